Source: an optimization exercise on an open RTL-to-GDS flow (aim: small area, a short achievable clock period and few clock cycles). Production flows keep margins and buffers that such runs may drop.
Where RTL was checked, it was by simulation tests only, not by an equivalence proof against the original.
Runs are listed by start time; runs that overlapped did not see each other's results, and the first one shown may already differ from the original design.
Some runs may be left out. An edit can pass the tests and still lose a function that they never use.
The RTL of runs 1, 2, 9 to 12, 15 and 16 was laid out without a check of its function.
Power figures rest on the tool's default switching activity, not on a simulated workload.

==> design.v <==
`timescale 1ns / 1ps
module mat_mul #
    (
        parameter integer INPUT_SIZE = 49,  
        parameter integer RESULT_SIZE = 1,
        parameter integer WEIGHT_SIZE = INPUT_SIZE*RESULT_SIZE,
        parameter integer INPUT_ADDR_SIZE = 10,  
        parameter integer RESULT_ADDR_SIZE = 2,  
        parameter integer WEIGHT_ADDR_SIZE = 6,  
        parameter integer FIXED_POINT_AMOUNT = 12, 
        parameter integer DATA_WIDTH = 32
    )
    (
        input wire  s00_axi_aclk,
        input wire  s00_axi_aresetn,
        output wire  s00_axis_tready,
        input  wire  [DATA_WIDTH-1 : 0] s00_axis_tdata,
        input  wire  s00_axis_tlast,
        input  wire  s00_axis_tvalid,
        output wire  m00_axis_tvalid,
        (* mark_debug = "true", keep = "true" *) output wire  [DATA_WIDTH-1 : 0] m00_axis_tdata,
        output wire  [(DATA_WIDTH/8)-1 : 0] m00_axis_tstrb,
        output wire  m00_axis_tlast,
        input  wire  m00_axis_tready,
        input wire sel,
        input wire start,
        output wire [DATA_WIDTH-1 : 0] MAC_result,
        output wire valid_MAC_result
    ); 
    assign m00_axis_tstrb = 4'hf;    
    wire [DATA_WIDTH-1:0] data_out_mat_INPUT;
    wire [DATA_WIDTH-1:0] data_out_mat_WEIGHTS;
    (* mark_debug = "true", keep = "true" *) wire [DATA_WIDTH-1:0] data_in_mat_RESULT;
    wire en_INPUT, rw_INPUT;
    wire en_WEIGHTS, rw_WEIGHTS;
    wire en_RESULT, rw_RESULT;
    wire clear;
    (* mark_debug = "true", keep = "true" *) wire [INPUT_ADDR_SIZE-1 : 0] addr_INPUT;
    (* mark_debug = "true", keep = "true" *) wire [WEIGHT_ADDR_SIZE-1 : 0] addr_WEIGHTS;
    (* mark_debug = "true", keep = "true" *) wire [RESULT_ADDR_SIZE-1 : 0] addr_RESULT;
    reg en_R_pipe_1;
    reg rw_R_pipe_1;
    reg en_R_pipe_2;
    reg rw_R_pipe_2;
    reg [RESULT_ADDR_SIZE-1 : 0] addr_R_pipe_1;
    reg [RESULT_ADDR_SIZE-1 : 0] addr_R_pipe_2;
    (* mark_debug = "true", keep = "true" *) wire m00_axis_tready_from_agu;
    reg m00_axis_tready_pipe_1;
    reg m00_axis_tready_pipe_2;
    reg m00_axis_tready_pipe_3;
    (* mark_debug = "true", keep = "true" *) wire m00_axis_tlast_from_agu;
    reg m00_axis_tlast_pipe_1;
    reg m00_axis_tlast_pipe_2;
    reg m00_axis_tlast_pipe_3;
    assign m00_axis_tvalid = m00_axis_tready_pipe_3;
    assign m00_axis_tlast = m00_axis_tlast_pipe_3;
    assign MAC_result = data_in_mat_RESULT;
    assign valid_MAC_result = rw_R_pipe_2;
    assign clear = en_R_pipe_2 & rw_R_pipe_2;
    wire en_A, en_B, en_R, rw_A, rw_B, rw_R;    
    AGU # (INPUT_SIZE, RESULT_SIZE, WEIGHT_SIZE, INPUT_ADDR_SIZE, RESULT_ADDR_SIZE,  WEIGHT_ADDR_SIZE, DATA_WIDTH) agu(s00_axi_aclk,
                                                         s00_axi_aresetn,
                                                         s00_axis_tready,            
                                                         s00_axis_tlast,             
                                                         s00_axis_tvalid,            
                                                         m00_axis_tready_from_agu,   
                                                         m00_axis_tlast_from_agu,    
                                                         m00_axis_tready,            
                                                         sel,
                                                         start,
                                                         en_A,
                                                         en_B,
                                                         en_R,
                                                         rw_A,
                                                         rw_B,
                                                         rw_R,
                                                         addr_INPUT,
                                                         addr_WEIGHTS,
                                                         addr_RESULT
                                                         );
    weight_storage # (INPUT_SIZE, RESULT_SIZE, WEIGHT_SIZE, WEIGHT_ADDR_SIZE, DATA_WIDTH) weights (s00_axi_aclk, s00_axi_aresetn, en_A, rw_A, addr_WEIGHTS, s00_axis_tdata, data_out_mat_WEIGHTS);
    vector_storage # (INPUT_SIZE, INPUT_ADDR_SIZE , DATA_WIDTH) inputs (s00_axi_aclk, s00_axi_aresetn, en_B, rw_B, addr_INPUT, s00_axis_tdata, data_out_mat_INPUT);
    MAC # (INPUT_SIZE, RESULT_SIZE, WEIGHT_SIZE, INPUT_ADDR_SIZE, RESULT_ADDR_SIZE,  WEIGHT_ADDR_SIZE, DATA_WIDTH, FIXED_POINT_AMOUNT) alu (s00_axi_aclk, s00_axi_aresetn, clear, data_out_mat_WEIGHTS, data_out_mat_INPUT, data_in_mat_RESULT);
    vector_storage # (RESULT_SIZE, RESULT_ADDR_SIZE , DATA_WIDTH) results (s00_axi_aclk, s00_axi_aresetn, en_R_pipe_2, rw_R_pipe_2, addr_R_pipe_2, data_in_mat_RESULT, m00_axis_tdata);
    always @ (posedge s00_axi_aclk)
        if(!s00_axi_aresetn) begin
            en_R_pipe_1 <= 1'b0;
            en_R_pipe_2 <= 1'b0;
            rw_R_pipe_1 <= 1'b0;
            rw_R_pipe_2 <= 1'b0;
            addr_R_pipe_1 <= 'b0;
            addr_R_pipe_2 <= 'b0;
            m00_axis_tready_pipe_1 <= 1'b0;
            m00_axis_tready_pipe_2 <= 1'b0;
            m00_axis_tready_pipe_3 <= 1'b0;
            m00_axis_tlast_pipe_1 <= 1'b0;
            m00_axis_tlast_pipe_2 <= 1'b0;
            m00_axis_tlast_pipe_3 <= 1'b0;
        end else begin
            en_R_pipe_1 <= en_R;
            en_R_pipe_2 <= en_R_pipe_1;
            rw_R_pipe_1 <= rw_R;
            rw_R_pipe_2 <= rw_R_pipe_1;
            addr_R_pipe_1 <= addr_RESULT;
            addr_R_pipe_2 <= addr_R_pipe_1;
            m00_axis_tready_pipe_1 <= m00_axis_tready_from_agu;
            m00_axis_tready_pipe_2 <= m00_axis_tready_pipe_1;
            m00_axis_tready_pipe_3 <= m00_axis_tready_pipe_2;
            m00_axis_tlast_pipe_1 <= m00_axis_tlast_from_agu;
            m00_axis_tlast_pipe_2 <= m00_axis_tlast_pipe_1;
            m00_axis_tlast_pipe_3 <= m00_axis_tlast_pipe_2;
        end
endmodule
module weight_storage #
    (
        parameter integer INPUT_SIZE = 784,
        parameter integer RESULT_SIZE = 1,
        parameter integer WEIGHT_SIZE = INPUT_SIZE*RESULT_SIZE,
        parameter integer WEIGHT_ADDR_SIZE = 10,  
        parameter integer DATA_WIDTH = 32
    )
    (
        input wire s00_axi_aclk,
        input wire s00_axi_aresetn,  
        input wire en,
        input wire rw,
        input wire [WEIGHT_ADDR_SIZE-1 : 0] addr,
        input wire [DATA_WIDTH-1 : 0] data_in,
        output reg [DATA_WIDTH-1 : 0] data_out
    );
    reg [DATA_WIDTH-1 : 0] mem [0 : WEIGHT_SIZE-1];  
    always @ (posedge s00_axi_aclk)
        if(!s00_axi_aresetn) begin: bram_init
            integer row;
            integer column;
            data_out <= 'b0;
            for (row = 0; row < WEIGHT_SIZE; row = row + 1)
                mem[row] <= 'b0;
        end else if (en)
                if (rw)
                    mem[addr] <= data_in;
                else
                    data_out <= mem[addr];
        else
            data_out <= 'b0;
endmodule
module vector_storage #
    (
        parameter integer RESULT_SIZE = 1,
        parameter integer RESULT_ADDR_SIZE = 2,  
        parameter integer DATA_WIDTH = 32
    )
    (
        input wire s00_axi_aclk,
        input wire s00_axi_aresetn,  
        input wire en,
        input wire rw,
        input wire [RESULT_ADDR_SIZE-1 : 0] addr,
        input wire [DATA_WIDTH-1 : 0] data_in,
        output reg [DATA_WIDTH-1 : 0] data_out
    );
    (* mark_debug = "true", keep = "true" *) reg [DATA_WIDTH-1 : 0] mem [0 : RESULT_SIZE-1];  
    always @ (posedge s00_axi_aclk)
        if(!s00_axi_aresetn) begin: bram_init
            integer i;
            data_out <= 'b0;
            for (i = 0; i < RESULT_SIZE; i = i + 1)
                mem[i] <= 'b0;
        end else if (en)
            if (rw)
                mem[addr] <= data_in;
            else if (addr < RESULT_SIZE)
                data_out <= mem[addr];
            else
                data_out <= 'b0;
        else
            data_out <= 'b0;
endmodule
module MAC #
    (
        parameter integer INPUT_SIZE = 784,
        parameter integer RESULT_SIZE = 1,
        parameter integer WEIGHT_SIZE = INPUT_SIZE*RESULT_SIZE,
        parameter integer INPUT_ADDR_SIZE = 10,  
        parameter integer RESULT_ADDR_SIZE = 2,  
        parameter integer WEIGHT_ADDR_SIZE = 10,  
        parameter integer DATA_WIDTH = 32,
        parameter integer FIXED_POINT_AMOUNT = 12
    )
    (
        input wire s00_axi_aclk,
        input wire s00_axi_aresetn,
        input wire clear, 
        input wire [DATA_WIDTH-1 : 0] data_WEIGHTS,
        input wire [DATA_WIDTH-1 : 0] data_INPUT,
        output wire [DATA_WIDTH-1 : 0] data_RESULT
    );
    (* mark_debug = "true", keep = "true" *) reg [DATA_WIDTH*2-1 : 0] reg_INPUT, reg_WEIGHTS;
    (* mark_debug = "true", keep = "true" *) reg [DATA_WIDTH*2-1 : 0] cur_result;
    (* mark_debug = "true", keep = "true" *) reg [DATA_WIDTH-1 : 0] pre_result;
    assign data_RESULT = cur_result[DATA_WIDTH-1 : 0];
    always @ (posedge s00_axi_aclk) begin
        if (!s00_axi_aresetn) begin
            reg_INPUT <= 'b0;
            reg_WEIGHTS <= 'b0;
        end else begin
            reg_INPUT <= { {DATA_WIDTH{data_INPUT[DATA_WIDTH-1]}}, data_INPUT[DATA_WIDTH-1:0] };
            reg_WEIGHTS <= { {DATA_WIDTH{data_WEIGHTS[DATA_WIDTH-1]}}, data_WEIGHTS[DATA_WIDTH-1:0] };
        end
    end
    always @ (reg_INPUT, reg_WEIGHTS, pre_result) begin
        cur_result = ( (reg_INPUT * reg_WEIGHTS) >> FIXED_POINT_AMOUNT )+ pre_result;
    end
    always @ (posedge s00_axi_aclk) begin
        if (!s00_axi_aresetn || clear) begin
            pre_result <= 'b0;
        end else begin
            pre_result <= cur_result;
        end
    end
endmodule
module AGU #
    (
        parameter integer INPUT_SIZE = 784,
        parameter integer RESULT_SIZE = 1,
        parameter integer WEIGHT_SIZE = INPUT_SIZE*RESULT_SIZE,
        parameter integer INPUT_ADDR_SIZE = 10,  
        parameter integer RESULT_ADDR_SIZE = 2,  
        parameter integer WEIGHT_ADDR_SIZE = 10,  
        parameter integer DATA_WIDTH = 32
    )
    (
        input wire  s00_axi_aclk,
        input wire  s00_axi_aresetn,
        output reg  s00_axis_tready,
        input wire  s00_axis_tlast,
        input wire  s00_axis_tvalid,
        output reg  m00_axis_tvalid,
        output reg  m00_axis_tlast,
        input wire  m00_axis_tready,
        input wire sel,
        input wire start,
        output reg en_A,  
        output reg en_B,  
        output reg en_R,
        output reg rw_A,
        output reg rw_B,
        output reg rw_R,
        output reg [INPUT_ADDR_SIZE-1 : 0] addr_INPUT,
        output reg [WEIGHT_ADDR_SIZE-1 : 0] addr_WEIGHTS,
        output reg [RESULT_ADDR_SIZE-1 : 0] addr_RESULT
    );
    localparam
        S_IDLE =        5'b00001,  
        S_LOAD_A =      5'b00010,  
        S_LOAD_B =      5'b00100,  
        S_CALCULATE =   5'b01000,  
        S_OUTPUT =      5'b10000;  
    (* mark_debug = "true", keep = "true" *) reg [4:0] cur_state;
    reg [4:0] next_state;
    reg [INPUT_ADDR_SIZE-1 : 0] addr_INPUT_in;
    reg [WEIGHT_ADDR_SIZE-1 : 0] addr_WEIGHTS_in;  
    reg [RESULT_ADDR_SIZE-1 : 0] output_neuron_cnt;     
    reg [INPUT_ADDR_SIZE-1 : 0] input_cnt;     
    integer counter;
    always@(cur_state, 
            s00_axis_tvalid,
            s00_axis_tlast,
            sel,
            start,
            output_neuron_cnt,
            m00_axis_tready,
            counter
            ) begin
        next_state = cur_state;
        case(cur_state) 
            S_IDLE: begin
                if (s00_axis_tvalid)
                    if (!sel)
                        next_state = S_LOAD_A;
                    else
                        next_state = S_LOAD_B;
                if (start)
                    next_state = S_CALCULATE;
                if (m00_axis_tready)  
                    next_state = S_OUTPUT;
            end
            S_LOAD_A: begin
                if (s00_axis_tlast)
                    next_state = S_IDLE;
            end
            S_LOAD_B: begin
                if (s00_axis_tlast)
                    next_state = S_IDLE;
            end
            S_CALCULATE: begin
                if (counter == INPUT_SIZE - 1 )
                    next_state = S_IDLE;
            end
            S_OUTPUT: begin
                if (output_neuron_cnt == RESULT_SIZE - 1 + 3)
                    next_state = S_IDLE;
            end
        endcase
    end
    always@(posedge s00_axi_aclk) begin
        if (!s00_axi_aresetn) begin
            cur_state <= S_IDLE;
        end else begin
            cur_state <= next_state;
        end
    end
    always@(posedge s00_axi_aclk) begin  
        if (!s00_axi_aresetn) begin
            addr_INPUT_in <= 'b0;
            addr_WEIGHTS_in <= 'b0;  
            output_neuron_cnt <= 'b0;
            input_cnt <= 'b0;
            counter <= 0;
        end else begin
            case(cur_state)
                S_IDLE: begin
                    addr_INPUT_in <= 'b0;
                    addr_WEIGHTS_in <= 'b0;  
                    output_neuron_cnt <= 'b0;
                    input_cnt <= 'b0;
                    counter <= 0;
                end
                S_LOAD_A: begin 
                    addr_WEIGHTS_in <= addr_WEIGHTS_in + 1;
                end
                S_LOAD_B: begin
                    addr_INPUT_in <= addr_INPUT_in + 1;
                end
                S_CALCULATE: begin
                    counter <= counter + 1;
                    input_cnt <= input_cnt+1;
                    if (input_cnt == INPUT_SIZE-1) begin
                        output_neuron_cnt <= output_neuron_cnt + 1;
                        input_cnt <= 0;
                    end
                end
                S_OUTPUT: begin
                    output_neuron_cnt <= output_neuron_cnt + 1;
                end
            endcase
        end
    end
    always@(posedge s00_axi_aclk) begin  
        if (!s00_axi_aresetn) begin
            {en_A, en_B, en_R} <= {1'b0, 1'b0, 1'b0};
            {rw_A, rw_B, rw_R} <= {1'b0, 1'b0, 1'b0};
            addr_INPUT <= 'b0;
            addr_WEIGHTS <= 'b0;
            addr_RESULT <= 'b0;
            {s00_axis_tready, m00_axis_tvalid, m00_axis_tlast} <= {1'b0, 1'b0, 1'b0};
        end else begin
            case(cur_state)
                S_IDLE: begin
                    {en_A, en_B, en_R} <= {1'b0, 1'b0, 1'b0};  
                    {rw_A, rw_B, rw_R} <= {1'b0, 1'b0, 1'b0};  
                    addr_INPUT <= 'b0;
                    addr_WEIGHTS <= 'b0;
                    addr_RESULT <= 'b0;
                    {s00_axis_tready, m00_axis_tvalid, m00_axis_tlast} <= {1'b0, 1'b0, 1'b0};
                end
                S_LOAD_A: begin 
                    {en_A, en_B, en_R} <= {1'b1, 1'b0, 1'b0};
                    {rw_A, rw_B, rw_R} <= {1'b1, 1'b0, 1'b0};
                    addr_WEIGHTS <= addr_WEIGHTS_in;
                    addr_INPUT <= 'b0;
                    addr_RESULT <= 'b0;
                    {s00_axis_tready, m00_axis_tvalid, m00_axis_tlast} <= {1'b1, 1'b0, 1'b0};
                end
                S_LOAD_B: begin
                    {en_A, en_B, en_R} <= {1'b0, 1'b1, 1'b0};
                    {rw_A, rw_B, rw_R} <= {1'b0, 1'b1, 1'b0};
                    addr_WEIGHTS <= 'b0;
                    addr_INPUT <= addr_INPUT_in;
                    addr_RESULT <= 'b0;
                    {s00_axis_tready, m00_axis_tvalid, m00_axis_tlast} <= {1'b1, 1'b0, 1'b0};
                end
                S_CALCULATE: begin
                    {en_A, en_B} <= {1'b1, 1'b1};
                    {rw_A, rw_B} <= {1'b0, 1'b0};
                    addr_WEIGHTS <= input_cnt;
                    addr_INPUT <= input_cnt;
                    if(input_cnt == INPUT_SIZE-1) begin
                        {en_R, rw_R} <= {1'b1, 1'b1};
                        addr_RESULT <= output_neuron_cnt;
                    end else begin
                        {en_R, rw_R} <= {1'b0, 1'b0};
                        addr_RESULT <= 'b0;
                    end
                    {s00_axis_tready, m00_axis_tvalid, m00_axis_tlast} <= {1'b0, 1'b0, 1'b0};
                end
                S_OUTPUT: begin
                    {en_A, en_B, en_R} <= {1'b0, 1'b0, 1'b1};
                    {rw_A, rw_B, rw_R} <= {1'b0, 1'b0, 1'b0};
                    addr_WEIGHTS <= 'b0;
                    addr_INPUT <= 'b0;
                    addr_RESULT <= output_neuron_cnt;
                    {s00_axis_tready, m00_axis_tvalid} <= {1'b0, 1'b1};
                    if(output_neuron_cnt == RESULT_SIZE-1) begin
                        m00_axis_tlast <= 1'b1;
                    end else begin
                        m00_axis_tlast <= 1'b0;
                    end                
                end
            endcase
        end
    end
endmodule
==> run.sh <==
#!/bin/bash
# synth_recipe.tcl (not shown) runs the flow's synth.tcl, then flattens the netlist and writes it again
# the make line also repeats each setting of config.mk as NAME=value (left out here)
make -C /OpenROAD-flow-scripts/flow DESIGN_CONFIG=/design/flow/config.mk WORK_HOME=/design/flow/orfs CLKGATE_MAP_FILE= SYNTH_SCRIPT=/design/flow/synth_recipe.tcl finish
==> config.mk <==
export PLATFORM = sky130hd
export DESIGN_NAME = mat_mul
export DESIGN_NICKNAME = mat_mul
export VERILOG_FILES = /design/flow/design.v
export SDC_FILE = /design/flow/constraint.sdc
export NUM_CORES = 4
export LEC_CHECK = 0
export CAP_MARGIN = 20
export CORE_MARGIN = 2
export CORE_UTILIZATION = 45
export PLACE_DENSITY = 0.6
export SLEW_MARGIN = 20
==> constraint.sdc <==
create_clock -name core_clock -period 15.0 [get_ports {s00_axi_aclk}]
set_input_delay 3.0000 -clock core_clock [delete_from_list [all_inputs] [get_ports {s00_axi_aclk}]]
set_output_delay 3.0000 -clock core_clock [all_outputs]
set_load 0.01 [all_outputs]
==> results.cfg, run 1 <==
[layout]
fin_area_sq_mm = 0.237
nets = 15779
final_cells = 21414
drive_gt1_frac = 0.135
area_growth_syn_to_layout_pct = 10.8

[critical_path]
worst_setup_path_end_kind = output pin
critical_path.max_stage_delay_ns = 0.91
crit_slowest_cell = dfxtp_1
cpMostUsedCell = fa_1
critPathKind = flip-flop to output pin
crit_arrival_ns = 11.28
crit_fanout = 20
cp-start-kind = flip-flop
critPathRequiredTime_ns = 12.00

[grt]
grt_antenna_before_repair = 50
grt_pass1_vias = 126935
grt.total_usage = 0.270
grt_max_degree = 108
grt_pass1_wl_mm = 939
grt_overflow = 0

[power_and_ir_drop]
p_per_area_mw_per_mm2 = 127
finalPower_mw = 30.1
peakVddDrop_v = 0.000118
leakage_nw = 86.6

[place]
place_congestion = 0.858
detailed_place.area_sq_mm = 0.223
port_buffers = 106
dp_cells = 20554
hpwl_mm = 386

[floorplanning]
num_rows = 253
dieArea_sq_mm = 0.482
die_h_um = 694
die_w_um = 694
core_sq_mm = 0.475
ios = 111
start_util = 0.452

[sta]
fin_crit_ns = 14.28
slew_headroom = 0.110
finalCritPeriodShare = 0.952
hold_viol = 0
maxSlewViolCount = 0
tightest_slew_ns = 1.32
setup_tns_ns = 0
skew_ns = 0.0982
max_freq_ghz = 0.0701
rsz0062_at_grt = no
setup_violations = 0

[route]
viasPerCell = 5.95
first_pass_iters = 9
vias = 127494
ant_nets = 0
drc = 0
drt_wl_total_mm = 659
dr.first_iter.drc_count = 16652
routedWlPerCell_um = 30.8

[clock_network]
clk_pin_slew_ns = 0.07
cts-root-buf = clkbuf_16
hold_buffers = 0
post_cts_resized = 0
clock_latency_ns = 1.08
cts.path.max_buffers = 4
numCtsBuffers = 452
cts_setup_buffers = 0
cts_sinks = 4432
cts_tree = done
ctsHtreeMaxLevel = 5

[logic_synthesis]
synth_area_sq_mm = 0.214
syn_avg_cell_area_sq_um = 14.1
yosys_warnings = 6
synth_cells = 15183

[worst_hold_path]
min_path_type = flip-flop to flip-flop

[run_status]
status = finished clean

[job]
cap_violations = 0
power breakdown:
part	total, mW	switching [mW]	internal (mW)
logic	5.10	3.54	1.56
clock network	11.0	4.94	6.07
registers	14.0	0.187	13.8
total	30.1	8.66	21.4
worst max-delay path, delay by kind of cell (launching register included):
family	cells	cell delay [ns]
adders and majority gates	11	4.29
DFF	1	0.91
and+or+nand+nor	4	1.06
xor gates and xnor gates	2	0.40
AOI/OAI and AO/OA	10	2.39
buffers and inverters	8	1.21
layout by cell type, fill, tap and decap left out, types with 24 or more instances in the layout:
cell type and n:
a22o_1 183, o21ai_4 99, clkbuf_1 103, nand4_1 188
a21oi_1 202, xnor2_1 34, ha_1 205, mux4_2 660
inv_1 782, o211ai_1 35, o21ai_0 107, and2_1 3750
a22oi_1 728, nand2b_1 31, nor2_1 262, buf_4 425
clkbuf_16 461, clkinv_1 111, clkdlybuf4s50_1 73, nand2_1 470
a31oi_1 92, edfxtp_1 4128, nor2_2 52, a221oi_1 175
nand3_1 56, fa_1 770, nor3_1 35, dfxtp_1 289
or3_1 24, xor2_1 30, clkinv_2 77, nor2_4 79
worst paths after layout:
kind         cells past startpoint                 from                  to  slack, ns
max reg2reg                     34   alu.reg_WEIGHTS[2]  results.mem[0][30]       5.03
min                              2  weights.data_out[7]  alu.reg_WEIGHTS[7]       0.42
max                             35   alu.reg_WEIGHTS[2]      MAC_result[30]       0.72
min reg2reg                      2  weights.data_out[7]  alu.reg_WEIGHTS[7]       0.42
metrics by stage:
| step | utilization | hold WS, ns | worst slack, ns |
|---|---|---|---|
| 6_report | 0.500 | 0.421 | 0.725 |
| 4_1_cts | 0.500 | 0.420 | 0.718 |
| 3_3_place_gp | 0.470 | 0.417 | 1.80 |
| 2_1_floorplan | - | 0.412 | 3.63 |
| 3_5_place_dp | 0.470 | 0.417 | 1.80 |
| 5_1_grt | 0.500 | 0.433 | 0.279 |
per-layer routing:
| layer | global-route usage | vias to the layer above | wire length, um |
|---|---|---|---|
| li1 | - | 53567 | - |
| met1 | 0.380 | 66711 | 267000 |
| met2 | 0.423 | 6292 | 304000 |
| met3 | 0.0546 | 916 | 64900 |
| met4 | 0.0895 | 8 | 23500 |
| met5 | 0 | - | 59 |
sequential cells by signal, summed over array words and instances (netlist names), 5 cells and up, named ones only:
name                 count
alu.reg_INPUT           32
results.mem             32
alu.pre_result          32
results.data_out        32
agu.addr_INPUT          10
agu.addr_WEIGHTS         6
agu.input_cnt           10
agu.addr_INPUT_in       10
weights.data_out        32
alu.reg_WEIGHTS         32
agu.cur_state            5
agu.addr_WEIGHTS_in      6
weights.mem           2048
agu.counter             32
inputs.mem            2048
inputs.data_out         32
area by class of cell:
type | instances | area (sq um)
sequential | 4432 | 130000
clock buffer | 579 | 12100
fill | 39544 | 237000
antenna | 22 | 55.1
inverter | 783 | 2940
multi-input combinational | 8571 | 77900
tap | 6247 | 7820
clock inverter | 255 | 2140
timing repair buffer | 525 | 4440
==> inputs of run 2 (changes only) <==
==> design.v (replaced) <==
`timescale 1ns / 1ps
module mat_mul #
    (
        parameter integer INPUT_SIZE = 49,
        parameter integer RESULT_SIZE = 1,
        parameter integer WEIGHT_SIZE = INPUT_SIZE*RESULT_SIZE,
        parameter integer INPUT_ADDR_SIZE = 10,
        parameter integer RESULT_ADDR_SIZE = 2,
        parameter integer WEIGHT_ADDR_SIZE = 6,
        parameter integer FIXED_POINT_AMOUNT = 12,
        parameter integer DATA_WIDTH = 32
    )
    (
        input wire  s00_axi_aclk,
        input wire  s00_axi_aresetn,
        output wire  s00_axis_tready,
        input  wire  [DATA_WIDTH-1 : 0] s00_axis_tdata,
        input  wire  s00_axis_tlast,
        input  wire  s00_axis_tvalid,
        output wire  m00_axis_tvalid,
        output wire  [DATA_WIDTH-1 : 0] m00_axis_tdata,
        output wire  [(DATA_WIDTH/8)-1 : 0] m00_axis_tstrb,
        output wire  m00_axis_tlast,
        input  wire  m00_axis_tready,
        input wire sel,
        input wire start,
        output wire [DATA_WIDTH-1 : 0] MAC_result,
        output wire valid_MAC_result
    );
    localparam integer N = 49;
    localparam integer NT = 6;
    wire clk = s00_axi_aclk;
    wire rst = !s00_axi_aresetn;
    function automatic in_taps(input [5:0] c);
        in_taps = (c == 6'd1) || (c == 6'd9) || (c == 6'd17) ||
                  (c == 6'd25) || (c == 6'd33) || (c == 6'd41);
    endfunction
    function automatic [NT-1:0] tap_onehot(input [5:0] c);
        tap_onehot = {c == 6'd41, c == 6'd33, c == 6'd25, c == 6'd17, c == 6'd9, c == 6'd1};
    endfunction
    function automatic [5:0] inc49(input [5:0] c);
        inc49 = (c == 6'd48) ? 6'd0 : c + 6'd1;
    endfunction
    reg        rdy;            
    reg        busy;           
    reg        w_ok, x_ok;     
    reg        dirty;          
    reg  [5:0] cw, cx;         
    reg  [5:0] d;              
    reg  [NT-1:0] tsel;        
    wire xfer  = s00_axis_tvalid & rdy;
    wire first = xfer & ~busy;
    wire ins_w = xfer & ~sel;
    wire ins_x = xfer & sel;
    localparam [2:0] SP_IDLE = 3'd0, SP_ALIGN = 3'd1, SP_SHIFT = 3'd2,
                     SP_WAIT = 3'd3, SP_RUN = 3'd4, SP_D1 = 3'd5, SP_D2 = 3'd6;
    reg  [2:0] sp;
    reg  [5:0] spc;
    wire rl = (sp == SP_SHIFT);
    reg        m1v, m1f, m1e;
    reg        m2v, m2f, m2e;
    reg        vq;             
    reg  [31:0] acc;
    reg  [31:0] res;
    reg        s0, s1, s2, tv;
    reg [31:0] w [0:N-1];
    reg [31:0] x [0:N-1];
    integer k;
    always @(posedge clk) begin
        for (k = 1; k < N; k = k + 1) begin
            w[k] <= w[k-1];
            x[k] <= x[k-1];
        end
        w[0] <= ins_w ? s00_axis_tdata : w[N-1];
        x[0] <= ins_x ? s00_axis_tdata : (rl ? acc : x[N-1]);
    end
    wire [31:0] wtap = ({32{tsel[0]}} & w[1])  | ({32{tsel[1]}} & w[9])  |
                       ({32{tsel[2]}} & w[17]) | ({32{tsel[3]}} & w[25]) |
                       ({32{tsel[4]}} & w[33]) | ({32{tsel[5]}} & w[41]);
    reg  [43:0] p2;
    wire [43:0] prod = $signed(x[0]) * $signed(wtap);
    always @(posedge clk) begin
        p2 <= prod;
    end
    always @(posedge clk) begin
        if (rst) begin
            acc <= 32'd0;
        end else if (rl) begin
            acc <= x[N-1];
        end else if (m2v) begin
            acc <= (m2f ? 32'd0 : acc) + (m2e ? p2[43:12] : 32'd0);
        end
    end
    wire [5:0] cw_n = (first & ~sel) ? 6'd1 : inc49(cw);
    always @(posedge clk) begin
        if (rst) begin
            rdy <= 1'b0; busy <= 1'b0; w_ok <= 1'b0; x_ok <= 1'b0; dirty <= 1'b0;
            cw <= 6'd0; cx <= 6'd0; d <= 6'd0; tsel <= {NT{1'b0}};
            sp <= SP_IDLE; spc <= 6'd0;
            m1v <= 1'b0; m1f <= 1'b0; m1e <= 1'b0;
            m2v <= 1'b0; m2f <= 1'b0; m2e <= 1'b0;
            vq <= 1'b0; res <= 32'd0;
            s0 <= 1'b0; s1 <= 1'b0; s2 <= 1'b0; tv <= 1'b0;
        end else begin
            if (xfer & s00_axis_tlast)
                busy <= 1'b0;
            else if (first)
                busy <= 1'b1;
            if (xfer & s00_axis_tlast)
                rdy <= 1'b0;
            else if (busy | first)
                rdy <= 1'b1;
            else if (s00_axis_tvalid & ~sel)
                rdy <= 1'b1;
            else
                rdy <= in_taps(cw_n);
            cw <= cw_n;
            if (first & sel)
                cx <= 6'd1;
            else if (!(rl && spc == 6'd0))
                cx <= inc49(cx);
            if (first & sel) begin
                d <= cw; tsel <= tap_onehot(cw);
                x_ok <= 1'b1; dirty <= 1'b0;
            end else if (first & ~sel) begin
                d <= (cx == 6'd0) ? 6'd0 : 6'd49 - cx;
                tsel <= tap_onehot((cx == 6'd0) ? 6'd0 : 6'd49 - cx);
                w_ok <= 1'b1; dirty <= 1'b1;
            end else if (rl && spc == 6'd0) begin
                d <= inc49(d); tsel <= tap_onehot(inc49(d));
            end
            m1v <= ins_x;
            m1f <= first & sel;
            m1e <= w_ok;
            case (sp)
                SP_IDLE: if (start & dirty) sp <= SP_ALIGN;
                SP_ALIGN: begin
                    if (|tsel) sp <= SP_WAIT;
                    else begin sp <= SP_SHIFT; spc <= 6'd49; end
                end
                SP_SHIFT: begin
                    spc <= spc - 6'd1;
                    if (spc == 6'd0) sp <= SP_ALIGN;
                end
                SP_WAIT: if (cx == 6'd0) begin
                    sp <= SP_RUN;
                    m1v <= 1'b1; m1f <= 1'b1; m1e <= x_ok;
                end
                SP_RUN: begin
                    m1v <= 1'b1; m1f <= 1'b0; m1e <= x_ok;
                    if (cx == 6'd48) sp <= SP_D1;
                end
                SP_D1: sp <= SP_D2;
                SP_D2: begin sp <= SP_IDLE; dirty <= 1'b0; end
                default: sp <= SP_IDLE;
            endcase
            m2v <= m1v; m2f <= m1f; m2e <= m1e;
            vq <= (start & ~dirty) | (sp == SP_D2);
            if (vq) res <= acc;
            s0 <= m00_axis_tready;
            s1 <= s0;
            s2 <= s1;
            tv <= m00_axis_tready | s0 | s1 | s2;
        end
    end
    assign s00_axis_tready  = rdy;
    assign valid_MAC_result = vq;
    assign MAC_result       = acc;
    assign m00_axis_tvalid  = tv;
    assign m00_axis_tlast   = s0;
    assign m00_axis_tdata   = res & {32{s0}};
    assign m00_axis_tstrb   = 4'hf;
endmodule
==> results.cfg, run 2 <==
[logic_synthesis]
synth_fa_ha_area_frac = 0.177
synthArstFlopShare = 0
synthSimpleGateAreaFrac = 0.0692
ys_seq_area_frac = 0.668
synth_area_leader_cell = dfxtp_1
synth_area_sq_mm = 0.0984
syn_avg_cell_area_sq_um = 13.7
synth_cells = 7194
synth_area_leaders = dfxtp_1 (67%), fa_1 (15%), and2_1 (3.3%)
synth-compound-area-share = 0.0276
synth-main-ff-cell = dfxtp_1
yosysMostFrequentCell = dfxtp_1
post_synth_num_cell_types = 72
synthMuxAreaShare = 0.00957
yosys-top-cells-count = dfxtp_1 (3281), inv_1 (757), fa_1 (746)
synth_top_area_frac = 0.668
synth_xor_area_frac = 0.0102
synth_edf_count = 0
synth_seq_cells = 3281
yosys_warnings = 3
synth_top_family_by_area = adder cells

[floorplanning]
start_util = 0.453
die_h_um = 472
dieArea_sq_mm = 0.222
core_sq_mm = 0.217
num_rows = 171
ios = 111
die_w_um = 472

[sta]
fin_crit_ns = 8.95
setup_tns_ns = 0
setup_violations = 0
max_freq_ghz = 0.112
slew_headroom = 0.212
finalCritPeriodShare = 0.597
hold_viol = 0
skew_ns = 0.0720
maxSlewViolCount = 0
rsz0062_at_grt = no
tightest_slew_ns = 1.18

[route]
vias = 48492
drt_wl_total_mm = 197
drc = 0
viasPerCell = 4.61
first_pass_iters = 5
dr.first_iter.drc_count = 3025
routedWlPerCell_um = 18.8
ant_nets = 0

[grt]
grt_pass1_wl_mm = 305
grt_max_degree = 84
grt_antenna_before_repair = 13
grt.total_usage = 0.181
grt_pass1_vias = 51144
grt_overflow = 0

[critical_path]
crit_fanout = 31
r2r-start = tsel[3]
crit_family = adder cells
cpMostUsedCell = fa_1
critical_path.max_stage_delay_ns = 0.85
critPathRequiredTime_ns = 15.80
cp-start-kind = flip-flop
crit_slowest_cell = nand3_2
critPathKind = flip-flop to flip-flop
cp-startpoint = tsel[3]
worst_setup_path_end_kind = flip-flop
worst-path-buf-inv = 3
crit_arrival_ns = 9.75

[place]
place_congestion = 0.850
hpwl_mm = 130
detailed_place.area_sq_mm = 0.103
port_buffers = 106

[layout]
fin_area_sq_mm = 0.113
nets = 8419
area_growth_syn_to_layout_pct = 14.5
drive_gt1_frac = 0.0848
final_common_cell = dfxtp_1
top_regs = w: 1568 flops, x: 1568 flops
mostFrequentLayoutCells = dfxtp_1 (3253), inv_1 (756), fa_1 (746)

[clock_network]
cts_sinks = 3281
cts_setup_buffers = 0
clock_latency_ns = 0.93
cts-root-buf = clkbuf_16
cts_tree = done
ctsHtreeMaxLevel = 5
numCtsBuffers = 307
clk_pin_slew_ns = 0.06
post_cts_resized = 0
hold_buffers = 0
cts.path.max_buffers = 4

[worst_hold_path]
min_path_type = flip-flop to flip-flop
min_from = x[41][15]

[run_status]
status = finished clean

[power_and_ir_drop]
leakage_nw = 48.7
p_per_area_mw_per_mm2 = 166
peakVddDrop_v = 0.000103

[job]
cap_violations = 0
==> run 2: stage by stage <==
stage               hold WS, ns  power (mW)  worst slack [ns]   util  std cells
global placement          0.310        11.4              6.36  0.473       9979
CTS                       0.272        18.9              6.12  0.518      10508
global route              0.286        19.5              5.75  0.518      10509
floorplan                 0.310        10.6              7.38      -       7197
finish                    0.279        18.7              6.05  0.518      10515
detailed placement        0.312        11.5              6.20  0.473       9980
==> run 2: logic make-up (layout without fill, tap and decap cells) <==
family,after synthesis,in the layout
other cells,1,11
compound gates,394,394
mux,90,90
buf+inv,999,1456
flops,3281,3281
fa+ha+maj,945,945
simple gates,1369,1369
xor+xnor,115,115
==> run 2: worst reg2reg max path, stage by stage (launching register included) <==
cell	delay, ns
dfxtp_2	0.43
buf_4	0.32
a22oi_1	0.32
nand3_2	0.85
and2_1	0.58
fa_1	0.49
inv_1	0.06
fa_1	0.47
fa_1	0.52
fa_1	0.51
inv_1	0.05
fa_1	0.55
fa_1	0.44
fa_1	0.51
fa_1	0.41
ha_1	0.38
a21oi_1	0.18
o21ai_0	0.13
a21oi_1	0.19
o21ai_0	0.13
and3_1	0.22
o31a_1	0.31
o41ai_4	0.33
nand2_2	0.15
a21oi_2	0.17
xnor2_1	0.11
==> run 2: routing by layer <==
| layer | routed length (um) | track usage | part of all wire |
|---|---|---|---|
| met1 | 92100 | 0.252 | 0.47 |
| met2 | 87100 | 0.278 | 0.44 |
| met3 | 12900 | 0.0406 | 0.065 |
| met4 | 5380 | 0.0620 | 0.027 |
| met5 | 0 | 0 | 0 |
==> run 2: area by class of cell <==
cell class / instances / area [sq um]
Antenna cell: 7 / 17.5
Clock buffer: 431 / 8900
Clock inverter: 97 / 978
Fill cell: 18026 / 105000
Inverter: 757 / 2840
Multi-Input combinational cell: 2917 / 29000
Sequential cell: 3281 / 65700
Tap cell: 2854 / 3570
Timing Repair Buffer: 171 / 1560
==> run 2: path summary, 6_finish.rpt <==
kind          endpoint  slack [ns]  depth (start not counted)
min reg2reg  x[42][15]        0.28                          0
max             p2[42]        6.05                         25
max reg2reg     p2[42]        6.05                         25
min          x[42][15]        0.28                          0
==> run 2: power by group <==
group | total (mW) | leakage, nW | switching (mW) | internal (mW)
sequential | 9.82 | 26.7 | 0.432 | 9.39
combinational | 1.49 | 17.1 | 1.02 | 0.476
clock | 7.42 | 4.88 | 3.03 | 4.39
==> run 3: too many edits to list; what changed since run 2 <==
design.v: 173 -> 1552 lines; modules unchanged: 0
  mat_mul: edited, 172 -> 193 lines
  booth_enc: new, 11 lines
  booth_mul44e: new, 1347 lines, shown in part
==> module mat_mul as of run 3 <==
module mat_mul #
    (
        parameter integer INPUT_SIZE = 49,
        parameter integer RESULT_SIZE = 1,
        parameter integer WEIGHT_SIZE = INPUT_SIZE*RESULT_SIZE,
        parameter integer INPUT_ADDR_SIZE = 10,
        parameter integer RESULT_ADDR_SIZE = 2,
        parameter integer WEIGHT_ADDR_SIZE = 6,
        parameter integer FIXED_POINT_AMOUNT = 12,
        parameter integer DATA_WIDTH = 32
    )
    (
        input wire  s00_axi_aclk,
        input wire  s00_axi_aresetn,
        output wire  s00_axis_tready,
        input  wire  [DATA_WIDTH-1 : 0] s00_axis_tdata,
        input  wire  s00_axis_tlast,
        input  wire  s00_axis_tvalid,
        output wire  m00_axis_tvalid,
        output wire  [DATA_WIDTH-1 : 0] m00_axis_tdata,
        output wire  [(DATA_WIDTH/8)-1 : 0] m00_axis_tstrb,
        output wire  m00_axis_tlast,
        input  wire  m00_axis_tready,
        input wire sel,
        input wire start,
        output wire [DATA_WIDTH-1 : 0] MAC_result,
        output wire valid_MAC_result
    );
    localparam integer N = 49;
    localparam integer NT = 6;    
    wire clk = s00_axi_aclk;
    wire rst = !s00_axi_aresetn;
    function automatic in_taps(input [5:0] c);
        in_taps = (c == 6'd1) || (c == 6'd9) || (c == 6'd17) ||
                  (c == 6'd25) || (c == 6'd33) || (c == 6'd41);
    endfunction
    function automatic [NT-1:0] tap_onehot(input [5:0] c);
        tap_onehot = {c == 6'd41, c == 6'd33, c == 6'd25, c == 6'd17, c == 6'd9, c == 6'd1};
    endfunction
    function automatic [5:0] inc49(input [5:0] c);
        inc49 = (c == 6'd48) ? 6'd0 : c + 6'd1;
    endfunction
    reg        rdy;            
    reg        busy;           
    reg        ldx;            
    reg        w_ok, x_ok;     
    reg        dirty;          
    reg  [5:0] cw, cx;         
    reg  [5:0] d;              
    reg  [NT-1:0] tsel;        
    wire xfer  = s00_axis_tvalid & rdy;
    wire first = xfer & ~busy;
    wire ins_w = xfer & ~sel;
    wire ins_x = xfer & sel;
    localparam [2:0] SP_IDLE = 3'd0, SP_ALIGN = 3'd1, SP_SHIFT = 3'd2,
                     SP_WAIT = 3'd3, SP_RUN = 3'd4, SP_D1 = 3'd5, SP_D2 = 3'd6;
    reg  [2:0] sp;
    reg  [5:0] spc;
    wire rl = (sp == SP_SHIFT);
    reg        m1v, m1f;       
    reg        m2v, m2f;       
    reg        vq;             
    reg        vr;             
    reg  [31:0] acc;           
    reg  [31:0] res;           
    reg  [31:0] od;            
    reg        s0, s1, s2, tv;
    reg [31:0] w [0:N-1];
    reg [31:0] x [0:N-1];
    integer k;
    always @(posedge clk) begin
        for (k = 1; k < N; k = k + 1) begin
            w[k] <= w[k-1];
            x[k] <= x[k-1];
        end
        w[0] <= ins_w ? s00_axis_tdata : w[N-1];
        x[0] <= ins_x ? s00_axis_tdata : (rl ? acc : x[N-1]);
    end
    wire        wen = (sp != SP_IDLE) ? x_ok : w_ok;
    wire [31:0] wtap = ({32{tsel[0]}} & w[0])  | ({32{tsel[1]}} & w[8])  |
                       ({32{tsel[2]}} & w[16]) | ({32{tsel[3]}} & w[24]) |
                       ({32{tsel[4]}} & w[32]) | ({32{tsel[5]}} & w[40]);
    wire [47:0] wenc;
    booth_enc benc (.y(wtap), .e(wenc));
    reg  [47:0] wb;
    always @(posedge clk) wb <= wenc & {48{wen}};
    wire [43:0] ms, mc;
    booth_mul44e mul (.e(wb), .m(x[0]), .s(ms), .c(mc));
    wire [12:0] lo = {1'b0, ms[11:0]} + {1'b0, mc[11:0]};
    reg  [31:0] ps, pc;
    reg         pcy;
    always @(posedge clk) begin
        ps  <= ms[43:12];
        pc  <= mc[43:12];
        pcy <= lo[12];
    end
    wire [31:0] acc_in = m2f ? 32'd0 : acc;
    wire [31:0] t3 = acc_in ^ ps ^ pc;
    wire [31:0] u3 = (acc_in & ps) | (acc_in & pc) | (ps & pc);
    wire [31:0] acc_sum = t3 + {u3[30:0], 1'b0} + {31'd0, pcy};
    always @(posedge clk) begin
        if (rst)
            acc <= 32'd0;
        else if (rl)
            acc <= x[N-1];
        else if (m2v)
            acc <= acc_sum;
    end
    wire [5:0] cw_n = (first & ~sel) ? 6'd1 : inc49(cw);
    wire [5:0] dx   = (cw >= cx) ? cw - cx : cw + 6'd49 - cx;
    always @(posedge clk) begin
        if (rst) begin
            rdy <= 1'b0; busy <= 1'b0; ldx <= 1'b0;
            w_ok <= 1'b0; x_ok <= 1'b0; dirty <= 1'b0;
            cw <= 6'd0; cx <= 6'd0; d <= 6'd0; tsel <= {NT{1'b0}};
            sp <= SP_IDLE; spc <= 6'd0;
            m1v <= 1'b0; m1f <= 1'b0; m2v <= 1'b0; m2f <= 1'b0;
            vq <= 1'b0; res <= 32'd0;
            s0 <= 1'b0; s1 <= 1'b0; s2 <= 1'b0; tv <= 1'b0;
        end else begin
            if (xfer & s00_axis_tlast)
                busy <= 1'b0;
            else if (first)
                busy <= 1'b1;
            if (first)
                ldx <= sel;
            if (xfer & s00_axis_tlast)
                rdy <= 1'b0;
            else if (busy | first)
                rdy <= 1'b1;
            else if (s00_axis_tvalid & ~sel)
                rdy <= 1'b1;
            else
                rdy <= in_taps(cw_n);
            cw <= cw_n;
            if (first & sel)
                cx <= 6'd1;
            else if (!(rl && spc == 6'd0))
                cx <= inc49(cx);
            if (first & sel) begin
                x_ok <= 1'b1; dirty <= 1'b0;
            end else if (first & ~sel) begin
                w_ok <= 1'b1; dirty <= 1'b1;
            end
            if (sp != SP_IDLE)
                tsel <= tap_onehot(rl && spc == 6'd0 ? inc49(d) : d);
            else if (!((first & sel) | (busy & ldx)))
                tsel <= tap_onehot(cw_n);
            m1v <= ins_x;
            m1f <= first & sel;
            case (sp)
                SP_IDLE: if (start & dirty) begin sp <= SP_ALIGN; d <= dx; end
                SP_ALIGN: begin
                    if (in_taps(d)) sp <= SP_WAIT;
                    else begin sp <= SP_SHIFT; spc <= 6'd49; end
                end
                SP_SHIFT: begin
                    spc <= spc - 6'd1;
                    if (spc == 6'd0) begin sp <= SP_ALIGN; d <= inc49(d); end
                end
                SP_WAIT: if (cx == 6'd0) begin
                    sp <= SP_RUN;
                    m1v <= 1'b1; m1f <= 1'b1;
                end
                SP_RUN: begin
                    m1v <= 1'b1; m1f <= 1'b0;
                    if (cx == 6'd48) sp <= SP_D1;
                end
                SP_D1: sp <= SP_D2;
                SP_D2: begin sp <= SP_IDLE; dirty <= 1'b0; end
                default: sp <= SP_IDLE;
            endcase
            m2v <= m1v; m2f <= m1f;
            vq <= (start & ~dirty) | (sp == SP_D2);
            if (vr) res <= acc;
            s0 <= m00_axis_tready;
            s1 <= s0;
            s2 <= s1;
            tv <= m00_axis_tready | s0 | s1 | s2;
        end
    end
    always @(posedge clk) begin
        vr <= (start & ~dirty) | (sp == SP_D2);
        od <= m00_axis_tready ? res : 32'd0;
    end
    assign s00_axis_tready  = rdy;
    assign valid_MAC_result = vq;
    assign MAC_result       = acc;
    assign m00_axis_tvalid  = tv;
    assign m00_axis_tlast   = s0;
    assign m00_axis_tdata   = od;
    assign m00_axis_tstrb   = 4'hf;
endmodule
==> module booth_enc as of run 3 <==
module booth_enc (input wire [31:0] y, output wire [47:0] e);
    genvar i;
    generate for (i = 0; i < 16; i = i + 1) begin : g
        wire b2 = y[2*i+1];
        wire b1 = y[2*i];
        wire b0 = (i == 0) ? 1'b0 : y[2*i-1];
        assign e[3*i]   = b1 ^ b0;
        assign e[3*i+1] = (b2 & ~b1 & ~b0) | (~b2 & b1 & b0);
        assign e[3*i+2] = b2;
    end endgenerate
endmodule
==> module booth_mul44e as of run 3, first 59 of 1347 lines <==
module booth_mul44e (input wire [47:0] e, input wire [31:0] m,
                    output wire [43:0] s, output wire [43:0] c);
    wire one0 = e[0];
    wire two0 = e[1];
    wire neg0 = e[2];
    wire one1 = e[3];
    wire two1 = e[4];
    wire neg1 = e[5];
    wire one2 = e[6];
    wire two2 = e[7];
    wire neg2 = e[8];
    wire one3 = e[9];
    wire two3 = e[10];
    wire neg3 = e[11];
    wire one4 = e[12];
    wire two4 = e[13];
    wire neg4 = e[14];
    wire one5 = e[15];
    wire two5 = e[16];
    wire neg5 = e[17];
    wire one6 = e[18];
    wire two6 = e[19];
    wire neg6 = e[20];
    wire one7 = e[21];
    wire two7 = e[22];
    wire neg7 = e[23];
    wire one8 = e[24];
    wire two8 = e[25];
    wire neg8 = e[26];
    wire one9 = e[27];
    wire two9 = e[28];
    wire neg9 = e[29];
    wire one10 = e[30];
    wire two10 = e[31];
    wire neg10 = e[32];
    wire one11 = e[33];
    wire two11 = e[34];
    wire neg11 = e[35];
    wire one12 = e[36];
    wire two12 = e[37];
    wire neg12 = e[38];
    wire one13 = e[39];
    wire two13 = e[40];
    wire neg13 = e[41];
    wire one14 = e[42];
    wire two14 = e[43];
    wire neg14 = e[44];
    wire one15 = e[45];
    wire two15 = e[46];
    wire neg15 = e[47];
    wire pp0_0 = ((one0 & m[0]) | (two0 & 1'b0)) ^ neg0;
    wire pp0_1 = ((one0 & m[1]) | (two0 & m[0])) ^ neg0;
    wire pp0_2 = ((one0 & m[2]) | (two0 & m[1])) ^ neg0;
    wire pp0_3 = ((one0 & m[3]) | (two0 & m[2])) ^ neg0;
    wire pp0_4 = ((one0 & m[4]) | (two0 & m[3])) ^ neg0;
    wire pp0_5 = ((one0 & m[5]) | (two0 & m[4])) ^ neg0;
    wire pp0_6 = ((one0 & m[6]) | (two0 & m[5])) ^ neg0;
    wire pp0_7 = ((one0 & m[7]) | (two0 & m[6])) ^ neg0;
    wire pp0_8 = ((one0 & m[8]) | (two0 & m[7])) ^ neg0;
--- a/config.mk
+++ b/config.mk
@@ -5,8 +5,12 @@
 export SDC_FILE = /design/flow/constraint.sdc
 export NUM_CORES = 4
 export LEC_CHECK = 0
+export ABC_AREA = 1
 export CAP_MARGIN = 20
 export CORE_MARGIN = 2
 export CORE_UTILIZATION = 45
+export CTS_BUF_LIST = sky130_fd_sc_hd__clkbuf_16
+export CTS_CLUSTER_DIAMETER = 100
+export CTS_CLUSTER_SIZE = 25
 export PLACE_DENSITY = 0.6
 export SLEW_MARGIN = 20
==> results.cfg, run 3 <==
[run_status]
status = finished clean

[logic_synthesis]
synth_edf_count = 0
yosys_warnings = 5
synth_area_sq_mm = 0.0939
synth_top_area_frac = 0.724
post_synth_num_cell_types = 50
synth_area_leaders = dfxtp_1 (72%), fa_1 (7.8%), xor2_1 (4.0%)
syn_avg_cell_area_sq_um = 12.9
synthArstFlopShare = 0
yosysMostFrequentCell = dfxtp_1
synth_area_leader_cell = dfxtp_1
ys_seq_area_frac = 0.724
yosys-top-cells-count = dfxtp_1 (3394), inv_1 (728), nand2_1 (723)
synth_seq_cells = 3394
synth_cells = 7262
synth-main-ff-cell = dfxtp_1

[grt]
grt_antenna_before_repair = 14
grt_overflow = 0
grt_pass1_wl_mm = 299
grt.total_usage = 0.188
grt_pass1_vias = 48199
grt_max_degree = 76

[floorplanning]
core_sq_mm = 0.207
num_rows = 167
die_h_um = 461
die_w_um = 461
dieArea_sq_mm = 0.212
start_util = 0.453
ios = 111

[place]
hpwl_mm = 133
place_congestion = 0.937
port_buffers = 106
dp_cells = 9957
detailed_place.area_sq_mm = 0.0978
place_ws_ns = 9.19

[layout]
final_common_cell = dfxtp_1
drive_gt1_frac = 0.0438
fill_cells = 18150
nets = 7837
final_cells = 10154
area_growth_syn_to_layout_pct = 9.00
final_util = 0.494
top_regs = w: 1568 flops, x: 1568 flops, wb: 48 flops
multi_input_area_sq_mm = 0.0219
regArea_sq_mm = 0.0680
mostFrequentLayoutCells = dfxtp_1 (3390), inv_1 (724), nand2_1 (723)
fin_area_sq_mm = 0.102

[clock_network]
cts.path.max_buffers = 3
cts-root-buf = clkbuf_16
post_cts_resized = 0
numCtsBuffers = 159
clk_pin_slew_ns = 0.09
cts_tree = done
clock_latency_ns = 0.84
cts_setup_buffers = 0
cts_sinks = 3394
ctsHtreeMaxLevel = 4
hold_buffers = 0

[critical_path]
reg2reg_setup_slack_ns = 9.78
r2r.worst_path.cells = 10
crit_arrival_ns = 5.95
critPathKind = flip-flop to flip-flop
worst_setup_path_end_kind = flip-flop
cp-startpoint = wb[5]
rr_endpoint = ps[22]
cp-start-kind = flip-flop
r2r-start = wb[5]
critPathRequiredTime_ns = 15.74
crit_fanout = 22

[route]
first_pass_iters = 6
routedWlPerCell_um = 19.6
viasPerCell = 4.72
drc = 0
ant_nets = 0
drt_wl_total_mm = 199
dr.first_iter.drc_count = 4063
vias = 47952

[power_and_ir_drop]
finalPower_mw = 16.2
peakVddDrop_v = 0.000117
leakage_nw = 43.0
p_per_area_mw_per_mm2 = 158

[sta]
setup_slack_ns = 9.78
fin_crit_ns = 5.22
max_freq_ghz = 0.192
skew_ns = 0.0364
setup_violations = 0
tightest_slew_ns = 1.24
finalCritPeriodShare = 0.348
slew_headroom = 0.173
finalHoldWorstSlack_ns = 0.300
rsz0062_at_grt = no
maxSlewViolCount = 0
hold_viol = 0
setup_tns_ns = 0

[worst_hold_path]
hold_path_depth = 0
min_from = w[36][2]
min_path_type = flip-flop to flip-flop
whs_endpoint = w[37][2]

[job]
cap_violations = 0
[run 3: cell types whose count changed after synthesis, sizes merged, moves of 113 or more]
cell / change
fa: -381
xor2: +399
o22ai: +394
nand2: +231
dfxtp: +113
and2: -507
[run 3: cell type report]
class | count | area share
Multi-Input combinational cell | 2836 | 0.214
Inverter | 765 | 0.0281
Sequential cell | 3394 | 0.664
Clock inverter | 30 | 0.00465
Antenna cell | 7 | 0.000171
Timing Repair Buffer | 174 | 0.0153
Clock buffer | 160 | 0.0391
Tap cell | 2788 | 0.0341
[run 3: kinds of logic (layout without fill, tap and decap cells)]
logic type,after synthesis,in the layout,synth area share
flops,3394,3394,0.724
mux,2,2,0.000240
simple gates,1103,1103,0.0479
compound gates,819,819,0.0528
other cells,1,11,0.0000399
xor+xnor,440,440,0.0411
buf+inv,1035,1129,0.0426
fa+ha+maj,468,468,0.0916
[run 3: critical path: stages, from the launching register on]
cell and delay [ns]:
dfxtp_1 0.32, buf_4 0.37, clkinv_1 0.74, xor2_1 0.57, fa_1 0.49, fa_1 0.53, fa_1 0.57, fa_1 0.46
fa_1 0.55, inv_1 0.05, fa_1 0.44
[run 3: worst max-delay path by stage]
| stage | to | slack (ns) | cells after the start |
|---|---|---|---|
| finish | ps[22] | 9.78 | 10 |
| global route | ps[22] | 9.60 | 10 |
| CTS | ps[22] | 9.79 | 10 |
| detailed placement | x[0][22] | 9.19 | 7 |
| global placement | x[0][17] | 9.21 | 7 |
| floorplan | ps[20] | 10.59 | 13 |
[run 3: report_power, final]
group,total [mW],switching [mW],internal [mW]
Clock,4.65,2.66,1.99
Combinational,1.84,1.27,0.567
Sequential,9.70,0.236,9.47
[run 3: per-layer routing]
metal  GRT usage  up-vias  share of wire
met4      0.0589        2          0.029
met3      0.0574      379          0.091
li1            -    22690              -
met2       0.273     1574           0.41
met5           0        -       0.000045
met1       0.267    23307           0.47
Testbench counts for the RTL of run 3, summed over its fixed seeds: cycles 27,609.
==> inputs of run 4 (changes only) <==
==> flow/run.sh (new file) <==
#!/bin/bash
set -euo pipefail
bash standard.sh SETUP_SLACK_MARGIN=10.8 \
    "BUFFER_PORTS_ARGS=-buffer_cell sky130_fd_sc_hd__buf_4" \
    finish > flow_make.log 2>&1
==> standard.sh (new file) <==
#!/bin/bash
# synth_recipe.tcl (not shown) runs the flow's synth.tcl, then flattens the netlist and writes it again
# the make line also repeats each setting of config.mk as NAME=value (left out here)
make -C /OpenROAD-flow-scripts/flow DESIGN_CONFIG=/design/flow/config.mk WORK_HOME=/design/flow/orfs CLKGATE_MAP_FILE= SYNTH_SCRIPT=/design/flow/synth_recipe.tcl "${@:-finish}"
removed: run.sh
==> results.cfg, run 4 <==
[run_status]
status = finished clean

[worst_hold_path]
min_from = x[40][19]
whs_endpoint = x[41][19]
min_path_type = flip-flop to flip-flop
hold_path_depth = 0

[sta]
setup_violations = 0
tightest_slew_ns = 1.11
fin_crit_ns = 4.36
skew_ns = 0.0405
slew_headroom = 0.254
setup_tns_ns = 0
rsz0062_at_grt = yes
hold_viol = 0
maxSlewViolCount = 0
finalCritPeriodShare = 0.291
setup_slack_ns = 10.64
max_freq_ghz = 0.229

[critical_path]
crit_slowest_cell = dfxtp_4
crit_family = flip-flops
path_cells = buf_6
critPathKind = flip-flop to output pin
worst_setup_path_end_kind = output pin
cp-start-kind = flip-flop
r2r.worst_path.cells = 12
reg2reg_setup_slack_ns = 10.65
rr_endpoint = ps[21]
crit_arrival_ns = 1.36
critPathRequiredTime_ns = 12.00
r2r-start = x[0][19]
critical_path.max_stage_delay_ns = 0.40
worst-path-buf-inv = 1
crit_fanout = 2

[logic_synthesis]
post_synth_num_cell_types = 50
synth_seq_cells = 3394
synth-compound-area-share = 0.0528
yosys_warnings = 5
yosys-top-cells-count = dfxtp_1 (3394), inv_1 (728), nand2_1 (723)
synth_edf_count = 0
synth_area_sq_mm = 0.0939
synthMuxAreaShare = 0.000240
synth_area_leaders = dfxtp_1 (72%), fa_1 (7.8%), xor2_1 (4.0%)
synth-main-ff-cell = dfxtp_1
synth_xor_area_frac = 0.0411
syn_avg_cell_area_sq_um = 12.9
synthSimpleGateAreaFrac = 0.0479
ys_seq_area_frac = 0.724
synth_cells = 7262
synth_top_area_frac = 0.724
synthArstFlopShare = 0
yosysMostFrequentCell = dfxtp_1
synth_fa_ha_area_frac = 0.0916
synth_top_family_by_area = adder cells
synth_area_leader_cell = dfxtp_1

[floorplanning]
die_h_um = 461
die_w_um = 461
ios = 111
start_util = 0.453
num_rows = 167
dieArea_sq_mm = 0.212
core_sq_mm = 0.207

[clock_network]
hold_buffers = 0
numCtsBuffers = 160
clock_latency_ns = 0.86
cts_sinks = 3394
cts-root-buf = clkbuf_16
clk_pin_slew_ns = 0.10
cts.path.max_buffers = 3
cts_tree = done
ctsHtreeMaxLevel = 4

[layout]
nets = 8033
area_growth_syn_to_layout_pct = 13.5
fill_cells = 17704
final_common_cell = dfxtp_1
mostFrequentLayoutCells = dfxtp_1 (3283), nand2_1 (721), inv_1 (665)
drive_gt1_frac = 0.124
top_regs = w: 1568 flops, x: 1568 flops, wb: 48 flops

[grt]
grt_pass1_vias = 49343
grt_pass1_wl_mm = 317
grt.total_usage = 0.202
grt_overflow = 0
grt_max_degree = 76
grt_antenna_before_repair = 15

[route]
top_layer = met5
first_pass_iters = 7
wl_met3_mm = 22.0
routedWlPerCell_um = 20.8
viasPerCell = 4.82
drc = 0
dr.first_iter.drc_count = 4550
ant_nets = 0
drt_wl_total_mm = 215
drt-met1-wl_mm = 97.3
wl_met2_mm = 86.0
vias = 49883

[place]
hpwl_mm = 135
place_ws_ns = 9.63
place_congestion = 0.952
port_buffers = 106

[power_and_ir_drop]
leakage_nw = 44.9
peakVddDrop_v = 0.000110
p_per_area_mw_per_mm2 = 156

[job]
cap_violations = 0
## run 4: cell count changes in the layout (fill, tap and decap cells not counted), moves of 45 or more
cell,previous run,this run
buf_12,0,49
clkdlybuf4s50_1,105,0
buf_4,68,193
o22ai_1,395,334
dfxtp_4,2,51
inv_1,724,665
o22ai_2,0,45
dfxtp_1,3390,3283
buf_6,0,87
dfxtp_2,2,60
## run 4: worst max path at each step
stage,from,end,slack [ns],cells past startpoint
floorplan,wb[1],ps[14],10.80,13
global placement,s00_axis_tvalid,x[0][17],9.69,7
detailed placement,s00_axis_tvalid,x[0][17],9.63,7
CTS,acc[6],MAC_result[6],10.55,1
global route,x[0][20],ps[20],10.57,12
finish,acc[31],MAC_result[31],10.64,1
## run 4: logic make-up (layout without fill, tap and decap cells)
family / after synthesis / after routing
multiplexers: 2 / 2
other: 1 / 9
buffers and inverters: 1035 / 1324
AND/OR/NAND/NOR: 1103 / 1104
flip-flops: 3394 / 3394
AO/OA/AOI/OAI: 819 / 819
XOR/XNOR: 440 / 440
adder cells (fa/ha/maj): 468 / 468
## run 4: routing by layer
metal / vias up / global-route usage
met2: 2127 / 0.287
met1: 24043 / 0.287
met5: - / 0
met4: 4 / 0.0816
li1: 23109 / -
met3: 600 / 0.0619
## run 4: timing repair
| item | 4_1_cts | 5_1_grt |
|---|---|---|
| resized for setup | 510 | 134 |
| setup endpoints to repair | 155 | 138 |
| gates cloned | 30 | 4 |
| buffers inserted | 139 | 21 |
| pin swaps | 88 | 109 |
## run 4: report_power, final
part | switching [mW] | internal, mW | total [mW] | leakage (nW)
combinational | 1.43 | 0.812 | 2.24 | 15.0
clock | 2.68 | 1.99 | 4.67 | 2.19
sequential | 0.248 | 9.48 | 9.73 | 27.7
total | 4.36 | 12.3 | 16.6 | 44.9
## run 4: through the flow
step / cells / instance area [sq um] / hold WS [ns] / util / power [mW]
6_report: 10348 / 107000 / 0.295 / 0.514 / 16.6
3_5_place_dp: 9958 / 97600 / 0.312 / 0.471 / 11.7
4_1_cts: 10318 / 106000 / 0.306 / 0.510 / 16.7
2_1_floorplan: 7265 / 93900 / 0.310 / - / 11.0
5_1_grt: 10344 / 107000 / 0.309 / 0.514 / 17.3
3_3_place_gp: 9958 / 97600 / 0.310 / 0.471 / 11.7
## run 4: layout make-up
type / count / area, sq um / share of cell area
sequential: 3394 / 68200 / 0.640
multi-input combinational: 2837 / 22800 / 0.214
timing repair buffer: 361 / 4310 / 0.0404
clock buffer: 161 / 4030 / 0.0378
tap: 2788 / 3490 / 0.0328
inverter: 765 / 3120 / 0.0293
clock inverter: 30 / 489 / 0.00459
timing repair inverter: 7 / 47.5 / 0.000446
antenna: 5 / 12.5 / 0.000117
==> inputs of run 5 (changes only) <==
==> flow/run.sh (replaced) <==
#!/bin/bash
set -euo pipefail
bash standard.sh SETUP_SLACK_MARGIN=11 \
    "BUFFER_PORTS_ARGS=-buffer_cell sky130_fd_sc_hd__buf_4" \
    "CTS_ARGS=-sink_clustering_enable -repair_clock_nets -sink_clustering_size 25 -sink_clustering_max_diameter 100 -buf_list sky130_fd_sc_hd__clkbuf_16 -dont_use_dummy_load" \
    finish > flow_make.log 2>&1
==> results.cfg, run 5 <==
[clock_network]
cts-root-buf = clkbuf_16
cts_sinks = 3394
hold_buffers = 0
cts_tree = done
clock_latency_ns = 0.85
cts.path.max_buffers = 3
numCtsBuffers = 158
clk_pin_slew_ns = 0.09
ctsHtreeMaxLevel = 4

[critical_path]
cp-start-kind = flip-flop
r2r.worst_path.cells = 14
critPathRequiredTime_ns = 15.75
crit_arrival_ns = 5.13
critPathKind = flip-flop to flip-flop
crit_fanout = 3
worst_setup_path_end_kind = flip-flop

[logic_synthesis]
synth_area_sq_mm = 0.0939
synthSimpleGateAreaFrac = 0.0479
synth_area_leader_cell = dfxtp_1
synth_top_area_frac = 0.724
synth_cells = 7262
yosys-top-cells-count = dfxtp_1 (3394), inv_1 (728), nand2_1 (723)
synth_top_family_by_area = adder cells
synth-main-ff-cell = dfxtp_1
synth_edf_count = 0
synth_fa_ha_area_frac = 0.0916
ys_seq_area_frac = 0.724
synth-compound-area-share = 0.0528
synth_seq_cells = 3394
synth_xor_area_frac = 0.0411
yosysMostFrequentCell = dfxtp_1
syn_avg_cell_area_sq_um = 12.9
synthArstFlopShare = 0
yosys_warnings = 5
synth_area_leaders = dfxtp_1 (72%), fa_1 (7.8%), xor2_1 (4.0%)
post_synth_num_cell_types = 50
synthMuxAreaShare = 0.000240

[layout]
final_common_cell = dfxtp_1
mostFrequentLayoutCells = dfxtp_1 (3282), nand2_1 (713), inv_1 (665)
final_util = 0.511
area_growth_syn_to_layout_pct = 12.8
drive_gt1_frac = 0.128
top_regs = w: 1568 flops, x: 1568 flops, wb: 48 flops
nets = 8011

[run_status]
status = finished clean

[sta]
setup_tns_ns = 0
hold_viol = 0
finalCritPeriodShare = 0.292
setup_slack_ns = 10.62
tightest_slew_ns = 1.08
setup_violations = 0
skew_ns = 0.0809
finalHoldWorstSlack_ns = 0.258
max_freq_ghz = 0.228
maxSlewViolCount = 0
slew_headroom = 0.276
rsz0062_at_grt = yes
fin_crit_ns = 4.38

[floorplanning]
die_w_um = 461
num_rows = 167
die_h_um = 461
dieArea_sq_mm = 0.212
ios = 111
start_util = 0.453
core_sq_mm = 0.207

[route]
routedWlPerCell_um = 20.5
dr.first_iter.drc_count = 4144
drt_wl_total_mm = 211
viasPerCell = 4.80
drc = 0
first_pass_iters = 6
vias = 49395
ant_nets = 0

[grt]
grt_antenna_before_repair = 11
grt_overflow = 0
grt_max_degree = 75
grt_pass1_wl_mm = 312
grt_pass1_vias = 49013
grt.total_usage = 0.198

[place]
port_buffers = 106
place_congestion = 0.937
place_ws_ns = 9.60
hpwl_mm = 133

[power_and_ir_drop]
leakage_nw = 44.4
finalPower_mw = 16.4
peakVddDrop_v = 0.000105
swShare = 0.257
p_per_area_mw_per_mm2 = 155
seqPwrFrac = 0.593
internal_power_mw = 12.2
pwr-share-clk = 0.268
power_frac_comb = 0.139
switching_power_mw = 4.21

[job]
cap_violations = 0

[worst_hold_path]
hold_path_depth = 0
min_path_type = flip-flop to flip-flop
run 5: cell counts after synthesis:
No cell type changed its count.
run 5: layout make-up:
type	instances	area [sq um]
Timing Repair Buffer	339	3790
Inverter	765	3150
Multi-Input combinational cell	2837	23200
Timing Repair inverter	9	68.8
Sequential cell	3394	68200
Clock buffer	158	3950
Antenna cell	7	17.5
Fill cell	17838	101000
Tap cell	2788	3490
run 5: worst max-delay path, cell delays in order, from the launching register on:
cell and delay (ns):
dfxtp_4 0.42, clkinvlp_4 0.15, buf_8 0.15, buf_12 0.13, o22ai_4 0.14, xor2_1 0.10, fa_1 0.54, inv_2 0.05
fa_1 0.57, inv_2 0.05, fa_1 0.49, fa_1 0.43, fa_1 0.51, inv_2 0.05, fa_2 0.52
run 5: path summary, 6_finish.rpt:
check	from	to	slack [ns]
worst max-delay path	x[0][22]	ps[14]	10.62
worst min-delay path	x[43][0]	x[44][0]	0.26
worst max register to register	x[0][22]	ps[14]	10.62
worst min register to register	x[43][0]	x[44][0]	0.26
run 5: repair_timing:
| action | in CTS | in global routing |
|---|---|---|
| gates cloned | 19 | 1 |
| gates resized for setup | 525 | 177 |
| pin swaps | 149 | 104 |
| endpoints found under the setup margin | 157 | 121 |
| buffers inserted | 140 | 21 |
run 5: logic make-up after synthesis:
kind of cell	after synthesis
AO/OA/AOI/OAI	819
XOR/XNOR	440
adder cells (fa/ha/maj)	468
buffers and inverters	1035
flip-flops	3394
multiplexers	2
other	1
AND/OR/NAND/NOR	1103
run 5: power by group through the flow:
stage                     clock (mW)  sequential (mW)  combinational (mW)
after floorplan                    0             9.78                1.20
after global placement             0             9.91                1.74
after detailed placement           0             9.91                1.77
after CTS                       4.57             9.73                2.12
after global routing            4.88             9.77                2.44
final                           4.40             9.73                2.27
run 5: stage by stage:
stage          cells  cell area, sq um
3_3_place_gp    9951             97700
5_1_grt        10291            106000
2_1_floorplan   7265             94300
6_report       10297            106000
4_1_cts        10268            105000
3_5_place_dp    9951             97700
run 5: layer usage:
layer  vias to the layer above  part of all wire  GRT usage
met5                         -          0.000062          0
met4                         2             0.044     0.0786
met3                       555             0.099     0.0623
met2                      1940              0.40      0.279
met1                     23877              0.46      0.281
li1                      23021                 -          -
==> inputs of run 6 (changes only) <==
==> flow/run.sh (replaced) <==
#!/bin/bash
set -euo pipefail
bash standard.sh SETUP_SLACK_MARGIN=10.8 \
    "BUFFER_PORTS_ARGS=-buffer_cell sky130_fd_sc_hd__buf_4" \
    finish > flow_make.log 2>&1
--- a/config.mk
+++ b/config.mk
@@ -8,9 +8,9 @@
 export ABC_AREA = 1
 export CAP_MARGIN = 20
 export CORE_MARGIN = 2
-export CORE_UTILIZATION = 45
+export CORE_UTILIZATION = 55
 export CTS_BUF_LIST = sky130_fd_sc_hd__clkbuf_16
 export CTS_CLUSTER_DIAMETER = 100
 export CTS_CLUSTER_SIZE = 25
-export PLACE_DENSITY = 0.6
+export PLACE_DENSITY = 0.65
 export SLEW_MARGIN = 20
==> results.cfg, run 6 <==
[route]
dr.first_iter.drc_count = 4045
drc = 0
first_pass_iters = 6
ant_nets = 0
vias = 49604
viasPerCell = 5.09
drt_wl_total_mm = 215
routedWlPerCell_um = 22.0

[sta]
hold_viol = 0
setup_tns_ns = 0
finalHoldWorstSlack_ns = 0.314
fin_crit_ns = 4.34
slew_headroom = 0.349
rsz0062_at_grt = yes
max_freq_ghz = 0.230
maxSlewViolCount = 0
finalCritPeriodShare = 0.290
setup_violations = 0
skew_ns = 0.0248
tightest_slew_ns = 0.975

[critical_path]
crit_slowest_cell = dfxtp_4
cp-startpoint = acc[17]
r2r.worst_path.cells = 13
critPathCapture = MAC_result[17]
critPathKind = flip-flop to output pin
rr_endpoint = ps[22]
worst_setup_path_end_kind = output pin
path_cells = buf_6
worst-path-buf-inv = 1
reg2reg_setup_slack_ns = 10.69
crit_arrival_ns = 1.34
crit_family = flip-flops
crit_fanout = 2
r2r-start = x[0][19]
critPathRequiredTime_ns = 12.00
cp-start-kind = flip-flop
path_depth = 1
critical_path.max_stage_delay_ns = 0.40

[run_status]
status = finished clean

[logic_synthesis]
ys_seq_area_frac = 0.724
synth_seq_cells = 3394
synth_area_sq_mm = 0.0939
synth_area_leaders = dfxtp_1 (72%), fa_1 (7.8%), xor2_1 (4.0%)
post_synth_num_cell_types = 50
yosysMostFrequentCell = dfxtp_1
synth_fa_ha_area_frac = 0.0916
synthArstFlopShare = 0
synthMuxAreaShare = 0.000240
synth-compound-area-share = 0.0528
synth_top_area_frac = 0.724
synth_top_family_by_area = adder cells
synth_area_leader_cell = dfxtp_1
synthSimpleGateAreaFrac = 0.0479
synth_xor_area_frac = 0.0411
yosys_warnings = 5
synth_edf_count = 0
syn_avg_cell_area_sq_um = 12.9
synth_cells = 7262
yosys-top-cells-count = dfxtp_1 (3394), inv_1 (728), nand2_1 (723)
synth-main-ff-cell = dfxtp_1

[grt]
grt_pass1_vias = 49286
grt_overflow = 0
grt_antenna_before_repair = 20
grt.total_usage = 0.247
grt_max_degree = 76
grt_pass1_wl_mm = 315

[floorplanning]
die_h_um = 417
core_sq_mm = 0.169
ios = 111
start_util = 0.554
dieArea_sq_mm = 0.174
die_w_um = 417
num_rows = 151

[clock_network]
clock_latency_ns = 0.84
cts_sinks = 3394
hold_buffers = 0
cts_tree = done
cts-root-buf = clkbuf_16
cts.path.max_buffers = 3
numCtsBuffers = 157
ctsHtreeMaxLevel = 4
clk_pin_slew_ns = 0.10

[place]
port_buffers = 106
place_congestion = 0.963
hpwl_mm = 137

[layout]
nets = 8016
area_growth_syn_to_layout_pct = 12.0
drive_gt1_frac = 0.118
final_util = 0.621
top_regs = w: 1568 flops, x: 1568 flops, wb: 48 flops
mostFrequentLayoutCells = dfxtp_1 (3280), nand2_1 (722), inv_1 (679)
final_common_cell = dfxtp_1

[power_and_ir_drop]
peakVddDrop_v = 0.000162
leakage_nw = 44.7
p_per_area_mw_per_mm2 = 156

[worst_hold_path]
min_path_type = flip-flop to flip-flop

[job]
cap_violations = 0
## run 6: cell counts after synthesis
No cell type changed its count.
## run 6: worst min path at each step
stage          startpoint   endpoint  slack, ns  depth (start not counted)
2_1_floorplan     w[9][0]   w[10][0]       0.31                          0
3_3_place_gp    x[21][14]  x[22][14]       0.31                          0
3_5_place_dp    w[10][18]  w[11][18]       0.31                          0
4_1_cts         x[15][15]  x[16][15]       0.32                          0
5_1_grt          x[12][3]   x[13][3]       0.32                          0
6_report         w[7][17]   w[8][17]       0.31                          0
## run 6: power breakdown
group	leakage (nW)	total, mW	switching, mW	internal [mW]
Clock	2.11	4.56	2.62	1.94
Combinational	14.9	2.15	1.40	0.755
Sequential	27.7	9.72	0.234	9.48
Total	44.7	16.4	4.26	12.2
## run 6: per-layer routing
| layer | wire length (um) | GRT usage |
|---|---|---|
| met5 | 307 | 0 |
| met4 | 9130 | 0.0973 |
| met3 | 21100 | 0.0782 |
| met2 | 90400 | 0.366 |
| met1 | 93700 | 0.336 |
## run 6: final cells by class
type	count	area [sq um]
fillers	13125	64300
repair buffers	349	4010
well taps	2218	2780
clock inverters	22	304
repair inverters	5	38.8
inverters	765	3090
diodes	5	12.5
multi-input cells	2837	22800
clock buffers	159	3980
flip-flops and latches	3394	68200
## run 6: logic make-up after synthesis
| kind of cell | after synthesis |
|---|---|
| flip-flops | 3394 |
| AO/OA/AOI/OAI | 819 |
| adder cells (fa/ha/maj) | 468 |
| multiplexers | 2 |
| AND/OR/NAND/NOR | 1103 |
| buffers and inverters | 1035 |
| XOR/XNOR | 440 |
| other | 1 |
## run 6: repair_timing
item	CTS	global route
endpoints found under the setup margin	155	149
gates cloned	22	1
resized for setup	464	161
pin swaps	72	104
buffers inserted	132	23
## run 6: stage by stage
step / total power, mW / setup slack, ns / area [sq um] / instances
floorplan: 11.0 / 10.80 / 93900 / 7265
global placement: 11.7 / 9.51 / 96900 / 9389
detailed placement: 11.7 / 9.41 / 96900 / 9390
CTS: 16.4 / 10.59 / 104000 / 9725
global route: 17.1 / 10.59 / 105000 / 9750
finish: 16.4 / 10.66 / 105000 / 9754
==> inputs of run 7 (changes only) <==
--- a/design.v
+++ b/design.v
@@ -32,11 +32,10 @@
     wire clk = s00_axi_aclk;
     wire rst = !s00_axi_aresetn;
     function automatic in_taps(input [5:0] c);
-        in_taps = (c == 6'd1) || (c == 6'd9) || (c == 6'd17) ||
-                  (c == 6'd25) || (c == 6'd33) || (c == 6'd41);
+        in_taps = (c[2:0] == 3'd1);
     endfunction
     function automatic [NT-1:0] tap_onehot(input [5:0] c);
-        tap_onehot = {c == 6'd41, c == 6'd33, c == 6'd25, c == 6'd17, c == 6'd9, c == 6'd1};
+        tap_onehot = (c[2:0] == 3'd1) ? (6'd1 << c[5:3]) : 6'd0;
     endfunction
     function automatic [5:0] inc49(input [5:0] c);
         inc49 = (c == 6'd48) ? 6'd0 : c + 6'd1;
@@ -47,16 +46,15 @@
     reg        w_ok, x_ok;     
     reg        dirty;          
     reg  [5:0] cw, cx;         
-    reg  [5:0] d;              
     reg  [NT-1:0] tsel;        
     wire xfer  = s00_axis_tvalid & rdy;
     wire first = xfer & ~busy;
     wire ins_w = xfer & ~sel;
     wire ins_x = xfer & sel;
-    localparam [2:0] SP_IDLE = 3'd0, SP_ALIGN = 3'd1, SP_SHIFT = 3'd2,
-                     SP_WAIT = 3'd3, SP_RUN = 3'd4, SP_D1 = 3'd5, SP_D2 = 3'd6;
+    localparam [2:0] SP_IDLE = 3'd0, SP_SYNC = 3'd1, SP_SHIFT = 3'd2,
+                     SP_RUN = 3'd3, SP_D1 = 3'd4, SP_D2 = 3'd5;
     reg  [2:0] sp;
-    reg  [5:0] spc;
+    reg        sh1;            
     wire rl = (sp == SP_SHIFT);
     reg        m1v, m1f;       
     reg        m2v, m2f;       
@@ -98,7 +96,7 @@
     wire [31:0] acc_in = m2f ? 32'd0 : acc;
     wire [31:0] t3 = acc_in ^ ps ^ pc;
     wire [31:0] u3 = (acc_in & ps) | (acc_in & pc) | (ps & pc);
-    wire [31:0] acc_sum = t3 + {u3[30:0], 1'b0} + {31'd0, pcy};
+    wire [31:0] acc_sum = t3 + {u3[30:0], pcy};
     always @(posedge clk) begin
         if (rst)
             acc <= 32'd0;
@@ -108,13 +106,12 @@
             acc <= acc_sum;
     end
     wire [5:0] cw_n = (first & ~sel) ? 6'd1 : inc49(cw);
-    wire [5:0] dx   = (cw >= cx) ? cw - cx : cw + 6'd49 - cx;
     always @(posedge clk) begin
         if (rst) begin
             rdy <= 1'b0; busy <= 1'b0; ldx <= 1'b0;
             w_ok <= 1'b0; x_ok <= 1'b0; dirty <= 1'b0;
-            cw <= 6'd0; cx <= 6'd0; d <= 6'd0; tsel <= {NT{1'b0}};
-            sp <= SP_IDLE; spc <= 6'd0;
+            cw <= 6'd0; cx <= 6'd0; tsel <= {NT{1'b0}};
+            sp <= SP_IDLE; sh1 <= 1'b0;
             m1v <= 1'b0; m1f <= 1'b0; m2v <= 1'b0; m2f <= 1'b0;
             vq <= 1'b0; res <= 32'd0;
             s0 <= 1'b0; s1 <= 1'b0; s2 <= 1'b0; tv <= 1'b0;
@@ -136,32 +133,28 @@
             cw <= cw_n;
             if (first & sel)
                 cx <= 6'd1;
-            else if (!(rl && spc == 6'd0))
+            else if (!(rl && sh1))
                 cx <= inc49(cx);
             if (first & sel) begin
                 x_ok <= 1'b1; dirty <= 1'b0;
             end else if (first & ~sel) begin
                 w_ok <= 1'b1; dirty <= 1'b1;
             end
-            if (sp != SP_IDLE)
-                tsel <= tap_onehot(rl && spc == 6'd0 ? inc49(d) : d);
-            else if (!((first & sel) | (busy & ldx)))
+            if (!((first & sel) | (busy & ldx) | (sp == SP_RUN) | (sp == SP_D1) | (sp == SP_D2) |
+                  (((sp == SP_SYNC) | (rl & ~sh1)) & (cx == 6'd0) & in_taps(cw))))
                 tsel <= tap_onehot(cw_n);
             m1v <= ins_x;
             m1f <= first & sel;
+            sh1 <= 1'b0;
             case (sp)
-                SP_IDLE: if (start & dirty) begin sp <= SP_ALIGN; d <= dx; end
-                SP_ALIGN: begin
-                    if (in_taps(d)) sp <= SP_WAIT;
-                    else begin sp <= SP_SHIFT; spc <= 6'd49; end
-                end
-                SP_SHIFT: begin
-                    spc <= spc - 6'd1;
-                    if (spc == 6'd0) begin sp <= SP_ALIGN; d <= inc49(d); end
-                end
-                SP_WAIT: if (cx == 6'd0) begin
-                    sp <= SP_RUN;
-                    m1v <= 1'b1; m1f <= 1'b1;
+                SP_IDLE: if (start & dirty) sp <= SP_SYNC;
+                SP_SYNC, SP_SHIFT: if (cx == 6'd0 && !(rl && sh1)) begin
+                    if (in_taps(cw)) begin
+                        sp <= SP_RUN;
+                        m1v <= 1'b1; m1f <= 1'b1;
+                    end else begin
+                        sp <= SP_SHIFT; sh1 <= 1'b1;
+                    end
                 end
                 SP_RUN: begin
                     m1v <= 1'b1; m1f <= 1'b0;
==> flow/run.sh (replaced) <==
#!/bin/bash
set -euo pipefail
bash standard.sh SETUP_SLACK_MARGIN=10.8 \
    "BUFFER_PORTS_ARGS=-buffer_cell sky130_fd_sc_hd__buf_4" \
    "CTS_ARGS=-sink_clustering_enable -repair_clock_nets -sink_clustering_size 25 -sink_clustering_max_diameter 100 -buf_list sky130_fd_sc_hd__clkbuf_16 -dont_use_dummy_load" \
    finish > flow_make.log 2>&1
==> results.cfg, run 7 <==
[run_status]
status = finished clean

[critical_path]
crit_arrival_ns = 5.08
r2r-start = x[0][29]
cp-startpoint = x[0][29]
crit_fanout = 5
critPathKind = flip-flop to flip-flop
r2r.worst_path.cells = 10
critPathRequiredTime_ns = 15.72
reg2reg_setup_slack_ns = 10.64
worst_setup_path_end_kind = flip-flop
rr_endpoint = ps[18]
cp-start-kind = flip-flop

[layout]
final_common_cell = dfxtp_1
area_growth_syn_to_layout_pct = 12.0
drive_gt1_frac = 0.122
nets = 7763
mostFrequentLayoutCells = dfxtp_1 (3269), nand2_1 (667), inv_1 (646)
final_cells = 9480
top_regs = w: 1568 flops, x: 1568 flops, wb: 48 flops

[clock_network]
numCtsBuffers = 155
cts_tree = done
ctsHtreeMaxLevel = 4
clock_latency_ns = 0.83
hold_buffers = 0
cts_sinks = 3383
clk_pin_slew_ns = 0.09
cts-root-buf = clkbuf_16
cts.path.max_buffers = 3

[route]
routedWlPerCell_um = 21.4
drc = 0
drt_wl_total_mm = 203
vias = 47710
viasPerCell = 5.03
ant_nets = 0
dr.first_iter.drc_count = 4004
first_pass_iters = 5

[logic_synthesis]
synth_seq_cells = 3383
synth_area_leaders = dfxtp_1 (73%), fa_1 (7.8%), xor2_1 (4.0%)
synth_area_leader_cell = dfxtp_1
yosys-top-cells-count = dfxtp_1 (3383), inv_1 (707), nand2_1 (670)
yosysMostFrequentCell = dfxtp_1
syn_avg_cell_area_sq_um = 13.2
synth_edf_count = 0
synth_cells = 7017
post_synth_num_cell_types = 51
ys_seq_area_frac = 0.732
synthArstFlopShare = 0
synth-main-ff-cell = dfxtp_1
synth_area_sq_mm = 0.0926
synth_top_area_frac = 0.732
yosys_warnings = 5

[grt]
grt_max_degree = 67
grt_overflow = 0
grt_antenna_before_repair = 13
grt_pass1_wl_mm = 298
grt_pass1_vias = 47172
grt.total_usage = 0.233

[floorplanning]
start_util = 0.554
num_rows = 150
ios = 111
die_w_um = 414
dieArea_sq_mm = 0.172
die_h_um = 414
core_sq_mm = 0.167

[sta]
fin_crit_ns = 4.36
slew_headroom = 0.332
finalCritPeriodShare = 0.291
rsz0062_at_grt = yes
setup_tns_ns = 0
setup_violations = 0
skew_ns = 0.0867
maxSlewViolCount = 0
tightest_slew_ns = 0.991
max_freq_ghz = 0.229
hold_viol = 0

[worst_hold_path]
whs_endpoint = x[10][13]
min_from = x[9][13]
min_path_type = flip-flop to flip-flop
hold_path_depth = 0

[place]
dp_cells = 9127
hpwl_mm = 126
port_buffers = 106
place_congestion = 0.941

[power_and_ir_drop]
leakage_nw = 43.4
peakVddDrop_v = 0.000112
p_per_area_mw_per_mm2 = 164
finalPower_mw = 17.0

[job]
cap_violations = 0
-- run 7: cell types whose count changed after synthesis, sizes merged, moves of 16 or more --
| cell | delta |
|---|---|
| a21oi | -83 |
| nand2 | -56 |
| o21ai | -40 |
| inv | -30 |
| nor2 | -29 |
| clkbuf | -27 |
| o211ai | +24 |
| buf | +21 |
| o22ai | +20 |
| ha | -16 |
-- run 7: per-layer routing --
metal | up-vias | GRT usage | share of wire | routed length, um
met4 | 10 | 0.0940 | 0.046 | 9400
li1 | 22273 | - | - | -
met2 | 1768 | 0.342 | 0.42 | 84300
met3 | 568 | 0.0705 | 0.092 | 18600
met1 | 23091 | 0.324 | 0.45 | 90500
met5 | - | 0 | 0.00045 | 92
-- run 7: logic make-up after synthesis --
logic type / synth area share
multiplexers: 0.000852
buffers and inverters: 0.0418
AO/OA/AOI/OAI: 0.0501
flip-flops: 0.732
XOR/XNOR: 0.0410
other: 0.0000405
adder cells (fa/ha/maj): 0.0898
AND/OR/NAND/NOR: 0.0448
-- run 7: what timing repair did --
item | CTS | global route
gates cloned | 21 | 8
setup buffers | 136 | 31
endpoints found under the setup margin | 127 | 120
resized for setup | 483 | 142
pin swaps | 60 | 95
-- run 7: cell type report --
type                            count  area [sq um]
Timing Repair inverter              5          35.0
Fill cell                       12776         63500
Tap cell                         2204          2760
Sequential cell                  3383         68000
Timing Repair Buffer              358          4170
Inverter                          736          3000
Multi-Input combinational cell   2637         21900
Clock buffer                      155          3880
Antenna cell                        2          5.00
-- run 7: worst max path at each step --
stage                endpoint  slack, ns  cells after the start
6_report               ps[18]      10.64                     10
2_1_floorplan          ps[20]      10.77                     13
3_5_place_dp           ps[21]       9.51                      9
5_1_grt                ps[19]      10.56                     14
4_1_cts        MAC_result[11]      10.63                      1
3_3_place_gp           ps[21]       9.59                      9
-- run 7: report_power, final --
group | internal (mW) | total [mW] | leakage [nW] | switching, mW
sequential | 10.5 | 10.9 | 27.7 | 0.418
clock | 1.85 | 4.33 | 1.91 | 2.48
combinational | 0.573 | 1.80 | 13.8 | 1.23
-- run 7: worst max-delay path, stage by stage, from the launching register on --
cell        delay [ns]
dfxtp_4           0.44
clkinvlp_4        0.26
o22ai_2           0.20
xor2_2            0.27
fa_1              0.47
fa_1              0.50
fa_1              0.59
fa_1              0.45
fa_1              0.54
inv_1             0.05
fa_2              0.52
-- run 7: through the flow --
| step | worst slack, ns | area (sq um) | hold slack [ns] | util |
|---|---|---|---|---|
| final | 10.64 | 104000 | 0.266 | 0.620 |
| after global routing | 10.56 | 104000 | 0.269 | 0.620 |
| after CTS | 10.63 | 103000 | 0.263 | 0.614 |
| after detailed placement | 9.51 | 95500 | 0.312 | 0.571 |
| after global placement | 9.59 | 95500 | 0.310 | 0.571 |
| after floorplan | 10.77 | 92600 | 0.310 | - |
Testbench counts for the RTL of run 7, summed over its fixed seeds: cycles 27,609.
==> inputs of run 8 (changes only) <==
==> flow/run.sh (replaced) <==
#!/bin/bash
set -euo pipefail
bash standard.sh SETUP_SLACK_MARGIN=11.2 \
    "BUFFER_PORTS_ARGS=-buffer_cell sky130_fd_sc_hd__buf_4" \
    "CTS_ARGS=-sink_clustering_enable -repair_clock_nets -sink_clustering_size 25 -sink_clustering_max_diameter 100 -buf_list sky130_fd_sc_hd__clkbuf_16 -dont_use_dummy_load" \
    finish > flow_make.log 2>&1
==> results.cfg, run 8 <==
[critical_path]
critical_path.max_stage_delay_ns = 0.38
crit_slowest_cell = dfxtp_4
crit_family = flip-flops
crit_arrival_ns = 1.31
worst-path-buf-inv = 1
critPathRequiredTime_ns = 12.00
path_cells = buf_6
worst_setup_path_end_kind = output pin
cp-start-kind = flip-flop
crit_fanout = 2
critPathKind = flip-flop to output pin

[floorplanning]
core_sq_mm = 0.167
start_util = 0.554
die_w_um = 414
num_rows = 150
ios = 111
die_h_um = 414
dieArea_sq_mm = 0.172

[logic_synthesis]
synth_top_family_by_area = adder cells
yosys_warnings = 5
synth-compound-area-share = 0.0501
synthMuxAreaShare = 0.000852
synth_seq_cells = 3383
synth_xor_area_frac = 0.0410
synth_edf_count = 0
synthSimpleGateAreaFrac = 0.0448
synth_area_sq_mm = 0.0926
synth_area_leader_cell = dfxtp_1
yosys-top-cells-count = dfxtp_1 (3383), inv_1 (707), nand2_1 (670)
synth-main-ff-cell = dfxtp_1
synth_cells = 7017
yosysMostFrequentCell = dfxtp_1
syn_avg_cell_area_sq_um = 13.2
synth_area_leaders = dfxtp_1 (73%), fa_1 (7.8%), xor2_1 (4.0%)
synth_fa_ha_area_frac = 0.0898
synth_top_area_frac = 0.732
post_synth_num_cell_types = 51
synthArstFlopShare = 0
ys_seq_area_frac = 0.732

[clock_network]
cts_sinks = 3383
cts-root-buf = clkbuf_16
cts.path.max_buffers = 3
ctsHtreeMaxLevel = 4
clk_pin_slew_ns = 0.10
cts_tree = done
numCtsBuffers = 156
hold_buffers = 0
clock_latency_ns = 0.83

[grt]
grt.total_usage = 0.237
grt_antenna_before_repair = 12
grt_max_degree = 65
grt_overflow = 0
grt_pass1_wl_mm = 302
grt_pass1_vias = 47933

[layout]
fill_cells = 12707
fin_area_sq_mm = 0.105
mostFrequentLayoutCells = dfxtp_1 (3261), nand2_1 (664), inv_1 (625)
regArea_sq_mm = 0.0680
top_regs = w: 1568 flops, x: 1568 flops, wb: 48 flops
final_common_cell = dfxtp_1
area_growth_syn_to_layout_pct = 13.1
final_cells = 9491
final_util = 0.626
nets = 7764
multi_input_area_sq_mm = 0.0226
drive_gt1_frac = 0.141

[power_and_ir_drop]
p_per_area_mw_per_mm2 = 164
peakVddDrop_v = 0.000117
leakage_nw = 43.6
finalPower_mw = 17.1

[route]
viasPerCell = 5.11
first_pass_iters = 6
dr.first_iter.drc_count = 4567
ant_nets = 0
vias = 48502
routedWlPerCell_um = 21.7
drt_wl_total_mm = 206
drc = 0

[sta]
setup_violations = 0
skew_ns = 0.110
slew_headroom = 0.220
fin_crit_ns = 4.31
setup_tns_ns = 0
rsz0062_at_grt = yes
max_freq_ghz = 0.232
maxSlewViolCount = 0
hold_viol = 0
tightest_slew_ns = 1.17
finalCritPeriodShare = 0.288

[place]
dp_cells = 9111
hpwl_mm = 124
detailed_place.area_sq_mm = 0.0958
port_buffers = 106
place_congestion = 0.960

[run_status]
status = finished clean

[job]
cap_violations = 0

[worst_hold_path]
min_path_type = flip-flop to flip-flop
## run 8: cell counts after synthesis
No cell type changed its count.
## run 8: path summary, 6_finish.rpt
path	slack (ns)	depth (start not counted)	endpoint	start
hold reg to reg	0.29	0	x[5][15]	x[4][15]
hold / removal	0.29	0	x[5][15]	x[4][15]
setup reg to reg	10.71	14	ps[14]	x[0][23]
setup / recovery	10.69	1	MAC_result[5]	acc[5]
## run 8: layout make-up
cell class                 count  area share
multi-input combinational   2638       0.215
timing repair buffer         347      0.0380
antenna                       12    0.000287
timing repair inverter        15     0.00131
sequential                  3383       0.650
clock buffer                 156      0.0373
inverter                     736      0.0315
tap                         2204      0.0263
## run 8: logic make-up after synthesis
group                    after synthesis
buffers and inverters               1000
AND/OR/NAND/NOR                     1002
adder cells (fa/ha/maj)              448
XOR/XNOR                             433
AO/OA/AOI/OAI                        743
multiplexers                           7
other                                  1
flip-flops                          3383
## run 8: power by group
| part | leakage [nW] | total [mW] | internal, mW | switching, mW |
|---|---|---|---|---|
| sequential | 27.8 | 10.9 | 10.5 | 0.439 |
| combinational | 13.9 | 1.89 | 0.585 | 1.30 |
| clock | 1.92 | 4.34 | 1.86 | 2.48 |
## run 8: layer usage
layer  global-route usage  vias to the layer above  wire, um
li1                     -                    22309         -
met1                0.319                    23362     88800
met2                0.346                     2129     84900
met3               0.0811                      696     21800
met4                0.106                        6     10500
met5                    0                        -        86
## run 8: per-stage QoR
step	hold WS, ns	setup slack [ns]
after global placement	0.309	9.81
after CTS	0.289	10.64
after global routing	0.292	10.62
after detailed placement	0.312	9.75
final	0.288	10.69
after floorplan	0.310	11.05
## run 8: what timing repair did
item,CTS,global route
gates cloned,26,7
pin swaps,130,88
setup buffers,155,24
setup endpoints to repair,166,138
gates resized for setup,617,144
==> inputs of run 9 (changes only) <==
--- a/design.v
+++ b/design.v
@@ -75,28 +75,29 @@
         w[0] <= ins_w ? s00_axis_tdata : w[N-1];
         x[0] <= ins_x ? s00_axis_tdata : (rl ? acc : x[N-1]);
     end
-    wire        wen = (sp != SP_IDLE) ? x_ok : w_ok;
     wire [31:0] wtap = ({32{tsel[0]}} & w[0])  | ({32{tsel[1]}} & w[8])  |
                        ({32{tsel[2]}} & w[16]) | ({32{tsel[3]}} & w[24]) |
                        ({32{tsel[4]}} & w[32]) | ({32{tsel[5]}} & w[40]);
     wire [47:0] wenc;
     booth_enc benc (.y(wtap), .e(wenc));
     reg  [47:0] wb;
-    always @(posedge clk) wb <= wenc & {48{wen}};
+    always @(posedge clk) wb <= wenc;
     wire [43:0] ms, mc;
     booth_mul44e mul (.e(wb), .m(x[0]), .s(ms), .c(mc));
-    wire [12:0] lo = {1'b0, ms[11:0]} + {1'b0, mc[11:0]};
+    wire        lo_cy;
+    cy12 lcy (.a(ms[11:0]), .b(mc[11:0]), .co(lo_cy));
     reg  [31:0] ps, pc;
     reg         pcy;
     always @(posedge clk) begin
         ps  <= ms[43:12];
         pc  <= mc[43:12];
-        pcy <= lo[12];
+        pcy <= lo_cy;
     end
     wire [31:0] acc_in = m2f ? 32'd0 : acc;
     wire [31:0] t3 = acc_in ^ ps ^ pc;
     wire [31:0] u3 = (acc_in & ps) | (acc_in & pc) | (ps & pc);
-    wire [31:0] acc_sum = t3 + {u3[30:0], pcy};
+    wire [31:0] acc_sum;
+    bk_add32 aadd (.a(t3), .b({u3[30:0], pcy}), .s(acc_sum));
     always @(posedge clk) begin
         if (rst)
             acc <= 32'd0;
@@ -142,7 +143,8 @@
             end
             if (!((first & sel) | (busy & ldx) | (sp == SP_RUN) | (sp == SP_D1) | (sp == SP_D2) |
                   (((sp == SP_SYNC) | (rl & ~sh1)) & (cx == 6'd0) & in_taps(cw))))
-                tsel <= tap_onehot(cw_n);
+                tsel <= tap_onehot(cw_n) &
+                        {NT{((sp != SP_IDLE) | (start & dirty)) ? x_ok : w_ok}};
             m1v <= ins_x;
             m1f <= first & sel;
             sh1 <= 1'b0;
@@ -1543,3 +1545,149 @@
     assign s[43] = s779;
     assign c[43] = c778;
 endmodule
+module bk_add32 (input wire [31:0] a, input wire [31:0] b, output wire [31:0] s);
+    wire [31:0] p = a ^ b;
+    wire [31:0] g = a & b;
+    wire G1 = g[1] | (p[1] & g[0]);
+    wire G2 = g[3] | (p[3] & g[2]);
+    wire P2 = p[3] & p[2];
+    wire G3 = g[5] | (p[5] & g[4]);
+    wire P3 = p[5] & p[4];
+    wire G4 = g[7] | (p[7] & g[6]);
+    wire P4 = p[7] & p[6];
+    wire G5 = g[9] | (p[9] & g[8]);
+    wire P5 = p[9] & p[8];
+    wire G6 = g[11] | (p[11] & g[10]);
+    wire P6 = p[11] & p[10];
+    wire G7 = g[13] | (p[13] & g[12]);
+    wire P7 = p[13] & p[12];
+    wire G8 = g[15] | (p[15] & g[14]);
+    wire P8 = p[15] & p[14];
+    wire G9 = g[17] | (p[17] & g[16]);
+    wire P9 = p[17] & p[16];
+    wire G10 = g[19] | (p[19] & g[18]);
+    wire P10 = p[19] & p[18];
+    wire G11 = g[21] | (p[21] & g[20]);
+    wire P11 = p[21] & p[20];
+    wire G12 = g[23] | (p[23] & g[22]);
+    wire P12 = p[23] & p[22];
+    wire G13 = g[25] | (p[25] & g[24]);
+    wire P13 = p[25] & p[24];
+    wire G14 = g[27] | (p[27] & g[26]);
+    wire P14 = p[27] & p[26];
+    wire G15 = g[29] | (p[29] & g[28]);
+    wire P15 = p[29] & p[28];
+    wire G16 = g[31] | (p[31] & g[30]);
+    wire P16 = p[31] & p[30];
+    wire G17 = G2 | (P2 & G1);
+    wire G18 = G4 | (P4 & G3);
+    wire P18 = P4 & P3;
+    wire G19 = G6 | (P6 & G5);
+    wire P19 = P6 & P5;
+    wire G20 = G8 | (P8 & G7);
+    wire P20 = P8 & P7;
+    wire G21 = G10 | (P10 & G9);
+    wire P21 = P10 & P9;
+    wire G22 = G12 | (P12 & G11);
+    wire P22 = P12 & P11;
+    wire G23 = G14 | (P14 & G13);
+    wire P23 = P14 & P13;
+    wire G24 = G16 | (P16 & G15);
+    wire P24 = P16 & P15;
+    wire G25 = G18 | (P18 & G17);
+    wire G26 = G20 | (P20 & G19);
+    wire P26 = P20 & P19;
+    wire G27 = G22 | (P22 & G21);
+    wire P27 = P22 & P21;
+    wire G28 = G24 | (P24 & G23);
+    wire P28 = P24 & P23;
+    wire G29 = G26 | (P26 & G25);
+    wire G30 = G28 | (P28 & G27);
+    wire P30 = P28 & P27;
+    wire G31 = G30 | (P30 & G29);
+    wire G32 = G27 | (P27 & G29);
+    wire G33 = G19 | (P19 & G25);
+    wire G34 = G21 | (P21 & G29);
+    wire G35 = G23 | (P23 & G32);
+    wire G36 = G3 | (P3 & G17);
+    wire G37 = G5 | (P5 & G25);
+    wire G38 = G7 | (P7 & G33);
+    wire G39 = G9 | (P9 & G29);
+    wire G40 = G11 | (P11 & G34);
+    wire G41 = G13 | (P13 & G32);
+    wire G42 = G15 | (P15 & G35);
+    wire G43 = g[2] | (p[2] & G1);
+    wire G44 = g[4] | (p[4] & G17);
+    wire G45 = g[6] | (p[6] & G36);
+    wire G46 = g[8] | (p[8] & G25);
+    wire G47 = g[10] | (p[10] & G37);
+    wire G48 = g[12] | (p[12] & G33);
+    wire G49 = g[14] | (p[14] & G38);
+    wire G50 = g[16] | (p[16] & G29);
+    wire G51 = g[18] | (p[18] & G39);
+    wire G52 = g[20] | (p[20] & G34);
+    wire G53 = g[22] | (p[22] & G40);
+    wire G54 = g[24] | (p[24] & G32);
+    wire G55 = g[26] | (p[26] & G41);
+    wire G56 = g[28] | (p[28] & G35);
+    wire G57 = g[30] | (p[30] & G42);
+    assign s[0] = p[0];
+    assign s[1] = p[1] ^ g[0];
+    assign s[2] = p[2] ^ G1;
+    assign s[3] = p[3] ^ G43;
+    assign s[4] = p[4] ^ G17;
+    assign s[5] = p[5] ^ G44;
+    assign s[6] = p[6] ^ G36;
+    assign s[7] = p[7] ^ G45;
+    assign s[8] = p[8] ^ G25;
+    assign s[9] = p[9] ^ G46;
+    assign s[10] = p[10] ^ G37;
+    assign s[11] = p[11] ^ G47;
+    assign s[12] = p[12] ^ G33;
+    assign s[13] = p[13] ^ G48;
+    assign s[14] = p[14] ^ G38;
+    assign s[15] = p[15] ^ G49;
+    assign s[16] = p[16] ^ G29;
+    assign s[17] = p[17] ^ G50;
+    assign s[18] = p[18] ^ G39;
+    assign s[19] = p[19] ^ G51;
+    assign s[20] = p[20] ^ G34;
+    assign s[21] = p[21] ^ G52;
+    assign s[22] = p[22] ^ G40;
+    assign s[23] = p[23] ^ G53;
+    assign s[24] = p[24] ^ G32;
+    assign s[25] = p[25] ^ G54;
+    assign s[26] = p[26] ^ G41;
+    assign s[27] = p[27] ^ G55;
+    assign s[28] = p[28] ^ G35;
+    assign s[29] = p[29] ^ G56;
+    assign s[30] = p[30] ^ G42;
+    assign s[31] = p[31] ^ G57;
+endmodule
+module cy12 (input wire [11:0] a, input wire [11:0] b, output wire co);
+    wire [11:0] p = a ^ b;
+    wire [11:0] g = a & b;
+    wire G1 = g[11] | (p[11] & g[10]);
+    wire P1 = p[11] & p[10];
+    wire G2 = G1 | (P1 & g[9]);
+    wire P2 = P1 & p[9];
+    wire G3 = g[8] | (p[8] & g[7]);
+    wire P3 = p[8] & p[7];
+    wire G4 = G3 | (P3 & g[6]);
+    wire P4 = P3 & p[6];
+    wire G5 = G2 | (P2 & G4);
+    wire P5 = P2 & P4;
+    wire G6 = g[5] | (p[5] & g[4]);
+    wire P6 = p[5] & p[4];
+    wire G7 = G6 | (P6 & g[3]);
+    wire P7 = P6 & p[3];
+    wire G8 = g[2] | (p[2] & g[1]);
+    wire P8 = p[2] & p[1];
+    wire G9 = G8 | (P8 & g[0]);
+    wire P9 = P8 & p[0];
+    wire G10 = G7 | (P7 & G9);
+    wire P10 = P7 & P9;
+    wire G11 = G5 | (P5 & G10);
+    wire P11 = P5 & P10;
+    assign co = G11;
+endmodule
==> flow/run.sh (replaced) <==
#!/bin/bash
set -euo pipefail
bash standard.sh SETUP_SLACK_MARGIN=10.8 \
    "BUFFER_PORTS_ARGS=-buffer_cell sky130_fd_sc_hd__buf_4" \
    "CTS_ARGS=-sink_clustering_enable -repair_clock_nets -sink_clustering_size 25 -sink_clustering_max_diameter 100 -buf_list sky130_fd_sc_hd__clkbuf_16 -dont_use_dummy_load" \
    finish > flow_make.log 2>&1
==> results.cfg, run 9 <==
[critical_path]
cp-start-kind = flip-flop
worst_setup_path_end_kind = flip-flop
path_depth = 13
crit_slowest_cell = fa_2
r2r-start = x[0][29]
crit_fanout = 4
critical_path.max_stage_delay_ns = 0.55
critPathRequiredTime_ns = 15.67
crit_arrival_ns = 5.11
rr_endpoint = ps[17]
reg2reg_setup_slack_ns = 10.57
path_cells = clkinvlp_4 > buf_6 > buf_6 > buf_6 > o22ai_4 > xor2_2 > fa_1 > fa_2 > fa_1 > fa_2 > fa_1 > inv_2 > fa_2
crit_family = adder cells
critPathKind = flip-flop to flip-flop
critPathCapture = ps[17]
worst-path-buf-inv = 5
r2r.worst_path.cells = 13
cp-startpoint = x[0][29]

[grt]
grt_max_degree = 57
grt_overflow = 0
grt_pass1_wl_mm = 280
grt_use_met3 = 0.0565
grt_pass1_vias = 45534
grt.busiest_layer = met2
met1_usage = 0.318
grt_antenna_before_repair = 8
grt.total_usage = 0.222
use_met2 = 0.321

[sta]
max_freq_ghz = 0.226
setup_violations = 0
fin_crit_ns = 4.43
slew_headroom = 0.269
tightest_slew_ns = 1.09
skew_ns = 0.0809
setup_tns_ns = 0
finalCritPeriodShare = 0.296
maxSlewViolCount = 0
hold_viol = 0
setup_slack_ns = 10.57
finalHoldWorstSlack_ns = 0.278
rsz0062_at_grt = yes

[floorplanning]
die_h_um = 411
core_sq_mm = 0.165
dieArea_sq_mm = 0.169
start_util = 0.553
die_w_um = 411
ios = 111
num_rows = 149

[clock_network]
cts.path.max_buffers = 3
hold_buffers = 0
clk_pin_slew_ns = 0.09
ctsHtreeMaxLevel = 4
cts_tree = done
cts-root-buf = clkbuf_16
numCtsBuffers = 156
clock_latency_ns = 0.84
cts_sinks = 3383

[place]
hpwl_mm = 116
place_ws_ns = 9.60
place_congestion = 0.908
dp_cells = 8718
port_buffers = 106

[layout]
drive_gt1_frac = 0.135
area_growth_syn_to_layout_pct = 12.3
regArea_sq_mm = 0.0680
mostFrequentLayoutCells = dfxtp_1 (3277), inv_1 (509), nand2_1 (488)
nets = 7390
final_cells = 9079
top_regs = w: 1568 flops, x: 1568 flops, wb: 48 flops
final_common_cell = dfxtp_1
multi_input_area_sq_mm = 0.0212
fill_cells = 12528

[route]
vias = 45367
viasPerCell = 5.00
drc = 0
ant_nets = 0
dr.first_iter.drc_count = 3713
first_pass_iters = 5
drt_wl_total_mm = 187
routedWlPerCell_um = 20.6

[logic_synthesis]
synth-main-ff-cell = dfxtp_1
synth_cells = 6612
synth_seq_cells = 3383
yosysMostFrequentCell = dfxtp_1
synth_edf_count = 0
synth_area_sq_mm = 0.0911
ys_seq_area_frac = 0.743
yosys_warnings = 5
post_synth_num_cell_types = 50
synth_top_area_frac = 0.743
synth_area_leader_cell = dfxtp_1
synth_area_leaders = dfxtp_1 (74%), fa_1 (8.3%), xor2_1 (4.3%)
synthArstFlopShare = 0
yosys-top-cells-count = dfxtp_1 (3383), inv_1 (573), nand2_1 (495)
syn_avg_cell_area_sq_um = 13.8

[run_status]
status = finished clean

[power_and_ir_drop]
peakVddDrop_v = 0.000140
p_per_area_mw_per_mm2 = 144
leakage_nw = 42.6

[worst_hold_path]
min_path_type = flip-flop to flip-flop
hold_path_depth = 0

[job]
cap_violations = 0
[run 9: changes by cell type in the layout (fill, tap and decap cells not counted), moves of 15 or more]
cell,before,now
a21oi_1,94,74
buf_4,181,201
clkinvlp_4,14,29
dfxtp_1,3261,3277
fa_1,287,330
fa_2,74,46
inv_1,625,509
nand2_1,664,488
nand3_1,124,66
xor2_1,378,415
xor2_2,46,31
[run 9: repair_timing]
item	CTS	global route
resized for setup	470	198
pin swaps	86	141
buffers inserted	135	44
setup endpoints to repair	139	127
cloned	21	3
[run 9: logic make-up after synthesis]
logic type / Yosys count / synth area share
buffers and inverters: 859 / 0.0362
adders and majority gates: 461 / 0.0943
muxes: 5 / 0.000618
DFF: 3383 / 0.743
other: 1 / 0.0000412
xor gates and xnor gates: 459 / 0.0441
AOI/OAI and AO/OA: 693 / 0.0472
and+or+nand+nor: 751 / 0.0341
[run 9: through the flow]
stage,util,cell area [sq um],total power [mW]
after floorplan,-,91200,10.1
final,0.621,102000,14.7
after global routing,0.621,102000,15.3
after detailed placement,0.571,94100,10.4
after global placement,0.571,94100,10.4
after CTS,0.613,101000,14.8
[run 9: where the power goes]
| group | total [mW] | internal (mW) | switching [mW] |
|---|---|---|---|
| logic | 0.746 | 0.265 | 0.481 |
| registers | 9.65 | 9.49 | 0.166 |
| clock network | 4.34 | 1.86 | 2.48 |
| total | 14.7 | 11.6 | 3.12 |
[run 9: worst reg2reg max path, cell delays in order, from the launching register on]
cell and delay, ns:
dfxtp_4 0.42, clkinvlp_4 0.16, buf_6 0.15, buf_6 0.12, buf_6 0.11, o22ai_4 0.19
xor2_2 0.24, fa_1 0.45, fa_2 0.55, fa_1 0.44, fa_2 0.55, fa_1 0.44
inv_2 0.08, fa_2 0.42
[run 9: final cells by class]
cell class	instances	area share
multi-input cells	2373	0.207
diodes	2	0.0000489
flip-flops and latches	3383	0.664
well taps	2189	0.0268
clock buffers	156	0.0381
inverters	603	0.0239
repair buffers	364	0.0389
repair inverters	9	0.000660
[run 9: worst min path at each step]
stage | from | to | slack (ns)
after floorplan | w[9][0] | w[10][0] | 0.31
after global placement | x[17][12] | x[18][12] | 0.31
after detailed placement | w[9][10] | w[10][10] | 0.31
after CTS | w[29][10] | w[30][10] | 0.27
after global routing | w[29][10] | w[30][10] | 0.27
final | w[19][22] | w[20][22] | 0.28
[run 9: layer usage]
metal | wire (um) | vias up | share of wire
li1 | - | 21107 | -
met1 | 86400 | 22106 | 0.46
met2 | 77100 | 1688 | 0.41
met3 | 15400 | 464 | 0.082
met4 | 8600 | 2 | 0.046
met5 | 11 | - | 0.000059
==> inputs of run 10 (changes only) <==
==> design.v (replaced) <==
`timescale 1ns / 1ps
module mat_mul #
    (
        parameter integer INPUT_SIZE = 49,
        parameter integer RESULT_SIZE = 1,
        parameter integer WEIGHT_SIZE = INPUT_SIZE*RESULT_SIZE,
        parameter integer INPUT_ADDR_SIZE = 10,
        parameter integer RESULT_ADDR_SIZE = 2,
        parameter integer WEIGHT_ADDR_SIZE = 6,
        parameter integer FIXED_POINT_AMOUNT = 12,
        parameter integer DATA_WIDTH = 32
    )
    (
        input wire  s00_axi_aclk,
        input wire  s00_axi_aresetn,
        output wire  s00_axis_tready,
        input  wire  [DATA_WIDTH-1 : 0] s00_axis_tdata,
        input  wire  s00_axis_tlast,
        input  wire  s00_axis_tvalid,
        output wire  m00_axis_tvalid,
        output wire  [DATA_WIDTH-1 : 0] m00_axis_tdata,
        output wire  [(DATA_WIDTH/8)-1 : 0] m00_axis_tstrb,
        output wire  m00_axis_tlast,
        input  wire  m00_axis_tready,
        input wire sel,
        input wire start,
        output wire [DATA_WIDTH-1 : 0] MAC_result,
        output wire valid_MAC_result
    );
    localparam integer N = 49;
    localparam integer NT = 6;    
    wire clk = s00_axi_aclk;
    wire rst = !s00_axi_aresetn;
    function automatic in_taps(input [5:0] c);
        in_taps = (c[2:0] == 3'd1);
    endfunction
    function automatic [NT-1:0] tap_onehot(input [5:0] c);
        tap_onehot = (c[2:0] == 3'd1) ? (6'd1 << c[5:3]) : 6'd0;
    endfunction
    function automatic [5:0] inc49(input [5:0] c);
        inc49 = (c == 6'd48) ? 6'd0 : c + 6'd1;
    endfunction
    reg        rdy;            
    reg        busy;           
    reg        ldx;            
    reg        w_ok, x_ok;     
    reg        dirty;          
    reg  [5:0] cw, cx;         
    reg  [NT-1:0] tsel;        
    wire xfer  = s00_axis_tvalid & rdy;
    wire first = xfer & ~busy;
    wire ins_w = xfer & ~sel;
    wire ins_x = xfer & sel;
    localparam [2:0] SP_IDLE = 3'd0, SP_SYNC = 3'd1, SP_SHIFT = 3'd2,
                     SP_RUN = 3'd3, SP_D1 = 3'd4, SP_D2 = 3'd5;
    reg  [2:0] sp;
    reg        sh1;            
    wire rl = (sp == SP_SHIFT);
    reg        m1v, m1f;       
    reg        m2v, m2f;       
    reg        vq;             
    reg        vr;             
    reg  [31:0] acc;           
    reg  [31:0] res;           
    reg  [31:0] od;            
    reg        s0, s1, s2, tv;
    reg [31:0] w [0:N-1];
    reg [31:0] x [0:N-1];
    reg [33:0] x3;             
    wire [31:0] x0_n = ins_x ? s00_axis_tdata : (rl ? acc : x[N-1]);
    integer k;
    always @(posedge clk) begin
        for (k = 1; k < N; k = k + 1) begin
            w[k] <= w[k-1];
            x[k] <= x[k-1];
        end
        w[0] <= ins_w ? s00_axis_tdata : w[N-1];
        x[0] <= x0_n;
        x3   <= {{2{x0_n[31]}}, x0_n} + {x0_n[31], x0_n, 1'b0};
    end
    wire [31:0] wtap = ({32{tsel[0]}} & w[0])  | ({32{tsel[1]}} & w[8])  |
                       ({32{tsel[2]}} & w[16]) | ({32{tsel[3]}} & w[24]) |
                       ({32{tsel[4]}} & w[32]) | ({32{tsel[5]}} & w[40]);
    wire [54:0] wenc;
    booth8_enc benc (.y(wtap), .e(wenc));
    reg  [54:0] wb;
    always @(posedge clk) wb <= wenc;
    wire [43:0] ms, mc;
    booth8_mul44 mul (.e(wb), .m(x[0]), .m3(x3), .s(ms), .c(mc));
    wire        lo_cy;
    cy12 lcy (.a(ms[11:0]), .b(mc[11:0]), .co(lo_cy));
    reg  [31:0] ps, pc;
    reg         pcy;
    always @(posedge clk) begin
        ps  <= ms[43:12];
        pc  <= mc[43:12];
        pcy <= lo_cy;
    end
    wire [31:0] acc_in = m2f ? 32'd0 : acc;
    wire [31:0] t3 = acc_in ^ ps ^ pc;
    wire [31:0] u3 = (acc_in & ps) | (acc_in & pc) | (ps & pc);
    wire [31:0] acc_sum;
    bk_add32 aadd (.a(t3), .b({u3[30:0], pcy}), .s(acc_sum));
    always @(posedge clk) begin
        if (rst)
            acc <= 32'd0;
        else if (rl)
            acc <= x[N-1];
        else if (m2v)
            acc <= acc_sum;
    end
    wire [5:0] cw_n = (first & ~sel) ? 6'd1 : inc49(cw);
    always @(posedge clk) begin
        if (rst) begin
            rdy <= 1'b0; busy <= 1'b0; ldx <= 1'b0;
            w_ok <= 1'b0; x_ok <= 1'b0; dirty <= 1'b0;
            cw <= 6'd0; cx <= 6'd0; tsel <= {NT{1'b0}};
            sp <= SP_IDLE; sh1 <= 1'b0;
            m1v <= 1'b0; m1f <= 1'b0; m2v <= 1'b0; m2f <= 1'b0;
            vq <= 1'b0; res <= 32'd0;
            s0 <= 1'b0; s1 <= 1'b0; s2 <= 1'b0; tv <= 1'b0;
        end else begin
            if (xfer & s00_axis_tlast)
                busy <= 1'b0;
            else if (first)
                busy <= 1'b1;
            if (first)
                ldx <= sel;
            if (xfer & s00_axis_tlast)
                rdy <= 1'b0;
            else if (busy | first)
                rdy <= 1'b1;
            else if (s00_axis_tvalid & ~sel)
                rdy <= 1'b1;
            else
                rdy <= in_taps(cw_n);
            cw <= cw_n;
            if (first & sel)
                cx <= 6'd1;
            else if (!(rl && sh1))
                cx <= inc49(cx);
            if (first & sel) begin
                x_ok <= 1'b1; dirty <= 1'b0;
            end else if (first & ~sel) begin
                w_ok <= 1'b1; dirty <= 1'b1;
            end
            if (!((first & sel) | (busy & ldx) | (sp == SP_RUN) | (sp == SP_D1) | (sp == SP_D2) |
                  (((sp == SP_SYNC) | (rl & ~sh1)) & (cx == 6'd0) & in_taps(cw))))
                tsel <= tap_onehot(cw_n) &
                        {NT{((sp != SP_IDLE) | (start & dirty)) ? x_ok : w_ok}};
            m1v <= ins_x;
            m1f <= first & sel;
            sh1 <= 1'b0;
            case (sp)
                SP_IDLE: if (start & dirty) sp <= SP_SYNC;
                SP_SYNC, SP_SHIFT: if (cx == 6'd0 && !(rl && sh1)) begin
                    if (in_taps(cw)) begin
                        sp <= SP_RUN;
                        m1v <= 1'b1; m1f <= 1'b1;
                    end else begin
                        sp <= SP_SHIFT; sh1 <= 1'b1;
                    end
                end
                SP_RUN: begin
                    m1v <= 1'b1; m1f <= 1'b0;
                    if (cx == 6'd48) sp <= SP_D1;
                end
                SP_D1: sp <= SP_D2;
                SP_D2: begin sp <= SP_IDLE; dirty <= 1'b0; end
                default: sp <= SP_IDLE;
            endcase
            m2v <= m1v; m2f <= m1f;
            vq <= (start & ~dirty) | (sp == SP_D2);
            if (vr) res <= acc;
            s0 <= m00_axis_tready;
            s1 <= s0;
            s2 <= s1;
            tv <= m00_axis_tready | s0 | s1 | s2;
        end
    end
    always @(posedge clk) begin
        vr <= (start & ~dirty) | (sp == SP_D2);
        od <= m00_axis_tready ? res : 32'd0;
    end
    assign s00_axis_tready  = rdy;
    assign valid_MAC_result = vq;
    assign MAC_result       = acc;
    assign m00_axis_tvalid  = tv;
    assign m00_axis_tlast   = s0;
    assign m00_axis_tdata   = od;
    assign m00_axis_tstrb   = 4'hf;
endmodule
module booth8_enc (input wire [31:0] y, output wire [54:0] e);
    wire [33:0] ye = {y[31], y[31], y};
    genvar i;
    generate for (i = 0; i < 11; i = i + 1) begin : g
        wire b3 = ye[3*i+2];
        wire c2 = ye[3*i+1] ^ b3;
        wire c1 = ye[3*i] ^ b3;
        wire c0 = ((i == 0) ? 1'b0 : ye[3*i-1]) ^ b3;
        assign e[5*i]   = ~c2 & (c1 ^ c0);
        assign e[5*i+1] = (~c2 & c1 & c0) | (c2 & ~c1 & ~c0);
        assign e[5*i+2] = c2 & (c1 ^ c0);
        assign e[5*i+3] = c2 & c1 & c0;
        assign e[5*i+4] = b3;
    end endgenerate
endmodule
module booth8_mul44 (input wire [54:0] e, input wire [31:0] m, input wire [33:0] m3,
                     output wire [43:0] s, output wire [43:0] c);
    wire one0 = e[0];
    wire two0 = e[1];
    wire thr0 = e[2];
    wire fou0 = e[3];
    wire neg0 = e[4];
    wire one1 = e[5];
    wire two1 = e[6];
    wire thr1 = e[7];
    wire fou1 = e[8];
    wire neg1 = e[9];
    wire one2 = e[10];
    wire two2 = e[11];
    wire thr2 = e[12];
    wire fou2 = e[13];
    wire neg2 = e[14];
    wire one3 = e[15];
    wire two3 = e[16];
    wire thr3 = e[17];
    wire fou3 = e[18];
    wire neg3 = e[19];
    wire one4 = e[20];
    wire two4 = e[21];
    wire thr4 = e[22];
    wire fou4 = e[23];
    wire neg4 = e[24];
    wire one5 = e[25];
    wire two5 = e[26];
    wire thr5 = e[27];
    wire fou5 = e[28];
    wire neg5 = e[29];
    wire one6 = e[30];
    wire two6 = e[31];
    wire thr6 = e[32];
    wire fou6 = e[33];
    wire neg6 = e[34];
    wire one7 = e[35];
    wire two7 = e[36];
    wire thr7 = e[37];
    wire fou7 = e[38];
    wire neg7 = e[39];
    wire one8 = e[40];
    wire two8 = e[41];
    wire thr8 = e[42];
    wire fou8 = e[43];
    wire neg8 = e[44];
    wire one9 = e[45];
    wire two9 = e[46];
    wire thr9 = e[47];
    wire fou9 = e[48];
    wire neg9 = e[49];
    wire one10 = e[50];
    wire two10 = e[51];
    wire thr10 = e[52];
    wire fou10 = e[53];
    wire neg10 = e[54];
    wire pp0_0 = ((one0 & m[0]) | (two0 & 1'b0) | (thr0 & m3[0]) | (fou0 & 1'b0)) ^ neg0;
    wire pp0_1 = ((one0 & m[1]) | (two0 & m[0]) | (thr0 & m3[1]) | (fou0 & 1'b0)) ^ neg0;
    wire pp0_2 = ((one0 & m[2]) | (two0 & m[1]) | (thr0 & m3[2]) | (fou0 & m[0])) ^ neg0;
    wire pp0_3 = ((one0 & m[3]) | (two0 & m[2]) | (thr0 & m3[3]) | (fou0 & m[1])) ^ neg0;
    wire pp0_4 = ((one0 & m[4]) | (two0 & m[3]) | (thr0 & m3[4]) | (fou0 & m[2])) ^ neg0;
    wire pp0_5 = ((one0 & m[5]) | (two0 & m[4]) | (thr0 & m3[5]) | (fou0 & m[3])) ^ neg0;
    wire pp0_6 = ((one0 & m[6]) | (two0 & m[5]) | (thr0 & m3[6]) | (fou0 & m[4])) ^ neg0;
    wire pp0_7 = ((one0 & m[7]) | (two0 & m[6]) | (thr0 & m3[7]) | (fou0 & m[5])) ^ neg0;
    wire pp0_8 = ((one0 & m[8]) | (two0 & m[7]) | (thr0 & m3[8]) | (fou0 & m[6])) ^ neg0;
    wire pp0_9 = ((one0 & m[9]) | (two0 & m[8]) | (thr0 & m3[9]) | (fou0 & m[7])) ^ neg0;
    wire pp0_10 = ((one0 & m[10]) | (two0 & m[9]) | (thr0 & m3[10]) | (fou0 & m[8])) ^ neg0;
    wire pp0_11 = ((one0 & m[11]) | (two0 & m[10]) | (thr0 & m3[11]) | (fou0 & m[9])) ^ neg0;
    wire pp0_12 = ((one0 & m[12]) | (two0 & m[11]) | (thr0 & m3[12]) | (fou0 & m[10])) ^ neg0;
    wire pp0_13 = ((one0 & m[13]) | (two0 & m[12]) | (thr0 & m3[13]) | (fou0 & m[11])) ^ neg0;
    wire pp0_14 = ((one0 & m[14]) | (two0 & m[13]) | (thr0 & m3[14]) | (fou0 & m[12])) ^ neg0;
    wire pp0_15 = ((one0 & m[15]) | (two0 & m[14]) | (thr0 & m3[15]) | (fou0 & m[13])) ^ neg0;
    wire pp0_16 = ((one0 & m[16]) | (two0 & m[15]) | (thr0 & m3[16]) | (fou0 & m[14])) ^ neg0;
    wire pp0_17 = ((one0 & m[17]) | (two0 & m[16]) | (thr0 & m3[17]) | (fou0 & m[15])) ^ neg0;
    wire pp0_18 = ((one0 & m[18]) | (two0 & m[17]) | (thr0 & m3[18]) | (fou0 & m[16])) ^ neg0;
    wire pp0_19 = ((one0 & m[19]) | (two0 & m[18]) | (thr0 & m3[19]) | (fou0 & m[17])) ^ neg0;
    wire pp0_20 = ((one0 & m[20]) | (two0 & m[19]) | (thr0 & m3[20]) | (fou0 & m[18])) ^ neg0;
    wire pp0_21 = ((one0 & m[21]) | (two0 & m[20]) | (thr0 & m3[21]) | (fou0 & m[19])) ^ neg0;
    wire pp0_22 = ((one0 & m[22]) | (two0 & m[21]) | (thr0 & m3[22]) | (fou0 & m[20])) ^ neg0;
    wire pp0_23 = ((one0 & m[23]) | (two0 & m[22]) | (thr0 & m3[23]) | (fou0 & m[21])) ^ neg0;
    wire pp0_24 = ((one0 & m[24]) | (two0 & m[23]) | (thr0 & m3[24]) | (fou0 & m[22])) ^ neg0;
    wire pp0_25 = ((one0 & m[25]) | (two0 & m[24]) | (thr0 & m3[25]) | (fou0 & m[23])) ^ neg0;
    wire pp0_26 = ((one0 & m[26]) | (two0 & m[25]) | (thr0 & m3[26]) | (fou0 & m[24])) ^ neg0;
    wire pp0_27 = ((one0 & m[27]) | (two0 & m[26]) | (thr0 & m3[27]) | (fou0 & m[25])) ^ neg0;
    wire pp0_28 = ((one0 & m[28]) | (two0 & m[27]) | (thr0 & m3[28]) | (fou0 & m[26])) ^ neg0;
    wire pp0_29 = ((one0 & m[29]) | (two0 & m[28]) | (thr0 & m3[29]) | (fou0 & m[27])) ^ neg0;
    wire pp0_30 = ((one0 & m[30]) | (two0 & m[29]) | (thr0 & m3[30]) | (fou0 & m[28])) ^ neg0;
    wire pp0_31 = ((one0 & m[31]) | (two0 & m[30]) | (thr0 & m3[31]) | (fou0 & m[29])) ^ neg0;
    wire pp0_32 = ((one0 & m[31]) | (two0 & m[31]) | (thr0 & m3[32]) | (fou0 & m[30])) ^ neg0;
    wire pp0_33 = ~(((one0 & m[31]) | (two0 & m[31]) | (thr0 & m3[33]) | (fou0 & m[31])) ^ neg0);
    wire pp1_0 = ((one1 & m[0]) | (two1 & 1'b0) | (thr1 & m3[0]) | (fou1 & 1'b0)) ^ neg1;
    wire pp1_1 = ((one1 & m[1]) | (two1 & m[0]) | (thr1 & m3[1]) | (fou1 & 1'b0)) ^ neg1;
    wire pp1_2 = ((one1 & m[2]) | (two1 & m[1]) | (thr1 & m3[2]) | (fou1 & m[0])) ^ neg1;
    wire pp1_3 = ((one1 & m[3]) | (two1 & m[2]) | (thr1 & m3[3]) | (fou1 & m[1])) ^ neg1;
    wire pp1_4 = ((one1 & m[4]) | (two1 & m[3]) | (thr1 & m3[4]) | (fou1 & m[2])) ^ neg1;
    wire pp1_5 = ((one1 & m[5]) | (two1 & m[4]) | (thr1 & m3[5]) | (fou1 & m[3])) ^ neg1;
    wire pp1_6 = ((one1 & m[6]) | (two1 & m[5]) | (thr1 & m3[6]) | (fou1 & m[4])) ^ neg1;
    wire pp1_7 = ((one1 & m[7]) | (two1 & m[6]) | (thr1 & m3[7]) | (fou1 & m[5])) ^ neg1;
    wire pp1_8 = ((one1 & m[8]) | (two1 & m[7]) | (thr1 & m3[8]) | (fou1 & m[6])) ^ neg1;
    wire pp1_9 = ((one1 & m[9]) | (two1 & m[8]) | (thr1 & m3[9]) | (fou1 & m[7])) ^ neg1;
    wire pp1_10 = ((one1 & m[10]) | (two1 & m[9]) | (thr1 & m3[10]) | (fou1 & m[8])) ^ neg1;
    wire pp1_11 = ((one1 & m[11]) | (two1 & m[10]) | (thr1 & m3[11]) | (fou1 & m[9])) ^ neg1;
    wire pp1_12 = ((one1 & m[12]) | (two1 & m[11]) | (thr1 & m3[12]) | (fou1 & m[10])) ^ neg1;
    wire pp1_13 = ((one1 & m[13]) | (two1 & m[12]) | (thr1 & m3[13]) | (fou1 & m[11])) ^ neg1;
    wire pp1_14 = ((one1 & m[14]) | (two1 & m[13]) | (thr1 & m3[14]) | (fou1 & m[12])) ^ neg1;
    wire pp1_15 = ((one1 & m[15]) | (two1 & m[14]) | (thr1 & m3[15]) | (fou1 & m[13])) ^ neg1;
    wire pp1_16 = ((one1 & m[16]) | (two1 & m[15]) | (thr1 & m3[16]) | (fou1 & m[14])) ^ neg1;
    wire pp1_17 = ((one1 & m[17]) | (two1 & m[16]) | (thr1 & m3[17]) | (fou1 & m[15])) ^ neg1;
    wire pp1_18 = ((one1 & m[18]) | (two1 & m[17]) | (thr1 & m3[18]) | (fou1 & m[16])) ^ neg1;
    wire pp1_19 = ((one1 & m[19]) | (two1 & m[18]) | (thr1 & m3[19]) | (fou1 & m[17])) ^ neg1;
    wire pp1_20 = ((one1 & m[20]) | (two1 & m[19]) | (thr1 & m3[20]) | (fou1 & m[18])) ^ neg1;
    wire pp1_21 = ((one1 & m[21]) | (two1 & m[20]) | (thr1 & m3[21]) | (fou1 & m[19])) ^ neg1;
    wire pp1_22 = ((one1 & m[22]) | (two1 & m[21]) | (thr1 & m3[22]) | (fou1 & m[20])) ^ neg1;
    wire pp1_23 = ((one1 & m[23]) | (two1 & m[22]) | (thr1 & m3[23]) | (fou1 & m[21])) ^ neg1;
    wire pp1_24 = ((one1 & m[24]) | (two1 & m[23]) | (thr1 & m3[24]) | (fou1 & m[22])) ^ neg1;
    wire pp1_25 = ((one1 & m[25]) | (two1 & m[24]) | (thr1 & m3[25]) | (fou1 & m[23])) ^ neg1;
    wire pp1_26 = ((one1 & m[26]) | (two1 & m[25]) | (thr1 & m3[26]) | (fou1 & m[24])) ^ neg1;
    wire pp1_27 = ((one1 & m[27]) | (two1 & m[26]) | (thr1 & m3[27]) | (fou1 & m[25])) ^ neg1;
    wire pp1_28 = ((one1 & m[28]) | (two1 & m[27]) | (thr1 & m3[28]) | (fou1 & m[26])) ^ neg1;
    wire pp1_29 = ((one1 & m[29]) | (two1 & m[28]) | (thr1 & m3[29]) | (fou1 & m[27])) ^ neg1;
    wire pp1_30 = ((one1 & m[30]) | (two1 & m[29]) | (thr1 & m3[30]) | (fou1 & m[28])) ^ neg1;
    wire pp1_31 = ((one1 & m[31]) | (two1 & m[30]) | (thr1 & m3[31]) | (fou1 & m[29])) ^ neg1;
    wire pp1_32 = ((one1 & m[31]) | (two1 & m[31]) | (thr1 & m3[32]) | (fou1 & m[30])) ^ neg1;
    wire pp1_33 = ~(((one1 & m[31]) | (two1 & m[31]) | (thr1 & m3[33]) | (fou1 & m[31])) ^ neg1);
    wire pp2_0 = ((one2 & m[0]) | (two2 & 1'b0) | (thr2 & m3[0]) | (fou2 & 1'b0)) ^ neg2;
    wire pp2_1 = ((one2 & m[1]) | (two2 & m[0]) | (thr2 & m3[1]) | (fou2 & 1'b0)) ^ neg2;
    wire pp2_2 = ((one2 & m[2]) | (two2 & m[1]) | (thr2 & m3[2]) | (fou2 & m[0])) ^ neg2;
    wire pp2_3 = ((one2 & m[3]) | (two2 & m[2]) | (thr2 & m3[3]) | (fou2 & m[1])) ^ neg2;
    wire pp2_4 = ((one2 & m[4]) | (two2 & m[3]) | (thr2 & m3[4]) | (fou2 & m[2])) ^ neg2;
    wire pp2_5 = ((one2 & m[5]) | (two2 & m[4]) | (thr2 & m3[5]) | (fou2 & m[3])) ^ neg2;
    wire pp2_6 = ((one2 & m[6]) | (two2 & m[5]) | (thr2 & m3[6]) | (fou2 & m[4])) ^ neg2;
    wire pp2_7 = ((one2 & m[7]) | (two2 & m[6]) | (thr2 & m3[7]) | (fou2 & m[5])) ^ neg2;
    wire pp2_8 = ((one2 & m[8]) | (two2 & m[7]) | (thr2 & m3[8]) | (fou2 & m[6])) ^ neg2;
    wire pp2_9 = ((one2 & m[9]) | (two2 & m[8]) | (thr2 & m3[9]) | (fou2 & m[7])) ^ neg2;
    wire pp2_10 = ((one2 & m[10]) | (two2 & m[9]) | (thr2 & m3[10]) | (fou2 & m[8])) ^ neg2;
    wire pp2_11 = ((one2 & m[11]) | (two2 & m[10]) | (thr2 & m3[11]) | (fou2 & m[9])) ^ neg2;
    wire pp2_12 = ((one2 & m[12]) | (two2 & m[11]) | (thr2 & m3[12]) | (fou2 & m[10])) ^ neg2;
    wire pp2_13 = ((one2 & m[13]) | (two2 & m[12]) | (thr2 & m3[13]) | (fou2 & m[11])) ^ neg2;
    wire pp2_14 = ((one2 & m[14]) | (two2 & m[13]) | (thr2 & m3[14]) | (fou2 & m[12])) ^ neg2;
    wire pp2_15 = ((one2 & m[15]) | (two2 & m[14]) | (thr2 & m3[15]) | (fou2 & m[13])) ^ neg2;
    wire pp2_16 = ((one2 & m[16]) | (two2 & m[15]) | (thr2 & m3[16]) | (fou2 & m[14])) ^ neg2;
    wire pp2_17 = ((one2 & m[17]) | (two2 & m[16]) | (thr2 & m3[17]) | (fou2 & m[15])) ^ neg2;
    wire pp2_18 = ((one2 & m[18]) | (two2 & m[17]) | (thr2 & m3[18]) | (fou2 & m[16])) ^ neg2;
    wire pp2_19 = ((one2 & m[19]) | (two2 & m[18]) | (thr2 & m3[19]) | (fou2 & m[17])) ^ neg2;
    wire pp2_20 = ((one2 & m[20]) | (two2 & m[19]) | (thr2 & m3[20]) | (fou2 & m[18])) ^ neg2;
    wire pp2_21 = ((one2 & m[21]) | (two2 & m[20]) | (thr2 & m3[21]) | (fou2 & m[19])) ^ neg2;
    wire pp2_22 = ((one2 & m[22]) | (two2 & m[21]) | (thr2 & m3[22]) | (fou2 & m[20])) ^ neg2;
    wire pp2_23 = ((one2 & m[23]) | (two2 & m[22]) | (thr2 & m3[23]) | (fou2 & m[21])) ^ neg2;
    wire pp2_24 = ((one2 & m[24]) | (two2 & m[23]) | (thr2 & m3[24]) | (fou2 & m[22])) ^ neg2;
    wire pp2_25 = ((one2 & m[25]) | (two2 & m[24]) | (thr2 & m3[25]) | (fou2 & m[23])) ^ neg2;
    wire pp2_26 = ((one2 & m[26]) | (two2 & m[25]) | (thr2 & m3[26]) | (fou2 & m[24])) ^ neg2;
    wire pp2_27 = ((one2 & m[27]) | (two2 & m[26]) | (thr2 & m3[27]) | (fou2 & m[25])) ^ neg2;
    wire pp2_28 = ((one2 & m[28]) | (two2 & m[27]) | (thr2 & m3[28]) | (fou2 & m[26])) ^ neg2;
    wire pp2_29 = ((one2 & m[29]) | (two2 & m[28]) | (thr2 & m3[29]) | (fou2 & m[27])) ^ neg2;
    wire pp2_30 = ((one2 & m[30]) | (two2 & m[29]) | (thr2 & m3[30]) | (fou2 & m[28])) ^ neg2;
    wire pp2_31 = ((one2 & m[31]) | (two2 & m[30]) | (thr2 & m3[31]) | (fou2 & m[29])) ^ neg2;
    wire pp2_32 = ((one2 & m[31]) | (two2 & m[31]) | (thr2 & m3[32]) | (fou2 & m[30])) ^ neg2;
    wire pp2_33 = ~(((one2 & m[31]) | (two2 & m[31]) | (thr2 & m3[33]) | (fou2 & m[31])) ^ neg2);
    wire pp3_0 = ((one3 & m[0]) | (two3 & 1'b0) | (thr3 & m3[0]) | (fou3 & 1'b0)) ^ neg3;
    wire pp3_1 = ((one3 & m[1]) | (two3 & m[0]) | (thr3 & m3[1]) | (fou3 & 1'b0)) ^ neg3;
    wire pp3_2 = ((one3 & m[2]) | (two3 & m[1]) | (thr3 & m3[2]) | (fou3 & m[0])) ^ neg3;
    wire pp3_3 = ((one3 & m[3]) | (two3 & m[2]) | (thr3 & m3[3]) | (fou3 & m[1])) ^ neg3;
    wire pp3_4 = ((one3 & m[4]) | (two3 & m[3]) | (thr3 & m3[4]) | (fou3 & m[2])) ^ neg3;
    wire pp3_5 = ((one3 & m[5]) | (two3 & m[4]) | (thr3 & m3[5]) | (fou3 & m[3])) ^ neg3;
    wire pp3_6 = ((one3 & m[6]) | (two3 & m[5]) | (thr3 & m3[6]) | (fou3 & m[4])) ^ neg3;
    wire pp3_7 = ((one3 & m[7]) | (two3 & m[6]) | (thr3 & m3[7]) | (fou3 & m[5])) ^ neg3;
    wire pp3_8 = ((one3 & m[8]) | (two3 & m[7]) | (thr3 & m3[8]) | (fou3 & m[6])) ^ neg3;
    wire pp3_9 = ((one3 & m[9]) | (two3 & m[8]) | (thr3 & m3[9]) | (fou3 & m[7])) ^ neg3;
    wire pp3_10 = ((one3 & m[10]) | (two3 & m[9]) | (thr3 & m3[10]) | (fou3 & m[8])) ^ neg3;
    wire pp3_11 = ((one3 & m[11]) | (two3 & m[10]) | (thr3 & m3[11]) | (fou3 & m[9])) ^ neg3;
    wire pp3_12 = ((one3 & m[12]) | (two3 & m[11]) | (thr3 & m3[12]) | (fou3 & m[10])) ^ neg3;
    wire pp3_13 = ((one3 & m[13]) | (two3 & m[12]) | (thr3 & m3[13]) | (fou3 & m[11])) ^ neg3;
    wire pp3_14 = ((one3 & m[14]) | (two3 & m[13]) | (thr3 & m3[14]) | (fou3 & m[12])) ^ neg3;
    wire pp3_15 = ((one3 & m[15]) | (two3 & m[14]) | (thr3 & m3[15]) | (fou3 & m[13])) ^ neg3;
    wire pp3_16 = ((one3 & m[16]) | (two3 & m[15]) | (thr3 & m3[16]) | (fou3 & m[14])) ^ neg3;
    wire pp3_17 = ((one3 & m[17]) | (two3 & m[16]) | (thr3 & m3[17]) | (fou3 & m[15])) ^ neg3;
    wire pp3_18 = ((one3 & m[18]) | (two3 & m[17]) | (thr3 & m3[18]) | (fou3 & m[16])) ^ neg3;
    wire pp3_19 = ((one3 & m[19]) | (two3 & m[18]) | (thr3 & m3[19]) | (fou3 & m[17])) ^ neg3;
    wire pp3_20 = ((one3 & m[20]) | (two3 & m[19]) | (thr3 & m3[20]) | (fou3 & m[18])) ^ neg3;
    wire pp3_21 = ((one3 & m[21]) | (two3 & m[20]) | (thr3 & m3[21]) | (fou3 & m[19])) ^ neg3;
    wire pp3_22 = ((one3 & m[22]) | (two3 & m[21]) | (thr3 & m3[22]) | (fou3 & m[20])) ^ neg3;
    wire pp3_23 = ((one3 & m[23]) | (two3 & m[22]) | (thr3 & m3[23]) | (fou3 & m[21])) ^ neg3;
    wire pp3_24 = ((one3 & m[24]) | (two3 & m[23]) | (thr3 & m3[24]) | (fou3 & m[22])) ^ neg3;
    wire pp3_25 = ((one3 & m[25]) | (two3 & m[24]) | (thr3 & m3[25]) | (fou3 & m[23])) ^ neg3;
    wire pp3_26 = ((one3 & m[26]) | (two3 & m[25]) | (thr3 & m3[26]) | (fou3 & m[24])) ^ neg3;
    wire pp3_27 = ((one3 & m[27]) | (two3 & m[26]) | (thr3 & m3[27]) | (fou3 & m[25])) ^ neg3;
    wire pp3_28 = ((one3 & m[28]) | (two3 & m[27]) | (thr3 & m3[28]) | (fou3 & m[26])) ^ neg3;
    wire pp3_29 = ((one3 & m[29]) | (two3 & m[28]) | (thr3 & m3[29]) | (fou3 & m[27])) ^ neg3;
    wire pp3_30 = ((one3 & m[30]) | (two3 & m[29]) | (thr3 & m3[30]) | (fou3 & m[28])) ^ neg3;
    wire pp3_31 = ((one3 & m[31]) | (two3 & m[30]) | (thr3 & m3[31]) | (fou3 & m[29])) ^ neg3;
    wire pp3_32 = ((one3 & m[31]) | (two3 & m[31]) | (thr3 & m3[32]) | (fou3 & m[30])) ^ neg3;
    wire pp3_33 = ~(((one3 & m[31]) | (two3 & m[31]) | (thr3 & m3[33]) | (fou3 & m[31])) ^ neg3);
    wire pp4_0 = ((one4 & m[0]) | (two4 & 1'b0) | (thr4 & m3[0]) | (fou4 & 1'b0)) ^ neg4;
    wire pp4_1 = ((one4 & m[1]) | (two4 & m[0]) | (thr4 & m3[1]) | (fou4 & 1'b0)) ^ neg4;
    wire pp4_2 = ((one4 & m[2]) | (two4 & m[1]) | (thr4 & m3[2]) | (fou4 & m[0])) ^ neg4;
    wire pp4_3 = ((one4 & m[3]) | (two4 & m[2]) | (thr4 & m3[3]) | (fou4 & m[1])) ^ neg4;
    wire pp4_4 = ((one4 & m[4]) | (two4 & m[3]) | (thr4 & m3[4]) | (fou4 & m[2])) ^ neg4;
    wire pp4_5 = ((one4 & m[5]) | (two4 & m[4]) | (thr4 & m3[5]) | (fou4 & m[3])) ^ neg4;
    wire pp4_6 = ((one4 & m[6]) | (two4 & m[5]) | (thr4 & m3[6]) | (fou4 & m[4])) ^ neg4;
    wire pp4_7 = ((one4 & m[7]) | (two4 & m[6]) | (thr4 & m3[7]) | (fou4 & m[5])) ^ neg4;
    wire pp4_8 = ((one4 & m[8]) | (two4 & m[7]) | (thr4 & m3[8]) | (fou4 & m[6])) ^ neg4;
    wire pp4_9 = ((one4 & m[9]) | (two4 & m[8]) | (thr4 & m3[9]) | (fou4 & m[7])) ^ neg4;
    wire pp4_10 = ((one4 & m[10]) | (two4 & m[9]) | (thr4 & m3[10]) | (fou4 & m[8])) ^ neg4;
    wire pp4_11 = ((one4 & m[11]) | (two4 & m[10]) | (thr4 & m3[11]) | (fou4 & m[9])) ^ neg4;
    wire pp4_12 = ((one4 & m[12]) | (two4 & m[11]) | (thr4 & m3[12]) | (fou4 & m[10])) ^ neg4;
    wire pp4_13 = ((one4 & m[13]) | (two4 & m[12]) | (thr4 & m3[13]) | (fou4 & m[11])) ^ neg4;
    wire pp4_14 = ((one4 & m[14]) | (two4 & m[13]) | (thr4 & m3[14]) | (fou4 & m[12])) ^ neg4;
    wire pp4_15 = ((one4 & m[15]) | (two4 & m[14]) | (thr4 & m3[15]) | (fou4 & m[13])) ^ neg4;
    wire pp4_16 = ((one4 & m[16]) | (two4 & m[15]) | (thr4 & m3[16]) | (fou4 & m[14])) ^ neg4;
    wire pp4_17 = ((one4 & m[17]) | (two4 & m[16]) | (thr4 & m3[17]) | (fou4 & m[15])) ^ neg4;
    wire pp4_18 = ((one4 & m[18]) | (two4 & m[17]) | (thr4 & m3[18]) | (fou4 & m[16])) ^ neg4;
    wire pp4_19 = ((one4 & m[19]) | (two4 & m[18]) | (thr4 & m3[19]) | (fou4 & m[17])) ^ neg4;
    wire pp4_20 = ((one4 & m[20]) | (two4 & m[19]) | (thr4 & m3[20]) | (fou4 & m[18])) ^ neg4;
    wire pp4_21 = ((one4 & m[21]) | (two4 & m[20]) | (thr4 & m3[21]) | (fou4 & m[19])) ^ neg4;
    wire pp4_22 = ((one4 & m[22]) | (two4 & m[21]) | (thr4 & m3[22]) | (fou4 & m[20])) ^ neg4;
    wire pp4_23 = ((one4 & m[23]) | (two4 & m[22]) | (thr4 & m3[23]) | (fou4 & m[21])) ^ neg4;
    wire pp4_24 = ((one4 & m[24]) | (two4 & m[23]) | (thr4 & m3[24]) | (fou4 & m[22])) ^ neg4;
    wire pp4_25 = ((one4 & m[25]) | (two4 & m[24]) | (thr4 & m3[25]) | (fou4 & m[23])) ^ neg4;
    wire pp4_26 = ((one4 & m[26]) | (two4 & m[25]) | (thr4 & m3[26]) | (fou4 & m[24])) ^ neg4;
    wire pp4_27 = ((one4 & m[27]) | (two4 & m[26]) | (thr4 & m3[27]) | (fou4 & m[25])) ^ neg4;
    wire pp4_28 = ((one4 & m[28]) | (two4 & m[27]) | (thr4 & m3[28]) | (fou4 & m[26])) ^ neg4;
    wire pp4_29 = ((one4 & m[29]) | (two4 & m[28]) | (thr4 & m3[29]) | (fou4 & m[27])) ^ neg4;
    wire pp4_30 = ((one4 & m[30]) | (two4 & m[29]) | (thr4 & m3[30]) | (fou4 & m[28])) ^ neg4;
    wire pp4_31 = ((one4 & m[31]) | (two4 & m[30]) | (thr4 & m3[31]) | (fou4 & m[29])) ^ neg4;
    wire pp5_0 = ((one5 & m[0]) | (two5 & 1'b0) | (thr5 & m3[0]) | (fou5 & 1'b0)) ^ neg5;
    wire pp5_1 = ((one5 & m[1]) | (two5 & m[0]) | (thr5 & m3[1]) | (fou5 & 1'b0)) ^ neg5;
    wire pp5_2 = ((one5 & m[2]) | (two5 & m[1]) | (thr5 & m3[2]) | (fou5 & m[0])) ^ neg5;
    wire pp5_3 = ((one5 & m[3]) | (two5 & m[2]) | (thr5 & m3[3]) | (fou5 & m[1])) ^ neg5;
    wire pp5_4 = ((one5 & m[4]) | (two5 & m[3]) | (thr5 & m3[4]) | (fou5 & m[2])) ^ neg5;
    wire pp5_5 = ((one5 & m[5]) | (two5 & m[4]) | (thr5 & m3[5]) | (fou5 & m[3])) ^ neg5;
    wire pp5_6 = ((one5 & m[6]) | (two5 & m[5]) | (thr5 & m3[6]) | (fou5 & m[4])) ^ neg5;
    wire pp5_7 = ((one5 & m[7]) | (two5 & m[6]) | (thr5 & m3[7]) | (fou5 & m[5])) ^ neg5;
    wire pp5_8 = ((one5 & m[8]) | (two5 & m[7]) | (thr5 & m3[8]) | (fou5 & m[6])) ^ neg5;
    wire pp5_9 = ((one5 & m[9]) | (two5 & m[8]) | (thr5 & m3[9]) | (fou5 & m[7])) ^ neg5;
    wire pp5_10 = ((one5 & m[10]) | (two5 & m[9]) | (thr5 & m3[10]) | (fou5 & m[8])) ^ neg5;
    wire pp5_11 = ((one5 & m[11]) | (two5 & m[10]) | (thr5 & m3[11]) | (fou5 & m[9])) ^ neg5;
    wire pp5_12 = ((one5 & m[12]) | (two5 & m[11]) | (thr5 & m3[12]) | (fou5 & m[10])) ^ neg5;
    wire pp5_13 = ((one5 & m[13]) | (two5 & m[12]) | (thr5 & m3[13]) | (fou5 & m[11])) ^ neg5;
    wire pp5_14 = ((one5 & m[14]) | (two5 & m[13]) | (thr5 & m3[14]) | (fou5 & m[12])) ^ neg5;
    wire pp5_15 = ((one5 & m[15]) | (two5 & m[14]) | (thr5 & m3[15]) | (fou5 & m[13])) ^ neg5;
    wire pp5_16 = ((one5 & m[16]) | (two5 & m[15]) | (thr5 & m3[16]) | (fou5 & m[14])) ^ neg5;
    wire pp5_17 = ((one5 & m[17]) | (two5 & m[16]) | (thr5 & m3[17]) | (fou5 & m[15])) ^ neg5;
    wire pp5_18 = ((one5 & m[18]) | (two5 & m[17]) | (thr5 & m3[18]) | (fou5 & m[16])) ^ neg5;
    wire pp5_19 = ((one5 & m[19]) | (two5 & m[18]) | (thr5 & m3[19]) | (fou5 & m[17])) ^ neg5;
    wire pp5_20 = ((one5 & m[20]) | (two5 & m[19]) | (thr5 & m3[20]) | (fou5 & m[18])) ^ neg5;
    wire pp5_21 = ((one5 & m[21]) | (two5 & m[20]) | (thr5 & m3[21]) | (fou5 & m[19])) ^ neg5;
    wire pp5_22 = ((one5 & m[22]) | (two5 & m[21]) | (thr5 & m3[22]) | (fou5 & m[20])) ^ neg5;
    wire pp5_23 = ((one5 & m[23]) | (two5 & m[22]) | (thr5 & m3[23]) | (fou5 & m[21])) ^ neg5;
    wire pp5_24 = ((one5 & m[24]) | (two5 & m[23]) | (thr5 & m3[24]) | (fou5 & m[22])) ^ neg5;
    wire pp5_25 = ((one5 & m[25]) | (two5 & m[24]) | (thr5 & m3[25]) | (fou5 & m[23])) ^ neg5;
    wire pp5_26 = ((one5 & m[26]) | (two5 & m[25]) | (thr5 & m3[26]) | (fou5 & m[24])) ^ neg5;
    wire pp5_27 = ((one5 & m[27]) | (two5 & m[26]) | (thr5 & m3[27]) | (fou5 & m[25])) ^ neg5;
    wire pp5_28 = ((one5 & m[28]) | (two5 & m[27]) | (thr5 & m3[28]) | (fou5 & m[26])) ^ neg5;
    wire pp6_0 = ((one6 & m[0]) | (two6 & 1'b0) | (thr6 & m3[0]) | (fou6 & 1'b0)) ^ neg6;
    wire pp6_1 = ((one6 & m[1]) | (two6 & m[0]) | (thr6 & m3[1]) | (fou6 & 1'b0)) ^ neg6;
    wire pp6_2 = ((one6 & m[2]) | (two6 & m[1]) | (thr6 & m3[2]) | (fou6 & m[0])) ^ neg6;
    wire pp6_3 = ((one6 & m[3]) | (two6 & m[2]) | (thr6 & m3[3]) | (fou6 & m[1])) ^ neg6;
    wire pp6_4 = ((one6 & m[4]) | (two6 & m[3]) | (thr6 & m3[4]) | (fou6 & m[2])) ^ neg6;
    wire pp6_5 = ((one6 & m[5]) | (two6 & m[4]) | (thr6 & m3[5]) | (fou6 & m[3])) ^ neg6;
    wire pp6_6 = ((one6 & m[6]) | (two6 & m[5]) | (thr6 & m3[6]) | (fou6 & m[4])) ^ neg6;
    wire pp6_7 = ((one6 & m[7]) | (two6 & m[6]) | (thr6 & m3[7]) | (fou6 & m[5])) ^ neg6;
    wire pp6_8 = ((one6 & m[8]) | (two6 & m[7]) | (thr6 & m3[8]) | (fou6 & m[6])) ^ neg6;
    wire pp6_9 = ((one6 & m[9]) | (two6 & m[8]) | (thr6 & m3[9]) | (fou6 & m[7])) ^ neg6;
    wire pp6_10 = ((one6 & m[10]) | (two6 & m[9]) | (thr6 & m3[10]) | (fou6 & m[8])) ^ neg6;
    wire pp6_11 = ((one6 & m[11]) | (two6 & m[10]) | (thr6 & m3[11]) | (fou6 & m[9])) ^ neg6;
    wire pp6_12 = ((one6 & m[12]) | (two6 & m[11]) | (thr6 & m3[12]) | (fou6 & m[10])) ^ neg6;
    wire pp6_13 = ((one6 & m[13]) | (two6 & m[12]) | (thr6 & m3[13]) | (fou6 & m[11])) ^ neg6;
    wire pp6_14 = ((one6 & m[14]) | (two6 & m[13]) | (thr6 & m3[14]) | (fou6 & m[12])) ^ neg6;
    wire pp6_15 = ((one6 & m[15]) | (two6 & m[14]) | (thr6 & m3[15]) | (fou6 & m[13])) ^ neg6;
    wire pp6_16 = ((one6 & m[16]) | (two6 & m[15]) | (thr6 & m3[16]) | (fou6 & m[14])) ^ neg6;
    wire pp6_17 = ((one6 & m[17]) | (two6 & m[16]) | (thr6 & m3[17]) | (fou6 & m[15])) ^ neg6;
    wire pp6_18 = ((one6 & m[18]) | (two6 & m[17]) | (thr6 & m3[18]) | (fou6 & m[16])) ^ neg6;
    wire pp6_19 = ((one6 & m[19]) | (two6 & m[18]) | (thr6 & m3[19]) | (fou6 & m[17])) ^ neg6;
    wire pp6_20 = ((one6 & m[20]) | (two6 & m[19]) | (thr6 & m3[20]) | (fou6 & m[18])) ^ neg6;
    wire pp6_21 = ((one6 & m[21]) | (two6 & m[20]) | (thr6 & m3[21]) | (fou6 & m[19])) ^ neg6;
    wire pp6_22 = ((one6 & m[22]) | (two6 & m[21]) | (thr6 & m3[22]) | (fou6 & m[20])) ^ neg6;
    wire pp6_23 = ((one6 & m[23]) | (two6 & m[22]) | (thr6 & m3[23]) | (fou6 & m[21])) ^ neg6;
    wire pp6_24 = ((one6 & m[24]) | (two6 & m[23]) | (thr6 & m3[24]) | (fou6 & m[22])) ^ neg6;
    wire pp6_25 = ((one6 & m[25]) | (two6 & m[24]) | (thr6 & m3[25]) | (fou6 & m[23])) ^ neg6;
    wire pp7_0 = ((one7 & m[0]) | (two7 & 1'b0) | (thr7 & m3[0]) | (fou7 & 1'b0)) ^ neg7;
    wire pp7_1 = ((one7 & m[1]) | (two7 & m[0]) | (thr7 & m3[1]) | (fou7 & 1'b0)) ^ neg7;
    wire pp7_2 = ((one7 & m[2]) | (two7 & m[1]) | (thr7 & m3[2]) | (fou7 & m[0])) ^ neg7;
    wire pp7_3 = ((one7 & m[3]) | (two7 & m[2]) | (thr7 & m3[3]) | (fou7 & m[1])) ^ neg7;
    wire pp7_4 = ((one7 & m[4]) | (two7 & m[3]) | (thr7 & m3[4]) | (fou7 & m[2])) ^ neg7;
    wire pp7_5 = ((one7 & m[5]) | (two7 & m[4]) | (thr7 & m3[5]) | (fou7 & m[3])) ^ neg7;
    wire pp7_6 = ((one7 & m[6]) | (two7 & m[5]) | (thr7 & m3[6]) | (fou7 & m[4])) ^ neg7;
    wire pp7_7 = ((one7 & m[7]) | (two7 & m[6]) | (thr7 & m3[7]) | (fou7 & m[5])) ^ neg7;
    wire pp7_8 = ((one7 & m[8]) | (two7 & m[7]) | (thr7 & m3[8]) | (fou7 & m[6])) ^ neg7;
    wire pp7_9 = ((one7 & m[9]) | (two7 & m[8]) | (thr7 & m3[9]) | (fou7 & m[7])) ^ neg7;
    wire pp7_10 = ((one7 & m[10]) | (two7 & m[9]) | (thr7 & m3[10]) | (fou7 & m[8])) ^ neg7;
    wire pp7_11 = ((one7 & m[11]) | (two7 & m[10]) | (thr7 & m3[11]) | (fou7 & m[9])) ^ neg7;
    wire pp7_12 = ((one7 & m[12]) | (two7 & m[11]) | (thr7 & m3[12]) | (fou7 & m[10])) ^ neg7;
    wire pp7_13 = ((one7 & m[13]) | (two7 & m[12]) | (thr7 & m3[13]) | (fou7 & m[11])) ^ neg7;
    wire pp7_14 = ((one7 & m[14]) | (two7 & m[13]) | (thr7 & m3[14]) | (fou7 & m[12])) ^ neg7;
    wire pp7_15 = ((one7 & m[15]) | (two7 & m[14]) | (thr7 & m3[15]) | (fou7 & m[13])) ^ neg7;
    wire pp7_16 = ((one7 & m[16]) | (two7 & m[15]) | (thr7 & m3[16]) | (fou7 & m[14])) ^ neg7;
    wire pp7_17 = ((one7 & m[17]) | (two7 & m[16]) | (thr7 & m3[17]) | (fou7 & m[15])) ^ neg7;
    wire pp7_18 = ((one7 & m[18]) | (two7 & m[17]) | (thr7 & m3[18]) | (fou7 & m[16])) ^ neg7;
    wire pp7_19 = ((one7 & m[19]) | (two7 & m[18]) | (thr7 & m3[19]) | (fou7 & m[17])) ^ neg7;
    wire pp7_20 = ((one7 & m[20]) | (two7 & m[19]) | (thr7 & m3[20]) | (fou7 & m[18])) ^ neg7;
    wire pp7_21 = ((one7 & m[21]) | (two7 & m[20]) | (thr7 & m3[21]) | (fou7 & m[19])) ^ neg7;
    wire pp7_22 = ((one7 & m[22]) | (two7 & m[21]) | (thr7 & m3[22]) | (fou7 & m[20])) ^ neg7;
    wire pp8_0 = ((one8 & m[0]) | (two8 & 1'b0) | (thr8 & m3[0]) | (fou8 & 1'b0)) ^ neg8;
    wire pp8_1 = ((one8 & m[1]) | (two8 & m[0]) | (thr8 & m3[1]) | (fou8 & 1'b0)) ^ neg8;
    wire pp8_2 = ((one8 & m[2]) | (two8 & m[1]) | (thr8 & m3[2]) | (fou8 & m[0])) ^ neg8;
    wire pp8_3 = ((one8 & m[3]) | (two8 & m[2]) | (thr8 & m3[3]) | (fou8 & m[1])) ^ neg8;
    wire pp8_4 = ((one8 & m[4]) | (two8 & m[3]) | (thr8 & m3[4]) | (fou8 & m[2])) ^ neg8;
    wire pp8_5 = ((one8 & m[5]) | (two8 & m[4]) | (thr8 & m3[5]) | (fou8 & m[3])) ^ neg8;
    wire pp8_6 = ((one8 & m[6]) | (two8 & m[5]) | (thr8 & m3[6]) | (fou8 & m[4])) ^ neg8;
    wire pp8_7 = ((one8 & m[7]) | (two8 & m[6]) | (thr8 & m3[7]) | (fou8 & m[5])) ^ neg8;
    wire pp8_8 = ((one8 & m[8]) | (two8 & m[7]) | (thr8 & m3[8]) | (fou8 & m[6])) ^ neg8;
    wire pp8_9 = ((one8 & m[9]) | (two8 & m[8]) | (thr8 & m3[9]) | (fou8 & m[7])) ^ neg8;
    wire pp8_10 = ((one8 & m[10]) | (two8 & m[9]) | (thr8 & m3[10]) | (fou8 & m[8])) ^ neg8;
    wire pp8_11 = ((one8 & m[11]) | (two8 & m[10]) | (thr8 & m3[11]) | (fou8 & m[9])) ^ neg8;
    wire pp8_12 = ((one8 & m[12]) | (two8 & m[11]) | (thr8 & m3[12]) | (fou8 & m[10])) ^ neg8;
    wire pp8_13 = ((one8 & m[13]) | (two8 & m[12]) | (thr8 & m3[13]) | (fou8 & m[11])) ^ neg8;
    wire pp8_14 = ((one8 & m[14]) | (two8 & m[13]) | (thr8 & m3[14]) | (fou8 & m[12])) ^ neg8;
    wire pp8_15 = ((one8 & m[15]) | (two8 & m[14]) | (thr8 & m3[15]) | (fou8 & m[13])) ^ neg8;
    wire pp8_16 = ((one8 & m[16]) | (two8 & m[15]) | (thr8 & m3[16]) | (fou8 & m[14])) ^ neg8;
    wire pp8_17 = ((one8 & m[17]) | (two8 & m[16]) | (thr8 & m3[17]) | (fou8 & m[15])) ^ neg8;
    wire pp8_18 = ((one8 & m[18]) | (two8 & m[17]) | (thr8 & m3[18]) | (fou8 & m[16])) ^ neg8;
    wire pp8_19 = ((one8 & m[19]) | (two8 & m[18]) | (thr8 & m3[19]) | (fou8 & m[17])) ^ neg8;
    wire pp9_0 = ((one9 & m[0]) | (two9 & 1'b0) | (thr9 & m3[0]) | (fou9 & 1'b0)) ^ neg9;
    wire pp9_1 = ((one9 & m[1]) | (two9 & m[0]) | (thr9 & m3[1]) | (fou9 & 1'b0)) ^ neg9;
    wire pp9_2 = ((one9 & m[2]) | (two9 & m[1]) | (thr9 & m3[2]) | (fou9 & m[0])) ^ neg9;
    wire pp9_3 = ((one9 & m[3]) | (two9 & m[2]) | (thr9 & m3[3]) | (fou9 & m[1])) ^ neg9;
    wire pp9_4 = ((one9 & m[4]) | (two9 & m[3]) | (thr9 & m3[4]) | (fou9 & m[2])) ^ neg9;
    wire pp9_5 = ((one9 & m[5]) | (two9 & m[4]) | (thr9 & m3[5]) | (fou9 & m[3])) ^ neg9;
    wire pp9_6 = ((one9 & m[6]) | (two9 & m[5]) | (thr9 & m3[6]) | (fou9 & m[4])) ^ neg9;
    wire pp9_7 = ((one9 & m[7]) | (two9 & m[6]) | (thr9 & m3[7]) | (fou9 & m[5])) ^ neg9;
    wire pp9_8 = ((one9 & m[8]) | (two9 & m[7]) | (thr9 & m3[8]) | (fou9 & m[6])) ^ neg9;
    wire pp9_9 = ((one9 & m[9]) | (two9 & m[8]) | (thr9 & m3[9]) | (fou9 & m[7])) ^ neg9;
    wire pp9_10 = ((one9 & m[10]) | (two9 & m[9]) | (thr9 & m3[10]) | (fou9 & m[8])) ^ neg9;
    wire pp9_11 = ((one9 & m[11]) | (two9 & m[10]) | (thr9 & m3[11]) | (fou9 & m[9])) ^ neg9;
    wire pp9_12 = ((one9 & m[12]) | (two9 & m[11]) | (thr9 & m3[12]) | (fou9 & m[10])) ^ neg9;
    wire pp9_13 = ((one9 & m[13]) | (two9 & m[12]) | (thr9 & m3[13]) | (fou9 & m[11])) ^ neg9;
    wire pp9_14 = ((one9 & m[14]) | (two9 & m[13]) | (thr9 & m3[14]) | (fou9 & m[12])) ^ neg9;
    wire pp9_15 = ((one9 & m[15]) | (two9 & m[14]) | (thr9 & m3[15]) | (fou9 & m[13])) ^ neg9;
    wire pp9_16 = ((one9 & m[16]) | (two9 & m[15]) | (thr9 & m3[16]) | (fou9 & m[14])) ^ neg9;
    wire pp10_0 = ((one10 & m[0]) | (two10 & 1'b0) | (thr10 & m3[0]) | (fou10 & 1'b0)) ^ neg10;
    wire pp10_1 = ((one10 & m[1]) | (two10 & m[0]) | (thr10 & m3[1]) | (fou10 & 1'b0)) ^ neg10;
    wire pp10_2 = ((one10 & m[2]) | (two10 & m[1]) | (thr10 & m3[2]) | (fou10 & m[0])) ^ neg10;
    wire pp10_3 = ((one10 & m[3]) | (two10 & m[2]) | (thr10 & m3[3]) | (fou10 & m[1])) ^ neg10;
    wire pp10_4 = ((one10 & m[4]) | (two10 & m[3]) | (thr10 & m3[4]) | (fou10 & m[2])) ^ neg10;
    wire pp10_5 = ((one10 & m[5]) | (two10 & m[4]) | (thr10 & m3[5]) | (fou10 & m[3])) ^ neg10;
    wire pp10_6 = ((one10 & m[6]) | (two10 & m[5]) | (thr10 & m3[6]) | (fou10 & m[4])) ^ neg10;
    wire pp10_7 = ((one10 & m[7]) | (two10 & m[6]) | (thr10 & m3[7]) | (fou10 & m[5])) ^ neg10;
    wire pp10_8 = ((one10 & m[8]) | (two10 & m[7]) | (thr10 & m3[8]) | (fou10 & m[6])) ^ neg10;
    wire pp10_9 = ((one10 & m[9]) | (two10 & m[8]) | (thr10 & m3[9]) | (fou10 & m[7])) ^ neg10;
    wire pp10_10 = ((one10 & m[10]) | (two10 & m[9]) | (thr10 & m3[10]) | (fou10 & m[8])) ^ neg10;
    wire pp10_11 = ((one10 & m[11]) | (two10 & m[10]) | (thr10 & m3[11]) | (fou10 & m[9])) ^ neg10;
    wire pp10_12 = ((one10 & m[12]) | (two10 & m[11]) | (thr10 & m3[12]) | (fou10 & m[10])) ^ neg10;
    wire pp10_13 = ((one10 & m[13]) | (two10 & m[12]) | (thr10 & m3[13]) | (fou10 & m[11])) ^ neg10;
    wire s1 = pp0_24 ^ pp1_21;
    wire c2 = pp0_24 & pp1_21;
    wire s3 = pp0_25 ^ pp1_22;
    wire c4 = pp0_25 & pp1_22;
    wire s5 = pp0_26 ^ pp1_23;
    wire c6 = pp0_26 & pp1_23;
    wire s7 = pp0_27 ^ pp1_24 ^ pp2_21;
    wire c8 = (pp0_27 & pp1_24) | (pp0_27 & pp2_21) | (pp1_24 & pp2_21);
    wire s9 = pp3_18 ^ pp4_15;
    wire c10 = pp3_18 & pp4_15;
    wire s11 = pp0_28 ^ pp1_25 ^ pp2_22;
    wire c12 = (pp0_28 & pp1_25) | (pp0_28 & pp2_22) | (pp1_25 & pp2_22);
    wire s13 = pp3_19 ^ pp4_16;
    wire c14 = pp3_19 & pp4_16;
    wire s15 = pp0_29 ^ pp1_26 ^ pp2_23;
    wire c16 = (pp0_29 & pp1_26) | (pp0_29 & pp2_23) | (pp1_26 & pp2_23);
    wire s17 = pp3_20 ^ pp4_17;
    wire c18 = pp3_20 & pp4_17;
    wire s19 = pp0_30 ^ pp1_27 ^ pp2_24;
    wire c20 = (pp0_30 & pp1_27) | (pp0_30 & pp2_24) | (pp1_27 & pp2_24);
    wire s21 = pp3_21 ^ pp4_18 ^ pp5_15;
    wire c22 = (pp3_21 & pp4_18) | (pp3_21 & pp5_15) | (pp4_18 & pp5_15);
    wire s23 = pp6_12 ^ pp7_9;
    wire c24 = pp6_12 & pp7_9;
    wire s25 = pp0_31 ^ pp1_28 ^ pp2_25;
    wire c26 = (pp0_31 & pp1_28) | (pp0_31 & pp2_25) | (pp1_28 & pp2_25);
    wire s27 = pp3_22 ^ pp4_19 ^ pp5_16;
    wire c28 = (pp3_22 & pp4_19) | (pp3_22 & pp5_16) | (pp4_19 & pp5_16);
    wire s29 = pp6_13 ^ pp7_10;
    wire c30 = pp6_13 & pp7_10;
    wire s31 = pp0_32 ^ pp1_29 ^ pp2_26;
    wire c32 = (pp0_32 & pp1_29) | (pp0_32 & pp2_26) | (pp1_29 & pp2_26);
    wire s33 = pp3_23 ^ pp4_20 ^ pp5_17;
    wire c34 = (pp3_23 & pp4_20) | (pp3_23 & pp5_17) | (pp4_20 & pp5_17);
    wire s35 = pp6_14 ^ pp7_11;
    wire c36 = pp6_14 & pp7_11;
    wire s37 = pp0_33 ^ pp1_30 ^ pp2_27;
    wire c38 = (pp0_33 & pp1_30) | (pp0_33 & pp2_27) | (pp1_30 & pp2_27);
    wire s39 = pp3_24 ^ pp4_21 ^ pp5_18;
    wire c40 = (pp3_24 & pp4_21) | (pp3_24 & pp5_18) | (pp4_21 & pp5_18);
    wire s41 = pp6_15 ^ pp7_12 ^ pp8_9;
    wire c42 = (pp6_15 & pp7_12) | (pp6_15 & pp8_9) | (pp7_12 & pp8_9);
    wire s43 = pp1_31 ^ pp2_28 ^ pp3_25;
    wire c44 = (pp1_31 & pp2_28) | (pp1_31 & pp3_25) | (pp2_28 & pp3_25);
    wire s45 = pp4_22 ^ pp5_19 ^ pp6_16;
    wire c46 = (pp4_22 & pp5_19) | (pp4_22 & pp6_16) | (pp5_19 & pp6_16);
    wire s47 = pp7_13 ^ pp8_10;
    wire c48 = pp7_13 & pp8_10;
    wire s49 = pp1_32 ^ pp2_29 ^ pp3_26;
    wire c50 = (pp1_32 & pp2_29) | (pp1_32 & pp3_26) | (pp2_29 & pp3_26);
    wire s51 = pp4_23 ^ pp5_20 ^ pp6_17;
    wire c52 = (pp4_23 & pp5_20) | (pp4_23 & pp6_17) | (pp5_20 & pp6_17);
    wire s53 = pp7_14 ^ pp8_11;
    wire c54 = pp7_14 & pp8_11;
    wire s55 = pp1_33 ^ pp2_30 ^ pp3_27;
    wire c56 = (pp1_33 & pp2_30) | (pp1_33 & pp3_27) | (pp2_30 & pp3_27);
    wire s57 = pp4_24 ^ pp5_21 ^ pp6_18;
    wire c58 = (pp4_24 & pp5_21) | (pp4_24 & pp6_18) | (pp5_21 & pp6_18);
    wire s59 = pp2_31 ^ pp3_28 ^ pp4_25;
    wire c60 = (pp2_31 & pp3_28) | (pp2_31 & pp4_25) | (pp3_28 & pp4_25);
    wire s61 = pp5_22 ^ pp6_19;
    wire c62 = pp5_22 & pp6_19;
    wire s63 = pp2_32 ^ pp3_29 ^ pp4_26;
    wire c64 = (pp2_32 & pp3_29) | (pp2_32 & pp4_26) | (pp3_29 & pp4_26);
    wire s65 = pp5_23 ^ pp6_20;
    wire c66 = pp5_23 & pp6_20;
    wire s67 = pp2_33 ^ pp3_30 ^ pp4_27;
    wire c68 = (pp2_33 & pp3_30) | (pp2_33 & pp4_27) | (pp3_30 & pp4_27);
    wire s69 = pp3_31 ^ pp4_28;
    wire c70 = pp3_31 & pp4_28;
    wire s71 = pp3_32 ^ pp4_29;
    wire c72 = pp3_32 & pp4_29;
    wire s73 = pp0_15 ^ pp1_12;
    wire c74 = pp0_15 & pp1_12;
    wire s75 = pp0_16 ^ pp1_13;
    wire c76 = pp0_16 & pp1_13;
    wire s77 = pp0_17 ^ pp1_14;
    wire c78 = pp0_17 & pp1_14;
    wire s79 = pp0_18 ^ pp1_15 ^ pp2_12;
    wire c80 = (pp0_18 & pp1_15) | (pp0_18 & pp2_12) | (pp1_15 & pp2_12);
    wire s81 = pp3_9 ^ pp4_6;
    wire c82 = pp3_9 & pp4_6;
    wire s83 = pp0_19 ^ pp1_16 ^ pp2_13;
    wire c84 = (pp0_19 & pp1_16) | (pp0_19 & pp2_13) | (pp1_16 & pp2_13);
    wire s85 = pp3_10 ^ pp4_7;
    wire c86 = pp3_10 & pp4_7;
    wire s87 = pp0_20 ^ pp1_17 ^ pp2_14;
    wire c88 = (pp0_20 & pp1_17) | (pp0_20 & pp2_14) | (pp1_17 & pp2_14);
    wire s89 = pp3_11 ^ pp4_8;
    wire c90 = pp3_11 & pp4_8;
    wire s91 = pp0_21 ^ pp1_18 ^ pp2_15;
    wire c92 = (pp0_21 & pp1_18) | (pp0_21 & pp2_15) | (pp1_18 & pp2_15);
    wire s93 = pp3_12 ^ pp4_9 ^ pp5_6;
    wire c94 = (pp3_12 & pp4_9) | (pp3_12 & pp5_6) | (pp4_9 & pp5_6);
    wire s95 = pp6_3 ^ pp7_0;
    wire c96 = pp6_3 & pp7_0;
    wire s97 = pp0_22 ^ pp1_19 ^ pp2_16;
    wire c98 = (pp0_22 & pp1_19) | (pp0_22 & pp2_16) | (pp1_19 & pp2_16);
    wire s99 = pp3_13 ^ pp4_10 ^ pp5_7;
    wire c100 = (pp3_13 & pp4_10) | (pp3_13 & pp5_7) | (pp4_10 & pp5_7);
    wire s101 = pp6_4 ^ pp7_1;
    wire c102 = pp6_4 & pp7_1;
    wire s103 = pp0_23 ^ pp1_20 ^ pp2_17;
    wire c104 = (pp0_23 & pp1_20) | (pp0_23 & pp2_17) | (pp1_20 & pp2_17);
    wire s105 = pp3_14 ^ pp4_11 ^ pp5_8;
    wire c106 = (pp3_14 & pp4_11) | (pp3_14 & pp5_8) | (pp4_11 & pp5_8);
    wire s107 = pp6_5 ^ pp7_2;
    wire c108 = pp6_5 & pp7_2;
    wire s109 = pp2_18 ^ pp3_15 ^ pp4_12;
    wire c110 = (pp2_18 & pp3_15) | (pp2_18 & pp4_12) | (pp3_15 & pp4_12);
    wire s111 = pp5_9 ^ pp6_6 ^ pp7_3;
    wire c112 = (pp5_9 & pp6_6) | (pp5_9 & pp7_3) | (pp6_6 & pp7_3);
    wire s113 = pp8_0 ^ neg8 ^ s1;
    wire c114 = (pp8_0 & neg8) | (pp8_0 & s1) | (neg8 & s1);
    wire s115 = pp2_19 ^ pp3_16 ^ pp4_13;
    wire c116 = (pp2_19 & pp3_16) | (pp2_19 & pp4_13) | (pp3_16 & pp4_13);
    wire s117 = pp5_10 ^ pp6_7 ^ pp7_4;
    wire c118 = (pp5_10 & pp6_7) | (pp5_10 & pp7_4) | (pp6_7 & pp7_4);
    wire s119 = pp8_1 ^ s3 ^ c2;
    wire c120 = (pp8_1 & s3) | (pp8_1 & c2) | (s3 & c2);
    wire s121 = pp2_20 ^ pp3_17 ^ pp4_14;
    wire c122 = (pp2_20 & pp3_17) | (pp2_20 & pp4_14) | (pp3_17 & pp4_14);
    wire s123 = pp5_11 ^ pp6_8 ^ pp7_5;
    wire c124 = (pp5_11 & pp6_8) | (pp5_11 & pp7_5) | (pp6_8 & pp7_5);
    wire s125 = pp8_2 ^ s5 ^ c4;
    wire c126 = (pp8_2 & s5) | (pp8_2 & c4) | (s5 & c4);
    wire s127 = pp5_12 ^ pp6_9 ^ pp7_6;
    wire c128 = (pp5_12 & pp6_9) | (pp5_12 & pp7_6) | (pp6_9 & pp7_6);
    wire s129 = pp8_3 ^ pp9_0 ^ neg9;
    wire c130 = (pp8_3 & pp9_0) | (pp8_3 & neg9) | (pp9_0 & neg9);
    wire s131 = s7 ^ s9 ^ c6;
    wire c132 = (s7 & s9) | (s7 & c6) | (s9 & c6);
    wire s133 = pp5_13 ^ pp6_10 ^ pp7_7;
    wire c134 = (pp5_13 & pp6_10) | (pp5_13 & pp7_7) | (pp6_10 & pp7_7);
    wire s135 = pp8_4 ^ pp9_1 ^ s11;
    wire c136 = (pp8_4 & pp9_1) | (pp8_4 & s11) | (pp9_1 & s11);
    wire s137 = s13 ^ c8 ^ c10;
    wire c138 = (s13 & c8) | (s13 & c10) | (c8 & c10);
    wire s139 = pp5_14 ^ pp6_11 ^ pp7_8;
    wire c140 = (pp5_14 & pp6_11) | (pp5_14 & pp7_8) | (pp6_11 & pp7_8);
    wire s141 = pp8_5 ^ pp9_2 ^ s15;
    wire c142 = (pp8_5 & pp9_2) | (pp8_5 & s15) | (pp9_2 & s15);
    wire s143 = s17 ^ c12 ^ c14;
    wire c144 = (s17 & c12) | (s17 & c14) | (c12 & c14);
    wire s145 = pp8_6 ^ pp9_3 ^ pp10_0;
    wire c146 = (pp8_6 & pp9_3) | (pp8_6 & pp10_0) | (pp9_3 & pp10_0);
    wire s147 = neg10 ^ s19 ^ s21;
    wire c148 = (neg10 & s19) | (neg10 & s21) | (s19 & s21);
    wire s149 = s23 ^ c16 ^ c18;
    wire c150 = (s23 & c16) | (s23 & c18) | (c16 & c18);
    wire s151 = pp8_7 ^ pp9_4 ^ pp10_1;
    wire c152 = (pp8_7 & pp9_4) | (pp8_7 & pp10_1) | (pp9_4 & pp10_1);
    wire s153 = s25 ^ s27 ^ s29;
    wire c154 = (s25 & s27) | (s25 & s29) | (s27 & s29);
    wire s155 = c20 ^ c22 ^ c24;
    wire c156 = (c20 & c22) | (c20 & c24) | (c22 & c24);
    wire s157 = pp8_8 ^ pp9_5 ^ pp10_2;
    wire c158 = (pp8_8 & pp9_5) | (pp8_8 & pp10_2) | (pp9_5 & pp10_2);
    wire s159 = s31 ^ s33 ^ s35;
    wire c160 = (s31 & s33) | (s31 & s35) | (s33 & s35);
    wire s161 = c26 ^ c28 ^ c30;
    wire c162 = (c26 & c28) | (c26 & c30) | (c28 & c30);
    wire s163 = pp9_6 ^ pp10_3 ^ 1'b1;
    wire c164 = (pp9_6 & pp10_3) | (pp9_6 & 1'b1) | (pp10_3 & 1'b1);
    wire s165 = s37 ^ s39 ^ s41;
    wire c166 = (s37 & s39) | (s37 & s41) | (s39 & s41);
    wire s167 = c32 ^ c34 ^ c36;
    wire c168 = (c32 & c34) | (c32 & c36) | (c34 & c36);
    wire s169 = pp9_7 ^ pp10_4 ^ 1'b1;
    wire c170 = (pp9_7 & pp10_4) | (pp9_7 & 1'b1) | (pp10_4 & 1'b1);
    wire s171 = s43 ^ s45 ^ s47;
    wire c172 = (s43 & s45) | (s43 & s47) | (s45 & s47);
    wire s173 = c38 ^ c40 ^ c42;
    wire c174 = (c38 & c40) | (c38 & c42) | (c40 & c42);
    wire s175 = pp9_8 ^ pp10_5 ^ 1'b1;
    wire c176 = (pp9_8 & pp10_5) | (pp9_8 & 1'b1) | (pp10_5 & 1'b1);
    wire s177 = s49 ^ s51 ^ s53;
    wire c178 = (s49 & s51) | (s49 & s53) | (s51 & s53);
    wire s179 = c44 ^ c46 ^ c48;
    wire c180 = (c44 & c46) | (c44 & c48) | (c46 & c48);
    wire s181 = pp7_15 ^ pp8_12 ^ pp9_9;
    wire c182 = (pp7_15 & pp8_12) | (pp7_15 & pp9_9) | (pp8_12 & pp9_9);
    wire s183 = pp10_6 ^ s55 ^ s57;
    wire c184 = (pp10_6 & s55) | (pp10_6 & s57) | (s55 & s57);
    wire s185 = c50 ^ c52 ^ c54;
    wire c186 = (c50 & c52) | (c50 & c54) | (c52 & c54);
    wire s187 = pp7_16 ^ pp8_13 ^ pp9_10;
    wire c188 = (pp7_16 & pp8_13) | (pp7_16 & pp9_10) | (pp8_13 & pp9_10);
    wire s189 = pp10_7 ^ 1'b1 ^ s59;
    wire c190 = (pp10_7 & 1'b1) | (pp10_7 & s59) | (1'b1 & s59);
    wire s191 = s61 ^ c56 ^ c58;
    wire c192 = (s61 & c56) | (s61 & c58) | (c56 & c58);
    wire s193 = pp7_17 ^ pp8_14 ^ pp9_11;
    wire c194 = (pp7_17 & pp8_14) | (pp7_17 & pp9_11) | (pp8_14 & pp9_11);
    wire s195 = pp10_8 ^ 1'b1 ^ s63;
    wire c196 = (pp10_8 & 1'b1) | (pp10_8 & s63) | (1'b1 & s63);
    wire s197 = s65 ^ c60 ^ c62;
    wire c198 = (s65 & c60) | (s65 & c62) | (c60 & c62);
    wire s199 = pp5_24 ^ pp6_21 ^ pp7_18;
    wire c200 = (pp5_24 & pp6_21) | (pp5_24 & pp7_18) | (pp6_21 & pp7_18);
    wire s201 = pp8_15 ^ pp9_12 ^ pp10_9;
    wire c202 = (pp8_15 & pp9_12) | (pp8_15 & pp10_9) | (pp9_12 & pp10_9);
    wire s203 = s67 ^ c64 ^ c66;
    wire c204 = (s67 & c64) | (s67 & c66) | (c64 & c66);
    wire s205 = pp5_25 ^ pp6_22 ^ pp7_19;
    wire c206 = (pp5_25 & pp6_22) | (pp5_25 & pp7_19) | (pp6_22 & pp7_19);
    wire s207 = pp8_16 ^ pp9_13 ^ pp10_10;
    wire c208 = (pp8_16 & pp9_13) | (pp8_16 & pp10_10) | (pp9_13 & pp10_10);
    wire s209 = 1'b1 ^ s69 ^ c68;
    wire c210 = (1'b1 & s69) | (1'b1 & c68) | (s69 & c68);
    wire s211 = pp5_26 ^ pp6_23 ^ pp7_20;
    wire c212 = (pp5_26 & pp6_23) | (pp5_26 & pp7_20) | (pp6_23 & pp7_20);
    wire s213 = pp8_17 ^ pp9_14 ^ pp10_11;
    wire c214 = (pp8_17 & pp9_14) | (pp8_17 & pp10_11) | (pp9_14 & pp10_11);
    wire s215 = 1'b1 ^ s71 ^ c70;
    wire c216 = (1'b1 & s71) | (1'b1 & c70) | (s71 & c70);
    wire s217 = pp3_33 ^ pp4_30 ^ pp5_27;
    wire c218 = (pp3_33 & pp4_30) | (pp3_33 & pp5_27) | (pp4_30 & pp5_27);
    wire s219 = pp6_24 ^ pp7_21 ^ pp8_18;
    wire c220 = (pp6_24 & pp7_21) | (pp6_24 & pp8_18) | (pp7_21 & pp8_18);
    wire s221 = pp9_15 ^ pp10_12 ^ c72;
    wire c222 = (pp9_15 & pp10_12) | (pp9_15 & c72) | (pp10_12 & c72);
    wire s223 = pp4_31 ^ pp5_28 ^ pp6_25;
    wire c224 = (pp4_31 & pp5_28) | (pp4_31 & pp6_25) | (pp5_28 & pp6_25);
    wire s225 = pp7_22 ^ pp8_19 ^ pp9_16;
    wire c226 = (pp7_22 & pp8_19) | (pp7_22 & pp9_16) | (pp8_19 & pp9_16);
    wire s227 = pp10_13 ^ 1'b1;
    wire c228 = pp10_13 & 1'b1;
    wire s229 = pp0_9 ^ pp1_6;
    wire c230 = pp0_9 & pp1_6;
    wire s231 = pp0_10 ^ pp1_7;
    wire c232 = pp0_10 & pp1_7;
    wire s233 = pp0_11 ^ pp1_8;
    wire c234 = pp0_11 & pp1_8;
    wire s235 = pp0_12 ^ pp1_9 ^ pp2_6;
    wire c236 = (pp0_12 & pp1_9) | (pp0_12 & pp2_6) | (pp1_9 & pp2_6);
    wire s237 = pp3_3 ^ pp4_0;
    wire c238 = pp3_3 & pp4_0;
    wire s239 = pp0_13 ^ pp1_10 ^ pp2_7;
    wire c240 = (pp0_13 & pp1_10) | (pp0_13 & pp2_7) | (pp1_10 & pp2_7);
    wire s241 = pp3_4 ^ pp4_1;
    wire c242 = pp3_4 & pp4_1;
    wire s243 = pp0_14 ^ pp1_11 ^ pp2_8;
    wire c244 = (pp0_14 & pp1_11) | (pp0_14 & pp2_8) | (pp1_11 & pp2_8);
    wire s245 = pp3_5 ^ pp4_2;
    wire c246 = pp3_5 & pp4_2;
    wire s247 = pp2_9 ^ pp3_6 ^ pp4_3;
    wire c248 = (pp2_9 & pp3_6) | (pp2_9 & pp4_3) | (pp3_6 & pp4_3);
    wire s249 = pp5_0 ^ neg5 ^ s73;
    wire c250 = (pp5_0 & neg5) | (pp5_0 & s73) | (neg5 & s73);
    wire s251 = pp2_10 ^ pp3_7 ^ pp4_4;
    wire c252 = (pp2_10 & pp3_7) | (pp2_10 & pp4_4) | (pp3_7 & pp4_4);
    wire s253 = pp5_1 ^ s75 ^ c74;
    wire c254 = (pp5_1 & s75) | (pp5_1 & c74) | (s75 & c74);
    wire s255 = pp2_11 ^ pp3_8 ^ pp4_5;
    wire c256 = (pp2_11 & pp3_8) | (pp2_11 & pp4_5) | (pp3_8 & pp4_5);
    wire s257 = pp5_2 ^ s77 ^ c76;
    wire c258 = (pp5_2 & s77) | (pp5_2 & c76) | (s77 & c76);
    wire s259 = pp5_3 ^ pp6_0 ^ neg6;
    wire c260 = (pp5_3 & pp6_0) | (pp5_3 & neg6) | (pp6_0 & neg6);
    wire s261 = s79 ^ s81 ^ c78;
    wire c262 = (s79 & s81) | (s79 & c78) | (s81 & c78);
    wire s263 = pp5_4 ^ pp6_1 ^ s83;
    wire c264 = (pp5_4 & pp6_1) | (pp5_4 & s83) | (pp6_1 & s83);
    wire s265 = s85 ^ c80 ^ c82;
    wire c266 = (s85 & c80) | (s85 & c82) | (c80 & c82);
    wire s267 = pp5_5 ^ pp6_2 ^ s87;
    wire c268 = (pp5_5 & pp6_2) | (pp5_5 & s87) | (pp6_2 & s87);
    wire s269 = s89 ^ c84 ^ c86;
    wire c270 = (s89 & c84) | (s89 & c86) | (c84 & c86);
    wire s271 = neg7 ^ s91 ^ s93;
    wire c272 = (neg7 & s91) | (neg7 & s93) | (s91 & s93);
    wire s273 = s95 ^ c88 ^ c90;
    wire c274 = (s95 & c88) | (s95 & c90) | (c88 & c90);
    wire s275 = s97 ^ s99 ^ s101;
    wire c276 = (s97 & s99) | (s97 & s101) | (s99 & s101);
    wire s277 = c92 ^ c94 ^ c96;
    wire c278 = (c92 & c94) | (c92 & c96) | (c94 & c96);
    wire s279 = s103 ^ s105 ^ s107;
    wire c280 = (s103 & s105) | (s103 & s107) | (s105 & s107);
    wire s281 = c98 ^ c100 ^ c102;
    wire c282 = (c98 & c100) | (c98 & c102) | (c100 & c102);
    wire s283 = s109 ^ s111 ^ s113;
    wire c284 = (s109 & s111) | (s109 & s113) | (s111 & s113);
    wire s285 = c104 ^ c106 ^ c108;
    wire c286 = (c104 & c106) | (c104 & c108) | (c106 & c108);
    wire s287 = s115 ^ s117 ^ s119;
    wire c288 = (s115 & s117) | (s115 & s119) | (s117 & s119);
    wire s289 = c110 ^ c112 ^ c114;
    wire c290 = (c110 & c112) | (c110 & c114) | (c112 & c114);
    wire s291 = s121 ^ s123 ^ s125;
    wire c292 = (s121 & s123) | (s121 & s125) | (s123 & s125);
    wire s293 = c116 ^ c118 ^ c120;
    wire c294 = (c116 & c118) | (c116 & c120) | (c118 & c120);
    wire s295 = s127 ^ s129 ^ s131;
    wire c296 = (s127 & s129) | (s127 & s131) | (s129 & s131);
    wire s297 = c122 ^ c124 ^ c126;
    wire c298 = (c122 & c124) | (c122 & c126) | (c124 & c126);
    wire s299 = s133 ^ s135 ^ s137;
    wire c300 = (s133 & s135) | (s133 & s137) | (s135 & s137);
    wire s301 = c128 ^ c130 ^ c132;
    wire c302 = (c128 & c130) | (c128 & c132) | (c130 & c132);
    wire s303 = s139 ^ s141 ^ s143;
    wire c304 = (s139 & s141) | (s139 & s143) | (s141 & s143);
    wire s305 = c134 ^ c136 ^ c138;
    wire c306 = (c134 & c136) | (c134 & c138) | (c136 & c138);
    wire s307 = s145 ^ s147 ^ s149;
    wire c308 = (s145 & s147) | (s145 & s149) | (s147 & s149);
    wire s309 = c140 ^ c142 ^ c144;
    wire c310 = (c140 & c142) | (c140 & c144) | (c142 & c144);
    wire s311 = s151 ^ s153 ^ s155;
    wire c312 = (s151 & s153) | (s151 & s155) | (s153 & s155);
    wire s313 = c146 ^ c148 ^ c150;
    wire c314 = (c146 & c148) | (c146 & c150) | (c148 & c150);
    wire s315 = s157 ^ s159 ^ s161;
    wire c316 = (s157 & s159) | (s157 & s161) | (s159 & s161);
    wire s317 = c152 ^ c154 ^ c156;
    wire c318 = (c152 & c154) | (c152 & c156) | (c154 & c156);
    wire s319 = s163 ^ s165 ^ s167;
    wire c320 = (s163 & s165) | (s163 & s167) | (s165 & s167);
    wire s321 = c158 ^ c160 ^ c162;
    wire c322 = (c158 & c160) | (c158 & c162) | (c160 & c162);
    wire s323 = s169 ^ s171 ^ s173;
    wire c324 = (s169 & s171) | (s169 & s173) | (s171 & s173);
    wire s325 = c164 ^ c166 ^ c168;
    wire c326 = (c164 & c166) | (c164 & c168) | (c166 & c168);
    wire s327 = s175 ^ s177 ^ s179;
    wire c328 = (s175 & s177) | (s175 & s179) | (s177 & s179);
    wire s329 = c170 ^ c172 ^ c174;
    wire c330 = (c170 & c172) | (c170 & c174) | (c172 & c174);
    wire s331 = s181 ^ s183 ^ s185;
    wire c332 = (s181 & s183) | (s181 & s185) | (s183 & s185);
    wire s333 = c176 ^ c178 ^ c180;
    wire c334 = (c176 & c178) | (c176 & c180) | (c178 & c180);
    wire s335 = s187 ^ s189 ^ s191;
    wire c336 = (s187 & s189) | (s187 & s191) | (s189 & s191);
    wire s337 = c182 ^ c184 ^ c186;
    wire c338 = (c182 & c184) | (c182 & c186) | (c184 & c186);
    wire s339 = s193 ^ s195 ^ s197;
    wire c340 = (s193 & s195) | (s193 & s197) | (s195 & s197);
    wire s341 = c188 ^ c190 ^ c192;
    wire c342 = (c188 & c190) | (c188 & c192) | (c190 & c192);
    wire s343 = s199 ^ s201 ^ s203;
    wire c344 = (s199 & s201) | (s199 & s203) | (s201 & s203);
    wire s345 = c194 ^ c196 ^ c198;
    wire c346 = (c194 & c196) | (c194 & c198) | (c196 & c198);
    wire s347 = s205 ^ s207 ^ s209;
    wire c348 = (s205 & s207) | (s205 & s209) | (s207 & s209);
    wire s349 = c200 ^ c202 ^ c204;
    wire c350 = (c200 & c202) | (c200 & c204) | (c202 & c204);
    wire s351 = s211 ^ s213 ^ s215;
    wire c352 = (s211 & s213) | (s211 & s215) | (s213 & s215);
    wire s353 = c206 ^ c208 ^ c210;
    wire c354 = (c206 & c208) | (c206 & c210) | (c208 & c210);
    wire s355 = s217 ^ s219 ^ s221;
    wire c356 = (s217 & s219) | (s217 & s221) | (s219 & s221);
    wire s357 = c212 ^ c214 ^ c216;
    wire c358 = (c212 & c214) | (c212 & c216) | (c214 & c216);
    wire s359 = s223 ^ s225 ^ s227;
    wire c360 = (s223 & s225) | (s223 & s227) | (s225 & s227);
    wire s361 = c218 ^ c220 ^ c222;
    wire c362 = (c218 & c220) | (c218 & c222) | (c220 & c222);
    wire s363 = pp0_6 ^ pp1_3;
    wire c364 = pp0_6 & pp1_3;
    wire s365 = pp0_7 ^ pp1_4;
    wire c366 = pp0_7 & pp1_4;
    wire s367 = pp0_8 ^ pp1_5;
    wire c368 = pp0_8 & pp1_5;
    wire s369 = pp2_3 ^ pp3_0 ^ neg3;
    wire c370 = (pp2_3 & pp3_0) | (pp2_3 & neg3) | (pp3_0 & neg3);
    wire s371 = pp2_4 ^ pp3_1 ^ s231;
    wire c372 = (pp2_4 & pp3_1) | (pp2_4 & s231) | (pp3_1 & s231);
    wire s373 = pp2_5 ^ pp3_2 ^ s233;
    wire c374 = (pp2_5 & pp3_2) | (pp2_5 & s233) | (pp3_2 & s233);
    wire s375 = neg4 ^ s235 ^ s237;
    wire c376 = (neg4 & s235) | (neg4 & s237) | (s235 & s237);
    wire s377 = s239 ^ s241 ^ c236;
    wire c378 = (s239 & s241) | (s239 & c236) | (s241 & c236);
    wire s379 = s243 ^ s245 ^ c240;
    wire c380 = (s243 & s245) | (s243 & c240) | (s245 & c240);
    wire s381 = s247 ^ s249 ^ c244;
    wire c382 = (s247 & s249) | (s247 & c244) | (s249 & c244);
    wire s383 = s251 ^ s253 ^ c248;
    wire c384 = (s251 & s253) | (s251 & c248) | (s253 & c248);
    wire s385 = s255 ^ s257 ^ c252;
    wire c386 = (s255 & s257) | (s255 & c252) | (s257 & c252);
    wire s387 = s259 ^ s261 ^ c256;
    wire c388 = (s259 & s261) | (s259 & c256) | (s261 & c256);
    wire s389 = s263 ^ s265 ^ c260;
    wire c390 = (s263 & s265) | (s263 & c260) | (s265 & c260);
    wire s391 = s267 ^ s269 ^ c264;
    wire c392 = (s267 & s269) | (s267 & c264) | (s269 & c264);
    wire s393 = s271 ^ s273 ^ c268;
    wire c394 = (s271 & s273) | (s271 & c268) | (s273 & c268);
    wire s395 = s275 ^ s277 ^ c272;
    wire c396 = (s275 & s277) | (s275 & c272) | (s277 & c272);
    wire s397 = s279 ^ s281 ^ c276;
    wire c398 = (s279 & s281) | (s279 & c276) | (s281 & c276);
    wire s399 = s283 ^ s285 ^ c280;
    wire c400 = (s283 & s285) | (s283 & c280) | (s285 & c280);
    wire s401 = s287 ^ s289 ^ c284;
    wire c402 = (s287 & s289) | (s287 & c284) | (s289 & c284);
    wire s403 = s291 ^ s293 ^ c288;
    wire c404 = (s291 & s293) | (s291 & c288) | (s293 & c288);
    wire s405 = s295 ^ s297 ^ c292;
    wire c406 = (s295 & s297) | (s295 & c292) | (s297 & c292);
    wire s407 = s299 ^ s301 ^ c296;
    wire c408 = (s299 & s301) | (s299 & c296) | (s301 & c296);
    wire s409 = s303 ^ s305 ^ c300;
    wire c410 = (s303 & s305) | (s303 & c300) | (s305 & c300);
    wire s411 = s307 ^ s309 ^ c304;
    wire c412 = (s307 & s309) | (s307 & c304) | (s309 & c304);
    wire s413 = s311 ^ s313 ^ c308;
    wire c414 = (s311 & s313) | (s311 & c308) | (s313 & c308);
    wire s415 = s315 ^ s317 ^ c312;
    wire c416 = (s315 & s317) | (s315 & c312) | (s317 & c312);
    wire s417 = s319 ^ s321 ^ c316;
    wire c418 = (s319 & s321) | (s319 & c316) | (s321 & c316);
    wire s419 = s323 ^ s325 ^ c320;
    wire c420 = (s323 & s325) | (s323 & c320) | (s325 & c320);
    wire s421 = s327 ^ s329 ^ c324;
    wire c422 = (s327 & s329) | (s327 & c324) | (s329 & c324);
    wire s423 = s331 ^ s333 ^ c328;
    wire c424 = (s331 & s333) | (s331 & c328) | (s333 & c328);
    wire s425 = s335 ^ s337 ^ c332;
    wire c426 = (s335 & s337) | (s335 & c332) | (s337 & c332);
    wire s427 = s339 ^ s341 ^ c336;
    wire c428 = (s339 & s341) | (s339 & c336) | (s341 & c336);
    wire s429 = s343 ^ s345 ^ c340;
    wire c430 = (s343 & s345) | (s343 & c340) | (s345 & c340);
    wire s431 = s347 ^ s349 ^ c344;
    wire c432 = (s347 & s349) | (s347 & c344) | (s349 & c344);
    wire s433 = s351 ^ s353 ^ c348;
    wire c434 = (s351 & s353) | (s351 & c348) | (s353 & c348);
    wire s435 = s355 ^ s357 ^ c352;
    wire c436 = (s355 & s357) | (s355 & c352) | (s357 & c352);
    wire s437 = s359 ^ s361 ^ c356;
    wire c438 = (s359 & s361) | (s359 & c356) | (s361 & c356);
    wire s439 = pp0_3 ^ pp1_0;
    wire c440 = pp0_3 & pp1_0;
    wire s441 = pp0_4 ^ pp1_1;
    wire c442 = pp0_4 & pp1_1;
    wire s443 = pp0_5 ^ pp1_2;
    wire c444 = pp0_5 & pp1_2;
    wire s445 = pp2_0 ^ neg2 ^ s363;
    wire c446 = (pp2_0 & neg2) | (pp2_0 & s363) | (neg2 & s363);
    wire s447 = pp2_1 ^ s365 ^ c364;
    wire c448 = (pp2_1 & s365) | (pp2_1 & c364) | (s365 & c364);
    wire s449 = pp2_2 ^ s367 ^ c366;
    wire c450 = (pp2_2 & s367) | (pp2_2 & c366) | (s367 & c366);
    wire s451 = s229 ^ s369 ^ c368;
    wire c452 = (s229 & s369) | (s229 & c368) | (s369 & c368);
    wire s453 = c230 ^ s371 ^ c370;
    wire c454 = (c230 & s371) | (c230 & c370) | (s371 & c370);
    wire s455 = c232 ^ s373 ^ c372;
    wire c456 = (c232 & s373) | (c232 & c372) | (s373 & c372);
    wire s457 = c234 ^ s375 ^ c374;
    wire c458 = (c234 & s375) | (c234 & c374) | (s375 & c374);
    wire s459 = c238 ^ s377 ^ c376;
    wire c460 = (c238 & s377) | (c238 & c376) | (s377 & c376);
    wire s461 = c242 ^ s379 ^ c378;
    wire c462 = (c242 & s379) | (c242 & c378) | (s379 & c378);
    wire s463 = c246 ^ s381 ^ c380;
    wire c464 = (c246 & s381) | (c246 & c380) | (s381 & c380);
    wire s465 = c250 ^ s383 ^ c382;
    wire c466 = (c250 & s383) | (c250 & c382) | (s383 & c382);
    wire s467 = c254 ^ s385 ^ c384;
    wire c468 = (c254 & s385) | (c254 & c384) | (s385 & c384);
    wire s469 = c258 ^ s387 ^ c386;
    wire c470 = (c258 & s387) | (c258 & c386) | (s387 & c386);
    wire s471 = c262 ^ s389 ^ c388;
    wire c472 = (c262 & s389) | (c262 & c388) | (s389 & c388);
    wire s473 = c266 ^ s391 ^ c390;
    wire c474 = (c266 & s391) | (c266 & c390) | (s391 & c390);
    wire s475 = c270 ^ s393 ^ c392;
    wire c476 = (c270 & s393) | (c270 & c392) | (s393 & c392);
    wire s477 = c274 ^ s395 ^ c394;
    wire c478 = (c274 & s395) | (c274 & c394) | (s395 & c394);
    wire s479 = c278 ^ s397 ^ c396;
    wire c480 = (c278 & s397) | (c278 & c396) | (s397 & c396);
    wire s481 = c282 ^ s399 ^ c398;
    wire c482 = (c282 & s399) | (c282 & c398) | (s399 & c398);
    wire s483 = c286 ^ s401 ^ c400;
    wire c484 = (c286 & s401) | (c286 & c400) | (s401 & c400);
    wire s485 = c290 ^ s403 ^ c402;
    wire c486 = (c290 & s403) | (c290 & c402) | (s403 & c402);
    wire s487 = c294 ^ s405 ^ c404;
    wire c488 = (c294 & s405) | (c294 & c404) | (s405 & c404);
    wire s489 = c298 ^ s407 ^ c406;
    wire c490 = (c298 & s407) | (c298 & c406) | (s407 & c406);
    wire s491 = c302 ^ s409 ^ c408;
    wire c492 = (c302 & s409) | (c302 & c408) | (s409 & c408);
    wire s493 = c306 ^ s411 ^ c410;
    wire c494 = (c306 & s411) | (c306 & c410) | (s411 & c410);
    wire s495 = c310 ^ s413 ^ c412;
    wire c496 = (c310 & s413) | (c310 & c412) | (s413 & c412);
    wire s497 = c314 ^ s415 ^ c414;
    wire c498 = (c314 & s415) | (c314 & c414) | (s415 & c414);
    wire s499 = c318 ^ s417 ^ c416;
    wire c500 = (c318 & s417) | (c318 & c416) | (s417 & c416);
    wire s501 = c322 ^ s419 ^ c418;
    wire c502 = (c322 & s419) | (c322 & c418) | (s419 & c418);
    wire s503 = c326 ^ s421 ^ c420;
    wire c504 = (c326 & s421) | (c326 & c420) | (s421 & c420);
    wire s505 = c330 ^ s423 ^ c422;
    wire c506 = (c330 & s423) | (c330 & c422) | (s423 & c422);
    wire s507 = c334 ^ s425 ^ c424;
    wire c508 = (c334 & s425) | (c334 & c424) | (s425 & c424);
    wire s509 = c338 ^ s427 ^ c426;
    wire c510 = (c338 & s427) | (c338 & c426) | (s427 & c426);
    wire s511 = c342 ^ s429 ^ c428;
    wire c512 = (c342 & s429) | (c342 & c428) | (s429 & c428);
    wire s513 = c346 ^ s431 ^ c430;
    wire c514 = (c346 & s431) | (c346 & c430) | (s431 & c430);
    wire s515 = c350 ^ s433 ^ c432;
    wire c516 = (c350 & s433) | (c350 & c432) | (s433 & c432);
    wire s517 = c354 ^ s435 ^ c434;
    wire c518 = (c354 & s435) | (c354 & c434) | (s435 & c434);
    wire s519 = c358 ^ s437 ^ c436;
    wire c520 = (c358 & s437) | (c358 & c436) | (s437 & c436);
    assign s[0] = pp0_0;
    assign c[0] = neg0;
    assign s[1] = pp0_1;
    assign c[1] = 1'b0;
    assign s[2] = pp0_2;
    assign c[2] = 1'b0;
    assign s[3] = neg1;
    assign c[3] = s439;
    assign s[4] = s441;
    assign c[4] = c440;
    assign s[5] = s443;
    assign c[5] = c442;
    assign s[6] = s445;
    assign c[6] = c444;
    assign s[7] = s447;
    assign c[7] = c446;
    assign s[8] = s449;
    assign c[8] = c448;
    assign s[9] = s451;
    assign c[9] = c450;
    assign s[10] = s453;
    assign c[10] = c452;
    assign s[11] = s455;
    assign c[11] = c454;
    assign s[12] = s457;
    assign c[12] = c456;
    assign s[13] = s459;
    assign c[13] = c458;
    assign s[14] = s461;
    assign c[14] = c460;
    assign s[15] = s463;
    assign c[15] = c462;
    assign s[16] = s465;
    assign c[16] = c464;
    assign s[17] = s467;
    assign c[17] = c466;
    assign s[18] = s469;
    assign c[18] = c468;
    assign s[19] = s471;
    assign c[19] = c470;
    assign s[20] = s473;
    assign c[20] = c472;
    assign s[21] = s475;
    assign c[21] = c474;
    assign s[22] = s477;
    assign c[22] = c476;
    assign s[23] = s479;
    assign c[23] = c478;
    assign s[24] = s481;
    assign c[24] = c480;
    assign s[25] = s483;
    assign c[25] = c482;
    assign s[26] = s485;
    assign c[26] = c484;
    assign s[27] = s487;
    assign c[27] = c486;
    assign s[28] = s489;
    assign c[28] = c488;
    assign s[29] = s491;
    assign c[29] = c490;
    assign s[30] = s493;
    assign c[30] = c492;
    assign s[31] = s495;
    assign c[31] = c494;
    assign s[32] = s497;
    assign c[32] = c496;
    assign s[33] = s499;
    assign c[33] = c498;
    assign s[34] = s501;
    assign c[34] = c500;
    assign s[35] = s503;
    assign c[35] = c502;
    assign s[36] = s505;
    assign c[36] = c504;
    assign s[37] = s507;
    assign c[37] = c506;
    assign s[38] = s509;
    assign c[38] = c508;
    assign s[39] = s511;
    assign c[39] = c510;
    assign s[40] = s513;
    assign c[40] = c512;
    assign s[41] = s515;
    assign c[41] = c514;
    assign s[42] = s517;
    assign c[42] = c516;
    assign s[43] = s519;
    assign c[43] = c518;
endmodule
module bk_add32 (input wire [31:0] a, input wire [31:0] b, output wire [31:0] s);
    wire [31:0] p = a ^ b;
    wire [31:0] g = a & b;
    wire G1 = g[1] | (p[1] & g[0]);
    wire G2 = g[3] | (p[3] & g[2]);
    wire P2 = p[3] & p[2];
    wire G3 = g[5] | (p[5] & g[4]);
    wire P3 = p[5] & p[4];
    wire G4 = g[7] | (p[7] & g[6]);
    wire P4 = p[7] & p[6];
    wire G5 = g[9] | (p[9] & g[8]);
    wire P5 = p[9] & p[8];
    wire G6 = g[11] | (p[11] & g[10]);
    wire P6 = p[11] & p[10];
    wire G7 = g[13] | (p[13] & g[12]);
    wire P7 = p[13] & p[12];
    wire G8 = g[15] | (p[15] & g[14]);
    wire P8 = p[15] & p[14];
    wire G9 = g[17] | (p[17] & g[16]);
    wire P9 = p[17] & p[16];
    wire G10 = g[19] | (p[19] & g[18]);
    wire P10 = p[19] & p[18];
    wire G11 = g[21] | (p[21] & g[20]);
    wire P11 = p[21] & p[20];
    wire G12 = g[23] | (p[23] & g[22]);
    wire P12 = p[23] & p[22];
    wire G13 = g[25] | (p[25] & g[24]);
    wire P13 = p[25] & p[24];
    wire G14 = g[27] | (p[27] & g[26]);
    wire P14 = p[27] & p[26];
    wire G15 = g[29] | (p[29] & g[28]);
    wire P15 = p[29] & p[28];
    wire G16 = g[31] | (p[31] & g[30]);
    wire P16 = p[31] & p[30];
    wire G17 = G2 | (P2 & G1);
    wire G18 = G4 | (P4 & G3);
    wire P18 = P4 & P3;
    wire G19 = G6 | (P6 & G5);
    wire P19 = P6 & P5;
    wire G20 = G8 | (P8 & G7);
    wire P20 = P8 & P7;
    wire G21 = G10 | (P10 & G9);
    wire P21 = P10 & P9;
    wire G22 = G12 | (P12 & G11);
    wire P22 = P12 & P11;
    wire G23 = G14 | (P14 & G13);
    wire P23 = P14 & P13;
    wire G24 = G16 | (P16 & G15);
    wire P24 = P16 & P15;
    wire G25 = G18 | (P18 & G17);
    wire G26 = G20 | (P20 & G19);
    wire P26 = P20 & P19;
    wire G27 = G22 | (P22 & G21);
    wire P27 = P22 & P21;
    wire G28 = G24 | (P24 & G23);
    wire P28 = P24 & P23;
    wire G29 = G26 | (P26 & G25);
    wire G30 = G28 | (P28 & G27);
    wire P30 = P28 & P27;
    wire G31 = G30 | (P30 & G29);
    wire G32 = G27 | (P27 & G29);
    wire G33 = G19 | (P19 & G25);
    wire G34 = G21 | (P21 & G29);
    wire G35 = G23 | (P23 & G32);
    wire G36 = G3 | (P3 & G17);
    wire G37 = G5 | (P5 & G25);
    wire G38 = G7 | (P7 & G33);
    wire G39 = G9 | (P9 & G29);
    wire G40 = G11 | (P11 & G34);
    wire G41 = G13 | (P13 & G32);
    wire G42 = G15 | (P15 & G35);
    wire G43 = g[2] | (p[2] & G1);
    wire G44 = g[4] | (p[4] & G17);
    wire G45 = g[6] | (p[6] & G36);
    wire G46 = g[8] | (p[8] & G25);
    wire G47 = g[10] | (p[10] & G37);
    wire G48 = g[12] | (p[12] & G33);
    wire G49 = g[14] | (p[14] & G38);
    wire G50 = g[16] | (p[16] & G29);
    wire G51 = g[18] | (p[18] & G39);
    wire G52 = g[20] | (p[20] & G34);
    wire G53 = g[22] | (p[22] & G40);
    wire G54 = g[24] | (p[24] & G32);
    wire G55 = g[26] | (p[26] & G41);
    wire G56 = g[28] | (p[28] & G35);
    wire G57 = g[30] | (p[30] & G42);
    assign s[0] = p[0];
    assign s[1] = p[1] ^ g[0];
    assign s[2] = p[2] ^ G1;
    assign s[3] = p[3] ^ G43;
    assign s[4] = p[4] ^ G17;
    assign s[5] = p[5] ^ G44;
    assign s[6] = p[6] ^ G36;
    assign s[7] = p[7] ^ G45;
    assign s[8] = p[8] ^ G25;
    assign s[9] = p[9] ^ G46;
    assign s[10] = p[10] ^ G37;
    assign s[11] = p[11] ^ G47;
    assign s[12] = p[12] ^ G33;
    assign s[13] = p[13] ^ G48;
    assign s[14] = p[14] ^ G38;
    assign s[15] = p[15] ^ G49;
    assign s[16] = p[16] ^ G29;
    assign s[17] = p[17] ^ G50;
    assign s[18] = p[18] ^ G39;
    assign s[19] = p[19] ^ G51;
    assign s[20] = p[20] ^ G34;
    assign s[21] = p[21] ^ G52;
    assign s[22] = p[22] ^ G40;
    assign s[23] = p[23] ^ G53;
    assign s[24] = p[24] ^ G32;
    assign s[25] = p[25] ^ G54;
    assign s[26] = p[26] ^ G41;
    assign s[27] = p[27] ^ G55;
    assign s[28] = p[28] ^ G35;
    assign s[29] = p[29] ^ G56;
    assign s[30] = p[30] ^ G42;
    assign s[31] = p[31] ^ G57;
endmodule
module cy12 (input wire [11:0] a, input wire [11:0] b, output wire co);
    wire [11:0] p = a ^ b;
    wire [11:0] g = a & b;
    wire G1 = g[11] | (p[11] & g[10]);
    wire P1 = p[11] & p[10];
    wire G2 = G1 | (P1 & g[9]);
    wire P2 = P1 & p[9];
    wire G3 = g[8] | (p[8] & g[7]);
    wire P3 = p[8] & p[7];
    wire G4 = G3 | (P3 & g[6]);
    wire P4 = P3 & p[6];
    wire G5 = G2 | (P2 & G4);
    wire P5 = P2 & P4;
    wire G6 = g[5] | (p[5] & g[4]);
    wire P6 = p[5] & p[4];
    wire G7 = G6 | (P6 & g[3]);
    wire P7 = P6 & p[3];
    wire G8 = g[2] | (p[2] & g[1]);
    wire P8 = p[2] & p[1];
    wire G9 = G8 | (P8 & g[0]);
    wire P9 = P8 & p[0];
    wire G10 = G7 | (P7 & G9);
    wire P10 = P7 & P9;
    wire G11 = G5 | (P5 & G10);
    wire P11 = P5 & P10;
    assign co = G11;
endmodule
==> results.cfg, run 10 <==
[run_status]
status = finished clean

[grt]
grt_max_degree = 52
grt_antenna_before_repair = 25
grt_pass1_vias = 48308
grt_pass1_wl_mm = 314
grt_overflow = 0
grt.total_usage = 0.247

[logic_synthesis]
yosysMostFrequentCell = dfxtp_1
syn_avg_cell_area_sq_um = 13.0
yosys-top-cells-count = dfxtp_1 (3420), nand2_1 (766), inv_1 (600)
synth_top_area_frac = 0.740
synth_area_leaders = dfxtp_1 (74%), fa_1 (5.5%), nand2_1 (3.1%)
synthArstFlopShare = 0
post_synth_num_cell_types = 53
ys_seq_area_frac = 0.740
synth_area_sq_mm = 0.0925
synth_edf_count = 0
synth_area_leader_cell = dfxtp_1
synth-main-ff-cell = dfxtp_1
yosys_warnings = 5
synth_cells = 7109
synth_seq_cells = 3420

[critical_path]
reg2reg_setup_slack_ns = 10.82
crit_slowest_cell = fa_2
critPathRequiredTime_ns = 15.66
critPathKind = primary input to flip-flop
cp-start-kind = primary input
crit_fanout = 7
worst_setup_path_end_kind = flip-flop
critical_path.max_stage_delay_ns = 0.36
cp-startpoint = sel
r2r-start = x[0][9]
cpMostUsedCell = nand2_1
path_cells = buf_6 > clkinvlp_4 > nor2_4 > buf_12 > clkinv_16 > o21ai_4 > ha_4 > inv_2 > fa_2 > o21ai_4 > nand2_1 > nand2_2 > nand2_1 > nand2_2 > nand3_2 > nand4_1 > nand2_1
crit_arrival_ns = 5.35

[route]
drt_wl_total_mm = 216
routedWlPerCell_um = 22.6
dr.first_iter.drc_count = 4410
viasPerCell = 5.18
vias = 49647
ant_nets = 0
first_pass_iters = 9
drc = 0

[clock_network]
clk_pin_slew_ns = 0.09
numCtsBuffers = 157
cts.path.max_buffers = 3
cts_sinks = 3420
cts-root-buf = clkbuf_16
ctsHtreeMaxLevel = 4
cts_tree = done
clock_latency_ns = 0.85

[sta]
rsz0062_at_grt = yes
fin_crit_ns = 4.68
skew_ns = 0.114
maxSlewViolCount = 0
hold_viol = 0
setup_tns_ns = 0
finalCritPeriodShare = 0.312
max_freq_ghz = 0.213
tightest_slew_ns = 1.01
slew_headroom = 0.324
setup_violations = 0
finalHoldWorstSlack_ns = 0.267

[layout]
fin_area_sq_mm = 0.104
largest_reg_flops = 1568
top_register = w
final_common_cell = dfxtp_1
fill_cells = 12830
regArea_sq_mm = 0.0687
top_regs = w: 1568 flops, x: 1567 flops, wb: 53 flops
drive_gt1_frac = 0.141
nets = 7776
final_cells = 9576
multi_input_area_sq_mm = 0.0222
area_growth_syn_to_layout_pct = 12.5
mostFrequentLayoutCells = dfxtp_1 (3317), nand2_1 (733), inv_1 (554)

[place]
place_congestion = 0.981
hpwl_mm = 144
detailed_place.area_sq_mm = 0.0958
dp_cells = 9221
port_buffers = 106

[power_and_ir_drop]
p_per_area_mw_per_mm2 = 145
finalPower_mw = 15.2
leakage_nw = 43.2
peakVddDrop_v = 0.000131

[floorplanning]
core_sq_mm = 0.167
start_util = 0.553
ios = 111
num_rows = 150
dieArea_sq_mm = 0.172
die_w_um = 414
die_h_um = 414

[worst_hold_path]
min_path_type = flip-flop to flip-flop
min_from = w[13][20]

[job]
cap_violations = 0
[run 10: cell types whose count changed in the layout (fill, tap and decap cells not counted), sizes merged, moves of 33 or more]
cell    change
dfxtp      +37
xor2      -124
nor2       +87
nand3      +33
o22ai     -137
a221oi    +249
fa        -124
nand2     +279
[run 10: critical path, delay by kind of cell]
kind	cells	cell delay [ns]
AO/OA/AOI/OAI	2	0.41
adder cells (fa/ha/maj)	2	0.53
buffers and inverters	5	0.58
AND/OR/NAND/NOR	8	0.79
[run 10: path summary, 6_finish.rpt]
| check | endpoint | cells after the start |
|---|---|---|
| max | x3[27] | 17 |
| min | w[14][20] | 0 |
| max reg2reg | ps[21] | 13 |
| min reg2reg | w[14][20] | 0 |
[run 10: per-stage QoR]
step / util / setup slack (ns)
final: 0.623 / 10.32
after global routing: 0.623 / 10.24
after CTS: 0.610 / 10.37
after detailed placement: 0.573 / 8.19
after global placement: 0.573 / 8.25
after floorplan: - / 10.01
[run 10: area by class of cell]
class                           instances  share of cell area
Antenna cell                            6            0.000144
Timing Repair Buffer                  371              0.0355
Tap cell                             2204              0.0265
Timing Repair inverter                 16             0.00157
Sequential cell                      3420               0.660
Multi-Input combinational cell       2766               0.213
Clock buffer                          157              0.0377
Inverter                              636              0.0257
[run 10: report_power, final]
part | total (mW) | switching [mW] | internal (mW)
clock | 4.37 | 2.50 | 1.87
combinational | 0.998 | 0.669 | 0.329
sequential | 9.78 | 0.238 | 9.54
[run 10: cell families (layout without fill, tap and decap cells)]
kind of cell | after synthesis | count (layout) | share of synthesized area
other | 1 | 10 | 0.0000405
multiplexers | 20 | 20 | 0.00239
flip-flops | 3420 | 3420 | 0.740
adder cells (fa/ha/maj) | 369 | 369 | 0.0703
AO/OA/AOI/OAI | 858 | 858 | 0.0642
XOR/XNOR | 343 | 343 | 0.0325
buffers and inverters | 926 | 1180 | 0.0388
AND/OR/NAND/NOR | 1172 | 1172 | 0.0518
[run 10: timing repair]
| action | in CTS | in global routing |
|---|---|---|
| pin swaps | 19 | 80 |
| setup buffers | 94 | 71 |
| setup endpoints to repair | 167 | 133 |
| gates cloned | 16 | 11 |
| hold buffers | 0 | 0 |
| gates resized for setup | 388 | 315 |
[run 10: layer usage]
| metal | part of all wire | track usage | routed length (um) |
|---|---|---|---|
| met2 | 0.42 | 0.362 | 89900 |
| met4 | 0.048 | 0.105 | 10500 |
| met1 | 0.44 | 0.342 | 95700 |
| met5 | 0.00075 | 0 | 162 |
| met3 | 0.093 | 0.0744 | 20200 |
==> inputs of run 11 (changes only) <==
--- a/design.v
+++ b/design.v
@@ -68,6 +68,8 @@
     reg [31:0] x [0:N-1];
     reg [33:0] x3;             
     wire [31:0] x0_n = ins_x ? s00_axis_tdata : (rl ? acc : x[N-1]);
+    wire [33:0] x3_n;
+    bk_add34 x3add (.a({{2{x0_n[31]}}, x0_n}), .b({x0_n[31], x0_n, 1'b0}), .s(x3_n));
     integer k;
     always @(posedge clk) begin
         for (k = 1; k < N; k = k + 1) begin
@@ -76,7 +78,7 @@
         end
         w[0] <= ins_w ? s00_axis_tdata : w[N-1];
         x[0] <= x0_n;
-        x3   <= {{2{x0_n[31]}}, x0_n} + {x0_n[31], x0_n, 1'b0};
+        x3   <= x3_n;
     end
     wire [31:0] wtap = ({32{tsel[0]}} & w[0])  | ({32{tsel[1]}} & w[8])  |
                        ({32{tsel[2]}} & w[16]) | ({32{tsel[3]}} & w[24]) |
@@ -1287,6 +1289,131 @@
     assign s[30] = p[30] ^ G42;
     assign s[31] = p[31] ^ G57;
 endmodule
+module bk_add34 (input wire [33:0] a, input wire [33:0] b, output wire [33:0] s);
+    wire [33:0] p = a ^ b;
+    wire [33:0] g = a & b;
+    wire G1 = g[1] | (p[1] & g[0]);
+    wire G2 = g[3] | (p[3] & g[2]);
+    wire P2 = p[3] & p[2];
+    wire G3 = g[5] | (p[5] & g[4]);
+    wire P3 = p[5] & p[4];
+    wire G4 = g[7] | (p[7] & g[6]);
+    wire P4 = p[7] & p[6];
+    wire G5 = g[9] | (p[9] & g[8]);
+    wire P5 = p[9] & p[8];
+    wire G6 = g[11] | (p[11] & g[10]);
+    wire P6 = p[11] & p[10];
+    wire G7 = g[13] | (p[13] & g[12]);
+    wire P7 = p[13] & p[12];
+    wire G8 = g[15] | (p[15] & g[14]);
+    wire P8 = p[15] & p[14];
+    wire G9 = g[17] | (p[17] & g[16]);
+    wire P9 = p[17] & p[16];
+    wire G10 = g[19] | (p[19] & g[18]);
+    wire P10 = p[19] & p[18];
+    wire G11 = g[21] | (p[21] & g[20]);
+    wire P11 = p[21] & p[20];
+    wire G12 = g[23] | (p[23] & g[22]);
+    wire P12 = p[23] & p[22];
+    wire G13 = g[25] | (p[25] & g[24]);
+    wire P13 = p[25] & p[24];
+    wire G14 = g[27] | (p[27] & g[26]);
+    wire P14 = p[27] & p[26];
+    wire G15 = g[29] | (p[29] & g[28]);
+    wire P15 = p[29] & p[28];
+    wire G16 = g[31] | (p[31] & g[30]);
+    wire P16 = p[31] & p[30];
+    wire G17 = g[33] | (p[33] & g[32]);
+    wire P17 = p[33] & p[32];
+    wire G18 = G2 | (P2 & G1);
+    wire G19 = G4 | (P4 & G3);
+    wire P19 = P4 & P3;
+    wire G20 = G6 | (P6 & G5);
+    wire P20 = P6 & P5;
+    wire G21 = G8 | (P8 & G7);
+    wire P21 = P8 & P7;
+    wire G22 = G10 | (P10 & G9);
+    wire P22 = P10 & P9;
+    wire G23 = G12 | (P12 & G11);
+    wire P23 = P12 & P11;
+    wire G24 = G14 | (P14 & G13);
+    wire P24 = P14 & P13;
+    wire G25 = G16 | (P16 & G15);
+    wire P25 = P16 & P15;
+    wire G26 = G19 | (P19 & G18);
+    wire G27 = G21 | (P21 & G20);
+    wire P27 = P21 & P20;
+    wire G28 = G23 | (P23 & G22);
+    wire P28 = P23 & P22;
+    wire G29 = G25 | (P25 & G24);
+    wire P29 = P25 & P24;
+    wire G30 = G27 | (P27 & G26);
+    wire G31 = G29 | (P29 & G28);
+    wire P31 = P29 & P28;
+    wire G32 = G31 | (P31 & G30);
+    wire G33 = G28 | (P28 & G30);
+    wire G34 = G20 | (P20 & G26);
+    wire G35 = G22 | (P22 & G30);
+    wire G36 = G24 | (P24 & G33);
+    wire G37 = G3 | (P3 & G18);
+    wire G38 = G5 | (P5 & G26);
+    wire G39 = G7 | (P7 & G34);
+    wire G40 = G9 | (P9 & G30);
+    wire G41 = G11 | (P11 & G35);
+    wire G42 = G13 | (P13 & G33);
+    wire G43 = G15 | (P15 & G36);
+    wire G44 = G17 | (P17 & G32);
+    wire G45 = g[2] | (p[2] & G1);
+    wire G46 = g[4] | (p[4] & G18);
+    wire G47 = g[6] | (p[6] & G37);
+    wire G48 = g[8] | (p[8] & G26);
+    wire G49 = g[10] | (p[10] & G38);
+    wire G50 = g[12] | (p[12] & G34);
+    wire G51 = g[14] | (p[14] & G39);
+    wire G52 = g[16] | (p[16] & G30);
+    wire G53 = g[18] | (p[18] & G40);
+    wire G54 = g[20] | (p[20] & G35);
+    wire G55 = g[22] | (p[22] & G41);
+    wire G56 = g[24] | (p[24] & G33);
+    wire G57 = g[26] | (p[26] & G42);
+    wire G58 = g[28] | (p[28] & G36);
+    wire G59 = g[30] | (p[30] & G43);
+    wire G60 = g[32] | (p[32] & G32);
+    assign s[0] = p[0];
+    assign s[1] = p[1] ^ g[0];
+    assign s[2] = p[2] ^ G1;
+    assign s[3] = p[3] ^ G45;
+    assign s[4] = p[4] ^ G18;
+    assign s[5] = p[5] ^ G46;
+    assign s[6] = p[6] ^ G37;
+    assign s[7] = p[7] ^ G47;
+    assign s[8] = p[8] ^ G26;
+    assign s[9] = p[9] ^ G48;
+    assign s[10] = p[10] ^ G38;
+    assign s[11] = p[11] ^ G49;
+    assign s[12] = p[12] ^ G34;
+    assign s[13] = p[13] ^ G50;
+    assign s[14] = p[14] ^ G39;
+    assign s[15] = p[15] ^ G51;
+    assign s[16] = p[16] ^ G30;
+    assign s[17] = p[17] ^ G52;
+    assign s[18] = p[18] ^ G40;
+    assign s[19] = p[19] ^ G53;
+    assign s[20] = p[20] ^ G35;
+    assign s[21] = p[21] ^ G54;
+    assign s[22] = p[22] ^ G41;
+    assign s[23] = p[23] ^ G55;
+    assign s[24] = p[24] ^ G33;
+    assign s[25] = p[25] ^ G56;
+    assign s[26] = p[26] ^ G42;
+    assign s[27] = p[27] ^ G57;
+    assign s[28] = p[28] ^ G36;
+    assign s[29] = p[29] ^ G58;
+    assign s[30] = p[30] ^ G43;
+    assign s[31] = p[31] ^ G59;
+    assign s[32] = p[32] ^ G32;
+    assign s[33] = p[33] ^ G60;
+endmodule
 module cy12 (input wire [11:0] a, input wire [11:0] b, output wire co);
     wire [11:0] p = a ^ b;
     wire [11:0] g = a & b;
==> results.cfg, run 11 <==
[run_status]
status = finished clean

[layout]
mostFrequentLayoutCells = dfxtp_1 (3328), nand2_1 (757), inv_1 (569)
top_regs = w: 1568 flops, x: 1567 flops, wb: 53 flops
final_cells = 9437
top_register = w
drive_gt1_frac = 0.114
final_common_cell = dfxtp_1
final_util = 0.611
nets = 7648
area_growth_syn_to_layout_pct = 10.6
largest_reg_flops = 1568

[critical_path]
r2r-start = x[0][27]
worst_setup_path_end_kind = flip-flop
crit_family = simple AND/OR/NAND/NOR gates
critPathRequiredTime_ns = 15.72
r2r.worst_path.cells = 13
worst-path-buf-inv = 3
path_cells = buf_8 > nand2_8 > nor2_4 > buf_12 > inv_16 > o211ai_1 > o21ai_2 > ha_1 > nand2_1 > nand2_1 > nand2_1 > nand2_1 > a21oi_2 > nand2_4 > nand2_4 > nand2_4 > nand2_2 > nand2_2 > nand2_2 > nand2_2 > fa_2 > xor2_1
crit_arrival_ns = 5.66
crit_slowest_cell = fa_2
rr_endpoint = ps[21]
critPathKind = primary input to flip-flop
cp-start-kind = primary input
reg2reg_setup_slack_ns = 10.54
critical_path.max_stage_delay_ns = 0.36
crit_fanout = 14

[sta]
maxSlewViolCount = 0
skew_ns = 0.102
setup_violations = 0
hold_viol = 0
fin_crit_ns = 4.94
slew_headroom = 0.219
rsz0062_at_grt = yes
max_freq_ghz = 0.202
finalCritPeriodShare = 0.330
setup_tns_ns = 0
tightest_slew_ns = 1.17

[logic_synthesis]
synthArstFlopShare = 0
post_synth_num_cell_types = 51
synth_edf_count = 0
synth_area_leader_cell = dfxtp_1
ys_seq_area_frac = 0.744
yosys-top-cells-count = dfxtp_1 (3420), nand2_1 (782), inv_1 (610)
synth_top_area_frac = 0.744
synth_cells = 7007
syn_avg_cell_area_sq_um = 13.1
synth_area_leaders = dfxtp_1 (74%), fa_1 (5.8%), nand2_1 (3.2%)
yosysMostFrequentCell = dfxtp_1
synth_area_sq_mm = 0.0920
synth_seq_cells = 3420
synth-main-ff-cell = dfxtp_1
yosys_warnings = 5

[clock_network]
numCtsBuffers = 157
cts.path.max_buffers = 3
cts_sinks = 3420
cts_tree = done
clk_pin_slew_ns = 0.10
cts-root-buf = clkbuf_16
clock_latency_ns = 0.82
hold_buffers = 0
ctsHtreeMaxLevel = 4

[floorplanning]
start_util = 0.552
die_w_um = 413
core_sq_mm = 0.167
ios = 111
dieArea_sq_mm = 0.171
die_h_um = 413
num_rows = 150

[power_and_ir_drop]
p_per_area_mw_per_mm2 = 145
pwr-share-clk = 0.297
internal_power_mw = 11.6
peakVddDrop_v = 0.000123
power_frac_comb = 0.039
switching_power_mw = 3.17
seqPwrFrac = 0.664
leakage_nw = 42.3
swShare = 0.215

[place]
port_buffers = 106
dp_cells = 9116
place_congestion = 0.994
hpwl_mm = 137

[grt]
grt_pass1_wl_mm = 310
grt_antenna_before_repair = 21
grt_overflow = 0
grt.total_usage = 0.249
grt.busiest_layer = met2
grt_max_degree = 62
grt_use_met3 = 0.0728
grt_pass1_vias = 47947
use_met2 = 0.367
met1_usage = 0.337

[route]
viasPerCell = 5.22
vias = 49290
ant_nets = 0
drt_wl_total_mm = 213
dr.first_iter.drc_count = 5282
drc = 0
first_pass_iters = 9
routedWlPerCell_um = 22.6

[worst_hold_path]
min_from = x[21][11]
whs_endpoint = x[22][11]
min_path_type = flip-flop to flip-flop
hold_path_depth = 0

[job]
cap_violations = 0
-- run 11: worst max path at each step --
stage | slack, ns | start | cells past startpoint | endpoint
2_1_floorplan | 9.64 | s00_axis_tvalid | 21 | x3[31]
3_3_place_gp | 8.39 | s00_axis_tvalid | 21 | x3[31]
3_5_place_dp | 8.36 | s00_axis_tvalid | 21 | x3[31]
4_1_cts | 10.23 | s00_axis_tvalid | 22 | x3[31]
5_1_grt | 9.98 | s00_axis_tvalid | 22 | x3[31]
6_report | 10.06 | s00_axis_tvalid | 22 | x3[31]
-- run 11: logic make-up after synthesis --
logic type,count (synthesis),synth area share
AND/OR/NAND/NOR,1124,0.0497
flip-flops,3420,0.744
XOR/XNOR,330,0.0314
other,1,0.0000408
multiplexers,1,0.000109
adder cells (fa/ha/maj),383,0.0738
buffers and inverters,938,0.0397
AO/OA/AOI/OAI,810,0.0613
-- run 11: cell type report --
| cell class | count | area, sq um |
|---|---|---|
| Multi-Input combinational cell | 2652 | 20600 |
| Tap cell | 2204 | 2760 |
| Timing Repair Buffer | 341 | 3110 |
| Sequential cell | 3420 | 68700 |
| Timing Repair inverter | 11 | 101 |
| Clock buffer | 157 | 3930 |
| Inverter | 643 | 2590 |
| Fill cell | 12980 | 64900 |
| Antenna cell | 9 | 22.5 |
-- run 11: power groups by stage --
stage	combinational, mW	clock (mW)	sequential, mW
6_report	0.575	4.38	9.80
5_1_grt	0.605	4.82	9.83
4_1_cts	0.531	4.51	9.79
3_5_place_dp	0.473	0	9.99
3_3_place_gp	0.462	0	9.99
2_1_floorplan	0.319	0	9.82
-- run 11: repair_timing --
| item | in CTS | in global routing |
|---|---|---|
| setup endpoints to repair | 168 | 132 |
| gates resized for setup | 323 | 81 |
| buffers inserted | 112 | 29 |
| pin swaps | 35 | 17 |
| cloned | 12 | 2 |
-- run 11: through the flow --
stage / total power [mW] / setup WS (ns) / instance area (sq um) / hold slack, ns
after detailed placement: 10.5 / 8.36 / 95300 / 0.312
after global routing: 15.3 / 9.98 / 102000 / 0.270
after global placement: 10.5 / 8.39 / 95300 / 0.310
after CTS: 14.8 / 10.23 / 101000 / 0.269
final: 14.8 / 10.06 / 102000 / 0.274
after floorplan: 10.1 / 9.64 / 92400 / 0.310
-- run 11: metal layers --
layer  part of all wire  vias up
met5            0.00044        -
met4              0.054       14
met3              0.095      674
met2               0.42     2212
met1               0.43    23759
li1                   -    22631
==> inputs of run 12 (changes only) <==
==> design.v: back to that of run 9 <==
==> flow/run.sh (replaced) <==
#!/bin/bash
set -euo pipefail
bash standard.sh SETUP_SLACK_MARGIN=11.0 \
    "BUFFER_PORTS_ARGS=-buffer_cell sky130_fd_sc_hd__buf_4" \
    "CTS_ARGS=-sink_clustering_enable -repair_clock_nets -sink_clustering_size 28 -sink_clustering_max_diameter 100 -buf_list sky130_fd_sc_hd__clkbuf_16 -dont_use_dummy_load" \
    finish > flow_make.log 2>&1
--- a/config.mk
+++ b/config.mk
@@ -8,9 +8,9 @@
 export ABC_AREA = 1
 export CAP_MARGIN = 20
 export CORE_MARGIN = 2
-export CORE_UTILIZATION = 55
+export CORE_UTILIZATION = 65
 export CTS_BUF_LIST = sky130_fd_sc_hd__clkbuf_16
 export CTS_CLUSTER_DIAMETER = 100
-export CTS_CLUSTER_SIZE = 25
-export PLACE_DENSITY = 0.65
+export CTS_CLUSTER_SIZE = 28
+export PLACE_DENSITY = 0.72
 export SLEW_MARGIN = 20
==> results.cfg, run 12 <==
[grt]
grt_overflow = 0
grt_antenna_before_repair = 8
grt_pass1_wl_mm = 284
grt.total_usage = 0.269
grt_pass1_vias = 46003
grt_max_degree = 58

[logic_synthesis]
synth_top_area_frac = 0.743
synth_fa_ha_area_frac = 0.0943
syn_avg_cell_area_sq_um = 13.8
yosysMostFrequentCell = dfxtp_1
synth_area_leaders = dfxtp_1 (74%), fa_1 (8.3%), xor2_1 (4.3%)
synthMuxAreaShare = 0.000618
yosys_warnings = 5
synth_cells = 6612
yosys-top-cells-count = dfxtp_1 (3383), inv_1 (573), nand2_1 (495)
synth-compound-area-share = 0.0472
synth_edf_count = 0
synth_area_sq_mm = 0.0911
ys_seq_area_frac = 0.743
synthSimpleGateAreaFrac = 0.0341
synth_top_family_by_area = adder cells
post_synth_num_cell_types = 50
synth_xor_area_frac = 0.0441
synth-main-ff-cell = dfxtp_1
synth_area_leader_cell = dfxtp_1
synthArstFlopShare = 0
synth_seq_cells = 3383

[sta]
finalHoldWorstSlack_ns = 0.245
hold_viol = 0
setup_slack_ns = 10.63
rsz0062_at_grt = yes
setup_violations = 0
skew_ns = 0.110
finalCritPeriodShare = 0.292
tightest_slew_ns = 1.14
maxSlewViolCount = 0
slew_headroom = 0.237
setup_tns_ns = 0
max_freq_ghz = 0.229
fin_crit_ns = 4.37

[route]
drt_wl_total_mm = 192
routedWlPerCell_um = 21.9
top_layer = met5
ant_nets = 0
dr.first_iter.drc_count = 4230
first_pass_iters = 7
wl_met3_mm = 18.2
drc = 0
vias = 46113
drt-met1-wl_mm = 84.2
viasPerCell = 5.26
wl_met2_mm = 81.0

[critical_path]
worst-path-buf-inv = 3
crit_family = adder cells
critical_path.max_stage_delay_ns = 0.63
cpMostUsedCell = fa_1
cp-start-kind = flip-flop
crit_fanout = 9
crit_arrival_ns = 5.06
crit_slowest_cell = fa_1
critPathKind = flip-flop to flip-flop
path_cells = clkinvlp_4 > buf_4 > o22ai_2 > xor2_2 > fa_1 > fa_1 > fa_1 > fa_1 > fa_1 > inv_2 > fa_2
critPathRequiredTime_ns = 15.69
worst_setup_path_end_kind = flip-flop

[floorplanning]
dieArea_sq_mm = 0.143
num_rows = 137
ios = 111
core_sq_mm = 0.139
die_h_um = 378
start_util = 0.654
die_w_um = 378

[place]
place_ws_ns = 9.80
dp_cells = 8400
place_congestion = 0.961
port_buffers = 106
hpwl_mm = 115

[job]
cap_violations = 0

[run_status]
status = finished clean

[layout]
drive_gt1_frac = 0.149
regArea_sq_mm = 0.0680
top_regs = w: 1568 flops, x: 1568 flops, wb: 48 flops
final_cells = 8770
mostFrequentLayoutCells = dfxtp_1 (3265), inv_1 (498), nand2_1 (476)
final_util = 0.735
final_common_cell = dfxtp_1
multi_input_area_sq_mm = 0.0216
nets = 7393
fill_cells = 8817
area_growth_syn_to_layout_pct = 12.5

[clock_network]
cts_sinks = 3383
clk_pin_slew_ns = 0.10
numCtsBuffers = 141
cts.path.max_buffers = 3
clock_latency_ns = 0.80
ctsHtreeMaxLevel = 4
hold_buffers = 0
cts-root-buf = clkbuf_16
cts_tree = done

[power_and_ir_drop]
p_per_area_mw_per_mm2 = 142
leakage_nw = 42.7
peakVddDrop_v = 0.000133

[worst_hold_path]
min_path_type = flip-flop to flip-flop
[run 12: cell count changes in the layout (fill, tap and decap cells not counted), moves of 30 or more]
cell,change
a221oi_1,-235
buf_12,+40
dfxtp_1,-63
fa_1,+67
fa_2,+43
ha_1,-30
inv_1,-71
nand2_1,-281
nor2_1,-50
o22ai_1,+47
o22ai_2,+56
o22ai_4,+30
xor2_1,+103
xor2_2,+38
[run 12: worst paths after layout]
check | startpoint | to | slack [ns] | depth (start not counted)
worst min-delay path | x[11][30] | x[12][30] | 0.24 | 0
worst min register to register | x[11][30] | x[12][30] | 0.24 | 0
worst max register to register | x[0][31] | ps[19] | 10.63 | 11
worst max-delay path | x[0][31] | ps[19] | 10.63 | 11
[run 12: stage by stage]
| stage | area [sq um] | total power, mW |
|---|---|---|
| after floorplan | 91700 | 10.1 |
| after global placement | 93900 | 10.4 |
| after global routing | 102000 | 15.0 |
| final | 102000 | 14.6 |
| after CTS | 101000 | 14.6 |
| after detailed placement | 93900 | 10.4 |
[run 12: layer usage]
layer / vias up / global-route usage
met5: - / 0
met4: 8 / 0.113
met3: 566 / 0.0769
met2: 2013 / 0.395
met1: 22446 / 0.376
li1: 21080 / -
[run 12: repair_timing]
| action | CTS | global route |
|---|---|---|
| pin swaps | 124 | 118 |
| gates cloned | 29 | 1 |
| buffers inserted | 153 | 43 |
| endpoints found under the hold margin | 0 | 0 |
| resized for setup | 553 | 210 |
| setup endpoints to repair | 150 | 134 |
[run 12: worst register-to-register path, delay by kind of cell, from the launching register on]
kind            cells  cell delay, ns
compound gates      1            0.25
xor+xnor            1            0.13
flops               1            0.46
buf+inv             3            0.38
fa+ha+maj           6            3.09
[run 12: cells by family (layout without fill, tap and decap cells)]
logic type | count (synthesis) | after routing
xor+xnor | 459 | 459
mux | 5 | 5
simple gates | 751 | 751
compound gates | 693 | 693
other cells | 1 | 7
fa+ha+maj | 461 | 461
buf+inv | 859 | 1135
flops | 3383 | 3383
[run 12: power breakdown]
group	switching (mW)	internal [mW]	total, mW
sequential	0.179	9.49	9.67
clock	2.46	1.69	4.15
combinational	0.493	0.274	0.767
total	3.13	11.5	14.6
[run 12: cell type report]
class                      count  share of cell area
sequential                  3383               0.664
multi-input combinational   2373               0.211
timing repair buffer         380              0.0422
clock buffer                 141              0.0344
inverter                     603              0.0248
tap                         1876              0.0229
timing repair inverter        11            0.000806
antenna                        3           0.0000733
==> inputs of run 13 (changes only) <==
--- a/design.v
+++ b/design.v
@@ -82,22 +82,13 @@
     booth_enc benc (.y(wtap), .e(wenc));
     reg  [47:0] wb;
     always @(posedge clk) wb <= wenc;
-    wire [43:0] ms, mc;
-    booth_mul44e mul (.e(wb), .m(x[0]), .s(ms), .c(mc));
-    wire        lo_cy;
-    cy12 lcy (.a(ms[11:0]), .b(mc[11:0]), .co(lo_cy));
-    reg  [31:0] ps, pc;
-    reg         pcy;
-    always @(posedge clk) begin
-        ps  <= ms[43:12];
-        pc  <= mc[43:12];
-        pcy <= lo_cy;
-    end
+    wire [97:0] hb;
+    booth_mul44h mul (.e(wb), .m(x[0]), .hb(hb));
+    reg  [97:0] ph;
+    always @(posedge clk) ph <= hb;
     wire [31:0] acc_in = m2f ? 32'd0 : acc;
-    wire [31:0] t3 = acc_in ^ ps ^ pc;
-    wire [31:0] u3 = (acc_in & ps) | (acc_in & pc) | (ps & pc);
     wire [31:0] acc_sum;
-    bk_add32 aadd (.a(t3), .b({u3[30:0], pcy}), .s(acc_sum));
+    acc_add aadd (.a(acc_in), .hb(ph), .s(acc_sum));
     always @(posedge clk) begin
         if (rst)
             acc <= 32'd0;
@@ -198,8 +189,7 @@
         assign e[3*i+2] = b2;
     end endgenerate
 endmodule
-module booth_mul44e (input wire [47:0] e, input wire [31:0] m,
-                    output wire [43:0] s, output wire [43:0] c);
+module booth_mul44h (input wire [47:0] e, input wire [31:0] m, output wire [97:0] hb);
     wire one0 = e[0];
     wire two0 = e[1];
     wire neg0 = e[2];
@@ -1392,158 +1382,323 @@
     wire c714 = (c480 & s629) | (c480 & c628) | (s629 & c628);
     wire s715 = c484 ^ s631 ^ c630;
     wire c716 = (c484 & s631) | (c484 & c630) | (s631 & c630);
-    wire s717 = c488 ^ s633 ^ c632;
-    wire c718 = (c488 & s633) | (c488 & c632) | (s633 & c632);
-    wire s719 = c492 ^ s635 ^ c634;
-    wire c720 = (c492 & s635) | (c492 & c634) | (s635 & c634);
-    wire s721 = c496 ^ s637 ^ c636;
-    wire c722 = (c496 & s637) | (c496 & c636) | (s637 & c636);
-    wire s723 = c500 ^ s639 ^ c638;
-    wire c724 = (c500 & s639) | (c500 & c638) | (s639 & c638);
-    wire s725 = c504 ^ s641 ^ c640;
-    wire c726 = (c504 & s641) | (c504 & c640) | (s641 & c640);
-    wire s727 = c508 ^ s643 ^ c642;
-    wire c728 = (c508 & s643) | (c508 & c642) | (s643 & c642);
-    wire s729 = c512 ^ s645 ^ c644;
-    wire c730 = (c512 & s645) | (c512 & c644) | (s645 & c644);
-    wire s731 = c516 ^ s647 ^ c646;
-    wire c732 = (c516 & s647) | (c516 & c646) | (s647 & c646);
-    wire s733 = c520 ^ s649 ^ c648;
-    wire c734 = (c520 & s649) | (c520 & c648) | (s649 & c648);
-    wire s735 = c524 ^ s651 ^ c650;
-    wire c736 = (c524 & s651) | (c524 & c650) | (s651 & c650);
-    wire s737 = c528 ^ s653 ^ c652;
-    wire c738 = (c528 & s653) | (c528 & c652) | (s653 & c652);
-    wire s739 = c532 ^ s655 ^ c654;
-    wire c740 = (c532 & s655) | (c532 & c654) | (s655 & c654);
-    wire s741 = c536 ^ s657 ^ c656;
-    wire c742 = (c536 & s657) | (c536 & c656) | (s657 & c656);
-    wire s743 = c540 ^ s659 ^ c658;
-    wire c744 = (c540 & s659) | (c540 & c658) | (s659 & c658);
-    wire s745 = c544 ^ s661 ^ c660;
-    wire c746 = (c544 & s661) | (c544 & c660) | (s661 & c660);
-    wire s747 = c548 ^ s663 ^ c662;
-    wire c748 = (c548 & s663) | (c548 & c662) | (s663 & c662);
-    wire s749 = c552 ^ s665 ^ c664;
-    wire c750 = (c552 & s665) | (c552 & c664) | (s665 & c664);
-    wire s751 = c556 ^ s667 ^ c666;
-    wire c752 = (c556 & s667) | (c556 & c666) | (s667 & c666);
-    wire s753 = c560 ^ s669 ^ c668;
-    wire c754 = (c560 & s669) | (c560 & c668) | (s669 & c668);
-    wire s755 = c564 ^ s671 ^ c670;
-    wire c756 = (c564 & s671) | (c564 & c670) | (s671 & c670);
-    wire s757 = c568 ^ s673 ^ c672;
-    wire c758 = (c568 & s673) | (c568 & c672) | (s673 & c672);
-    wire s759 = c572 ^ s675 ^ c674;
-    wire c760 = (c572 & s675) | (c572 & c674) | (s675 & c674);
-    wire s761 = c576 ^ s677 ^ c676;
-    wire c762 = (c576 & s677) | (c576 & c676) | (s677 & c676);
-    wire s763 = c580 ^ s679 ^ c678;
-    wire c764 = (c580 & s679) | (c580 & c678) | (s679 & c678);
-    wire s765 = c584 ^ s681 ^ c680;
-    wire c766 = (c584 & s681) | (c584 & c680) | (s681 & c680);
-    wire s767 = c588 ^ s683 ^ c682;
-    wire c768 = (c588 & s683) | (c588 & c682) | (s683 & c682);
-    wire s769 = c592 ^ s685 ^ c684;
-    wire c770 = (c592 & s685) | (c592 & c684) | (s685 & c684);
-    wire s771 = c596 ^ s687 ^ c686;
-    wire c772 = (c596 & s687) | (c596 & c686) | (s687 & c686);
-    wire s773 = c600 ^ s689 ^ c688;
-    wire c774 = (c600 & s689) | (c600 & c688) | (s689 & c688);
-    wire s775 = c604 ^ s691 ^ c690;
-    wire c776 = (c604 & s691) | (c604 & c690) | (s691 & c690);
-    wire s777 = c608 ^ s693 ^ c692;
-    wire c778 = (c608 & s693) | (c608 & c692) | (s693 & c692);
-    wire s779 = c612 ^ s695 ^ c694;
-    wire c780 = (c612 & s695) | (c612 & c694) | (s695 & c694);
-    assign s[0] = pp0_0;
-    assign c[0] = neg0;
-    assign s[1] = pp0_1;
-    assign c[1] = 1'b0;
-    assign s[2] = neg1;
-    assign c[2] = s697;
-    assign s[3] = s699;
-    assign c[3] = c698;
-    assign s[4] = s701;
-    assign c[4] = c700;
-    assign s[5] = s703;
-    assign c[5] = c702;
-    assign s[6] = s705;
-    assign c[6] = c704;
-    assign s[7] = s707;
-    assign c[7] = c706;
-    assign s[8] = s709;
-    assign c[8] = c708;
-    assign s[9] = s711;
-    assign c[9] = c710;
-    assign s[10] = s713;
-    assign c[10] = c712;
-    assign s[11] = s715;
-    assign c[11] = c714;
-    assign s[12] = s717;
-    assign c[12] = c716;
-    assign s[13] = s719;
-    assign c[13] = c718;
-    assign s[14] = s721;
-    assign c[14] = c720;
-    assign s[15] = s723;
-    assign c[15] = c722;
-    assign s[16] = s725;
-    assign c[16] = c724;
-    assign s[17] = s727;
-    assign c[17] = c726;
-    assign s[18] = s729;
-    assign c[18] = c728;
-    assign s[19] = s731;
-    assign c[19] = c730;
-    assign s[20] = s733;
-    assign c[20] = c732;
-    assign s[21] = s735;
-    assign c[21] = c734;
-    assign s[22] = s737;
-    assign c[22] = c736;
-    assign s[23] = s739;
-    assign c[23] = c738;
-    assign s[24] = s741;
-    assign c[24] = c740;
-    assign s[25] = s743;
-    assign c[25] = c742;
-    assign s[26] = s745;
-    assign c[26] = c744;
-    assign s[27] = s747;
-    assign c[27] = c746;
-    assign s[28] = s749;
-    assign c[28] = c748;
-    assign s[29] = s751;
-    assign c[29] = c750;
-    assign s[30] = s753;
-    assign c[30] = c752;
-    assign s[31] = s755;
-    assign c[31] = c754;
-    assign s[32] = s757;
-    assign c[32] = c756;
-    assign s[33] = s759;
-    assign c[33] = c758;
-    assign s[34] = s761;
-    assign c[34] = c760;
-    assign s[35] = s763;
-    assign c[35] = c762;
-    assign s[36] = s765;
-    assign c[36] = c764;
-    assign s[37] = s767;
-    assign c[37] = c766;
-    assign s[38] = s769;
-    assign c[38] = c768;
-    assign s[39] = s771;
-    assign c[39] = c770;
-    assign s[40] = s773;
-    assign c[40] = c772;
-    assign s[41] = s775;
-    assign c[41] = c774;
-    assign s[42] = s777;
-    assign c[42] = c776;
-    assign s[43] = s779;
-    assign c[43] = c778;
+    wire cg1 = (s715 & c714) | ((s715 ^ c714) & (s713 & c712));
+    wire cp1 = (s715 ^ c714) & (s713 ^ c712);
+    wire cg2 = cg1 | (cp1 & (s711 & c710));
+    wire cp2 = cp1 & (s711 ^ c710);
+    wire cg3 = (s709 & c708) | ((s709 ^ c708) & (s707 & c706));
+    wire cp3 = (s709 ^ c708) & (s707 ^ c706);
+    wire cg4 = cg3 | (cp3 & (s705 & c704));
+    wire cp4 = cp3 & (s705 ^ c704);
+    wire cg5 = cg2 | (cp2 & cg4);
+    wire cp5 = cp2 & cp4;
+    wire cg6 = (s703 & c702) | ((s703 ^ c702) & (s701 & c700));
+    wire cp6 = (s703 ^ c702) & (s701 ^ c700);
+    wire cg7 = cg6 | (cp6 & (s699 & c698));
+    wire cp7 = cp6 & (s699 ^ c698);
+    wire cg8 = (neg1 & s697) | ((neg1 ^ s697) & (pp0_1 & 1'b0));
+    wire cp8 = (neg1 ^ s697) & (pp0_1 ^ 1'b0);
+    wire cg9 = cg8 | (cp8 & (pp0_0 & neg0));
+    wire cp9 = cp8 & (pp0_0 ^ neg0);
+    wire cg10 = cg7 | (cp7 & cg9);
+    wire cp10 = cp7 & cp9;
+    wire cg11 = cg5 | (cp5 & cg10);
+    wire cp11 = cp5 & cp10;
+    assign hb[0] = c488;
+    assign hb[1] = s633;
+    assign hb[2] = c632;
+    assign hb[3] = c716;
+    assign hb[4] = cg11;
+    assign hb[5] = c492;
+    assign hb[6] = s635;
+    assign hb[7] = c634;
+    assign hb[8] = c496;
+    assign hb[9] = s637;
+    assign hb[10] = c636;
+    assign hb[11] = c500;
+    assign hb[12] = s639;
+    assign hb[13] = c638;
+    assign hb[14] = c504;
+    assign hb[15] = s641;
+    assign hb[16] = c640;
+    assign hb[17] = c508;
+    assign hb[18] = s643;
+    assign hb[19] = c642;
+    assign hb[20] = c512;
+    assign hb[21] = s645;
+    assign hb[22] = c644;
+    assign hb[23] = c516;
+    assign hb[24] = s647;
+    assign hb[25] = c646;
+    assign hb[26] = c520;
+    assign hb[27] = s649;
+    assign hb[28] = c648;
+    assign hb[29] = c524;
+    assign hb[30] = s651;
+    assign hb[31] = c650;
+    assign hb[32] = c528;
+    assign hb[33] = s653;
+    assign hb[34] = c652;
+    assign hb[35] = c532;
+    assign hb[36] = s655;
+    assign hb[37] = c654;
+    assign hb[38] = c536;
+    assign hb[39] = s657;
+    assign hb[40] = c656;
+    assign hb[41] = c540;
+    assign hb[42] = s659;
+    assign hb[43] = c658;
+    assign hb[44] = c544;
+    assign hb[45] = s661;
+    assign hb[46] = c660;
+    assign hb[47] = c548;
+    assign hb[48] = s663;
+    assign hb[49] = c662;
+    assign hb[50] = c552;
+    assign hb[51] = s665;
+    assign hb[52] = c664;
+    assign hb[53] = c556;
+    assign hb[54] = s667;
+    assign hb[55] = c666;
+    assign hb[56] = c560;
+    assign hb[57] = s669;
+    assign hb[58] = c668;
+    assign hb[59] = c564;
+    assign hb[60] = s671;
+    assign hb[61] = c670;
+    assign hb[62] = c568;
+    assign hb[63] = s673;
+    assign hb[64] = c672;
+    assign hb[65] = c572;
+    assign hb[66] = s675;
+    assign hb[67] = c674;
+    assign hb[68] = c576;
+    assign hb[69] = s677;
+    assign hb[70] = c676;
+    assign hb[71] = c580;
+    assign hb[72] = s679;
+    assign hb[73] = c678;
+    assign hb[74] = c584;
+    assign hb[75] = s681;
+    assign hb[76] = c680;
+    assign hb[77] = c588;
+    assign hb[78] = s683;
+    assign hb[79] = c682;
+    assign hb[80] = c592;
+    assign hb[81] = s685;
+    assign hb[82] = c684;
+    assign hb[83] = c596;
+    assign hb[84] = s687;
+    assign hb[85] = c686;
+    assign hb[86] = c600;
+    assign hb[87] = s689;
+    assign hb[88] = c688;
+    assign hb[89] = c604;
+    assign hb[90] = s691;
+    assign hb[91] = c690;
+    assign hb[92] = c608;
+    assign hb[93] = s693;
+    assign hb[94] = c692;
+    assign hb[95] = c612;
+    assign hb[96] = s695;
+    assign hb[97] = c694;
+endmodule
+module acc_add (input wire [31:0] a, input wire [97:0] hb, output wire [31:0] s);
+    wire s1 = a[0] ^ hb[0] ^ hb[1];
+    wire c2 = (a[0] & hb[0]) | (a[0] & hb[1]) | (hb[0] & hb[1]);
+    wire s3 = a[1] ^ hb[5];
+    wire c4 = a[1] & hb[5];
+    wire s5 = a[2] ^ hb[8];
+    wire c6 = a[2] & hb[8];
+    wire s7 = a[3] ^ hb[11];
+    wire c8 = a[3] & hb[11];
+    wire s9 = a[4] ^ hb[14];
+    wire c10 = a[4] & hb[14];
+    wire s11 = a[5] ^ hb[17];
+    wire c12 = a[5] & hb[17];
+    wire s13 = a[6] ^ hb[20];
+    wire c14 = a[6] & hb[20];
+    wire s15 = a[7] ^ hb[23];
+    wire c16 = a[7] & hb[23];
+    wire s17 = a[8] ^ hb[26];
+    wire c18 = a[8] & hb[26];
+    wire s19 = a[9] ^ hb[29];
+    wire c20 = a[9] & hb[29];
+    wire s21 = a[10] ^ hb[32];
+    wire c22 = a[10] & hb[32];
+    wire s23 = a[11] ^ hb[35];
+    wire c24 = a[11] & hb[35];
+    wire s25 = a[12] ^ hb[38];
+    wire c26 = a[12] & hb[38];
+    wire s27 = a[13] ^ hb[41];
+    wire c28 = a[13] & hb[41];
+    wire s29 = a[14] ^ hb[44];
+    wire c30 = a[14] & hb[44];
+    wire s31 = a[15] ^ hb[47];
+    wire c32 = a[15] & hb[47];
+    wire s33 = a[16] ^ hb[50];
+    wire c34 = a[16] & hb[50];
+    wire s35 = a[17] ^ hb[53];
+    wire c36 = a[17] & hb[53];
+    wire s37 = a[18] ^ hb[56];
+    wire c38 = a[18] & hb[56];
+    wire s39 = a[19] ^ hb[59];
+    wire c40 = a[19] & hb[59];
+    wire s41 = a[20] ^ hb[62];
+    wire c42 = a[20] & hb[62];
+    wire s43 = a[21] ^ hb[65];
+    wire c44 = a[21] & hb[65];
+    wire s45 = a[22] ^ hb[68];
+    wire c46 = a[22] & hb[68];
+    wire s47 = a[23] ^ hb[71];
+    wire c48 = a[23] & hb[71];
+    wire s49 = a[24] ^ hb[74];
+    wire c50 = a[24] & hb[74];
+    wire s51 = a[25] ^ hb[77];
+    wire c52 = a[25] & hb[77];
+    wire s53 = a[26] ^ hb[80];
+    wire c54 = a[26] & hb[80];
+    wire s55 = a[27] ^ hb[83];
+    wire c56 = a[27] & hb[83];
+    wire s57 = a[28] ^ hb[86];
+    wire c58 = a[28] & hb[86];
+    wire s59 = a[29] ^ hb[89];
+    wire c60 = a[29] & hb[89];
+    wire s61 = a[30] ^ hb[92];
+    wire c62 = a[30] & hb[92];
+    wire s63 = a[31] ^ hb[95];
+    wire c64 = a[31] & hb[95];
+    wire s65 = hb[2] ^ hb[3];
+    wire c66 = hb[2] & hb[3];
+    wire s67 = hb[6] ^ hb[7] ^ s3;
+    wire c68 = (hb[6] & hb[7]) | (hb[6] & s3) | (hb[7] & s3);
+    wire s69 = hb[9] ^ hb[10] ^ s5;
+    wire c70 = (hb[9] & hb[10]) | (hb[9] & s5) | (hb[10] & s5);
+    wire s71 = hb[12] ^ hb[13] ^ s7;
+    wire c72 = (hb[12] & hb[13]) | (hb[12] & s7) | (hb[13] & s7);
+    wire s73 = hb[15] ^ hb[16] ^ s9;
+    wire c74 = (hb[15] & hb[16]) | (hb[15] & s9) | (hb[16] & s9);
+    wire s75 = hb[18] ^ hb[19] ^ s11;
+    wire c76 = (hb[18] & hb[19]) | (hb[18] & s11) | (hb[19] & s11);
+    wire s77 = hb[21] ^ hb[22] ^ s13;
+    wire c78 = (hb[21] & hb[22]) | (hb[21] & s13) | (hb[22] & s13);
+    wire s79 = hb[24] ^ hb[25] ^ s15;
+    wire c80 = (hb[24] & hb[25]) | (hb[24] & s15) | (hb[25] & s15);
+    wire s81 = hb[27] ^ hb[28] ^ s17;
+    wire c82 = (hb[27] & hb[28]) | (hb[27] & s17) | (hb[28] & s17);
+    wire s83 = hb[30] ^ hb[31] ^ s19;
+    wire c84 = (hb[30] & hb[31]) | (hb[30] & s19) | (hb[31] & s19);
+    wire s85 = hb[33] ^ hb[34] ^ s21;
+    wire c86 = (hb[33] & hb[34]) | (hb[33] & s21) | (hb[34] & s21);
+    wire s87 = hb[36] ^ hb[37] ^ s23;
+    wire c88 = (hb[36] & hb[37]) | (hb[36] & s23) | (hb[37] & s23);
+    wire s89 = hb[39] ^ hb[40] ^ s25;
+    wire c90 = (hb[39] & hb[40]) | (hb[39] & s25) | (hb[40] & s25);
+    wire s91 = hb[42] ^ hb[43] ^ s27;
+    wire c92 = (hb[42] & hb[43]) | (hb[42] & s27) | (hb[43] & s27);
+    wire s93 = hb[45] ^ hb[46] ^ s29;
+    wire c94 = (hb[45] & hb[46]) | (hb[45] & s29) | (hb[46] & s29);
+    wire s95 = hb[48] ^ hb[49] ^ s31;
+    wire c96 = (hb[48] & hb[49]) | (hb[48] & s31) | (hb[49] & s31);
+    wire s97 = hb[51] ^ hb[52] ^ s33;
+    wire c98 = (hb[51] & hb[52]) | (hb[51] & s33) | (hb[52] & s33);
+    wire s99 = hb[54] ^ hb[55] ^ s35;
+    wire c100 = (hb[54] & hb[55]) | (hb[54] & s35) | (hb[55] & s35);
+    wire s101 = hb[57] ^ hb[58] ^ s37;
+    wire c102 = (hb[57] & hb[58]) | (hb[57] & s37) | (hb[58] & s37);
+    wire s103 = hb[60] ^ hb[61] ^ s39;
+    wire c104 = (hb[60] & hb[61]) | (hb[60] & s39) | (hb[61] & s39);
+    wire s105 = hb[63] ^ hb[64] ^ s41;
+    wire c106 = (hb[63] & hb[64]) | (hb[63] & s41) | (hb[64] & s41);
+    wire s107 = hb[66] ^ hb[67] ^ s43;
+    wire c108 = (hb[66] & hb[67]) | (hb[66] & s43) | (hb[67] & s43);
+    wire s109 = hb[69] ^ hb[70] ^ s45;
+    wire c110 = (hb[69] & hb[70]) | (hb[69] & s45) | (hb[70] & s45);
+    wire s111 = hb[72] ^ hb[73] ^ s47;
+    wire c112 = (hb[72] & hb[73]) | (hb[72] & s47) | (hb[73] & s47);
+    wire s113 = hb[75] ^ hb[76] ^ s49;
+    wire c114 = (hb[75] & hb[76]) | (hb[75] & s49) | (hb[76] & s49);
+    wire s115 = hb[78] ^ hb[79] ^ s51;
+    wire c116 = (hb[78] & hb[79]) | (hb[78] & s51) | (hb[79] & s51);
+    wire s117 = hb[81] ^ hb[82] ^ s53;
+    wire c118 = (hb[81] & hb[82]) | (hb[81] & s53) | (hb[82] & s53);
+    wire s119 = hb[84] ^ hb[85] ^ s55;
+    wire c120 = (hb[84] & hb[85]) | (hb[84] & s55) | (hb[85] & s55);
+    wire s121 = hb[87] ^ hb[88] ^ s57;
+    wire c122 = (hb[87] & hb[88]) | (hb[87] & s57) | (hb[88] & s57);
+    wire s123 = hb[90] ^ hb[91] ^ s59;
+    wire c124 = (hb[90] & hb[91]) | (hb[90] & s59) | (hb[91] & s59);
+    wire s125 = hb[93] ^ hb[94] ^ s61;
+    wire c126 = (hb[93] & hb[94]) | (hb[93] & s61) | (hb[94] & s61);
+    wire s127 = hb[96] ^ hb[97] ^ s63;
+    wire c128 = (hb[96] & hb[97]) | (hb[96] & s63) | (hb[97] & s63);
+    wire s129 = hb[4] ^ s1;
+    wire c130 = hb[4] & s1;
+    wire s131 = c2 ^ s67 ^ c66;
+    wire c132 = (c2 & s67) | (c2 & c66) | (s67 & c66);
+    wire s133 = c4 ^ s69 ^ c68;
+    wire c134 = (c4 & s69) | (c4 & c68) | (s69 & c68);
+    wire s135 = c6 ^ s71 ^ c70;
+    wire c136 = (c6 & s71) | (c6 & c70) | (s71 & c70);
+    wire s137 = c8 ^ s73 ^ c72;
+    wire c138 = (c8 & s73) | (c8 & c72) | (s73 & c72);
+    wire s139 = c10 ^ s75 ^ c74;
+    wire c140 = (c10 & s75) | (c10 & c74) | (s75 & c74);
+    wire s141 = c12 ^ s77 ^ c76;
+    wire c142 = (c12 & s77) | (c12 & c76) | (s77 & c76);
+    wire s143 = c14 ^ s79 ^ c78;
+    wire c144 = (c14 & s79) | (c14 & c78) | (s79 & c78);
+    wire s145 = c16 ^ s81 ^ c80;
+    wire c146 = (c16 & s81) | (c16 & c80) | (s81 & c80);
+    wire s147 = c18 ^ s83 ^ c82;
+    wire c148 = (c18 & s83) | (c18 & c82) | (s83 & c82);
+    wire s149 = c20 ^ s85 ^ c84;
+    wire c150 = (c20 & s85) | (c20 & c84) | (s85 & c84);
+    wire s151 = c22 ^ s87 ^ c86;
+    wire c152 = (c22 & s87) | (c22 & c86) | (s87 & c86);
+    wire s153 = c24 ^ s89 ^ c88;
+    wire c154 = (c24 & s89) | (c24 & c88) | (s89 & c88);
+    wire s155 = c26 ^ s91 ^ c90;
+    wire c156 = (c26 & s91) | (c26 & c90) | (s91 & c90);
+    wire s157 = c28 ^ s93 ^ c92;
+    wire c158 = (c28 & s93) | (c28 & c92) | (s93 & c92);
+    wire s159 = c30 ^ s95 ^ c94;
+    wire c160 = (c30 & s95) | (c30 & c94) | (s95 & c94);
+    wire s161 = c32 ^ s97 ^ c96;
+    wire c162 = (c32 & s97) | (c32 & c96) | (s97 & c96);
+    wire s163 = c34 ^ s99 ^ c98;
+    wire c164 = (c34 & s99) | (c34 & c98) | (s99 & c98);
+    wire s165 = c36 ^ s101 ^ c100;
+    wire c166 = (c36 & s101) | (c36 & c100) | (s101 & c100);
+    wire s167 = c38 ^ s103 ^ c102;
+    wire c168 = (c38 & s103) | (c38 & c102) | (s103 & c102);
+    wire s169 = c40 ^ s105 ^ c104;
+    wire c170 = (c40 & s105) | (c40 & c104) | (s105 & c104);
+    wire s171 = c42 ^ s107 ^ c106;
+    wire c172 = (c42 & s107) | (c42 & c106) | (s107 & c106);
+    wire s173 = c44 ^ s109 ^ c108;
+    wire c174 = (c44 & s109) | (c44 & c108) | (s109 & c108);
+    wire s175 = c46 ^ s111 ^ c110;
+    wire c176 = (c46 & s111) | (c46 & c110) | (s111 & c110);
+    wire s177 = c48 ^ s113 ^ c112;
+    wire c178 = (c48 & s113) | (c48 & c112) | (s113 & c112);
+    wire s179 = c50 ^ s115 ^ c114;
+    wire c180 = (c50 & s115) | (c50 & c114) | (s115 & c114);
+    wire s181 = c52 ^ s117 ^ c116;
+    wire c182 = (c52 & s117) | (c52 & c116) | (s117 & c116);
+    wire s183 = c54 ^ s119 ^ c118;
+    wire c184 = (c54 & s119) | (c54 & c118) | (s119 & c118);
+    wire s185 = c56 ^ s121 ^ c120;
+    wire c186 = (c56 & s121) | (c56 & c120) | (s121 & c120);
+    wire s187 = c58 ^ s123 ^ c122;
+    wire c188 = (c58 & s123) | (c58 & c122) | (s123 & c122);
+    wire s189 = c60 ^ s125 ^ c124;
+    wire c190 = (c60 & s125) | (c60 & c124) | (s125 & c124);
+    wire s191 = c62 ^ s127 ^ c126;
+    wire c192 = (c62 & s127) | (c62 & c126) | (s127 & c126);
+    wire [31:0] ra = {s191, s189, s187, s185, s183, s181, s179, s177, s175, s173, s171, s169, s167, s165, s163, s161, s159, s157, s155, s153, s151, s149, s147, s145, s143, s141, s139, s137, s135, s133, s131, s65};
+    wire [31:0] rb = {c190, c188, c186, c184, c182, c180, c178, c176, c174, c172, c170, c168, c166, c164, c162, c160, c158, c156, c154, c152, c150, c148, c146, c144, c142, c140, c138, c136, c134, c132, c130, s129};
+    bk_add32 add (.a(ra), .b(rb), .s(s));
 endmodule
 module bk_add32 (input wire [31:0] a, input wire [31:0] b, output wire [31:0] s);
     wire [31:0] p = a ^ b;
@@ -1664,30 +1819,3 @@
     assign s[30] = p[30] ^ G42;
     assign s[31] = p[31] ^ G57;
 endmodule
-module cy12 (input wire [11:0] a, input wire [11:0] b, output wire co);
-    wire [11:0] p = a ^ b;
-    wire [11:0] g = a & b;
-    wire G1 = g[11] | (p[11] & g[10]);
-    wire P1 = p[11] & p[10];
-    wire G2 = G1 | (P1 & g[9]);
-    wire P2 = P1 & p[9];
-    wire G3 = g[8] | (p[8] & g[7]);
-    wire P3 = p[8] & p[7];
-    wire G4 = G3 | (P3 & g[6]);
-    wire P4 = P3 & p[6];
-    wire G5 = G2 | (P2 & G4);
-    wire P5 = P2 & P4;
-    wire G6 = g[5] | (p[5] & g[4]);
-    wire P6 = p[5] & p[4];
-    wire G7 = G6 | (P6 & g[3]);
-    wire P7 = P6 & p[3];
-    wire G8 = g[2] | (p[2] & g[1]);
-    wire P8 = p[2] & p[1];
-    wire G9 = G8 | (P8 & g[0]);
-    wire P9 = P8 & p[0];
-    wire G10 = G7 | (P7 & G9);
-    wire P10 = P7 & P9;
-    wire G11 = G5 | (P5 & G10);
-    wire P11 = P5 & P10;
-    assign co = G11;
-endmodule
==> flow/run.sh (replaced) <==
#!/bin/bash
set -euo pipefail
bash standard.sh SETUP_SLACK_MARGIN=10.8 \
    "BUFFER_PORTS_ARGS=-buffer_cell sky130_fd_sc_hd__buf_4" \
    "CTS_ARGS=-sink_clustering_enable -repair_clock_nets -sink_clustering_size 25 -sink_clustering_max_diameter 100 -buf_list sky130_fd_sc_hd__clkbuf_16 -dont_use_dummy_load" \
    finish > flow_make.log 2>&1
--- a/config.mk
+++ b/config.mk
@@ -8,9 +8,9 @@
 export ABC_AREA = 1
 export CAP_MARGIN = 20
 export CORE_MARGIN = 2
-export CORE_UTILIZATION = 65
+export CORE_UTILIZATION = 55
 export CTS_BUF_LIST = sky130_fd_sc_hd__clkbuf_16
 export CTS_CLUSTER_DIAMETER = 100
-export CTS_CLUSTER_SIZE = 28
-export PLACE_DENSITY = 0.72
+export CTS_CLUSTER_SIZE = 25
+export PLACE_DENSITY = 0.65
 export SLEW_MARGIN = 20
==> results.cfg, run 13 <==
[job]
cap_violations = 0

[grt]
grt_antenna_before_repair = 14
grt_pass1_vias = 44928
grt.total_usage = 0.224
grt_overflow = 0
grt_pass1_wl_mm = 287
grt_max_degree = 66

[layout]
drive_gt1_frac = 0.105
nets = 7483
fill_cells = 12925
top_regs = w: 1568 flops, x: 1568 flops, ph: 98 flops
mostFrequentLayoutCells = dfxtp_1 (3326), inv_1 (653), xor2_1 (444)
final_common_cell = dfxtp_1
area_growth_syn_to_layout_pct = 9.49
fin_area_sq_mm = 0.102

[critical_path]
crit_arrival_ns = 1.34
crit_fanout = 2
worst-path-buf-inv = 1
critPathKind = flip-flop to output pin
worst_setup_path_end_kind = output pin
cp-start-kind = flip-flop
critPathRequiredTime_ns = 12.00
critical_path.max_stage_delay_ns = 0.41
crit_family = flip-flops
crit_slowest_cell = dfxtp_4
path_cells = buf_6

[logic_synthesis]
synth_area_leader_cell = dfxtp_1
yosysMostFrequentCell = dfxtp_1
synth_top_area_frac = 0.737
syn_avg_cell_area_sq_um = 13.7
synth_edf_count = 0
synth_fa_ha_area_frac = 0.0966
synthArstFlopShare = 0
synth_area_sq_mm = 0.0928
synthMuxAreaShare = 0.000607
synth-main-ff-cell = dfxtp_1
yosys_warnings = 5
synth-compound-area-share = 0.0494
post_synth_num_cell_types = 51
ys_seq_area_frac = 0.737
yosys-top-cells-count = dfxtp_1 (3416), inv_1 (698), nand2_1 (449)
synthSimpleGateAreaFrac = 0.0316
synth_top_family_by_area = adder cells
synth_xor_area_frac = 0.0433
synth_cells = 6795
synth_area_leaders = dfxtp_1 (74%), fa_1 (8.1%), xor2_1 (4.2%)
synth_seq_cells = 3416

[sta]
finalCritPeriodShare = 0.289
max_freq_ghz = 0.231
slew_headroom = 0.274
setup_slack_ns = 10.66
skew_ns = 0.0593
tightest_slew_ns = 1.09
hold_viol = 0
setup_violations = 0
maxSlewViolCount = 0
fin_crit_ns = 4.34
setup_tns_ns = 0
rsz0062_at_grt = yes

[floorplanning]
num_rows = 150
start_util = 0.555
dieArea_sq_mm = 0.172
die_h_um = 415
ios = 111
die_w_um = 415
core_sq_mm = 0.167

[route]
routedWlPerCell_um = 21.1
ant_nets = 0
vias = 45536
drc = 0
viasPerCell = 4.97
drt_wl_total_mm = 193
dr.first_iter.drc_count = 3532
first_pass_iters = 6

[place]
hpwl_mm = 125
place_congestion = 0.971
place_ws_ns = 9.70
port_buffers = 106
detailed_place.area_sq_mm = 0.0958

[clock_network]
cts_sinks = 3416
cts_tree = done
cts.path.max_buffers = 3
hold_buffers = 0
numCtsBuffers = 156
clock_latency_ns = 0.81
clk_pin_slew_ns = 0.09
cts-root-buf = clkbuf_16
ctsHtreeMaxLevel = 4

[worst_hold_path]
min_path_type = flip-flop to flip-flop

[power_and_ir_drop]
finalPower_mw = 15.2
p_per_area_mw_per_mm2 = 150
leakage_nw = 43.7
peakVddDrop_v = 0.000148

[run_status]
status = finished clean
==> run 13: layout make-up <==
class | instances | area [sq um] | share of cell area
Sequential cell | 3416 | 68500 | 0.674
Multi-Input combinational cell | 2393 | 21300 | 0.209
Clock buffer | 156 | 3900 | 0.0384
Inverter | 729 | 2870 | 0.0282
Tap cell | 2204 | 2760 | 0.0271
Timing Repair Buffer | 250 | 2250 | 0.0221
Timing Repair inverter | 6 | 45.0 | 0.000443
Antenna cell | 2 | 5.00 | 0.0000492
==> run 13: path summary, 6_finish.rpt <==
| kind | start | endpoint | slack (ns) | cells after the start |
|---|---|---|---|---|
| max | acc[31] | MAC_result[31] | 10.66 | 1 |
| min | w[2][5] | w[3][5] | 0.29 | 0 |
| max reg2reg | m2f | acc[31] | 10.68 | 26 |
| min reg2reg | w[2][5] | w[3][5] | 0.29 | 0 |
==> run 13: report_power, final <==
group          total (mW)  internal (mW)  switching (mW)
registers            9.73           9.51           0.226
logic                1.13          0.361           0.773
clock network        4.36           1.86            2.50
total                15.2           11.7            3.50
==> run 13: kinds of logic after synthesis <==
kind of cell,count (synthesis)
flip-flops,3416
buffers and inverters,990
AO/OA/AOI/OAI,751
AND/OR/NAND/NOR,681
adder cells (fa/ha/maj),492
XOR/XNOR,459
multiplexers,5
other,1
==> run 13: per-stage QoR <==
step	utilization	std cells	hold slack (ns)
6_report	0.607	9156	0.290
3_3_place_gp	0.572	8911	0.309
4_1_cts	0.601	9109	0.278
5_1_grt	0.607	9154	0.284
3_5_place_dp	0.572	8911	0.312
2_1_floorplan	-	6798	0.310
==> run 13: repair_timing <==
| action | in CTS | in global routing |
|---|---|---|
| setup buffers | 36 | 43 |
| setup endpoints to repair | 157 | 121 |
| cloned | 6 | 2 |
| pin swaps | 13 | 89 |
| gates resized for setup | 208 | 170 |
==> run 13: worst reg2reg max path: cells and delay by family (launching register included) <==
kind                     cells  cell delay (ns)
AO/OA/AOI/OAI                1             0.14
XOR/XNOR                     3             0.47
adder cells (fa/ha/maj)      5             1.92
buffers and inverters        3             0.28
flip-flops                   1             0.37
AND/OR/NAND/NOR             14             1.07
==> run 13: metal layers <==
metal,up-vias,wire (um),track usage,part of all wire
met4,4,7530,0.0850,0.039
met2,1595,80600,0.328,0.42
met3,451,17300,0.0693,0.089
met5,-,35,0,0.00018
li1,21369,-,-,-
met1,22117,87900,0.313,0.45
Testbench counts for the RTL of run 13, summed over its fixed seeds: cycles 27,609.
==> inputs of run 14 (changes only) <==
--- a/config.mk
+++ b/config.mk
@@ -8,9 +8,9 @@
 export ABC_AREA = 1
 export CAP_MARGIN = 20
 export CORE_MARGIN = 2
-export CORE_UTILIZATION = 55
+export CORE_UTILIZATION = 65
 export CTS_BUF_LIST = sky130_fd_sc_hd__clkbuf_16
 export CTS_CLUSTER_DIAMETER = 100
 export CTS_CLUSTER_SIZE = 25
-export PLACE_DENSITY = 0.65
+export PLACE_DENSITY = 0.72
 export SLEW_MARGIN = 20
==> results.cfg, run 14 <==
[run_status]
status = finished clean

[grt]
grt.total_usage = 0.266
grt_max_degree = 69
grt_overflow = 0
grt_pass1_wl_mm = 288
grt_pass1_vias = 47018
grt_antenna_before_repair = 15

[place]
hpwl_mm = 123
place_congestion = 0.987
place_ws_ns = 9.66
port_buffers = 106

[route]
viasPerCell = 5.21
vias = 46202
dr.first_iter.drc_count = 3751
ant_nets = 0
routedWlPerCell_um = 21.8
drt_wl_total_mm = 193
drc = 0
first_pass_iters = 6

[clock_network]
clk_pin_slew_ns = 0.09
numCtsBuffers = 157
cts_sinks = 3416
cts.path.max_buffers = 3
cts-root-buf = clkbuf_16
ctsHtreeMaxLevel = 4
cts_tree = done
clock_latency_ns = 0.84
hold_buffers = 0

[layout]
area_growth_syn_to_layout_pct = 9.18
final_common_cell = dfxtp_1
drive_gt1_frac = 0.106
final_util = 0.716
multi_input_area_sq_mm = 0.0212
regArea_sq_mm = 0.0685
nets = 7507
mostFrequentLayoutCells = dfxtp_1 (3323), inv_1 (654), xor2_1 (444)
top_regs = w: 1568 flops, x: 1568 flops, ph: 98 flops
fill_cells = 9249

[floorplanning]
die_w_um = 382
num_rows = 138
die_h_um = 382
ios = 111
start_util = 0.656
dieArea_sq_mm = 0.146
core_sq_mm = 0.142

[critical_path]
critical_path.max_stage_delay_ns = 0.60
critPathKind = flip-flop to flip-flop
cpMostUsedCell = nand2_4
crit_arrival_ns = 5.18
worst_setup_path_end_kind = flip-flop
worst-path-buf-inv = 4
crit_family = adder cells
crit_fanout = 5
crit_slowest_cell = fa_2
critPathRequiredTime_ns = 15.70
cp-start-kind = flip-flop

[sta]
slew_headroom = 0.260
maxSlewViolCount = 0
tightest_slew_ns = 1.11
setup_tns_ns = 0
setup_slack_ns = 10.52
rsz0062_at_grt = yes
fin_crit_ns = 4.48
hold_viol = 0
skew_ns = 0.109
finalCritPeriodShare = 0.298
max_freq_ghz = 0.223
setup_violations = 0

[power_and_ir_drop]
peakVddDrop_v = 0.000143
seqPwrFrac = 0.638
leakage_nw = 43.8
p_per_area_mw_per_mm2 = 150
swShare = 0.229
power_frac_comb = 0.074
switching_power_mw = 3.50
internal_power_mw = 11.8
pwr-share-clk = 0.288

[logic_synthesis]
synth_top_area_frac = 0.737
synth_area_sq_mm = 0.0928
synth-main-ff-cell = dfxtp_1
synthArstFlopShare = 0
post_synth_num_cell_types = 51
synth_seq_cells = 3416
synth_edf_count = 0
yosys-top-cells-count = dfxtp_1 (3416), inv_1 (698), nand2_1 (449)
synth_area_leaders = dfxtp_1 (74%), fa_1 (8.1%), xor2_1 (4.2%)
ys_seq_area_frac = 0.737
syn_avg_cell_area_sq_um = 13.7
yosys_warnings = 5
synth_area_leader_cell = dfxtp_1
synth_cells = 6795
yosysMostFrequentCell = dfxtp_1

[job]
cap_violations = 0

[worst_hold_path]
min_path_type = flip-flop to flip-flop
-- run 14: cell types whose count changed in the layout (fill, tap and decap cells not counted), sizes merged --
cell | before | now
clkinvlp | 26 | 30
diode | 2 | 3
buf | 249 | 273
clkinv | 13 | 9
-- run 14: path summary, 6_finish.rpt --
check / slack, ns / startpoint / endpoint / cells after the start
worst max-delay path: 10.52 / m2f / acc[31] / 25
worst max register to register: 10.52 / m2f / acc[31] / 25
worst min register to register: 0.27 / w[46][0] / w[47][0] / 0
worst min-delay path: 0.27 / w[46][0] / w[47][0] / 0
-- run 14: layout make-up --
cell class / instances / share of cell area
inverters: 729 / 0.0284
repair inverters: 6 / 0.000420
diodes: 3 / 0.0000741
repair buffers: 273 / 0.0239
multi-input cells: 2393 / 0.209
clock buffers: 157 / 0.0388
flip-flops and latches: 3416 / 0.676
well taps: 1890 / 0.0233
-- run 14: worst reg2reg max path, cell delays in order (launching register included) --
cell and delay, ns:
dfxtp_4 0.41, buf_12 0.13, buf_8 0.13, nor2_1 0.06, ha_1 0.28, inv_1 0.05
fa_1 0.54, inv_2 0.04, fa_2 0.60, ha_4 0.22, nand2_4 0.08, nor2_2 0.07
a21oi_4 0.18, nand2_4 0.10, nand2_4 0.08, nand2_4 0.06, nand2_2 0.06, nand2_2 0.05
nand2_1 0.06, nand2_1 0.06, fa_2 0.35, xor2_2 0.15, xnor2_1 0.18, xor2_1 0.22
nand2_1 0.09, a21oi_2 0.13
-- run 14: metrics by stage --
| stage | area (sq um) | instances | total power [mW] | hold slack, ns |
|---|---|---|---|---|
| 6_report | 101000 | 8867 | 15.3 | 0.274 |
| 5_1_grt | 101000 | 8864 | 15.7 | 0.274 |
| 4_1_cts | 101000 | 8837 | 15.3 | 0.262 |
| 3_5_place_dp | 95400 | 8597 | 10.8 | 0.312 |
| 3_3_place_gp | 95400 | 8596 | 10.8 | 0.310 |
| 2_1_floorplan | 92900 | 6798 | 10.4 | 0.310 |
-- run 14: kinds of logic after synthesis --
kind of cell	count (synthesis)	synth area share
compound gates	751	0.0494
mux	5	0.000606
buf+inv	990	0.0417
fa+ha+maj	492	0.0966
xor+xnor	459	0.0433
other cells	1	0.0000404
simple gates	681	0.0316
flops	3416	0.737
-- run 14: timing repair --
action,4_1_cts,5_1_grt
cloned,7,0
pin swaps,105,32
setup endpoints to repair,159,114
gates resized for setup,265,109
setup buffers,76,27
-- run 14: power groups by stage --
stage	sequential, mW	clock [mW]	combinational, mW
floorplan	9.80	0	0.575
global placement	9.90	0	0.907
detailed placement	9.91	0	0.924
CTS	9.73	4.49	1.05
global route	9.78	4.79	1.18
finish	9.74	4.39	1.13
-- run 14: metal layers --
metal,part of all wire,vias to the layer above,wire length [um],GRT usage
met5,0.00039,-,76,0
li1,-,21400,-,-
met4,0.046,14,8810,0.110
met3,0.097,574,18700,0.0804
met2,0.42,1926,82100,0.394
met1,0.43,22288,83700,0.366
==> inputs of run 15 (changes only) <==
--- a/design.v
+++ b/design.v
@@ -57,7 +57,7 @@
     reg        sh1;            
     wire rl = (sp == SP_SHIFT);
     reg        m1v, m1f;       
-    reg        m2v, m2f;       
+    reg        m2v;            
     reg        vq;             
     reg        vr;             
     reg  [31:0] acc;           
@@ -86,14 +86,15 @@
     booth_mul44h mul (.e(wb), .m(x[0]), .hb(hb));
     reg  [97:0] ph;
     always @(posedge clk) ph <= hb;
-    wire [31:0] acc_in = m2f ? 32'd0 : acc;
     wire [31:0] acc_sum;
-    acc_add aadd (.a(acc_in), .hb(ph), .s(acc_sum));
+    acc_add aadd (.a(acc), .hb(ph), .s(acc_sum));
     always @(posedge clk) begin
         if (rst)
             acc <= 32'd0;
         else if (rl)
             acc <= x[N-1];
+        else if (m1f)
+            acc <= 32'd0;
         else if (m2v)
             acc <= acc_sum;
     end
@@ -104,7 +105,7 @@
             w_ok <= 1'b0; x_ok <= 1'b0; dirty <= 1'b0;
             cw <= 6'd0; cx <= 6'd0; tsel <= {NT{1'b0}};
             sp <= SP_IDLE; sh1 <= 1'b0;
-            m1v <= 1'b0; m1f <= 1'b0; m2v <= 1'b0; m2f <= 1'b0;
+            m1v <= 1'b0; m1f <= 1'b0; m2v <= 1'b0;
             vq <= 1'b0; res <= 32'd0;
             s0 <= 1'b0; s1 <= 1'b0; s2 <= 1'b0; tv <= 1'b0;
         end else begin
@@ -157,7 +158,7 @@
                 SP_D2: begin sp <= SP_IDLE; dirty <= 1'b0; end
                 default: sp <= SP_IDLE;
             endcase
-            m2v <= m1v; m2f <= m1f;
+            m2v <= m1v;
             vq <= (start & ~dirty) | (sp == SP_D2);
             if (vr) res <= acc;
             s0 <= m00_axis_tready;
==> flow/run.sh (replaced) <==
#!/bin/bash
set -euo pipefail
bash standard.sh SETUP_SLACK_MARGIN=10.7 \
    "BUFFER_PORTS_ARGS=-buffer_cell sky130_fd_sc_hd__buf_4" \
    "CTS_ARGS=-sink_clustering_enable -repair_clock_nets -sink_clustering_size 25 -sink_clustering_max_diameter 100 -buf_list sky130_fd_sc_hd__clkbuf_16 -dont_use_dummy_load" \
    finish > flow_make.log 2>&1
--- a/config.mk
+++ b/config.mk
@@ -8,9 +8,9 @@
 export ABC_AREA = 1
 export CAP_MARGIN = 20
 export CORE_MARGIN = 2
-export CORE_UTILIZATION = 65
+export CORE_UTILIZATION = 55
 export CTS_BUF_LIST = sky130_fd_sc_hd__clkbuf_16
 export CTS_CLUSTER_DIAMETER = 100
 export CTS_CLUSTER_SIZE = 25
-export PLACE_DENSITY = 0.72
+export PLACE_DENSITY = 0.65
 export SLEW_MARGIN = 20
==> results.cfg, run 15 <==
[route]
dr.first_iter.drc_count = 4184
first_pass_iters = 6
drc = 0
ant_nets = 0
vias = 46059
drt_wl_total_mm = 197
routedWlPerCell_um = 21.5
viasPerCell = 5.02

[power_and_ir_drop]
internal_power_mw = 12.9
power_frac_comb = 0.108
finalPower_mw = 17.1
swShare = 0.246
leakage_nw = 43.5
p_per_area_mw_per_mm2 = 169
seqPwrFrac = 0.634
peakVddDrop_v = 0.000130
switching_power_mw = 4.20
pwr-share-clk = 0.258

[logic_synthesis]
syn_avg_cell_area_sq_um = 13.6
synth_seq_cells = 3415
synth-main-ff-cell = dfxtp_1
synth_top_area_frac = 0.738
synth_area_leaders = dfxtp_1 (74%), fa_1 (8.1%), xor2_1 (4.1%)
yosys-top-cells-count = dfxtp_1 (3415), inv_1 (707), nand2_1 (443)
ys_seq_area_frac = 0.738
synth_area_leader_cell = dfxtp_1
yosys_warnings = 5
yosysMostFrequentCell = dfxtp_1
synth_area_sq_mm = 0.0927
synthArstFlopShare = 0
post_synth_num_cell_types = 42
synth_edf_count = 0
synth_cells = 6796

[clock_network]
cts.path.max_buffers = 3
hold_buffers = 0
cts_sinks = 3415
clock_latency_ns = 0.84
ctsHtreeMaxLevel = 4
clk_pin_slew_ns = 0.10
cts-root-buf = clkbuf_16
cts_tree = done
numCtsBuffers = 158

[grt]
grt.total_usage = 0.229
grt_antenna_before_repair = 19
grt_pass1_wl_mm = 292
met1_usage = 0.327
grt_max_degree = 65
grt_pass1_vias = 45863
use_met2 = 0.332
grt_overflow = 0
grt.busiest_layer = met2
grt_use_met3 = 0.0588

[critical_path]
worst_setup_path_end_kind = output pin
cpMostUsedCell = buf_6
critPathKind = flip-flop to output pin
crit_fanout = 2
crit_arrival_ns = 1.39
rr_endpoint = acc[30]
critPathRequiredTime_ns = 12.00
crit_slowest_cell = dfxtp_2
cp-start-kind = flip-flop
path_cells = buf_6 > buf_6
critical_path.max_stage_delay_ns = 0.35
r2r.worst_path.cells = 23
reg2reg_setup_slack_ns = 10.70
r2r-start = acc[3]
crit_family = flip-flops
worst-path-buf-inv = 2

[sta]
max_freq_ghz = 0.228
tightest_slew_ns = 1.12
fin_crit_ns = 4.39
skew_ns = 0.118
slew_headroom = 0.249
hold_viol = 0
rsz0062_at_grt = yes
setup_violations = 0
setup_tns_ns = 0
maxSlewViolCount = 0
finalCritPeriodShare = 0.293

[worst_hold_path]
min_path_type = flip-flop to flip-flop
min_from = x[7][3]
hold_path_depth = 0
whs_endpoint = x[8][3]

[floorplanning]
die_w_um = 415
core_sq_mm = 0.167
ios = 111
num_rows = 150
start_util = 0.554
die_h_um = 415
dieArea_sq_mm = 0.172

[run_status]
status = finished clean

[place]
hpwl_mm = 125
place_congestion = 0.959
port_buffers = 106

[job]
cap_violations = 0

[layout]
multi_input_area_sq_mm = 0.0208
mostFrequentLayoutCells = dfxtp_1 (3336), inv_1 (683), nand2_1 (434), xor2_1 (434), o22ai_1 (409)
top_regs = w: 1568 flops, x: 1568 flops, ph: 98 flops
final_common_cell = dfxtp_1
area_growth_syn_to_layout_pct = 9.13
nets = 7493
fill_cells = 12944
regArea_sq_mm = 0.0685
final_util = 0.605
drive_gt1_frac = 0.0894
-- run 15: cell count changes after synthesis, moves of 11 or more --
| cell | previous run | this run |
|---|---|---|
| a21oi_1 | 136 | 70 |
| a22oi_1 | 3 | 14 |
| buf_2 | 63 | 37 |
| clkbuf_1 | 162 | 179 |
| mux2_2 | 5 | 16 |
| nor2_1 | 96 | 126 |
| o211ai_1 | 0 | 16 |
| o21ai_0 | 124 | 106 |
| o21ai_1 | 1 | 29 |
| o221ai_1 | 11 | 0 |
| o22ai_1 | 395 | 410 |
| xor2_1 | 448 | 436 |
-- run 15: layout make-up --
class	count	area share
diodes	7	0.000173
flip-flops and latches	3415	0.677
multi-input cells	2391	0.205
repair buffers	257	0.0221
repair inverters	4	0.000247
well taps	2204	0.0273
clock buffers	158	0.0391
inverters	735	0.0282
-- run 15: per-stage QoR --
stage / area (sq um) / hold WS, ns / std cells / worst slack (ns)
after floorplan: 92700 / 0.310 / 6799 / 10.96
after global placement: 95800 / 0.310 / 8928 / 9.59
after detailed placement: 95800 / 0.312 / 8929 / 9.60
after CTS: 101000 / 0.270 / 9137 / 10.53
after global routing: 101000 / 0.272 / 9166 / 10.54
final: 101000 / 0.275 / 9171 / 10.61
-- run 15: metal layers --
layer / share of wire / wire [um]
met5: 0.00020 / 39
met4: 0.042 / 8310
met3: 0.085 / 16800
met2: 0.42 / 82100
met1: 0.46 / 89700
-- run 15: timing repair --
action,CTS,global route
pin swaps,3,24
resized for setup,182,86
hold endpoints to repair,0,0
gates cloned,2,2
endpoints found under the setup margin,134,110
buffers inserted,48,25
-- run 15: cell families after synthesis --
logic type	after synthesis	synth area share
other	1	0.0000405
adder cells (fa/ha/maj)	492	0.0968
AO/OA/AOI/OAI	725	0.0478
multiplexers	16	0.00194
XOR/XNOR	455	0.0430
AND/OR/NAND/NOR	699	0.0315
flip-flops	3415	0.738
buffers and inverters	993	0.0414
-- run 15: worst max path at each step --
stage,startpoint,to,cells past startpoint
final,acc[2],MAC_result[2],2
after global routing,acc[4],MAC_result[4],2
after CTS,acc[2],MAC_result[2],2
after detailed placement,sel,x[0][12],7
after global placement,sel,x[0][17],7
after floorplan,sel,tsel[4],9
-- run 15: power groups by stage --
stage	clock [mW]	combinational [mW]	sequential [mW]
5_1_grt	4.85	1.94	10.9
4_1_cts	4.53	1.71	10.8
6_report	4.40	1.84	10.8
2_1_floorplan	0	0.892	10.8
3_3_place_gp	0	1.52	11.0
3_5_place_dp	0	1.54	11.0
==> inputs of run 16 (changes only) <==
==> flow/run.sh (replaced) <==
#!/bin/bash
set -euo pipefail
bash standard.sh SETUP_SLACK_MARGIN=10.55 \
    "BUFFER_PORTS_ARGS=-buffer_cell sky130_fd_sc_hd__buf_4" \
    "CTS_ARGS=-sink_clustering_enable -repair_clock_nets -sink_clustering_size 25 -sink_clustering_max_diameter 100 -buf_list sky130_fd_sc_hd__clkbuf_16 -dont_use_dummy_load" \
    finish > flow_make.log 2>&1
==> results.cfg, run 16 <==
[logic_synthesis]
yosys_warnings = 5
synth_xor_area_frac = 0.0430
ys_seq_area_frac = 0.738
synth_top_area_frac = 0.738
synth_fa_ha_area_frac = 0.0968
synth_area_leaders = dfxtp_1 (74%), fa_1 (8.1%), xor2_1 (4.1%)
synthMuxAreaShare = 0.00194
yosys-top-cells-count = dfxtp_1 (3415), inv_1 (707), nand2_1 (443)
synth_top_family_by_area = adder cells
synth-main-ff-cell = dfxtp_1
synthSimpleGateAreaFrac = 0.0315
synth_seq_cells = 3415
syn_avg_cell_area_sq_um = 13.6
synth_cells = 6796
synthArstFlopShare = 0
synth_area_sq_mm = 0.0927
yosysMostFrequentCell = dfxtp_1
synth-compound-area-share = 0.0478
post_synth_num_cell_types = 42
synth_area_leader_cell = dfxtp_1
synth_edf_count = 0

[route]
dr.first_iter.drc_count = 4099
drc = 0
wl_met3_mm = 16.8
first_pass_iters = 5
drt_wl_total_mm = 195
vias = 45575
drt-met1-wl_mm = 89.1
routedWlPerCell_um = 21.4
wl_met2_mm = 81.1
viasPerCell = 5.00
ant_nets = 0
top_layer = met5

[sta]
finalCritPeriodShare = 0.296
maxSlewViolCount = 0
setup_violations = 0
skew_ns = 0.123
max_freq_ghz = 0.226
slew_headroom = 0.234
tightest_slew_ns = 1.15
hold_viol = 0
rsz0062_at_grt = yes
fin_crit_ns = 4.43
finalHoldWorstSlack_ns = 0.274
setup_tns_ns = 0

[critical_path]
crit_slowest_cell = dfxtp_1
cp-start-kind = flip-flop
critPathKind = flip-flop to flip-flop
crit_arrival_ns = 5.11
critical_path.max_stage_delay_ns = 0.62
path_cells = inv_1 > buf_4 > o22ai_1 > xor2_1 > fa_1 > fa_1 > fa_1 > inv_1 > fa_1 > fa_1
worst_setup_path_end_kind = flip-flop
critPathRequiredTime_ns = 15.68
cpMostUsedCell = fa_1
crit_fanout = 12

[floorplanning]
start_util = 0.554
die_h_um = 415
die_w_um = 415
dieArea_sq_mm = 0.172
core_sq_mm = 0.167
num_rows = 150
ios = 111

[clock_network]
cts-root-buf = clkbuf_16
numCtsBuffers = 158
hold_buffers = 0
ctsHtreeMaxLevel = 4
cts_sinks = 3415
cts.path.max_buffers = 3
clock_latency_ns = 0.85
cts_tree = done
clk_pin_slew_ns = 0.10

[worst_hold_path]
min_path_type = flip-flop to flip-flop

[power_and_ir_drop]
p_per_area_mw_per_mm2 = 169
peakVddDrop_v = 0.000130
leakage_nw = 43.2

[job]
cap_violations = 0

[place]
dp_cells = 8929
hpwl_mm = 125
place_congestion = 0.959
port_buffers = 106
detailed_place.area_sq_mm = 0.0958

[layout]
final_cells = 9120
final_common_cell = dfxtp_1
nets = 7447
mostFrequentLayoutCells = dfxtp_1 (3376), inv_1 (689), nand2_1 (436), xor2_1 (436), o22ai_1 (409)
area_growth_syn_to_layout_pct = 8.14
top_regs = w: 1568 flops, x: 1568 flops, ph: 98 flops
drive_gt1_frac = 0.0722
fin_area_sq_mm = 0.100

[grt]
grt.total_usage = 0.227
grt_antenna_before_repair = 16
grt_pass1_vias = 45554
grt_max_degree = 65
grt_overflow = 0
grt_pass1_wl_mm = 290

[run_status]
status = finished clean
[run 16: repair_timing]
item                                    in CTS  in global routing
resized for setup                           70                 30
buffers inserted                             9                 20
pin swaps                                    0                  5
gates cloned                                 0                  2
endpoints found under the setup margin      80                 33
[run 16: layout make-up]
cell class	instances	area (sq um)
Antenna cell	2	5.00
Clock buffer	158	3950
Timing Repair Buffer	213	1690
Multi-Input combinational cell	2391	20600
Tap cell	2204	2760
Inverter	735	2810
Timing Repair inverter	2	10.0
Fill cell	13052	67000
Sequential cell	3415	68400
[run 16: through the flow]
stage / utilization / power (mW) / worst slack (ns)
6_report: 0.599 / 16.9 / 10.57
5_1_grt: 0.599 / 17.6 / 10.53
4_1_cts: 0.598 / 17.0 / 10.53
3_5_place_dp: 0.573 / 12.6 / 9.60
3_3_place_gp: 0.573 / 12.5 / 9.59
2_1_floorplan: - / 11.7 / 10.96
[run 16: final timing paths]
kind	startpoint	to	slack, ns	cells after the start
setup / recovery	x[0][20]	ph[66]	10.57	10
hold / removal	x[7][3]	x[8][3]	0.27	0
setup reg to reg	x[0][20]	ph[66]	10.57	10
hold reg to reg	x[7][3]	x[8][3]	0.27	0
[run 16: critical path, delay by kind of cell, from the launching register on]
kind	cells	cell delay, ns
flip-flops	1	0.62
AO/OA/AOI/OAI	1	0.18
XOR/XNOR	1	0.24
buffers and inverters	3	0.74
adder cells (fa/ha/maj)	5	2.52
[run 16: cell families (layout without fill, tap and decap cells)]
family                     Yosys count  count (layout)
xor gates and xnor gates           455             455
muxes                               16              16
DFF                               3415            3415
AOI/OAI and AO/OA                  725             725
other                                1               6
adders and majority gates          492             492
and+or+nand+nor                    699             699
buffers and inverters              993            1108
[run 16: routing by layer]
metal | track usage | vias to the layer above
li1 | - | 21300
met1 | 0.323 | 22189
met2 | 0.330 | 1646
met3 | 0.0598 | 436
met4 | 0.0916 | 4
met5 | 0 | -
[run 16: report_power, final]
group	leakage (nW)	total, mW	switching, mW	internal (mW)
combinational	13.3	1.69	1.18	0.506
clock	1.95	4.40	2.52	1.88
sequential	27.9	10.8	0.443	10.4

## static timing again, ports no longer ideal
The flow's constraints put no driver on any port. The routed layouts listed below were extracted and timed again, unchanged, in two steps. Step 1 sets driving cells, clkbuf_16 on the clock port and buf_2 on the other inputs (assumed; they add their load-dependent delay and slew). Step 2, shift: input delay + t, output delay - t, t = (earliest + latest rising clock arrival at the registers) / 2. This alone moves slack from input paths to output paths. Slacks: ideal / step 1 / step 2; pairs: ideal / step 1.
run	shift t [ns]	slack for setup (ns)	worst register clock-pin slew, ns
run 1	1.146	0.725 / 0.600 / 1.746	0.07 / 0.07
run 2	0.988	6.047 / 6.047 / 6.047	0.08 / 0.08
run 3	0.918	9.781 / 9.781 / 9.258	0.10 / 0.10
run 4	0.917	10.640 / 10.553 / 10.077	0.10 / 0.10
run 5	0.881	10.623 / 10.573 / 10.263	0.10 / 0.10
run 6	0.909	10.656 / 10.573 / 10.203	0.11 / 0.11
run 7	0.870	10.638 / 10.626 / 10.203	0.10 / 0.10
run 8	0.875	10.686 / 10.591 / 10.355	0.10 / 0.10
run 9	0.885	10.567 / 10.532 / 10.073	0.10 / 0.10
run 10	0.882	10.316 / 10.360 / 9.477	0.10 / 0.10
run 11	0.862	10.057 / 10.087 / 9.225	0.10 / 0.10
run 12	0.830	10.625 / 10.569 / 10.156	0.12 / 0.12
run 13	0.873	10.664 / 10.582 / 10.184	0.10 / 0.10
run 14	0.861	10.523 / 10.523 / 10.210	0.10 / 0.10
run 15	0.869	10.608 / 10.523 / 9.860	0.10 / 0.10
run 16	0.872	10.567 / 10.523 / 9.882	0.10 / 0.10
After both steps every run listed still meets setup and hold. For run 10, which loses most, drivers alone change the setup slack by +0.044 ns; drivers and shift together by -0.839 ns.
